This design comes from an exercise in tuning for small area and a short achievable clock period on the open sky130 flow, not from production work. RTL that was checked went through simulation tests only; none was proved equivalent to the original. Runs are listed by start time; runs that overlapped did not see each other's results, and the first one shown may already differ from the original design. Not every run is shown, and edits may drop behaviour that the tests do not exercise. For runs 4, 6, 9 to 11, 13, 17, 19, 20, 23, 24, 30 and 36, only the layout was checked, not whether the RTL still works.

==> flow/design.v <==
module divu8 (
    input  wire [7:0] n,
    input  wire [7:0] d,
    output wire [7:0] q,
    output wire [7:0] r
);
    wire [7:0] rr [0:8];
    assign rr[8] = 8'd0;
    genvar i;
    generate
        for (i = 7; i >= 0; i = i - 1) begin : st
            localparam W = 8 - i;
            wire [W-1:0] trial;
            if (W == 1) begin : w1
                assign trial = n[i];
            end else begin : wn
                assign trial = {rr[i+1][W-2:0], n[i]};
            end
            wire hz = ~|(d >> W);
            wire [W:0] diff = {1'b0, trial} - {1'b0, d[W-1:0]};
            wire ge = hz & ~diff[W];
            assign q[i] = ge;
            assign rr[i] = ge ? diff[W-1:0] : trial;
        end
    endgenerate
    assign r = rr[0];
endmodule
module main (
    input wire clk,
    input wire rst,
    input wire [7:0] in,
    input wire [2:0] op,
    input wire apply,
    output wire [7:0] tail,
    output wire empty,
    output reg valid
);
    reg [7:0] q0, q1, q2, q3, q4;
    reg [4:0] t;
    assign tail  = q0;
    assign empty = ~t[0];
    wire [7:0] a = t[4] ? q4 : t[3] ? q3 : t[2] ? q2 : q1;
    wire [7:0] b = t[4] ? q3 : t[3] ? q2 : t[2] ? q1 : q0;
    wire [7:0] quo, rem;
    divu8 u_div (.n(b), .d(a), .q(quo), .r(rem));
    reg [7:0] res;
    always @* begin
        case (op)
            3'd0:    res = in;
            3'd2:    res = a + b;
            3'd3:    res = a * b;
            3'd4:    res = b - a;
            3'd5:    res = quo;
            default: res = rem;
        endcase
    end
    wire bad = (op == 3'd7)
             | ((op == 3'd0) & t[4])
             | ((op == 3'd1) & ~t[0])
             | ((op != 3'd0) & (op != 3'd1) & ~t[1])
             | (((op == 3'd5) | (op == 3'd6)) & (a == 8'd0));
    always @(posedge clk) begin
        if (apply && op != 3'd1) begin
            q0 <= res;
            q1 <= q0;
            q2 <= q1;
            q3 <= q2;
            q4 <= q3;
        end
    end
    always @(posedge clk or posedge rst) begin
        if (rst) begin
            t     <= 5'd0;
            valid <= 1'b1;
        end else if (apply) begin
            if (op == 3'd0) t <= {t[3:0], 1'b1};
            else            t <= {1'b0, t[4:1]};
            if (bad) valid <= 1'b0;
        end
    end
endmodule
==> flow/run.sh <==
#!/bin/bash
# synth_recipe.tcl (not shown) runs the flow's synth.tcl, then flattens the netlist and writes it again
# the make line also repeats each setting of config.mk as NAME=value (left out here)
make -C /OpenROAD-flow-scripts/flow DESIGN_CONFIG=/design/flow/config.mk WORK_HOME=/design/flow/orfs CLKGATE_MAP_FILE= SYNTH_SCRIPT=/design/flow/synth_recipe.tcl finish
==> flow/config.mk <==
export PLATFORM = sky130hd
export DESIGN_NAME = main
export DESIGN_NICKNAME = main
export VERILOG_FILES = /design/flow/design.v
export SDC_FILE = /design/flow/constraint.sdc
export NUM_CORES = 4
export LEC_CHECK = 0
export CAP_MARGIN = 20
export CORE_MARGIN = 2
export CORE_UTILIZATION = 40
export SLEW_MARGIN = 20
==> flow/constraint.sdc <==
create_clock -name core_clock -period 15.5 [get_ports {clk}]
set_input_delay 3.1000 -clock core_clock [delete_from_list [all_inputs] [get_ports {clk}]]
set_output_delay 3.1000 -clock core_clock [all_outputs]
set_load 0.01 [all_outputs]
==> summary.txt, run 1 <==
Placement
  – Routability cong.: ~0.94
  – Place WS: 786.1 ps
  – Dpl cells: 793
  – DP Wirelength: 11270 um
  – Port Buffers: 23

Worst setup path
  – Worst path buffer plus inverter count: 6
  – Worst Path Arrival: between 10000 and 15000 ps
  – Critical path type: reg -> reg
  – Worst Path Required: between 15000 and 20000 ps
  – Worst path max stage delay: 660 ps
  – Slowest cell on crit path: dfrtp_1
  – Worst Setup Start Kind: register
  – Most common cell on crit path: o21ai_0
  – Family with the most delay on the worst path: compound AO/OA/AOI/OAI gates
  – Largest fanout on the critical path: 25
  – Crit path capture type: register

Layout
  – Share of layout cells above drive strength 1: 0.06699
  – Synthesis-to-finish area growth: 11.29%
  – ANT cells: 0
  – Nets@finish: about 730
  – Final Util: 0.4584
  – Fillers: approximately 1300
  – Final non-filler cell total: about 800

Die
  – Die Height: 121.0 um
  – Die ar.: ~0.015 mm2
  – Initial Util: 0.4119
  – Die X-Extent: 121.0 um
  – Std cell rows: 42
  – Core area: 0.01330 mm2
  – IO Count: 24

Global route
  – Initial antenna violation count: 0
  – GRT Overall Usage: 0.2055
  – Vias in the first global route: 4615
  – Grt ovf: 0
  – First-pass GRT wire length: about 24000 um
  – Largest net degree at the start of global routing: 41

Synthesis
  – Yosys warns: 2
  – Synthesized area per cell: ~9 um2
  – Synth Flop Type: edfxtp_1
  – Area leader, netlist: edfxtp_1
  – Top post-synthesis cells by area: edfxtp_1, ha_1, fa_1, mux2i_1, xnor2_1
  – Most numerous cell in the Yosys netlist: ha_1
  – Seq/Total Area, Yosys: 0.2470
  – Synth top area share: 0.2193
  – EDFF count, synth: 40
  – FF+latch count, synth: 46
  – Syn nets: 706
  – Syn Std Cell Area: 0.005477 mm2
  – Yosys cell types: 62
  – Gate count of the mapped netlist: 606
  – Synth top cells by count: ha_1, inv_1, nor2_1, edfxtp_1, nand2_1
  – Async S/R FF share, synth: 0.1304

Clock tree
  – Clock slew at reported path FFs: around 60 ps
  – Total CTS buffers: 5
  – CTS tree: done
  – Insertion delay to the later sink of the worst-skew pair: just under 300 ps
  – CTS root buffer: clkbuf_16
  – CTS Buffer Depth: 2
  – H-tree depth: 2
  – Cts hold-fix bufs: 0
  – Clk sinks: 46

Drt
  – Wire length per cell: 18.04 um
  – Vias: 4529
  – Vias/cell: around 5.6
  – Remaining antenna violation count: 0
  – First-pass iteration count of the detailed router: 5
  – Initial drt markers: 354
  – DRC Markers: 0
  – Total Wirelength: 14490 um

Run
  – Max_cap viols: 0

STA
  – Max-slew violations: 0
  – Tcrit/Tclk final: 0.9058
  – Worst Skew: 6.643 ps
  – Fin. Hold Viols: 0
  – FMAX: 71.22 MHz
  – Final WS setup: 1460 ps
  – RSZ-0062 raised after global routing: false
  – Min cycle time layout: 14040 ps
  – Worst slew pin tran: 1088 ps
  – Final setup fails: 0
  – Max_slew headroom: 0.2731
  – Total negative slack: 0 ps

Run status
  – Status: timing/DRC/antenna clean

Worst hold path
  – Worst min path class: reg -> reg
==> cells in the final DEF, fill, tap and decap left out, types with 7 or more instances in the layout <==
cell and count:
xor2_1 17, a31oi_1 8, a21oi_1 38, nor2b_1 11, o21ai_0 39, buf_4 8, nor2_1 53, ha_1 66
inv_1 54, a211oi_1 7, mux2_2 8, nand3_1 9, nand2_1 40, nand2b_1 13, edfxtp_1 40, clkdlybuf4s50_1 23
fa_1 20, a21o_1 25, xnor2_1 30, mux2i_1 29
==> path summary, 6_finish.rpt <==
| kind | startpoint | endpoint | slack (ps) | cells after the start |
|---|---|---|---|---|
| worst max-delay path | t[4] | q0[6] | 1460 | 59 |
| worst min-delay path | q1[6] | q2[6] | 480 | 0 |
| worst max register to register | t[4] | q0[6] | 1460 | 59 |
| worst min register to register | q1[6] | q2[6] | 480 | 0 |
| max in group asynchronous | rst | valid | 12220 | 2 |
| min in group asynchronous | rst | t[0] | 3030 | 2 |
==> per-layer routing <==
metal / track usage / wire length [um] / vias to the layer above
li1: - / - / 2195
met1: 0.2829 / 6780 / 2189
met2: 0.3409 / 6698 / 120
met3: 0.02115 / 660 / 25
met4: 0.06105 / 348 / 0
met5: 0 / 0 / -
==> registers in the layout (all words and copies together) (netlist names) <==
register	count
q0	8
q1	8
q2	8
q3	8
q4	8
t	5
valid	1
==> stage by stage <==
| stage | cell area, um2 | hold slack (ps) |
|---|---|---|
| 2_1_floorplan | 5477 | 444.4 |
| 3_3_place_gp | 5901 | 451.2 |
| 3_5_place_dp | 5901 | 468.8 |
| 4_1_cts | 6066 | 489.3 |
| 5_1_grt | 6095 | 507.6 |
| 6_report | 6095 | 482.2 |
==> what timing repair did <==
action / in CTS / in global routing
setup buffers: 0 / 2
resized for setup: 0 / 4
endpoints found under the setup margin: 0 / 8
==> area by class of cell <==
class                   count  area [um2]  share of cell area
clock buffers               5       125.1             0.02053
repair buffers             31       290.3             0.04763
flip-flops and latches     46        1355              0.2223
multi-input cells         485        3850              0.6317
inverters                  57       214.0             0.03511
well taps                 176       220.2             0.03613
clock inverters             3       40.04            0.006569
==> cell families after synthesis <==
logic type	after synthesis	share of synthesized area
flip-flops	46	0.2470
adder cells (fa/ha/maj)	87	0.2257
AO/OA/AOI/OAI	156	0.1848
XOR/XNOR	47	0.07516
buffers and inverters	75	0.05460
multiplexers	40	0.07768
AND/OR/NAND/NOR	155	0.1350
Power of run 1 is not shown: the default activity estimate is doubtful for this run.
==> run 2, diff against run 1 <==
--- a/flow/design.v
+++ b/flow/design.v
@@ -38,9 +38,18 @@
     reg [7:0] q0, q1, q2, q3, q4;
-    reg [4:0] t;
+    reg [2:0] c;     
     assign tail  = q0;
-    assign empty = ~t[0];
-    wire [7:0] a = t[4] ? q4 : t[3] ? q3 : t[2] ? q2 : q1;
-    wire [7:0] b = t[4] ? q3 : t[3] ? q2 : t[2] ? q1 : q0;
+    assign empty = (c == 3'd0);
+    reg [7:0] a, b;
+    always @* begin
+        case ({c[2], c[0]})
+            2'd0: begin a = q1; b = q0; end
+            2'd1: begin a = q2; b = q1; end
+            2'd2: begin a = q3; b = q2; end
+            default: begin a = q4; b = q3; end
+        endcase
+    end
     wire [7:0] quo, rem;
     divu8 u_div (.n(b), .d(a), .q(quo), .r(rem));
+    wire       sub = op[2];
+    wire [7:0] sum = b + (a ^ {8{sub}}) + {7'd0, sub};
     reg [7:0] res;
@@ -49,13 +58,15 @@
             3'd0:    res = in;
-            3'd2:    res = a + b;
             3'd3:    res = a * b;
-            3'd4:    res = b - a;
             3'd5:    res = quo;
-            default: res = rem;
+            3'd6:    res = rem;
+            default: res = sum;
         endcase
     end
+    wire full = c[2] & c[0];
+    wire ge2  = c[2] | c[1];
+    wire ge1  = c != 3'd0;
     wire bad = (op == 3'd7)
-             | ((op == 3'd0) & t[4])
-             | ((op == 3'd1) & ~t[0])
-             | ((op != 3'd0) & (op != 3'd1) & ~t[1])
+             | ((op == 3'd0) & full)
+             | ((op == 3'd1) & ~ge1)
+             | ((op != 3'd0) & (op != 3'd1) & ~ge2)
              | (((op == 3'd5) | (op == 3'd6)) & (a == 8'd0));
@@ -72,7 +83,7 @@
         if (rst) begin
-            t     <= 5'd0;
+            c     <= 3'd0;
             valid <= 1'b1;
         end else if (apply) begin
-            if (op == 3'd0) t <= {t[3:0], 1'b1};
-            else            t <= {1'b0, t[4:1]};
+            if (op == 3'd0) c <= c + 3'd1;
+            else            c <= c - 3'd1;
             if (bad) valid <= 1'b0;
--- a/flow/config.mk
+++ b/flow/config.mk
@@ -9,3 +9,4 @@
 export CORE_MARGIN = 2
-export CORE_UTILIZATION = 40
+export CORE_UTILIZATION = 60
+export SETUP_SLACK_MARGIN = 5
 export SLEW_MARGIN = 20
==> run 2 against run 1 <==
  * Clock skew grew 1.2 ps
  * Wire length increased by 3.8%
  * Maximum frequency grew 22%
  * Sequential share of layout area decreased by 2.4 points
  * Worst hold slack worse by 9.1 ps
  * Critical endpoint is now q0[7]
  * Still clean
  * Critical path type unchanged
  * Sequential cell count fell by 2
  * Cell count decreased by 9.6%
  * Global-route usage is 11 points higher
==> summary.txt, run 2 <==
Clock tree
  – H-tree depth: 2 (unchanged)
  – Cts hold-fix bufs: 0 (unchanged)
  – CTS tree: done (unchanged)
  – Insertion delay to the later sink of the worst-skew pair: 290 ps (about the same)
  – Clk sinks: 44 (was 46)
  – Total CTS buffers: 5 (unchanged)
  – Clock slew at reported path FFs: 90 ps (was 60 ps)
  – CTS Buffer Depth: 2 (unchanged)
  – CTS root buffer: clkbuf_8 (was clkbuf_16)

Layout
  – Most common cell after layout, fill and taps aside: inv_1 (was ha_1)
  – Synthesis-to-finish area growth: 24.72% (was 11.29%)
  – Nets@finish: 717 (was 726)
  – ANT cells: 0 (unchanged)
  – Most frequent cells in the layout: inv_1, ha_1, buf_4 (was ha_1, inv_1, nor2_1)
  – Share of layout cells above drive strength 1: 0.2621 (was 0.06699)
  – Fillers: 594 (was 1272)

Die
  – Std cell rows: 34 (was 42)
  – Core area: 0.008636 mm2 (was 0.01330 mm2)
  – Initial Util: 0.6124 (was 0.4119)
  – IO Count: 24 (unchanged)
  – Die ar.: 0.009581 mm2 (was 0.01464 mm2)
  – Die X-Extent: 97.89 um (was 121.0 um)
  – Die Height: 97.89 um (was 121.0 um)

STA
  – Worst slew pin tran: 722.4 ps (was 1088 ps)
  – Tcrit/Tclk final: 0.7451 (was 0.9058)
  – FMAX: 86.58 MHz (was 71.22 MHz)
  – RSZ-0062 raised after global routing: true (was false)
  – Max-slew violations: 0 (unchanged)
  – Fin. Hold Viols: 0 (unchanged)
  – Final setup fails: 0 (unchanged)
  – Total negative slack: 0 ps (unchanged)
  – Min cycle time layout: 11550 ps (was 14040 ps)
  – Worst Skew: 7.816 ps (was 6.643 ps)
  – Max_slew headroom: 0.5169 (was 0.2731)

Run status
  – Status: timing/DRC/antenna clean (unchanged)

Run
  – Max_cap viols: 0 (unchanged)

Worst setup path
  – Critical R2R Launch: c[0] (was t[4])
  – Worst Path Arrival: 11680 ps (was 14080 ps)
  – Largest fanout on the critical path: 7 (was 25)
  – Worst Path Required: 15630 ps (was 15540 ps)
  – Worst Setup Start Kind: register (unchanged)
  – Cells on worst reg2reg path: 49 (was 59)
  – FF-to-FF End: q0[7] (was q0[6])
  – Crit path capture type: register (unchanged)
  – Slowest cell on crit path: mux4_2 (was dfrtp_1)
  – Worst path max stage delay: 590 ps (was 660 ps)
  – Worst path buffer plus inverter count: 3 (was 6)
  – Family with the most delay on the worst path: compound AO/OA/AOI/OAI gates (unchanged)
  – R2R Setup Slk: 3950 ps (was 1460 ps)
  – Critical path type: reg -> reg (unchanged)
  – Most common cell on crit path: a21o_1 (was o21ai_0)

Synthesis
  – FF+latch count, synth: 44 (was 46)
  – Area leader, netlist: edfxtp_1 (unchanged)
  – Synth Flop Type: edfxtp_1 (unchanged)
  – Async S/R FF share, synth: 0.09091 (was 0.1304)
  – Seq/Total Area, Yosys: 0.2463 (was 0.2470)
  – Syn nets: 633 (was 706)
  – EDFF count, synth: 40 (unchanged)
  – Synth top cells by count: ha_1, inv_1, nand2_1, nor2_1, edfxtp_1 (was ha_1, inv_1, nor2_1, edfxtp_1, nand2_1)
  – Syn Std Cell Area: 0.005289 mm2 (was 0.005477 mm2)
  – Top post-synthesis cells by area: edfxtp_1, ha_1, fa_1, xnor2_1, mux4_2 (was edfxtp_1, ha_1, fa_1, mux2i_1, xnor2_1)
  – Most numerous cell in the Yosys netlist: ha_1 (unchanged)
  – Yosys warns: 2 (unchanged)
  – Synthesized area per cell: 9.923 um2 (was 9.037 um2)
  – Yosys cell types: 71 (was 62)
  – Synth top area share: 0.2271 (was 0.2193)
  – Gate count of the mapped netlist: 533 (was 606)

Drt
  – Vias: 4560 (was 4529)
  – Total Wirelength: 15040 um (was 14490 um)
  – Wire length per cell: 20.72 um (was 18.04 um)
  – Vias/cell: 6.281 (was 5.640)
  – Initial drt markers: 359 (was 354)
  – First-pass iteration count of the detailed router: 5 (unchanged)
  – DRC Markers: 0 (unchanged)
  – Remaining antenna violation count: 0 (unchanged)

Global route
  – Vias in the first global route: 4668 (was 4615)
  – Largest net degree at the start of global routing: 29 (was 41)
  – Grt ovf: 0 (unchanged)
  – First-pass GRT wire length: 23930 um (was 23890 um)
  – Initial antenna violation count: 0 (unchanged)
  – GRT Overall Usage: 0.3147 (was 0.2055)

Worst hold path
  – Hold path endpoint: q4[5] (was q2[6])
  – WHS Path Cells: 0 (unchanged)
  – Hold_sp: q3[5] (was q1[6])
  – Worst min path class: reg -> reg (unchanged)

Placement
  – Port Buffers: 23 (unchanged)
  – Routability cong.: 0.9560 (was 0.9365)
  – DP Wirelength: 10230 um (was 11270 um)
## run 2: cell types whose count changed after synthesis, moves of 6 or more
cell / previous run / this run
a21o_1: 25 / 18
mux4_2: 0 / 13
nand2b_1: 13 / 2
inv_1: 54 / 63
clkbuf_1: 12 / 6
mux2i_1: 29 / 9
o21ai_0: 39 / 18
a21oi_1: 38 / 25
a31oi_1: 9 / 3
nor2b_1: 12 / 6
xnor2_1: 30 / 38
nor2_1: 53 / 43
## run 2: worst register-to-register path, delay by kind of cell, from the launching register on
family,cells,cell delay [ps]
buffers and inverters,3,380
multiplexers,6,2100
flip-flops,1,530
AND/OR/NAND/NOR,8,1610
adder cells (fa/ha/maj),7,2080
AO/OA/AOI/OAI,25,4700
## run 2: per-layer routing
| layer | up-vias | GRT usage | share of wire |
|---|---|---|---|
| met5 | - | 0 | 0 |
| met4 | 0 | 0.08440 | 0.028 |
| met3 | 35 | 0.05655 | 0.080 |
| met2 | 216 | 0.5153 | 0.47 |
| met1 | 2229 | 0.4342 | 0.42 |
| li1 | 2080 | - | - |
## run 2: cell type report
type / instances / area (um2) / area share
Multi-Input combinational cell: 413 / 4025 / 0.6102
Clock inverter: 2 / 35.03 / 0.005311
Clock buffer: 6 / 72.57 / 0.01100
Tap cell: 108 / 135.1 / 0.02049
Inverter: 64 / 242.7 / 0.03680
Timing Repair Buffer: 89 / 775.7 / 0.1176
Sequential cell: 44 / 1310 / 0.1986
## run 2: timing repair
| item | in CTS | in global routing |
|---|---|---|
| resized for setup | 46 | 11 |
| pin swaps | 45 | 42 |
| buffers inserted | 49 | 16 |
| endpoints found under the hold margin | 0 | 0 |
| endpoints found under the setup margin | 8 | 8 |
| gates cloned | 0 | 0 |
## run 2: through the flow
step | std cells | instance area (um2) | hold WS [ps] | worst slack, ps | utilization
6_report | 726 | 6596 | 473.1 | 3950 | 0.7638
5_1_grt | 726 | 6596 | 485.7 | 3435 | 0.7638
4_1_cts | 710 | 6407 | 470.5 | 4236 | 0.7420
3_3_place_gp | 653 | 5727 | 447.2 | 2798 | 0.6631
3_5_place_dp | 653 | 5727 | 459.4 | 2511 | 0.6631
2_1_floorplan | 533 | 5410 | 435.6 | 4139 | -
## run 2: worst max path at each step
stage | depth (start not counted) | to | startpoint
2_1_floorplan | 52 | q0[7] | c[0]
3_3_place_gp | 50 | q0[7] | c[2]
3_5_place_dp | 49 | q0[7] | c[2]
4_1_cts | 50 | q0[7] | c[0]
5_1_grt | 50 | q0[7] | c[2]
6_report | 49 | q0[7] | c[0]
## run 2: kinds of logic (layout without fill, tap and decap cells)
kind of cell | Yosys count | count (layout) | share of synthesized area
buffers and inverters | 76 | 161 | 0.05607
flip-flops | 44 | 44 | 0.2463
AO/OA/AOI/OAI | 117 | 117 | 0.1613
XOR/XNOR | 52 | 52 | 0.08611
multiplexers | 35 | 35 | 0.1098
adder cells (fa/ha/maj) | 86 | 86 | 0.2333
AND/OR/NAND/NOR | 123 | 123 | 0.1072
Power of run 2 is left out: the tool's default activity adds up to more than one toggle a clock period on the data nets, which glitch-free logic cannot reach.
==> run 3, diff against run 2 <==
--- a/flow/config.mk
+++ b/flow/config.mk
@@ -9,4 +9,3 @@
 export CORE_MARGIN = 2
-export CORE_UTILIZATION = 60
-export SETUP_SLACK_MARGIN = 5
+export CORE_UTILIZATION = 40
 export SLEW_MARGIN = 20
==> run 3 against run 2 <==
  * Still clean on timing, DRC and antenna
  * Critical path type unchanged
  * Clock skew fell by 2.7 ps
  * Wire length fell by 7.7%
  * Global-route usage fell by 11 points
  * Cell count rose by 0.69%
  * Via count fell by 9.7%
  * Worst hold slack got worse by 0.59 ps
  * First-iteration DRC count fell by 14%
  * Sequential cell count did not move
  * Setup slack got worse by 2600 ps
  * Core utilization fell by 31 points
  * Non-clock buffer count fell by 63
  * Synthesized cell count did not move
==> summary.txt, run 3 <==
Synthesis
  – Syn nets: 633 (unchanged)
  – EDFF count, synth: 40 (unchanged)
  – Seq/Total Area, Yosys: 0.2463 (unchanged)
  – FF+latch count, synth: 44 (unchanged)
  – Synth top area share: 0.2271 (unchanged)
  – Synth Flop Type: edfxtp_1 (unchanged)
  – Most numerous cell in the Yosys netlist: ha_1 (unchanged)
  – Area leader, netlist: edfxtp_1 (unchanged)
  – Synthesized area per cell: 9.923 um2 (unchanged)
  – Synth top cells by count: ha_1, inv_1, nand2_1, nor2_1, edfxtp_1 (unchanged)
  – Yosys cell types: 71 (unchanged)
  – Async S/R FF share, synth: 0.09091 (unchanged)
  – Top post-synthesis cells by area: edfxtp_1, ha_1, fa_1, xnor2_1, mux4_2 (unchanged)
  – Syn Std Cell Area: 0.005289 mm2 (unchanged)
  – Gate count of the mapped netlist: 533 (unchanged)
  – Yosys warns: 2 (unchanged)

Worst setup path
  – Worst Setup Start Kind: register (unchanged)
  – Crit path capture type: register (unchanged)
  – Largest fanout on the critical path: 14 (was 7)
  – Slowest cell on crit path: mux4_2 (unchanged)
  – Worst path max stage delay: 650 ps (was 590 ps)
  – Critical path type: reg -> reg (unchanged)
  – Worst Path Required: 15610 ps (was 15630 ps)
  – Most common cell on crit path: a21o_1 (unchanged)
  – Worst Path Arrival: 14290 ps (was 11680 ps)

STA
  – RSZ-0062 raised after global routing: false (was true)
  – Final setup fails: 0 (unchanged)
  – Total negative slack: 0 ps (unchanged)
  – Worst Skew: 5.096 ps (was 7.816 ps)
  – Min cycle time layout: 14180 ps (was 11550 ps)
  – Fin. Hold Viols: 0 (unchanged)
  – Worst slew pin tran: 832.0 ps (was 722.4 ps)
  – Max-slew violations: 0 (unchanged)
  – Tcrit/Tclk final: 0.9149 (was 0.7451)
  – Max_slew headroom: 0.4453 (was 0.5169)
  – FMAX: 70.51 MHz (was 86.58 MHz)

Global route
  – GRT Overall Usage: 0.1999 (was 0.3147)
  – Largest net degree at the start of global routing: 24 (was 29)
  – Vias in the first global route: 4072 (was 4668)
  – Grt ovf: 0 (unchanged)
  – First-pass GRT wire length: 22110 um (was 23930 um)
  – Initial antenna violation count: 0 (unchanged)

Clock tree
  – CTS tree: done (unchanged)
  – CTS Buffer Depth: 2 (unchanged)
  – Clk sinks: 44 (unchanged)
  – Cts hold-fix bufs: 0 (unchanged)
  – CTS root buffer: clkbuf_16 (was clkbuf_8)
  – Insertion delay to the later sink of the worst-skew pair: 280 ps (was 290 ps)
  – Clock slew at reported path FFs: 60 ps (was 90 ps)
  – Post-CTS setup repair buffer count: 0 (was 49)
  – H-tree depth: 2 (unchanged)
  – Post-cts sizing count: 0 (was 46)
  – Total CTS buffers: 5 (unchanged)

Die
  – IO Count: 24 (unchanged)
  – Core area: 0.01309 mm2 (was 0.008636 mm2)
  – Std cell rows: 42 (was 34)
  – Die ar.: 0.01416 mm2 (was 0.009581 mm2)
  – Die Height: 119.0 um (was 97.89 um)
  – Die X-Extent: 119.0 um (was 97.89 um)
  – Initial Util: 0.4042 (was 0.6124)

Layout
  – Most common cell after layout, fill and taps aside: ha_1 (was inv_1)
  – ANT cells: 0 (unchanged)
  – Share of layout cells above drive strength 1: 0.09730 (was 0.2621)
  – Design Area, Final: 0.005884 mm2 (was 0.006596 mm2)
  – Most frequent cells in the layout: ha_1, inv_1, nor2_1, nand2_1, edfxtp_1 (was inv_1, ha_1, buf_4)
  – Synthesis-to-finish area growth: 11.26% (was 24.72%)
  – Nets@finish: 654 (was 717)

Drt
  – Total Wirelength: 13890 um (was 15040 um)
  – Vias: 4117 (was 4560)
  – Wire length per cell: 19.01 um (was 20.72 um)
  – Remaining antenna violation count: 0 (unchanged)
  – DRC Markers: 0 (unchanged)
  – First-pass iteration count of the detailed router: 4 (was 5)
  – Vias/cell: 5.632 (was 6.281)
  – Initial drt markers: 307 (was 359)

Placement
  – Routability cong.: 0.9772 (was 0.9560)
  – Post-DP Area: 0.005705 mm2 (was 0.005727 mm2)
  – DP Wirelength: 10850 um (was 10230 um)
  – Port Buffers: 23 (unchanged)

Run
  – Max_cap viols: 0 (unchanged)

Worst hold path
  – Worst min path class: reg -> reg (unchanged)

Run status
  – Status: timing/DRC/antenna clean (unchanged)
## run 3: cell counts after synthesis
Identical to the previous run, type by type.
## run 3: cells by family (layout without fill, tap and decap cells)
logic type,count (synthesis),in the layout,share of synthesized area
flip-flops,44,44,0.2463
adder cells (fa/ha/maj),86,86,0.2333
buffers and inverters,76,98,0.05607
AND/OR/NAND/NOR,123,123,0.1072
AO/OA/AOI/OAI,117,117,0.1613
XOR/XNOR,52,52,0.08611
multiplexers,35,35,0.1098
## run 3: layer usage
| layer | vias to the layer above | track usage | part of all wire |
|---|---|---|---|
| li1 | 1953 | - | - |
| met1 | 2011 | 0.2830 | 0.46 |
| met2 | 136 | 0.3319 | 0.48 |
| met3 | 17 | 0.01868 | 0.050 |
| met4 | 0 | 0.04613 | 0.018 |
| met5 | - | 0 | 0 |
## run 3: worst paths after layout
path                            start     to  slack, ps  cells after the start
worst max-delay path             c[0]  q0[7]       1320                     51
worst min-delay path            q1[2]  q2[2]        470                      0
worst max register to register   c[0]  q0[7]       1320                     51
worst min register to register  q1[2]  q2[2]        470                      0
max in group asynchronous         rst  valid      12280                      2
min in group asynchronous         rst   c[1]       3000                      2
## run 3: stage by stage
| step | setup WS [ps] | hold WS [ps] | utilization | cells |
|---|---|---|---|---|
| 6_report | 1318 | 472.5 | 0.4497 | 731 |
| 4_1_cts | 827.2 | 479.5 | 0.4486 | 731 |
| 3_5_place_dp | 902.8 | 454.4 | 0.4360 | 723 |
| 3_3_place_gp | 1357 | 450.8 | 0.4360 | 723 |
| 5_1_grt | 138.2 | 494.1 | 0.4497 | 731 |
| 2_1_floorplan | 2607 | 435.6 | - | 533 |
## run 3: critical path, delay by kind of cell, from the launching register on
family / cells / cell delay, ps
flip-flops: 1 / 510
adder cells (fa/ha/maj): 7 / 2510
buffers and inverters: 4 / 630
multiplexers: 7 / 2540
AO/OA/AOI/OAI: 24 / 5790
AND/OR/NAND/NOR: 9 / 2020
## run 3: area by class of cell
type                       instances  area [um2]
sequential                        44        1305
tap                              176       220.2
clock buffer                       6       128.9
clock inverter                     2       35.03
multi-input combinational        413        3702
fill                            1197        7201
timing repair buffer              26       252.7
inverter                          64       240.2
Power of run 3 is left out for the same reason.
==> run 4, diff against run 3 <==
--- a/flow/design.v
+++ b/flow/design.v
@@ -6,19 +6,27 @@
 );
-    wire [7:0] rr [0:8];
-    assign rr[8] = 8'd0;
-    genvar i;
+    wire [9:0] d1 = {2'b00, d};
+    wire [9:0] d2 = {1'b0, d, 1'b0};
+    wire [9:0] d3 = d1 + d2;
+    wire [7:0] rr [0:4];
+    assign rr[4] = 8'd0;
+    genvar k;
     generate
-        for (i = 7; i >= 0; i = i - 1) begin : st
-            localparam W = 8 - i;
-            wire [W-1:0] trial;
-            if (W == 1) begin : w1
-                assign trial = n[i];
+        for (k = 3; k >= 0; k = k - 1) begin : st
+            localparam W = 8 - 2 * k;
+            wire [9:0] x;
+            if (W == 2) begin : w2
+                assign x = {8'd0, n[2*k+1], n[2*k]};
             end else begin : wn
-                assign trial = {rr[i+1][W-2:0], n[i]};
+                assign x = {{(10-W){1'b0}}, rr[k+1][W-3:0], n[2*k+1], n[2*k]};
             end
-            wire hz = ~|(d >> W);
-            wire [W:0] diff = {1'b0, trial} - {1'b0, d[W-1:0]};
-            wire ge = hz & ~diff[W];
-            assign q[i] = ge;
-            assign rr[i] = ge ? diff[W-1:0] : trial;
+            wire g1 = x >= d1;
+            wire g2 = x >= d2;
+            wire g3 = x >= d3;
+            wire [W-1:0] s1 = x[W-1:0] - d1[W-1:0];
+            wire [W-1:0] s2 = x[W-1:0] - d2[W-1:0];
+            wire [W-1:0] s3 = x[W-1:0] - d3[W-1:0];
+            assign q[2*k+1] = g2;
+            assign q[2*k]   = g3 | (g1 & ~g2);
+            wire [W-1:0] nr = g3 ? s3 : g2 ? s2 : g1 ? s1 : x[W-1:0];
+            assign rr[k] = nr;
         end
--- a/flow/config.mk
+++ b/flow/config.mk
@@ -9,3 +9,4 @@
 export CORE_MARGIN = 2
-export CORE_UTILIZATION = 40
+export CORE_UTILIZATION = 60
+export SETUP_SLACK_MARGIN = 5
 export SLEW_MARGIN = 20
==> run 4 against run 3 <==
  * Via count up 54%
  * Worst hold slack improved by 8.1 ps
  * Core utilization up 26 points
  * Global-route usage grew 14 points
  * First-iteration DRC count increased by 100%
  * Non-clock buffer count up 28
  * Critical path depth decreased by 12
  * Critical path type unchanged
==> summary.txt, run 4 <==
Layout
  – Nets@finish: 919 (was 654)
  – Synthesis-to-finish area growth: 14.23% (was 11.26%)
  – Most frequent cells in the layout: ha_1, inv_1, nor2_1 (was ha_1, inv_1, nor2_1, nand2_1, edfxtp_1)
  – Most common cell after layout, fill and taps aside: ha_1 (unchanged)
  – Design Area, Final: 0.007812 mm2 (was 0.005884 mm2)
  – ANT cells: 0 (unchanged)
  – Fillers: 834 (was 1197)
  – Share of layout cells above drive strength 1: 0.1290 (was 0.09730)

Clock tree
  – Clock slew at reported path FFs: 70 ps (was 60 ps)
  – CTS Buffer Depth: 2 (unchanged)
  – Cts hold-fix bufs: 0 (unchanged)
  – Total CTS buffers: 5 (unchanged)
  – CTS root buffer: clkbuf_16 (unchanged)
  – CTS tree: done (unchanged)
  – H-tree depth: 2 (unchanged)
  – Clk sinks: 44 (unchanged)
  – Insertion delay to the later sink of the worst-skew pair: 300 ps (was 280 ps)

Worst setup path
  – Worst Setup Start Kind: register (unchanged)
  – Worst Path Arrival: 10250 ps (was 14290 ps)
  – Worst Path Required: 15500 ps (was 15610 ps)
  – Worst Setup SP: c[0] (unchanged)
  – Family with the most delay on the worst path: compound AO/OA/AOI/OAI gates (unchanged)
  – Slowest cell on crit path: mux4_2 (unchanged)
  – Critical path type: reg -> reg (unchanged)
  – Most common cell on crit path: ha_1 (was a21o_1)
  – Largest fanout on the critical path: 14 (unchanged)
  – Crit path capture type: register (unchanged)
  – Worst path buffer plus inverter count: 3 (was 4)
  – Worst path max stage delay: 610 ps (was 650 ps)
  – Critical R2R Launch: c[0] (unchanged)

Drt
  – Wire length per cell: 23.27 um (was 19.01 um)
  – Remaining antenna violation count: 0 (unchanged)
  – DRC Markers: 0 (unchanged)
  – Vias/cell: 6.830 (was 5.632)
  – Total Wirelength: 21670 um (was 13890 um)
  – Initial drt markers: 621 (was 307)
  – First-pass iteration count of the detailed router: 8 (was 4)
  – Vias: 6359 (was 4117)

Global route
  – Initial antenna violation count: 1 (was 0)
  – Largest net degree at the start of global routing: 36 (was 24)
  – Vias in the first global route: 6007 (was 4072)
  – First-pass GRT wire length: 32690 um (was 22110 um)
  – Grt ovf: 0 (unchanged)
  – GRT Overall Usage: 0.3386 (was 0.1999)

Die
  – Std cell rows: 38 (was 42)
  – Die ar.: 0.01227 mm2 (was 0.01416 mm2)
  – Die Height: 110.8 um (was 119.0 um)
  – Initial Util: 0.6227 (was 0.4042)
  – Die X-Extent: 110.8 um (was 119.0 um)
  – Core area: 0.01098 mm2 (was 0.01309 mm2)
  – IO Count: 24 (unchanged)

Synthesis
  – Seq/Total Area, Yosys: 0.1905 (was 0.2463)
  – Synthesized area per cell: 9.023 um2 (was 9.923 um2)
  – EDFF count, synth: 40 (unchanged)
  – Adder-cell area share of the yosys netlist: 0.2378 (was 0.2333)
  – Syn nets: 887 (was 633)
  – Synth Flop Type: edfxtp_1 (unchanged)
  – Synth Area in Compound Gates: 0.2040 (was 0.1613)
  – Area leader, netlist: edfxtp_1 (unchanged)
  – Async S/R FF share, synth: 0.09091 (unchanged)
  – XOR/XNOR Fraction of Synth Area: 0.09093 (was 0.08611)
  – FF+latch count, synth: 44 (unchanged)
  – Syn Std Cell Area: 0.006839 mm2 (was 0.005289 mm2)
  – Synth top cells by count: ha_1, inv_1, nor2_1, a21oi_1, nand2_1 (was ha_1, inv_1, nand2_1, nor2_1, edfxtp_1)
  – Top post-synthesis cells by area: edfxtp_1, ha_1, fa_1, mux4_2, xnor2_1 (was edfxtp_1, ha_1, fa_1, xnor2_1, mux4_2)
  – Multiplexer share of the synthesized area: 0.07775 (was 0.1098)
  – Largest family of logic cells by synthesized area: adder cells (unchanged)
  – Synth top area share: 0.1756 (was 0.2271)
  – Simple-Gate Fraction of Synth Area: 0.1394 (was 0.1072)
  – Most numerous cell in the Yosys netlist: ha_1 (unchanged)
  – Yosys cell types: 74 (was 71)
  – Gate count of the mapped netlist: 758 (was 533)
  – Yosys warns: 2 (unchanged)

STA
  – Hold slack: 480.7 ps (was 472.5 ps)
  – Tcrit/Tclk final: 0.6612 (was 0.9149)
  – Max_slew headroom: 0.4650 (was 0.4453)
  – Worst slew pin tran: 792.5 ps (was 832.0 ps)
  – RSZ-0062 raised after global routing: false (unchanged)
  – FMAX: 97.57 MHz (was 70.51 MHz)
  – Fin. Hold Viols: 0 (unchanged)
  – Final setup fails: 0 (unchanged)
  – Worst Skew: 7.153 ps (was 5.096 ps)
  – Total negative slack: 0 ps (unchanged)
  – Min cycle time layout: 10250 ps (was 14180 ps)
  – Max-slew violations: 0 (unchanged)

Placement
  – Post-DP Area: 0.007164 mm2 (was 0.005705 mm2)
  – Port Buffers: 23 (unchanged)
  – DP Wirelength: 15470 um (was 10850 um)
  – Routability cong.: 1.023 (was 0.9772)

Worst hold path
  – Worst min path class: reg -> reg (unchanged)
  – Hold_sp: q1[7] (was q1[2])

Run
  – Max_cap viols: 0 (unchanged)

Run status
  – Status: timing/DRC/antenna clean (unchanged)
-- run 4: repair_timing --
| action | CTS | global route |
|---|---|---|
| gates cloned | 2 | 2 |
| buffers inserted | 6 | 17 |
| pin swaps | 2 | 7 |
| gates resized for setup | 19 | 29 |
| setup endpoints to repair | 8 | 8 |
-- run 4: final cells by class --
cell class,count,area [um2],share of cell area
clock inverters,2,60.06,0.007687
flip-flops and latches,44,1304,0.1669
multi-input cells,616,5385,0.6893
inverters,69,259.0,0.03315
clock buffers,6,128.9,0.01650
well taps,140,175.2,0.02242
repair buffers,54,500.5,0.06406
-- run 4: stage by stage --
step,setup WS [ps],std cells,util
after CTS,5009,912,0.6850
after floorplan,5074,758,-
after global placement,3928,896,0.6523
after detailed placement,3494,896,0.6523
after global routing,4898,931,0.7113
final,5251,931,0.7113
-- run 4: layer usage --
metal	part of all wire	global-route usage	wire (um)	vias up
met5	0	0	0	-
met2	0.46	0.5476	10050	411
met1	0.39	0.4397	8481	3019
met3	0.095	0.06506	2058	95
met4	0.050	0.1558	1082	0
li1	-	-	-	2834
-- run 4: cell families (layout without fill, tap and decap cells) --
family | count (synthesis) | after routing
buffers and inverters | 101 | 131
DFF | 44 | 44
xor gates and xnor gates | 71 | 71
adders and majority gates | 115 | 115
muxes | 32 | 34
and+or+nand+nor | 189 | 189
AOI/OAI and AO/OA | 206 | 207
-- run 4: worst paths after layout --
kind | endpoint | slack [ps] | depth (start not counted)
worst max-delay path | q0[6] | 5250 | 39
min in group asynchronous | c[2] | 2990 | 2
max in group asynchronous | valid | 12280 | 2
worst min register to register | q2[7] | 480 | 0
worst min-delay path | q2[7] | 480 | 0
worst max register to register | q0[6] | 5250 | 39
Power of run 4 is left out for the same reason.
==> run 5, diff against run 4 <==
--- a/flow/design.v
+++ b/flow/design.v
@@ -6,27 +6,19 @@
 );
-    wire [9:0] d1 = {2'b00, d};
-    wire [9:0] d2 = {1'b0, d, 1'b0};
-    wire [9:0] d3 = d1 + d2;
-    wire [7:0] rr [0:4];
-    assign rr[4] = 8'd0;
-    genvar k;
+    wire [7:0] rr [0:8];
+    assign rr[8] = 8'd0;
+    genvar i;
     generate
-        for (k = 3; k >= 0; k = k - 1) begin : st
-            localparam W = 8 - 2 * k;
-            wire [9:0] x;
-            if (W == 2) begin : w2
-                assign x = {8'd0, n[2*k+1], n[2*k]};
+        for (i = 7; i >= 0; i = i - 1) begin : st
+            localparam W = 8 - i;
+            wire [W-1:0] trial;
+            if (W == 1) begin : w1
+                assign trial = n[i];
             end else begin : wn
-                assign x = {{(10-W){1'b0}}, rr[k+1][W-3:0], n[2*k+1], n[2*k]};
+                assign trial = {rr[i+1][W-2:0], n[i]};
             end
-            wire g1 = x >= d1;
-            wire g2 = x >= d2;
-            wire g3 = x >= d3;
-            wire [W-1:0] s1 = x[W-1:0] - d1[W-1:0];
-            wire [W-1:0] s2 = x[W-1:0] - d2[W-1:0];
-            wire [W-1:0] s3 = x[W-1:0] - d3[W-1:0];
-            assign q[2*k+1] = g2;
-            assign q[2*k]   = g3 | (g1 & ~g2);
-            wire [W-1:0] nr = g3 ? s3 : g2 ? s2 : g1 ? s1 : x[W-1:0];
-            assign rr[k] = nr;
+            wire hz = ~|(d >> W);
+            wire [W:0] diff = {1'b0, trial} - {1'b0, d[W-1:0]};
+            wire ge = hz & ~diff[W];
+            assign q[i] = ge;
+            assign rr[i] = ge ? diff[W-1:0] : trial;
         end
==> flow/flow/run.sh (new file) <==
#!/bin/bash
MARGIN=$(cat flow/margin.txt)
sed "s/SETUP_SLACK_MARGIN=[0-9.]*/SETUP_SLACK_MARGIN=$MARGIN/" standard.sh > standard_margin.sh
bash standard_margin.sh > standard.log 2>&1
==> flow/flow/margin.txt (new file) <==
8
==> flow/standard.sh (new file) <==
#!/bin/bash
# synth_recipe.tcl (not shown) runs the flow's synth.tcl, then flattens the netlist and writes it again
# the make line also repeats each setting of config.mk as NAME=value (left out here)
make -C /OpenROAD-flow-scripts/flow DESIGN_CONFIG=/design/flow/config.mk WORK_HOME=/design/flow/orfs CLKGATE_MAP_FILE= SYNTH_SCRIPT=/design/flow/synth_recipe.tcl "${@:-finish}"
--- a/flow/config.mk
+++ b/flow/config.mk
@@ -7,2 +7,3 @@
 export LEC_CHECK = 0
+export ABC_AREA = 1
 export CAP_MARGIN = 20
removed: flow/run.sh
==> run 5 against run 4 <==
  * Non-clock buffer count grew 57
  * First-iteration DRC count decreased by 40%
  * Via count shrank 16%
  * Clock skew grew 1.1 ps
  * Wire length decreased by 20%
  * Critical path depth grew 33
  * Maximum frequency down 0.37%
  * Cell count is 4.8% lower
  * Count of clock-buffer cells in the layout is the same
  * Core utilization grew 10 points
  * Largest cell class unchanged
==> summary.txt, run 5 <==
Run status
  – Status: timing/DRC/antenna clean (unchanged)

Synthesis
  – Most numerous cell in the Yosys netlist: nand2_1 (was ha_1)
  – Syn nets: 765 (was 887)
  – Synthesized area per cell: 8.077 um2 (was 9.023 um2)
  – Syn Std Cell Area: 0.005371 mm2 (was 0.006839 mm2)
  – Gate count of the mapped netlist: 665 (was 758)
  – Top post-synthesis cells by area: edfxtp_1, ha_1, nand2_1, fa_1, inv_1 (was edfxtp_1, ha_1, fa_1, mux4_2, xnor2_1)
  – Yosys warns: 2 (unchanged)
  – Synth top cells by count: nand2_1, inv_1, ha_1, edfxtp_1, nand3_1 (was ha_1, inv_1, nor2_1, a21oi_1, nand2_1)
  – Synth Flop Type: edfxtp_1 (unchanged)
  – EDFF count, synth: 40 (unchanged)
  – Area leader, netlist: edfxtp_1 (unchanged)
  – Async S/R FF share, synth: 0.09091 (unchanged)
  – Yosys cell types: 51 (was 74)
  – Seq/Total Area, Yosys: 0.2425 (was 0.1905)
  – Synth top area share: 0.2236 (was 0.1756)
  – FF+latch count, synth: 44 (unchanged)

Drt
  – Initial drt markers: 373 (was 621)
  – Remaining antenna violation count: 0 (unchanged)
  – Vias: 5339 (was 6359)
  – Wire length per cell: 19.54 um (was 23.27 um)
  – DRC Markers: 0 (unchanged)
  – Total Wirelength: 17310 um (was 21670 um)
  – First-pass iteration count of the detailed router: 5 (was 8)
  – Vias/cell: 6.026 (was 6.830)

STA
  – Final setup fails: 0 (unchanged)
  – Max_slew headroom: 0.5175 (was 0.4650)
  – Max-slew violations: 0 (unchanged)
  – Worst Skew: 8.248 ps (was 7.153 ps)
  – Fin. Hold Viols: 0 (unchanged)
  – Tcrit/Tclk final: 0.6637 (was 0.6612)
  – FMAX: 97.20 MHz (was 97.57 MHz)
  – Total negative slack: 0 ps (unchanged)
  – Final WS setup: 5212 ps (was 5251 ps)
  – RSZ-0062 raised after global routing: true (was false)
  – Min cycle time layout: 10290 ps (was 10250 ps)
  – Worst slew pin tran: 721.1 ps (was 792.5 ps)

Worst setup path
  – Worst path max stage delay: 570 ps (was 610 ps)
  – Worst path buffer plus inverter count: 14 (was 3)
  – Worst Setup Start Kind: register (unchanged)
  – Worst Path Required: 15520 ps (was 15500 ps)
  – Slowest cell on crit path: dfrtp_4 (was mux4_2)
  – Critical path type: reg -> reg (unchanged)
  – Most common cell on crit path: nand2_2 (was ha_1)
  – Family with the most delay on the worst path: simple AND/OR/NAND/NOR gates (was compound AO/OA/AOI/OAI gates)
  – Largest fanout on the critical path: 6 (was 14)
  – Crit path capture type: register (unchanged)
  – Worst Path Arrival: 10310 ps (was 10250 ps)

Run
  – Max_cap viols: 0 (unchanged)

Placement
  – Routability cong.: 0.9889 (was 1.023)
  – DP Wirelength: 11140 um (was 15470 um)
  – Place WS: 4025 ps (was 3494 ps)
  – Port Buffers: 23 (unchanged)

Clock tree
  – Cts hold-fix bufs: 0 (unchanged)
  – CTS Buffer Depth: 2 (unchanged)
  – Clock slew at reported path FFs: 90 ps (was 70 ps)
  – CTS root buffer: clkbuf_8 (was clkbuf_16)
  – Total CTS buffers: 5 (unchanged)
  – Clk sinks: 44 (unchanged)
  – CTS tree: done (unchanged)
  – Insertion delay to the later sink of the worst-skew pair: 300 ps (about the same)
  – H-tree depth: 2 (unchanged)

Die
  – Initial Util: 0.6159 (was 0.6227)
  – Die X-Extent: 98.62 um (was 110.8 um)
  – Die Height: 98.62 um (was 110.8 um)
  – Std cell rows: 34 (was 38)
  – Core area: 0.008721 mm2 (was 0.01098 mm2)
  – IO Count: 24 (unchanged)
  – Die ar.: 0.009725 mm2 (was 0.01227 mm2)

Layout
  – Most frequent cells in the layout: nand2_1, buf_4, inv_1 (was ha_1, inv_1, nor2_1)
  – Fillers: 530 (was 834)
  – ANT cells: 0 (unchanged)
  – Most common cell after layout, fill and taps aside: nand2_1 (was ha_1)
  – Share of layout cells above drive strength 1: 0.3265 (was 0.1290)
  – Nets@finish: 877 (was 919)
  – Synthesis-to-finish area growth: 32.31% (was 14.23%)

Global route
  – Grt ovf: 0 (unchanged)
  – Largest net degree at the start of global routing: 24 (was 36)
  – Vias in the first global route: 5220 (was 6007)
  – GRT Overall Usage: 0.3375 (was 0.3386)
  – First-pass GRT wire length: 25810 um (was 32690 um)
  – Initial antenna violation count: 0 (was 1)

Worst hold path
  – Worst min path class: reg -> reg (unchanged)
[run 5: cell count changes in the layout (fill, tap and decap cells not counted), moves of 27 or more]
cell,delta
nand2_1,+79
buf_4,+51
ha_1,-37
a21oi_1,-31
nor2_1,-28
nand3_1,+27
[run 5: final timing paths]
check                      startpoint     to  slack [ps]  cells past startpoint
setup / recovery                 c[2]  q0[6]        5210                     72
hold / removal                  valid  valid         480                      1
setup reg to reg                 c[2]  q0[6]        5210                     72
hold reg to reg                 valid  valid         480                      1
max in group asynchronous         rst  valid       12300                      2
min in group asynchronous         rst   c[0]        2970                      2
[run 5: metal layers]
| layer | global-route usage | part of all wire | vias up |
|---|---|---|---|
| li1 | - | - | 2440 |
| met4 | 0.1486 | 0.050 | 0 |
| met3 | 0.06879 | 0.098 | 79 |
| met2 | 0.5379 | 0.47 | 309 |
| met5 | 0 | 0 | - |
| met1 | 0.4469 | 0.39 | 2511 |
[run 5: what timing repair did]
action | 4_1_cts | 5_1_grt
setup endpoints to repair | 8 | 8
gates cloned | 2 | 0
resized for setup | 77 | 31
pin swaps | 44 | 29
buffers inserted | 62 | 25
[run 5: kinds of logic after synthesis]
logic type,count (synthesis),share of synthesized area
and+or+nand+nor,278,0.2574
DFF,44,0.2425
buffers and inverters,105,0.08013
adders and majority gates,86,0.2297
AOI/OAI and AO/OA,114,0.1284
xor gates and xnor gates,38,0.06196
[run 5: final cells by class]
type	count	area (um2)	share of cell area
clock inverter	2	35.03	0.004930
sequential	44	1310	0.1843
inverter	97	389.1	0.05475
multi-input combinational	518	4242	0.5968
clock buffer	6	72.57	0.01021
tap	108	135.1	0.01901
timing repair buffer	111	923.4	0.1299
[run 5: per-stage QoR]
| step | cell area (um2) | hold WS (ps) | utilization | cells |
|---|---|---|---|---|
| 3_3_place_gp | 5873 | 456.3 | 0.6735 | 789 |
| 4_1_cts | 6793 | 484.8 | 0.7789 | 861 |
| 6_report | 7107 | 482.1 | 0.8149 | 886 |
| 3_5_place_dp | 5873 | 463.9 | 0.6735 | 789 |
| 2_1_floorplan | 5559 | 444.6 | - | 665 |
| 5_1_grt | 7107 | 509.8 | 0.8149 | 886 |
Power of run 5 is left out for the same reason.
==> run 6, diff against run 5 <==
--- a/flow/design.v
+++ b/flow/design.v
@@ -6,19 +6,27 @@
 );
-    wire [7:0] rr [0:8];
-    assign rr[8] = 8'd0;
-    genvar i;
+    wire [9:0] d1 = {2'b00, d};
+    wire [9:0] d2 = {1'b0, d, 1'b0};
+    wire [9:0] d3 = d1 + d2;
+    wire [7:0] rr [0:4];
+    assign rr[4] = 8'd0;
+    genvar k;
     generate
-        for (i = 7; i >= 0; i = i - 1) begin : st
-            localparam W = 8 - i;
-            wire [W-1:0] trial;
-            if (W == 1) begin : w1
-                assign trial = n[i];
+        for (k = 3; k >= 0; k = k - 1) begin : st
+            localparam W = 8 - 2 * k;
+            wire [9:0] x;
+            if (W == 2) begin : w2
+                assign x = {8'd0, n[2*k+1], n[2*k]};
             end else begin : wn
-                assign trial = {rr[i+1][W-2:0], n[i]};
+                assign x = {{(10-W){1'b0}}, rr[k+1][W-3:0], n[2*k+1], n[2*k]};
             end
-            wire hz = ~|(d >> W);
-            wire [W:0] diff = {1'b0, trial} - {1'b0, d[W-1:0]};
-            wire ge = hz & ~diff[W];
-            assign q[i] = ge;
-            assign rr[i] = ge ? diff[W-1:0] : trial;
+            wire g1 = x >= d1;
+            wire g2 = x >= d2;
+            wire g3 = x >= d3;
+            wire [W-1:0] s1 = x[W-1:0] - d1[W-1:0];
+            wire [W-1:0] s2 = x[W-1:0] - d2[W-1:0];
+            wire [W-1:0] s3 = x[W-1:0] - d3[W-1:0];
+            assign q[2*k+1] = g2;
+            assign q[2*k]   = g3 | (g1 & ~g2);
+            wire [W-1:0] nr = g3 ? s3 : g2 ? s2 : g1 ? s1 : x[W-1:0];
+            assign rr[k] = nr;
         end
==> run 6 against run 5 <==
  * Sequential share of layout area fell by 4.0 points
  * Maximum frequency rose by 23%
  * Core utilization fell by 2.1 points
  * Wire length rose by 46%
  * Area after synthesis rose by 30%
  * Clock skew rose by 2.5 ps
  * Non-clock buffer count rose by 9
  * Worst hold slack got worse by 1.3 ps
  * Sequential cell count did not move
  * Final area rose by 27%
  * Largest cell class unchanged
==> summary.txt, run 6 <==
Run status
  – Status: timing/DRC/antenna clean (unchanged)

Clock tree
  – CTS Buffer Depth: 2 (unchanged)
  – Total CTS buffers: 5 (unchanged)
  – Cts hold-fix bufs: 0 (unchanged)
  – Insertion delay to the later sink of the worst-skew pair: 290 ps (was 300 ps)
  – CTS root buffer: clkbuf_16 (was clkbuf_8)
  – Clock slew at reported path FFs: 70 ps (was 90 ps)
  – Clk sinks: 44 (unchanged)
  – CTS tree: done (unchanged)
  – H-tree depth: 2 (unchanged)

Die
  – Die X-Extent: 111.8 um (was 98.62 um)
  – Std cell rows: 39 (was 34)
  – Initial Util: 0.6134 (was 0.6159)
  – Core area: 0.01137 mm2 (was 0.008721 mm2)
  – Die ar.: 0.01250 mm2 (was 0.009725 mm2)
  – Die Height: 111.8 um (was 98.62 um)
  – IO Count: 24 (unchanged)

Synthesis
  – Async S/R FF share, synth: 0.09091 (unchanged)
  – FF+latch count, synth: 44 (unchanged)
  – Synth Flop Type: edfxtp_1 (unchanged)
  – Syn Std Cell Area: 0.006974 mm2 (was 0.005371 mm2)
  – Most numerous cell in the Yosys netlist: nand2_1 (unchanged)
  – Yosys warns: 2 (unchanged)
  – Top post-synthesis cells by area: edfxtp_1, ha_1, nand2_1, fa_1, inv_1 (unchanged)
  – Synth top area share: 0.1722 (was 0.2236)
  – EDFF count, synth: 40 (unchanged)
  – Area leader, netlist: edfxtp_1 (unchanged)
  – Seq/Total Area, Yosys: 0.1868 (was 0.2425)
  – Yosys cell types: 63 (was 51)
  – Synthesized area per cell: 7.706 um2 (was 8.077 um2)
  – Gate count of the mapped netlist: 905 (was 665)
  – Syn nets: 1034 (was 765)
  – Synth top cells by count: nand2_1, inv_1, ha_1, nand3_1, nor2_1 (was nand2_1, inv_1, ha_1, edfxtp_1, nand3_1)

Layout
  – Most frequent cells in the layout: nand2_1, inv_1, buf_4 (was nand2_1, buf_4, inv_1)
  – Final Util: 0.7934 (was 0.8149)
  – ANT cells: 0 (unchanged)
  – Share of layout cells above drive strength 1: 0.3157 (was 0.3265)
  – Nets@finish: 1151 (was 877)
  – Synthesis-to-finish area growth: 29.35% (was 32.31%)
  – Most common cell after layout, fill and taps aside: nand2_1 (unchanged)

STA
  – Total negative slack: 0 ps (unchanged)
  – Fin. Hold Viols: 0 (unchanged)
  – Worst slew pin tran: 1054 ps (was 721.1 ps)
  – Final setup fails: 0 (unchanged)
  – Final WS setup: 7143 ps (was 5212 ps)
  – Max-slew violations: 0 (unchanged)
  – FMAX: 119.7 MHz (was 97.20 MHz)
  – Worst Skew: 10.75 ps (was 8.248 ps)
  – Tcrit/Tclk final: 0.5392 (was 0.6637)
  – Max_slew headroom: 0.2948 (was 0.5175)
  – RSZ-0062 raised after global routing: true (unchanged)
  – Hold slack: 480.8 ps (was 482.1 ps)
  – Min cycle time layout: 8357 ps (was 10290 ps)

Drt
  – Initial drt markers: 968 (was 373)
  – Total Wirelength: 25290 um (was 17310 um)
  – Wire length per cell: 21.69 um (was 19.54 um)
  – Vias/cell: 6.323 (was 6.026)
  – DRC Markers: 0 (unchanged)
  – Remaining antenna violation count: 0 (unchanged)
  – Vias: 7373 (was 5339)
  – First-pass iteration count of the detailed router: 8 (was 5)

Worst setup path
  – Worst Path Required: 15540 ps (was 15520 ps)
  – Family with the most delay on the worst path: simple AND/OR/NAND/NOR gates (unchanged)
  – Worst Setup Start Kind: register (unchanged)
  – Slowest cell on crit path: dfrtp_4 (unchanged)
  – Worst path buffer plus inverter count: 8 (was 14)
  – Crit path capture type: register (unchanged)
  – Worst Path Arrival: 8390 ps (was 10310 ps)
  – Largest fanout on the critical path: 6 (unchanged)
  – Critical path type: reg -> reg (unchanged)
  – Worst path max stage delay: 580 ps (was 570 ps)
  – Most common cell on crit path: nand2_1 (was nand2_2)

Global route
  – Grt ovf: 0 (unchanged)
  – Largest net degree at the start of global routing: 35 (was 24)
  – First-pass GRT wire length: 37700 um (was 25810 um)
  – Initial antenna violation count: 0 (unchanged)
  – Vias in the first global route: 7169 (was 5220)
  – GRT Overall Usage: 0.3822 (was 0.3375)

Worst hold path
  – Worst min path class: reg -> reg (unchanged)

Placement
  – DP Wirelength: 16840 um (was 11140 um)
  – Place WS: 5953 ps (was 4025 ps)
  – Routability cong.: 1.025 (was 0.9889)
  – Port Buffers: 23 (unchanged)

Run
  – Max_cap viols: 0 (unchanged)
-- run 6: path summary, 6_finish.rpt --
check / depth (start not counted) / from / slack [ps] / endpoint
min in group asynchronous: 2 / rst / 2990 / c[0]
max in group asynchronous: 2 / rst / 12290 / valid
max: 57 / c[2] / 7140 / q0[2]
min reg2reg: 1 / valid / 480 / valid
min: 1 / valid / 480 / valid
max reg2reg: 57 / c[2] / 7140 / q0[2]
-- run 6: repair_timing --
action,4_1_cts,5_1_grt
resized for setup,88,48
pin swaps,48,44
setup buffers,64,26
cloned,2,0
setup endpoints to repair,8,8
-- run 6: through the flow --
| step | cells | cell area, um2 |
|---|---|---|
| 2_1_floorplan | 905 | 7157 |
| 3_3_place_gp | 1066 | 7518 |
| 3_5_place_dp | 1066 | 7518 |
| 4_1_cts | 1140 | 8603 |
| 5_1_grt | 1166 | 9021 |
| 6_report | 1166 | 9021 |
-- run 6: area by class of cell --
| cell class | instances | area [um2] |
|---|---|---|
| Multi-Input combinational cell | 719 | 5776 |
| Fill cell | 742 | 2349 |
| Sequential cell | 44 | 1306 |
| Timing Repair Buffer | 120 | 1044 |
| Inverter | 132 | 545.5 |
| Tap cell | 143 | 178.9 |
| Clock buffer | 5 | 125.1 |
| Clock inverter | 3 | 46.29 |
-- run 6: logic make-up after synthesis --
family	share of synthesized area
simple gates	0.2985
xor+xnor	0.06638
buf+inv	0.08558
fa+ha+maj	0.2332
flops	0.1868
compound gates	0.1295
-- run 6: per-layer routing --
layer	vias to the layer above	part of all wire	track usage
li1	3262	-	-
met1	3456	0.36	0.4544
met2	510	0.48	0.6558
met3	145	0.090	0.07349
met4	0	0.068	0.2000
met5	-	0	0
Power of run 6 is left out for the same reason.
==> run 7, diff against run 6 <==
--- a/flow/design.v
+++ b/flow/design.v
@@ -6,27 +6,19 @@
 );
-    wire [9:0] d1 = {2'b00, d};
-    wire [9:0] d2 = {1'b0, d, 1'b0};
-    wire [9:0] d3 = d1 + d2;
-    wire [7:0] rr [0:4];
-    assign rr[4] = 8'd0;
-    genvar k;
+    wire [7:0] rr [0:8];
+    assign rr[8] = 8'd0;
+    genvar i;
     generate
-        for (k = 3; k >= 0; k = k - 1) begin : st
-            localparam W = 8 - 2 * k;
-            wire [9:0] x;
-            if (W == 2) begin : w2
-                assign x = {8'd0, n[2*k+1], n[2*k]};
+        for (i = 7; i >= 0; i = i - 1) begin : st
+            localparam W = 8 - i;
+            wire [W-1:0] trial;
+            if (W == 1) begin : w1
+                assign trial = n[i];
             end else begin : wn
-                assign x = {{(10-W){1'b0}}, rr[k+1][W-3:0], n[2*k+1], n[2*k]};
+                assign trial = {rr[i+1][W-2:0], n[i]};
             end
-            wire g1 = x >= d1;
-            wire g2 = x >= d2;
-            wire g3 = x >= d3;
-            wire [W-1:0] s1 = x[W-1:0] - d1[W-1:0];
-            wire [W-1:0] s2 = x[W-1:0] - d2[W-1:0];
-            wire [W-1:0] s3 = x[W-1:0] - d3[W-1:0];
-            assign q[2*k+1] = g2;
-            assign q[2*k]   = g3 | (g1 & ~g2);
-            wire [W-1:0] nr = g3 ? s3 : g2 ? s2 : g1 ? s1 : x[W-1:0];
-            assign rr[k] = nr;
+            wire hz = ~|(d >> W);
+            wire [W:0] diff = {1'b0, trial} - {1'b0, d[W-1:0]};
+            wire ge = hz & ~diff[W];
+            assign q[i] = ge;
+            assign rr[i] = ge ? diff[W-1:0] : trial;
         end
==> flow/run.sh (new file) <==
#!/bin/bash
# synth_recipe.tcl (not shown) runs the flow's synth.tcl, then flattens the netlist and writes it again
# the make line also repeats each setting of config.mk as NAME=value (left out here)
make -C /OpenROAD-flow-scripts/flow DESIGN_CONFIG=/design/flow/config.mk WORK_HOME=/design/flow/orfs CLKGATE_MAP_FILE= SYNTH_SCRIPT=/design/flow/synth_recipe.tcl finish
removed: flow/flow/run.sh
removed: flow/flow/margin.txt
removed: flow/standard.sh
==> run 7 against run 6 <==
  * Sequential share of layout area grew 4.6 points
  * Sequential cell count stayed put
  * Synthesized cell count is 27% lower
  * Global-route usage fell by 5.8 points
  * Maximum frequency decreased by 18%
  * Die area shrank 22%
  * Critical endpoint unchanged
==> summary.txt, run 7 <==
Synthesis
  – Yosys cell types: 51 (was 63)
  – EDFF count, synth: 40 (unchanged)
  – Yosys warns: 2 (unchanged)
  – Synth top cells by count: nand2_1, inv_1, ha_1, edfxtp_1, nand3_1 (was nand2_1, inv_1, ha_1, nand3_1, nor2_1)
  – Synth top area share: 0.2236 (was 0.1722)
  – Gate count of the mapped netlist: 665 (was 905)
  – Most numerous cell in the Yosys netlist: nand2_1 (unchanged)
  – Top post-synthesis cells by area: edfxtp_1, ha_1, nand2_1, fa_1, inv_1 (unchanged)
  – Synth Flop Type: edfxtp_1 (unchanged)
  – Async S/R FF share, synth: 0.09091 (unchanged)
  – Seq/Total Area, Yosys: 0.2425 (was 0.1868)
  – Area leader, netlist: edfxtp_1 (unchanged)
  – Synthesized area per cell: 8.077 um2 (was 7.706 um2)
  – FF+latch count, synth: 44 (unchanged)
  – Syn nets: 765 (was 1034)
  – Syn Std Cell Area: 0.005371 mm2 (was 0.006974 mm2)

Die
  – Core area: 0.008721 mm2 (was 0.01137 mm2)
  – Die Height: 98.62 um (was 111.8 um)
  – Initial Util: 0.6159 (was 0.6134)
  – Std cell rows: 34 (was 39)
  – IO Count: 24 (unchanged)
  – Die ar.: 0.009725 mm2 (was 0.01250 mm2)
  – Die X-Extent: 98.62 um (was 111.8 um)

Drt
  – Wire length per cell: 18.95 um (was 21.69 um)
  – Remaining antenna violation count: 0 (unchanged)
  – DRC Markers: 0 (unchanged)
  – Vias: 5154 (was 7373)
  – First-pass iteration count of the detailed router: 6 (was 8)
  – Initial drt markers: 546 (was 968)
  – Total Wirelength: 16390 um (was 25290 um)
  – Vias/cell: 5.958 (was 6.323)

STA
  – Max-slew violations: 0 (unchanged)
  – Final WS setup: 5310 ps (was 7143 ps)
  – Total negative slack: 0 ps (unchanged)
  – Min cycle time layout: 10190 ps (was 8357 ps)
  – RSZ-0062 raised after global routing: false (was true)
  – Tcrit/Tclk final: 0.6575 (was 0.5392)
  – Final setup fails: 0 (unchanged)
  – Max_slew headroom: 0.5103 (was 0.2948)
  – FMAX: 98.13 MHz (was 119.7 MHz)
  – Fin. Hold Viols: 0 (unchanged)
  – Worst Skew: 4.477 ps (was 10.75 ps)
  – Worst slew pin tran: 731.8 ps (was 1054 ps)
  – Hold slack: 485.1 ps (was 480.8 ps)

Clock tree
  – Insertion delay to the later sink of the worst-skew pair: 300 ps (was 290 ps)
  – H-tree depth: 2 (unchanged)
  – CTS Buffer Depth: 2 (unchanged)
  – Clock slew at reported path FFs: 80 ps (was 70 ps)
  – Total CTS buffers: 5 (unchanged)
  – Clk sinks: 44 (unchanged)
  – CTS root buffer: clkbuf_8 (was clkbuf_16)
  – Cts hold-fix bufs: 0 (unchanged)
  – CTS tree: done (unchanged)

Global route
  – GRT Overall Usage: 0.3241 (was 0.3822)
  – Largest net degree at the start of global routing: 32 (was 35)
  – First-pass GRT wire length: 24850 um (was 37700 um)
  – Grt ovf: 0 (unchanged)
  – Initial antenna violation count: 0 (unchanged)
  – Vias in the first global route: 4907 (was 7169)

Layout
  – Most common cell after layout, fill and taps aside: nand2_1 (unchanged)
  – Nets@finish: 856 (was 1151)
  – Synthesis-to-finish area growth: 27.63% (was 29.35%)
  – Final Util: 0.7861 (was 0.7934)
  – ANT cells: 0 (unchanged)
  – Share of layout cells above drive strength 1: 0.2933 (was 0.3157)
  – Most frequent cells in the layout: nand2_1, inv_1, buf_4 (unchanged)

Worst setup path
  – Most common cell on crit path: nand2_2 (was nand2_1)
  – Worst Setup Start Kind: register (unchanged)
  – Worst path max stage delay: 530 ps (was 580 ps)
  – Crit path capture type: register (unchanged)
  – Worst Path Arrival: 10230 ps (was 8390 ps)
  – Slowest cell on crit path: dfrtp_4 (unchanged)
  – Worst Path Required: 15540 ps (about the same)
  – Largest fanout on the critical path: 9 (was 6)
  – Critical path type: reg -> reg (unchanged)

Placement
  – Routability cong.: 0.9632 (was 1.025)
  – Port Buffers: 23 (unchanged)
  – DP Wirelength: 11360 um (was 16840 um)
  – Place WS: 3269 ps (was 5953 ps)

Run
  – Max_cap viols: 0 (unchanged)

Run status
  – Status: timing/DRC/antenna clean (unchanged)

Worst hold path
  – Worst min path class: reg -> reg (unchanged)
==> run 7: cell types whose count changed in the layout (fill, tap and decap cells not counted), sizes merged, moves of 25 or more <==
| cell | before | now |
|---|---|---|
| ha | 90 | 65 |
| nand3 | 80 | 49 |
| inv | 129 | 93 |
| buf | 96 | 69 |
| nor2 | 73 | 41 |
| nand2 | 206 | 159 |
==> run 7: worst max-delay path, delay by kind of cell (launching register included) <==
| family | cells | cell delay, ps |
|---|---|---|
| AOI/OAI and AO/OA | 21 | 2700 |
| adders and majority gates | 8 | 2180 |
| buffers and inverters | 16 | 1730 |
| DFF | 1 | 530 |
| and+or+nand+nor | 26 | 2760 |
==> run 7: final timing paths <==
| check | cells after the start | endpoint | slack (ps) | start |
|---|---|---|---|---|
| worst max register to register | 71 | q0[2] | 5310 | c[2] |
| worst min register to register | 0 | q2[4] | 490 | q1[4] |
| min in group asynchronous | 2 | c[0] | 2990 | rst |
| worst max-delay path | 71 | q0[2] | 5310 | c[2] |
| worst min-delay path | 0 | q2[4] | 490 | q1[4] |
| max in group asynchronous | 2 | valid | 12280 | rst |
==> run 7: metal layers <==
metal  vias up  wire, um  GRT usage
li1       2408         -          -
met1      2421      6965     0.4522
met2       272      7553     0.5086
met3        53      1309    0.05106
met4         0       561     0.1286
met5         -         0          0
==> run 7: cell families after synthesis <==
group | synth area share
simple gates | 0.2574
xor+xnor | 0.06196
flops | 0.2425
compound gates | 0.1284
fa+ha+maj | 0.2297
buf+inv | 0.08013
==> run 7: cell type report <==
class,instances,area (um2)
Clock inverter,2,35.03
Fill cell,601,1866
Tap cell,108,135.1
Clock buffer,6,72.57
Inverter,97,386.6
Timing Repair Buffer,92,790.8
Sequential cell,44,1310
Multi-Input combinational cell,516,4125
==> run 7: metrics by stage <==
stage          cells  instance area [um2]
2_1_floorplan    665                 5375
3_3_place_gp     790                 5700
3_5_place_dp     790                 5700
4_1_cts          819                 6136
5_1_grt          865                 6855
6_report         865                 6855
==> run 7: repair_timing <==
| item | CTS | global route |
|---|---|---|
| pin swaps | 5 | 54 |
| resized for setup | 36 | 93 |
| setup endpoints to repair | 8 | 8 |
| gates cloned | 0 | 0 |
| setup buffers | 21 | 46 |
| hold endpoints to repair | 0 | 0 |
Power of run 7 is left out for the same reason.
==> run 8, diff against run 7 <==
--- a/flow/config.mk
+++ b/flow/config.mk
@@ -10,3 +10,3 @@
 export CORE_MARGIN = 2
-export CORE_UTILIZATION = 60
+export CORE_UTILIZATION = 75
 export SETUP_SLACK_MARGIN = 5
==> run 8 against run 7 <==
  * The run now fails in 5_1_grt
  * Synthesized cell count did not move
  * Area after synthesis unchanged
==> summary.txt, run 8 <==
Synthesis
  – Top post-synthesis cells by area: edfxtp_1, ha_1, nand2_1, fa_1, inv_1 (unchanged)
  – Synth top cells by count: nand2_1, inv_1, ha_1, edfxtp_1, nand3_1 (unchanged)
  – Syn Std Cell Area: 0.005371 mm2 (unchanged)
  – Seq/Total Area, Yosys: 0.2425 (unchanged)
  – Async S/R FF share, synth: 0.09091 (unchanged)
  – FF+latch count, synth: 44 (unchanged)
  – Gate count of the mapped netlist: 665 (unchanged)
  – Synthesized area per cell: 8.077 um2 (unchanged)
  – Synth Flop Type: edfxtp_1 (unchanged)
  – Synth top area share: 0.2236 (unchanged)
  – Most numerous cell in the Yosys netlist: nand2_1 (unchanged)
  – EDFF count, synth: 40 (unchanged)
  – Area leader, netlist: edfxtp_1 (unchanged)
  – Yosys cell types: 51 (unchanged)
  – Yosys warns: 2 (unchanged)
  – Syn nets: 765 (unchanged)

Placement
  – Routability cong.: 1.002 (was 0.9632)
  – Port Buffers: 23 (unchanged)
  – DP Wirelength: 11280 um (was 11360 um)

Clock tree
  – CTS Buffer Depth: 2 (unchanged)
  – Cts hold-fix bufs: 0 (unchanged)
  – Total CTS buffers: 5 (unchanged)
  – H-tree depth: 2 (unchanged)
  – Clk sinks: 44 (unchanged)
  – CTS root buffer: clkbuf_8 (unchanged)

Die
  – Initial Util: 0.7820 (was 0.6159)
  – IO Count: 24 (unchanged)
  – Die X-Extent: 88.63 um (was 98.62 um)
  – Std cell rows: 30 (was 34)
  – Die Height: 88.63 um (was 98.62 um)

Run status
  – Stopped at: 5_1_grt
  – Status: aborted with a tool error (was timing/DRC/antenna clean)
  – Halt Reason: [ERROR DPL-0038] Utilization greater than 100%, impossible to legalize

STA
  – Worst endpoint, post-GRT repair: q0[7]$_DFFE_PP_/D
  – Worst_ep kind: register input

Global route
  – Largest net degree at the start of global routing: 24
run 8: cell families after synthesis:
group | count (synthesis) | synth area share
DFF | 44 | 0.2425
adders and majority gates | 86 | 0.2297
buffers and inverters | 105 | 0.08013
xor gates and xnor gates | 38 | 0.06196
AOI/OAI and AO/OA | 114 | 0.1284
and+or+nand+nor | 278 | 0.2574
run 8: metrics by stage:
stage	util	setup WS [ps]	area, um2	instances	hold slack [ps]
3_3_place_gp	0.8277	3876	5685	778	463.2
3_5_place_dp	0.8277	3320	5685	778	468.7
4_1_cts	0.8960	5014	6155	812	494.1
2_1_floorplan	-	5067	5375	665	444.6
run 8: worst min-delay path by stage:
stage               startpoint    end  depth (start not counted)
detailed placement       q1[3]  q2[3]                          0
floorplan                q1[0]  q2[0]                          0
global placement         q1[3]  q2[3]                          0
CTS                      q1[5]  q2[5]                          0
run 8: timing repair:
item	4_1_cts
gates cloned	0
pin swaps	7
setup buffers	26
resized for setup	33
setup endpoints to repair	8
==> run 9, diff against run 8 <==
--- a/flow/design.v
+++ b/flow/design.v
@@ -27,2 +27,48 @@
 endmodule
+module mul8lo (
+    input  wire [7:0] a,
+    input  wire [7:0] b,
+    output wire [7:0] p
+);
+    wire [7:0] s [0:7];
+    wire [8:0] c [0:7];
+    genvar i, j;
+    generate
+        for (j = 0; j < 8; j = j + 1) begin : r0
+            assign s[0][j] = a[j] & b[0];
+        end
+        assign c[0] = 9'd0;
+        for (i = 1; i < 8; i = i + 1) begin : row
+            for (j = 0; j < i; j = j + 1) begin : lo
+                assign s[i][j] = s[i-1][j];
+            end
+            assign c[i][i:0] = {(i+1){1'b0}};
+            for (j = i; j < 8; j = j + 1) begin : col
+                wire x = s[i-1][j];
+                wire y = c[i-1][j];
+                wire z = a[j-i] & b[i];
+                assign s[i][j]   = x ^ y ^ z;
+                assign c[i][j+1] = (x & y) | (x & z) | (y & z);
+            end
+        end
+    endgenerate
+    assign p = s[7];
+endmodule
+module addsub8 (
+    input  wire [7:0] a,
+    input  wire [7:0] b,
+    input  wire       sub,
+    output wire [7:0] y
+);
+    wire [7:0] x = a ^ {8{sub}};
+    wire [8:0] c;
+    assign c[0] = sub;
+    genvar j;
+    generate
+        for (j = 0; j < 8; j = j + 1) begin : bt
+            assign y[j]   = b[j] ^ x[j] ^ c[j];
+            assign c[j+1] = (b[j] & x[j]) | (b[j] & c[j]) | (x[j] & c[j]);
+        end
+    endgenerate
+endmodule
 module main (
@@ -53,3 +99,5 @@
     wire       sub = op[2];
-    wire [7:0] sum = b + (a ^ {8{sub}}) + {7'd0, sub};
+    wire [7:0] sum, prod;
+    addsub8 u_as (.a(a), .b(b), .sub(sub), .y(sum));
+    mul8lo u_mul (.a(a), .b(b), .p(prod));
     reg [7:0] res;
@@ -58,3 +106,3 @@
             3'd0:    res = in;
-            3'd3:    res = a * b;
+            3'd3:    res = prod;
             3'd5:    res = quo;
--- a/flow/config.mk
+++ b/flow/config.mk
@@ -10,3 +10,3 @@
 export CORE_MARGIN = 2
-export CORE_UTILIZATION = 75
+export CORE_UTILIZATION = 60
 export SETUP_SLACK_MARGIN = 5
==> run 9 against run 8 <==
  * Synthesized cell count down 8.0%
  * Area after synthesis fell by 3.6%
  * Now clean on timing, DRC and antenna
==> summary.txt, run 9 <==
Layout
  – Nets@finish: 790
  – Most common cell after layout, fill and taps aside: nand2_1
  – Multi-input combinational cell area: about 0.0039 mm2
  – Synthesis-to-finish area growth: 26.09%
  – Sequential cell area: 0.001310 mm2
  – ANT cells: 0
  – Most frequent cells in the layout: nand2_1, inv_1, buf_4
  – Share of layout cells above drive strength 1: 0.3047
  – Fillers: 548
  – Final non-filler cell total: roughly 800

Clock tree
  – Clock slew at reported path FFs: 80 ps
  – CTS root buffer: clkbuf_8 (unchanged)
  – CTS tree: done
  – Cts hold-fix bufs: 0 (unchanged)
  – Insertion delay to the later sink of the worst-skew pair: 300 ps
  – Total CTS buffers: 5 (unchanged)
  – CTS Buffer Depth: 2 (unchanged)
  – H-tree depth: 2 (unchanged)
  – Clk sinks: 44 (unchanged)

Worst hold path
  – Hold_sp: q1[3]
  – Worst min path class: reg -> reg

Worst setup path
  – Worst path max stage delay: about 550 ps
  – Slowest cell on crit path: dfrtp_4
  – Critical R2R Launch: c[2]
  – Worst Path Arrival: 10320 ps
  – Worst Path Required: 15530 ps
  – Worst Setup SP: c[2]
  – Family with the most delay on the worst path: compound AO/OA/AOI/OAI gates
  – WP depth: 67
  – Most common cell on crit path: nand2_2
  – FF-to-FF End: q0[2]
  – Critical path type: reg -> reg
  – Cells on worst reg2reg path: 67
  – R2R Setup Slk: 5210 ps
  – Worst setup path end: q0[2]
  – Crit path capture type: register
  – Worst path buffer plus inverter count: 9
  – Worst Setup Start Kind: register
  – Largest fanout on the critical path: 8

Global route
  – Largest net degree at the start of global routing: 26
  – First-pass GRT wire length: 22740 um
  – GRT Overall Usage: 0.3044
  – Met1 GRT Util: 0.3965
  – Routing usage on met2: 0.5272
  – Top Usage Layer GRT: met2
  – Grt ovf: 0
  – Vias in the first global route: between 4000 and 5000
  – Initial antenna violation count: 0
  – GRT met3 Usage: 0.02601

Placement
  – Dpl cells: 733 (was 778)
  – Port Buffers: 23 (unchanged)
  – Routability cong.: 0.9151 (was 1.002)
  – Place WS: 3664 ps (was 3320 ps)
  – DP Wirelength: 10410 um (was 11280 um)

Synthesis
  – Seq/Total Area, Yosys: 0.2515 (was 0.2425)
  – Area leader, netlist: edfxtp_1 (unchanged)
  – EDFF count, synth: 40 (unchanged)
  – Synthesized area per cell: 8.462 um2 (was 8.077 um2)
  – FF+latch count, synth: 44 (unchanged)
  – Syn Std Cell Area: 0.005179 mm2 (was 0.005371 mm2)
  – Synth top area share: 0.2319 (was 0.2236)
  – Gate count of the mapped netlist: 612 (was 665)
  – Yosys warns: 3 (was 2)
  – Yosys cell types: 50 (was 51)
  – Async S/R FF share, synth: 0.09091 (unchanged)
  – Syn nets: 704 (was 765)
  – Most numerous cell in the Yosys netlist: nand2_1 (unchanged)
  – Top post-synthesis cells by area: edfxtp_1, ha_1, fa_1, nand2_1, inv_1 (was edfxtp_1, ha_1, nand2_1, fa_1, inv_1)
  – Synth Flop Type: edfxtp_1 (unchanged)
  – Synth top cells by count: nand2_1, inv_1, ha_1, edfxtp_1, o21ai_0 (was nand2_1, inv_1, ha_1, edfxtp_1, nand3_1)

Die
  – Die X-Extent: 96.91 um (was 88.63 um)
  – Initial Util: 0.6240 (was 0.7820)
  – Core area: 0.008299 mm2
  – IO Count: 24 (unchanged)
  – Die Height: 96.91 um (was 88.63 um)
  – Std cell rows: 33 (was 30)
  – Die ar.: 0.009391 mm2

Drt
  – Initial drt markers: 365
  – Vias: a little under 5000
  – Wire length per cell: ~19 um
  – First-pass iteration count of the detailed router: 5
  – Vias/cell: 6.019
  – Total Wirelength: 15490 um
  – DRC Markers: 0
  – Remaining antenna violation count: 0

STA
  – Worst Skew: 3.535 ps
  – Total negative slack: 0 ps
  – Min cycle time layout: slightly above 10000 ps
  – Final WS setup: 5210 ps
  – Final setup fails: 0
  – Tcrit/Tclk final: 0.6639
  – Hold slack: roughly 490 ps
  – Max-slew violations: 0
  – RSZ-0062 raised after global routing: true
  – Fin. Hold Viols: 0
  – Max_slew headroom: 0.4514
  – FMAX: ~100 MHz
  – Worst slew pin tran: 816.6 ps

Run
  – Max_cap viols: 0

Run status
  – Status: timing/DRC/antenna clean (was aborted with a tool error)
## run 9: layout make-up
type,instances,area share
well taps,105,0.02012
clock buffers,6,0.01111
flip-flops and latches,44,0.2006
repair buffers,88,0.1169
clock inverters,2,0.001724
multi-input cells,464,0.5932
inverters,94,0.05518
repair inverters,1,0.001150
## run 9: how the worst min path moves through the flow
stage	cells past startpoint	slack, ps	end
6_report	0	490	q2[3]
5_1_grt	1	500	valid
4_1_cts	0	480	q2[2]
3_5_place_dp	0	460	q2[2]
3_3_place_gp	0	460	q2[2]
2_1_floorplan	0	440	q4[3]
## run 9: routing by layer
metal | part of all wire | vias to the layer above
met5 | 0 | -
met4 | 0.038 | 0
met3 | 0.079 | 54
met2 | 0.50 | 303
met1 | 0.38 | 2279
li1 | - | 2203
## run 9: worst register-to-register path: cells and delay by family (launching register included)
| kind | cells | cell delay (ps) |
|---|---|---|
| AO/OA/AOI/OAI | 26 | 3760 |
| AND/OR/NAND/NOR | 24 | 2640 |
| adder cells (fa/ha/maj) | 8 | 2310 |
| buffers and inverters | 9 | 780 |
| flip-flops | 1 | 550 |
## run 9: logic make-up after synthesis
logic type,count (synthesis),synth area share
compound gates,110,0.1266
xor+xnor,37,0.06258
fa+ha+maj,78,0.2305
buf+inv,104,0.08214
flops,44,0.2515
simple gates,239,0.2467
## run 9: stage by stage
stage	area (um2)	util
6_report	6530	0.7868
5_1_grt	6530	0.7868
4_1_cts	5989	0.7217
3_5_place_dp	5534	0.6668
3_3_place_gp	5534	0.6668
2_1_floorplan	5215	-
## run 9: what timing repair did
item | in CTS | in global routing
pin swaps | 18 | 49
cloned | 2 | 0
buffers inserted | 32 | 29
endpoints found under the setup margin | 8 | 8
resized for setup | 25 | 76
Power of run 9 is left out for the same reason.
==> run 10, diff against run 9 <==
--- a/flow/config.mk
+++ b/flow/config.mk
@@ -11,2 +11,3 @@
 export CORE_UTILIZATION = 60
+export PLACE_DENSITY = 0.8
 export SETUP_SLACK_MARGIN = 5
==> run 10 against run 9 <==
  * Non-clock buffer count up 45
  * Register-to-register slack got worse by 460 ps
  * Area after synthesis unchanged
  * Worst hold slack lost 3.5 ps
  * Sequential cell count did not move
  * Critical endpoint is now q0[0]
  * Wire length increased by 24%
  * Via count is 13% higher
  * Setup slack worse by 460 ps
  * Synthesized cell count stayed put
==> summary.txt, run 10 <==
Die
  – Core area: 0.008299 mm2 (unchanged)
  – Die Height: 96.91 um (unchanged)
  – Die X-Extent: 96.91 um (unchanged)
  – Die ar.: 0.009391 mm2 (unchanged)
  – Std cell rows: 33 (unchanged)
  – Initial Util: 0.6240 (unchanged)
  – IO Count: 24 (unchanged)

Clock tree
  – Clock slew at reported path FFs: 90 ps (was 80 ps)
  – CTS tree: done (unchanged)
  – CTS root buffer: clkbuf_8 (unchanged)
  – Cts hold-fix bufs: 0 (unchanged)
  – Total CTS buffers: 5 (unchanged)
  – CTS Buffer Depth: 2 (unchanged)
  – H-tree depth: 2 (unchanged)
  – Clk sinks: 44 (unchanged)
  – Insertion delay to the later sink of the worst-skew pair: 310 ps (was 300 ps)

Drt
  – Total Wirelength: 19270 um (was 15490 um)
  – Wire length per cell: 22.69 um (was 19.26 um)
  – Vias/cell: 6.468 (was 6.019)
  – First-pass iteration count of the detailed router: 10 (was 5)
  – DRC Markers: 0 (unchanged)
  – Initial drt markers: 753 (was 365)
  – Vias: 5491 (was 4839)
  – Remaining antenna violation count: 0 (unchanged)

Global route
  – Largest net degree at the start of global routing: 35 (was 26)
  – Vias in the first global route: 5055 (was 4520)
  – Initial antenna violation count: 0 (unchanged)
  – First-pass GRT wire length: 25650 um (was 22740 um)
  – GRT Overall Usage: 0.3464 (was 0.3044)
  – Grt ovf: 0 (unchanged)

STA
  – RSZ-0062 raised after global routing: true (unchanged)
  – Hold slack: 491.0 ps (was 494.5 ps)
  – Worst Skew: 9.285 ps (was 3.535 ps)
  – Tcrit/Tclk final: 0.6938 (was 0.6639)
  – FMAX: 92.99 MHz (was 97.18 MHz)
  – Total negative slack: 0 ps (unchanged)
  – Min cycle time layout: 10750 ps (was 10290 ps)
  – Max-slew violations: 0 (unchanged)
  – Worst slew pin tran: 1202 ps (was 816.6 ps)
  – Fin. Hold Viols: 0 (unchanged)
  – Final setup fails: 0 (unchanged)
  – Max_slew headroom: 0.1927 (was 0.4514)

Worst setup path
  – Worst Path Required: 15560 ps (was 15530 ps)
  – Cells on worst reg2reg path: 75 (was 67)
  – Worst Path Arrival: 10810 ps (was 10320 ps)
  – Critical path type: reg -> reg (unchanged)
  – FF-to-FF End: q0[0] (was q0[2])
  – Worst path max stage delay: 590 ps (was 550 ps)
  – Worst Setup SP: c[2] (unchanged)
  – Worst Setup Start Kind: register (unchanged)
  – Critical R2R Launch: c[2] (unchanged)
  – Crit path capture type: register (unchanged)
  – Most common cell on crit path: buf_4 (was nand2_2)
  – Slowest cell on crit path: dfrtp_4 (unchanged)
  – Largest fanout on the critical path: 7 (was 8)
  – R2R Setup Slk: 4750 ps (was 5210 ps)
  – Worst setup path end: q0[0] (was q0[2])

Layout
  – Nets@finish: 835 (was 790)
  – Final Util: 0.8462 (was 0.7868)
  – Most frequent cells in the layout: buf_4, nand2_1, inv_1 (was nand2_1, inv_1, buf_4)
  – Fillers: 396 (was 548)
  – Share of layout cells above drive strength 1: 0.3642 (was 0.3047)
  – ANT cells: 0 (unchanged)
  – Most common cell after layout, fill and taps aside: buf_4 (was nand2_1)
  – Synthesis-to-finish area growth: 35.61% (was 26.09%)
  – Design Area, Final: 0.007023 mm2 (was 0.006530 mm2)

Synthesis
  – Syn nets: 704 (unchanged)
  – Most numerous cell in the Yosys netlist: nand2_1 (unchanged)
  – FF+latch count, synth: 44 (unchanged)
  – Gate count of the mapped netlist: 612 (unchanged)
  – Synth top cells by count: nand2_1, inv_1, ha_1, edfxtp_1, o21ai_0 (unchanged)
  – Seq/Total Area, Yosys: 0.2515 (unchanged)
  – Yosys cell types: 50 (unchanged)
  – Synth top area share: 0.2319 (unchanged)
  – EDFF count, synth: 40 (unchanged)
  – Synth Flop Type: edfxtp_1 (unchanged)
  – Yosys warns: 3 (unchanged)
  – Top post-synthesis cells by area: edfxtp_1, ha_1, fa_1, nand2_1, inv_1 (unchanged)
  – Syn Std Cell Area: 0.005179 mm2 (unchanged)
  – Synthesized area per cell: 8.462 um2 (unchanged)
  – Async S/R FF share, synth: 0.09091 (unchanged)
  – Area leader, netlist: edfxtp_1 (unchanged)

Worst hold path
  – Worst min path class: reg -> reg (unchanged)

Placement
  – DP Wirelength: 10360 um (was 10410 um)
  – Routability cong.: 1.001 (was 0.9151)
  – Post-DP Area: 0.005542 mm2 (was 0.005534 mm2)
  – Port Buffers: 23 (unchanged)

Run status
  – Status: timing/DRC/antenna clean (unchanged)

Run
  – Max_cap viols: 0 (unchanged)
[run 10: cell counts after synthesis]
No cell type changed its count.
[run 10: repair_timing]
| action | in CTS | in global routing |
|---|---|---|
| gates resized for setup | 29 | 112 |
| setup buffers | 77 | 28 |
| cloned | 2 | 0 |
| pin swaps | 24 | 61 |
| endpoints found under the setup margin | 8 | 8 |
[run 10: area by class of cell]
| type | count | area, um2 | share of cell area |
|---|---|---|---|
| Clock inverter | 2 | 38.79 | 0.005523 |
| Timing Repair Buffer | 133 | 1127 | 0.1605 |
| Inverter | 94 | 362.8 | 0.05167 |
| Timing Repair inverter | 1 | 7.507 | 0.001069 |
| Multi-Input combinational cell | 464 | 3963 | 0.5642 |
| Sequential cell | 44 | 1310 | 0.1865 |
| Tap cell | 105 | 131.4 | 0.01871 |
| Clock buffer | 6 | 82.58 | 0.01176 |
[run 10: how the worst min path moves through the flow]
| stage | from | end | slack (ps) | cells after the start |
|---|---|---|---|---|
| 2_1_floorplan | q3[3] | q4[3] | 440 | 0 |
| 3_3_place_gp | q1[6] | q2[6] | 450 | 0 |
| 3_5_place_dp | q1[6] | q2[6] | 460 | 0 |
| 4_1_cts | q1[6] | q2[6] | 480 | 0 |
| 5_1_grt | q3[5] | q4[5] | 510 | 0 |
| 6_report | valid | valid | 490 | 1 |
[run 10: layer usage]
layer	track usage	vias up	part of all wire
li1	-	2286	-
met1	0.4096	2476	0.33
met2	0.5641	527	0.46
met3	0.06358	202	0.11
met4	0.2503	0	0.094
met5	0	-	0
[run 10: critical path, delay by kind of cell, from the launching register on]
| kind | cells | cell delay, ps |
|---|---|---|
| buffers and inverters | 43 | 5030 |
| AO/OA/AOI/OAI | 16 | 2180 |
| AND/OR/NAND/NOR | 12 | 1510 |
| adder cells (fa/ha/maj) | 4 | 1180 |
| flip-flops | 1 | 590 |
[run 10: cell families after synthesis]
| kind of cell | count (synthesis) | share of synthesized area |
|---|---|---|
| compound gates | 110 | 0.1266 |
| xor+xnor | 37 | 0.06258 |
| simple gates | 239 | 0.2467 |
| buf+inv | 104 | 0.08214 |
| flops | 44 | 0.2515 |
| fa+ha+maj | 78 | 0.2305 |
[run 10: stage by stage]
| stage | setup WS, ps | instances |
|---|---|---|
| after floorplan | 5005 | 612 |
| after global routing | 4312 | 849 |
| after CTS | 5008 | 821 |
| after global placement | 4083 | 734 |
| final | 4746 | 849 |
| after detailed placement | 3453 | 734 |
Power of run 10 is left out for the same reason.
==> run 11, diff against run 10 <==
--- a/flow/config.mk
+++ b/flow/config.mk
@@ -8,7 +8,7 @@
 export ABC_AREA = 1
-export CAP_MARGIN = 20
+export CAP_MARGIN = 0
 export CORE_MARGIN = 2
 export CORE_UTILIZATION = 60
-export PLACE_DENSITY = 0.8
 export SETUP_SLACK_MARGIN = 5
-export SLEW_MARGIN = 20
+export SLEW_MARGIN = 0
+export TNS_END_PERCENT = 10
==> run 11 against run 10 <==
  * Non-clock buffer count is 48 lower
  * Register-to-register slack improved by 480 ps
  * Die area unchanged
  * Highest routed layer unchanged
==> summary.txt, run 11 <==
Run status
  – Status: timing/DRC/antenna clean (unchanged)

STA
  – FMAX: 97.37 MHz (was 92.99 MHz)
  – Final setup fails: 0 (unchanged)
  – Fin. Hold Viols: 0 (unchanged)
  – Max-slew violations: 0 (unchanged)
  – Worst slew pin tran: 1169 ps (was 1202 ps)
  – Min cycle time layout: 10270 ps (was 10750 ps)
  – Worst Skew: 2.641 ps (was 9.285 ps)
  – RSZ-0062 raised after global routing: true (unchanged)
  – Tcrit/Tclk final: 0.6626 (was 0.6938)
  – Max_slew headroom: 0.2144 (was 0.1927)
  – Total negative slack: 0 ps (unchanged)

Global route
  – Largest net degree at the start of global routing: 26 (was 35)
  – GRT Overall Usage: 0.3044 (was 0.3464)
  – Vias in the first global route: 4520 (was 5055)
  – Grt ovf: 0 (unchanged)
  – Initial antenna violation count: 0 (unchanged)
  – First-pass GRT wire length: 22740 um (was 25650 um)

Layout
  – Final Util: 0.7781 (was 0.8462)
  – Most frequent cells in the layout: nand2_1, inv_1, buf_4 (was buf_4, nand2_1, inv_1)
  – Design Area, Final: 0.006457 mm2 (was 0.007023 mm2)
  – Nets@finish: 787 (was 835)
  – ANT cells: 0 (unchanged)
  – Final non-filler cell total: 801 (was 849)
  – Share of layout cells above drive strength 1: 0.2859 (was 0.3642)
  – Synthesis-to-finish area growth: 24.69% (was 35.61%)
  – Most common cell after layout, fill and taps aside: nand2_1 (was buf_4)

Worst setup path
  – Worst path max stage delay: 550 ps (was 590 ps)
  – Crit path capture type: register (unchanged)
  – Slowest cell on crit path: dfrtp_4 (unchanged)
  – Worst Path Required: 15520 ps (was 15560 ps)
  – Cells on worst reg2reg path: 67 (was 75)
  – Critical path type: reg -> reg (unchanged)
  – Most common cell on crit path: nand2_2 (was buf_4)
  – Worst Path Arrival: 10300 ps (was 10810 ps)
  – Family with the most delay on the worst path: compound AO/OA/AOI/OAI gates (was buffers and inverters)
  – Worst Setup Start Kind: register (unchanged)
  – Worst path buffer plus inverter count: 9 (was 43)
  – WP depth: 67 (was 75)
  – Largest fanout on the critical path: 8 (was 7)

Synthesis
  – Syn nets: 704 (unchanged)
  – EDFF count, synth: 40 (unchanged)
  – Synth top area share: 0.2319 (unchanged)
  – Async S/R FF share, synth: 0.09091 (unchanged)
  – Most numerous cell in the Yosys netlist: nand2_1 (unchanged)
  – Yosys cell types: 50 (unchanged)
  – FF+latch count, synth: 44 (unchanged)
  – Synth top cells by count: nand2_1, inv_1, ha_1, edfxtp_1, o21ai_0 (unchanged)
  – Synthesized area per cell: 8.462 um2 (unchanged)
  – Top post-synthesis cells by area: edfxtp_1, ha_1, fa_1, nand2_1, inv_1 (unchanged)
  – Gate count of the mapped netlist: 612 (unchanged)
  – Yosys warns: 3 (unchanged)
  – Seq/Total Area, Yosys: 0.2515 (unchanged)
  – Synth Flop Type: edfxtp_1 (unchanged)
  – Syn Std Cell Area: 0.005179 mm2 (unchanged)
  – Area leader, netlist: edfxtp_1 (unchanged)

Die
  – Core area: 0.008299 mm2 (unchanged)
  – Die ar.: 0.009391 mm2 (unchanged)
  – IO Count: 24 (unchanged)
  – Die Height: 96.91 um (unchanged)
  – Std cell rows: 33 (unchanged)
  – Initial Util: 0.6240 (unchanged)
  – Die X-Extent: 96.91 um (unchanged)

Drt
  – Initial drt markers: 465 (was 753)
  – First-pass iteration count of the detailed router: 5 (was 10)
  – Detail Route met2 WL: 7540 um (was 8844 um)
  – Total Wirelength: 15180 um (was 19270 um)
  – M1 WL: 5985 um (was 6451 um)
  – Vias: 4773 (was 5491)
  – Wire length per cell: 18.95 um (was 22.69 um)
  – Highest routed layer: met4 (unchanged)
  – Met3 WL post-DR: 1034 um (was 2163 um)
  – Vias/cell: 5.959 (was 6.468)
  – Remaining antenna violation count: 0 (unchanged)
  – DRC Markers: 0 (unchanged)

Placement
  – Dpl cells: 733 (was 734)
  – Routability cong.: 0.9151 (was 1.001)
  – Post-DP Area: 0.005534 mm2 (was 0.005542 mm2)
  – Port Buffers: 23 (unchanged)
  – DP Wirelength: 10410 um (was 10360 um)

Clock tree
  – Clk sinks: 44 (unchanged)
  – Cts hold-fix bufs: 0 (unchanged)
  – H-tree depth: 2 (unchanged)
  – Clock slew at reported path FFs: 80 ps (was 90 ps)
  – Insertion delay to the later sink of the worst-skew pair: 290 ps (was 310 ps)
  – Total CTS buffers: 5 (unchanged)
  – CTS root buffer: clkbuf_8 (unchanged)
  – CTS tree: done (unchanged)
  – CTS Buffer Depth: 2 (unchanged)

Worst hold path
  – WHS Path Cells: 0 (was 1)
  – Worst min path class: reg -> reg (unchanged)

Run
  – Max_cap viols: 0 (unchanged)
[run 11: logic make-up (layout without fill, tap and decap cells)]
logic type      after synthesis  in the layout  share of synthesized area
simple gates                239            239                     0.2467
compound gates              110            110                     0.1266
buf+inv                     104            188                    0.08214
fa+ha+maj                    78             78                     0.2305
flops                        44             44                     0.2515
xor+xnor                     37             37                    0.06258
[run 11: area by class of cell]
class                      count  area [um2]
multi-input combinational    464        3831
timing repair inverter         1       7.507
fill                         565        1842
clock buffer                   6       72.57
tap                          105       131.4
inverter                      94       360.3
sequential                    44        1310
timing repair buffer          85       733.2
clock inverter                 2       11.26
[run 11: repair_timing]
action / CTS / global route
cloned: 2 / 0
gates resized for setup: 25 / 63
pin swaps: 18 / 47
setup endpoints to repair: 8 / 8
setup buffers: 32 / 26
[run 11: final timing paths]
check | endpoint | slack, ps | startpoint
worst max-delay path | q0[2] | 5230 | c[2]
worst min-delay path | q2[4] | 500 | q1[4]
worst max register to register | q0[2] | 5230 | c[2]
worst min register to register | q2[4] | 500 | q1[4]
max in group asynchronous | valid | 12260 | rst
min in group asynchronous | c[1] | 3000 | rst
[run 11: stage by stage]
stage / hold slack [ps] / setup WS (ps)
2_1_floorplan: 438.6 / 5005
3_3_place_gp: 463.9 / 3974
3_5_place_dp: 463.8 / 3664
4_1_cts: 484.3 / 5017
5_1_grt: 502.0 / 4712
6_report: 495.1 / 5230
[run 11: routing by layer]
layer	up-vias	GRT usage
met5	-	0
met4	0	0.1159
met3	56	0.02601
met2	259	0.5272
met1	2272	0.3965
li1	2186	-
Power of run 11 is left out for the same reason.
==> run 12, diff against run 11 <==
--- a/flow/design.v
+++ b/flow/design.v
@@ -6,22 +6,215 @@
 );
-    wire [7:0] rr [0:8];
-    assign rr[8] = 8'd0;
-    genvar i;
-    generate
-        for (i = 7; i >= 0; i = i - 1) begin : st
-            localparam W = 8 - i;
-            wire [W-1:0] trial;
-            if (W == 1) begin : w1
-                assign trial = n[i];
-            end else begin : wn
-                assign trial = {rr[i+1][W-2:0], n[i]};
-            end
-            wire hz = ~|(d >> W);
-            wire [W:0] diff = {1'b0, trial} - {1'b0, d[W-1:0]};
-            wire ge = hz & ~diff[W];
-            assign q[i] = ge;
-            assign rr[i] = ge ? diff[W-1:0] : trial;
-        end
-    endgenerate
-    assign r = rr[0];
+    wire hz7 = ~d[1] & ~d[2] & ~d[3] & ~d[4] & ~d[5] & ~d[6] & ~d[7];
+    wire g7_0_0 = ~n[7] & d[0];
+    wire p7_0_0 = ~(n[7] ^ d[0]);
+    wire ge7 = hz7 & ~g7_0_0;
+    assign q[7] = ge7;
+    wire r7_0 = ge7 ? (n[7] ^ d[0] ^ 1'b0) : n[7];
+    wire hz6 = ~d[2] & ~d[3] & ~d[4] & ~d[5] & ~d[6] & ~d[7];
+    wire g6_0_0 = ~n[6] & d[0];
+    wire p6_0_0 = ~(n[6] ^ d[0]);
+    wire g6_1_0 = ~r7_0 & d[1];
+    wire p6_1_0 = ~(r7_0 ^ d[1]);
+    wire g6_1_1 = g6_1_0 | (p6_1_0 & g6_0_0);
+    wire p6_1_1 = p6_1_0 & p6_0_0;
+    wire ge6 = hz6 & ~g6_1_1;
+    assign q[6] = ge6;
+    wire r6_0 = ge6 ? (n[6] ^ d[0] ^ 1'b0) : n[6];
+    wire r6_1 = ge6 ? (r7_0 ^ d[1] ^ g6_0_0) : r7_0;
+    wire hz5 = ~d[3] & ~d[4] & ~d[5] & ~d[6] & ~d[7];
+    wire g5_0_0 = ~n[5] & d[0];
+    wire p5_0_0 = ~(n[5] ^ d[0]);
+    wire g5_1_0 = ~r6_0 & d[1];
+    wire p5_1_0 = ~(r6_0 ^ d[1]);
+    wire g5_2_0 = ~r6_1 & d[2];
+    wire p5_2_0 = ~(r6_1 ^ d[2]);
+    wire g5_1_1 = g5_1_0 | (p5_1_0 & g5_0_0);
+    wire p5_1_1 = p5_1_0 & p5_0_0;
+    wire g5_2_2 = g5_2_0 | (p5_2_0 & g5_1_1);
+    wire p5_2_2 = p5_2_0 & p5_1_1;
+    wire ge5 = hz5 & ~g5_2_2;
+    assign q[5] = ge5;
+    wire r5_0 = ge5 ? (n[5] ^ d[0] ^ 1'b0) : n[5];
+    wire r5_1 = ge5 ? (r6_0 ^ d[1] ^ g5_0_0) : r6_0;
+    wire r5_2 = ge5 ? (r6_1 ^ d[2] ^ g5_1_1) : r6_1;
+    wire hz4 = ~d[4] & ~d[5] & ~d[6] & ~d[7];
+    wire g4_0_0 = ~n[4] & d[0];
+    wire p4_0_0 = ~(n[4] ^ d[0]);
+    wire g4_1_0 = ~r5_0 & d[1];
+    wire p4_1_0 = ~(r5_0 ^ d[1]);
+    wire g4_2_0 = ~r5_1 & d[2];
+    wire p4_2_0 = ~(r5_1 ^ d[2]);
+    wire g4_3_0 = ~r5_2 & d[3];
+    wire p4_3_0 = ~(r5_2 ^ d[3]);
+    wire g4_1_1 = g4_1_0 | (p4_1_0 & g4_0_0);
+    wire p4_1_1 = p4_1_0 & p4_0_0;
+    wire g4_3_1 = g4_3_0 | (p4_3_0 & g4_2_0);
+    wire p4_3_1 = p4_3_0 & p4_2_0;
+    wire g4_2_2 = g4_2_0 | (p4_2_0 & g4_1_1);
+    wire p4_2_2 = p4_2_0 & p4_1_1;
+    wire g4_3_2 = g4_3_1 | (p4_3_1 & g4_1_1);
+    wire p4_3_2 = p4_3_1 & p4_1_1;
+    wire ge4 = hz4 & ~g4_3_2;
+    assign q[4] = ge4;
+    wire r4_0 = ge4 ? (n[4] ^ d[0] ^ 1'b0) : n[4];
+    wire r4_1 = ge4 ? (r5_0 ^ d[1] ^ g4_0_0) : r5_0;
+    wire r4_2 = ge4 ? (r5_1 ^ d[2] ^ g4_1_1) : r5_1;
+    wire r4_3 = ge4 ? (r5_2 ^ d[3] ^ g4_2_2) : r5_2;
+    wire hz3 = ~d[5] & ~d[6] & ~d[7];
+    wire g3_0_0 = ~n[3] & d[0];
+    wire p3_0_0 = ~(n[3] ^ d[0]);
+    wire g3_1_0 = ~r4_0 & d[1];
+    wire p3_1_0 = ~(r4_0 ^ d[1]);
+    wire g3_2_0 = ~r4_1 & d[2];
+    wire p3_2_0 = ~(r4_1 ^ d[2]);
+    wire g3_3_0 = ~r4_2 & d[3];
+    wire p3_3_0 = ~(r4_2 ^ d[3]);
+    wire g3_4_0 = ~r4_3 & d[4];
+    wire p3_4_0 = ~(r4_3 ^ d[4]);
+    wire g3_1_1 = g3_1_0 | (p3_1_0 & g3_0_0);
+    wire p3_1_1 = p3_1_0 & p3_0_0;
+    wire g3_3_1 = g3_3_0 | (p3_3_0 & g3_2_0);
+    wire p3_3_1 = p3_3_0 & p3_2_0;
+    wire g3_2_2 = g3_2_0 | (p3_2_0 & g3_1_1);
+    wire p3_2_2 = p3_2_0 & p3_1_1;
+    wire g3_3_2 = g3_3_1 | (p3_3_1 & g3_1_1);
+    wire p3_3_2 = p3_3_1 & p3_1_1;
+    wire g3_4_3 = g3_4_0 | (p3_4_0 & g3_3_2);
+    wire p3_4_3 = p3_4_0 & p3_3_2;
+    wire ge3 = hz3 & ~g3_4_3;
+    assign q[3] = ge3;
+    wire r3_0 = ge3 ? (n[3] ^ d[0] ^ 1'b0) : n[3];
+    wire r3_1 = ge3 ? (r4_0 ^ d[1] ^ g3_0_0) : r4_0;
+    wire r3_2 = ge3 ? (r4_1 ^ d[2] ^ g3_1_1) : r4_1;
+    wire r3_3 = ge3 ? (r4_2 ^ d[3] ^ g3_2_2) : r4_2;
+    wire r3_4 = ge3 ? (r4_3 ^ d[4] ^ g3_3_2) : r4_3;
+    wire hz2 = ~d[6] & ~d[7];
+    wire g2_0_0 = ~n[2] & d[0];
+    wire p2_0_0 = ~(n[2] ^ d[0]);
+    wire g2_1_0 = ~r3_0 & d[1];
+    wire p2_1_0 = ~(r3_0 ^ d[1]);
+    wire g2_2_0 = ~r3_1 & d[2];
+    wire p2_2_0 = ~(r3_1 ^ d[2]);
+    wire g2_3_0 = ~r3_2 & d[3];
+    wire p2_3_0 = ~(r3_2 ^ d[3]);
+    wire g2_4_0 = ~r3_3 & d[4];
+    wire p2_4_0 = ~(r3_3 ^ d[4]);
+    wire g2_5_0 = ~r3_4 & d[5];
+    wire p2_5_0 = ~(r3_4 ^ d[5]);
+    wire g2_1_1 = g2_1_0 | (p2_1_0 & g2_0_0);
+    wire p2_1_1 = p2_1_0 & p2_0_0;
+    wire g2_3_1 = g2_3_0 | (p2_3_0 & g2_2_0);
+    wire p2_3_1 = p2_3_0 & p2_2_0;
+    wire g2_5_1 = g2_5_0 | (p2_5_0 & g2_4_0);
+    wire p2_5_1 = p2_5_0 & p2_4_0;
+    wire g2_2_2 = g2_2_0 | (p2_2_0 & g2_1_1);
+    wire p2_2_2 = p2_2_0 & p2_1_1;
+    wire g2_3_2 = g2_3_1 | (p2_3_1 & g2_1_1);
+    wire p2_3_2 = p2_3_1 & p2_1_1;
+    wire g2_4_3 = g2_4_0 | (p2_4_0 & g2_3_2);
+    wire p2_4_3 = p2_4_0 & p2_3_2;
+    wire g2_5_3 = g2_5_1 | (p2_5_1 & g2_3_2);
+    wire p2_5_3 = p2_5_1 & p2_3_2;
+    wire ge2 = hz2 & ~g2_5_3;
+    assign q[2] = ge2;
+    wire r2_0 = ge2 ? (n[2] ^ d[0] ^ 1'b0) : n[2];
+    wire r2_1 = ge2 ? (r3_0 ^ d[1] ^ g2_0_0) : r3_0;
+    wire r2_2 = ge2 ? (r3_1 ^ d[2] ^ g2_1_1) : r3_1;
+    wire r2_3 = ge2 ? (r3_2 ^ d[3] ^ g2_2_2) : r3_2;
+    wire r2_4 = ge2 ? (r3_3 ^ d[4] ^ g2_3_2) : r3_3;
+    wire r2_5 = ge2 ? (r3_4 ^ d[5] ^ g2_4_3) : r3_4;
+    wire hz1 = ~d[7];
+    wire g1_0_0 = ~n[1] & d[0];
+    wire p1_0_0 = ~(n[1] ^ d[0]);
+    wire g1_1_0 = ~r2_0 & d[1];
+    wire p1_1_0 = ~(r2_0 ^ d[1]);
+    wire g1_2_0 = ~r2_1 & d[2];
+    wire p1_2_0 = ~(r2_1 ^ d[2]);
+    wire g1_3_0 = ~r2_2 & d[3];
+    wire p1_3_0 = ~(r2_2 ^ d[3]);
+    wire g1_4_0 = ~r2_3 & d[4];
+    wire p1_4_0 = ~(r2_3 ^ d[4]);
+    wire g1_5_0 = ~r2_4 & d[5];
+    wire p1_5_0 = ~(r2_4 ^ d[5]);
+    wire g1_6_0 = ~r2_5 & d[6];
+    wire p1_6_0 = ~(r2_5 ^ d[6]);
+    wire g1_1_1 = g1_1_0 | (p1_1_0 & g1_0_0);
+    wire p1_1_1 = p1_1_0 & p1_0_0;
+    wire g1_3_1 = g1_3_0 | (p1_3_0 & g1_2_0);
+    wire p1_3_1 = p1_3_0 & p1_2_0;
+    wire g1_5_1 = g1_5_0 | (p1_5_0 & g1_4_0);
+    wire p1_5_1 = p1_5_0 & p1_4_0;
+    wire g1_2_2 = g1_2_0 | (p1_2_0 & g1_1_1);
+    wire p1_2_2 = p1_2_0 & p1_1_1;
+    wire g1_3_2 = g1_3_1 | (p1_3_1 & g1_1_1);
+    wire p1_3_2 = p1_3_1 & p1_1_1;
+    wire g1_6_2 = g1_6_0 | (p1_6_0 & g1_5_1);
+    wire p1_6_2 = p1_6_0 & p1_5_1;
+    wire g1_4_3 = g1_4_0 | (p1_4_0 & g1_3_2);
+    wire p1_4_3 = p1_4_0 & p1_3_2;
+    wire g1_5_3 = g1_5_1 | (p1_5_1 & g1_3_2);
+    wire p1_5_3 = p1_5_1 & p1_3_2;
+    wire g1_6_3 = g1_6_2 | (p1_6_2 & g1_3_2);
+    wire p1_6_3 = p1_6_2 & p1_3_2;
+    wire ge1 = hz1 & ~g1_6_3;
+    assign q[1] = ge1;
+    wire r1_0 = ge1 ? (n[1] ^ d[0] ^ 1'b0) : n[1];
+    wire r1_1 = ge1 ? (r2_0 ^ d[1] ^ g1_0_0) : r2_0;
+    wire r1_2 = ge1 ? (r2_1 ^ d[2] ^ g1_1_1) : r2_1;
+    wire r1_3 = ge1 ? (r2_2 ^ d[3] ^ g1_2_2) : r2_2;
+    wire r1_4 = ge1 ? (r2_3 ^ d[4] ^ g1_3_2) : r2_3;
+    wire r1_5 = ge1 ? (r2_4 ^ d[5] ^ g1_4_3) : r2_4;
+    wire r1_6 = ge1 ? (r2_5 ^ d[6] ^ g1_5_3) : r2_5;
+    wire hz0 = 1'b1;
+    wire g0_0_0 = ~n[0] & d[0];
+    wire p0_0_0 = ~(n[0] ^ d[0]);
+    wire g0_1_0 = ~r1_0 & d[1];
+    wire p0_1_0 = ~(r1_0 ^ d[1]);
+    wire g0_2_0 = ~r1_1 & d[2];
+    wire p0_2_0 = ~(r1_1 ^ d[2]);
+    wire g0_3_0 = ~r1_2 & d[3];
+    wire p0_3_0 = ~(r1_2 ^ d[3]);
+    wire g0_4_0 = ~r1_3 & d[4];
+    wire p0_4_0 = ~(r1_3 ^ d[4]);
+    wire g0_5_0 = ~r1_4 & d[5];
+    wire p0_5_0 = ~(r1_4 ^ d[5]);
+    wire g0_6_0 = ~r1_5 & d[6];
+    wire p0_6_0 = ~(r1_5 ^ d[6]);
+    wire g0_7_0 = ~r1_6 & d[7];
+    wire p0_7_0 = ~(r1_6 ^ d[7]);
+    wire g0_1_1 = g0_1_0 | (p0_1_0 & g0_0_0);
+    wire p0_1_1 = p0_1_0 & p0_0_0;
+    wire g0_3_1 = g0_3_0 | (p0_3_0 & g0_2_0);
+    wire p0_3_1 = p0_3_0 & p0_2_0;
+    wire g0_5_1 = g0_5_0 | (p0_5_0 & g0_4_0);
+    wire p0_5_1 = p0_5_0 & p0_4_0;
+    wire g0_7_1 = g0_7_0 | (p0_7_0 & g0_6_0);
+    wire p0_7_1 = p0_7_0 & p0_6_0;
+    wire g0_2_2 = g0_2_0 | (p0_2_0 & g0_1_1);
+    wire p0_2_2 = p0_2_0 & p0_1_1;
+    wire g0_3_2 = g0_3_1 | (p0_3_1 & g0_1_1);
+    wire p0_3_2 = p0_3_1 & p0_1_1;
+    wire g0_6_2 = g0_6_0 | (p0_6_0 & g0_5_1);
+    wire p0_6_2 = p0_6_0 & p0_5_1;
+    wire g0_7_2 = g0_7_1 | (p0_7_1 & g0_5_1);
+    wire p0_7_2 = p0_7_1 & p0_5_1;
+    wire g0_4_3 = g0_4_0 | (p0_4_0 & g0_3_2);
+    wire p0_4_3 = p0_4_0 & p0_3_2;
+    wire g0_5_3 = g0_5_1 | (p0_5_1 & g0_3_2);
+    wire p0_5_3 = p0_5_1 & p0_3_2;
+    wire g0_6_3 = g0_6_2 | (p0_6_2 & g0_3_2);
+    wire p0_6_3 = p0_6_2 & p0_3_2;
+    wire g0_7_3 = g0_7_2 | (p0_7_2 & g0_3_2);
+    wire p0_7_3 = p0_7_2 & p0_3_2;
+    wire ge0 = hz0 & ~g0_7_3;
+    assign q[0] = ge0;
+    wire r0_0 = ge0 ? (n[0] ^ d[0] ^ 1'b0) : n[0];
+    wire r0_1 = ge0 ? (r1_0 ^ d[1] ^ g0_0_0) : r1_0;
+    wire r0_2 = ge0 ? (r1_1 ^ d[2] ^ g0_1_1) : r1_1;
+    wire r0_3 = ge0 ? (r1_2 ^ d[3] ^ g0_2_2) : r1_2;
+    wire r0_4 = ge0 ? (r1_3 ^ d[4] ^ g0_3_2) : r1_3;
+    wire r0_5 = ge0 ? (r1_4 ^ d[5] ^ g0_4_3) : r1_4;
+    wire r0_6 = ge0 ? (r1_5 ^ d[6] ^ g0_5_3) : r1_5;
+    wire r0_7 = ge0 ? (r1_6 ^ d[7] ^ g0_6_3) : r1_6;
+    assign r = {r0_7, r0_6, r0_5, r0_4, r0_3, r0_2, r0_1, r0_0};
 endmodule
==> run 12 against run 11 <==
  * Count of clock-buffer cells in the layout is the same
  * Non-clock buffer count shrank 14
  * First-iteration DRC count shrank 18%
  * Clock skew is 8.5 ps higher
  * Critical path type unchanged
==> summary.txt, run 12 <==
Synthesis
  – Yosys cell types: 47 (was 50)
  – Syn Std Cell Area: 0.004826 mm2 (was 0.005179 mm2)
  – Syn nets: 645 (was 704)
  – FF+latch count, synth: 44 (unchanged)
  – Yosys warns: 2 (was 3)
  – EDFF count, synth: 40 (unchanged)
  – Seq/Total Area, Yosys: 0.2699 (was 0.2515)
  – Top post-synthesis cells by area: edfxtp_1, fa_1, ha_1, nand2_1, inv_1 (was edfxtp_1, ha_1, fa_1, nand2_1, inv_1)
  – Synth top cells by count: nand2_1, inv_1, ha_1, edfxtp_1, fa_1 (was nand2_1, inv_1, ha_1, edfxtp_1, o21ai_0)
  – Most numerous cell in the Yosys netlist: nand2_1 (unchanged)
  – Synthesized area per cell: 8.758 um2 (was 8.462 um2)
  – Gate count of the mapped netlist: 551 (was 612)
  – Synth top area share: 0.2489 (was 0.2319)
  – Synth Flop Type: edfxtp_1 (unchanged)
  – Async S/R FF share, synth: 0.09091 (unchanged)
  – Area leader, netlist: edfxtp_1 (unchanged)

Drt
  – Total Wirelength: 14010 um (was 15180 um)
  – DRC Markers: 0 (unchanged)
  – First-pass iteration count of the detailed router: 5 (unchanged)
  – Vias/cell: 5.867 (was 5.959)
  – Wire length per cell: 19.42 um (was 18.95 um)
  – Initial drt markers: 379 (was 465)
  – Vias: 4230 (was 4773)
  – Remaining antenna violation count: 0 (unchanged)

Worst setup path
  – Slowest cell on crit path: dfrtp_4 (unchanged)
  – Worst path max stage delay: 530 ps (was 550 ps)
  – Critical path type: reg -> reg (unchanged)
  – Crit path capture type: register (unchanged)
  – Worst Path Required: 15550 ps (was 15520 ps)
  – Largest fanout on the critical path: 12 (was 8)
  – Critical R2R Launch: c[0] (was c[2])
  – Worst Setup Start Kind: register (unchanged)
  – Worst Path Arrival: 10760 ps (was 10300 ps)
  – FF-to-FF End: q0[4] (was q0[2])
  – R2R Setup Slk: 4790 ps (was 5230 ps)
  – Cells on worst reg2reg path: 64 (was 67)
  – Most common cell on crit path: fa_2 (was nand2_2)

Global route
  – First-pass GRT wire length: 22650 um (was 22740 um)
  – Top Usage Layer GRT: met2 (unchanged)
  – GRT Overall Usage: 0.3385 (was 0.3044)
  – GRT met3 Usage: 0.03130 (was 0.02601)
  – Vias in the first global route: 4384 (was 4520)
  – Largest net degree at the start of global routing: 22 (was 26)
  – Initial antenna violation count: 0 (unchanged)
  – Routing usage on met2: 0.5887 (was 0.5272)
  – Met1 GRT Util: 0.4237 (was 0.3965)
  – Grt ovf: 0 (unchanged)

STA
  – Min cycle time layout: 10710 ps (was 10270 ps)
  – Final setup fails: 0 (unchanged)
  – FMAX: 93.39 MHz (was 97.37 MHz)
  – Max_slew headroom: 0.4141 (was 0.2144)
  – Max-slew violations: 0 (unchanged)
  – RSZ-0062 raised after global routing: true (unchanged)
  – Fin. Hold Viols: 0 (unchanged)
  – Worst Skew: 11.09 ps (was 2.641 ps)
  – Worst slew pin tran: 872.1 ps (was 1169 ps)
  – Total negative slack: 0 ps (unchanged)
  – Tcrit/Tclk final: 0.6908 (was 0.6626)

Layout
  – ANT cells: 0 (unchanged)
  – Final Util: 0.7527 (was 0.7781)
  – Synthesis-to-finish area growth: 21.16% (was 24.69%)
  – Most frequent cells in the layout: nand2_1, inv_1, buf_4 (unchanged)
  – Most common cell after layout, fill and taps aside: nand2_1 (unchanged)
  – Share of layout cells above drive strength 1: 0.2391 (was 0.2859)
  – Nets@finish: 712 (was 787)
  – Fillers: 571 (was 565)

Die
  – IO Count: 24 (unchanged)
  – Initial Util: 0.6213 (was 0.6240)
  – Std cell rows: 32 (was 33)
  – Die Height: 93.69 um (was 96.91 um)
  – Die X-Extent: 93.69 um (was 96.91 um)
  – Core area: 0.007767 mm2 (was 0.008299 mm2)
  – Die ar.: 0.008777 mm2 (was 0.009391 mm2)

Clock tree
  – CTS tree: done (unchanged)
  – H-tree depth: 2 (unchanged)
  – Insertion delay to the later sink of the worst-skew pair: 300 ps (was 290 ps)
  – CTS root buffer: clkbuf_8 (unchanged)
  – Cts hold-fix bufs: 0 (unchanged)
  – Total CTS buffers: 5 (unchanged)
  – Clk sinks: 44 (unchanged)
  – Clock slew at reported path FFs: 80 ps (about the same)
  – CTS Buffer Depth: 2 (unchanged)

Run status
  – Status: timing/DRC/antenna clean (unchanged)

Run
  – Max_cap viols: 0 (unchanged)

Worst hold path
  – Worst min path class: reg -> reg (unchanged)
  – Hold path endpoint: q2[2] (was q2[4])
  – WHS Path Cells: 0 (unchanged)
  – Hold_sp: q1[2] (was q1[4])

Placement
  – DP Wirelength: 10160 um (was 10410 um)
  – Port Buffers: 23 (unchanged)
  – Routability cong.: 0.9437 (was 0.9151)
## run 12: kinds of logic after synthesis
family,Yosys count,synth area share
fa+ha+maj,80,0.2681
xor+xnor,31,0.05626
buf+inv,86,0.07467
flops,44,0.2699
simple gates,225,0.2193
compound gates,85,0.1117
## run 12: metal layers
metal / up-vias / part of all wire
met1: 2005 / 0.39
met3: 56 / 0.060
met5: - / 0
li1: 1954 / -
met4: 0 / 0.052
met2: 215 / 0.50
## run 12: critical path, delay by kind of cell, from the launching register on
kind	cells	cell delay (ps)
and+or+nand+nor	26	3020
AOI/OAI and AO/OA	20	2810
adders and majority gates	9	3160
DFF	1	530
buffers and inverters	9	950
## run 12: how the worst max path moves through the flow
stage	start	endpoint	slack, ps	depth (start not counted)
CTS	c[0]	q0[4]	5010	60
finish	c[0]	q0[4]	4790	64
floorplan	c[0]	q0[0]	5010	60
global placement	c[0]	q0[0]	3660	61
global route	c[0]	q0[4]	4210	64
detailed placement	c[0]	q0[0]	3190	63
## run 12: area by class of cell
type	count	area, um2	share of cell area
Multi-Input combinational cell	422	3413	0.5838
Sequential cell	44	1308	0.2236
Timing Repair Buffer	71	593.1	0.1014
Inverter	74	297.8	0.05093
Tap cell	102	127.6	0.02183
Clock buffer	6	72.57	0.01241
Clock inverter	2	35.03	0.005992
## run 12: repair_timing
item	4_1_cts	5_1_grt
pin swaps	35	0
buffers inserted	44	0
gates resized for setup	42	0
setup endpoints to repair	8	8
cloned	1	0
## run 12: stage by stage
stage / hold slack, ps / worst slack, ps / std cells / area, um2
6_report: 445.6 / 4792 / 721 / 5847
5_1_grt: 457.4 / 4212 / 721 / 5847
4_1_cts: 447.0 / 5008 / 721 / 5847
2_1_floorplan: 426.4 / 5010 / 551 / 4982
3_3_place_gp: 431.6 / 3658 / 668 / 5270
3_5_place_dp: 437.4 / 3194 / 668 / 5270
Power of run 12 is left out for the same reason.
==> run 13, diff against run 12 <==
--- a/flow/design.v
+++ b/flow/design.v
@@ -277,14 +277,7 @@
     reg [7:0] q0, q1, q2, q3, q4;
-    reg [2:0] c;     
+    reg [5:0] s;     
     assign tail  = q0;
-    assign empty = (c == 3'd0);
-    reg [7:0] a, b;
-    always @* begin
-        case ({c[2], c[0]})
-            2'd0: begin a = q1; b = q0; end
-            2'd1: begin a = q2; b = q1; end
-            2'd2: begin a = q3; b = q2; end
-            default: begin a = q4; b = q3; end
-        endcase
-    end
+    assign empty = s[0];
+    wire [7:0] a = ({8{s[2]}} & q1) | ({8{s[3]}} & q2) | ({8{s[4]}} & q3) | ({8{s[5]}} & q4);
+    wire [7:0] b = ({8{s[2]}} & q0) | ({8{s[3]}} & q1) | ({8{s[4]}} & q2) | ({8{s[5]}} & q3);
     wire [7:0] quo, rem;
@@ -305,5 +298,5 @@
     end
-    wire full = c[2] & c[0];
-    wire ge2  = c[2] | c[1];
-    wire ge1  = c != 3'd0;
+    wire full = s[5];
+    wire ge2  = ~s[0] & ~s[1];
+    wire ge1  = ~s[0];
     wire bad = (op == 3'd7)
@@ -324,7 +317,7 @@
         if (rst) begin
-            c     <= 3'd0;
+            s     <= 6'd1;
             valid <= 1'b1;
         end else if (apply) begin
-            if (op == 3'd0) c <= c + 3'd1;
-            else            c <= c - 3'd1;
+            if (op == 3'd0) s <= {s[4:0], 1'b0};
+            else            s <= {1'b0, s[5:1]};
             if (bad) valid <= 1'b0;
==> run 13 against run 12 <==
  * Sequential share of layout area shrank 1.3 points
  * Register-to-register slack gained 370 ps
  * Critical endpoint is now q0[5]
  * Clock skew grew 3.2 ps
  * Synthesized cell count grew 2.5%
  * Worst hold slack gained 24 ps
  * Critical path depth shrank 5
==> summary.txt, run 13 <==
Layout
  – Multi-input combinational cell area: 0.003676 mm2 (was 0.003413 mm2)
  – Fillers: 520 (was 571)
  – Synthesis-to-finish area growth: 30.73% (was 21.16%)
  – Share of layout cells above drive strength 1: 0.3501 (was 0.2391)
  – Most frequent cells in the layout: nand2_1, buf_4, inv_1 (was nand2_1, inv_1, buf_4)
  – Most common cell after layout, fill and taps aside: nand2_1 (unchanged)
  – Sequential cell area: 0.001386 mm2 (was 0.001308 mm2)
  – Nets@finish: 766 (was 712)
  – ANT cells: 0 (unchanged)
  – Final Util: 0.8033 (was 0.7527)

Synthesis
  – Adder-cell area share of the yosys netlist: 0.2535 (was 0.2681)
  – FF+latch count, synth: 47 (was 44)
  – Synth Flop Type: edfxtp_1 (unchanged)
  – Synth top cells by count: nand2_1, inv_1, ha_1, edfxtp_1, nor2_1 (was nand2_1, inv_1, ha_1, edfxtp_1, fa_1)
  – Most numerous cell in the Yosys netlist: nand2_1 (unchanged)
  – Syn nets: 658 (was 645)
  – Async S/R FF share, synth: 0.1489 (was 0.09091)
  – Yosys warns: 2 (unchanged)
  – Area leader, netlist: edfxtp_1 (unchanged)
  – Yosys cell types: 54 (was 47)
  – Largest family of logic cells by synthesized area: adder cells (unchanged)
  – Simple-Gate Fraction of Synth Area: 0.2351 (was 0.2193)
  – XOR/XNOR Fraction of Synth Area: 0.05056 (was 0.05626)
  – Seq/Total Area, Yosys: 0.2745 (was 0.2699)
  – Syn Std Cell Area: 0.005024 mm2 (was 0.004826 mm2)
  – Top post-synthesis cells by area: edfxtp_1, fa_1, ha_1, nand2_1, inv_1 (unchanged)
  – Multiplexer share of the synthesized area: 0 (unchanged)
  – Gate count of the mapped netlist: 565 (was 551)
  – EDFF count, synth: 40 (unchanged)
  – Synth Area in Compound Gates: 0.1078 (was 0.1117)
  – Synthesized area per cell: 8.891 um2 (was 8.758 um2)
  – Synth top area share: 0.2391 (was 0.2489)

STA
  – Min cycle time layout: 10340 ps (was 10710 ps)
  – Total negative slack: 0 ps (unchanged)
  – FMAX: 96.75 MHz (was 93.39 MHz)
  – Fin. Hold Viols: 0 (unchanged)
  – Max_slew headroom: 0.3400 (was 0.4141)
  – Worst slew pin tran: 982.4 ps (was 872.1 ps)
  – Tcrit/Tclk final: 0.6669 (was 0.6908)
  – Worst Skew: 14.27 ps (was 11.09 ps)
  – Final setup fails: 0 (unchanged)
  – Max-slew violations: 0 (unchanged)
  – RSZ-0062 raised after global routing: true (unchanged)

Worst setup path
  – Cells on worst reg2reg path: 59 (was 64)
  – Most common cell on crit path: fa_2 (unchanged)
  – Worst Setup SP: s[2] (was c[0])
  – Crit path capture type: register (unchanged)
  – Worst Path Arrival: 10370 ps (was 10760 ps)
  – Critical R2R Launch: s[2] (was c[0])
  – R2R Setup Slk: 5160 ps (was 4790 ps)
  – Worst path buffer plus inverter count: 8 (was 9)
  – Largest fanout on the critical path: 8 (was 12)
  – Worst Path Required: 15530 ps (was 15550 ps)
  – Family with the most delay on the worst path: compound AO/OA/AOI/OAI gates (was adder cells)
  – Critical path type: reg -> reg (unchanged)
  – Worst path max stage delay: 510 ps (was 530 ps)
  – Worst Setup Start Kind: register (unchanged)
  – Slowest cell on crit path: dfrtp_4 (unchanged)
  – FF-to-FF End: q0[5] (was q0[4])

Clock tree
  – CTS tree: done (unchanged)
  – Cts hold-fix bufs: 0 (unchanged)
  – Total CTS buffers: 5 (unchanged)
  – Clk sinks: 47 (was 44)
  – H-tree depth: 2 (unchanged)
  – CTS Buffer Depth: 2 (unchanged)
  – Insertion delay to the later sink of the worst-skew pair: 300 ps (about the same)
  – CTS root buffer: clkbuf_8 (unchanged)
  – Clock slew at reported path FFs: 90 ps (was 80 ps)

Global route
  – Initial antenna violation count: 0 (unchanged)
  – First-pass GRT wire length: 20780 um (was 22650 um)
  – Largest net degree at the start of global routing: 34 (was 22)
  – Vias in the first global route: 4164 (was 4384)
  – Grt ovf: 0 (unchanged)
  – GRT Overall Usage: 0.3022 (was 0.3385)

Worst hold path
  – Hold path endpoint: q2[0] (was q2[2])
  – Worst min path class: reg -> reg (unchanged)
  – WHS Path Cells: 0 (unchanged)
  – Hold_sp: q1[0] (was q1[2])

Die
  – IO Count: 24 (unchanged)
  – Die ar.: 0.009120 mm2 (was 0.008777 mm2)
  – Die X-Extent: 95.50 um (was 93.69 um)
  – Std cell rows: 33 (was 32)
  – Initial Util: 0.6145 (was 0.6213)
  – Core area: 0.008175 mm2 (was 0.007767 mm2)
  – Die Height: 95.50 um (was 93.69 um)

Drt
  – Total Wirelength: 14450 um (was 14010 um)
  – First-pass iteration count of the detailed router: 5 (unchanged)
  – Wire length per cell: 18.55 um (was 19.42 um)
  – DRC Markers: 0 (unchanged)
  – Initial drt markers: 254 (was 379)
  – Vias: 4450 (was 4230)
  – Remaining antenna violation count: 0 (unchanged)
  – Vias/cell: 5.712 (was 5.867)

Placement
  – DP Wirelength: 9393 um (was 10160 um)
  – Port Buffers: 23 (unchanged)
  – Routability cong.: 0.9294 (was 0.9437)

Run status
  – Status: timing/DRC/antenna clean (unchanged)

Run
  – Max_cap viols: 0 (unchanged)
==> run 13: per-stage QoR <==
step	setup slack, ps	area (um2)	hold slack (ps)	instances
after floorplan	5016	5051	426.4	565
after global placement	4027	5353	434.9	683
after detailed placement	3676	5353	444.6	683
after CTS	5013	5844	464.7	733
after global routing	4716	6568	473.8	779
final	5164	6568	469.6	779
==> run 13: cell type report <==
class,count,share of cell area
well taps,105,0.02000
clock inverters,1,0.0007620
clock buffers,7,0.01315
repair buffers,113,0.1429
multi-input cells,422,0.5597
inverters,83,0.05125
repair inverters,1,0.001143
flip-flops and latches,47,0.2111
==> run 13: cells by family after synthesis <==
family,Yosys count
fa+ha+maj,79
flops,47
xor+xnor,29
compound gates,76
simple gates,238
buf+inv,96
==> run 13: worst max path at each step <==
| stage | to | slack (ps) | cells past startpoint |
|---|---|---|---|
| 5_1_grt | q0[3] | 4720 | 60 |
| 2_1_floorplan | q0[5] | 5020 | 61 |
| 3_5_place_dp | q0[4] | 3680 | 58 |
| 6_report | q0[5] | 5160 | 59 |
| 4_1_cts | q0[4] | 5010 | 63 |
| 3_3_place_gp | q0[4] | 4030 | 55 |
==> run 13: layer usage <==
| layer | vias to the layer above | wire, um | track usage |
|---|---|---|---|
| met4 | 0 | 509 | 0.1131 |
| met3 | 39 | 754 | 0.03478 |
| met5 | - | 0 | 0 |
| met2 | 159 | 7419 | 0.5211 |
| li1 | 2064 | - | - |
| met1 | 2188 | 5767 | 0.3914 |
==> run 13: what timing repair did <==
item | in CTS | in global routing
cloned | 0 | 1
pin swaps | 13 | 61
resized for setup | 32 | 94
buffers inserted | 42 | 45
setup endpoints to repair | 8 | 8
Power of run 13 is not shown: the default activity estimate is doubtful for this run.
==> run 14, diff against run 13 <==
--- a/flow/design.v
+++ b/flow/design.v
@@ -277,7 +277,14 @@
     reg [7:0] q0, q1, q2, q3, q4;
-    reg [5:0] s;     
+    reg [2:0] c;     
     assign tail  = q0;
-    assign empty = s[0];
-    wire [7:0] a = ({8{s[2]}} & q1) | ({8{s[3]}} & q2) | ({8{s[4]}} & q3) | ({8{s[5]}} & q4);
-    wire [7:0] b = ({8{s[2]}} & q0) | ({8{s[3]}} & q1) | ({8{s[4]}} & q2) | ({8{s[5]}} & q3);
+    assign empty = (c == 3'd0);
+    reg [7:0] a, b;
+    always @* begin
+        case ({c[2], c[0]})
+            2'd0: begin a = q1; b = q0; end
+            2'd1: begin a = q2; b = q1; end
+            2'd2: begin a = q3; b = q2; end
+            default: begin a = q4; b = q3; end
+        endcase
+    end
     wire [7:0] quo, rem;
@@ -298,5 +305,5 @@
     end
-    wire full = s[5];
-    wire ge2  = ~s[0] & ~s[1];
-    wire ge1  = ~s[0];
+    wire full = c[2] & c[0];
+    wire ge2  = c[2] | c[1];
+    wire ge1  = c != 3'd0;
     wire bad = (op == 3'd7)
@@ -317,7 +324,7 @@
         if (rst) begin
-            s     <= 6'd1;
+            c     <= 3'd0;
             valid <= 1'b1;
         end else if (apply) begin
-            if (op == 3'd0) s <= {s[4:0], 1'b0};
-            else            s <= {1'b0, s[5:1]};
+            if (op == 3'd0) c <= c + 3'd1;
+            else            c <= c - 3'd1;
             if (bad) valid <= 1'b0;
--- a/flow/config.mk
+++ b/flow/config.mk
@@ -7,3 +7,2 @@
 export LEC_CHECK = 0
-export ABC_AREA = 1
 export CAP_MARGIN = 0
==> run 14 against run 13 <==
  * Maximum frequency is 9.5% lower
  * Still clean
  * Count of clock-buffer cells in the layout down 2
  * Cell count fell by 20%
  * Core utilization fell by 2.8 points
  * Global-route usage grew 1.6 points
  * First-iteration DRC count up 46%
  * Sequential share of layout area grew 0.64 points
  * Non-clock buffer count shrank 32
  * Worst hold slack better by 15 ps
  * Die area shrank 3.4%
  * Via count down 12%
  * Critical endpoint is now q0[6]
==> summary.txt, run 14 <==
Synthesis
  – Syn Std Cell Area: 0.004845 mm2 (was 0.005024 mm2)
  – Async S/R FF share, synth: 0.09091 (was 0.1489)
  – Synth Flop Type: edfxtp_1 (unchanged)
  – Seq/Total Area, Yosys: 0.2689 (was 0.2745)
  – Synthesized area per cell: 10.72 um2 (was 8.891 um2)
  – Top post-synthesis cells by area: edfxtp_1, fa_1, ha_1, mux4_2, inv_1 (was edfxtp_1, fa_1, ha_1, nand2_1, inv_1)
  – Gate count of the mapped netlist: 452 (was 565)
  – EDFF count, synth: 40 (unchanged)
  – Syn nets: 546 (was 658)
  – Yosys cell types: 57 (was 54)
  – Yosys warns: 2 (unchanged)
  – Synth top cells by count: inv_1, ha_1, edfxtp_1, fa_1, nand2_1 (was nand2_1, inv_1, ha_1, edfxtp_1, nor2_1)
  – Synth top area share: 0.2479 (was 0.2391)
  – FF+latch count, synth: 44 (was 47)
  – Area leader, netlist: edfxtp_1 (unchanged)
  – Most numerous cell in the Yosys netlist: inv_1 (was nand2_1)

Worst setup path
  – Worst setup path end: q0[6] (was q0[5])
  – Family with the most delay on the worst path: compound AO/OA/AOI/OAI gates (unchanged)
  – Worst Path Arrival: 11480 ps (was 10370 ps)
  – Worst path buffer plus inverter count: 4 (was 8)
  – WP depth: 47 (was 59)
  – Worst path max stage delay: 580 ps (was 510 ps)
  – Largest fanout on the critical path: 6 (was 8)
  – Worst Path Required: 15560 ps (was 15530 ps)
  – Critical R2R Launch: c[2] (was s[2])
  – Worst Setup SP: c[2] (was s[2])
  – R2R Setup Slk: 4080 ps (was 5160 ps)
  – Most common cell on crit path: fa_2 (unchanged)
  – Worst Setup Start Kind: register (unchanged)
  – Crit path capture type: register (unchanged)
  – Slowest cell on crit path: mux4_2 (was dfrtp_4)
  – Critical path type: reg -> reg (unchanged)
  – Cells on worst reg2reg path: 47 (was 59)
  – FF-to-FF End: q0[6] (was q0[5])

Clock tree
  – Clock slew at reported path FFs: 90 ps (about the same)
  – CTS root buffer: clkbuf_8 (unchanged)
  – Cts hold-fix bufs: 0 (unchanged)
  – Clk sinks: 44 (was 47)
  – H-tree depth: 2 (unchanged)
  – CTS tree: done (unchanged)
  – Total CTS buffers: 5 (unchanged)
  – Insertion delay to the later sink of the worst-skew pair: 300 ps (about the same)
  – CTS Buffer Depth: 2 (unchanged)

Global route
  – Initial antenna violation count: 0 (unchanged)
  – Grt ovf: 0 (unchanged)
  – Vias in the first global route: 3909 (was 4164)
  – GRT Overall Usage: 0.3181 (was 0.3022)
  – Largest net degree at the start of global routing: 27 (was 34)
  – First-pass GRT wire length: 21070 um (was 20780 um)

Die
  – Initial Util: 0.6237 (was 0.6145)
  – Std cell rows: 32 (was 33)
  – Die Height: 93.86 um (was 95.50 um)
  – Die X-Extent: 93.86 um (was 95.50 um)
  – Die ar.: 0.008809 mm2 (was 0.009120 mm2)
  – IO Count: 24 (unchanged)
  – Core area: 0.007767 mm2 (was 0.008175 mm2)

STA
  – Max-slew violations: 0 (unchanged)
  – Max_slew headroom: 0.4182 (was 0.3400)
  – Min cycle time layout: 11420 ps (was 10340 ps)
  – Worst slew pin tran: 870.0 ps (was 982.4 ps)
  – RSZ-0062 raised after global routing: true (unchanged)
  – Final WS setup: 4083 ps (was 5164 ps)
  – Fin. Hold Viols: 0 (unchanged)
  – Tcrit/Tclk final: 0.7366 (was 0.6669)
  – Total negative slack: 0 ps (unchanged)
  – Worst Skew: 10.29 ps (was 14.27 ps)
  – FMAX: 87.59 MHz (was 96.75 MHz)
  – Final setup fails: 0 (unchanged)

Placement
  – Routability cong.: 0.8645 (was 0.9294)
  – Port Buffers: 23 (unchanged)
  – DP Wirelength: 9174 um (was 9393 um)
  – Post-DP Area: 0.005356 mm2 (was 0.005353 mm2)
  – Place WS: 2676 ps (was 3676 ps)

Layout
  – Most frequent cells in the layout: buf_4, inv_1, edfxtp_1 (was nand2_1, buf_4, inv_1)
  – ANT cells: 0 (unchanged)
  – Synthesis-to-finish area growth: 24.35% (was 30.73%)
  – Most common cell after layout, fill and taps aside: buf_4 (was nand2_1)
  – Final Util: 0.7756 (was 0.8033)
  – Design Area, Final: 0.006025 mm2 (was 0.006568 mm2)
  – Share of layout cells above drive strength 1: 0.2797 (was 0.3501)
  – Nets@finish: 615 (was 766)

Drt
  – Remaining antenna violation count: 0 (unchanged)
  – Wire length per cell: 22.31 um (was 18.55 um)
  – Vias: 3933 (was 4450)
  – Vias/cell: 6.303 (was 5.712)
  – Total Wirelength: 13920 um (was 14450 um)
  – First-pass iteration count of the detailed router: 5 (unchanged)
  – DRC Markers: 0 (unchanged)
  – Initial drt markers: 372 (was 254)

Worst hold path
  – Worst min path class: reg -> reg (unchanged)

Run
  – Max_cap viols: 0 (unchanged)

Run status
  – Status: timing/DRC/antenna clean (unchanged)
## run 14: final cells by class
class | count | area, um2
multi-input combinational | 343 | 3577
fill | 535 | 1743
sequential | 44 | 1310
timing repair buffer | 81 | 723.2
inverter | 46 | 175.2
tap | 102 | 127.6
clock buffer | 5 | 68.82
clock inverter | 3 | 42.54
## run 14: metal layers
metal | vias to the layer above | global-route usage | routed length (um)
li1 | 1745 | - | -
met1 | 1982 | 0.4468 | 5754
met2 | 184 | 0.5131 | 6675
met3 | 22 | 0.06501 | 1173
met4 | 0 | 0.07246 | 316
met5 | - | 0 | 0
## run 14: cell families after synthesis
group                      after synthesis  share of synthesized area
xor gates and xnor gates                35                    0.06327
and+or+nand+nor                        110                     0.1113
DFF                                     44                     0.2689
adders and majority gates               80                     0.2670
buffers and inverters                   65                    0.05605
AOI/OAI and AO/OA                       84                     0.1139
muxes                                   34                     0.1196
## run 14: what timing repair did
item | in CTS | in global routing
setup endpoints to repair | 8 | 8
buffers inserted | 33 | 22
pin swaps | 13 | 39
resized for setup | 17 | 14
hold endpoints to repair | 0 | 0
cloned | 0 | 1
## run 14: how the worst min path moves through the flow
stage | from | to | slack [ps] | cells after the start
4_1_cts | q2[6] | q3[6] | 480 | 0
3_3_place_gp | q2[5] | q3[5] | 450 | 0
2_1_floorplan | q2[3] | q3[3] | 430 | 0
5_1_grt | q0[6] | q1[6] | 500 | 0
6_report | q0[6] | q1[6] | 480 | 0
3_5_place_dp | q1[5] | q2[5] | 460 | 0
## run 14: metrics by stage
| stage | cells | hold WS [ps] |
|---|---|---|
| finish | 624 | 484.3 |
| global route | 624 | 500.3 |
| CTS | 601 | 483.8 |
| detailed placement | 560 | 456.0 |
| global placement | 560 | 451.4 |
| floorplan | 452 | 432.3 |
Power of run 14 is not shown: default switching activity piles up to over one toggle a cycle in this logic, so the estimate is an artifact.
==> run 15, diff against run 14 <==
--- a/flow/config.mk
+++ b/flow/config.mk
@@ -7,2 +7,3 @@
 export LEC_CHECK = 0
+export ABC_AREA = 1
 export CAP_MARGIN = 0
@@ -10,3 +11,3 @@
 export CORE_UTILIZATION = 60
-export SETUP_SLACK_MARGIN = 5
+export SETUP_SLACK_MARGIN = 4
 export SLEW_MARGIN = 0
==> run 15 against run 14 <==
  * Global-route usage is 0.26 points lower
  * Sequential cell count stayed put
  * Wire length is 4.2% lower
  * Area after synthesis is 0.39% lower
  * Sequential share of layout area is 0.62 points higher
  * Maximum frequency is 3.0% higher
  * Setup slack better by 330 ps
  * Critical path depth is 12 higher
  * Count of clock-buffer cells in the layout stayed put
  * Non-clock buffer count is 5 lower
  * Register-to-register slack better by 330 ps
==> summary.txt, run 15 <==
Run status
  – Status: timing/DRC/antenna clean (unchanged)

Drt
  – Wire length per cell: 18.37 um (was 22.31 um)
  – Initial drt markers: 243 (was 372)
  – M1 WL: 5447 um (was 5754 um)
  – Detail Route met2 WL: 6602 um (was 6675 um)
  – Total Wirelength: 13340 um (was 13920 um)
  – First-pass iteration count of the detailed router: 6 (was 5)
  – DRC Markers: 0 (unchanged)
  – Highest routed layer: met4 (unchanged)
  – Met3 WL post-DR: 645 um (was 1173 um)
  – Remaining antenna violation count: 0 (unchanged)
  – Vias/cell: 5.782 (was 6.303)
  – Vias: 4198 (was 3933)

Clock tree
  – Clk sinks: 44 (unchanged)
  – Total CTS buffers: 5 (unchanged)
  – Clock slew at reported path FFs: 80 ps (was 90 ps)
  – CTS Buffer Depth: 2 (unchanged)
  – H-tree depth: 2 (unchanged)
  – CTS root buffer: clkbuf_8 (unchanged)
  – CTS tree: done (unchanged)
  – Insertion delay to the later sink of the worst-skew pair: 300 ps (about the same)
  – Cts hold-fix bufs: 0 (unchanged)

Layout
  – Share of layout cells above drive strength 1: 0.2356 (was 0.2797)
  – Most common cell after layout, fill and taps aside: nand2_1 (was buf_4)
  – Most frequent cells in the layout: nand2_1, inv_1, buf_4 (was buf_4, inv_1, edfxtp_1)
  – Nets@finish: 717 (was 615)
  – Synthesis-to-finish area growth: 21.13% (was 24.35%)
  – ANT cells: 0 (unchanged)

Worst setup path
  – Critical R2R Launch: c[2] (unchanged)
  – Worst path max stage delay: 480 ps (was 580 ps)
  – Critical path type: reg -> reg (unchanged)
  – Worst Setup Start Kind: register (unchanged)
  – Worst Path Required: 15550 ps (was 15560 ps)
  – Worst Setup SP: c[2] (unchanged)
  – Family with the most delay on the worst path: adder cells (was compound AO/OA/AOI/OAI gates)
  – Worst Path Arrival: 11130 ps (was 11480 ps)
  – R2R Setup Slk: 4410 ps (was 4080 ps)
  – Crit path capture type: register (unchanged)
  – Worst path buffer plus inverter count: 6 (was 4)
  – Most common cell on crit path: a21oi_2 (was fa_2)
  – Slowest cell on crit path: dfrtp_2 (was mux4_2)
  – Largest fanout on the critical path: 8 (was 6)

Die
  – Std cell rows: 32 (unchanged)
  – IO Count: 24 (unchanged)
  – Die Height: 93.69 um (was 93.86 um)
  – Core area: 0.007767 mm2 (unchanged)
  – Die ar.: 0.008777 mm2 (was 0.008809 mm2)
  – Initial Util: 0.6213 (was 0.6237)
  – Die X-Extent: 93.69 um (was 93.86 um)

Synthesis
  – Most numerous cell in the Yosys netlist: nand2_1 (was inv_1)
  – Largest family of logic cells by synthesized area: adder cells (unchanged)
  – FF+latch count, synth: 44 (unchanged)
  – Synthesized area per cell: 8.758 um2 (was 10.72 um2)
  – Yosys cell types: 47 (was 57)
  – Syn Std Cell Area: 0.004826 mm2 (was 0.004845 mm2)
  – Seq/Total Area, Yosys: 0.2699 (was 0.2689)
  – Synth Area in Compound Gates: 0.1117 (was 0.1139)
  – Adder-cell area share of the yosys netlist: 0.2681 (was 0.2670)
  – Synth top area share: 0.2489 (was 0.2479)
  – Syn nets: 645 (was 546)
  – Simple-Gate Fraction of Synth Area: 0.2193 (was 0.1113)
  – EDFF count, synth: 40 (unchanged)
  – Top post-synthesis cells by area: edfxtp_1, fa_1, ha_1, nand2_1, inv_1 (was edfxtp_1, fa_1, ha_1, mux4_2, inv_1)
  – Async S/R FF share, synth: 0.09091 (unchanged)
  – XOR/XNOR Fraction of Synth Area: 0.05626 (was 0.06327)
  – Synth top cells by count: nand2_1, inv_1, ha_1, edfxtp_1, fa_1 (was inv_1, ha_1, edfxtp_1, fa_1, nand2_1)
  – Synth Flop Type: edfxtp_1 (unchanged)
  – Multiplexer share of the synthesized area: 0 (was 0.1196)
  – Yosys warns: 2 (unchanged)
  – Area leader, netlist: edfxtp_1 (unchanged)
  – Gate count of the mapped netlist: 551 (was 452)

STA
  – Worst Skew: 6.295 ps (was 10.29 ps)
  – Final setup fails: 0 (unchanged)
  – Fin. Hold Viols: 0 (unchanged)
  – Tcrit/Tclk final: 0.7152 (was 0.7366)
  – Worst slew pin tran: 816.7 ps (was 870.0 ps)
  – Min cycle time layout: 11090 ps (was 11420 ps)
  – Final WS setup: 4414 ps (was 4083 ps)
  – Total negative slack: 0 ps (unchanged)
  – Hold slack: 456.4 ps (was 484.3 ps)
  – RSZ-0062 raised after global routing: false (was true)
  – Max-slew violations: 0 (unchanged)
  – Max_slew headroom: 0.4513 (was 0.4182)
  – FMAX: 90.21 MHz (was 87.59 MHz)

Placement
  – Place WS: 2206 ps (was 2676 ps)
  – Port Buffers: 23 (unchanged)
  – Routability cong.: 0.9146 (was 0.8645)
  – DP Wirelength: 9605 um (was 9174 um)

Worst hold path
  – Hold_sp: q1[2] (was q0[6])
  – Worst min path class: reg -> reg (unchanged)

Global route
  – Vias in the first global route: 4191 (was 3909)
  – GRT Overall Usage: 0.3155 (was 0.3181)
  – Grt ovf: 0 (unchanged)
  – Largest net degree at the start of global routing: 38 (was 27)
  – First-pass GRT wire length: 21210 um (was 21070 um)
  – Initial antenna violation count: 0 (unchanged)

Run
  – Max_cap viols: 0 (unchanged)
run 15: kinds of logic after synthesis:
| kind of cell | after synthesis |
|---|---|
| and+or+nand+nor | 225 |
| adders and majority gates | 80 |
| buffers and inverters | 86 |
| AOI/OAI and AO/OA | 85 |
| xor gates and xnor gates | 31 |
| DFF | 44 |
run 15: path summary, 6_finish.rpt:
| path | end | cells past startpoint |
|---|---|---|
| worst max register to register | q0[4] | 59 |
| max in group asynchronous | valid | 2 |
| worst min register to register | q2[2] | 0 |
| worst min-delay path | q2[2] | 0 |
| worst max-delay path | q0[4] | 59 |
| min in group asynchronous | c[0] | 2 |
run 15: final cells by class:
type	instances	area [um2]
Inverter	74	316.6
Sequential cell	44	1308
Tap cell	102	127.6
Clock inverter	3	37.54
Fill cell	577	1922
Timing Repair Buffer	76	643.1
Multi-Input combinational cell	421	3339
Clock buffer	5	68.82
Timing Repair inverter	1	5.005
run 15: what timing repair did:
action	CTS	global route
resized for setup	36	37
setup buffers	24	24
pin swaps	9	22
setup endpoints to repair	8	8
cloned	0	1
run 15: worst register-to-register path: cells and delay by family (launching register included):
kind | cells | cell delay, ps
AND/OR/NAND/NOR | 23 | 3190
adder cells (fa/ha/maj) | 10 | 3250
AO/OA/AOI/OAI | 20 | 3120
buffers and inverters | 6 | 820
flip-flops | 1 | 480
run 15: metrics by stage:
step                      utilization  cells  instance area, um2
after floorplan                     -    551                4836
after CTS                      0.7189    701                5584
after detailed placement       0.6630    669                5150
after global routing           0.7526    726                5846
final                          0.7526    726                5846
after global placement         0.6630    669                5150
run 15: layer usage:
layer	vias up	global-route usage
li1	1969	-
met1	1998	0.4118
met2	184	0.5220
met3	47	0.02970
met4	0	0.1655
met5	-	0
Power of run 15 is left out for the same reason.
==> run 16, diff against run 15 <==
==> flow/flow/run.sh (new file) <==
#!/bin/bash
MARGIN=$(cat flow/margin.txt)
sed "s/SETUP_SLACK_MARGIN=[0-9.]*/SETUP_SLACK_MARGIN=$MARGIN/" standard.sh > standard_margin.sh
bash standard_margin.sh > standard.log 2>&1
==> flow/flow/margin.txt (new file) <==
6.5
==> flow/standard.sh (new file) <==
#!/bin/bash
# synth_recipe.tcl (not shown) runs the flow's synth.tcl, then flattens the netlist and writes it again
# the make line also repeats each setting of config.mk as NAME=value (left out here)
make -C /OpenROAD-flow-scripts/flow DESIGN_CONFIG=/design/flow/config.mk WORK_HOME=/design/flow/orfs CLKGATE_MAP_FILE= SYNTH_SCRIPT=/design/flow/synth_recipe.tcl "${@:-finish}"
--- a/flow/config.mk
+++ b/flow/config.mk
@@ -11,3 +11,3 @@
 export CORE_UTILIZATION = 60
-export SETUP_SLACK_MARGIN = 4
+export SETUP_SLACK_MARGIN = 5
 export SLEW_MARGIN = 0
removed: flow/run.sh
==> run 16 against run 15 <==
  * Final area up 1.4%
  * Still clean
  * Area after synthesis did not move
  * Sequential cell count unchanged
  * Critical path type unchanged
  * Via count down 0.21%
==> summary.txt, run 16 <==
Run status
  – Status: timing/DRC/antenna clean (unchanged)

Synthesis
  – EDFF count, synth: 40 (unchanged)
  – Synth Area in Compound Gates: 0.1117 (unchanged)
  – FF+latch count, synth: 44 (unchanged)
  – Largest family of logic cells by synthesized area: adder cells (unchanged)
  – Adder-cell area share of the yosys netlist: 0.2681 (unchanged)
  – Yosys cell types: 47 (unchanged)
  – Most numerous cell in the Yosys netlist: nand2_1 (unchanged)
  – Async S/R FF share, synth: 0.09091 (unchanged)
  – Synth top cells by count: nand2_1, inv_1, ha_1, edfxtp_1, fa_1 (unchanged)
  – Yosys warns: 2 (unchanged)
  – Syn nets: 645 (unchanged)
  – Syn Std Cell Area: 0.004826 mm2 (unchanged)
  – Top post-synthesis cells by area: edfxtp_1, fa_1, ha_1, nand2_1, inv_1 (unchanged)
  – Synth top area share: 0.2489 (unchanged)
  – XOR/XNOR Fraction of Synth Area: 0.05626 (unchanged)
  – Seq/Total Area, Yosys: 0.2699 (unchanged)
  – Gate count of the mapped netlist: 551 (unchanged)
  – Area leader, netlist: edfxtp_1 (unchanged)
  – Synth Flop Type: edfxtp_1 (unchanged)
  – Multiplexer share of the synthesized area: 0 (unchanged)
  – Simple-Gate Fraction of Synth Area: 0.2193 (unchanged)
  – Synthesized area per cell: 8.758 um2 (unchanged)

Worst hold path
  – Worst min path class: reg -> reg (unchanged)
  – WHS Path Cells: 0 (unchanged)
  – Hold_sp: q1[0] (was q1[2])
  – Hold path endpoint: q2[0] (was q2[2])

Die
  – Die ar.: 0.008777 mm2 (unchanged)
  – IO Count: 24 (unchanged)
  – Die Height: 93.69 um (unchanged)
  – Die X-Extent: 93.69 um (unchanged)
  – Core area: 0.007767 mm2 (unchanged)
  – Initial Util: 0.6213 (unchanged)
  – Std cell rows: 32 (unchanged)

Drt
  – Vias/cell: 5.810 (was 5.782)
  – Remaining antenna violation count: 0 (unchanged)
  – Vias: 4189 (was 4198)
  – DRC Markers: 0 (unchanged)
  – Initial drt markers: 361 (was 243)
  – Wire length per cell: 18.35 um (was 18.37 um)
  – First-pass iteration count of the detailed router: 7 (was 6)
  – Total Wirelength: 13230 um (was 13340 um)

Clock tree
  – Total CTS buffers: 5 (unchanged)
  – Insertion delay to the later sink of the worst-skew pair: 300 ps (about the same)
  – Cts hold-fix bufs: 0 (unchanged)
  – CTS tree: done (unchanged)
  – Clk sinks: 44 (unchanged)
  – CTS Buffer Depth: 2 (unchanged)
  – CTS root buffer: clkbuf_8 (unchanged)
  – Clock slew at reported path FFs: 80 ps (about the same)
  – H-tree depth: 2 (unchanged)

Worst setup path
  – R2R Setup Slk: 5050 ps (was 4410 ps)
  – Critical R2R Launch: c[0] (was c[2])
  – Worst Path Arrival: 10480 ps (was 11130 ps)
  – Crit path capture type: register (unchanged)
  – Worst path max stage delay: 570 ps (was 480 ps)
  – FF-to-FF End: q0[0] (was q0[4])
  – Critical path type: reg -> reg (unchanged)
  – Worst Setup Start Kind: register (unchanged)
  – Cells on worst reg2reg path: 60 (was 59)
  – Largest fanout on the critical path: 10 (was 8)
  – Most common cell on crit path: fa_2 (was a21oi_2)
  – Slowest cell on crit path: dfrtp_4 (was dfrtp_2)
  – Worst Path Required: 15540 ps (was 15550 ps)

STA
  – RSZ-0062 raised after global routing: true (was false)
  – Final setup fails: 0 (unchanged)
  – Total negative slack: 0 ps (unchanged)
  – Fin. Hold Viols: 0 (unchanged)
  – Max-slew violations: 0 (unchanged)
  – Worst slew pin tran: 841.6 ps (was 816.7 ps)
  – FMAX: 95.73 MHz (was 90.21 MHz)
  – Min cycle time layout: 10450 ps (was 11090 ps)
  – Tcrit/Tclk final: 0.6739 (was 0.7152)
  – Final WS setup: 5054 ps (was 4414 ps)
  – Max_slew headroom: 0.4346 (was 0.4513)
  – Worst Skew: 5.986 ps (was 6.295 ps)

Layout
  – Final non-filler cell total: 721 (was 726)
  – Nets@finish: 712 (was 717)
  – Fillers: 564 (was 577)
  – ANT cells: 0 (unchanged)
  – Synthesis-to-finish area growth: 22.84% (was 21.13%)
  – Most frequent cells in the layout: nand2_1, inv_1, buf_4 (unchanged)
  – Share of layout cells above drive strength 1: 0.2536 (was 0.2356)
  – Design Area, Final: 0.005928 mm2 (was 0.005846 mm2)
  – Most common cell after layout, fill and taps aside: nand2_1 (unchanged)

Placement
  – Port Buffers: 23 (unchanged)
  – DP Wirelength: 9687 um (was 9605 um)
  – Dpl cells: 669 (unchanged)
  – Place WS: 3424 ps (was 2206 ps)
  – Routability cong.: 0.9460 (was 0.9146)
  – Post-DP Area: 0.005356 mm2 (was 0.005150 mm2)

Global route
  – Vias in the first global route: 4371 (was 4191)
  – First-pass GRT wire length: 21960 um (was 21210 um)
  – GRT Overall Usage: 0.3289 (was 0.3155)
  – Initial antenna violation count: 0 (unchanged)
  – Largest net degree at the start of global routing: 38 (unchanged)
  – Grt ovf: 0 (unchanged)

Run
  – Max_cap viols: 0 (unchanged)
[run 16: cell counts after synthesis]
No cell type changed its count.
[run 16: logic make-up (layout without fill, tap and decap cells)]
kind of cell,count (synthesis),in the layout
fa+ha+maj,80,80
xor+xnor,31,31
flops,44,44
compound gates,85,85
buf+inv,86,154
simple gates,225,225
[run 16: worst max-delay path: cells and delay by family (launching register included)]
| family | cells | cell delay (ps) |
|---|---|---|
| DFF | 1 | 570 |
| buffers and inverters | 5 | 530 |
| adders and majority gates | 9 | 3120 |
| AOI/OAI and AO/OA | 24 | 3480 |
| and+or+nand+nor | 22 | 2460 |
[run 16: layout make-up]
class	count	area, um2	share of cell area
clock buffer	6	72.57	0.01224
clock inverter	2	35.03	0.005910
inverter	74	300.3	0.05065
multi-input combinational	421	3473	0.5859
sequential	44	1308	0.2206
tap	102	127.6	0.02153
timing repair buffer	72	611.8	0.1032
[run 16: per-stage QoR]
step	hold slack, ps	utilization
after floorplan	426.4	-
after global placement	432.0	0.6896
after detailed placement	448.0	0.6896
after CTS	467.9	0.7624
after global routing	485.4	0.7632
final	463.4	0.7632
[run 16: metal layers]
metal | global-route usage | wire (um)
met5 | 0 | 0
met4 | 0.1630 | 600
met3 | 0.03291 | 696
met2 | 0.5560 | 6572
met1 | 0.4215 | 5362
[run 16: repair_timing]
| action | CTS | global route |
|---|---|---|
| endpoints found under the setup margin | 8 | 8 |
| resized for setup | 28 | 2 |
| buffers inserted | 44 | 0 |
| pin swaps | 30 | 0 |
[run 16: worst max path at each step]
stage | start | end | slack [ps] | cells after the start
3_5_place_dp | c[0] | q0[0] | 3420 | 62
2_1_floorplan | c[0] | q0[0] | 5140 | 65
4_1_cts | c[2] | q0[0] | 5250 | 62
3_3_place_gp | c[0] | q0[0] | 3760 | 61
6_report | c[0] | q0[0] | 5050 | 60
5_1_grt | c[2] | q0[0] | 4370 | 62
Power of run 16 is left out for the same reason.
==> run 17, diff against run 16 <==
--- a/flow/design.v
+++ b/flow/design.v
@@ -4,3 +4,5 @@
     output wire [7:0] q,
-    output wire [7:0] r
+    output wire [7:0] r,
+    output wire [7:0] t0,    
+    output wire [7:0] s0     
 );
@@ -11,3 +13,4 @@
     assign q[7] = ge7;
-    wire r7_0 = ge7 ? (n[7] ^ d[0] ^ 1'b0) : n[7];
+    wire s7_0 = n[7] ^ d[0] ^ 1'b0;
+    wire r7_0 = ge7 ? s7_0 : n[7];
     wire hz6 = ~d[2] & ~d[3] & ~d[4] & ~d[5] & ~d[6] & ~d[7];
@@ -21,4 +24,6 @@
     assign q[6] = ge6;
-    wire r6_0 = ge6 ? (n[6] ^ d[0] ^ 1'b0) : n[6];
-    wire r6_1 = ge6 ? (r7_0 ^ d[1] ^ g6_0_0) : r7_0;
+    wire s6_0 = n[6] ^ d[0] ^ 1'b0;
+    wire r6_0 = ge6 ? s6_0 : n[6];
+    wire s6_1 = r7_0 ^ d[1] ^ g6_0_0;
+    wire r6_1 = ge6 ? s6_1 : r7_0;
     wire hz5 = ~d[3] & ~d[4] & ~d[5] & ~d[6] & ~d[7];
@@ -36,5 +41,8 @@
     assign q[5] = ge5;
-    wire r5_0 = ge5 ? (n[5] ^ d[0] ^ 1'b0) : n[5];
-    wire r5_1 = ge5 ? (r6_0 ^ d[1] ^ g5_0_0) : r6_0;
-    wire r5_2 = ge5 ? (r6_1 ^ d[2] ^ g5_1_1) : r6_1;
+    wire s5_0 = n[5] ^ d[0] ^ 1'b0;
+    wire r5_0 = ge5 ? s5_0 : n[5];
+    wire s5_1 = r6_0 ^ d[1] ^ g5_0_0;
+    wire r5_1 = ge5 ? s5_1 : r6_0;
+    wire s5_2 = r6_1 ^ d[2] ^ g5_1_1;
+    wire r5_2 = ge5 ? s5_2 : r6_1;
     wire hz4 = ~d[4] & ~d[5] & ~d[6] & ~d[7];
@@ -58,6 +66,10 @@
     assign q[4] = ge4;
-    wire r4_0 = ge4 ? (n[4] ^ d[0] ^ 1'b0) : n[4];
-    wire r4_1 = ge4 ? (r5_0 ^ d[1] ^ g4_0_0) : r5_0;
-    wire r4_2 = ge4 ? (r5_1 ^ d[2] ^ g4_1_1) : r5_1;
-    wire r4_3 = ge4 ? (r5_2 ^ d[3] ^ g4_2_2) : r5_2;
+    wire s4_0 = n[4] ^ d[0] ^ 1'b0;
+    wire r4_0 = ge4 ? s4_0 : n[4];
+    wire s4_1 = r5_0 ^ d[1] ^ g4_0_0;
+    wire r4_1 = ge4 ? s4_1 : r5_0;
+    wire s4_2 = r5_1 ^ d[2] ^ g4_1_1;
+    wire r4_2 = ge4 ? s4_2 : r5_1;
+    wire s4_3 = r5_2 ^ d[3] ^ g4_2_2;
+    wire r4_3 = ge4 ? s4_3 : r5_2;
     wire hz3 = ~d[5] & ~d[6] & ~d[7];
@@ -85,7 +97,12 @@
     assign q[3] = ge3;
-    wire r3_0 = ge3 ? (n[3] ^ d[0] ^ 1'b0) : n[3];
-    wire r3_1 = ge3 ? (r4_0 ^ d[1] ^ g3_0_0) : r4_0;
-    wire r3_2 = ge3 ? (r4_1 ^ d[2] ^ g3_1_1) : r4_1;
-    wire r3_3 = ge3 ? (r4_2 ^ d[3] ^ g3_2_2) : r4_2;
-    wire r3_4 = ge3 ? (r4_3 ^ d[4] ^ g3_3_2) : r4_3;
+    wire s3_0 = n[3] ^ d[0] ^ 1'b0;
+    wire r3_0 = ge3 ? s3_0 : n[3];
+    wire s3_1 = r4_0 ^ d[1] ^ g3_0_0;
+    wire r3_1 = ge3 ? s3_1 : r4_0;
+    wire s3_2 = r4_1 ^ d[2] ^ g3_1_1;
+    wire r3_2 = ge3 ? s3_2 : r4_1;
+    wire s3_3 = r4_2 ^ d[3] ^ g3_2_2;
+    wire r3_3 = ge3 ? s3_3 : r4_2;
+    wire s3_4 = r4_3 ^ d[4] ^ g3_3_2;
+    wire r3_4 = ge3 ? s3_4 : r4_3;
     wire hz2 = ~d[6] & ~d[7];
@@ -119,8 +136,14 @@
     assign q[2] = ge2;
-    wire r2_0 = ge2 ? (n[2] ^ d[0] ^ 1'b0) : n[2];
-    wire r2_1 = ge2 ? (r3_0 ^ d[1] ^ g2_0_0) : r3_0;
-    wire r2_2 = ge2 ? (r3_1 ^ d[2] ^ g2_1_1) : r3_1;
-    wire r2_3 = ge2 ? (r3_2 ^ d[3] ^ g2_2_2) : r3_2;
-    wire r2_4 = ge2 ? (r3_3 ^ d[4] ^ g2_3_2) : r3_3;
-    wire r2_5 = ge2 ? (r3_4 ^ d[5] ^ g2_4_3) : r3_4;
+    wire s2_0 = n[2] ^ d[0] ^ 1'b0;
+    wire r2_0 = ge2 ? s2_0 : n[2];
+    wire s2_1 = r3_0 ^ d[1] ^ g2_0_0;
+    wire r2_1 = ge2 ? s2_1 : r3_0;
+    wire s2_2 = r3_1 ^ d[2] ^ g2_1_1;
+    wire r2_2 = ge2 ? s2_2 : r3_1;
+    wire s2_3 = r3_2 ^ d[3] ^ g2_2_2;
+    wire r2_3 = ge2 ? s2_3 : r3_2;
+    wire s2_4 = r3_3 ^ d[4] ^ g2_3_2;
+    wire r2_4 = ge2 ? s2_4 : r3_3;
+    wire s2_5 = r3_4 ^ d[5] ^ g2_4_3;
+    wire r2_5 = ge2 ? s2_5 : r3_4;
     wire hz1 = ~d[7];
@@ -160,9 +183,16 @@
     assign q[1] = ge1;
-    wire r1_0 = ge1 ? (n[1] ^ d[0] ^ 1'b0) : n[1];
-    wire r1_1 = ge1 ? (r2_0 ^ d[1] ^ g1_0_0) : r2_0;
-    wire r1_2 = ge1 ? (r2_1 ^ d[2] ^ g1_1_1) : r2_1;
-    wire r1_3 = ge1 ? (r2_2 ^ d[3] ^ g1_2_2) : r2_2;
-    wire r1_4 = ge1 ? (r2_3 ^ d[4] ^ g1_3_2) : r2_3;
-    wire r1_5 = ge1 ? (r2_4 ^ d[5] ^ g1_4_3) : r2_4;
-    wire r1_6 = ge1 ? (r2_5 ^ d[6] ^ g1_5_3) : r2_5;
+    wire s1_0 = n[1] ^ d[0] ^ 1'b0;
+    wire r1_0 = ge1 ? s1_0 : n[1];
+    wire s1_1 = r2_0 ^ d[1] ^ g1_0_0;
+    wire r1_1 = ge1 ? s1_1 : r2_0;
+    wire s1_2 = r2_1 ^ d[2] ^ g1_1_1;
+    wire r1_2 = ge1 ? s1_2 : r2_1;
+    wire s1_3 = r2_2 ^ d[3] ^ g1_2_2;
+    wire r1_3 = ge1 ? s1_3 : r2_2;
+    wire s1_4 = r2_3 ^ d[4] ^ g1_3_2;
+    wire r1_4 = ge1 ? s1_4 : r2_3;
+    wire s1_5 = r2_4 ^ d[5] ^ g1_4_3;
+    wire r1_5 = ge1 ? s1_5 : r2_4;
+    wire s1_6 = r2_5 ^ d[6] ^ g1_5_3;
+    wire r1_6 = ge1 ? s1_6 : r2_5;
     wire hz0 = 1'b1;
@@ -210,10 +240,34 @@
     assign q[0] = ge0;
-    wire r0_0 = ge0 ? (n[0] ^ d[0] ^ 1'b0) : n[0];
-    wire r0_1 = ge0 ? (r1_0 ^ d[1] ^ g0_0_0) : r1_0;
-    wire r0_2 = ge0 ? (r1_1 ^ d[2] ^ g0_1_1) : r1_1;
-    wire r0_3 = ge0 ? (r1_2 ^ d[3] ^ g0_2_2) : r1_2;
-    wire r0_4 = ge0 ? (r1_3 ^ d[4] ^ g0_3_2) : r1_3;
-    wire r0_5 = ge0 ? (r1_4 ^ d[5] ^ g0_4_3) : r1_4;
-    wire r0_6 = ge0 ? (r1_5 ^ d[6] ^ g0_5_3) : r1_5;
-    wire r0_7 = ge0 ? (r1_6 ^ d[7] ^ g0_6_3) : r1_6;
+    wire s0_0 = n[0] ^ d[0] ^ 1'b0;
+    wire r0_0 = ge0 ? s0_0 : n[0];
+    assign t0[0] = n[0];
+    assign s0[0] = s0_0;
+    wire s0_1 = r1_0 ^ d[1] ^ g0_0_0;
+    wire r0_1 = ge0 ? s0_1 : r1_0;
+    assign t0[1] = r1_0;
+    assign s0[1] = s0_1;
+    wire s0_2 = r1_1 ^ d[2] ^ g0_1_1;
+    wire r0_2 = ge0 ? s0_2 : r1_1;
+    assign t0[2] = r1_1;
+    assign s0[2] = s0_2;
+    wire s0_3 = r1_2 ^ d[3] ^ g0_2_2;
+    wire r0_3 = ge0 ? s0_3 : r1_2;
+    assign t0[3] = r1_2;
+    assign s0[3] = s0_3;
+    wire s0_4 = r1_3 ^ d[4] ^ g0_3_2;
+    wire r0_4 = ge0 ? s0_4 : r1_3;
+    assign t0[4] = r1_3;
+    assign s0[4] = s0_4;
+    wire s0_5 = r1_4 ^ d[5] ^ g0_4_3;
+    wire r0_5 = ge0 ? s0_5 : r1_4;
+    assign t0[5] = r1_4;
+    assign s0[5] = s0_5;
+    wire s0_6 = r1_5 ^ d[6] ^ g0_5_3;
+    wire r0_6 = ge0 ? s0_6 : r1_5;
+    assign t0[6] = r1_5;
+    assign s0[6] = s0_6;
+    wire s0_7 = r1_6 ^ d[7] ^ g0_6_3;
+    wire r0_7 = ge0 ? s0_7 : r1_6;
+    assign t0[7] = r1_6;
+    assign s0[7] = s0_7;
     assign r = {r0_7, r0_6, r0_5, r0_4, r0_3, r0_2, r0_1, r0_0};
@@ -289,4 +343,4 @@
     end
-    wire [7:0] quo, rem;
-    divu8 u_div (.n(b), .d(a), .q(quo), .r(rem));
+    wire [7:0] quo, rem, dt, ds;
+    divu8 u_div (.n(b), .d(a), .q(quo), .r(rem), .t0(dt), .s0(ds));
     wire       sub = op[2];
@@ -295,12 +349,16 @@
     mul8lo u_mul (.a(a), .b(b), .p(prod));
-    reg [7:0] res;
+    reg [7:0] early;
     always @* begin
         case (op)
-            3'd0:    res = in;
-            3'd3:    res = prod;
-            3'd5:    res = quo;
-            3'd6:    res = rem;
-            default: res = sum;
+            3'd0:    early = in;
+            3'd3:    early = prod;
+            3'd5:    early = {quo[7:1], 1'b0};
+            default: early = sum;
         endcase
     end
+    wire       is5  = (op == 3'd5);
+    wire       is6  = (op == 3'd6);
+    wire [7:0] res1 = is6 ? ds : (early | {7'd0, is5});
+    wire [7:0] res0 = is6 ? dt : early;
+    wire [7:0] res  = quo[0] ? res1 : res0;
     wire full = c[2] & c[0];
==> flow/run.sh (new file) <==
#!/bin/bash
# synth_recipe.tcl (not shown) runs the flow's synth.tcl, then flattens the netlist and writes it again
# the make line also repeats each setting of config.mk as NAME=value (left out here)
make -C /OpenROAD-flow-scripts/flow DESIGN_CONFIG=/design/flow/config.mk WORK_HOME=/design/flow/orfs CLKGATE_MAP_FILE= SYNTH_SCRIPT=/design/flow/synth_recipe.tcl finish
removed: flow/flow/run.sh
removed: flow/flow/margin.txt
removed: flow/standard.sh
==> run 17 against run 16 <==
  * Maximum frequency grew 0.56%
  * Register-to-register slack better by 60 ps
  * Synthesized cell count is 2.7% higher
  * Final area rose by 7.4%
  * Core utilization grew 1.9 points
  * Wire length increased by 13%
  * Clock skew rose by 2.3 ps
  * Critical path depth fell by 1
  * Largest cell class unchanged
==> summary.txt, run 17 <==
Layout
  – Design Area, Final: 0.006365 mm2 (was 0.005928 mm2)
  – Most frequent cells in the layout: nand2_1, inv_1, buf_4 (unchanged)
  – Sequential cell area: 0.001310 mm2 (was 0.001308 mm2)
  – Multi-input combinational cell area: 0.003751 mm2 (was 0.003473 mm2)
  – Share of layout cells above drive strength 1: 0.3282 (was 0.2536)
  – Fillers: 535 (was 564)
  – Nets@finish: 748 (was 712)
  – Synthesis-to-finish area growth: 28.23% (was 22.84%)
  – Most common cell after layout, fill and taps aside: nand2_1 (unchanged)
  – ANT cells: 0 (unchanged)

Clock tree
  – CTS root buffer: clkbuf_8 (unchanged)
  – Insertion delay to the later sink of the worst-skew pair: 300 ps (about the same)
  – Clock slew at reported path FFs: 80 ps (about the same)
  – CTS tree: done (unchanged)
  – Total CTS buffers: 5 (unchanged)
  – H-tree depth: 2 (unchanged)
  – Clk sinks: 44 (unchanged)
  – CTS Buffer Depth: 2 (unchanged)
  – Cts hold-fix bufs: 0 (unchanged)

Worst setup path
  – Largest fanout on the critical path: 8 (was 10)
  – Worst Setup Start Kind: register (unchanged)
  – Slowest cell on crit path: dfrtp_4 (unchanged)
  – Worst Path Required: 15550 ps (was 15540 ps)
  – Most common cell on crit path: nand2_2 (was fa_2)
  – Worst Path Arrival: 10440 ps (was 10480 ps)
  – Critical path type: reg -> reg (unchanged)
  – R2R Setup Slk: 5110 ps (was 5050 ps)
  – Cells on worst reg2reg path: 59 (was 60)
  – Crit path capture type: register (unchanged)
  – Critical R2R Launch: c[0] (unchanged)
  – Worst path buffer plus inverter count: 8 (was 5)
  – FF-to-FF End: q0[5] (was q0[0])
  – Worst path max stage delay: 560 ps (was 570 ps)
  – Family with the most delay on the worst path: adder cells (was compound AO/OA/AOI/OAI gates)

Synthesis
  – Async S/R FF share, synth: 0.09091 (unchanged)
  – EDFF count, synth: 40 (unchanged)
  – Synthesized area per cell: 8.769 um2 (was 8.758 um2)
  – Synth top cells by count: nand2_1, inv_1, ha_1, edfxtp_1 (was nand2_1, inv_1, ha_1, edfxtp_1, fa_1)
  – FF+latch count, synth: 44 (unchanged)
  – Area leader, netlist: edfxtp_1 (unchanged)
  – Syn Std Cell Area: 0.004964 mm2 (was 0.004826 mm2)
  – Syn nets: 660 (was 645)
  – Synth Flop Type: edfxtp_1 (unchanged)
  – Gate count of the mapped netlist: 566 (was 551)
  – Top post-synthesis cells by area: edfxtp_1, fa_1, ha_1, nand2_1, inv_1 (unchanged)
  – Seq/Total Area, Yosys: 0.2624 (was 0.2699)
  – Yosys cell types: 53 (was 47)
  – Synth top area share: 0.2420 (was 0.2489)
  – Yosys warns: 2 (unchanged)
  – Most numerous cell in the Yosys netlist: nand2_1 (unchanged)

Drt
  – Remaining antenna violation count: 0 (unchanged)
  – First-pass iteration count of the detailed router: 5 (was 7)
  – Initial drt markers: 407 (was 361)
  – Wire length per cell: 19.71 um (was 18.35 um)
  – Total Wirelength: 14980 um (was 13230 um)
  – Vias/cell: 5.955 (was 5.810)
  – DRC Markers: 0 (unchanged)
  – Vias: 4526 (was 4189)

Placement
  – Routability cong.: 0.9734 (was 0.9460)
  – Post-DP Area: 0.005328 mm2 (was 0.005356 mm2)
  – Port Buffers: 23 (unchanged)
  – DP Wirelength: 10060 um (was 9687 um)

Worst hold path
  – Hold_sp: q1[0] (unchanged)
  – Worst min path class: reg -> reg (unchanged)
  – Hold path endpoint: q2[0] (unchanged)
  – WHS Path Cells: 0 (unchanged)

STA
  – Max_slew headroom: 0.3735 (was 0.4346)
  – Final setup fails: 0 (unchanged)
  – RSZ-0062 raised after global routing: true (unchanged)
  – Hold slack: 450.0 ps (was 463.4 ps)
  – Fin. Hold Viols: 0 (unchanged)
  – Min cycle time layout: 10390 ps (was 10450 ps)
  – Tcrit/Tclk final: 0.6702 (was 0.6739)
  – Total negative slack: 0 ps (unchanged)
  – Max-slew violations: 0 (unchanged)
  – FMAX: 96.26 MHz (was 95.73 MHz)
  – Worst Skew: 8.261 ps (was 5.986 ps)
  – Worst slew pin tran: 932.6 ps (was 841.6 ps)

Global route
  – First-pass GRT wire length: 21470 um (was 21960 um)
  – Largest net degree at the start of global routing: 31 (was 38)
  – Initial antenna violation count: 0 (unchanged)
  – Vias in the first global route: 4277 (was 4371)
  – Grt ovf: 0 (unchanged)
  – GRT Overall Usage: 0.3156 (was 0.3289)

Run status
  – Status: timing/DRC/antenna clean (unchanged)

Die
  – Std cell rows: 33 (was 32)
  – Die Height: 94.96 um (was 93.69 um)
  – Core area: 0.008134 mm2 (was 0.007767 mm2)
  – Die ar.: 0.009016 mm2 (was 0.008777 mm2)
  – IO Count: 24 (unchanged)
  – Die X-Extent: 94.96 um (was 93.69 um)
  – Initial Util: 0.6102 (was 0.6213)

Run
  – Max_cap viols: 0 (unchanged)
run 17: changes by cell type after synthesis, moves of 6 or more:
cell	before	now
nand2_1	109	122
o21ai_0	30	17
o21ai_2	3	12
inv_1	66	72
run 17: kinds of logic after synthesis:
logic type,Yosys count,synth area share
adders and majority gates,80,0.2607
and+or+nand+nor,240,0.2349
AOI/OAI and AO/OA,82,0.1170
buffers and inverters,94,0.07764
xor gates and xnor gates,26,0.04739
DFF,44,0.2624
run 17: how the worst max path moves through the flow:
stage	from	endpoint	slack [ps]	depth (start not counted)
floorplan	c[0]	q0[4]	5020	65
global placement	c[2]	q0[5]	3730	58
detailed placement	c[2]	q0[4]	3410	63
CTS	c[2]	q0[4]	5000	63
global route	c[0]	q0[4]	4680	63
finish	c[0]	q0[5]	5110	59
run 17: stage by stage:
| step | utilization | setup WS [ps] | cells |
|---|---|---|---|
| finish | 0.7825 | 5112 | 760 |
| global placement | 0.6550 | 3729 | 688 |
| CTS | 0.7184 | 4998 | 734 |
| global route | 0.7825 | 4682 | 760 |
| detailed placement | 0.6550 | 3407 | 688 |
| floorplan | - | 5018 | 566 |
run 17: final cells by class:
type / count / area share
clock buffers: 6 / 0.01140
clock inverters: 2 / 0.001769
well taps: 105 / 0.02064
multi-input cells: 429 / 0.5893
flip-flops and latches: 44 / 0.2058
repair buffers: 88 / 0.1179
inverters: 86 / 0.05308
run 17: routing by layer:
layer / vias up / part of all wire / track usage
met5: - / 0 / 0
met4: 0 / 0.061 / 0.1304
met3: 75 / 0.065 / 0.03512
met2: 233 / 0.50 / 0.5615
met1: 2170 / 0.37 / 0.3889
li1: 2048 / - / -
run 17: worst register-to-register path: cells and delay by family, from the launching register on:
kind	cells	cell delay, ps
adder cells (fa/ha/maj)	11	3520
AND/OR/NAND/NOR	27	3070
AO/OA/AOI/OAI	12	2000
buffers and inverters	8	780
flip-flops	1	560
XOR/XNOR	1	170
run 17: repair_timing:
item	in CTS	in global routing
setup buffers	37	26
endpoints found under the setup margin	8	8
gates cloned	1	0
pin swaps	22	45
gates resized for setup	32	74
Power of run 17 is left out for the same reason.
==> run 18, diff against run 17 <==
==> flow/design.v: back to that of run 12 <==
==> flow/flow/run.sh (new file) <==
#!/bin/bash
# The standard layout (standard.sh) with extra ORFS settings read from
# flow/extra.txt (for example power recovery, which downsizes gates off the
# critical paths). ORFS writes each step's log under orfs/logs; make's own
# output goes to standard.log.
EXTRA=$(cat flow/extra.txt)
sed "s|\"\${@:-finish}\"|$EXTRA \"\${@:-finish}\"|" standard.sh > standard_extra.sh
bash standard_extra.sh > standard.log 2>&1
==> flow/flow/extra.txt (new file) <==
RECOVER_POWER=100
==> flow/standard.sh (new file) <==
#!/bin/bash
# synth_recipe.tcl (not shown) runs the flow's synth.tcl, then flattens the netlist and writes it again
# the make line also repeats each setting of config.mk as NAME=value (left out here)
make -C /OpenROAD-flow-scripts/flow DESIGN_CONFIG=/design/flow/config.mk WORK_HOME=/design/flow/orfs CLKGATE_MAP_FILE= SYNTH_SCRIPT=/design/flow/synth_recipe.tcl "${@:-finish}"
removed: flow/run.sh
==> run 18 against run 17 <==
  * Still clean on timing, DRC and antenna
  * Sequential share of layout area grew 2.0 points
  * Non-clock buffer count decreased by 17
  * Worst hold slack got worse by 5.2 ps
  * Clock skew rose by 4.7 ps
  * Synthesized cell count down 2.7%
  * Critical path depth is 6 higher
  * Cell count decreased by 5.1%
  * Register-to-register slack lost 1300 ps
  * Setup slack lost 1300 ps
  * Global-route usage grew 2.3 points
  * Area after synthesis shrank 2.8%
  * Largest cell class unchanged
  * Highest routed layer unchanged
==> summary.txt, run 18 <==
Run status
  – Status: timing/DRC/antenna clean (unchanged)

STA
  – Min cycle time layout: 11700 ps (was 10390 ps)
  – FMAX: 85.48 MHz (was 96.26 MHz)
  – Max_slew headroom: 0.2599 (was 0.3735)
  – Fin. Hold Viols: 0 (unchanged)
  – Worst slew pin tran: 1110 ps (was 932.6 ps)
  – Total negative slack: 0 ps (unchanged)
  – Tcrit/Tclk final: 0.7548 (was 0.6702)
  – Worst Skew: 12.97 ps (was 8.261 ps)
  – RSZ-0062 raised after global routing: true (unchanged)
  – Final setup fails: 0 (unchanged)
  – Final WS setup: 3801 ps (was 5112 ps)
  – Max-slew violations: 0 (unchanged)

Die
  – IO Count: 24 (unchanged)
  – Initial Util: 0.6213 (was 0.6102)
  – Core area: 0.007767 mm2 (was 0.008134 mm2)
  – Die X-Extent: 93.69 um (was 94.96 um)
  – Die Height: 93.69 um (was 94.96 um)
  – Std cell rows: 32 (was 33)
  – Die ar.: 0.008777 mm2 (was 0.009016 mm2)

Synthesis
  – FF+latch count, synth: 44 (unchanged)
  – Syn Std Cell Area: 0.004826 mm2 (was 0.004964 mm2)
  – Yosys warns: 2 (unchanged)
  – Most numerous cell in the Yosys netlist: nand2_1 (unchanged)
  – Syn nets: 645 (was 660)
  – Synthesized area per cell: 8.758 um2 (was 8.769 um2)
  – Area leader, netlist: edfxtp_1 (unchanged)
  – Top post-synthesis cells by area: edfxtp_1, fa_1, ha_1, nand2_1, inv_1 (unchanged)
  – Async S/R FF share, synth: 0.09091 (unchanged)
  – Synth top cells by count: nand2_1, inv_1, ha_1, edfxtp_1, fa_1 (was nand2_1, inv_1, ha_1, edfxtp_1)
  – EDFF count, synth: 40 (unchanged)
  – Synth top area share: 0.2489 (was 0.2420)
  – Gate count of the mapped netlist: 551 (was 566)
  – Synth Flop Type: edfxtp_1 (unchanged)
  – Yosys cell types: 47 (was 53)
  – Seq/Total Area, Yosys: 0.2699 (was 0.2624)

Global route
  – Grt ovf: 0 (unchanged)
  – First-pass GRT wire length: 22650 um (was 21470 um)
  – Vias in the first global route: 4384 (was 4277)
  – Initial antenna violation count: 0 (unchanged)
  – GRT Overall Usage: 0.3385 (was 0.3156)
  – Largest net degree at the start of global routing: 22 (was 31)

Worst setup path
  – Critical path type: reg -> reg (unchanged)
  – Worst path max stage delay: 490 ps (was 560 ps)
  – Worst Setup SP: c[2] (was c[0])
  – Largest fanout on the critical path: 12 (was 8)
  – Worst Path Required: 15550 ps (about the same)
  – Critical R2R Launch: c[2] (was c[0])
  – Slowest cell on crit path: dfrtp_1 (was dfrtp_4)
  – Worst Setup Start Kind: register (unchanged)
  – Crit path capture type: register (unchanged)
  – Family with the most delay on the worst path: compound AO/OA/AOI/OAI gates (was adder cells)
  – Worst path buffer plus inverter count: 10 (was 8)
  – Worst Path Arrival: 11750 ps (was 10440 ps)

Placement
  – Port Buffers: 23 (unchanged)
  – DP Wirelength: 10160 um (was 10060 um)
  – Place WS: 3194 ps (was 3407 ps)
  – Routability cong.: 0.9437 (was 0.9734)
  – Dpl cells: 668 (was 688)

Clock tree
  – Clock slew at reported path FFs: 90 ps (was 80 ps)
  – CTS root buffer: clkbuf_8 (unchanged)
  – CTS tree: done (unchanged)
  – Clk sinks: 44 (unchanged)
  – Insertion delay to the later sink of the worst-skew pair: 310 ps (was 300 ps)
  – Total CTS buffers: 5 (unchanged)
  – CTS Buffer Depth: 2 (unchanged)
  – H-tree depth: 2 (unchanged)

Layout
  – Synthesis-to-finish area growth: 20.07% (was 28.23%)
  – Fillers: 582 (was 535)
  – Multi-input combinational cell area: 0.003377 mm2 (was 0.003751 mm2)
  – Share of layout cells above drive strength 1: 0.2197 (was 0.3282)
  – Final non-filler cell total: 721 (was 760)
  – Most frequent cells in the layout: nand2_1, inv_1, buf_4 (unchanged)
  – Most common cell after layout, fill and taps aside: nand2_1 (unchanged)
  – ANT cells: 0 (unchanged)
  – Sequential cell area: 0.001306 mm2 (was 0.001310 mm2)
  – Nets@finish: 712 (was 748)

Drt
  – Remaining antenna violation count: 0 (unchanged)
  – Wire length per cell: 19.38 um (was 19.71 um)
  – Initial drt markers: 325 (was 407)
  – Vias/cell: 5.911 (was 5.955)
  – DRC Markers: 0 (unchanged)
  – First-pass iteration count of the detailed router: 5 (unchanged)
  – Vias: 4262 (was 4526)
  – Total Wirelength: 13970 um (was 14980 um)

Worst hold path
  – Hold_sp: q1[2] (was q1[0])
  – Worst min path class: reg -> reg (unchanged)

Run
  – Max_cap viols: 0 (unchanged)
==> run 18: cell types whose count changed after synthesis, moves of 6 or more <==
cell and delta:
o21ai_2 -9, inv_1 -6, o21ai_0 +13, nand2_1 -13
==> run 18: kinds of logic after synthesis <==
kind of cell / share of synthesized area
buffers and inverters: 0.07467
AOI/OAI and AO/OA: 0.1117
adders and majority gates: 0.2681
and+or+nand+nor: 0.2193
xor gates and xnor gates: 0.05626
DFF: 0.2699
==> run 18: repair_timing <==
item,in CTS,in global routing
pin swaps,35,0
setup buffers,44,0
hold buffers,0,0
gates resized for setup,42,0
cloned,1,0
endpoints found under the setup margin,8,8
==> run 18: final cells by class <==
cell class	count	share of cell area
multi-input cells	422	0.5828
flip-flops and latches	44	0.2254
repair buffers	71	0.09976
inverters	74	0.05139
well taps	102	0.02203
clock buffers	6	0.01252
clock inverters	2	0.006046
==> run 18: worst paths after layout <==
path	endpoint	slack, ps	depth (start not counted)
min reg2reg	q2[2]	440	0
max in group asynchronous	valid	12180	2
min	q2[2]	440	0
max reg2reg	q0[4]	3800	65
max	q0[4]	3800	65
min in group asynchronous	c[1]	3100	2
==> run 18: worst register-to-register path, delay by kind of cell (launching register included) <==
kind	cells	cell delay, ps
simple gates	24	3040
fa+ha+maj	9	3170
flops	1	490
compound gates	22	3260
buf+inv	10	1520
==> run 18: metrics by stage <==
| stage | util | hold WS [ps] | instance area, um2 |
|---|---|---|---|
| 2_1_floorplan | - | 426.4 | 4982 |
| 3_3_place_gp | 0.6785 | 431.6 | 5270 |
| 5_1_grt | 0.7460 | 457.4 | 5794 |
| 6_report | 0.7460 | 444.8 | 5794 |
| 3_5_place_dp | 0.6785 | 437.4 | 5270 |
| 4_1_cts | 0.7527 | 447.0 | 5847 |
==> run 18: layer usage <==
metal	global-route usage	vias to the layer above	wire [um]
met5	0	-	0
met4	0.1618	0	736
met3	0.03130	63	809
met2	0.5887	218	6978
met1	0.4237	2028	5446
li1	-	1953	-
Power of run 18 is left out for the same reason.
==> run 19, diff against run 18 <==
--- a/flow/design.v
+++ b/flow/design.v
@@ -1,4 +1,7 @@
 module divu8 (
-    input  wire [7:0] n,
-    input  wire [7:0] d,
+    input  wire [7:0] n,       
+    input  wire [7:0] d,       
+    input  wire [31:0] nc,     
+    input  wire [31:0] dc,     
+    input  wire [1:0] sel,     
     output wire [7:0] q,
@@ -6,19 +9,74 @@
 );
-    wire hz7 = ~d[1] & ~d[2] & ~d[3] & ~d[4] & ~d[5] & ~d[6] & ~d[7];
-    wire g7_0_0 = ~n[7] & d[0];
-    wire p7_0_0 = ~(n[7] ^ d[0]);
-    wire ge7 = hz7 & ~g7_0_0;
-    assign q[7] = ge7;
-    wire r7_0 = ge7 ? (n[7] ^ d[0] ^ 1'b0) : n[7];
-    wire hz6 = ~d[2] & ~d[3] & ~d[4] & ~d[5] & ~d[6] & ~d[7];
-    wire g6_0_0 = ~n[6] & d[0];
-    wire p6_0_0 = ~(n[6] ^ d[0]);
-    wire g6_1_0 = ~r7_0 & d[1];
-    wire p6_1_0 = ~(r7_0 ^ d[1]);
-    wire g6_1_1 = g6_1_0 | (p6_1_0 & g6_0_0);
-    wire p6_1_1 = p6_1_0 & p6_0_0;
-    wire ge6 = hz6 & ~g6_1_1;
-    assign q[6] = ge6;
-    wire r6_0 = ge6 ? (n[6] ^ d[0] ^ 1'b0) : n[6];
-    wire r6_1 = ge6 ? (r7_0 ^ d[1] ^ g6_0_0) : r7_0;
+    wire k0_hz7 = ~dc[1] & ~dc[2] & ~dc[3] & ~dc[4] & ~dc[5] & ~dc[6] & ~dc[7];
+    wire k0_g7_0_0 = ~nc[7] & dc[0];
+    wire k0_p7_0_0 = ~(nc[7] ^ dc[0]);
+    wire k0_ge7 = k0_hz7 & ~k0_g7_0_0;
+    wire k0_r7_0 = k0_ge7 ? (nc[7] ^ dc[0] ^ 1'b0) : nc[7];
+    wire k0_hz6 = ~dc[2] & ~dc[3] & ~dc[4] & ~dc[5] & ~dc[6] & ~dc[7];
+    wire k0_g6_0_0 = ~nc[6] & dc[0];
+    wire k0_p6_0_0 = ~(nc[6] ^ dc[0]);
+    wire k0_g6_1_0 = ~k0_r7_0 & dc[1];
+    wire k0_p6_1_0 = ~(k0_r7_0 ^ dc[1]);
+    wire k0_g6_1_1 = k0_g6_1_0 | (k0_p6_1_0 & k0_g6_0_0);
+    wire k0_p6_1_1 = k0_p6_1_0 & k0_p6_0_0;
+    wire k0_ge6 = k0_hz6 & ~k0_g6_1_1;
+    wire k0_r6_0 = k0_ge6 ? (nc[6] ^ dc[0] ^ 1'b0) : nc[6];
+    wire k0_r6_1 = k0_ge6 ? (k0_r7_0 ^ dc[1] ^ k0_g6_0_0) : k0_r7_0;
+    wire k1_hz7 = ~dc[9] & ~dc[10] & ~dc[11] & ~dc[12] & ~dc[13] & ~dc[14] & ~dc[15];
+    wire k1_g7_0_0 = ~nc[15] & dc[8];
+    wire k1_p7_0_0 = ~(nc[15] ^ dc[8]);
+    wire k1_ge7 = k1_hz7 & ~k1_g7_0_0;
+    wire k1_r7_0 = k1_ge7 ? (nc[15] ^ dc[8] ^ 1'b0) : nc[15];
+    wire k1_hz6 = ~dc[10] & ~dc[11] & ~dc[12] & ~dc[13] & ~dc[14] & ~dc[15];
+    wire k1_g6_0_0 = ~nc[14] & dc[8];
+    wire k1_p6_0_0 = ~(nc[14] ^ dc[8]);
+    wire k1_g6_1_0 = ~k1_r7_0 & dc[9];
+    wire k1_p6_1_0 = ~(k1_r7_0 ^ dc[9]);
+    wire k1_g6_1_1 = k1_g6_1_0 | (k1_p6_1_0 & k1_g6_0_0);
+    wire k1_p6_1_1 = k1_p6_1_0 & k1_p6_0_0;
+    wire k1_ge6 = k1_hz6 & ~k1_g6_1_1;
+    wire k1_r6_0 = k1_ge6 ? (nc[14] ^ dc[8] ^ 1'b0) : nc[14];
+    wire k1_r6_1 = k1_ge6 ? (k1_r7_0 ^ dc[9] ^ k1_g6_0_0) : k1_r7_0;
+    wire k2_hz7 = ~dc[17] & ~dc[18] & ~dc[19] & ~dc[20] & ~dc[21] & ~dc[22] & ~dc[23];
+    wire k2_g7_0_0 = ~nc[23] & dc[16];
+    wire k2_p7_0_0 = ~(nc[23] ^ dc[16]);
+    wire k2_ge7 = k2_hz7 & ~k2_g7_0_0;
+    wire k2_r7_0 = k2_ge7 ? (nc[23] ^ dc[16] ^ 1'b0) : nc[23];
+    wire k2_hz6 = ~dc[18] & ~dc[19] & ~dc[20] & ~dc[21] & ~dc[22] & ~dc[23];
+    wire k2_g6_0_0 = ~nc[22] & dc[16];
+    wire k2_p6_0_0 = ~(nc[22] ^ dc[16]);
+    wire k2_g6_1_0 = ~k2_r7_0 & dc[17];
+    wire k2_p6_1_0 = ~(k2_r7_0 ^ dc[17]);
+    wire k2_g6_1_1 = k2_g6_1_0 | (k2_p6_1_0 & k2_g6_0_0);
+    wire k2_p6_1_1 = k2_p6_1_0 & k2_p6_0_0;
+    wire k2_ge6 = k2_hz6 & ~k2_g6_1_1;
+    wire k2_r6_0 = k2_ge6 ? (nc[22] ^ dc[16] ^ 1'b0) : nc[22];
+    wire k2_r6_1 = k2_ge6 ? (k2_r7_0 ^ dc[17] ^ k2_g6_0_0) : k2_r7_0;
+    wire k3_hz7 = ~dc[25] & ~dc[26] & ~dc[27] & ~dc[28] & ~dc[29] & ~dc[30] & ~dc[31];
+    wire k3_g7_0_0 = ~nc[31] & dc[24];
+    wire k3_p7_0_0 = ~(nc[31] ^ dc[24]);
+    wire k3_ge7 = k3_hz7 & ~k3_g7_0_0;
+    wire k3_r7_0 = k3_ge7 ? (nc[31] ^ dc[24] ^ 1'b0) : nc[31];
+    wire k3_hz6 = ~dc[26] & ~dc[27] & ~dc[28] & ~dc[29] & ~dc[30] & ~dc[31];
+    wire k3_g6_0_0 = ~nc[30] & dc[24];
+    wire k3_p6_0_0 = ~(nc[30] ^ dc[24]);
+    wire k3_g6_1_0 = ~k3_r7_0 & dc[25];
+    wire k3_p6_1_0 = ~(k3_r7_0 ^ dc[25]);
+    wire k3_g6_1_1 = k3_g6_1_0 | (k3_p6_1_0 & k3_g6_0_0);
+    wire k3_p6_1_1 = k3_p6_1_0 & k3_p6_0_0;
+    wire k3_ge6 = k3_hz6 & ~k3_g6_1_1;
+    wire k3_r6_0 = k3_ge6 ? (nc[30] ^ dc[24] ^ 1'b0) : nc[30];
+    wire k3_r6_1 = k3_ge6 ? (k3_r7_0 ^ dc[25] ^ k3_g6_0_0) : k3_r7_0;
+    reg [1:0] qe;
+    reg [1:0] re;
+    always @* begin
+        case (sel)
+            2'd0: begin qe = {k0_ge7, k0_ge6}; re = {k0_r6_1, k0_r6_0}; end
+            2'd1: begin qe = {k1_ge7, k1_ge6}; re = {k1_r6_1, k1_r6_0}; end
+            2'd2: begin qe = {k2_ge7, k2_ge6}; re = {k2_r6_1, k2_r6_0}; end
+            default: begin qe = {k3_ge7, k3_ge6}; re = {k3_r6_1, k3_r6_0}; end
+        endcase
+    end
+    assign q[7] = qe[1];
+    assign q[6] = qe[0];
     wire hz5 = ~d[3] & ~d[4] & ~d[5] & ~d[6] & ~d[7];
@@ -26,6 +84,6 @@
     wire p5_0_0 = ~(n[5] ^ d[0]);
-    wire g5_1_0 = ~r6_0 & d[1];
-    wire p5_1_0 = ~(r6_0 ^ d[1]);
-    wire g5_2_0 = ~r6_1 & d[2];
-    wire p5_2_0 = ~(r6_1 ^ d[2]);
+    wire g5_1_0 = ~re[0] & d[1];
+    wire p5_1_0 = ~(re[0] ^ d[1]);
+    wire g5_2_0 = ~re[1] & d[2];
+    wire p5_2_0 = ~(re[1] ^ d[2]);
     wire g5_1_1 = g5_1_0 | (p5_1_0 & g5_0_0);
@@ -35,6 +93,6 @@
     wire ge5 = hz5 & ~g5_2_2;
-    assign q[5] = ge5;
     wire r5_0 = ge5 ? (n[5] ^ d[0] ^ 1'b0) : n[5];
-    wire r5_1 = ge5 ? (r6_0 ^ d[1] ^ g5_0_0) : r6_0;
-    wire r5_2 = ge5 ? (r6_1 ^ d[2] ^ g5_1_1) : r6_1;
+    wire r5_1 = ge5 ? (re[0] ^ d[1] ^ g5_0_0) : re[0];
+    wire r5_2 = ge5 ? (re[1] ^ d[2] ^ g5_1_1) : re[1];
+    assign q[5] = ge5;
     wire hz4 = ~d[4] & ~d[5] & ~d[6] & ~d[7];
@@ -57,3 +115,2 @@
     wire ge4 = hz4 & ~g4_3_2;
-    assign q[4] = ge4;
     wire r4_0 = ge4 ? (n[4] ^ d[0] ^ 1'b0) : n[4];
@@ -62,2 +119,3 @@
     wire r4_3 = ge4 ? (r5_2 ^ d[3] ^ g4_2_2) : r5_2;
+    assign q[4] = ge4;
     wire hz3 = ~d[5] & ~d[6] & ~d[7];
@@ -84,3 +142,2 @@
     wire ge3 = hz3 & ~g3_4_3;
-    assign q[3] = ge3;
     wire r3_0 = ge3 ? (n[3] ^ d[0] ^ 1'b0) : n[3];
@@ -90,2 +147,3 @@
     wire r3_4 = ge3 ? (r4_3 ^ d[4] ^ g3_3_2) : r4_3;
+    assign q[3] = ge3;
     wire hz2 = ~d[6] & ~d[7];
@@ -118,3 +176,2 @@
     wire ge2 = hz2 & ~g2_5_3;
-    assign q[2] = ge2;
     wire r2_0 = ge2 ? (n[2] ^ d[0] ^ 1'b0) : n[2];
@@ -125,2 +182,3 @@
     wire r2_5 = ge2 ? (r3_4 ^ d[5] ^ g2_4_3) : r3_4;
+    assign q[2] = ge2;
     wire hz1 = ~d[7];
@@ -159,3 +217,2 @@
     wire ge1 = hz1 & ~g1_6_3;
-    assign q[1] = ge1;
     wire r1_0 = ge1 ? (n[1] ^ d[0] ^ 1'b0) : n[1];
@@ -167,2 +224,3 @@
     wire r1_6 = ge1 ? (r2_5 ^ d[6] ^ g1_5_3) : r2_5;
+    assign q[1] = ge1;
     wire hz0 = 1'b1;
@@ -209,3 +267,2 @@
     wire ge0 = hz0 & ~g0_7_3;
-    assign q[0] = ge0;
     wire r0_0 = ge0 ? (n[0] ^ d[0] ^ 1'b0) : n[0];
@@ -218,2 +275,3 @@
     wire r0_7 = ge0 ? (r1_6 ^ d[7] ^ g0_6_3) : r1_6;
+    assign q[0] = ge0;
     assign r = {r0_7, r0_6, r0_5, r0_4, r0_3, r0_2, r0_1, r0_0};
@@ -290,3 +348,4 @@
     wire [7:0] quo, rem;
-    divu8 u_div (.n(b), .d(a), .q(quo), .r(rem));
+    divu8 u_div (.n(b), .d(a), .nc({q3, q2, q1, q0}), .dc({q4, q3, q2, q1}), .sel({c[2], c[0]}),
+                 .q(quo), .r(rem));
     wire       sub = op[2];
==> flow/run.sh (new file) <==
#!/bin/bash
# synth_recipe.tcl (not shown) runs the flow's synth.tcl, then flattens the netlist and writes it again
# the make line also repeats each setting of config.mk as NAME=value (left out here)
make -C /OpenROAD-flow-scripts/flow DESIGN_CONFIG=/design/flow/config.mk WORK_HOME=/design/flow/orfs CLKGATE_MAP_FILE= SYNTH_SCRIPT=/design/flow/synth_recipe.tcl finish
removed: flow/flow/run.sh
removed: flow/flow/extra.txt
removed: flow/standard.sh
==> run 19 against run 18 <==
  * Largest cell class unchanged
  * Still clean on timing, DRC and antenna
  * Setup slack better by 1200 ps
  * Non-clock buffer count is 10 higher
  * Wire length is 16% higher
  * Highest routed layer unchanged
  * Count of clock-buffer cells in the layout is 1 lower
  * Via count is 21% higher
  * Maximum frequency is 12% higher
  * Worst hold slack better by 46 ps
==> summary.txt, run 19 <==
Drt
  – Remaining antenna violation count: 0 (unchanged)
  – Total Wirelength: 16230 um (was 13970 um)
  – Vias: 5141 (was 4262)
  – Initial drt markers: 339 (was 325)
  – First-pass iteration count of the detailed router: 5 (unchanged)
  – Vias/cell: 5.999 (was 5.911)
  – DRC Markers: 0 (unchanged)
  – Wire length per cell: 18.94 um (was 19.38 um)

Worst setup path
  – Critical R2R Launch: q2[7] (was c[2])
  – Crit path capture type: register (unchanged)
  – Largest fanout on the critical path: 8 (was 12)
  – Worst path max stage delay: 440 ps (was 490 ps)
  – Worst Setup Start Kind: register (unchanged)
  – Most common cell on crit path: nand2_2
  – Slowest cell on crit path: edfxtp_1 (was dfrtp_1)
  – Worst Path Required: 15680 ps (was 15550 ps)
  – Worst Setup SP: q2[7] (was c[2])
  – Worst Path Arrival: 10630 ps (was 11750 ps)
  – Critical path type: reg -> reg (unchanged)

Global route
  – Met1 GRT Util: 0.4067 (was 0.4237)
  – Top Usage Layer GRT: met2 (unchanged)
  – Initial antenna violation count: 0 (unchanged)
  – First-pass GRT wire length: 24610 um (was 22650 um)
  – Vias in the first global route: 4960 (was 4384)
  – Routing usage on met2: 0.5615 (was 0.5887)
  – GRT met3 Usage: 0.02908 (was 0.03130)
  – GRT Overall Usage: 0.3223 (was 0.3385)
  – Largest net degree at the start of global routing: 39 (was 22)
  – Grt ovf: 0 (unchanged)

Die
  – Core area: 0.008678 mm2 (was 0.007767 mm2)
  – Die ar.: 0.009692 mm2 (was 0.008777 mm2)
  – Die Height: 98.45 um (was 93.69 um)
  – Die X-Extent: 98.45 um (was 93.69 um)
  – Initial Util: 0.6168 (was 0.6213)
  – IO Count: 24 (unchanged)
  – Std cell rows: 34 (was 32)

STA
  – Worst slew pin tran: 1077 ps (was 1110 ps)
  – Final setup fails: 0 (unchanged)
  – Max-slew violations: 0 (unchanged)
  – Fin. Hold Viols: 0 (unchanged)
  – Min cycle time layout: 10450 ps (was 11700 ps)
  – Hold slack: 490.6 ps (was 444.8 ps)
  – Total negative slack: 0 ps (unchanged)
  – Worst Skew: 8.286 ps (was 12.97 ps)
  – FMAX: 95.68 MHz (was 85.48 MHz)
  – Max_slew headroom: 0.2762 (was 0.2599)
  – Tcrit/Tclk final: 0.6743 (was 0.7548)
  – RSZ-0062 raised after global routing: true (unchanged)

Synthesis
  – EDFF count, synth: 40 (unchanged)
  – Seq/Total Area, Yosys: 0.2433 (was 0.2699)
  – Most numerous cell in the Yosys netlist: nand2_1 (unchanged)
  – Synth top cells by count: nand2_1, inv_1, nor2_1, ha_1, nand3_1 (was nand2_1, inv_1, ha_1, edfxtp_1, fa_1)
  – Syn Std Cell Area: 0.005353 mm2 (was 0.004826 mm2)
  – Gate count of the mapped netlist: 669 (was 551)
  – Yosys warns: 3 (was 2)
  – Top post-synthesis cells by area: edfxtp_1, fa_1, nand2_1, ha_1, inv_1 (was edfxtp_1, fa_1, ha_1, nand2_1, inv_1)
  – Synth Flop Type: edfxtp_1 (unchanged)
  – Syn nets: 770 (was 645)
  – Synth top area share: 0.2244 (was 0.2489)
  – Async S/R FF share, synth: 0.09091 (unchanged)
  – Synthesized area per cell: 8.001 um2 (was 8.758 um2)
  – Yosys cell types: 50 (was 47)
  – Area leader, netlist: edfxtp_1 (unchanged)
  – FF+latch count, synth: 44 (unchanged)

Worst hold path
  – Hold_sp: valid (was q1[2])
  – Worst min path class: reg -> reg (unchanged)

Placement
  – Post-DP Area: 0.005702 mm2 (was 0.005270 mm2)
  – Routability cong.: 1.040 (was 0.9437)
  – Port Buffers: 23 (unchanged)
  – DP Wirelength: 11740 um (was 10160 um)

Layout
  – Most common cell after layout, fill and taps aside: nand2_1 (unchanged)
  – Most frequent cells in the layout: nand2_1, inv_1, buf_4 (unchanged)
  – Nets@finish: 849 (was 712)
  – Design Area, Final: 0.006631 mm2 (was 0.005794 mm2)
  – Synthesis-to-finish area growth: 23.89% (was 20.07%)
  – ANT cells: 0 (unchanged)
  – Share of layout cells above drive strength 1: 0.2697 (was 0.2197)

Clock tree
  – Clock slew at reported path FFs: 90 ps (about the same)
  – Cts hold-fix bufs: 0 (unchanged)
  – CTS root buffer: clkbuf_8 (unchanged)
  – CTS Buffer Depth: 2 (unchanged)
  – Total CTS buffers: 5 (unchanged)
  – Clk sinks: 44 (unchanged)
  – CTS tree: done (unchanged)
  – H-tree depth: 2 (unchanged)
  – Insertion delay to the later sink of the worst-skew pair: 310 ps (about the same)

Run
  – Max_cap viols: 0 (unchanged)

Run status
  – Status: timing/DRC/antenna clean (unchanged)
run 19: changes by cell type in the layout (fill, tap and decap cells not counted), sizes merged, moves of 12 or more:
cell	previous run	this run
buf	45	58
clkdlybuf4s50	11	23
dlygate4sd3	12	0
inv	73	97
nand2	118	162
nand3	37	50
nor2	38	65
run 19: routing by layer:
layer  wire (um)  vias to the layer above
met5           0                        -
met4         704                        0
met3         970                       64
met2        8242                      237
met1        6312                     2489
li1            -                     2351
run 19: final cells by class:
| type | instances | area (um2) |
|---|---|---|
| multi-input combinational | 515 | 4004 |
| fill | 635 | 2047 |
| sequential | 44 | 1305 |
| timing repair buffer | 81 | 673.1 |
| inverter | 99 | 385.4 |
| tap | 108 | 135.1 |
| clock buffer | 5 | 68.82 |
| clock inverter | 3 | 47.55 |
| timing repair inverter | 2 | 12.51 |
run 19: cell families after synthesis:
group | Yosys count | share of synthesized area
AND/OR/NAND/NOR | 317 | 0.2688
flip-flops | 44 | 0.2433
AO/OA/AOI/OAI | 88 | 0.1050
adder cells (fa/ha/maj) | 87 | 0.2623
XOR/XNOR | 23 | 0.03763
buffers and inverters | 110 | 0.08298
run 19: through the flow:
| stage | instances | setup WS (ps) | utilization |
|---|---|---|---|
| after floorplan | 669 | 5051 | - |
| after global placement | 795 | 4160 | 0.6570 |
| after detailed placement | 795 | 3769 | 0.6570 |
| after CTS | 817 | 5008 | 0.6939 |
| after global routing | 857 | 4547 | 0.7641 |
| final | 857 | 5049 | 0.7641 |
run 19: timing repair:
action	CTS	global route
pin swaps	13	67
buffers inserted	14	38
cloned	0	2
setup endpoints to repair	8	8
gates resized for setup	30	87
run 19: worst paths after layout:
check / depth (start not counted) / slack (ps) / endpoint
worst max-delay path: 65 / 5050 / q0[0]
worst min-delay path: 1 / 490 / valid
worst max register to register: 65 / 5050 / q0[0]
worst min register to register: 1 / 490 / valid
max in group asynchronous: 2 / 12260 / valid
min in group asynchronous: 2 / 2990 / c[1]
run 19: worst max-delay path: cells and delay by family, from the launching register on:
family                     cells  cell delay (ps)
DFF                            1              440
adders and majority gates      9             2910
buffers and inverters          9              820
and+or+nand+nor               30             3680
AOI/OAI and AO/OA             17             2480
Power of run 19 is left out for the same reason.
==> run 20, diff against run 19 <==
--- a/flow/design.v
+++ b/flow/design.v
@@ -1,7 +1,4 @@
 module divu8 (
-    input  wire [7:0] n,       
-    input  wire [7:0] d,       
-    input  wire [31:0] nc,     
-    input  wire [31:0] dc,     
-    input  wire [1:0] sel,     
+    input  wire [7:0] n,
+    input  wire [7:0] d,
     output wire [7:0] q,
@@ -9,74 +6,19 @@
 );
-    wire k0_hz7 = ~dc[1] & ~dc[2] & ~dc[3] & ~dc[4] & ~dc[5] & ~dc[6] & ~dc[7];
-    wire k0_g7_0_0 = ~nc[7] & dc[0];
-    wire k0_p7_0_0 = ~(nc[7] ^ dc[0]);
-    wire k0_ge7 = k0_hz7 & ~k0_g7_0_0;
-    wire k0_r7_0 = k0_ge7 ? (nc[7] ^ dc[0] ^ 1'b0) : nc[7];
-    wire k0_hz6 = ~dc[2] & ~dc[3] & ~dc[4] & ~dc[5] & ~dc[6] & ~dc[7];
-    wire k0_g6_0_0 = ~nc[6] & dc[0];
-    wire k0_p6_0_0 = ~(nc[6] ^ dc[0]);
-    wire k0_g6_1_0 = ~k0_r7_0 & dc[1];
-    wire k0_p6_1_0 = ~(k0_r7_0 ^ dc[1]);
-    wire k0_g6_1_1 = k0_g6_1_0 | (k0_p6_1_0 & k0_g6_0_0);
-    wire k0_p6_1_1 = k0_p6_1_0 & k0_p6_0_0;
-    wire k0_ge6 = k0_hz6 & ~k0_g6_1_1;
-    wire k0_r6_0 = k0_ge6 ? (nc[6] ^ dc[0] ^ 1'b0) : nc[6];
-    wire k0_r6_1 = k0_ge6 ? (k0_r7_0 ^ dc[1] ^ k0_g6_0_0) : k0_r7_0;
-    wire k1_hz7 = ~dc[9] & ~dc[10] & ~dc[11] & ~dc[12] & ~dc[13] & ~dc[14] & ~dc[15];
-    wire k1_g7_0_0 = ~nc[15] & dc[8];
-    wire k1_p7_0_0 = ~(nc[15] ^ dc[8]);
-    wire k1_ge7 = k1_hz7 & ~k1_g7_0_0;
-    wire k1_r7_0 = k1_ge7 ? (nc[15] ^ dc[8] ^ 1'b0) : nc[15];
-    wire k1_hz6 = ~dc[10] & ~dc[11] & ~dc[12] & ~dc[13] & ~dc[14] & ~dc[15];
-    wire k1_g6_0_0 = ~nc[14] & dc[8];
-    wire k1_p6_0_0 = ~(nc[14] ^ dc[8]);
-    wire k1_g6_1_0 = ~k1_r7_0 & dc[9];
-    wire k1_p6_1_0 = ~(k1_r7_0 ^ dc[9]);
-    wire k1_g6_1_1 = k1_g6_1_0 | (k1_p6_1_0 & k1_g6_0_0);
-    wire k1_p6_1_1 = k1_p6_1_0 & k1_p6_0_0;
-    wire k1_ge6 = k1_hz6 & ~k1_g6_1_1;
-    wire k1_r6_0 = k1_ge6 ? (nc[14] ^ dc[8] ^ 1'b0) : nc[14];
-    wire k1_r6_1 = k1_ge6 ? (k1_r7_0 ^ dc[9] ^ k1_g6_0_0) : k1_r7_0;
-    wire k2_hz7 = ~dc[17] & ~dc[18] & ~dc[19] & ~dc[20] & ~dc[21] & ~dc[22] & ~dc[23];
-    wire k2_g7_0_0 = ~nc[23] & dc[16];
-    wire k2_p7_0_0 = ~(nc[23] ^ dc[16]);
-    wire k2_ge7 = k2_hz7 & ~k2_g7_0_0;
-    wire k2_r7_0 = k2_ge7 ? (nc[23] ^ dc[16] ^ 1'b0) : nc[23];
-    wire k2_hz6 = ~dc[18] & ~dc[19] & ~dc[20] & ~dc[21] & ~dc[22] & ~dc[23];
-    wire k2_g6_0_0 = ~nc[22] & dc[16];
-    wire k2_p6_0_0 = ~(nc[22] ^ dc[16]);
-    wire k2_g6_1_0 = ~k2_r7_0 & dc[17];
-    wire k2_p6_1_0 = ~(k2_r7_0 ^ dc[17]);
-    wire k2_g6_1_1 = k2_g6_1_0 | (k2_p6_1_0 & k2_g6_0_0);
-    wire k2_p6_1_1 = k2_p6_1_0 & k2_p6_0_0;
-    wire k2_ge6 = k2_hz6 & ~k2_g6_1_1;
-    wire k2_r6_0 = k2_ge6 ? (nc[22] ^ dc[16] ^ 1'b0) : nc[22];
-    wire k2_r6_1 = k2_ge6 ? (k2_r7_0 ^ dc[17] ^ k2_g6_0_0) : k2_r7_0;
-    wire k3_hz7 = ~dc[25] & ~dc[26] & ~dc[27] & ~dc[28] & ~dc[29] & ~dc[30] & ~dc[31];
-    wire k3_g7_0_0 = ~nc[31] & dc[24];
-    wire k3_p7_0_0 = ~(nc[31] ^ dc[24]);
-    wire k3_ge7 = k3_hz7 & ~k3_g7_0_0;
-    wire k3_r7_0 = k3_ge7 ? (nc[31] ^ dc[24] ^ 1'b0) : nc[31];
-    wire k3_hz6 = ~dc[26] & ~dc[27] & ~dc[28] & ~dc[29] & ~dc[30] & ~dc[31];
-    wire k3_g6_0_0 = ~nc[30] & dc[24];
-    wire k3_p6_0_0 = ~(nc[30] ^ dc[24]);
-    wire k3_g6_1_0 = ~k3_r7_0 & dc[25];
-    wire k3_p6_1_0 = ~(k3_r7_0 ^ dc[25]);
-    wire k3_g6_1_1 = k3_g6_1_0 | (k3_p6_1_0 & k3_g6_0_0);
-    wire k3_p6_1_1 = k3_p6_1_0 & k3_p6_0_0;
-    wire k3_ge6 = k3_hz6 & ~k3_g6_1_1;
-    wire k3_r6_0 = k3_ge6 ? (nc[30] ^ dc[24] ^ 1'b0) : nc[30];
-    wire k3_r6_1 = k3_ge6 ? (k3_r7_0 ^ dc[25] ^ k3_g6_0_0) : k3_r7_0;
-    reg [1:0] qe;
-    reg [1:0] re;
-    always @* begin
-        case (sel)
-            2'd0: begin qe = {k0_ge7, k0_ge6}; re = {k0_r6_1, k0_r6_0}; end
-            2'd1: begin qe = {k1_ge7, k1_ge6}; re = {k1_r6_1, k1_r6_0}; end
-            2'd2: begin qe = {k2_ge7, k2_ge6}; re = {k2_r6_1, k2_r6_0}; end
-            default: begin qe = {k3_ge7, k3_ge6}; re = {k3_r6_1, k3_r6_0}; end
-        endcase
-    end
-    assign q[7] = qe[1];
-    assign q[6] = qe[0];
+    wire hz7 = ~d[1] & ~d[2] & ~d[3] & ~d[4] & ~d[5] & ~d[6] & ~d[7];
+    wire g7_0_0 = ~n[7] & d[0];
+    wire p7_0_0 = ~(n[7] ^ d[0]);
+    wire ge7 = hz7 & ~g7_0_0;
+    assign q[7] = ge7;
+    wire r7_0 = ge7 ? (n[7] ^ d[0] ^ 1'b0) : n[7];
+    wire hz6 = ~d[2] & ~d[3] & ~d[4] & ~d[5] & ~d[6] & ~d[7];
+    wire g6_0_0 = ~n[6] & d[0];
+    wire p6_0_0 = ~(n[6] ^ d[0]);
+    wire g6_1_0 = ~r7_0 & d[1];
+    wire p6_1_0 = ~(r7_0 ^ d[1]);
+    wire g6_1_1 = g6_1_0 | (p6_1_0 & g6_0_0);
+    wire p6_1_1 = p6_1_0 & p6_0_0;
+    wire ge6 = hz6 & ~g6_1_1;
+    assign q[6] = ge6;
+    wire r6_0 = ge6 ? (n[6] ^ d[0] ^ 1'b0) : n[6];
+    wire r6_1 = ge6 ? (r7_0 ^ d[1] ^ g6_0_0) : r7_0;
     wire hz5 = ~d[3] & ~d[4] & ~d[5] & ~d[6] & ~d[7];
@@ -84,6 +26,6 @@
     wire p5_0_0 = ~(n[5] ^ d[0]);
-    wire g5_1_0 = ~re[0] & d[1];
-    wire p5_1_0 = ~(re[0] ^ d[1]);
-    wire g5_2_0 = ~re[1] & d[2];
-    wire p5_2_0 = ~(re[1] ^ d[2]);
+    wire g5_1_0 = ~r6_0 & d[1];
+    wire p5_1_0 = ~(r6_0 ^ d[1]);
+    wire g5_2_0 = ~r6_1 & d[2];
+    wire p5_2_0 = ~(r6_1 ^ d[2]);
     wire g5_1_1 = g5_1_0 | (p5_1_0 & g5_0_0);
@@ -93,6 +35,6 @@
     wire ge5 = hz5 & ~g5_2_2;
-    wire r5_0 = ge5 ? (n[5] ^ d[0] ^ 1'b0) : n[5];
-    wire r5_1 = ge5 ? (re[0] ^ d[1] ^ g5_0_0) : re[0];
-    wire r5_2 = ge5 ? (re[1] ^ d[2] ^ g5_1_1) : re[1];
     assign q[5] = ge5;
+    wire r5_0 = ge5 ? (n[5] ^ d[0] ^ 1'b0) : n[5];
+    wire r5_1 = ge5 ? (r6_0 ^ d[1] ^ g5_0_0) : r6_0;
+    wire r5_2 = ge5 ? (r6_1 ^ d[2] ^ g5_1_1) : r6_1;
     wire hz4 = ~d[4] & ~d[5] & ~d[6] & ~d[7];
@@ -115,2 +57,3 @@
     wire ge4 = hz4 & ~g4_3_2;
+    assign q[4] = ge4;
     wire r4_0 = ge4 ? (n[4] ^ d[0] ^ 1'b0) : n[4];
@@ -119,3 +62,2 @@
     wire r4_3 = ge4 ? (r5_2 ^ d[3] ^ g4_2_2) : r5_2;
-    assign q[4] = ge4;
     wire hz3 = ~d[5] & ~d[6] & ~d[7];
@@ -142,2 +84,3 @@
     wire ge3 = hz3 & ~g3_4_3;
+    assign q[3] = ge3;
     wire r3_0 = ge3 ? (n[3] ^ d[0] ^ 1'b0) : n[3];
@@ -147,3 +90,2 @@
     wire r3_4 = ge3 ? (r4_3 ^ d[4] ^ g3_3_2) : r4_3;
-    assign q[3] = ge3;
     wire hz2 = ~d[6] & ~d[7];
@@ -176,2 +118,3 @@
     wire ge2 = hz2 & ~g2_5_3;
+    assign q[2] = ge2;
     wire r2_0 = ge2 ? (n[2] ^ d[0] ^ 1'b0) : n[2];
@@ -182,3 +125,2 @@
     wire r2_5 = ge2 ? (r3_4 ^ d[5] ^ g2_4_3) : r3_4;
-    assign q[2] = ge2;
     wire hz1 = ~d[7];
@@ -217,2 +159,3 @@
     wire ge1 = hz1 & ~g1_6_3;
+    assign q[1] = ge1;
     wire r1_0 = ge1 ? (n[1] ^ d[0] ^ 1'b0) : n[1];
@@ -224,3 +167,2 @@
     wire r1_6 = ge1 ? (r2_5 ^ d[6] ^ g1_5_3) : r2_5;
-    assign q[1] = ge1;
     wire hz0 = 1'b1;
@@ -267,2 +209,3 @@
     wire ge0 = hz0 & ~g0_7_3;
+    assign q[0] = ge0;
     wire r0_0 = ge0 ? (n[0] ^ d[0] ^ 1'b0) : n[0];
@@ -275,3 +218,2 @@
     wire r0_7 = ge0 ? (r1_6 ^ d[7] ^ g0_6_3) : r1_6;
-    assign q[0] = ge0;
     assign r = {r0_7, r0_6, r0_5, r0_4, r0_3, r0_2, r0_1, r0_0};
@@ -338,14 +280,10 @@
     assign empty = (c == 3'd0);
-    reg [7:0] a, b;
-    always @* begin
-        case ({c[2], c[0]})
-            2'd0: begin a = q1; b = q0; end
-            2'd1: begin a = q2; b = q1; end
-            2'd2: begin a = q3; b = q2; end
-            default: begin a = q4; b = q3; end
-        endcase
-    end
+    wire s2 = ~c[2] & ~c[0];
+    wire s3 = ~c[2] &  c[0];
+    wire s4 =  c[2] & ~c[0];
+    wire s5 =  c[2] &  c[0];
+    wire [7:0] a = ({8{s2}} & q1) | ({8{s3}} & q2) | ({8{s4}} & q3) | ({8{s5}} & q4);
+    wire [7:0] b = ({8{s2}} & q0) | ({8{s3}} & q1) | ({8{s4}} & q2) | ({8{s5}} & q3);
     wire [7:0] quo, rem;
-    divu8 u_div (.n(b), .d(a), .nc({q3, q2, q1, q0}), .dc({q4, q3, q2, q1}), .sel({c[2], c[0]}),
-                 .q(quo), .r(rem));
+    divu8 u_div (.n(b), .d(a), .q(quo), .r(rem));
     wire       sub = op[2];
==> run 20 against run 19 <==
  * Still clean
  * Via count down 12%
  * Cell count down 12%
  * Area after synthesis down 9.2%
  * Wire length down 9.1%
  * Sequential share of layout area up 1.5 points
  * First-iteration DRC count up 7.1%
  * Count of clock-buffer cells in the layout up 1
  * Core utilization up 2.7 points
  * Register-to-register slack worse by 360 ps
  * Clock skew up 2.8 ps
  * Synthesized cell count down 14%
  * Worst hold slack worse by 42 ps
  * Critical endpoint is now q0[2]
  * Largest cell class unchanged
==> summary.txt, run 20 <==
STA
  – FMAX: 92.46 MHz (was 95.68 MHz)
  – Fin. Hold Viols: 0 (unchanged)
  – Min cycle time layout: 10820 ps (was 10450 ps)
  – Worst Skew: 11.09 ps (was 8.286 ps)
  – Final WS setup: 4684 ps (was 5049 ps)
  – RSZ-0062 raised after global routing: true (unchanged)
  – Total negative slack: 0 ps (unchanged)
  – Final setup fails: 0 (unchanged)
  – Max_slew headroom: 0.4460 (was 0.2762)
  – Max-slew violations: 0 (unchanged)
  – Worst slew pin tran: 824.6 ps (was 1077 ps)
  – Tcrit/Tclk final: 0.6978 (was 0.6743)

Run
  – Max_cap viols: 0 (unchanged)

Layout
  – Most frequent cells in the layout: nand2_1, inv_1, buf_4 (unchanged)
  – ANT cells: 0 (unchanged)
  – Synthesis-to-finish area growth: 26.55% (was 23.89%)
  – Share of layout cells above drive strength 1: 0.2759 (was 0.2697)
  – Fillers: 501 (was 635)
  – Most common cell after layout, fill and taps aside: nand2_1 (unchanged)
  – Nets@finish: 749 (was 849)

Placement
  – Port Buffers: 23 (unchanged)
  – Place WS: 3253 ps (was 3769 ps)
  – DP Wirelength: 10250 um (was 11740 um)
  – Routability cong.: 1.022 (was 1.040)

Global route
  – Largest net degree at the start of global routing: 34 (was 39)
  – Vias in the first global route: 4437 (was 4960)
  – First-pass GRT wire length: 22510 um (was 24610 um)
  – GRT Overall Usage: 0.3367 (was 0.3223)
  – Grt ovf: 0 (unchanged)
  – Initial antenna violation count: 0 (unchanged)

Die
  – Core area: 0.007767 mm2 (was 0.008678 mm2)
  – Std cell rows: 32 (was 34)
  – Initial Util: 0.6255 (was 0.6168)
  – IO Count: 24 (unchanged)
  – Die X-Extent: 93.99 um (was 98.45 um)
  – Die Height: 93.99 um (was 98.45 um)
  – Die ar.: 0.008833 mm2 (was 0.009692 mm2)

Clock tree
  – CTS tree: done (unchanged)
  – Clock slew at reported path FFs: 90 ps (about the same)
  – CTS root buffer: clkbuf_8 (unchanged)
  – Clk sinks: 44 (unchanged)
  – Cts hold-fix bufs: 0 (unchanged)
  – Total CTS buffers: 5 (unchanged)
  – CTS Buffer Depth: 2 (unchanged)
  – H-tree depth: 2 (unchanged)
  – Insertion delay to the later sink of the worst-skew pair: 300 ps (was 310 ps)

Synthesis
  – Synthesized area per cell: 8.479 um2 (was 8.001 um2)
  – Top post-synthesis cells by area: edfxtp_1, fa_1, ha_1, nand2_1, inv_1 (was edfxtp_1, fa_1, nand2_1, ha_1, inv_1)
  – Most numerous cell in the Yosys netlist: nand2_1 (unchanged)
  – Gate count of the mapped netlist: 573 (was 669)
  – Yosys cell types: 45 (was 50)
  – Synth top cells by count: nand2_1, inv_1, ha_1, edfxtp_1, nor2_1 (was nand2_1, inv_1, nor2_1, ha_1, nand3_1)
  – Syn Std Cell Area: 0.004858 mm2 (was 0.005353 mm2)
  – Syn nets: 667 (was 770)
  – Synth top area share: 0.2472 (was 0.2244)
  – Yosys warns: 2 (was 3)
  – Seq/Total Area, Yosys: 0.2681 (was 0.2433)
  – Area leader, netlist: edfxtp_1 (unchanged)
  – EDFF count, synth: 40 (unchanged)
  – Async S/R FF share, synth: 0.09091 (unchanged)
  – FF+latch count, synth: 44 (unchanged)
  – Synth Flop Type: edfxtp_1 (unchanged)

Drt
  – First-pass iteration count of the detailed router: 5 (unchanged)
  – Remaining antenna violation count: 0 (unchanged)
  – Total Wirelength: 14750 um (was 16230 um)
  – Vias: 4509 (was 5141)
  – DRC Markers: 0 (unchanged)
  – Initial drt markers: 363 (was 339)
  – Vias/cell: 5.949 (was 5.999)
  – Wire length per cell: 19.46 um (was 18.94 um)

Worst setup path
  – Worst Path Arrival: 10860 ps (was 10630 ps)
  – R2R Setup Slk: 4680 ps (was 5050 ps)
  – Worst Setup Start Kind: register (unchanged)
  – Critical path type: reg -> reg (unchanged)
  – Most common cell on crit path: fa_2 (was nand2_2)
  – Slowest cell on crit path: dfrtp_2 (was edfxtp_1)
  – Largest fanout on the critical path: 7 (was 8)
  – Worst path max stage delay: 480 ps (was 440 ps)
  – Worst Path Required: 15550 ps (was 15680 ps)
  – Worst path buffer plus inverter count: 10 (was 9)
  – Crit path capture type: register (unchanged)
  – Family with the most delay on the worst path: simple AND/OR/NAND/NOR gates (unchanged)

Run status
  – Status: timing/DRC/antenna clean (unchanged)

Worst hold path
  – Worst min path class: reg -> reg (unchanged)
-- run 20: cell count changes after synthesis, moves of 6 or more --
cell	change
nand3_1	-6
o21ai_0	-7
nor2_1	-21
inv_1	-19
nand2_1	-21
a21oi_1	-6
-- run 20: worst paths after layout --
check / from / depth (start not counted) / end
worst min register to register: q1[1] / 0 / q2[1]
max in group asynchronous: rst / 2 / valid
worst max-delay path: c[2] / 65 / q0[2]
worst min-delay path: q1[1] / 0 / q2[1]
worst max register to register: c[2] / 65 / q0[2]
min in group asynchronous: rst / 2 / c[1]
-- run 20: final cells by class --
type,instances,area [um2],area share
Clock inverter,2,60.06,0.009768
Timing Repair Buffer,84,711.9,0.1158
Sequential cell,44,1305,0.2123
Clock buffer,6,72.57,0.01180
Tap cell,102,127.6,0.02076
Multi-Input combinational cell,439,3540,0.5757
Inverter,81,331.6,0.05393
-- run 20: cell families (layout without fill, tap and decap cells) --
group / after synthesis / after routing / share of synthesized area
adder cells (fa/ha/maj): 80 / 80 / 0.2663
AND/OR/NAND/NOR: 257 / 258 / 0.2416
XOR/XNOR: 30 / 30 / 0.05408
buffers and inverters: 91 / 173 / 0.07546
flip-flops: 44 / 44 / 0.2681
AO/OA/AOI/OAI: 71 / 71 / 0.09452
-- run 20: layer usage --
metal / track usage / up-vias / routed length [um] / share of wire
li1: - / 2032 / - / -
met1: 0.4082 / 2169 / 5413 / 0.37
met2: 0.6065 / 245 / 7597 / 0.51
met3: 0.03692 / 63 / 1032 / 0.070
met4: 0.1401 / 0 / 711 / 0.048
met5: 0 / - / 0 / 0
-- run 20: stage by stage --
step	std cells	hold slack, ps	area [um2]	util
after floorplan	573	426.4	4921	-
after CTS	737	452.8	5846	0.7526
final	758	449.1	6148	0.7916
after global placement	691	430.8	5236	0.6741
after detailed placement	691	434.0	5236	0.6741
after global routing	758	468.5	6148	0.7916
-- run 20: repair_timing --
| action | 4_1_cts | 5_1_grt |
|---|---|---|
| buffers inserted | 37 | 21 |
| pin swaps | 25 | 40 |
| cloned | 1 | 0 |
| endpoints found under the setup margin | 8 | 8 |
| gates resized for setup | 51 | 41 |
-- run 20: worst reg2reg max path, delay by kind of cell, from the launching register on --
family          cells  cell delay [ps]
compound gates     18             2740
fa+ha+maj           9             3020
buf+inv            10             1090
flops               1              480
simple gates       28             3210
Power of run 20 is left out for the same reason.
==> run 21, diff against run 20 <==
--- a/flow/design.v
+++ b/flow/design.v
@@ -280,8 +280,11 @@
     assign empty = (c == 3'd0);
-    wire s2 = ~c[2] & ~c[0];
-    wire s3 = ~c[2] &  c[0];
-    wire s4 =  c[2] & ~c[0];
-    wire s5 =  c[2] &  c[0];
-    wire [7:0] a = ({8{s2}} & q1) | ({8{s3}} & q2) | ({8{s4}} & q3) | ({8{s5}} & q4);
-    wire [7:0] b = ({8{s2}} & q0) | ({8{s3}} & q1) | ({8{s4}} & q2) | ({8{s5}} & q3);
+    reg [7:0] a, b;
+    always @* begin
+        case ({c[2], c[0]})
+            2'd0: begin a = q1; b = q0; end
+            2'd1: begin a = q2; b = q1; end
+            2'd2: begin a = q3; b = q2; end
+            default: begin a = q4; b = q3; end
+        endcase
+    end
     wire [7:0] quo, rem;
--- a/flow/config.mk
+++ b/flow/config.mk
@@ -10,3 +10,3 @@
 export CORE_MARGIN = 2
-export CORE_UTILIZATION = 60
+export CORE_UTILIZATION = 50
 export SETUP_SLACK_MARGIN = 5
==> run 21 against run 20 <==
  * Clock skew is 2.0 ps higher
  * Die area is 18% higher
  * Setup slack better by 160 ps
  * Still clean on timing, DRC and antenna
  * Wire length is 3.5% lower
  * Sequential cell count stayed put
  * Non-clock buffer count is 6 higher
  * First-iteration DRC count is 23% lower
  * Count of clock-buffer cells in the layout stayed put
  * Via count is 6.4% lower
  * Critical endpoint unchanged
  * Synthesized cell count is 3.8% lower
  * Area after synthesis is 0.67% lower
  * Sequential share of layout area is 0.058 points lower
==> summary.txt, run 21 <==
Clock tree
  – Clk sinks: 44 (unchanged)
  – CTS Buffer Depth: 2 (unchanged)
  – Clock slew at reported path FFs: 90 ps (about the same)
  – Total CTS buffers: 5 (unchanged)
  – Cts hold-fix bufs: 0 (unchanged)
  – H-tree depth: 2 (unchanged)
  – Insertion delay to the later sink of the worst-skew pair: 300 ps (about the same)
  – CTS tree: done (unchanged)
  – CTS root buffer: clkbuf_8 (unchanged)

Synthesis
  – Top post-synthesis cells by area: edfxtp_1, fa_1, ha_1, nand2_1, inv_1 (unchanged)
  – Synth top area share: 0.2489 (was 0.2472)
  – Adder-cell area share of the yosys netlist: 0.2681 (was 0.2663)
  – Synthesized area per cell: 8.758 um2 (was 8.479 um2)
  – Yosys cell types: 47 (was 45)
  – Seq/Total Area, Yosys: 0.2699 (was 0.2681)
  – Largest family of logic cells by synthesized area: adder cells (unchanged)
  – FF+latch count, synth: 44 (unchanged)
  – Syn nets: 645 (was 667)
  – Syn Std Cell Area: 0.004826 mm2 (was 0.004858 mm2)
  – Synth Area in Compound Gates: 0.1117 (was 0.09451)
  – Simple-Gate Fraction of Synth Area: 0.2193 (was 0.2416)
  – Most numerous cell in the Yosys netlist: nand2_1 (unchanged)
  – Area leader, netlist: edfxtp_1 (unchanged)
  – Async S/R FF share, synth: 0.09091 (unchanged)
  – Yosys warns: 2 (unchanged)
  – Synth Flop Type: edfxtp_1 (unchanged)
  – Gate count of the mapped netlist: 551 (was 573)
  – EDFF count, synth: 40 (unchanged)
  – Synth top cells by count: nand2_1, inv_1, ha_1, edfxtp_1, fa_1 (was nand2_1, inv_1, ha_1, edfxtp_1, nor2_1)
  – Multiplexer share of the synthesized area: 0 (unchanged)
  – XOR/XNOR Fraction of Synth Area: 0.05626 (was 0.05408)

Placement
  – DP Wirelength: 10300 um (was 10250 um)
  – Port Buffers: 23 (unchanged)
  – Post-DP Area: 0.005311 mm2 (was 0.005236 mm2)
  – Routability cong.: 0.9072 (was 1.022)

Drt
  – Detail Route met2 WL: 7077 um (was 7597 um)
  – First-pass iteration count of the detailed router: 6 (was 5)
  – Total Wirelength: 14230 um (was 14750 um)
  – Vias: 4219 (was 4509)
  – Initial drt markers: 279 (was 363)
  – Met3 WL post-DR: 717 um (was 1032 um)
  – Vias/cell: 5.508 (was 5.949)
  – DRC Markers: 0 (unchanged)
  – M1 WL: 5836 um (was 5413 um)
  – Highest routed layer: met4 (unchanged)
  – Wire length per cell: 18.58 um (was 19.46 um)
  – Remaining antenna violation count: 0 (unchanged)

Run
  – Max_cap viols: 0 (unchanged)

STA
  – FMAX: 93.87 MHz (was 92.46 MHz)
  – Tcrit/Tclk final: 0.6873 (was 0.6978)
  – Max_slew headroom: 0.4220 (was 0.4460)
  – Fin. Hold Viols: 0 (unchanged)
  – Final setup fails: 0 (unchanged)
  – Worst slew pin tran: 860.4 ps (was 824.6 ps)
  – Max-slew violations: 0 (unchanged)
  – Min cycle time layout: 10650 ps (was 10820 ps)
  – RSZ-0062 raised after global routing: true (unchanged)
  – Total negative slack: 0 ps (unchanged)
  – Worst Skew: 13.05 ps (was 11.09 ps)

Die
  – Std cell rows: 35 (was 32)
  – Initial Util: 0.5198 (was 0.6255)
  – Core area: 0.009284 mm2 (was 0.007767 mm2)
  – Die ar.: 0.01045 mm2 (was 0.008833 mm2)
  – Die Height: 102.2 um (was 93.99 um)
  – IO Count: 24 (unchanged)
  – Die X-Extent: 102.2 um (was 93.99 um)

Layout
  – Most common cell after layout, fill and taps aside: nand2_1 (unchanged)
  – Share of layout cells above drive strength 1: 0.2983 (was 0.2759)
  – ANT cells: 0 (unchanged)
  – Design Area, Final: 0.006177 mm2 (was 0.006148 mm2)
  – Final Util: 0.6654 (was 0.7916)
  – Nets@finish: 730 (was 749)
  – Synthesis-to-finish area growth: 28.00% (was 26.55%)
  – Most frequent cells in the layout: nand2_1, inv_1, buf_4 (unchanged)

Worst setup path
  – Worst Path Required: 15540 ps (was 15550 ps)
  – Critical path type: reg -> reg (unchanged)
  – Slowest cell on crit path: dfrtp_2 (unchanged)
  – Worst Path Arrival: 10700 ps (was 10860 ps)
  – Crit path capture type: register (unchanged)
  – Largest fanout on the critical path: 8 (was 7)
  – Worst Setup Start Kind: register (unchanged)
  – Worst path max stage delay: 510 ps (was 480 ps)

Global route
  – Largest net degree at the start of global routing: 36 (was 34)
  – First-pass GRT wire length: 21980 um (was 22510 um)
  – Grt ovf: 0 (unchanged)
  – Initial antenna violation count: 0 (unchanged)
  – GRT Overall Usage: 0.2793 (was 0.3367)
  – Vias in the first global route: 4254 (was 4437)

Worst hold path
  – Worst min path class: reg -> reg (unchanged)

Run status
  – Status: timing/DRC/antenna clean (unchanged)
==> run 21: cell families (layout without fill, tap and decap cells) <==
kind of cell,after synthesis,count (layout)
AND/OR/NAND/NOR,225,225
buffers and inverters,86,172
AO/OA/AOI/OAI,85,85
adder cells (fa/ha/maj),80,80
flip-flops,44,44
XOR/XNOR,31,31
==> run 21: repair_timing <==
item,CTS,global route
setup endpoints to repair,8,8
pin swaps,21,43
gates resized for setup,42,46
setup buffers,47,15
hold endpoints to repair,0,0
==> run 21: metrics by stage <==
step / cells / setup slack, ps / hold WS (ps)
after floorplan: 551 / 5010 / 426.4
after global placement: 696 / 3557 / 433.7
after detailed placement: 696 / 3203 / 435.7
after CTS: 751 / 4991 / 450.7
after global routing: 766 / 4312 / 462.1
final: 766 / 4847 / 446.1
==> run 21: critical path, delay by kind of cell (launching register included) <==
| kind | cells | cell delay [ps] |
|---|---|---|
| compound gates | 23 | 3360 |
| fa+ha+maj | 9 | 3070 |
| buf+inv | 6 | 730 |
| flops | 1 | 510 |
| simple gates | 24 | 2720 |
==> run 21: final cells by class <==
| class | instances | area, um2 |
|---|---|---|
| Fill cell | 769 | 3107 |
| Clock buffer | 6 | 72.57 |
| Tap cell | 129 | 161.4 |
| Multi-Input combinational cell | 421 | 3510 |
| Clock inverter | 2 | 35.03 |
| Timing Repair Buffer | 90 | 788.3 |
| Sequential cell | 44 | 1308 |
| Inverter | 74 | 302.8 |
==> run 21: path summary, 6_finish.rpt <==
path	start	endpoint	slack [ps]	cells past startpoint
worst max-delay path	c[2]	q0[2]	4850	62
worst min-delay path	q1[2]	q2[2]	450	0
worst max register to register	c[2]	q0[2]	4850	62
worst min register to register	q1[2]	q2[2]	450	0
max in group asynchronous	rst	valid	12280	2
min in group asynchronous	rst	c[0]	2990	2
==> run 21: metal layers <==
metal / up-vias / track usage
met5: - / 0
met4: 0 / 0.1333
met3: 48 / 0.02668
met2: 154 / 0.4904
met1: 2028 / 0.3458
li1: 1989 / -
Power of run 21 is left out for the same reason.
==> run 22, diff against run 21 <==
--- a/flow/config.mk
+++ b/flow/config.mk
@@ -10,3 +10,3 @@
 export CORE_MARGIN = 2
-export CORE_UTILIZATION = 50
+export CORE_UTILIZATION = 68
 export SETUP_SLACK_MARGIN = 5
==> run 22 against run 21 <==
  * Final area fell by 5.0%
  * Setup slack got worse by 120 ps
  * Clock skew fell by 6.5 ps
  * Area after synthesis did not move
  * Cell count fell by 6.4%
  * Critical path type unchanged
  * Largest cell class unchanged
  * Maximum frequency fell by 1.1%
  * Wire length fell by 2.1%
  * Sequential share of layout area rose by 1.1 points
  * Core utilization rose by 19 points
  * Non-clock buffer count fell by 16
  * Sequential cell count did not move
==> summary.txt, run 22 <==
Run status
  – Status: timing/DRC/antenna clean (unchanged)

Layout
  – Share of layout cells above drive strength 1: 0.2609 (was 0.2983)
  – Most common cell after layout, fill and taps aside: nand2_1 (unchanged)
  – Most frequent cells in the layout: nand2_1, inv_1, buf_4 (unchanged)
  – ANT cells: 0 (unchanged)
  – Synthesis-to-finish area growth: 21.55% (was 28.00%)
  – Nets@finish: 714 (was 730)

Clock tree
  – Clock slew at reported path FFs: 90 ps (about the same)
  – Insertion delay to the later sink of the worst-skew pair: 300 ps (about the same)
  – CTS root buffer: clkbuf_8 (unchanged)
  – CTS tree: done (unchanged)
  – Total CTS buffers: 5 (unchanged)
  – Clk sinks: 44 (unchanged)
  – CTS Buffer Depth: 2 (unchanged)
  – H-tree depth: 2 (unchanged)

Global route
  – Vias in the first global route: 4417 (was 4254)
  – GRT Overall Usage: 0.3691 (was 0.2793)
  – First-pass GRT wire length: 21620 um (was 21980 um)
  – Largest net degree at the start of global routing: 27 (was 36)
  – Initial antenna violation count: 0 (unchanged)
  – Grt ovf: 0 (unchanged)

Drt
  – Wire length per cell: 19.43 um (was 18.58 um)
  – M1 WL: 4944 um (was 5836 um)
  – Total Wirelength: 13930 um (was 14230 um)
  – DRC Markers: 0 (unchanged)
  – Initial drt markers: 351 (was 279)
  – Detail Route met2 WL: 6890 um (was 7077 um)
  – First-pass iteration count of the detailed router: 6 (unchanged)
  – Vias/cell: 6.192 (was 5.508)
  – Vias: 4440 (was 4219)
  – Met3 WL post-DR: 1155 um (was 717 um)
  – Highest routed layer: met4 (unchanged)
  – Remaining antenna violation count: 0 (unchanged)

Worst setup path
  – Worst Path Required: 15560 ps (was 15540 ps)
  – Crit path capture type: register (unchanged)
  – Slowest cell on crit path: dfrtp_4 (was dfrtp_2)
  – Largest fanout on the critical path: 10 (was 8)
  – Worst path max stage delay: 540 ps (was 510 ps)
  – R2R Setup Slk: 4730 ps (was 4850 ps)
  – Critical path type: reg -> reg (unchanged)
  – Critical R2R Launch: c[0] (was c[2])
  – Worst Setup Start Kind: register (unchanged)
  – Worst Setup SP: c[0] (was c[2])
  – Worst Path Arrival: 10830 ps (was 10700 ps)

Synthesis
  – Synth top cells by count: nand2_1, inv_1, ha_1, edfxtp_1, fa_1 (unchanged)
  – Synth Flop Type: edfxtp_1 (unchanged)
  – Top post-synthesis cells by area: edfxtp_1, fa_1, ha_1, nand2_1, inv_1 (unchanged)
  – Seq/Total Area, Yosys: 0.2699 (unchanged)
  – Syn nets: 645 (unchanged)
  – EDFF count, synth: 40 (unchanged)
  – Gate count of the mapped netlist: 551 (unchanged)
  – Most numerous cell in the Yosys netlist: nand2_1 (unchanged)
  – FF+latch count, synth: 44 (unchanged)
  – Async S/R FF share, synth: 0.09091 (unchanged)
  – Yosys cell types: 47 (unchanged)
  – Synth top area share: 0.2489 (unchanged)
  – Area leader, netlist: edfxtp_1 (unchanged)
  – Synthesized area per cell: 8.758 um2 (unchanged)
  – Syn Std Cell Area: 0.004826 mm2 (unchanged)
  – Yosys warns: 2 (unchanged)

Placement
  – Port Buffers: 23 (unchanged)
  – Routability cong.: 0.9598 (was 0.9072)
  – DP Wirelength: 9849 um (was 10300 um)

STA
  – Min cycle time layout: 10770 ps (was 10650 ps)
  – Fin. Hold Viols: 0 (unchanged)
  – Final setup fails: 0 (unchanged)
  – Worst Skew: 6.537 ps (was 13.05 ps)
  – Total negative slack: 0 ps (unchanged)
  – FMAX: 92.85 MHz (was 93.87 MHz)
  – RSZ-0062 raised after global routing: true (unchanged)
  – Worst slew pin tran: 799.2 ps (was 860.4 ps)
  – Max-slew violations: 0 (unchanged)
  – Tcrit/Tclk final: 0.6948 (was 0.6873)
  – Max_slew headroom: 0.4631 (was 0.4220)

Run
  – Max_cap viols: 0 (unchanged)

Die
  – IO Count: 24 (unchanged)
  – Die X-Extent: 88.24 um (was 102.2 um)
  – Initial Util: 0.7064 (was 0.5198)
  – Std cell rows: 30 (was 35)
  – Core area: 0.006832 mm2 (was 0.009284 mm2)
  – Die ar.: 0.007786 mm2 (was 0.01045 mm2)
  – Die Height: 88.24 um (was 102.2 um)

Worst hold path
  – Hold_sp: q1[2] (unchanged)
  – Worst min path class: reg -> reg (unchanged)
[run 22: cell types whose count changed in the layout (fill, tap and decap cells not counted), moves of 3 or more]
cell / before / now
nand3_2: 12 / 9
or2_4: 4 / 1
buf_4: 57 / 46
nand3_1: 23 / 26
buf_6: 8 / 3
nand2_1: 91 / 95
[run 22: worst max-delay path, delay by kind of cell (launching register included)]
family	cells	cell delay, ps
buffers and inverters	5	600
DFF	1	540
AOI/OAI and AO/OA	21	3300
adders and majority gates	9	3160
and+or+nand+nor	25	2950
[run 22: area by class of cell]
class	count	area, um2
Fill cell	386	965.9
Tap cell	96	120.1
Clock inverter	3	18.77
Sequential cell	44	1308
Inverter	74	302.8
Timing Repair Buffer	74	619.3
Multi-Input combinational cell	421	3428
Clock buffer	5	68.82
[run 22: path summary, 6_finish.rpt]
path | endpoint | cells after the start
hold reg to reg | q2[2] | 0
setup / recovery | q0[2] | 60
max in group asynchronous | valid | 2
min in group asynchronous | c[2] | 2
hold / removal | q2[2] | 0
setup reg to reg | q0[2] | 60
[run 22: what timing repair did]
| action | CTS | global route |
|---|---|---|
| gates resized for setup | 25 | 25 |
| endpoints found under the setup margin | 8 | 8 |
| buffers inserted | 37 | 10 |
| hold buffers | 0 | 0 |
| pin swaps | 16 | 17 |
[run 22: cells by family (layout without fill, tap and decap cells)]
kind of cell / after synthesis / in the layout / share of synthesized area
flops: 44 / 44 / 0.2699
simple gates: 225 / 225 / 0.2193
compound gates: 85 / 85 / 0.1117
xor+xnor: 31 / 31 / 0.05626
fa+ha+maj: 80 / 80 / 0.2681
buf+inv: 86 / 156 / 0.07467
[run 22: metal layers]
| metal | vias up | global-route usage |
|---|---|---|
| li1 | 1954 | - |
| met1 | 2104 | 0.4380 |
| met3 | 97 | 0.05784 |
| met4 | 0 | 0.2025 |
| met5 | - | 0 |
| met2 | 285 | 0.6411 |
[run 22: stage by stage]
stage	std cells	cell area [um2]	setup slack, ps	util	hold slack (ps)
floorplan	551	4982	5010	-	426.4
global placement	662	5263	3709	0.7703	437.5
detailed placement	662	5263	3339	0.7703	456.5
CTS	707	5712	5009	0.8361	477.2
global route	717	5866	4207	0.8586	495.3
finish	717	5866	4730	0.8586	475.6
Power of run 22 is left out for the same reason.
==> run 23, diff against run 22 <==
--- a/flow/design.v
+++ b/flow/design.v
@@ -1,4 +1,5 @@
-module divu8 (
-    input  wire [7:0] n,
-    input  wire [7:0] d,
+module divmul8 (
+    input  wire [7:0] n,       
+    input  wire [7:0] d,       
+    input  wire       mul,     
     output wire [7:0] q,
@@ -6,2 +7,5 @@
 );
+    wire [7:0] nd = -d;
+    wire [7:0] ds = mul ? nd : d;
+    wire [3:0] pt = n[7:4] * d[3:0];
     wire hz7 = ~d[1] & ~d[2] & ~d[3] & ~d[4] & ~d[5] & ~d[6] & ~d[7];
@@ -62,13 +66,18 @@
     wire r4_3 = ge4 ? (r5_2 ^ d[3] ^ g4_2_2) : r5_2;
-    wire hz3 = ~d[5] & ~d[6] & ~d[7];
-    wire g3_0_0 = ~n[3] & d[0];
-    wire p3_0_0 = ~(n[3] ^ d[0]);
-    wire g3_1_0 = ~r4_0 & d[1];
-    wire p3_1_0 = ~(r4_0 ^ d[1]);
-    wire g3_2_0 = ~r4_1 & d[2];
-    wire p3_2_0 = ~(r4_1 ^ d[2]);
-    wire g3_3_0 = ~r4_2 & d[3];
-    wire p3_3_0 = ~(r4_2 ^ d[3]);
-    wire g3_4_0 = ~r4_3 & d[4];
-    wire p3_4_0 = ~(r4_3 ^ d[4]);
+    wire t3_0 = mul ? 1'b0 : n[3];
+    wire t3_1 = mul ? pt[0] : r4_0;
+    wire t3_2 = mul ? pt[1] : r4_1;
+    wire t3_3 = mul ? pt[2] : r4_2;
+    wire t3_4 = mul ? pt[3] : r4_3;
+    wire hz3 = ~d[5] & ~d[6] & ~d[7] & ~mul;
+    wire g3_0_0 = ~t3_0 & ds[0];
+    wire p3_0_0 = ~(t3_0 ^ ds[0]);
+    wire g3_1_0 = ~t3_1 & ds[1];
+    wire p3_1_0 = ~(t3_1 ^ ds[1]);
+    wire g3_2_0 = ~t3_2 & ds[2];
+    wire p3_2_0 = ~(t3_2 ^ ds[2]);
+    wire g3_3_0 = ~t3_3 & ds[3];
+    wire p3_3_0 = ~(t3_3 ^ ds[3]);
+    wire g3_4_0 = ~t3_4 & ds[4];
+    wire p3_4_0 = ~(t3_4 ^ ds[4]);
     wire g3_1_1 = g3_1_0 | (p3_1_0 & g3_0_0);
@@ -83,22 +92,23 @@
     wire p3_4_3 = p3_4_0 & p3_3_2;
-    wire ge3 = hz3 & ~g3_4_3;
+    wire ge3 = (hz3 & ~g3_4_3) | (mul & n[3]);
     assign q[3] = ge3;
-    wire r3_0 = ge3 ? (n[3] ^ d[0] ^ 1'b0) : n[3];
-    wire r3_1 = ge3 ? (r4_0 ^ d[1] ^ g3_0_0) : r4_0;
-    wire r3_2 = ge3 ? (r4_1 ^ d[2] ^ g3_1_1) : r4_1;
-    wire r3_3 = ge3 ? (r4_2 ^ d[3] ^ g3_2_2) : r4_2;
-    wire r3_4 = ge3 ? (r4_3 ^ d[4] ^ g3_3_2) : r4_3;
-    wire hz2 = ~d[6] & ~d[7];
-    wire g2_0_0 = ~n[2] & d[0];
-    wire p2_0_0 = ~(n[2] ^ d[0]);
-    wire g2_1_0 = ~r3_0 & d[1];
-    wire p2_1_0 = ~(r3_0 ^ d[1]);
-    wire g2_2_0 = ~r3_1 & d[2];
-    wire p2_2_0 = ~(r3_1 ^ d[2]);
-    wire g2_3_0 = ~r3_2 & d[3];
-    wire p2_3_0 = ~(r3_2 ^ d[3]);
-    wire g2_4_0 = ~r3_3 & d[4];
-    wire p2_4_0 = ~(r3_3 ^ d[4]);
-    wire g2_5_0 = ~r3_4 & d[5];
-    wire p2_5_0 = ~(r3_4 ^ d[5]);
+    wire r3_0 = ge3 ? (t3_0 ^ ds[0] ^ 1'b0) : t3_0;
+    wire r3_1 = ge3 ? (t3_1 ^ ds[1] ^ g3_0_0) : t3_1;
+    wire r3_2 = ge3 ? (t3_2 ^ ds[2] ^ g3_1_1) : t3_2;
+    wire r3_3 = ge3 ? (t3_3 ^ ds[3] ^ g3_2_2) : t3_3;
+    wire r3_4 = ge3 ? (t3_4 ^ ds[4] ^ g3_3_2) : t3_4;
+    wire nb2 = n[2] & ~mul;
+    wire hz2 = ~d[6] & ~d[7] & ~mul;
+    wire g2_0_0 = ~nb2 & ds[0];
+    wire p2_0_0 = ~(nb2 ^ ds[0]);
+    wire g2_1_0 = ~r3_0 & ds[1];
+    wire p2_1_0 = ~(r3_0 ^ ds[1]);
+    wire g2_2_0 = ~r3_1 & ds[2];
+    wire p2_2_0 = ~(r3_1 ^ ds[2]);
+    wire g2_3_0 = ~r3_2 & ds[3];
+    wire p2_3_0 = ~(r3_2 ^ ds[3]);
+    wire g2_4_0 = ~r3_3 & ds[4];
+    wire p2_4_0 = ~(r3_3 ^ ds[4]);
+    wire g2_5_0 = ~r3_4 & ds[5];
+    wire p2_5_0 = ~(r3_4 ^ ds[5]);
     wire g2_1_1 = g2_1_0 | (p2_1_0 & g2_0_0);
@@ -117,25 +127,26 @@
     wire p2_5_3 = p2_5_1 & p2_3_2;
-    wire ge2 = hz2 & ~g2_5_3;
+    wire ge2 = (hz2 & ~g2_5_3) | (mul & n[2]);
     assign q[2] = ge2;
-    wire r2_0 = ge2 ? (n[2] ^ d[0] ^ 1'b0) : n[2];
-    wire r2_1 = ge2 ? (r3_0 ^ d[1] ^ g2_0_0) : r3_0;
-    wire r2_2 = ge2 ? (r3_1 ^ d[2] ^ g2_1_1) : r3_1;
-    wire r2_3 = ge2 ? (r3_2 ^ d[3] ^ g2_2_2) : r3_2;
-    wire r2_4 = ge2 ? (r3_3 ^ d[4] ^ g2_3_2) : r3_3;
-    wire r2_5 = ge2 ? (r3_4 ^ d[5] ^ g2_4_3) : r3_4;
-    wire hz1 = ~d[7];
-    wire g1_0_0 = ~n[1] & d[0];
-    wire p1_0_0 = ~(n[1] ^ d[0]);
-    wire g1_1_0 = ~r2_0 & d[1];
-    wire p1_1_0 = ~(r2_0 ^ d[1]);
-    wire g1_2_0 = ~r2_1 & d[2];
-    wire p1_2_0 = ~(r2_1 ^ d[2]);
-    wire g1_3_0 = ~r2_2 & d[3];
-    wire p1_3_0 = ~(r2_2 ^ d[3]);
-    wire g1_4_0 = ~r2_3 & d[4];
-    wire p1_4_0 = ~(r2_3 ^ d[4]);
-    wire g1_5_0 = ~r2_4 & d[5];
-    wire p1_5_0 = ~(r2_4 ^ d[5]);
-    wire g1_6_0 = ~r2_5 & d[6];
-    wire p1_6_0 = ~(r2_5 ^ d[6]);
+    wire r2_0 = ge2 ? (nb2 ^ ds[0] ^ 1'b0) : nb2;
+    wire r2_1 = ge2 ? (r3_0 ^ ds[1] ^ g2_0_0) : r3_0;
+    wire r2_2 = ge2 ? (r3_1 ^ ds[2] ^ g2_1_1) : r3_1;
+    wire r2_3 = ge2 ? (r3_2 ^ ds[3] ^ g2_2_2) : r3_2;
+    wire r2_4 = ge2 ? (r3_3 ^ ds[4] ^ g2_3_2) : r3_3;
+    wire r2_5 = ge2 ? (r3_4 ^ ds[5] ^ g2_4_3) : r3_4;
+    wire nb1 = n[1] & ~mul;
+    wire hz1 = ~d[7] & ~mul;
+    wire g1_0_0 = ~nb1 & ds[0];
+    wire p1_0_0 = ~(nb1 ^ ds[0]);
+    wire g1_1_0 = ~r2_0 & ds[1];
+    wire p1_1_0 = ~(r2_0 ^ ds[1]);
+    wire g1_2_0 = ~r2_1 & ds[2];
+    wire p1_2_0 = ~(r2_1 ^ ds[2]);
+    wire g1_3_0 = ~r2_2 & ds[3];
+    wire p1_3_0 = ~(r2_2 ^ ds[3]);
+    wire g1_4_0 = ~r2_3 & ds[4];
+    wire p1_4_0 = ~(r2_3 ^ ds[4]);
+    wire g1_5_0 = ~r2_4 & ds[5];
+    wire p1_5_0 = ~(r2_4 ^ ds[5]);
+    wire g1_6_0 = ~r2_5 & ds[6];
+    wire p1_6_0 = ~(r2_5 ^ ds[6]);
     wire g1_1_1 = g1_1_0 | (p1_1_0 & g1_0_0);
@@ -158,28 +169,29 @@
     wire p1_6_3 = p1_6_2 & p1_3_2;
-    wire ge1 = hz1 & ~g1_6_3;
+    wire ge1 = (hz1 & ~g1_6_3) | (mul & n[1]);
     assign q[1] = ge1;
-    wire r1_0 = ge1 ? (n[1] ^ d[0] ^ 1'b0) : n[1];
-    wire r1_1 = ge1 ? (r2_0 ^ d[1] ^ g1_0_0) : r2_0;
-    wire r1_2 = ge1 ? (r2_1 ^ d[2] ^ g1_1_1) : r2_1;
-    wire r1_3 = ge1 ? (r2_2 ^ d[3] ^ g1_2_2) : r2_2;
-    wire r1_4 = ge1 ? (r2_3 ^ d[4] ^ g1_3_2) : r2_3;
-    wire r1_5 = ge1 ? (r2_4 ^ d[5] ^ g1_4_3) : r2_4;
-    wire r1_6 = ge1 ? (r2_5 ^ d[6] ^ g1_5_3) : r2_5;
-    wire hz0 = 1'b1;
-    wire g0_0_0 = ~n[0] & d[0];
-    wire p0_0_0 = ~(n[0] ^ d[0]);
-    wire g0_1_0 = ~r1_0 & d[1];
-    wire p0_1_0 = ~(r1_0 ^ d[1]);
-    wire g0_2_0 = ~r1_1 & d[2];
-    wire p0_2_0 = ~(r1_1 ^ d[2]);
-    wire g0_3_0 = ~r1_2 & d[3];
-    wire p0_3_0 = ~(r1_2 ^ d[3]);
-    wire g0_4_0 = ~r1_3 & d[4];
-    wire p0_4_0 = ~(r1_3 ^ d[4]);
-    wire g0_5_0 = ~r1_4 & d[5];
-    wire p0_5_0 = ~(r1_4 ^ d[5]);
-    wire g0_6_0 = ~r1_5 & d[6];
-    wire p0_6_0 = ~(r1_5 ^ d[6]);
-    wire g0_7_0 = ~r1_6 & d[7];
-    wire p0_7_0 = ~(r1_6 ^ d[7]);
+    wire r1_0 = ge1 ? (nb1 ^ ds[0] ^ 1'b0) : nb1;
+    wire r1_1 = ge1 ? (r2_0 ^ ds[1] ^ g1_0_0) : r2_0;
+    wire r1_2 = ge1 ? (r2_1 ^ ds[2] ^ g1_1_1) : r2_1;
+    wire r1_3 = ge1 ? (r2_2 ^ ds[3] ^ g1_2_2) : r2_2;
+    wire r1_4 = ge1 ? (r2_3 ^ ds[4] ^ g1_3_2) : r2_3;
+    wire r1_5 = ge1 ? (r2_4 ^ ds[5] ^ g1_4_3) : r2_4;
+    wire r1_6 = ge1 ? (r2_5 ^ ds[6] ^ g1_5_3) : r2_5;
+    wire nb0 = n[0] & ~mul;
+    wire hz0 = 1'b1 & ~mul;
+    wire g0_0_0 = ~nb0 & ds[0];
+    wire p0_0_0 = ~(nb0 ^ ds[0]);
+    wire g0_1_0 = ~r1_0 & ds[1];
+    wire p0_1_0 = ~(r1_0 ^ ds[1]);
+    wire g0_2_0 = ~r1_1 & ds[2];
+    wire p0_2_0 = ~(r1_1 ^ ds[2]);
+    wire g0_3_0 = ~r1_2 & ds[3];
+    wire p0_3_0 = ~(r1_2 ^ ds[3]);
+    wire g0_4_0 = ~r1_3 & ds[4];
+    wire p0_4_0 = ~(r1_3 ^ ds[4]);
+    wire g0_5_0 = ~r1_4 & ds[5];
+    wire p0_5_0 = ~(r1_4 ^ ds[5]);
+    wire g0_6_0 = ~r1_5 & ds[6];
+    wire p0_6_0 = ~(r1_5 ^ ds[6]);
+    wire g0_7_0 = ~r1_6 & ds[7];
+    wire p0_7_0 = ~(r1_6 ^ ds[7]);
     wire g0_1_1 = g0_1_0 | (p0_1_0 & g0_0_0);
@@ -208,43 +220,14 @@
     wire p0_7_3 = p0_7_2 & p0_3_2;
-    wire ge0 = hz0 & ~g0_7_3;
+    wire ge0 = (hz0 & ~g0_7_3) | (mul & n[0]);
     assign q[0] = ge0;
-    wire r0_0 = ge0 ? (n[0] ^ d[0] ^ 1'b0) : n[0];
-    wire r0_1 = ge0 ? (r1_0 ^ d[1] ^ g0_0_0) : r1_0;
-    wire r0_2 = ge0 ? (r1_1 ^ d[2] ^ g0_1_1) : r1_1;
-    wire r0_3 = ge0 ? (r1_2 ^ d[3] ^ g0_2_2) : r1_2;
-    wire r0_4 = ge0 ? (r1_3 ^ d[4] ^ g0_3_2) : r1_3;
-    wire r0_5 = ge0 ? (r1_4 ^ d[5] ^ g0_4_3) : r1_4;
-    wire r0_6 = ge0 ? (r1_5 ^ d[6] ^ g0_5_3) : r1_5;
-    wire r0_7 = ge0 ? (r1_6 ^ d[7] ^ g0_6_3) : r1_6;
+    wire r0_0 = ge0 ? (nb0 ^ ds[0] ^ 1'b0) : nb0;
+    wire r0_1 = ge0 ? (r1_0 ^ ds[1] ^ g0_0_0) : r1_0;
+    wire r0_2 = ge0 ? (r1_1 ^ ds[2] ^ g0_1_1) : r1_1;
+    wire r0_3 = ge0 ? (r1_2 ^ ds[3] ^ g0_2_2) : r1_2;
+    wire r0_4 = ge0 ? (r1_3 ^ ds[4] ^ g0_3_2) : r1_3;
+    wire r0_5 = ge0 ? (r1_4 ^ ds[5] ^ g0_4_3) : r1_4;
+    wire r0_6 = ge0 ? (r1_5 ^ ds[6] ^ g0_5_3) : r1_5;
+    wire r0_7 = ge0 ? (r1_6 ^ ds[7] ^ g0_6_3) : r1_6;
     assign r = {r0_7, r0_6, r0_5, r0_4, r0_3, r0_2, r0_1, r0_0};
 endmodule
-module mul8lo (
-    input  wire [7:0] a,
-    input  wire [7:0] b,
-    output wire [7:0] p
-);
-    wire [7:0] s [0:7];
-    wire [8:0] c [0:7];
-    genvar i, j;
-    generate
-        for (j = 0; j < 8; j = j + 1) begin : r0
-            assign s[0][j] = a[j] & b[0];
-        end
-        assign c[0] = 9'd0;
-        for (i = 1; i < 8; i = i + 1) begin : row
-            for (j = 0; j < i; j = j + 1) begin : lo
-                assign s[i][j] = s[i-1][j];
-            end
-            assign c[i][i:0] = {(i+1){1'b0}};
-            for (j = i; j < 8; j = j + 1) begin : col
-                wire x = s[i-1][j];
-                wire y = c[i-1][j];
-                wire z = a[j-i] & b[i];
-                assign s[i][j]   = x ^ y ^ z;
-                assign c[i][j+1] = (x & y) | (x & z) | (y & z);
-            end
-        end
-    endgenerate
-    assign p = s[7];
-endmodule
 module addsub8 (
@@ -290,7 +273,6 @@
     wire [7:0] quo, rem;
-    divu8 u_div (.n(b), .d(a), .q(quo), .r(rem));
+    divmul8 u_div (.n(b), .d(a), .mul(op == 3'd3), .q(quo), .r(rem));
     wire       sub = op[2];
-    wire [7:0] sum, prod;
+    wire [7:0] sum;
     addsub8 u_as (.a(a), .b(b), .sub(sub), .y(sum));
-    mul8lo u_mul (.a(a), .b(b), .p(prod));
     reg [7:0] res;
@@ -299,3 +281,3 @@
             3'd0:    res = in;
-            3'd3:    res = prod;
+            3'd3:    res = rem;      
             3'd5:    res = quo;
--- a/flow/config.mk
+++ b/flow/config.mk
@@ -10,3 +10,3 @@
 export CORE_MARGIN = 2
-export CORE_UTILIZATION = 68
+export CORE_UTILIZATION = 60
 export SETUP_SLACK_MARGIN = 5
==> run 23 against run 22 <==
  * Still clean
  * Wire length down 2.2%
  * Global-route usage down 5.0 points
  * Clock skew up 0.93 ps
  * Final area up 0.92%
  * Area after synthesis down 7.2%
==> summary.txt, run 23 <==
Worst hold path
  – Worst min path class: reg -> reg (unchanged)
  – Hold path endpoint: q2[2] (unchanged)
  – WHS Path Cells: 0 (unchanged)
  – Hold_sp: q1[2] (unchanged)

STA
  – Max-slew violations: 0 (unchanged)
  – Total negative slack: 0 ps (unchanged)
  – Worst slew pin tran: 982.9 ps (was 799.2 ps)
  – RSZ-0062 raised after global routing: true (unchanged)
  – Final setup fails: 0 (unchanged)
  – Max_slew headroom: 0.3397 (was 0.4631)
  – Fin. Hold Viols: 0 (unchanged)
  – FMAX: 88.05 MHz (was 92.85 MHz)
  – Hold slack: 483.9 ps (was 475.6 ps)
  – Tcrit/Tclk final: 0.7328 (was 0.6948)
  – Worst Skew: 7.472 ps (was 6.537 ps)
  – Min cycle time layout: 11360 ps (was 10770 ps)

Layout
  – Synthesis-to-finish area growth: 32.15% (was 21.55%)
  – ANT cells: 0 (unchanged)
  – Most frequent cells in the layout: nand2_1, buf_4, inv_1 (was nand2_1, inv_1, buf_4)
  – Share of layout cells above drive strength 1: 0.3460 (was 0.2609)
  – Fillers: 458 (was 386)
  – Nets@finish: 703 (was 714)
  – Most common cell after layout, fill and taps aside: nand2_1 (unchanged)

Worst setup path
  – Critical R2R Launch: c[0] (unchanged)
  – Worst path buffer plus inverter count: 13 (was 5)
  – Cells on worst reg2reg path: 73 (was 60)
  – R2R Setup Slk: 4140 ps (was 4730 ps)
  – Critical path type: reg -> reg (unchanged)
  – Crit path capture type: register (unchanged)
  – Worst Path Arrival: 11360 ps (was 10830 ps)
  – WP depth: 73 (was 60)
  – Most common cell on crit path: nand2_2
  – Worst Setup Start Kind: register (unchanged)
  – Largest fanout on the critical path: 10 (unchanged)
  – Slowest cell on crit path: dfrtp_4 (unchanged)
  – Family with the most delay on the worst path: simple AND/OR/NAND/NOR gates (was compound AO/OA/AOI/OAI gates)
  – Worst path max stage delay: 560 ps (was 540 ps)
  – Worst Path Required: 15500 ps (was 15560 ps)
  – FF-to-FF End: q0[4] (was q0[2])

Global route
  – Vias in the first global route: 4171 (was 4417)
  – Initial antenna violation count: 0 (unchanged)
  – First-pass GRT wire length: 20760 um (was 21620 um)
  – Grt ovf: 0 (unchanged)
  – GRT Overall Usage: 0.3192 (was 0.3691)
  – Largest net degree at the start of global routing: 26 (was 27)

Synthesis
  – Synth Area in Compound Gates: 0.1017 (was 0.1117)
  – Multiplexer share of the synthesized area: 0 (unchanged)
  – XOR/XNOR Fraction of Synth Area: 0.05866 (was 0.05626)
  – Area leader, netlist: edfxtp_1 (unchanged)
  – Seq/Total Area, Yosys: 0.2908 (was 0.2699)
  – Synth top area share: 0.2682 (was 0.2489)
  – Syn nets: 610 (was 645)
  – Adder-cell area share of the yosys netlist: 0.2078 (was 0.2681)
  – Gate count of the mapped netlist: 536 (was 551)
  – Yosys warns: 1 (was 2)
  – Synth top cells by count: nand2_1, inv_1, nand3_1, edfxtp_1, ha_1 (was nand2_1, inv_1, ha_1, edfxtp_1, fa_1)
  – Async S/R FF share, synth: 0.09091 (unchanged)
  – Yosys cell types: 42 (was 47)
  – EDFF count, synth: 40 (unchanged)
  – FF+latch count, synth: 44 (unchanged)
  – Most numerous cell in the Yosys netlist: nand2_1 (unchanged)
  – Simple-Gate Fraction of Synth Area: 0.2754 (was 0.2193)
  – Largest family of logic cells by synthesized area: simple AND/OR/NAND/NOR gates (was adder cells)
  – Synthesized area per cell: 8.357 um2 (was 8.758 um2)
  – Synth Flop Type: edfxtp_1 (unchanged)
  – Syn Std Cell Area: 0.004479 mm2 (was 0.004826 mm2)
  – Top post-synthesis cells by area: edfxtp_1, fa_1, nand2_1, ha_1, nand3_1 (was edfxtp_1, fa_1, ha_1, nand2_1, inv_1)

Die
  – IO Count: 24 (unchanged)
  – Die Height: 90.41 um (was 88.24 um)
  – Die X-Extent: 90.41 um (was 88.24 um)
  – Std cell rows: 31 (was 30)
  – Core area: 0.007253 mm2 (was 0.006832 mm2)
  – Die ar.: 0.008173 mm2 (was 0.007786 mm2)
  – Initial Util: 0.6176 (was 0.7064)

Placement
  – Port Buffers: 23 (unchanged)
  – DP Wirelength: 8722 um (was 9849 um)
  – Routability cong.: 0.8986 (was 0.9598)

Clock tree
  – Clock slew at reported path FFs: 80 ps (was 90 ps)
  – H-tree depth: 2 (unchanged)
  – CTS Buffer Depth: 2 (unchanged)
  – CTS tree: done (unchanged)
  – Cts hold-fix bufs: 0 (unchanged)
  – Insertion delay to the later sink of the worst-skew pair: 290 ps (was 300 ps)
  – CTS root buffer: clkbuf_8 (unchanged)
  – Total CTS buffers: 5 (unchanged)
  – Clk sinks: 44 (unchanged)

Run status
  – Status: timing/DRC/antenna clean (unchanged)

Drt
  – Vias/cell: 5.925 (was 6.192)
  – Wire length per cell: 18.68 um (was 19.43 um)
  – First-pass iteration count of the detailed router: 7 (was 6)
  – Remaining antenna violation count: 0 (unchanged)
  – Total Wirelength: 13620 um (was 13930 um)
  – Initial drt markers: 357 (was 351)
  – DRC Markers: 0 (unchanged)
  – Vias: 4319 (was 4440)

Run
  – Max_cap viols: 0 (unchanged)
## run 23: cell count changes after synthesis, moves of 5 or more
| cell | delta |
|---|---|
| nand2_1 | +19 |
| fa_1 | -15 |
| inv_1 | -15 |
| nand3_1 | +12 |
| o211ai_1 | -8 |
| o21ai_1 | +8 |
| xor2_1 | -8 |
| nor2_1 | -7 |
| xnor2_1 | +7 |
| a21o_1 | -5 |
| ha_1 | -5 |
| nand2_4 | +5 |
## run 23: cells by family (layout without fill, tap and decap cells)
logic type | count (synthesis) | after routing
AO/OA/AOI/OAI | 78 | 79
adder cells (fa/ha/maj) | 60 | 60
XOR/XNOR | 30 | 30
flip-flops | 44 | 44
AND/OR/NAND/NOR | 255 | 256
buffers and inverters | 69 | 161
## run 23: layer usage
metal / share of wire / global-route usage / wire length, um
met1: 0.37 / 0.3900 / 5084
met2: 0.50 / 0.5602 / 6790
met3: 0.078 / 0.03840 / 1065
met5: 0 / 0 / 0
met4: 0.050 / 0.1551 / 680
## run 23: worst max-delay path by stage
stage                     start     to  slack, ps
after global routing       c[0]  q0[0]       3710
after detailed placement   c[0]  q0[6]       2710
after floorplan            c[2]  q0[5]       5010
after CTS                  c[2]  q0[4]       4680
final                      c[0]  q0[4]       4140
after global placement     c[0]  q0[4]       2940
## run 23: what timing repair did
item	4_1_cts	5_1_grt
gates cloned	2	0
setup endpoints to repair	8	8
gates resized for setup	46	50
pin swaps	34	57
buffers inserted	41	28
hold endpoints to repair	0	0
## run 23: area by class of cell
class,count,area (um2),area share
Multi-Input combinational cell,425,3363,0.5682
Clock inverter,2,35.03,0.005918
Timing Repair Buffer,95,789.5,0.1334
Tap cell,99,123.9,0.02093
Clock buffer,6,72.57,0.01226
Inverter,58,225.2,0.03805
Sequential cell,44,1310,0.2213
## run 23: through the flow
stage	cell area, um2	cells	util	worst slack (ps)
after floorplan	4588	536	-	5012
after global placement	4887	650	0.6738	2937
after detailed placement	4887	650	0.6738	2707
after CTS	5495	701	0.7576	4678
after global routing	5919	729	0.8161	3705
final	5919	729	0.8161	4142
Power of run 23 is left out for the same reason.
==> run 24, diff against run 23 <==
--- a/flow/design.v
+++ b/flow/design.v
@@ -9,3 +9,3 @@
     wire [7:0] ds = mul ? nd : d;
-    wire [3:0] pt = n[7:4] * d[3:0];
+    wire [2:0] pt = n[7:5] * d[2:0];
     wire hz7 = ~d[1] & ~d[2] & ~d[3] & ~d[4] & ~d[5] & ~d[6] & ~d[7];
@@ -43,11 +43,15 @@
     wire r5_2 = ge5 ? (r6_1 ^ d[2] ^ g5_1_1) : r6_1;
-    wire hz4 = ~d[4] & ~d[5] & ~d[6] & ~d[7];
-    wire g4_0_0 = ~n[4] & d[0];
-    wire p4_0_0 = ~(n[4] ^ d[0]);
-    wire g4_1_0 = ~r5_0 & d[1];
-    wire p4_1_0 = ~(r5_0 ^ d[1]);
-    wire g4_2_0 = ~r5_1 & d[2];
-    wire p4_2_0 = ~(r5_1 ^ d[2]);
-    wire g4_3_0 = ~r5_2 & d[3];
-    wire p4_3_0 = ~(r5_2 ^ d[3]);
+    wire t4_0 = mul ? 1'b0 : n[4];
+    wire t4_1 = mul ? pt[0] : r5_0;
+    wire t4_2 = mul ? pt[1] : r5_1;
+    wire t4_3 = mul ? pt[2] : r5_2;
+    wire hz4 = ~d[4] & ~d[5] & ~d[6] & ~d[7] & ~mul;
+    wire g4_0_0 = ~t4_0 & ds[0];
+    wire p4_0_0 = ~(t4_0 ^ ds[0]);
+    wire g4_1_0 = ~t4_1 & ds[1];
+    wire p4_1_0 = ~(t4_1 ^ ds[1]);
+    wire g4_2_0 = ~t4_2 & ds[2];
+    wire p4_2_0 = ~(t4_2 ^ ds[2]);
+    wire g4_3_0 = ~t4_3 & ds[3];
+    wire p4_3_0 = ~(t4_3 ^ ds[3]);
     wire g4_1_1 = g4_1_0 | (p4_1_0 & g4_0_0);
@@ -60,24 +64,20 @@
     wire p4_3_2 = p4_3_1 & p4_1_1;
-    wire ge4 = hz4 & ~g4_3_2;
+    wire ge4 = (hz4 & ~g4_3_2) | (mul & n[4]);
     assign q[4] = ge4;
-    wire r4_0 = ge4 ? (n[4] ^ d[0] ^ 1'b0) : n[4];
-    wire r4_1 = ge4 ? (r5_0 ^ d[1] ^ g4_0_0) : r5_0;
-    wire r4_2 = ge4 ? (r5_1 ^ d[2] ^ g4_1_1) : r5_1;
-    wire r4_3 = ge4 ? (r5_2 ^ d[3] ^ g4_2_2) : r5_2;
-    wire t3_0 = mul ? 1'b0 : n[3];
-    wire t3_1 = mul ? pt[0] : r4_0;
-    wire t3_2 = mul ? pt[1] : r4_1;
-    wire t3_3 = mul ? pt[2] : r4_2;
-    wire t3_4 = mul ? pt[3] : r4_3;
+    wire r4_0 = ge4 ? (t4_0 ^ ds[0] ^ 1'b0) : t4_0;
+    wire r4_1 = ge4 ? (t4_1 ^ ds[1] ^ g4_0_0) : t4_1;
+    wire r4_2 = ge4 ? (t4_2 ^ ds[2] ^ g4_1_1) : t4_2;
+    wire r4_3 = ge4 ? (t4_3 ^ ds[3] ^ g4_2_2) : t4_3;
+    wire nb3 = n[3] & ~mul;
     wire hz3 = ~d[5] & ~d[6] & ~d[7] & ~mul;
-    wire g3_0_0 = ~t3_0 & ds[0];
-    wire p3_0_0 = ~(t3_0 ^ ds[0]);
-    wire g3_1_0 = ~t3_1 & ds[1];
-    wire p3_1_0 = ~(t3_1 ^ ds[1]);
-    wire g3_2_0 = ~t3_2 & ds[2];
-    wire p3_2_0 = ~(t3_2 ^ ds[2]);
-    wire g3_3_0 = ~t3_3 & ds[3];
-    wire p3_3_0 = ~(t3_3 ^ ds[3]);
-    wire g3_4_0 = ~t3_4 & ds[4];
-    wire p3_4_0 = ~(t3_4 ^ ds[4]);
+    wire g3_0_0 = ~nb3 & ds[0];
+    wire p3_0_0 = ~(nb3 ^ ds[0]);
+    wire g3_1_0 = ~r4_0 & ds[1];
+    wire p3_1_0 = ~(r4_0 ^ ds[1]);
+    wire g3_2_0 = ~r4_1 & ds[2];
+    wire p3_2_0 = ~(r4_1 ^ ds[2]);
+    wire g3_3_0 = ~r4_2 & ds[3];
+    wire p3_3_0 = ~(r4_2 ^ ds[3]);
+    wire g3_4_0 = ~r4_3 & ds[4];
+    wire p3_4_0 = ~(r4_3 ^ ds[4]);
     wire g3_1_1 = g3_1_0 | (p3_1_0 & g3_0_0);
@@ -94,7 +94,7 @@
     assign q[3] = ge3;
-    wire r3_0 = ge3 ? (t3_0 ^ ds[0] ^ 1'b0) : t3_0;
-    wire r3_1 = ge3 ? (t3_1 ^ ds[1] ^ g3_0_0) : t3_1;
-    wire r3_2 = ge3 ? (t3_2 ^ ds[2] ^ g3_1_1) : t3_2;
-    wire r3_3 = ge3 ? (t3_3 ^ ds[3] ^ g3_2_2) : t3_3;
-    wire r3_4 = ge3 ? (t3_4 ^ ds[4] ^ g3_3_2) : t3_4;
+    wire r3_0 = ge3 ? (nb3 ^ ds[0] ^ 1'b0) : nb3;
+    wire r3_1 = ge3 ? (r4_0 ^ ds[1] ^ g3_0_0) : r4_0;
+    wire r3_2 = ge3 ? (r4_1 ^ ds[2] ^ g3_1_1) : r4_1;
+    wire r3_3 = ge3 ? (r4_2 ^ ds[3] ^ g3_2_2) : r4_2;
+    wire r3_4 = ge3 ? (r4_3 ^ ds[4] ^ g3_3_2) : r4_3;
     wire nb2 = n[2] & ~mul;
==> run 24 against run 23 <==
  * Cell count fell by 2.7%
  * Still clean on timing, DRC and antenna
  * Global-route usage grew 1.1 points
  * Count of clock-buffer cells in the layout did not move
  * First-iteration DRC count is 5.3% lower
  * Largest cell class unchanged
  * Maximum frequency fell by 1.1%
  * Highest routed layer unchanged
  * Critical endpoint is now q0[5]
  * Clock skew up 0.74 ps
  * Synthesized cell count is 3.5% lower
  * Final area is 4.7% lower
  * Sequential cell count is the same
  * Via count shrank 4.7%
  * Setup slack worse by 120 ps
  * Wire length decreased by 7.8%
==> summary.txt, run 24 <==
Run status
  – Status: timing/DRC/antenna clean (unchanged)

Clock tree
  – Clk sinks: 44 (unchanged)
  – CTS tree: done (unchanged)
  – H-tree depth: 2 (unchanged)
  – CTS Buffer Depth: 2 (unchanged)
  – Cts hold-fix bufs: 0 (unchanged)
  – CTS root buffer: clkbuf_8 (unchanged)
  – Clock slew at reported path FFs: 80 ps (about the same)
  – Insertion delay to the later sink of the worst-skew pair: 300 ps (was 290 ps)
  – Total CTS buffers: 5 (unchanged)

Global route
  – Routing usage on met2: 0.5780 (was 0.5602)
  – Vias in the first global route: 4160 (was 4171)
  – Met1 GRT Util: 0.4094 (was 0.3900)
  – GRT met3 Usage: 0.02612 (was 0.03840)
  – GRT Overall Usage: 0.3297 (was 0.3192)
  – Grt ovf: 0 (unchanged)
  – Top Usage Layer GRT: met2 (unchanged)
  – Initial antenna violation count: 0 (unchanged)
  – First-pass GRT wire length: 19700 um (was 20760 um)
  – Largest net degree at the start of global routing: 41 (was 26)

Synthesis
  – Async S/R FF share, synth: 0.09091 (unchanged)
  – Yosys warns: 1 (unchanged)
  – Gate count of the mapped netlist: 517 (was 536)
  – Yosys cell types: 46 (was 42)
  – Syn Std Cell Area: 0.004320 mm2 (was 0.004479 mm2)
  – FF+latch count, synth: 44 (unchanged)
  – EDFF count, synth: 40 (unchanged)
  – Synth Flop Type: edfxtp_1 (unchanged)
  – Syn nets: 587 (was 610)
  – Synth top area share: 0.2780 (was 0.2682)
  – Synth top cells by count: nand2_1, inv_1, nand3_1, edfxtp_1, ha_1 (unchanged)
  – Top post-synthesis cells by area: edfxtp_1, fa_1, nand2_1, ha_1, nand3_1 (unchanged)
  – Seq/Total Area, Yosys: 0.3015 (was 0.2908)
  – Area leader, netlist: edfxtp_1 (unchanged)
  – Synthesized area per cell: 8.357 um2 (about the same)
  – Most numerous cell in the Yosys netlist: nand2_1 (unchanged)

STA
  – Min cycle time layout: 11480 ps (was 11360 ps)
  – FMAX: 87.11 MHz (was 88.05 MHz)
  – Max-slew violations: 0 (unchanged)
  – Max_slew headroom: 0.2711 (was 0.3397)
  – Hold slack: 483.0 ps (was 483.9 ps)
  – Total negative slack: 0 ps (unchanged)
  – RSZ-0062 raised after global routing: true (unchanged)
  – Tcrit/Tclk final: 0.7407 (was 0.7328)
  – Worst slew pin tran: 1091 ps (was 982.9 ps)
  – Worst Skew: 8.208 ps (was 7.472 ps)
  – Fin. Hold Viols: 0 (unchanged)
  – Final setup fails: 0 (unchanged)

Worst setup path
  – Crit path capture type: register (unchanged)
  – Slowest cell on crit path: dfrtp_4 (unchanged)
  – Most common cell on crit path: nand2_1 (was nand2_2)
  – Worst Setup SP: c[0] (unchanged)
  – Worst Path Required: 15530 ps (was 15500 ps)
  – Largest fanout on the critical path: 8 (was 10)
  – FF-to-FF End: q0[5] (was q0[4])
  – Worst Setup Start Kind: register (unchanged)
  – Worst Path Arrival: 11510 ps (was 11360 ps)
  – Critical R2R Launch: c[0] (unchanged)
  – Worst path max stage delay: 550 ps (was 560 ps)
  – Worst setup path end: q0[5] (was q0[4])
  – Cells on worst reg2reg path: 80 (was 73)
  – Critical path type: reg -> reg (unchanged)
  – R2R Setup Slk: 4020 ps (was 4140 ps)

Run
  – Max_cap viols: 0 (unchanged)

Placement
  – DP Wirelength: 8333 um (was 8722 um)
  – Port Buffers: 23 (unchanged)
  – Routability cong.: 0.9199 (was 0.8986)

Drt
  – DRC Markers: 0 (unchanged)
  – Remaining antenna violation count: 0 (unchanged)
  – Wire length per cell: 17.71 um (was 18.68 um)
  – First-pass iteration count of the detailed router: 5 (was 7)
  – Total Wirelength: 12560 um (was 13620 um)
  – Initial drt markers: 338 (was 357)
  – Vias: 4114 (was 4319)
  – Vias/cell: 5.803 (was 5.925)

Worst hold path
  – Worst min path class: reg -> reg (unchanged)

Layout
  – Nets@finish: 682 (was 703)
  – Final Util: 0.8215 (was 0.8161)
  – ANT cells: 0 (unchanged)
  – Share of layout cells above drive strength 1: 0.3051 (was 0.3460)
  – Most common cell after layout, fill and taps aside: nand2_1 (unchanged)
  – Most frequent cells in the layout: nand2_1, buf_4, inv_1, nand3_1, edfxtp_1 (was nand2_1, buf_4, inv_1)
  – Synthesis-to-finish area growth: 30.61% (was 32.15%)

Die
  – Die X-Extent: 88.86 um (was 90.41 um)
  – IO Count: 24 (unchanged)
  – Die Height: 88.86 um (was 90.41 um)
  – Core area: 0.006869 mm2 (was 0.007253 mm2)
  – Initial Util: 0.6290 (was 0.6176)
  – Std cell rows: 30 (was 31)
  – Die ar.: 0.007895 mm2 (was 0.008173 mm2)
-- run 24: cell count changes after synthesis, moves of 4 or more --
cell / change
or2_0: +5
xor2_1: +4
ha_1: -4
nand2_1: -6
or2_4: -4
xnor2_1: -7
o21ai_1: -6
-- run 24: per-layer routing --
layer,routed length [um],vias to the layer above
li1,-,1919
met1,4964,1963
met2,6373,197
met3,756,35
met4,462,0
met5,0,-
-- run 24: worst max-delay path: cells and delay by family (launching register included) --
family / cells / cell delay, ps
simple gates: 35 / 3780
fa+ha+maj: 10 / 2870
compound gates: 21 / 2750
buf+inv: 14 / 1240
flops: 1 / 550
-- run 24: cell type report --
type                    count  area, um2
well taps                  96      120.1
repair buffers             98      827.0
multi-input cells         406       3077
inverters                  56      217.7
fillers                   441       1226
repair inverters            1      7.507
flip-flops and latches     44       1310
clock inverters             2      11.26
clock buffers               6      72.57
-- run 24: stage by stage --
step / worst slack [ps] / area, um2 / instances
after floorplan: 4621 / 4498 / 517
after global placement: 2470 / 4763 / 625
after detailed placement: 2200 / 4763 / 625
after CTS: 4245 / 5444 / 692
after global routing: 3341 / 5643 / 709
final: 4020 / 5643 / 709
-- run 24: worst min path at each step --
stage | from | endpoint | slack [ps] | cells after the start
floorplan | q3[2] | q4[2] | 440 | 0
global placement | q1[2] | q2[2] | 460 | 0
detailed placement | q3[2] | q4[2] | 450 | 0
CTS | q1[4] | q2[4] | 480 | 0
global route | q1[3] | q2[3] | 490 | 0
finish | valid | valid | 480 | 1
-- run 24: logic make-up after synthesis --
family | count (synthesis) | synth area share
compound gates | 79 | 0.1112
xor+xnor | 27 | 0.05474
fa+ha+maj | 56 | 0.2039
buf+inv | 67 | 0.06458
flops | 44 | 0.3015
simple gates | 244 | 0.2641
-- run 24: repair_timing --
| item | CTS | global route |
|---|---|---|
| gates cloned | 1 | 0 |
| gates resized for setup | 46 | 19 |
| setup endpoints to repair | 8 | 8 |
| pin swaps | 27 | 11 |
| setup buffers | 58 | 17 |
Power of run 24 is left out for the same reason.
==> run 25, diff against run 24 <==
--- a/flow/design.v
+++ b/flow/design.v
@@ -7,5 +7,4 @@
 );
-    wire [7:0] nd = -d;
-    wire [7:0] ds = mul ? nd : d;
-    wire [2:0] pt = n[7:5] * d[2:0];
+    wire [7:0] ds = d ^ {8{mul}};
+    wire [3:0] pt = n[7:4] * d[3:0];
     wire hz7 = ~d[1] & ~d[2] & ~d[3] & ~d[4] & ~d[5] & ~d[6] & ~d[7];
@@ -43,15 +42,11 @@
     wire r5_2 = ge5 ? (r6_1 ^ d[2] ^ g5_1_1) : r6_1;
-    wire t4_0 = mul ? 1'b0 : n[4];
-    wire t4_1 = mul ? pt[0] : r5_0;
-    wire t4_2 = mul ? pt[1] : r5_1;
-    wire t4_3 = mul ? pt[2] : r5_2;
-    wire hz4 = ~d[4] & ~d[5] & ~d[6] & ~d[7] & ~mul;
-    wire g4_0_0 = ~t4_0 & ds[0];
-    wire p4_0_0 = ~(t4_0 ^ ds[0]);
-    wire g4_1_0 = ~t4_1 & ds[1];
-    wire p4_1_0 = ~(t4_1 ^ ds[1]);
-    wire g4_2_0 = ~t4_2 & ds[2];
-    wire p4_2_0 = ~(t4_2 ^ ds[2]);
-    wire g4_3_0 = ~t4_3 & ds[3];
-    wire p4_3_0 = ~(t4_3 ^ ds[3]);
+    wire hz4 = ~d[4] & ~d[5] & ~d[6] & ~d[7];
+    wire g4_0_0 = ~n[4] & d[0];
+    wire p4_0_0 = ~(n[4] ^ d[0]);
+    wire g4_1_0 = ~r5_0 & d[1];
+    wire p4_1_0 = ~(r5_0 ^ d[1]);
+    wire g4_2_0 = ~r5_1 & d[2];
+    wire p4_2_0 = ~(r5_1 ^ d[2]);
+    wire g4_3_0 = ~r5_2 & d[3];
+    wire p4_3_0 = ~(r5_2 ^ d[3]);
     wire g4_1_1 = g4_1_0 | (p4_1_0 & g4_0_0);
@@ -64,21 +59,26 @@
     wire p4_3_2 = p4_3_1 & p4_1_1;
-    wire ge4 = (hz4 & ~g4_3_2) | (mul & n[4]);
+    wire ge4 = hz4 & ~g4_3_2;
     assign q[4] = ge4;
-    wire r4_0 = ge4 ? (t4_0 ^ ds[0] ^ 1'b0) : t4_0;
-    wire r4_1 = ge4 ? (t4_1 ^ ds[1] ^ g4_0_0) : t4_1;
-    wire r4_2 = ge4 ? (t4_2 ^ ds[2] ^ g4_1_1) : t4_2;
-    wire r4_3 = ge4 ? (t4_3 ^ ds[3] ^ g4_2_2) : t4_3;
-    wire nb3 = n[3] & ~mul;
+    wire r4_0 = ge4 ? (n[4] ^ d[0] ^ 1'b0) : n[4];
+    wire r4_1 = ge4 ? (r5_0 ^ d[1] ^ g4_0_0) : r5_0;
+    wire r4_2 = ge4 ? (r5_1 ^ d[2] ^ g4_1_1) : r5_1;
+    wire r4_3 = ge4 ? (r5_2 ^ d[3] ^ g4_2_2) : r5_2;
+    wire t3_0 = mul ? 1'b0 : n[3];
+    wire t3_1 = mul ? pt[0] : r4_0;
+    wire t3_2 = mul ? pt[1] : r4_1;
+    wire t3_3 = mul ? pt[2] : r4_2;
+    wire t3_4 = mul ? pt[3] : r4_3;
     wire hz3 = ~d[5] & ~d[6] & ~d[7] & ~mul;
-    wire g3_0_0 = ~nb3 & ds[0];
-    wire p3_0_0 = ~(nb3 ^ ds[0]);
-    wire g3_1_0 = ~r4_0 & ds[1];
-    wire p3_1_0 = ~(r4_0 ^ ds[1]);
-    wire g3_2_0 = ~r4_1 & ds[2];
-    wire p3_2_0 = ~(r4_1 ^ ds[2]);
-    wire g3_3_0 = ~r4_2 & ds[3];
-    wire p3_3_0 = ~(r4_2 ^ ds[3]);
-    wire g3_4_0 = ~r4_3 & ds[4];
-    wire p3_4_0 = ~(r4_3 ^ ds[4]);
-    wire g3_1_1 = g3_1_0 | (p3_1_0 & g3_0_0);
+    wire g3_0_0 = ~t3_0 & ds[0];
+    wire p3_0_0 = ~(t3_0 ^ ds[0]);
+    wire g3_1_0 = ~t3_1 & ds[1];
+    wire p3_1_0 = ~(t3_1 ^ ds[1]);
+    wire g3_2_0 = ~t3_2 & ds[2];
+    wire p3_2_0 = ~(t3_2 ^ ds[2]);
+    wire g3_3_0 = ~t3_3 & ds[3];
+    wire p3_3_0 = ~(t3_3 ^ ds[3]);
+    wire g3_4_0 = ~t3_4 & ds[4];
+    wire p3_4_0 = ~(t3_4 ^ ds[4]);
+    wire g3_0_b = g3_0_0 | (p3_0_0 & mul);
+    wire g3_1_1 = g3_1_0 | (p3_1_0 & g3_0_b);
     wire p3_1_1 = p3_1_0 & p3_0_0;
@@ -94,7 +94,7 @@
     assign q[3] = ge3;
-    wire r3_0 = ge3 ? (nb3 ^ ds[0] ^ 1'b0) : nb3;
-    wire r3_1 = ge3 ? (r4_0 ^ ds[1] ^ g3_0_0) : r4_0;
-    wire r3_2 = ge3 ? (r4_1 ^ ds[2] ^ g3_1_1) : r4_1;
-    wire r3_3 = ge3 ? (r4_2 ^ ds[3] ^ g3_2_2) : r4_2;
-    wire r3_4 = ge3 ? (r4_3 ^ ds[4] ^ g3_3_2) : r4_3;
+    wire r3_0 = ge3 ? (t3_0 ^ ds[0] ^ mul) : t3_0;
+    wire r3_1 = ge3 ? (t3_1 ^ ds[1] ^ g3_0_b) : t3_1;
+    wire r3_2 = ge3 ? (t3_2 ^ ds[2] ^ g3_1_1) : t3_2;
+    wire r3_3 = ge3 ? (t3_3 ^ ds[3] ^ g3_2_2) : t3_3;
+    wire r3_4 = ge3 ? (t3_4 ^ ds[4] ^ g3_3_2) : t3_4;
     wire nb2 = n[2] & ~mul;
@@ -113,3 +113,4 @@
     wire p2_5_0 = ~(r3_4 ^ ds[5]);
-    wire g2_1_1 = g2_1_0 | (p2_1_0 & g2_0_0);
+    wire g2_0_b = g2_0_0 | (p2_0_0 & mul);
+    wire g2_1_1 = g2_1_0 | (p2_1_0 & g2_0_b);
     wire p2_1_1 = p2_1_0 & p2_0_0;
@@ -129,4 +130,4 @@
     assign q[2] = ge2;
-    wire r2_0 = ge2 ? (nb2 ^ ds[0] ^ 1'b0) : nb2;
-    wire r2_1 = ge2 ? (r3_0 ^ ds[1] ^ g2_0_0) : r3_0;
+    wire r2_0 = ge2 ? (nb2 ^ ds[0] ^ mul) : nb2;
+    wire r2_1 = ge2 ? (r3_0 ^ ds[1] ^ g2_0_b) : r3_0;
     wire r2_2 = ge2 ? (r3_1 ^ ds[2] ^ g2_1_1) : r3_1;
@@ -151,3 +152,4 @@
     wire p1_6_0 = ~(r2_5 ^ ds[6]);
-    wire g1_1_1 = g1_1_0 | (p1_1_0 & g1_0_0);
+    wire g1_0_b = g1_0_0 | (p1_0_0 & mul);
+    wire g1_1_1 = g1_1_0 | (p1_1_0 & g1_0_b);
     wire p1_1_1 = p1_1_0 & p1_0_0;
@@ -171,4 +173,4 @@
     assign q[1] = ge1;
-    wire r1_0 = ge1 ? (nb1 ^ ds[0] ^ 1'b0) : nb1;
-    wire r1_1 = ge1 ? (r2_0 ^ ds[1] ^ g1_0_0) : r2_0;
+    wire r1_0 = ge1 ? (nb1 ^ ds[0] ^ mul) : nb1;
+    wire r1_1 = ge1 ? (r2_0 ^ ds[1] ^ g1_0_b) : r2_0;
     wire r1_2 = ge1 ? (r2_1 ^ ds[2] ^ g1_1_1) : r2_1;
@@ -196,3 +198,4 @@
     wire p0_7_0 = ~(r1_6 ^ ds[7]);
-    wire g0_1_1 = g0_1_0 | (p0_1_0 & g0_0_0);
+    wire g0_0_b = g0_0_0 | (p0_0_0 & mul);
+    wire g0_1_1 = g0_1_0 | (p0_1_0 & g0_0_b);
     wire p0_1_1 = p0_1_0 & p0_0_0;
@@ -222,4 +225,4 @@
     assign q[0] = ge0;
-    wire r0_0 = ge0 ? (nb0 ^ ds[0] ^ 1'b0) : nb0;
-    wire r0_1 = ge0 ? (r1_0 ^ ds[1] ^ g0_0_0) : r1_0;
+    wire r0_0 = ge0 ? (nb0 ^ ds[0] ^ mul) : nb0;
+    wire r0_1 = ge0 ? (r1_0 ^ ds[1] ^ g0_0_b) : r1_0;
     wire r0_2 = ge0 ? (r1_1 ^ ds[2] ^ g0_1_1) : r1_1;
@@ -273,3 +276,3 @@
     wire [7:0] quo, rem;
-    divmul8 u_div (.n(b), .d(a), .mul(op == 3'd3), .q(quo), .r(rem));
+    divmul8 u_div (.n(b), .d(a), .mul(op[1] & op[0]), .q(quo), .r(rem));
     wire       sub = op[2];
==> run 25 against run 24 <==
  * Setup slack better by 840 ps
  * Area after synthesis is 0.20% higher
  * First-iteration DRC count is 23% higher
  * Sequential cell count unchanged
  * Via count up 4.2%
  * Count of clock-buffer cells in the layout unchanged
  * Worst hold slack got worse by 5.2 ps
  * Clock skew fell by 2.4 ps
  * Final area up 3.1%
  * Maximum frequency increased by 7.9%
  * Global-route usage fell by 0.97 points
  * Critical endpoint is now q0[6]
==> summary.txt, run 25 <==
Layout
  – Share of layout cells above drive strength 1: 0.3514 (was 0.3051)
  – Nets@finish: 661 (was 682)
  – Synthesis-to-finish area growth: 34.36% (was 30.61%)
  – Fillers: 412 (was 441)
  – Most common cell after layout, fill and taps aside: nand2_1 (unchanged)
  – Final Util: 0.8422 (was 0.8215)
  – Final non-filler cell total: 688 (was 709)
  – ANT cells: 0 (unchanged)
  – Most frequent cells in the layout: nand2_1, buf_4, edfxtp_1 (was nand2_1, buf_4, inv_1, nand3_1, edfxtp_1)

Synthesis
  – Synth Flop Type: edfxtp_1 (unchanged)
  – Synth top cells by count: nand2_1, nand3_1, inv_1, edfxtp_1, ha_1 (was nand2_1, inv_1, nand3_1, edfxtp_1, ha_1)
  – Top post-synthesis cells by area: edfxtp_1, nand2_1, fa_1, ha_1, nand3_1 (was edfxtp_1, fa_1, nand2_1, ha_1, nand3_1)
  – Multiplexer share of the synthesized area: 0 (unchanged)
  – Yosys warns: 1 (unchanged)
  – Adder-cell area share of the yosys netlist: 0.2035 (was 0.2039)
  – Seq/Total Area, Yosys: 0.3009 (was 0.3015)
  – Largest family of logic cells by synthesized area: simple AND/OR/NAND/NOR gates (unchanged)
  – Syn nets: 581 (was 587)
  – Synth Area in Compound Gates: 0.1121 (was 0.1112)
  – Gate count of the mapped netlist: 511 (was 517)
  – Syn Std Cell Area: 0.004329 mm2 (was 0.004320 mm2)
  – EDFF count, synth: 40 (unchanged)
  – FF+latch count, synth: 44 (unchanged)
  – Yosys cell types: 50 (was 46)
  – Synthesized area per cell: 8.472 um2 (was 8.357 um2)
  – Simple-Gate Fraction of Synth Area: 0.2564 (was 0.2641)
  – Synth top area share: 0.2775 (was 0.2780)
  – Area leader, netlist: edfxtp_1 (unchanged)
  – Most numerous cell in the Yosys netlist: nand2_1 (unchanged)
  – Async S/R FF share, synth: 0.09091 (unchanged)
  – XOR/XNOR Fraction of Synth Area: 0.06676 (was 0.05474)

Worst setup path
  – Worst path buffer plus inverter count: 9 (was 14)
  – Largest fanout on the critical path: 7 (was 8)
  – Critical path type: reg -> reg (unchanged)
  – Worst Path Arrival: 10680 ps (was 11510 ps)
  – Worst Setup Start Kind: register (unchanged)
  – Worst path max stage delay: 570 ps (was 550 ps)
  – Crit path capture type: register (unchanged)
  – Worst Path Required: 15540 ps (was 15530 ps)
  – Slowest cell on crit path: dfrtp_4 (unchanged)
  – Family with the most delay on the worst path: simple AND/OR/NAND/NOR gates (unchanged)

STA
  – Min cycle time layout: 10640 ps (was 11480 ps)
  – Worst Skew: 5.848 ps (was 8.208 ps)
  – FMAX: 93.99 MHz (was 87.11 MHz)
  – Final setup fails: 0 (unchanged)
  – Worst slew pin tran: 1052 ps (was 1091 ps)
  – Max_slew headroom: 0.2965 (was 0.2711)
  – Total negative slack: 0 ps (unchanged)
  – RSZ-0062 raised after global routing: true (unchanged)
  – Max-slew violations: 0 (unchanged)
  – Fin. Hold Viols: 0 (unchanged)
  – Hold slack: 477.8 ps (was 483.0 ps)
  – Tcrit/Tclk final: 0.6864 (was 0.7407)

Die
  – Core area: 0.006907 mm2 (was 0.006869 mm2)
  – Die ar.: 0.007910 mm2 (was 0.007895 mm2)
  – Die Height: 88.94 um (was 88.86 um)
  – Std cell rows: 30 (unchanged)
  – Initial Util: 0.6268 (was 0.6290)
  – IO Count: 24 (unchanged)
  – Die X-Extent: 88.94 um (was 88.86 um)

Global route
  – Grt ovf: 0 (unchanged)
  – Largest net degree at the start of global routing: 34 (was 41)
  – Initial antenna violation count: 0 (unchanged)
  – GRT Overall Usage: 0.3200 (was 0.3297)
  – Vias in the first global route: 3896 (was 4160)
  – First-pass GRT wire length: 19120 um (was 19700 um)

Drt
  – Vias/cell: 6.231 (was 5.803)
  – Wire length per cell: 19.67 um (was 17.71 um)
  – Initial drt markers: 415 (was 338)
  – First-pass iteration count of the detailed router: 6 (was 5)
  – DRC Markers: 0 (unchanged)
  – Total Wirelength: 13540 um (was 12560 um)
  – Vias: 4287 (was 4114)
  – Remaining antenna violation count: 0 (unchanged)

Clock tree
  – CTS Buffer Depth: 2 (unchanged)
  – Total CTS buffers: 5 (unchanged)
  – CTS root buffer: clkbuf_8 (unchanged)
  – Clk sinks: 44 (unchanged)
  – CTS tree: done (unchanged)
  – Insertion delay to the later sink of the worst-skew pair: 300 ps (about the same)
  – H-tree depth: 2 (unchanged)
  – Clock slew at reported path FFs: 80 ps (about the same)

Placement
  – DP Wirelength: 8300 um (was 8333 um)
  – Port Buffers: 23 (unchanged)
  – Dpl cells: 622 (was 625)
  – Routability cong.: 0.9237 (was 0.9199)

Worst hold path
  – Worst min path class: reg -> reg (unchanged)

Run
  – Max_cap viols: 0 (unchanged)

Run status
  – Status: timing/DRC/antenna clean (unchanged)
run 25: through the flow:
stage	setup slack, ps	instance area [um2]
finish	4861	5817
global placement	3534	4647
global route	4369	5817
CTS	5001	5279
floorplan	5044	4337
detailed placement	3293	4647
run 25: per-layer routing:
layer | part of all wire | global-route usage | up-vias | wire length (um)
met5 | 0 | 0 | - | 0
met1 | 0.37 | 0.4015 | 2056 | 4996
met3 | 0.084 | 0.04617 | 81 | 1132
li1 | - | - | 1884 | -
met4 | 0.052 | 0.1425 | 0 | 704
met2 | 0.50 | 0.5502 | 266 | 6702
run 25: final timing paths:
check                      start    end  slack, ps  depth (start not counted)
max                         c[0]  q0[6]       4860                         65
min                        q1[7]  q2[7]        480                          0
max reg2reg                 c[0]  q0[6]       4860                         65
min reg2reg                q1[7]  q2[7]        480                          0
max in group asynchronous    rst  valid      12300                          2
min in group asynchronous    rst   c[0]       2970                          2
run 25: cell type report:
cell class	instances	area (um2)	share of cell area
clock buffer	6	72.57	0.01248
clock inverter	2	35.03	0.006023
inverter	52	220.2	0.03786
multi-input combinational	406	3368	0.5790
sequential	44	1310	0.2252
tap	96	120.1	0.02065
timing repair buffer	81	684.4	0.1177
timing repair inverter	1	6.256	0.001075
run 25: worst reg2reg max path, delay by kind of cell (launching register included):
kind | cells | cell delay, ps
and+or+nand+nor | 35 | 3860
adders and majority gates | 10 | 3300
AOI/OAI and AO/OA | 9 | 1250
buffers and inverters | 9 | 1040
DFF | 1 | 570
xor gates and xnor gates | 2 | 330
run 25: cell families (layout without fill, tap and decap cells):
logic type,Yosys count,count (layout)
AOI/OAI and AO/OA,74,74
xor gates and xnor gates,33,33
adders and majority gates,56,56
buffers and inverters,62,142
DFF,44,44
and+or+nand+nor,242,243
run 25: timing repair:
item                       in CTS  in global routing
hold buffers                    0                  0
pin swaps                      16                 51
gates cloned                    1                  1
resized for setup              66                 76
setup buffers                  33                 23
setup endpoints to repair       8                  8
Power of run 25 is left out for the same reason.
==> run 26, diff against run 25 <==
--- a/flow/design.v
+++ b/flow/design.v
@@ -4,2 +4,4 @@
     input  wire       mul,     
+    input  wire       as,      
+    input  wire       add,     
     output wire [7:0] q,
@@ -8,2 +10,4 @@
     wire [7:0] ds = d ^ {8{mul}};
+    wire inv0 = mul | (as & add);
+    wire [7:0] ds0 = d ^ {8{inv0}};
     wire [3:0] pt = n[7:4] * d[3:0];
@@ -137,3 +141,3 @@
     wire nb1 = n[1] & ~mul;
-    wire hz1 = ~d[7] & ~mul;
+    wire hz1 = ~d[7] & ~mul & ~as;
     wire g1_0_0 = ~nb1 & ds[0];
@@ -173,28 +177,35 @@
     assign q[1] = ge1;
-    wire r1_0 = ge1 ? (nb1 ^ ds[0] ^ mul) : nb1;
-    wire r1_1 = ge1 ? (r2_0 ^ ds[1] ^ g1_0_b) : r2_0;
-    wire r1_2 = ge1 ? (r2_1 ^ ds[2] ^ g1_1_1) : r2_1;
-    wire r1_3 = ge1 ? (r2_2 ^ ds[3] ^ g1_2_2) : r2_2;
-    wire r1_4 = ge1 ? (r2_3 ^ ds[4] ^ g1_3_2) : r2_3;
-    wire r1_5 = ge1 ? (r2_4 ^ ds[5] ^ g1_4_3) : r2_4;
-    wire r1_6 = ge1 ? (r2_5 ^ ds[6] ^ g1_5_3) : r2_5;
+    wire u1_0 = as ? n[1] : nb1;
+    wire r1_0 = ge1 ? (nb1 ^ ds[0] ^ mul) : u1_0;
+    wire u1_1 = as ? n[2] : r2_0;
+    wire r1_1 = ge1 ? (r2_0 ^ ds[1] ^ g1_0_b) : u1_1;
+    wire u1_2 = as ? n[3] : r2_1;
+    wire r1_2 = ge1 ? (r2_1 ^ ds[2] ^ g1_1_1) : u1_2;
+    wire u1_3 = as ? n[4] : r2_2;
+    wire r1_3 = ge1 ? (r2_2 ^ ds[3] ^ g1_2_2) : u1_3;
+    wire u1_4 = as ? n[5] : r2_3;
+    wire r1_4 = ge1 ? (r2_3 ^ ds[4] ^ g1_3_2) : u1_4;
+    wire u1_5 = as ? n[6] : r2_4;
+    wire r1_5 = ge1 ? (r2_4 ^ ds[5] ^ g1_4_3) : u1_5;
+    wire u1_6 = as ? n[7] : r2_5;
+    wire r1_6 = ge1 ? (r2_5 ^ ds[6] ^ g1_5_3) : u1_6;
     wire nb0 = n[0] & ~mul;
-    wire hz0 = 1'b1 & ~mul;
-    wire g0_0_0 = ~nb0 & ds[0];
-    wire p0_0_0 = ~(nb0 ^ ds[0]);
-    wire g0_1_0 = ~r1_0 & ds[1];
-    wire p0_1_0 = ~(r1_0 ^ ds[1]);
-    wire g0_2_0 = ~r1_1 & ds[2];
-    wire p0_2_0 = ~(r1_1 ^ ds[2]);
-    wire g0_3_0 = ~r1_2 & ds[3];
-    wire p0_3_0 = ~(r1_2 ^ ds[3]);
-    wire g0_4_0 = ~r1_3 & ds[4];
-    wire p0_4_0 = ~(r1_3 ^ ds[4]);
-    wire g0_5_0 = ~r1_4 & ds[5];
-    wire p0_5_0 = ~(r1_4 ^ ds[5]);
-    wire g0_6_0 = ~r1_5 & ds[6];
-    wire p0_6_0 = ~(r1_5 ^ ds[6]);
-    wire g0_7_0 = ~r1_6 & ds[7];
-    wire p0_7_0 = ~(r1_6 ^ ds[7]);
-    wire g0_0_b = g0_0_0 | (p0_0_0 & mul);
+    wire hz0 = 1'b1 & ~mul & ~as;
+    wire g0_0_0 = ~nb0 & ds0[0];
+    wire p0_0_0 = ~(nb0 ^ ds0[0]);
+    wire g0_1_0 = ~r1_0 & ds0[1];
+    wire p0_1_0 = ~(r1_0 ^ ds0[1]);
+    wire g0_2_0 = ~r1_1 & ds0[2];
+    wire p0_2_0 = ~(r1_1 ^ ds0[2]);
+    wire g0_3_0 = ~r1_2 & ds0[3];
+    wire p0_3_0 = ~(r1_2 ^ ds0[3]);
+    wire g0_4_0 = ~r1_3 & ds0[4];
+    wire p0_4_0 = ~(r1_3 ^ ds0[4]);
+    wire g0_5_0 = ~r1_4 & ds0[5];
+    wire p0_5_0 = ~(r1_4 ^ ds0[5]);
+    wire g0_6_0 = ~r1_5 & ds0[6];
+    wire p0_6_0 = ~(r1_5 ^ ds0[6]);
+    wire g0_7_0 = ~r1_6 & ds0[7];
+    wire p0_7_0 = ~(r1_6 ^ ds0[7]);
+    wire g0_0_b = g0_0_0 | (p0_0_0 & inv0);
     wire g0_1_1 = g0_1_0 | (p0_1_0 & g0_0_b);
@@ -223,31 +234,14 @@
     wire p0_7_3 = p0_7_2 & p0_3_2;
-    wire ge0 = (hz0 & ~g0_7_3) | (mul & n[0]);
+    wire ge0 = (hz0 & ~g0_7_3) | (mul & n[0]) | as;
     assign q[0] = ge0;
-    wire r0_0 = ge0 ? (nb0 ^ ds[0] ^ mul) : nb0;
-    wire r0_1 = ge0 ? (r1_0 ^ ds[1] ^ g0_0_b) : r1_0;
-    wire r0_2 = ge0 ? (r1_1 ^ ds[2] ^ g0_1_1) : r1_1;
-    wire r0_3 = ge0 ? (r1_2 ^ ds[3] ^ g0_2_2) : r1_2;
-    wire r0_4 = ge0 ? (r1_3 ^ ds[4] ^ g0_3_2) : r1_3;
-    wire r0_5 = ge0 ? (r1_4 ^ ds[5] ^ g0_4_3) : r1_4;
-    wire r0_6 = ge0 ? (r1_5 ^ ds[6] ^ g0_5_3) : r1_5;
-    wire r0_7 = ge0 ? (r1_6 ^ ds[7] ^ g0_6_3) : r1_6;
+    wire r0_0 = ge0 ? (nb0 ^ ds0[0] ^ inv0) : nb0;
+    wire r0_1 = ge0 ? (r1_0 ^ ds0[1] ^ g0_0_b) : r1_0;
+    wire r0_2 = ge0 ? (r1_1 ^ ds0[2] ^ g0_1_1) : r1_1;
+    wire r0_3 = ge0 ? (r1_2 ^ ds0[3] ^ g0_2_2) : r1_2;
+    wire r0_4 = ge0 ? (r1_3 ^ ds0[4] ^ g0_3_2) : r1_3;
+    wire r0_5 = ge0 ? (r1_4 ^ ds0[5] ^ g0_4_3) : r1_4;
+    wire r0_6 = ge0 ? (r1_5 ^ ds0[6] ^ g0_5_3) : r1_5;
+    wire r0_7 = ge0 ? (r1_6 ^ ds0[7] ^ g0_6_3) : r1_6;
     assign r = {r0_7, r0_6, r0_5, r0_4, r0_3, r0_2, r0_1, r0_0};
 endmodule
-module addsub8 (
-    input  wire [7:0] a,
-    input  wire [7:0] b,
-    input  wire       sub,
-    output wire [7:0] y
-);
-    wire [7:0] x = a ^ {8{sub}};
-    wire [8:0] c;
-    assign c[0] = sub;
-    genvar j;
-    generate
-        for (j = 0; j < 8; j = j + 1) begin : bt
-            assign y[j]   = b[j] ^ x[j] ^ c[j];
-            assign c[j+1] = (b[j] & x[j]) | (b[j] & c[j]) | (x[j] & c[j]);
-        end
-    endgenerate
-endmodule
 module main (
@@ -275,7 +269,7 @@
     end
+    wire       mul = op[1] & op[0];
+    wire       as  = ~op[0] & (op[1] ^ op[2]);
+    wire       add = ~op[2];
     wire [7:0] quo, rem;
-    divmul8 u_div (.n(b), .d(a), .mul(op[1] & op[0]), .q(quo), .r(rem));
-    wire       sub = op[2];
-    wire [7:0] sum;
-    addsub8 u_as (.a(a), .b(b), .sub(sub), .y(sum));
+    divmul8 u_div (.n(b), .d(a), .mul(mul), .as(as), .add(add), .q(quo), .r(rem));
     reg [7:0] res;
@@ -284,6 +278,4 @@
             3'd0:    res = in;
-            3'd3:    res = rem;      
             3'd5:    res = quo;
-            3'd6:    res = rem;
-            default: res = sum;
+            default: res = rem;
         endcase
==> run 26 against run 25 <==
  * Cell count grew 7.1%
  * Non-clock buffer count up 34
  * Wire length rose by 15%
  * Clock skew rose by 3.5 ps
  * Area after synthesis decreased by 2.6%
  * Maximum frequency fell by 4.0%
  * Register-to-register slack got worse by 440 ps
==> summary.txt, run 26 <==
Worst setup path
  – Worst Setup Start Kind: register (unchanged)
  – Slowest cell on crit path: dfrtp_4 (unchanged)
  – Worst path buffer plus inverter count: 11 (was 9)
  – Critical path type: reg -> reg (unchanged)
  – Family with the most delay on the worst path: simple AND/OR/NAND/NOR gates (unchanged)
  – Worst path max stage delay: 540 ps (was 570 ps)
  – Worst Path Arrival: 11230 ps (was 10680 ps)
  – Worst Path Required: 15650 ps (was 15540 ps)
  – Largest fanout on the critical path: 7 (unchanged)
  – Crit path capture type: register (unchanged)
  – Most common cell on crit path: nand2_1

Synthesis
  – Synth Flop Type: edfxtp_1 (unchanged)
  – EDFF count, synth: 40 (unchanged)
  – Synthesized area per cell: 7.968 um2 (was 8.472 um2)
  – FF+latch count, synth: 44 (unchanged)
  – Top post-synthesis cells by area: edfxtp_1, nand2_1, ha_1, fa_1, inv_1 (was edfxtp_1, nand2_1, fa_1, ha_1, nand3_1)
  – Syn Std Cell Area: 0.004215 mm2 (was 0.004329 mm2)
  – Yosys cell types: 47 (was 50)
  – Seq/Total Area, Yosys: 0.3090 (was 0.3009)
  – Async S/R FF share, synth: 0.09091 (unchanged)
  – Area leader, netlist: edfxtp_1 (unchanged)
  – Gate count of the mapped netlist: 529 (was 511)
  – Most numerous cell in the Yosys netlist: nand2_1 (unchanged)
  – Synth top cells by count: nand2_1, inv_1, nand3_1, edfxtp_1, nor2_1 (was nand2_1, nand3_1, inv_1, edfxtp_1, ha_1)
  – Yosys warns: 1 (unchanged)
  – Synth top area share: 0.2850 (was 0.2775)
  – Syn nets: 592 (was 581)

STA
  – Worst Skew: 9.300 ps (was 5.848 ps)
  – Total negative slack: 0 ps (unchanged)
  – FMAX: 90.24 MHz (was 93.99 MHz)
  – Max_slew headroom: 0.5608 (was 0.2965)
  – Hold slack: 475.2 ps (was 477.8 ps)
  – Fin. Hold Viols: 0 (unchanged)
  – Final setup fails: 0 (unchanged)
  – Worst slew pin tran: 656.6 ps (was 1052 ps)
  – Tcrit/Tclk final: 0.7150 (was 0.6864)
  – RSZ-0062 raised after global routing: true (unchanged)
  – Min cycle time layout: 11080 ps (was 10640 ps)
  – Max-slew violations: 0 (unchanged)

Run status
  – Status: timing/DRC/antenna clean (unchanged)

Drt
  – Highest routed layer: met4 (unchanged)
  – Detail Route met2 WL: 7700 um (was 6702 um)
  – Total Wirelength: 15610 um (was 13540 um)
  – Vias/cell: 6.251 (was 6.231)
  – DRC Markers: 0 (unchanged)
  – Vias: 4607 (was 4287)
  – Met3 WL post-DR: 1381 um (was 1132 um)
  – First-pass iteration count of the detailed router: 6 (unchanged)
  – M1 WL: 5360 um (was 4996 um)
  – Initial drt markers: 541 (was 415)
  – Remaining antenna violation count: 0 (unchanged)
  – Wire length per cell: 21.18 um (was 19.67 um)

Layout
  – ANT cells: 0 (unchanged)
  – Multi-input combinational cell area: 0.003168 mm2 (was 0.003368 mm2)
  – Share of layout cells above drive strength 1: 0.3604 (was 0.3514)
  – Most common cell after layout, fill and taps aside: nand2_1 (unchanged)
  – Nets@finish: 703 (was 661)
  – Most frequent cells in the layout: nand2_1, buf_4, inv_1 (was nand2_1, buf_4, edfxtp_1)
  – Sequential cell area: 0.001310 mm2 (unchanged)
  – Synthesis-to-finish area growth: 41.67% (was 34.36%)
  – Fillers: 331 (was 412)

Global route
  – First-pass GRT wire length: 20870 um (was 19120 um)
  – Initial antenna violation count: 0 (unchanged)
  – GRT Overall Usage: 0.3561 (was 0.3200)
  – Vias in the first global route: 4384 (was 3896)
  – Largest net degree at the start of global routing: 31 (was 34)
  – Grt ovf: 0 (unchanged)

Die
  – Initial Util: 0.6204 (was 0.6268)
  – Core area: 0.006794 mm2 (was 0.006907 mm2)
  – Die X-Extent: 87.82 um (was 88.94 um)
  – IO Count: 24 (unchanged)
  – Std cell rows: 30 (unchanged)
  – Die ar.: 0.007712 mm2 (was 0.007910 mm2)
  – Die Height: 87.82 um (was 88.94 um)

Run
  – Max_cap viols: 0 (unchanged)

Clock tree
  – H-tree depth: 2 (unchanged)
  – CTS root buffer: clkbuf_8 (unchanged)
  – Clk sinks: 44 (unchanged)
  – CTS Buffer Depth: 2 (unchanged)
  – Total CTS buffers: 5 (unchanged)
  – Cts hold-fix bufs: 0 (unchanged)
  – CTS tree: done (unchanged)
  – Clock slew at reported path FFs: 80 ps (about the same)
  – Insertion delay to the later sink of the worst-skew pair: 290 ps (was 300 ps)

Placement
  – Routability cong.: 0.8919 (was 0.9237)
  – DP Wirelength: 8251 um (was 8300 um)
  – Port Buffers: 23 (unchanged)

Worst hold path
  – Worst min path class: reg -> reg (unchanged)
## run 26: metrics by stage
| stage | utilization | cell area [um2] | instances | worst slack [ps] |
|---|---|---|---|---|
| floorplan | - | 4238 | 529 | 5003 |
| global placement | 0.6669 | 4531 | 639 | 2783 |
| detailed placement | 0.6669 | 4531 | 639 | 2555 |
| CTS | 0.8035 | 5459 | 716 | 4873 |
| global route | 0.8790 | 5972 | 737 | 4034 |
| finish | 0.8790 | 5972 | 737 | 4418 |
## run 26: kinds of logic after synthesis
group	Yosys count	share of synthesized area
AOI/OAI and AO/OA	80	0.1152
xor gates and xnor gates	29	0.06025
adders and majority gates	49	0.1775
buffers and inverters	80	0.07777
DFF	44	0.3090
muxes	1	0.002375
and+or+nand+nor	246	0.2579
## run 26: final timing paths
kind / start / endpoint / slack, ps / cells past startpoint
max: c[2] / q0[5] / 4420 / 68
min: q1[5] / q2[5] / 480 / 0
max reg2reg: c[2] / q0[5] / 4420 / 68
min reg2reg: q1[5] / q2[5] / 480 / 0
max in group asynchronous: rst / valid / 12260 / 2
min in group asynchronous: rst / c[0] / 3010 / 2
## run 26: area by class of cell
class                           count  area share
Sequential cell                    44      0.2194
Clock inverter                      1    0.005028
Timing Repair Buffer              115      0.1647
Multi-Input combinational cell    405      0.5305
Inverter                           69     0.04756
Clock buffer                        7     0.01278
Tap cell                           96     0.02011
## run 26: routing by layer
| layer | track usage | up-vias |
|---|---|---|
| li1 | - | 1977 |
| met3 | 0.05184 | 121 |
| met5 | 0 | - |
| met1 | 0.4213 | 2159 |
| met2 | 0.6212 | 350 |
| met4 | 0.1944 | 0 |
## run 26: timing repair
| item | in CTS | in global routing |
|---|---|---|
| setup endpoints to repair | 8 | 8 |
| gates resized for setup | 66 | 92 |
| pin swaps | 23 | 71 |
| setup buffers | 69 | 21 |
Power of run 26 is left out for the same reason.
==> run 27, diff against run 26 <==
--- a/flow/config.mk
+++ b/flow/config.mk
@@ -11,3 +11,3 @@
 export CORE_UTILIZATION = 60
-export SETUP_SLACK_MARGIN = 5
+export SETUP_SLACK_MARGIN = 4
 export SLEW_MARGIN = 0
==> run 27 against run 26 <==
  * Still clean
  * Sequential share of layout area up 3.0 points
  * Maximum frequency down 0.59%
  * Via count shrank 13%
  * Critical path depth fell by 20
  * Final area shrank 12%
  * Critical endpoint is now q0[3]
==> summary.txt, run 27 <==
Synthesis
  – Syn Std Cell Area: 0.004215 mm2 (unchanged)
  – Yosys cell types: 47 (unchanged)
  – Area leader, netlist: edfxtp_1 (unchanged)
  – Adder-cell area share of the yosys netlist: 0.1775 (unchanged)
  – FF+latch count, synth: 44 (unchanged)
  – Largest family of logic cells by synthesized area: simple AND/OR/NAND/NOR gates (unchanged)
  – Syn nets: 592 (unchanged)
  – Yosys warns: 1 (unchanged)
  – Synth Area in Compound Gates: 0.1152 (unchanged)
  – XOR/XNOR Fraction of Synth Area: 0.06026 (unchanged)
  – Gate count of the mapped netlist: 529 (unchanged)
  – Synthesized area per cell: 7.968 um2 (unchanged)
  – Top post-synthesis cells by area: edfxtp_1, nand2_1, ha_1, fa_1, inv_1 (unchanged)
  – Synth top area share: 0.2850 (unchanged)
  – Seq/Total Area, Yosys: 0.3090 (unchanged)
  – Async S/R FF share, synth: 0.09091 (unchanged)
  – EDFF count, synth: 40 (unchanged)
  – Synth top cells by count: nand2_1, inv_1, nand3_1, edfxtp_1, nor2_1 (unchanged)
  – Multiplexer share of the synthesized area: 0.002375 (unchanged)
  – Most numerous cell in the Yosys netlist: nand2_1 (unchanged)
  – Simple-Gate Fraction of Synth Area: 0.2579 (unchanged)
  – Synth Flop Type: edfxtp_1 (unchanged)

STA
  – Worst Skew: 5.793 ps (was 9.300 ps)
  – Final setup fails: 0 (unchanged)
  – Max_slew headroom: 0.5493 (was 0.5608)
  – Tcrit/Tclk final: 0.7192 (was 0.7150)
  – Fin. Hold Viols: 0 (unchanged)
  – FMAX: 89.70 MHz (was 90.24 MHz)
  – Total negative slack: 0 ps (unchanged)
  – Min cycle time layout: 11150 ps (was 11080 ps)
  – Max-slew violations: 0 (unchanged)
  – RSZ-0062 raised after global routing: false (was true)
  – Worst slew pin tran: 674.5 ps (was 656.6 ps)

Global route
  – GRT Overall Usage: 0.3030 (was 0.3561)
  – First-pass GRT wire length: 17870 um (was 20870 um)
  – Grt ovf: 0 (unchanged)
  – Vias in the first global route: 3616 (was 4384)
  – Initial antenna violation count: 0 (unchanged)
  – Largest net degree at the start of global routing: 39 (was 31)

Worst setup path
  – Worst path buffer plus inverter count: 9 (was 11)
  – Largest fanout on the critical path: 12 (was 7)
  – Cells on worst reg2reg path: 73 (was 68)
  – Crit path capture type: register (unchanged)
  – Critical path type: in -> reg (was reg -> reg)
  – Worst path max stage delay: 550 ps (was 540 ps)
  – Worst Setup Start Kind: input port (was register)
  – Family with the most delay on the worst path: simple AND/OR/NAND/NOR gates (unchanged)
  – Most common cell on crit path: nand2_1 (unchanged)
  – Worst Path Required: 15530 ps (was 15650 ps)
  – WP depth: 48 (was 68)
  – Worst Path Arrival: 11180 ps (was 11230 ps)
  – Slowest cell on crit path: nand2_1 (was dfrtp_4)

Drt
  – Wire length per cell: 16.69 um (was 21.18 um)
  – Vias/cell: 5.793 (was 6.251)
  – First-pass iteration count of the detailed router: 5 (was 6)
  – Highest routed layer: met4 (unchanged)
  – Detail Route met2 WL: 5781 um (was 7700 um)
  – Met3 WL post-DR: 734 um (was 1381 um)
  – DRC Markers: 0 (unchanged)
  – Remaining antenna violation count: 0 (unchanged)
  – Initial drt markers: 396 (was 541)
  – Vias: 4020 (was 4607)
  – M1 WL: 4601 um (was 5360 um)
  – Total Wirelength: 11580 um (was 15610 um)

Layout
  – Share of layout cells above drive strength 1: 0.2274 (was 0.3604)
  – Multi-input combinational cell area: 0.002863 mm2 (was 0.003168 mm2)
  – Design Area, Final: 0.005259 mm2 (was 0.005972 mm2)
  – Final non-filler cell total: 694 (was 737)
  – Most common cell after layout, fill and taps aside: nand2_1 (unchanged)
  – Synthesis-to-finish area growth: 24.76% (was 41.67%)
  – Sequential cell area: 0.001310 mm2 (unchanged)
  – Fillers: 476 (was 331)
  – ANT cells: 0 (unchanged)
  – Nets@finish: 660 (was 703)
  – Most frequent cells in the layout: nand2_1, inv_1, nand3_1 (was nand2_1, buf_4, inv_1)

Clock tree
  – Cts hold-fix bufs: 0 (unchanged)
  – CTS tree: done (unchanged)
  – Clock slew at reported path FFs: 80 ps (about the same)
  – Clk sinks: 44 (unchanged)
  – Insertion delay to the later sink of the worst-skew pair: 290 ps (about the same)
  – Total CTS buffers: 5 (unchanged)
  – CTS Buffer Depth: 2 (unchanged)
  – H-tree depth: 2 (unchanged)
  – CTS root buffer: clkbuf_8 (unchanged)

Die
  – IO Count: 24 (unchanged)
  – Initial Util: 0.6204 (unchanged)
  – Core area: 0.006794 mm2 (unchanged)
  – Die Height: 87.82 um (unchanged)
  – Die ar.: 0.007712 mm2 (unchanged)
  – Std cell rows: 30 (unchanged)
  – Die X-Extent: 87.82 um (unchanged)

Placement
  – Post-DP Area: 0.004512 mm2 (was 0.004531 mm2)
  – Dpl cells: 639 (unchanged)
  – DP Wirelength: 8095 um (was 8251 um)
  – Routability cong.: 0.8888 (was 0.8919)
  – Port Buffers: 23 (unchanged)

Worst hold path
  – Worst min path class: reg -> reg (unchanged)
  – WHS Path Cells: 1 (was 0)

Run status
  – Status: timing/DRC/antenna clean (unchanged)

Run
  – Max_cap viols: 0 (unchanged)
-- run 27: stage by stage --
stage	hold WS [ps]	util	setup slack (ps)
after global routing	495.6	0.7740	3841
final	485.4	0.7740	4352
after floorplan	444.6	-	4481
after detailed placement	467.2	0.6641	2414
after CTS	485.3	0.7127	4007
after global placement	456.6	0.6641	2685
-- run 27: what timing repair did --
item / CTS / global route
setup buffers: 17 / 29
endpoints found under the hold margin: 0 / 0
pin swaps: 3 / 22
gates cloned: 0 / 1
setup endpoints to repair: 8 / 8
resized for setup: 29 / 45
-- run 27: metal layers --
metal / GRT usage / vias up
met3: 0.03205 / 38
met5: 0 / -
li1: - / 1891
met2: 0.4952 / 200
met1: 0.4040 / 1891
met4: 0.1455 / 0
-- run 27: worst paths after layout --
path                       startpoint    end  slack, ps
min reg2reg                     valid  valid        490
max in group asynchronous         rst  valid      12290
max reg2reg                      c[0]  q0[3]       4610
min in group asynchronous         rst   c[1]       2980
max                             op[0]  q0[3]       4350
min                             valid  valid        490
-- run 27: layout make-up --
class                           count  area share
Clock inverter                      2    0.006662
Clock buffer                        6     0.01380
Tap cell                           96     0.02284
Sequential cell                    44      0.2491
Timing Repair Buffer               71      0.1116
Multi-Input combinational cell    406      0.5444
Inverter                           69     0.05163
-- run 27: kinds of logic (layout without fill, tap and decap cells) --
logic type | after synthesis | count (layout)
flops | 44 | 44
fa+ha+maj | 49 | 49
xor+xnor | 29 | 29
mux | 1 | 1
compound gates | 80 | 80
simple gates | 246 | 247
buf+inv | 80 | 148
Power of run 27 is left out for the same reason.
==> run 28, diff against run 27 <==
--- a/flow/config.mk
+++ b/flow/config.mk
@@ -11,3 +11,3 @@
 export CORE_UTILIZATION = 60
-export SETUP_SLACK_MARGIN = 4
+export SETUP_SLACK_MARGIN = 2
 export SLEW_MARGIN = 0
==> run 28 against run 27 <==
  * Wire length decreased by 11%
  * Maximum frequency down 9.8%
  * Final area is 12% lower
  * Area after synthesis did not move
  * Clock skew rose by 1.0 ps
  * Synthesized cell count stayed put
  * Cell count down 6.8%
  * Largest cell class unchanged
  * Via count is 9.2% lower
  * Sequential cell count did not move
==> summary.txt, run 28 <==
Drt
  – Remaining antenna violation count: 0 (unchanged)
  – First-pass iteration count of the detailed router: 5 (unchanged)
  – Wire length per cell: 15.85 um (was 16.69 um)
  – DRC Markers: 0 (unchanged)
  – Total Wirelength: 10260 um (was 11580 um)
  – Initial drt markers: 332 (was 396)
  – Vias: 3652 (was 4020)
  – Vias/cell: 5.645 (was 5.793)

Die
  – Core area: 0.006794 mm2 (unchanged)
  – Die ar.: 0.007712 mm2 (unchanged)
  – Std cell rows: 30 (unchanged)
  – Die Height: 87.82 um (unchanged)
  – Die X-Extent: 87.82 um (unchanged)
  – Initial Util: 0.6204 (unchanged)
  – IO Count: 24 (unchanged)

Synthesis
  – Async S/R FF share, synth: 0.09091 (unchanged)
  – Syn nets: 592 (unchanged)
  – FF+latch count, synth: 44 (unchanged)
  – Syn Std Cell Area: 0.004215 mm2 (unchanged)
  – Most numerous cell in the Yosys netlist: nand2_1 (unchanged)
  – Synth Flop Type: edfxtp_1 (unchanged)
  – Gate count of the mapped netlist: 529 (unchanged)
  – Seq/Total Area, Yosys: 0.3090 (unchanged)
  – Yosys warns: 1 (unchanged)
  – Top post-synthesis cells by area: edfxtp_1, nand2_1, ha_1, fa_1, inv_1 (unchanged)
  – Synth top area share: 0.2850 (unchanged)
  – Synth top cells by count: nand2_1, inv_1, nand3_1, edfxtp_1, nor2_1 (unchanged)
  – Area leader, netlist: edfxtp_1 (unchanged)
  – Synthesized area per cell: 7.968 um2 (unchanged)
  – Yosys cell types: 47 (unchanged)
  – EDFF count, synth: 40 (unchanged)

Placement
  – Port Buffers: 23 (unchanged)
  – DP Wirelength: 8095 um (unchanged)
  – Dpl cells: 639 (unchanged)
  – Routability cong.: 0.8888 (unchanged)
  – Post-DP Area: 0.004512 mm2 (unchanged)

STA
  – RSZ-0062 raised after global routing: true (was false)
  – Max-slew violations: 0 (unchanged)
  – Total negative slack: 0 ps (unchanged)
  – Max_slew headroom: 0.5221 (was 0.5493)
  – Min cycle time layout: 12370 ps (was 11150 ps)
  – Worst slew pin tran: 714.4 ps (was 674.5 ps)
  – Fin. Hold Viols: 0 (unchanged)
  – Final setup fails: 0 (unchanged)
  – Hold slack: 482.3 ps (was 485.4 ps)
  – FMAX: 80.87 MHz (was 89.70 MHz)
  – Tcrit/Tclk final: 0.7978 (was 0.7192)
  – Worst Skew: 6.817 ps (was 5.793 ps)

Layout
  – Nets@finish: 613 (was 660)
  – Most frequent cells in the layout: nand2_1, inv_1, nand3_1 (unchanged)
  – Fillers: 577 (was 476)
  – Design Area, Final: 0.004647 mm2 (was 0.005259 mm2)
  – Share of layout cells above drive strength 1: 0.08348 (was 0.2274)
  – Synthesis-to-finish area growth: 10.24% (was 24.76%)
  – Most common cell after layout, fill and taps aside: nand2_1 (unchanged)
  – Final non-filler cell total: 647 (was 694)
  – ANT cells: 0 (unchanged)

Worst hold path
  – Worst min path class: reg -> reg (unchanged)
  – Hold_sp: valid (unchanged)

Worst setup path
  – Critical R2R Launch: c[0] (unchanged)
  – Crit path capture type: register (unchanged)
  – Family with the most delay on the worst path: simple AND/OR/NAND/NOR gates (unchanged)
  – Worst Path Arrival: 12420 ps (was 11180 ps)
  – Worst Setup Start Kind: register (was input port)
  – Critical path type: reg -> reg (was in -> reg)
  – Worst path buffer plus inverter count: 12 (was 9)
  – Worst Setup SP: c[0] (was op[0])
  – Worst Path Required: 15550 ps (was 15530 ps)
  – Slowest cell on crit path: dfrtp_4 (was nand2_1)
  – Worst path max stage delay: 600 ps (was 550 ps)
  – Largest fanout on the critical path: 23 (was 12)
  – Most common cell on crit path: nand2_1 (unchanged)

Clock tree
  – CTS tree: done (unchanged)
  – CTS root buffer: clkbuf_8 (unchanged)
  – CTS Buffer Depth: 2 (unchanged)
  – H-tree depth: 2 (unchanged)
  – Clock slew at reported path FFs: 80 ps (about the same)
  – Post-CTS setup repair buffer count: 0 (was 17)
  – Insertion delay to the later sink of the worst-skew pair: 300 ps (was 290 ps)
  – Total CTS buffers: 5 (unchanged)
  – Clk sinks: 44 (unchanged)

Global route
  – Initial antenna violation count: 0 (unchanged)
  – GRT Overall Usage: 0.2875 (was 0.3030)
  – First-pass GRT wire length: 16920 um (was 17870 um)
  – Vias in the first global route: 3433 (was 3616)
  – Largest net degree at the start of global routing: 39 (unchanged)
  – Grt ovf: 0 (unchanged)

Run status
  – Status: timing/DRC/antenna clean (unchanged)

Run
  – Max_cap viols: 0 (unchanged)
-- run 28: cell families (layout without fill, tap and decap cells) --
| logic type | after synthesis | in the layout | share of synthesized area |
|---|---|---|---|
| compound gates | 80 | 80 | 0.1152 |
| xor+xnor | 29 | 29 | 0.06025 |
| fa+ha+maj | 49 | 49 | 0.1775 |
| buf+inv | 80 | 102 | 0.07777 |
| flops | 44 | 44 | 0.3090 |
| mux | 1 | 1 | 0.002375 |
| simple gates | 246 | 246 | 0.2579 |
-- run 28: area by class of cell --
cell class | instances | area (um2) | share of cell area
inverters | 69 | 259.0 | 0.05573
flip-flops and latches | 44 | 1308 | 0.2814
clock inverters | 2 | 35.03 | 0.007539
clock buffers | 6 | 72.57 | 0.01562
repair buffers | 25 | 245.2 | 0.05277
multi-input cells | 405 | 2608 | 0.5611
well taps | 96 | 120.1 | 0.02585
-- run 28: worst paths after layout --
path	to	slack, ps	depth (start not counted)
max in group asynchronous	valid	12290	2
setup / recovery	q0[4]	3130	73
hold reg to reg	valid	480	1
min in group asynchronous	c[1]	2980	2
setup reg to reg	q0[4]	3130	73
hold / removal	valid	480	1
-- run 28: repair_timing --
item                                    4_1_cts  5_1_grt
endpoints found under the setup margin        0        8
hold buffers                                  0        0
gates resized for setup                       0       14
-- run 28: layer usage --
layer	wire length, um	GRT usage	share of wire	vias to the layer above
met1	4465	0.3911	0.44	1708
met2	4995	0.4787	0.49	127
li1	-	-	-	1795
met5	0	0	0	-
met3	511	0.02639	0.050	22
met4	282	0.1077	0.027	0
-- run 28: stage by stage --
| stage | utilization | setup WS (ps) |
|---|---|---|
| 2_1_floorplan | - | 4481 |
| 3_3_place_gp | 0.6641 | 2685 |
| 3_5_place_dp | 0.6641 | 2414 |
| 4_1_cts | 0.6799 | 2397 |
| 5_1_grt | 0.6840 | 1980 |
| 6_report | 0.6840 | 3135 |
Power of run 28 is left out for the same reason.
==> run 29, diff against run 28 <==
--- a/flow/config.mk
+++ b/flow/config.mk
@@ -11,3 +11,3 @@
 export CORE_UTILIZATION = 60
-export SETUP_SLACK_MARGIN = 2
+export SETUP_SLACK_MARGIN = 3
 export SLEW_MARGIN = 0
==> run 29 against run 28 <==
  * Still clean on timing, DRC and antenna
  * Area after synthesis did not move
  * Maximum frequency is 6.6% higher
  * Synthesized cell count did not move
  * Worst hold slack better by 2.7 ps
  * Sequential cell count stayed put
  * Count of clock-buffer cells in the layout unchanged
  * Wire length is 5.1% higher
  * Die area unchanged
  * Critical path depth shrank 26
  * First-iteration DRC count rose by 3.0%
  * Via count is 3.5% higher
  * Largest cell class unchanged
  * Highest routed layer unchanged
==> summary.txt, run 29 <==
Layout
  – Most common cell after layout, fill and taps aside: nand2_1 (unchanged)
  – Share of layout cells above drive strength 1: 0.1235 (was 0.08348)
  – Nets@finish: 629 (was 613)
  – Final Util: 0.7129 (was 0.6840)
  – Sequential cell area: 0.001310 mm2 (was 0.001308 mm2)
  – Synthesis-to-finish area growth: 14.90% (was 10.24%)
  – Design Area, Final: 0.004843 mm2 (was 0.004647 mm2)
  – Multi-input combinational cell area: 0.002678 mm2 (was 0.002608 mm2)
  – ANT cells: 0 (unchanged)
  – Most frequent cells in the layout: nand2_1, inv_1, nand3_1 (unchanged)
  – Fillers: 548 (was 577)

Synthesis
  – EDFF count, synth: 40 (unchanged)
  – Gate count of the mapped netlist: 529 (unchanged)
  – Yosys cell types: 47 (unchanged)
  – Top post-synthesis cells by area: edfxtp_1, nand2_1, ha_1, fa_1, inv_1 (unchanged)
  – Synthesized area per cell: 7.968 um2 (unchanged)
  – Area leader, netlist: edfxtp_1 (unchanged)
  – Syn Std Cell Area: 0.004215 mm2 (unchanged)
  – Synth Flop Type: edfxtp_1 (unchanged)
  – Async S/R FF share, synth: 0.09091 (unchanged)
  – FF+latch count, synth: 44 (unchanged)
  – Yosys warns: 1 (unchanged)
  – Seq/Total Area, Yosys: 0.3090 (unchanged)
  – Synth top cells by count: nand2_1, inv_1, nand3_1, edfxtp_1, nor2_1 (unchanged)
  – Most numerous cell in the Yosys netlist: nand2_1 (unchanged)
  – Synth top area share: 0.2850 (unchanged)
  – Syn nets: 592 (unchanged)

STA
  – RSZ-0062 raised after global routing: false (was true)
  – Total negative slack: 0 ps (unchanged)
  – Fin. Hold Viols: 0 (unchanged)
  – Max_slew headroom: 0.5292 (was 0.5221)
  – Worst slew pin tran: 703.8 ps (was 714.4 ps)
  – Final WS setup: 3903 ps (was 3135 ps)
  – Final setup fails: 0 (unchanged)
  – Min cycle time layout: 11600 ps (was 12370 ps)
  – Tcrit/Tclk final: 0.7482 (was 0.7978)
  – Worst Skew: 5.628 ps (was 6.817 ps)
  – FMAX: 86.23 MHz (was 80.87 MHz)
  – Max-slew violations: 0 (unchanged)

Clock tree
  – Clk sinks: 44 (unchanged)
  – Clock slew at reported path FFs: 80 ps (about the same)
  – CTS tree: done (unchanged)
  – Cts hold-fix bufs: 0 (unchanged)
  – Total CTS buffers: 5 (unchanged)
  – CTS Buffer Depth: 2 (unchanged)
  – H-tree depth: 2 (unchanged)
  – Insertion delay to the later sink of the worst-skew pair: 300 ps (about the same)
  – CTS root buffer: clkbuf_8 (unchanged)

Worst setup path
  – Largest fanout on the critical path: 17 (was 23)
  – Worst path max stage delay: 670 ps (was 600 ps)
  – Crit path capture type: register (unchanged)
  – Family with the most delay on the worst path: simple AND/OR/NAND/NOR gates (unchanged)
  – Worst path buffer plus inverter count: 9 (was 12)
  – Worst Path Arrival: 11650 ps (was 12420 ps)
  – Slowest cell on crit path: inv_1 (was dfrtp_4)
  – Critical path type: in -> reg (was reg -> reg)
  – Worst Path Required: 15550 ps (about the same)
  – Most common cell on crit path: nand2_1 (unchanged)
  – Worst Setup Start Kind: input port (was register)

Placement
  – Routability cong.: 0.8888 (unchanged)
  – Port Buffers: 23 (unchanged)
  – Post-DP Area: 0.004512 mm2 (unchanged)
  – Place WS: 2414 ps (unchanged)
  – DP Wirelength: 8095 um (unchanged)

Die
  – Die X-Extent: 87.82 um (unchanged)
  – IO Count: 24 (unchanged)
  – Die ar.: 0.007712 mm2 (unchanged)
  – Initial Util: 0.6204 (unchanged)
  – Std cell rows: 30 (unchanged)
  – Core area: 0.006794 mm2 (unchanged)
  – Die Height: 87.82 um (unchanged)

Drt
  – Total Wirelength: 10780 um (was 10260 um)
  – Wire length per cell: 16.25 um (was 15.85 um)
  – Initial drt markers: 342 (was 332)
  – First-pass iteration count of the detailed router: 6 (was 5)
  – Vias/cell: 5.700 (was 5.645)
  – Vias: 3779 (was 3652)
  – DRC Markers: 0 (unchanged)
  – Remaining antenna violation count: 0 (unchanged)

Global route
  – GRT Overall Usage: 0.2874 (was 0.2875)
  – Initial antenna violation count: 0 (unchanged)
  – First-pass GRT wire length: 16920 um (unchanged)
  – Grt ovf: 0 (unchanged)
  – Largest net degree at the start of global routing: 39 (unchanged)
  – Vias in the first global route: 3436 (was 3433)

Run status
  – Status: timing/DRC/antenna clean (unchanged)

Worst hold path
  – Worst min path class: reg -> reg (unchanged)

Run
  – Max_cap viols: 0 (unchanged)
run 29: cell count changes in the layout (fill, tap and decap cells not counted), moves of 2 or more:
cell,delta
nor2_4,+2
nor2_1,-2
inv_1,-2
nand2_4,+2
buf_4,+14
run 29: cell type report:
cell class,count,share of cell area
flip-flops and latches,44,0.2705
clock inverters,2,0.007233
clock buffers,6,0.01498
well taps,96,0.02480
multi-input cells,405,0.5528
repair buffers,41,0.07492
inverters,69,0.05477
run 29: layer usage:
layer / share of wire / global-route usage / vias to the layer above
met3: 0.060 / 0.02639 / 26
met1: 0.41 / 0.3879 / 1771
li1: - / - / 1832
met4: 0.030 / 0.1077 / 0
met2: 0.50 / 0.4821 / 150
met5: 0 / 0 / -
run 29: final timing paths:
path / startpoint / to / slack (ps) / cells past startpoint
max in group asynchronous: rst / valid / 12290 / 2
worst min register to register: valid / valid / 490 / 1
min in group asynchronous: rst / c[0] / 2980 / 2
worst max register to register: c[2] / q0[4] / 3920 / 71
worst max-delay path: op[0] / q0[4] / 3900 / 47
worst min-delay path: valid / valid / 490 / 1
run 29: stage by stage:
step | instances | hold slack, ps
after floorplan | 529 | 444.6
after global placement | 639 | 456.6
after detailed placement | 639 | 467.2
after CTS | 647 | 485.3
after global routing | 663 | 495.5
final | 663 | 485.1
run 29: cells by family after synthesis:
kind of cell    count (synthesis)  share of synthesized area
buf+inv                        80                    0.07777
xor+xnor                       29                    0.06025
flops                          44                     0.3090
fa+ha+maj                      49                     0.1775
simple gates                  246                     0.2579
mux                             1                   0.002375
compound gates                 80                     0.1152
run 29: what timing repair did:
action,in CTS,in global routing
gates resized for setup,10,21
setup buffers,0,16
pin swaps,0,3
gates cloned,0,0
setup endpoints to repair,8,8
Power of run 29 is left out for the same reason.
==> run 30, diff against run 29 <==
--- a/flow/design.v
+++ b/flow/design.v
@@ -12,3 +12,3 @@
     wire [7:0] ds0 = d ^ {8{inv0}};
-    wire [3:0] pt = n[7:4] * d[3:0];
+    wire [2:0] pt = n[7:5] * d[2:0];
     wire hz7 = ~d[1] & ~d[2] & ~d[3] & ~d[4] & ~d[5] & ~d[6] & ~d[7];
@@ -46,12 +46,17 @@
     wire r5_2 = ge5 ? (r6_1 ^ d[2] ^ g5_1_1) : r6_1;
-    wire hz4 = ~d[4] & ~d[5] & ~d[6] & ~d[7];
-    wire g4_0_0 = ~n[4] & d[0];
-    wire p4_0_0 = ~(n[4] ^ d[0]);
-    wire g4_1_0 = ~r5_0 & d[1];
-    wire p4_1_0 = ~(r5_0 ^ d[1]);
-    wire g4_2_0 = ~r5_1 & d[2];
-    wire p4_2_0 = ~(r5_1 ^ d[2]);
-    wire g4_3_0 = ~r5_2 & d[3];
-    wire p4_3_0 = ~(r5_2 ^ d[3]);
-    wire g4_1_1 = g4_1_0 | (p4_1_0 & g4_0_0);
+    wire t4_0 = mul ? 1'b0 : n[4];
+    wire t4_1 = mul ? pt[0] : r5_0;
+    wire t4_2 = mul ? pt[1] : r5_1;
+    wire t4_3 = mul ? pt[2] : r5_2;
+    wire hz4 = ~d[4] & ~d[5] & ~d[6] & ~d[7] & ~mul;
+    wire g4_0_0 = ~t4_0 & ds[0];
+    wire p4_0_0 = ~(t4_0 ^ ds[0]);
+    wire g4_1_0 = ~t4_1 & ds[1];
+    wire p4_1_0 = ~(t4_1 ^ ds[1]);
+    wire g4_2_0 = ~t4_2 & ds[2];
+    wire p4_2_0 = ~(t4_2 ^ ds[2]);
+    wire g4_3_0 = ~t4_3 & ds[3];
+    wire p4_3_0 = ~(t4_3 ^ ds[3]);
+    wire g4_0_b = g4_0_0 | (p4_0_0 & mul);
+    wire g4_1_1 = g4_1_0 | (p4_1_0 & g4_0_b);
     wire p4_1_1 = p4_1_0 & p4_0_0;
@@ -63,24 +68,20 @@
     wire p4_3_2 = p4_3_1 & p4_1_1;
-    wire ge4 = hz4 & ~g4_3_2;
+    wire ge4 = (hz4 & ~g4_3_2) | (mul & n[4]);
     assign q[4] = ge4;
-    wire r4_0 = ge4 ? (n[4] ^ d[0] ^ 1'b0) : n[4];
-    wire r4_1 = ge4 ? (r5_0 ^ d[1] ^ g4_0_0) : r5_0;
-    wire r4_2 = ge4 ? (r5_1 ^ d[2] ^ g4_1_1) : r5_1;
-    wire r4_3 = ge4 ? (r5_2 ^ d[3] ^ g4_2_2) : r5_2;
-    wire t3_0 = mul ? 1'b0 : n[3];
-    wire t3_1 = mul ? pt[0] : r4_0;
-    wire t3_2 = mul ? pt[1] : r4_1;
-    wire t3_3 = mul ? pt[2] : r4_2;
-    wire t3_4 = mul ? pt[3] : r4_3;
+    wire r4_0 = ge4 ? (t4_0 ^ ds[0] ^ mul) : t4_0;
+    wire r4_1 = ge4 ? (t4_1 ^ ds[1] ^ g4_0_b) : t4_1;
+    wire r4_2 = ge4 ? (t4_2 ^ ds[2] ^ g4_1_1) : t4_2;
+    wire r4_3 = ge4 ? (t4_3 ^ ds[3] ^ g4_2_2) : t4_3;
+    wire nb3 = n[3] & ~mul;
     wire hz3 = ~d[5] & ~d[6] & ~d[7] & ~mul;
-    wire g3_0_0 = ~t3_0 & ds[0];
-    wire p3_0_0 = ~(t3_0 ^ ds[0]);
-    wire g3_1_0 = ~t3_1 & ds[1];
-    wire p3_1_0 = ~(t3_1 ^ ds[1]);
-    wire g3_2_0 = ~t3_2 & ds[2];
-    wire p3_2_0 = ~(t3_2 ^ ds[2]);
-    wire g3_3_0 = ~t3_3 & ds[3];
-    wire p3_3_0 = ~(t3_3 ^ ds[3]);
-    wire g3_4_0 = ~t3_4 & ds[4];
-    wire p3_4_0 = ~(t3_4 ^ ds[4]);
+    wire g3_0_0 = ~nb3 & ds[0];
+    wire p3_0_0 = ~(nb3 ^ ds[0]);
+    wire g3_1_0 = ~r4_0 & ds[1];
+    wire p3_1_0 = ~(r4_0 ^ ds[1]);
+    wire g3_2_0 = ~r4_1 & ds[2];
+    wire p3_2_0 = ~(r4_1 ^ ds[2]);
+    wire g3_3_0 = ~r4_2 & ds[3];
+    wire p3_3_0 = ~(r4_2 ^ ds[3]);
+    wire g3_4_0 = ~r4_3 & ds[4];
+    wire p3_4_0 = ~(r4_3 ^ ds[4]);
     wire g3_0_b = g3_0_0 | (p3_0_0 & mul);
@@ -98,7 +99,7 @@
     assign q[3] = ge3;
-    wire r3_0 = ge3 ? (t3_0 ^ ds[0] ^ mul) : t3_0;
-    wire r3_1 = ge3 ? (t3_1 ^ ds[1] ^ g3_0_b) : t3_1;
-    wire r3_2 = ge3 ? (t3_2 ^ ds[2] ^ g3_1_1) : t3_2;
-    wire r3_3 = ge3 ? (t3_3 ^ ds[3] ^ g3_2_2) : t3_3;
-    wire r3_4 = ge3 ? (t3_4 ^ ds[4] ^ g3_3_2) : t3_4;
+    wire r3_0 = ge3 ? (nb3 ^ ds[0] ^ mul) : nb3;
+    wire r3_1 = ge3 ? (r4_0 ^ ds[1] ^ g3_0_b) : r4_0;
+    wire r3_2 = ge3 ? (r4_1 ^ ds[2] ^ g3_1_1) : r4_1;
+    wire r3_3 = ge3 ? (r4_2 ^ ds[3] ^ g3_2_2) : r4_2;
+    wire r3_4 = ge3 ? (r4_3 ^ ds[4] ^ g3_3_2) : r4_3;
     wire nb2 = n[2] & ~mul;
==> run 30 against run 29 <==
  * Core utilization increased by 1.9 points
  * Register-to-register slack got worse by 240 ps
  * Clock skew about the same
  * Critical path depth increased by 4
  * Count of clock-buffer cells in the layout increased by 1
  * Maximum frequency decreased by 2.0%
  * Wire length increased by 6.1%
==> summary.txt, run 30 <==
Layout
  – Most common cell after layout, fill and taps aside: nand2_1 (unchanged)
  – Synthesis-to-finish area growth: 19.33% (was 14.90%)
  – Nets@finish: 622 (was 629)
  – Final non-filler cell total: 645 (was 663)
  – Most frequent cells in the layout: nand2_1, inv_1, nand3_1 (unchanged)
  – ANT cells: 0 (unchanged)
  – Share of layout cells above drive strength 1: 0.1593 (was 0.1235)

Clock tree
  – H-tree depth: 2 (unchanged)
  – Insertion delay to the later sink of the worst-skew pair: 300 ps (about the same)
  – Clk sinks: 44 (unchanged)
  – CTS tree: done (unchanged)
  – CTS root buffer: clkbuf_8 (unchanged)
  – Clock slew at reported path FFs: 80 ps (about the same)
  – CTS Buffer Depth: 2 (unchanged)
  – Total CTS buffers: 5 (unchanged)

Die
  – Die ar.: 0.007504 mm2 (was 0.007712 mm2)
  – Die X-Extent: 86.63 um (was 87.82 um)
  – Die Height: 86.63 um (was 87.82 um)
  – Initial Util: 0.6131 (was 0.6204)
  – Std cell rows: 30 (unchanged)
  – IO Count: 24 (unchanged)
  – Core area: 0.006681 mm2 (was 0.006794 mm2)

Placement
  – Dpl cells: 602 (was 639)
  – DP Wirelength: 8429 um (was 8095 um)
  – Port Buffers: 23 (unchanged)
  – Routability cong.: 0.9525 (was 0.8888)

Synthesis
  – Synth Flop Type: edfxtp_1 (unchanged)
  – Synth top cells by count: nand2_1, inv_1, nand3_1, edfxtp_1, o21ai_0 (was nand2_1, inv_1, nand3_1, edfxtp_1, nor2_1)
  – Synthesized area per cell: 8.032 um2 (was 7.968 um2)
  – FF+latch count, synth: 44 (unchanged)
  – Top post-synthesis cells by area: edfxtp_1, nand2_1, fa_1, ha_1, nand3_1 (was edfxtp_1, nand2_1, ha_1, fa_1, inv_1)
  – Area leader, netlist: edfxtp_1 (unchanged)
  – Yosys warns: 1 (unchanged)
  – Syn Std Cell Area: 0.004096 mm2 (was 0.004215 mm2)
  – Most numerous cell in the Yosys netlist: nand2_1 (unchanged)
  – EDFF count, synth: 40 (unchanged)
  – Async S/R FF share, synth: 0.09091 (unchanged)
  – Synth top area share: 0.2932 (was 0.2850)
  – Yosys cell types: 44 (was 47)
  – Seq/Total Area, Yosys: 0.3180 (was 0.3090)
  – Gate count of the mapped netlist: 510 (was 529)
  – Syn nets: 568 (was 592)

Worst setup path
  – Critical path type: in -> reg (unchanged)
  – Most common cell on crit path: inv_1 (was nand2_1)
  – Critical R2R Launch: c[2] (unchanged)
  – Worst Setup Start Kind: input port (unchanged)
  – Slowest cell on crit path: clkdlybuf4s50_1 (was inv_1)
  – Largest fanout on the critical path: 12 (was 17)
  – Worst Path Required: 15540 ps (was 15550 ps)
  – Worst path max stage delay: 520 ps (was 670 ps)
  – Crit path capture type: register (unchanged)
  – Worst path buffer plus inverter count: 9 (unchanged)
  – Worst Setup SP: op[1] (was op[0])
  – Worst Path Arrival: 11880 ps (was 11650 ps)
  – Family with the most delay on the worst path: simple AND/OR/NAND/NOR gates (unchanged)

Global route
  – GRT met3 Usage: 0.04000 (was 0.02639)
  – Met1 GRT Util: 0.3982 (was 0.3879)
  – First-pass GRT wire length: 17490 um (was 16920 um)
  – Top Usage Layer GRT: met2 (unchanged)
  – GRT Overall Usage: 0.3047 (was 0.2874)
  – Routing usage on met2: 0.5070 (was 0.4821)
  – Vias in the first global route: 3508 (was 3436)
  – Grt ovf: 0 (unchanged)
  – Largest net degree at the start of global routing: 41 (was 39)
  – Initial antenna violation count: 0 (unchanged)

Drt
  – Vias/cell: 5.912 (was 5.700)
  – Remaining antenna violation count: 0 (unchanged)
  – Vias: 3813 (was 3779)
  – Wire length per cell: 17.73 um (was 16.25 um)
  – DRC Markers: 0 (unchanged)
  – Initial drt markers: 302 (was 342)
  – First-pass iteration count of the detailed router: 5 (was 6)
  – Total Wirelength: 11440 um (was 10780 um)

STA
  – Max-slew violations: 0 (unchanged)
  – Min cycle time layout: 11840 ps (was 11600 ps)
  – Worst Skew: 5.590 ps (was 5.628 ps)
  – RSZ-0062 raised after global routing: false (unchanged)
  – Tcrit/Tclk final: 0.7637 (was 0.7482)
  – Worst slew pin tran: 1137 ps (was 703.8 ps)
  – Total negative slack: 0 ps (unchanged)
  – FMAX: 84.48 MHz (was 86.23 MHz)
  – Max_slew headroom: 0.2400 (was 0.5292)
  – Final setup fails: 0 (unchanged)
  – Fin. Hold Viols: 0 (unchanged)

Run status
  – Status: timing/DRC/antenna clean (unchanged)

Worst hold path
  – Hold_sp: q1[7] (was valid)
  – Worst min path class: reg -> reg (unchanged)

Run
  – Max_cap viols: 0 (unchanged)
run 30: changes by cell type after synthesis, moves of 3 or more:
cell      change
a21oi_1       -8
and2_1        +3
buf_4         -4
ha_1          -5
inv_1         -6
inv_2         +3
nand2_1      -10
nand2_2       -3
nor2_1        -5
o211ai_1      +3
o21ai_0      +11
or2_2         -4
run 30: cell families after synthesis:
logic type / Yosys count / synth area share
AOI/OAI and AO/OA: 86 / 0.1280
muxes: 1 / 0.002444
and+or+nand+nor: 227 / 0.2431
adders and majority gates: 44 / 0.1674
DFF: 44 / 0.3180
xor gates and xnor gates: 30 / 0.06414
buffers and inverters: 78 / 0.07697
run 30: cell type report:
cell class              instances  area [um2]
flip-flops and latches         44        1306
clock inverters                 1       5.005
fillers                       524        1793
clock buffers                   7       76.32
multi-input cells             389        2616
repair buffers                 58       530.5
well taps                      80       100.1
inverters                      66       254.0
run 30: worst reg2reg max path: cells and delay by family (launching register included):
family	cells	cell delay (ps)
fa+ha+maj	10	3590
simple gates	27	3380
compound gates	19	2920
buf+inv	11	1110
flops	1	370
xor+xnor	1	180
run 30: final timing paths:
| check | endpoint | slack (ps) | cells after the start |
|---|---|---|---|
| worst min register to register | q2[7] | 480 | 0 |
| worst min-delay path | q2[7] | 480 | 0 |
| worst max register to register | q0[0] | 3680 | 68 |
| min in group asynchronous | c[0] | 2970 | 2 |
| max in group asynchronous | valid | 12310 | 2 |
| worst max-delay path | q0[0] | 3660 | 51 |
run 30: timing repair:
action,CTS,global route
hold buffers,0,0
resized for setup,11,23
setup buffers,7,27
pin swaps,2,10
endpoints found under the setup margin,8,8
gates cloned,0,1
run 30: through the flow:
| step | hold slack (ps) | worst slack [ps] | area [um2] | utilization |
|---|---|---|---|---|
| CTS | 483.0 | 3030 | 4562 | 0.6828 |
| global route | 496.8 | 2844 | 4888 | 0.7316 |
| finish | 482.4 | 3662 | 4888 | 0.7316 |
| global placement | 452.9 | 2245 | 4374 | 0.6547 |
| floorplan | 438.6 | 4006 | 4096 | - |
| detailed placement | 462.5 | 1970 | 4374 | 0.6547 |
run 30: routing by layer:
metal,part of all wire,routed length [um]
met1,0.40,4625
met2,0.48,5505
met3,0.067,771
met4,0.047,535
met5,0,0
Power of run 30 is left out for the same reason.
==> run 31, diff against run 30 <==
==> flow/design.v: back to that of run 26 <==
--- a/flow/config.mk
+++ b/flow/config.mk
@@ -11,3 +11,3 @@
 export CORE_UTILIZATION = 60
-export SETUP_SLACK_MARGIN = 3
+export SETUP_SLACK_MARGIN = 2.5
 export SLEW_MARGIN = 0
==> run 31 against run 30 <==
  * Critical path depth grew 21
  * Setup slack lost 120 ps
  * Via count shrank 1.8%
  * Wire length shrank 6.3%
  * Sequential cell count is the same
  * Global-route usage shrank 1.7 points
  * Synthesized cell count grew 3.7%
  * First-iteration DRC count grew 22%
  * Count of clock-buffer cells in the layout shrank 1
  * Largest cell class unchanged
==> summary.txt, run 31 <==
Die
  – Core area: 0.006794 mm2 (was 0.006681 mm2)
  – Initial Util: 0.6204 (was 0.6131)
  – Std cell rows: 30 (unchanged)
  – Die X-Extent: 87.82 um (was 86.63 um)
  – Die Height: 87.82 um (was 86.63 um)
  – IO Count: 24 (unchanged)
  – Die ar.: 0.007712 mm2 (was 0.007504 mm2)

Synthesis
  – Area leader, netlist: edfxtp_1 (unchanged)
  – EDFF count, synth: 40 (unchanged)
  – Yosys warns: 1 (unchanged)
  – Most numerous cell in the Yosys netlist: nand2_1 (unchanged)
  – Synth top cells by count: nand2_1, inv_1, nand3_1, edfxtp_1, nor2_1 (was nand2_1, inv_1, nand3_1, edfxtp_1, o21ai_0)
  – Syn Std Cell Area: 0.004215 mm2 (was 0.004096 mm2)
  – Yosys cell types: 47 (was 44)
  – Async S/R FF share, synth: 0.09091 (unchanged)
  – Synth top area share: 0.2850 (was 0.2932)
  – Synthesized area per cell: 7.968 um2 (was 8.032 um2)
  – Gate count of the mapped netlist: 529 (was 510)
  – Top post-synthesis cells by area: edfxtp_1, nand2_1, ha_1, fa_1, inv_1 (was edfxtp_1, nand2_1, fa_1, ha_1, nand3_1)
  – Syn nets: 592 (was 568)
  – Synth Flop Type: edfxtp_1 (unchanged)
  – Seq/Total Area, Yosys: 0.3090 (was 0.3180)
  – FF+latch count, synth: 44 (unchanged)

Clock tree
  – CTS root buffer: clkbuf_8 (unchanged)
  – Clock slew at reported path FFs: 80 ps (about the same)
  – Clk sinks: 44 (unchanged)
  – Insertion delay to the later sink of the worst-skew pair: 300 ps (about the same)
  – H-tree depth: 2 (unchanged)
  – CTS Buffer Depth: 2 (unchanged)
  – Cts hold-fix bufs: 0 (unchanged)
  – CTS tree: done (unchanged)
  – Total CTS buffers: 5 (unchanged)

STA
  – FMAX: 83.61 MHz (was 84.48 MHz)
  – Worst slew pin tran: 715.4 ps (was 1137 ps)
  – Max_slew headroom: 0.5214 (was 0.2400)
  – Total negative slack: 0 ps (unchanged)
  – Tcrit/Tclk final: 0.7716 (was 0.7637)
  – Min cycle time layout: 11960 ps (was 11840 ps)
  – RSZ-0062 raised after global routing: false (unchanged)
  – Max-slew violations: 0 (unchanged)
  – Final setup fails: 0 (unchanged)
  – Fin. Hold Viols: 0 (unchanged)
  – Worst Skew: 6.624 ps (was 5.590 ps)

Drt
  – Total Wirelength: 10710 um (was 11440 um)
  – First-pass iteration count of the detailed router: 5 (unchanged)
  – Vias: 3745 (was 3813)
  – Vias/cell: 5.683 (was 5.912)
  – Remaining antenna violation count: 0 (unchanged)
  – Wire length per cell: 16.26 um (was 17.73 um)
  – DRC Markers: 0 (unchanged)
  – Initial drt markers: 367 (was 302)

Layout
  – Synthesis-to-finish area growth: 13.54% (was 19.33%)
  – Nets@finish: 625 (was 622)
  – Design Area, Final: 0.004786 mm2 (was 0.004888 mm2)
  – Final Util: 0.7044 (was 0.7316)
  – Most frequent cells in the layout: nand2_1, inv_1, nand3_1 (unchanged)
  – ANT cells: 0 (unchanged)
  – Fillers: 554 (was 524)
  – Share of layout cells above drive strength 1: 0.1119 (was 0.1593)
  – Most common cell after layout, fill and taps aside: nand2_1 (unchanged)

Global route
  – GRT Overall Usage: 0.2876 (was 0.3047)
  – Top Usage Layer GRT: met2 (unchanged)
  – Routing usage on met2: 0.4787 (was 0.5070)
  – GRT met3 Usage: 0.02639 (was 0.04000)
  – Initial antenna violation count: 0 (unchanged)
  – Vias in the first global route: 3435 (was 3508)
  – Met1 GRT Util: 0.3915 (was 0.3982)
  – Grt ovf: 0 (unchanged)
  – First-pass GRT wire length: 16930 um (was 17490 um)
  – Largest net degree at the start of global routing: 39 (was 41)

Worst hold path
  – Worst min path class: reg -> reg (unchanged)

Worst setup path
  – Largest fanout on the critical path: 13 (was 12)
  – Crit path capture type: register (unchanged)
  – Worst path max stage delay: 550 ps (was 520 ps)
  – Most common cell on crit path: nand2_1 (was inv_1)
  – Worst Path Arrival: 12010 ps (was 11880 ps)
  – Slowest cell on crit path: dfrtp_4 (was clkdlybuf4s50_1)
  – Worst Setup Start Kind: register (was input port)
  – Worst Path Required: 15550 ps (was 15540 ps)
  – Critical path type: reg -> reg (was in -> reg)

Placement
  – Post-DP Area: 0.004512 mm2 (was 0.004374 mm2)
  – Port Buffers: 23 (unchanged)
  – DP Wirelength: 8095 um (was 8429 um)
  – Routability cong.: 0.8888 (was 0.9525)

Run status
  – Status: timing/DRC/antenna clean (unchanged)

Run
  – Max_cap viols: 0 (unchanged)
[run 31: layout make-up]
type                       instances  area (um2)  area share
inverter                          69       265.3     0.05542
clock inverter                     2       35.03    0.007320
sequential                        44        1310      0.2737
tap                               96       120.1     0.02510
timing repair buffer              37       335.3     0.07007
multi-input combinational        405        2648      0.5532
clock buffer                       6       72.57     0.01516
[run 31: cell families (layout without fill, tap and decap cells)]
| family | Yosys count | in the layout | share of synthesized area |
|---|---|---|---|
| buf+inv | 80 | 114 | 0.07777 |
| compound gates | 80 | 80 | 0.1152 |
| mux | 1 | 1 | 0.002375 |
| flops | 44 | 44 | 0.3090 |
| simple gates | 246 | 246 | 0.2579 |
| fa+ha+maj | 49 | 49 | 0.1775 |
| xor+xnor | 29 | 29 | 0.06025 |
[run 31: path summary, 6_finish.rpt]
check                      depth (start not counted)  startpoint    end  slack [ps]
hold / removal                                     1       valid  valid         490
min in group asynchronous                          2         rst   c[0]        2980
setup reg to reg                                  72        c[0]  q0[4]        3540
setup / recovery                                  72        c[0]  q0[4]        3540
hold reg to reg                                    1       valid  valid         490
max in group asynchronous                          2         rst  valid       12290
[run 31: critical path, delay by kind of cell, from the launching register on]
family / cells / cell delay, ps
AO/OA/AOI/OAI: 12 / 1720
AND/OR/NAND/NOR: 36 / 3940
flip-flops: 1 / 550
adder cells (fa/ha/maj): 10 / 3790
buffers and inverters: 12 / 1270
XOR/XNOR: 2 / 410
[run 31: repair_timing]
item	CTS	global route
buffers inserted	0	12
setup endpoints to repair	3	8
pin swaps	0	2
resized for setup	2	23
[run 31: metal layers]
| layer | wire length (um) | vias up |
|---|---|---|
| met1 | 4610 | 1756 |
| met2 | 5192 | 137 |
| met3 | 522 | 33 |
| met4 | 388 | 0 |
| li1 | - | 1819 |
| met5 | 0 | - |
[run 31: metrics by stage]
step | hold slack (ps) | std cells | setup WS, ps
6_report | 485.0 | 659 | 3539
5_1_grt | 495.5 | 659 | 2482
4_1_cts | 485.3 | 647 | 2641
3_5_place_dp | 467.2 | 639 | 2414
3_3_place_gp | 456.6 | 639 | 2685
2_1_floorplan | 444.6 | 529 | 4481
Power of run 31 is left out for the same reason.
==> run 32, diff against run 31 <==
--- a/flow/config.mk
+++ b/flow/config.mk
@@ -11,3 +11,4 @@
 export CORE_UTILIZATION = 60
-export SETUP_SLACK_MARGIN = 2.5
+export GPL_TIMING_DRIVEN = 0
+export SETUP_SLACK_MARGIN = 3
 export SLEW_MARGIN = 0
==> run 32 against run 31 <==
  * Still clean on timing, DRC and antenna
  * Final area up 2.1%
  * Non-clock buffer count up 9
  * Register-to-register slack better by 390 ps
  * Core utilization up 1.5 points
  * Sequential share of layout area down 0.66 points
  * Critical path type unchanged
  * Largest cell class unchanged
==> summary.txt, run 32 <==
Synthesis
  – Yosys cell types: 47 (unchanged)
  – Syn nets: 592 (unchanged)
  – Gate count of the mapped netlist: 529 (unchanged)
  – Yosys warns: 1 (unchanged)
  – Synth top cells by count: nand2_1, inv_1, nand3_1, edfxtp_1, nor2_1 (unchanged)
  – EDFF count, synth: 40 (unchanged)
  – FF+latch count, synth: 44 (unchanged)
  – Area leader, netlist: edfxtp_1 (unchanged)
  – Synth Flop Type: edfxtp_1 (unchanged)
  – Seq/Total Area, Yosys: 0.3090 (unchanged)
  – Syn Std Cell Area: 0.004215 mm2 (unchanged)
  – Top post-synthesis cells by area: edfxtp_1, nand2_1, ha_1, fa_1, inv_1 (unchanged)
  – Synthesized area per cell: 7.968 um2 (unchanged)
  – Most numerous cell in the Yosys netlist: nand2_1 (unchanged)
  – Async S/R FF share, synth: 0.09091 (unchanged)
  – Synth top area share: 0.2850 (unchanged)

Placement
  – Port Buffers: 23 (unchanged)
  – DP Wirelength: 8294 um (was 8095 um)
  – Post-DP Area: 0.004566 mm2 (was 0.004512 mm2)
  – Routability cong.: 0.9165 (was 0.8888)

Layout
  – Most common cell after layout, fill and taps aside: nand2_1 (unchanged)
  – Multi-input combinational cell area: 0.002691 mm2 (was 0.002648 mm2)
  – Most frequent cells in the layout: nand2_1, inv_1, nand3_1 (unchanged)
  – Final Util: 0.7192 (was 0.7044)
  – Synthesis-to-finish area growth: 15.91% (was 13.54%)
  – Fillers: 548 (was 554)
  – Sequential cell area: 0.001305 mm2 (was 0.001310 mm2)
  – ANT cells: 0 (unchanged)
  – Share of layout cells above drive strength 1: 0.1346 (was 0.1119)
  – Nets@finish: 634 (was 625)
  – Design Area, Final: 0.004886 mm2 (was 0.004786 mm2)

Worst setup path
  – Worst path max stage delay: 460 ps (was 550 ps)
  – Cells on worst reg2reg path: 78 (was 72)
  – Worst Path Arrival: 11610 ps (was 12010 ps)
  – R2R Setup Slk: 3930 ps (was 3540 ps)
  – Worst Path Required: 15540 ps (was 15550 ps)
  – Worst Setup Start Kind: register (unchanged)
  – Crit path capture type: register (unchanged)
  – Critical R2R Launch: c[0] (unchanged)
  – Critical path type: reg -> reg (unchanged)
  – Largest fanout on the critical path: 10 (was 13)
  – Most common cell on crit path: nand2_1 (unchanged)
  – FF-to-FF End: q0[4] (unchanged)
  – Slowest cell on crit path: dfrtp_2 (was dfrtp_4)

Clock tree
  – CTS Buffer Depth: 2 (unchanged)
  – CTS root buffer: clkbuf_8 (unchanged)
  – Total CTS buffers: 5 (unchanged)
  – Clock slew at reported path FFs: 90 ps (was 80 ps)
  – CTS tree: done (unchanged)
  – H-tree depth: 2 (unchanged)
  – Cts hold-fix bufs: 0 (unchanged)
  – Clk sinks: 44 (unchanged)
  – Insertion delay to the later sink of the worst-skew pair: 300 ps (about the same)

Die
  – Std cell rows: 30 (unchanged)
  – IO Count: 24 (unchanged)
  – Die X-Extent: 87.82 um (unchanged)
  – Die ar.: 0.007712 mm2 (unchanged)
  – Initial Util: 0.6204 (unchanged)
  – Core area: 0.006794 mm2 (unchanged)
  – Die Height: 87.82 um (unchanged)

STA
  – Total negative slack: 0 ps (unchanged)
  – Max-slew violations: 0 (unchanged)
  – RSZ-0062 raised after global routing: false (unchanged)
  – Max_slew headroom: 0.4336 (was 0.5214)
  – Fin. Hold Viols: 0 (unchanged)
  – Tcrit/Tclk final: 0.7466 (was 0.7716)
  – Min cycle time layout: 11570 ps (was 11960 ps)
  – Worst Skew: 12.46 ps (was 6.624 ps)
  – Final setup fails: 0 (unchanged)
  – FMAX: 86.42 MHz (was 83.61 MHz)
  – Worst slew pin tran: 848.3 ps (was 715.4 ps)

Drt
  – Wire length per cell: 16.37 um (was 16.26 um)
  – First-pass iteration count of the detailed router: 7 (was 5)
  – DRC Markers: 0 (unchanged)
  – Remaining antenna violation count: 0 (unchanged)
  – Initial drt markers: 362 (was 367)
  – Total Wirelength: 10940 um (was 10710 um)
  – Vias/cell: 5.826 (was 5.683)
  – Vias: 3892 (was 3745)

Run status
  – Status: timing/DRC/antenna clean (unchanged)

Worst hold path
  – Hold path endpoint: q2[7] (was valid)
  – WHS Path Cells: 0 (was 1)
  – Hold_sp: q1[7] (was valid)
  – Worst min path class: reg -> reg (unchanged)

Run
  – Max_cap viols: 0 (unchanged)

Global route
  – Largest net degree at the start of global routing: 41 (was 39)
  – Initial antenna violation count: 0 (unchanged)
  – Grt ovf: 0 (unchanged)
  – Vias in the first global route: 3640 (was 3435)
  – GRT Overall Usage: 0.2974 (was 0.2876)
  – First-pass GRT wire length: 17640 um (was 16930 um)
-- run 32: cell count changes in the layout (fill, tap and decap cells not counted), moves of 3 or more --
| cell | change |
|---|---|
| buf_4 | +4 |
| fa_1 | -3 |
| fa_2 | +3 |
| inv_1 | -3 |
| inv_2 | +4 |
| nor2_1 | +3 |
-- run 32: cell families after synthesis --
family / count (synthesis) / share of synthesized area
flip-flops: 44 / 0.3090
AND/OR/NAND/NOR: 246 / 0.2579
adder cells (fa/ha/maj): 49 / 0.1775
buffers and inverters: 80 / 0.07777
XOR/XNOR: 29 / 0.06025
multiplexers: 1 / 0.002375
AO/OA/AOI/OAI: 80 / 0.1152
-- run 32: layer usage --
| metal | vias to the layer above | global-route usage | routed length [um] | part of all wire |
|---|---|---|---|---|
| met3 | 29 | 0.03487 | 660 | 0.060 |
| met1 | 1868 | 0.3908 | 4470 | 0.41 |
| met4 | 0 | 0.1105 | 333 | 0.030 |
| met2 | 160 | 0.5062 | 5473 | 0.50 |
| li1 | 1835 | - | - | - |
| met5 | - | 0 | 0 | 0 |
-- run 32: how the worst max path moves through the flow --
stage | from | end | slack, ps
5_1_grt | c[0] | q0[4] | 2950
6_report | c[0] | q0[4] | 3930
2_1_floorplan | c[0] | q0[4] | 4480
3_5_place_dp | c[0] | q0[4] | 2450
4_1_cts | c[2] | q0[4] | 3030
3_3_place_gp | c[0] | q0[4] | 2670
-- run 32: critical path, delay by kind of cell (launching register included) --
family,cells,cell delay (ps)
AND/OR/NAND/NOR,38,3450
adder cells (fa/ha/maj),10,3450
AO/OA/AOI/OAI,15,2220
buffers and inverters,14,1580
flip-flops,1,460
XOR/XNOR,1,150
-- run 32: per-stage QoR --
| stage | std cells | hold WS, ps | setup slack (ps) |
|---|---|---|---|
| after floorplan | 529 | 444.6 | 4481 |
| after global placement | 648 | 455.6 | 2669 |
| after detailed placement | 648 | 468.1 | 2450 |
| after CTS | 658 | 470.4 | 3032 |
| after global routing | 668 | 487.9 | 2949 |
| final | 668 | 478.7 | 3928 |
-- run 32: area by class of cell --
cell class / count / area share
multi-input combinational: 405 / 0.5508
sequential: 44 / 0.2671
buffer: 11 / 0.01613
clock buffer: 6 / 0.01485
tap: 96 / 0.02458
inverter: 69 / 0.05378
timing repair buffer: 35 / 0.06556
clock inverter: 2 / 0.007170
-- run 32: repair_timing --
action,in CTS,in global routing
buffers inserted,2,10
pin swaps,0,5
endpoints found under the setup margin,8,8
resized for setup,3,30
Power of run 32 is left out for the same reason.
==> run 33, diff against run 32 <==
--- a/flow/config.mk
+++ b/flow/config.mk
@@ -10,4 +10,3 @@
 export CORE_MARGIN = 2
-export CORE_UTILIZATION = 60
-export GPL_TIMING_DRIVEN = 0
+export CORE_UTILIZATION = 70
 export SETUP_SLACK_MARGIN = 3
==> run 33 against run 32 <==
  * Clock skew is 7.4 ps higher
  * Count of clock-buffer cells in the layout unchanged
  * Non-clock buffer count decreased by 2
  * Via count is 3.3% higher
  * Setup slack worse by 78 ps
  * Core utilization grew 10 points
  * Critical path type unchanged
==> summary.txt, run 33 <==
Drt
  – Initial drt markers: 550 (was 362)
  – Total Wirelength: 12320 um (was 10940 um)
  – Wire length per cell: 19.11 um (was 16.37 um)
  – First-pass iteration count of the detailed router: 5 (was 7)
  – Vias/cell: 6.236 (was 5.826)
  – Vias: 4022 (was 3892)
  – DRC Markers: 0 (unchanged)
  – Remaining antenna violation count: 0 (unchanged)

Global route
  – Met1 GRT Util: 0.4524 (was 0.3908)
  – Top Usage Layer GRT: met2 (unchanged)
  – Largest net degree at the start of global routing: 24 (was 41)
  – Grt ovf: 0 (unchanged)
  – GRT met3 Usage: 0.04286 (was 0.03487)
  – First-pass GRT wire length: 17630 um (was 17640 um)
  – Vias in the first global route: 3569 (was 3640)
  – GRT Overall Usage: 0.3558 (was 0.2974)
  – Initial antenna violation count: 0 (unchanged)
  – Routing usage on met2: 0.6107 (was 0.5062)

Synthesis
  – Syn Std Cell Area: 0.004215 mm2 (unchanged)
  – Top post-synthesis cells by area: edfxtp_1, nand2_1, ha_1, fa_1, inv_1 (unchanged)
  – Area leader, netlist: edfxtp_1 (unchanged)
  – Syn nets: 592 (unchanged)
  – Largest family of logic cells by synthesized area: simple AND/OR/NAND/NOR gates (unchanged)
  – Adder-cell area share of the yosys netlist: 0.1775 (unchanged)
  – Most numerous cell in the Yosys netlist: nand2_1 (unchanged)
  – Synth Area in Compound Gates: 0.1152 (unchanged)
  – Synth top cells by count: nand2_1, inv_1, nand3_1, edfxtp_1, nor2_1 (unchanged)
  – FF+latch count, synth: 44 (unchanged)
  – Yosys warns: 1 (unchanged)
  – Gate count of the mapped netlist: 529 (unchanged)
  – XOR/XNOR Fraction of Synth Area: 0.06026 (unchanged)
  – EDFF count, synth: 40 (unchanged)
  – Async S/R FF share, synth: 0.09091 (unchanged)
  – Yosys cell types: 47 (unchanged)
  – Synth top area share: 0.2850 (unchanged)
  – Synth Flop Type: edfxtp_1 (unchanged)
  – Synthesized area per cell: 7.968 um2 (unchanged)
  – Simple-Gate Fraction of Synth Area: 0.2579 (unchanged)
  – Multiplexer share of the synthesized area: 0.002375 (unchanged)
  – Seq/Total Area, Yosys: 0.3090 (unchanged)

Placement
  – Dpl cells: 618 (was 648)
  – Port Buffers: 23 (unchanged)
  – DP Wirelength: 8814 um (was 8294 um)
  – Routability cong.: 0.9787 (was 0.9165)
  – Place WS: 2445 ps (was 2450 ps)

Layout
  – Final non-filler cell total: 645 (was 668)
  – ANT cells: 0 (unchanged)
  – Most frequent cells in the layout: nand2_1, inv_1, nand3_1 (unchanged)
  – Most common cell after layout, fill and taps aside: nand2_1 (unchanged)
  – Synthesis-to-finish area growth: 14.78% (was 15.91%)
  – Share of layout cells above drive strength 1: 0.1263 (was 0.1346)
  – Nets@finish: 632 (was 634)

STA
  – Tcrit/Tclk final: 0.7516 (was 0.7466)
  – Worst slew pin tran: 969.5 ps (was 848.3 ps)
  – Final setup fails: 0 (unchanged)
  – Worst Skew: 19.86 ps (was 12.46 ps)
  – RSZ-0062 raised after global routing: false (unchanged)
  – Final WS setup: 3850 ps (was 3928 ps)
  – Total negative slack: 0 ps (unchanged)
  – Max_slew headroom: 0.3513 (was 0.4336)
  – Fin. Hold Viols: 0 (unchanged)
  – FMAX: 85.84 MHz (was 86.42 MHz)
  – Max-slew violations: 0 (unchanged)
  – Min cycle time layout: 11650 ps (was 11570 ps)

Clock tree
  – H-tree depth: 2 (unchanged)
  – Total CTS buffers: 5 (unchanged)
  – CTS Buffer Depth: 2 (unchanged)
  – Cts hold-fix bufs: 0 (unchanged)
  – Clock slew at reported path FFs: 100 ps (was 90 ps)
  – Insertion delay to the later sink of the worst-skew pair: 310 ps (was 300 ps)
  – CTS root buffer: clkbuf_8 (unchanged)
  – CTS tree: done (unchanged)
  – Clk sinks: 44 (unchanged)

Die
  – Std cell rows: 28 (was 30)
  – IO Count: 24 (unchanged)
  – Die X-Extent: 81.60 um (was 87.82 um)
  – Core area: 0.005886 mm2 (was 0.006794 mm2)
  – Die ar.: 0.006659 mm2 (was 0.007712 mm2)
  – Initial Util: 0.7162 (was 0.6204)
  – Die Height: 81.60 um (was 87.82 um)

Worst setup path
  – Critical path type: reg -> reg (unchanged)
  – R2R Setup Slk: 3850 ps (was 3930 ps)
  – Crit path capture type: register (unchanged)
  – Worst path max stage delay: 580 ps (was 460 ps)
  – Largest fanout on the critical path: 13 (was 10)
  – Most common cell on crit path: nand2_1 (unchanged)
  – Slowest cell on crit path: dfrtp_4 (was dfrtp_2)
  – Worst Path Arrival: 11680 ps (was 11610 ps)
  – Worst Path Required: 15530 ps (was 15540 ps)
  – Worst Setup Start Kind: register (unchanged)

Run
  – Max_cap viols: 0 (unchanged)

Run status
  – Status: timing/DRC/antenna clean (unchanged)

Worst hold path
  – Worst min path class: reg -> reg (unchanged)
-- run 33: cell counts after synthesis --
No cell type changed its count.
-- run 33: area by class of cell --
class | count | area, um2
multi-input combinational | 405 | 2671
inverter | 69 | 267.8
clock inverter | 2 | 35.03
fill | 371 | 1047
timing repair buffer | 44 | 387.9
clock buffer | 6 | 72.57
tap | 75 | 93.84
sequential | 44 | 1310
-- run 33: critical path, delay by kind of cell (launching register included) --
family                   cells  cell delay, ps
flip-flops                   1             580
XOR/XNOR                     2             320
buffers and inverters       10             820
AND/OR/NAND/NOR             31            3350
adder cells (fa/ha/maj)     10            3790
AO/OA/AOI/OAI               16            2440
-- run 33: metrics by stage --
| step | util | hold slack (ps) | cell area, um2 |
|---|---|---|---|
| after global routing | 0.8221 | 485.9 | 4838 |
| after detailed placement | 0.7621 | 464.1 | 4486 |
| after global placement | 0.7621 | 454.8 | 4486 |
| after CTS | 0.7817 | 480.3 | 4601 |
| after floorplan | - | 444.6 | 4215 |
| final | 0.8221 | 477.5 | 4838 |
-- run 33: metal layers --
layer,up-vias,share of wire
met5,-,0
met4,0,0.042
met3,49,0.085
met2,263,0.51
met1,1874,0.37
li1,1836,-
-- run 33: cells by family after synthesis --
logic type,count (synthesis)
adder cells (fa/ha/maj),49
AO/OA/AOI/OAI,80
buffers and inverters,80
multiplexers,1
XOR/XNOR,29
AND/OR/NAND/NOR,246
flip-flops,44
-- run 33: final timing paths --
| check | from | end | depth (start not counted) |
|---|---|---|---|
| max in group asynchronous | rst | valid | 2 |
| worst min-delay path | q0[6] | q1[6] | 0 |
| worst max register to register | c[0] | q0[3] | 69 |
| worst min register to register | q0[6] | q1[6] | 0 |
| min in group asynchronous | rst | c[2] | 2 |
| worst max-delay path | c[0] | q0[3] | 69 |
-- run 33: what timing repair did --
item / in CTS / in global routing
endpoints found under the setup margin: 8 / 8
gates resized for setup: 5 / 27
gates cloned: 0 / 0
setup buffers: 0 / 19
pin swaps: 0 / 3
Power of run 33 is left out for the same reason.
==> run 34, diff against run 33 <==
==> flow/design.v: back to that of run 25 <==
--- a/flow/config.mk
+++ b/flow/config.mk
@@ -10,3 +10,3 @@
 export CORE_MARGIN = 2
-export CORE_UTILIZATION = 70
+export CORE_UTILIZATION = 60
 export SETUP_SLACK_MARGIN = 3
==> run 34 against run 33 <==
  * Still clean
  * First-iteration DRC count is 54% lower
  * Via count is 9.6% lower
  * Count of clock-buffer cells in the layout increased by 1
  * Synthesized cell count down 3.4%
  * Wire length is 15% lower
  * Die area up 19%
  * Maximum frequency is 0.43% higher
  * Critical path type unchanged
==> summary.txt, run 34 <==
STA
  – Min cycle time layout: 11600 ps (was 11650 ps)
  – Max_slew headroom: 0.2598 (was 0.3513)
  – Worst Skew: 5.704 ps (was 19.86 ps)
  – Tcrit/Tclk final: 0.7484 (was 0.7516)
  – Max-slew violations: 0 (unchanged)
  – FMAX: 86.21 MHz (was 85.84 MHz)
  – RSZ-0062 raised after global routing: false (unchanged)
  – Total negative slack: 0 ps (unchanged)
  – Worst slew pin tran: 1106 ps (was 969.5 ps)
  – Fin. Hold Viols: 0 (unchanged)
  – Final setup fails: 0 (unchanged)

Synthesis
  – Most numerous cell in the Yosys netlist: nand2_1 (unchanged)
  – EDFF count, synth: 40 (unchanged)
  – Top post-synthesis cells by area: edfxtp_1, nand2_1, fa_1, ha_1, nand3_1 (was edfxtp_1, nand2_1, ha_1, fa_1, inv_1)
  – Seq/Total Area, Yosys: 0.3009 (was 0.3090)
  – Synth Flop Type: edfxtp_1 (unchanged)
  – Synth top cells by count: nand2_1, nand3_1, inv_1, edfxtp_1, ha_1 (was nand2_1, inv_1, nand3_1, edfxtp_1, nor2_1)
  – Yosys warns: 1 (unchanged)
  – Synth top area share: 0.2775 (was 0.2850)
  – Area leader, netlist: edfxtp_1 (unchanged)
  – Gate count of the mapped netlist: 511 (was 529)
  – Async S/R FF share, synth: 0.09091 (unchanged)
  – Yosys cell types: 50 (was 47)
  – Synthesized area per cell: 8.472 um2 (was 7.968 um2)
  – FF+latch count, synth: 44 (unchanged)
  – Syn nets: 581 (was 592)
  – Syn Std Cell Area: 0.004329 mm2 (was 0.004215 mm2)

Layout
  – Share of layout cells above drive strength 1: 0.1171 (was 0.1263)
  – ANT cells: 0 (unchanged)
  – Final non-filler cell total: 634 (was 645)
  – Nets@finish: 607 (was 632)
  – Fillers: 594 (was 371)
  – Most common cell after layout, fill and taps aside: nand2_1 (unchanged)
  – Synthesis-to-finish area growth: 11.21% (was 14.78%)
  – Design Area, Final: 0.004815 mm2 (was 0.004838 mm2)
  – Most frequent cells in the layout: nand2_1, nand3_1, inv_1 (was nand2_1, inv_1, nand3_1)

Worst hold path
  – Hold path endpoint: q1[1] (was q1[6])
  – Hold_sp: q0[1] (was q0[6])
  – WHS Path Cells: 0 (unchanged)
  – Worst min path class: reg -> reg (unchanged)

Clock tree
  – Clock slew at reported path FFs: 80 ps (was 100 ps)
  – CTS tree: done (unchanged)
  – Clk sinks: 44 (unchanged)
  – CTS Buffer Depth: 2 (unchanged)
  – H-tree depth: 2 (unchanged)
  – CTS root buffer: clkbuf_8 (unchanged)
  – Total CTS buffers: 5 (unchanged)
  – Insertion delay to the later sink of the worst-skew pair: 300 ps (was 310 ps)

Drt
  – Wire length per cell: 16.59 um (was 19.11 um)
  – Vias: 3637 (was 4022)
  – DRC Markers: 0 (unchanged)
  – Total Wirelength: 10520 um (was 12320 um)
  – Vias/cell: 5.737 (was 6.236)
  – Remaining antenna violation count: 0 (unchanged)
  – Initial drt markers: 254 (was 550)
  – First-pass iteration count of the detailed router: 4 (was 5)

Run status
  – Status: timing/DRC/antenna clean (unchanged)

Run
  – Max_cap viols: 0 (unchanged)

Placement
  – Routability cong.: 0.9790 (was 0.9787)
  – Post-DP Area: 0.004639 mm2 (was 0.004486 mm2)
  – Port Buffers: 23 (unchanged)
  – Dpl cells: 622 (was 618)
  – DP Wirelength: 8104 um (was 8814 um)

Worst setup path
  – Worst Setup Start Kind: register (unchanged)
  – Critical path type: reg -> reg (unchanged)
  – Worst Path Required: 15540 ps (was 15530 ps)
  – R2R Setup Slk: 3900 ps (was 3850 ps)
  – Largest fanout on the critical path: 13 (unchanged)
  – Slowest cell on crit path: dfrtp_4 (unchanged)
  – Crit path capture type: register (unchanged)
  – Critical R2R Launch: c[0] (unchanged)
  – FF-to-FF End: q0[1] (was q0[3])
  – Cells on worst reg2reg path: 63 (was 69)
  – Worst Path Arrival: 11640 ps (was 11680 ps)
  – Worst path max stage delay: 570 ps (was 580 ps)
  – Worst path buffer plus inverter count: 7 (was 10)
  – Family with the most delay on the worst path: adder cells (unchanged)
  – Most common cell on crit path: nand2_1 (unchanged)

Global route
  – Grt ovf: 0 (unchanged)
  – GRT Overall Usage: 0.2816 (was 0.3558)
  – Vias in the first global route: 3539 (was 3569)
  – Largest net degree at the start of global routing: 34 (was 24)
  – First-pass GRT wire length: 17020 um (was 17630 um)
  – Initial antenna violation count: 0 (unchanged)

Die
  – Std cell rows: 30 (was 28)
  – Die X-Extent: 88.94 um (was 81.60 um)
  – Initial Util: 0.6268 (was 0.7162)
  – IO Count: 24 (unchanged)
  – Core area: 0.006907 mm2 (was 0.005886 mm2)
  – Die ar.: 0.007910 mm2 (was 0.006659 mm2)
  – Die Height: 88.94 um (was 81.60 um)
-- run 34: changes by cell type after synthesis, sizes merged, moves of 4 or more --
cell    before  now
inv         69   49
nor2        36   23
a21oi       29   20
fa          18   24
xnor2        6   12
a21boi       6    2
and2         1    5
nand4       12    8
-- run 34: cell families after synthesis --
logic type / count (synthesis) / share of synthesized area
simple gates: 242 / 0.2564
xor+xnor: 33 / 0.06676
compound gates: 74 / 0.1121
flops: 44 / 0.3009
fa+ha+maj: 56 / 0.2035
buf+inv: 62 / 0.06040
-- run 34: timing repair --
| item | 4_1_cts | 5_1_grt |
|---|---|---|
| pin swaps | 0 | 2 |
| cloned | 0 | 1 |
| endpoints found under the hold margin | 0 | 0 |
| hold buffers | 0 | 0 |
| setup endpoints to repair | 8 | 8 |
| buffers inserted | 0 | 3 |
| resized for setup | 3 | 16 |
-- run 34: worst max-delay path by stage --
stage               start    end  slack [ps]  depth (start not counted)
global route         c[0]  q0[1]        2960                         68
CTS                  c[0]  q0[1]        3030                         62
global placement     c[2]  q0[1]        3120                         62
detailed placement   c[2]  q0[1]        2790                         62
finish               c[0]  q0[1]        3900                         63
floorplan            c[2]  q0[5]        4810                         61
-- run 34: area by class of cell --
class / instances / area [um2] / area share
Timing Repair Buffer: 28 / 267.8 / 0.05561
Tap cell: 96 / 120.1 / 0.02495
Multi-Input combinational cell: 405 / 2829 / 0.5876
Sequential cell: 44 / 1310 / 0.2721
Timing Repair inverter: 1 / 5.005 / 0.001040
Inverter: 52 / 201.4 / 0.04184
Clock buffer: 7 / 76.32 / 0.01585
Clock inverter: 1 / 5.005 / 0.001040
-- run 34: worst reg2reg max path, delay by kind of cell, from the launching register on --
family                     cells  cell delay (ps)
AOI/OAI and AO/OA             15             2230
xor gates and xnor gates       2              350
adders and majority gates     11             4200
buffers and inverters          7              800
DFF                            1              570
and+or+nand+nor               28             3180
-- run 34: stage by stage --
step           worst slack (ps)  hold slack, ps    util
3_3_place_gp               3122           456.8  0.6717
3_5_place_dp               2787           456.8  0.6717
5_1_grt                    2959           496.9  0.6971
6_report                   3900           482.6  0.6971
4_1_cts                    3027           485.7  0.6846
2_1_floorplan              4813           444.6       -
-- run 34: layer usage --
metal  wire length, um  track usage  share of wire  vias to the layer above
met5                 0            0              0                        -
met4               235      0.09769          0.022                        0
met2              5114       0.4695           0.49                      119
li1                  -            -              -                     1771
met3               523      0.02770          0.050                       18
met1              4644       0.3865           0.44                     1729
Power of run 34 is left out for the same reason.
==> run 35, diff against run 34 <==
==> flow/design.v: back to that of run 26 <==
--- a/flow/config.mk
+++ b/flow/config.mk
@@ -7,3 +7,2 @@
 export LEC_CHECK = 0
-export ABC_AREA = 1
 export CAP_MARGIN = 0
==> run 35 against run 34 <==
  * Still clean
  * Worst hold slack worse by 29 ps
  * Wire length is 15% higher
  * Synthesized cell count is 19% lower
  * Sequential share of layout area is 3.5 points lower
  * Non-clock buffer count is 56 higher
  * Critical path depth is 9 lower
  * Final area is 14% higher
  * Highest routed layer unchanged
==> summary.txt, run 35 <==
Synthesis
  – Synth top area share: 0.2774 (was 0.2775)
  – Syn Std Cell Area: 0.004330 mm2 (was 0.004329 mm2)
  – Area leader, netlist: edfxtp_1 (unchanged)
  – Adder-cell area share of the yosys netlist: 0.1728 (was 0.2035)
  – Synthesized area per cell: 10.51 um2 (was 8.472 um2)
  – Syn nets: 475 (was 581)
  – Synth Area in Compound Gates: 0.1713 (was 0.1121)
  – Top post-synthesis cells by area: edfxtp_1, ha_1, fa_1, mux4_2, xnor2_1 (was edfxtp_1, nand2_1, fa_1, ha_1, nand3_1)
  – Simple-Gate Fraction of Synth Area: 0.1251 (was 0.2564)
  – XOR/XNOR Fraction of Synth Area: 0.06877 (was 0.06676)
  – Yosys warns: 1 (unchanged)
  – Multiplexer share of the synthesized area: 0.1098 (was 0)
  – Synth top cells by count: nand2_1, edfxtp_1, ha_1, xnor2_1, inv_1 (was nand2_1, nand3_1, inv_1, edfxtp_1, ha_1)
  – Synth Flop Type: edfxtp_1 (unchanged)
  – Gate count of the mapped netlist: 412 (was 511)
  – Yosys cell types: 73 (was 50)
  – Seq/Total Area, Yosys: 0.3008 (was 0.3009)
  – Largest family of logic cells by synthesized area: adder cells (was simple AND/OR/NAND/NOR gates)
  – Async S/R FF share, synth: 0.09091 (unchanged)
  – EDFF count, synth: 40 (unchanged)
  – Most numerous cell in the Yosys netlist: nand2_1 (unchanged)
  – FF+latch count, synth: 44 (unchanged)

Worst setup path
  – Most common cell on crit path: fa_2 (was nand2_1)
  – Slowest cell on crit path: or4_4 (was dfrtp_4)
  – Largest fanout on the critical path: 9 (was 13)
  – Critical path type: reg -> reg (unchanged)
  – Worst Path Required: 15540 ps (about the same)
  – Worst path max stage delay: 560 ps (was 570 ps)
  – R2R Setup Slk: 3150 ps (was 3900 ps)
  – Worst Setup Start Kind: register (unchanged)
  – Crit path capture type: register (unchanged)
  – Worst Path Arrival: 12380 ps (was 11640 ps)

Placement
  – Port Buffers: 23 (unchanged)
  – Routability cong.: 0.8865 (was 0.9790)
  – DP Wirelength: 8211 um (was 8104 um)

STA
  – Max-slew violations: 0 (unchanged)
  – Fin. Hold Viols: 0 (unchanged)
  – Final setup fails: 0 (unchanged)
  – Min cycle time layout: 12350 ps (was 11600 ps)
  – FMAX: 81.00 MHz (was 86.21 MHz)
  – Tcrit/Tclk final: 0.7965 (was 0.7484)
  – Worst Skew: 11.36 ps (was 5.704 ps)
  – Worst slew pin tran: 806.7 ps (was 1106 ps)
  – Total negative slack: 0 ps (unchanged)
  – RSZ-0062 raised after global routing: true (was false)
  – Max_slew headroom: 0.4583 (was 0.2598)

Clock tree
  – Insertion delay to the later sink of the worst-skew pair: 300 ps (about the same)
  – Total CTS buffers: 5 (unchanged)
  – CTS Buffer Depth: 2 (unchanged)
  – Cts hold-fix bufs: 0 (unchanged)
  – CTS root buffer: clkbuf_8 (unchanged)
  – Clock slew at reported path FFs: 80 ps (about the same)
  – CTS tree: done (unchanged)
  – H-tree depth: 2 (unchanged)
  – Clk sinks: 44 (unchanged)

Global route
  – First-pass GRT wire length: 17640 um (was 17020 um)
  – Grt ovf: 0 (unchanged)
  – Initial antenna violation count: 0 (unchanged)
  – Largest net degree at the start of global routing: 26 (was 34)
  – Vias in the first global route: 3343 (was 3539)
  – GRT Overall Usage: 0.2997 (was 0.2816)

Run
  – Max_cap viols: 0 (unchanged)

Worst hold path
  – Worst min path class: reg -> reg (unchanged)

Drt
  – Wire length per cell: 20.87 um (was 16.59 um)
  – Total Wirelength: 12090 um (was 10520 um)
  – Vias: 3732 (was 3637)
  – DRC Markers: 0 (unchanged)
  – Initial drt markers: 305 (was 254)
  – Remaining antenna violation count: 0 (unchanged)
  – Vias/cell: 6.446 (was 5.737)
  – First-pass iteration count of the detailed router: 5 (was 4)

Die
  – Die Height: 88.96 um (was 88.94 um)
  – IO Count: 24 (unchanged)
  – Core area: 0.006907 mm2 (unchanged)
  – Die ar.: 0.007913 mm2 (was 0.007910 mm2)
  – Initial Util: 0.6270 (was 0.6268)
  – Std cell rows: 30 (unchanged)
  – Die X-Extent: 88.96 um (was 88.94 um)

Layout
  – Fillers: 441 (was 594)
  – Most frequent cells in the layout: buf_4, edfxtp_1, nand2_1 (was nand2_1, nand3_1, inv_1)
  – ANT cells: 0 (unchanged)
  – Nets@finish: 545 (was 607)
  – Synthesis-to-finish area growth: 27.13% (was 11.21%)
  – Share of layout cells above drive strength 1: 0.3478 (was 0.1171)
  – Most common cell after layout, fill and taps aside: buf_4 (was nand2_1)

Run status
  – Status: timing/DRC/antenna clean (unchanged)
## run 35: cell types whose count changed after synthesis, moves of 8 or more
cell,before,now
xor2_1,21,5
nor2_1,18,26
mux4_2,0,12
inv_1,43,27
o21ai_1,14,6
nand3_1,45,4
clkbuf_1,2,10
a21o_1,2,11
nand2_1,129,41
nand2_2,9,0
xnor2_1,12,29
## run 35: kinds of logic (layout without fill, tap and decap cells)
group,after synthesis,after routing
simple gates,107,107
compound gates,102,102
fa+ha+maj,49,49
buf+inv,49,120
flops,44,44
xor+xnor,34,34
mux,27,27
## run 35: metrics by stage
stage                     hold slack (ps)  std cells  utilization  setup slack [ps]  area, um2
after floorplan                     435.3        412            -              3006       4410
after global placement              433.0        514       0.6736              1376       4652
after detailed placement            439.9        514       0.6736              1182       4652
after CTS                           453.1        552       0.7426              2980       5129
after global routing                491.8        579       0.7971              2811       5505
final                               453.9        579       0.7971              3155       5505
## run 35: metal layers
metal / up-vias / track usage / share of wire
met2: 218 / 0.4837 / 0.48
met1: 1826 / 0.4368 / 0.40
met4: 0 / 0.05427 / 0.020
li1: 1656 / - / -
met3: 32 / 0.04986 / 0.094
met5: - / 0 / 0
## run 35: layout make-up
cell class,count,area (um2),share of cell area
flip-flops and latches,44,1308,0.2375
clock buffers,6,82.58,0.01500
well taps,96,120.1,0.02182
repair buffers,84,728.2,0.1323
clock inverters,2,38.79,0.007045
multi-input cells,319,3123,0.5673
inverters,28,105.1,0.01909
## run 35: critical path: cells and delay by family (launching register included)
kind	cells	cell delay, ps
AO/OA/AOI/OAI	19	3010
flip-flops	1	460
AND/OR/NAND/NOR	13	3360
multiplexers	3	1040
adder cells (fa/ha/maj)	10	3100
buffers and inverters	7	810
XOR/XNOR	2	280
## run 35: timing repair
action                     CTS  global route
setup buffers               30            27
hold endpoints to repair     0             0
setup endpoints to repair    8             8
resized for setup           36            40
pin swaps                   15            43
## run 35: path summary, 6_finish.rpt
check | start | endpoint | cells past startpoint
worst max-delay path | c[0] | q0[7] | 54
worst min-delay path | valid | valid | 2
worst max register to register | c[0] | q0[7] | 54
worst min register to register | valid | valid | 2
max in group asynchronous | rst | valid | 2
min in group asynchronous | rst | c[2] | 2
Power of run 35 is left out for the same reason.
==> run 36, diff against run 35 <==
--- a/flow/design.v
+++ b/flow/design.v
@@ -4,4 +4,2 @@
     input  wire       mul,     
-    input  wire       as,      
-    input  wire       add,     
     output wire [7:0] q,
@@ -10,5 +8,3 @@
     wire [7:0] ds = d ^ {8{mul}};
-    wire inv0 = mul | (as & add);
-    wire [7:0] ds0 = d ^ {8{inv0}};
-    wire [3:0] pt = n[7:4] * d[3:0];
+    wire [4:0] pt = n[7:3] * d[4:0];
     wire hz7 = ~d[1] & ~d[2] & ~d[3] & ~d[4] & ~d[5] & ~d[6] & ~d[7];
@@ -69,20 +65,14 @@
     wire r4_3 = ge4 ? (r5_2 ^ d[3] ^ g4_2_2) : r5_2;
-    wire t3_0 = mul ? 1'b0 : n[3];
-    wire t3_1 = mul ? pt[0] : r4_0;
-    wire t3_2 = mul ? pt[1] : r4_1;
-    wire t3_3 = mul ? pt[2] : r4_2;
-    wire t3_4 = mul ? pt[3] : r4_3;
-    wire hz3 = ~d[5] & ~d[6] & ~d[7] & ~mul;
-    wire g3_0_0 = ~t3_0 & ds[0];
-    wire p3_0_0 = ~(t3_0 ^ ds[0]);
-    wire g3_1_0 = ~t3_1 & ds[1];
-    wire p3_1_0 = ~(t3_1 ^ ds[1]);
-    wire g3_2_0 = ~t3_2 & ds[2];
-    wire p3_2_0 = ~(t3_2 ^ ds[2]);
-    wire g3_3_0 = ~t3_3 & ds[3];
-    wire p3_3_0 = ~(t3_3 ^ ds[3]);
-    wire g3_4_0 = ~t3_4 & ds[4];
-    wire p3_4_0 = ~(t3_4 ^ ds[4]);
-    wire g3_0_b = g3_0_0 | (p3_0_0 & mul);
-    wire g3_1_1 = g3_1_0 | (p3_1_0 & g3_0_b);
+    wire hz3 = ~d[5] & ~d[6] & ~d[7];
+    wire g3_0_0 = ~n[3] & d[0];
+    wire p3_0_0 = ~(n[3] ^ d[0]);
+    wire g3_1_0 = ~r4_0 & d[1];
+    wire p3_1_0 = ~(r4_0 ^ d[1]);
+    wire g3_2_0 = ~r4_1 & d[2];
+    wire p3_2_0 = ~(r4_1 ^ d[2]);
+    wire g3_3_0 = ~r4_2 & d[3];
+    wire p3_3_0 = ~(r4_2 ^ d[3]);
+    wire g3_4_0 = ~r4_3 & d[4];
+    wire p3_4_0 = ~(r4_3 ^ d[4]);
+    wire g3_1_1 = g3_1_0 | (p3_1_0 & g3_0_0);
     wire p3_1_1 = p3_1_0 & p3_0_0;
@@ -96,23 +86,28 @@
     wire p3_4_3 = p3_4_0 & p3_3_2;
-    wire ge3 = (hz3 & ~g3_4_3) | (mul & n[3]);
+    wire ge3 = hz3 & ~g3_4_3;
     assign q[3] = ge3;
-    wire r3_0 = ge3 ? (t3_0 ^ ds[0] ^ mul) : t3_0;
-    wire r3_1 = ge3 ? (t3_1 ^ ds[1] ^ g3_0_b) : t3_1;
-    wire r3_2 = ge3 ? (t3_2 ^ ds[2] ^ g3_1_1) : t3_2;
-    wire r3_3 = ge3 ? (t3_3 ^ ds[3] ^ g3_2_2) : t3_3;
-    wire r3_4 = ge3 ? (t3_4 ^ ds[4] ^ g3_3_2) : t3_4;
-    wire nb2 = n[2] & ~mul;
+    wire r3_0 = ge3 ? (n[3] ^ d[0] ^ 1'b0) : n[3];
+    wire r3_1 = ge3 ? (r4_0 ^ d[1] ^ g3_0_0) : r4_0;
+    wire r3_2 = ge3 ? (r4_1 ^ d[2] ^ g3_1_1) : r4_1;
+    wire r3_3 = ge3 ? (r4_2 ^ d[3] ^ g3_2_2) : r4_2;
+    wire r3_4 = ge3 ? (r4_3 ^ d[4] ^ g3_3_2) : r4_3;
+    wire t2_0 = mul ? 1'b0 : n[2];
+    wire t2_1 = mul ? pt[0] : r3_0;
+    wire t2_2 = mul ? pt[1] : r3_1;
+    wire t2_3 = mul ? pt[2] : r3_2;
+    wire t2_4 = mul ? pt[3] : r3_3;
+    wire t2_5 = mul ? pt[4] : r3_4;
     wire hz2 = ~d[6] & ~d[7] & ~mul;
-    wire g2_0_0 = ~nb2 & ds[0];
-    wire p2_0_0 = ~(nb2 ^ ds[0]);
-    wire g2_1_0 = ~r3_0 & ds[1];
-    wire p2_1_0 = ~(r3_0 ^ ds[1]);
-    wire g2_2_0 = ~r3_1 & ds[2];
-    wire p2_2_0 = ~(r3_1 ^ ds[2]);
-    wire g2_3_0 = ~r3_2 & ds[3];
-    wire p2_3_0 = ~(r3_2 ^ ds[3]);
-    wire g2_4_0 = ~r3_3 & ds[4];
-    wire p2_4_0 = ~(r3_3 ^ ds[4]);
-    wire g2_5_0 = ~r3_4 & ds[5];
-    wire p2_5_0 = ~(r3_4 ^ ds[5]);
+    wire g2_0_0 = ~t2_0 & ds[0];
+    wire p2_0_0 = ~(t2_0 ^ ds[0]);
+    wire g2_1_0 = ~t2_1 & ds[1];
+    wire p2_1_0 = ~(t2_1 ^ ds[1]);
+    wire g2_2_0 = ~t2_2 & ds[2];
+    wire p2_2_0 = ~(t2_2 ^ ds[2]);
+    wire g2_3_0 = ~t2_3 & ds[3];
+    wire p2_3_0 = ~(t2_3 ^ ds[3]);
+    wire g2_4_0 = ~t2_4 & ds[4];
+    wire p2_4_0 = ~(t2_4 ^ ds[4]);
+    wire g2_5_0 = ~t2_5 & ds[5];
+    wire p2_5_0 = ~(t2_5 ^ ds[5]);
     wire g2_0_b = g2_0_0 | (p2_0_0 & mul);
@@ -134,10 +129,10 @@
     assign q[2] = ge2;
-    wire r2_0 = ge2 ? (nb2 ^ ds[0] ^ mul) : nb2;
-    wire r2_1 = ge2 ? (r3_0 ^ ds[1] ^ g2_0_b) : r3_0;
-    wire r2_2 = ge2 ? (r3_1 ^ ds[2] ^ g2_1_1) : r3_1;
-    wire r2_3 = ge2 ? (r3_2 ^ ds[3] ^ g2_2_2) : r3_2;
-    wire r2_4 = ge2 ? (r3_3 ^ ds[4] ^ g2_3_2) : r3_3;
-    wire r2_5 = ge2 ? (r3_4 ^ ds[5] ^ g2_4_3) : r3_4;
+    wire r2_0 = ge2 ? (t2_0 ^ ds[0] ^ mul) : t2_0;
+    wire r2_1 = ge2 ? (t2_1 ^ ds[1] ^ g2_0_b) : t2_1;
+    wire r2_2 = ge2 ? (t2_2 ^ ds[2] ^ g2_1_1) : t2_2;
+    wire r2_3 = ge2 ? (t2_3 ^ ds[3] ^ g2_2_2) : t2_3;
+    wire r2_4 = ge2 ? (t2_4 ^ ds[4] ^ g2_3_2) : t2_4;
+    wire r2_5 = ge2 ? (t2_5 ^ ds[5] ^ g2_4_3) : t2_5;
     wire nb1 = n[1] & ~mul;
-    wire hz1 = ~d[7] & ~mul & ~as;
+    wire hz1 = ~d[7] & ~mul;
     wire g1_0_0 = ~nb1 & ds[0];
@@ -177,35 +172,28 @@
     assign q[1] = ge1;
-    wire u1_0 = as ? n[1] : nb1;
-    wire r1_0 = ge1 ? (nb1 ^ ds[0] ^ mul) : u1_0;
-    wire u1_1 = as ? n[2] : r2_0;
-    wire r1_1 = ge1 ? (r2_0 ^ ds[1] ^ g1_0_b) : u1_1;
-    wire u1_2 = as ? n[3] : r2_1;
-    wire r1_2 = ge1 ? (r2_1 ^ ds[2] ^ g1_1_1) : u1_2;
-    wire u1_3 = as ? n[4] : r2_2;
-    wire r1_3 = ge1 ? (r2_2 ^ ds[3] ^ g1_2_2) : u1_3;
-    wire u1_4 = as ? n[5] : r2_3;
-    wire r1_4 = ge1 ? (r2_3 ^ ds[4] ^ g1_3_2) : u1_4;
-    wire u1_5 = as ? n[6] : r2_4;
-    wire r1_5 = ge1 ? (r2_4 ^ ds[5] ^ g1_4_3) : u1_5;
-    wire u1_6 = as ? n[7] : r2_5;
-    wire r1_6 = ge1 ? (r2_5 ^ ds[6] ^ g1_5_3) : u1_6;
+    wire r1_0 = ge1 ? (nb1 ^ ds[0] ^ mul) : nb1;
+    wire r1_1 = ge1 ? (r2_0 ^ ds[1] ^ g1_0_b) : r2_0;
+    wire r1_2 = ge1 ? (r2_1 ^ ds[2] ^ g1_1_1) : r2_1;
+    wire r1_3 = ge1 ? (r2_2 ^ ds[3] ^ g1_2_2) : r2_2;
+    wire r1_4 = ge1 ? (r2_3 ^ ds[4] ^ g1_3_2) : r2_3;
+    wire r1_5 = ge1 ? (r2_4 ^ ds[5] ^ g1_4_3) : r2_4;
+    wire r1_6 = ge1 ? (r2_5 ^ ds[6] ^ g1_5_3) : r2_5;
     wire nb0 = n[0] & ~mul;
-    wire hz0 = 1'b1 & ~mul & ~as;
-    wire g0_0_0 = ~nb0 & ds0[0];
-    wire p0_0_0 = ~(nb0 ^ ds0[0]);
-    wire g0_1_0 = ~r1_0 & ds0[1];
-    wire p0_1_0 = ~(r1_0 ^ ds0[1]);
-    wire g0_2_0 = ~r1_1 & ds0[2];
-    wire p0_2_0 = ~(r1_1 ^ ds0[2]);
-    wire g0_3_0 = ~r1_2 & ds0[3];
-    wire p0_3_0 = ~(r1_2 ^ ds0[3]);
-    wire g0_4_0 = ~r1_3 & ds0[4];
-    wire p0_4_0 = ~(r1_3 ^ ds0[4]);
-    wire g0_5_0 = ~r1_4 & ds0[5];
-    wire p0_5_0 = ~(r1_4 ^ ds0[5]);
-    wire g0_6_0 = ~r1_5 & ds0[6];
-    wire p0_6_0 = ~(r1_5 ^ ds0[6]);
-    wire g0_7_0 = ~r1_6 & ds0[7];
-    wire p0_7_0 = ~(r1_6 ^ ds0[7]);
-    wire g0_0_b = g0_0_0 | (p0_0_0 & inv0);
+    wire hz0 = 1'b1 & ~mul;
+    wire g0_0_0 = ~nb0 & ds[0];
+    wire p0_0_0 = ~(nb0 ^ ds[0]);
+    wire g0_1_0 = ~r1_0 & ds[1];
+    wire p0_1_0 = ~(r1_0 ^ ds[1]);
+    wire g0_2_0 = ~r1_1 & ds[2];
+    wire p0_2_0 = ~(r1_1 ^ ds[2]);
+    wire g0_3_0 = ~r1_2 & ds[3];
+    wire p0_3_0 = ~(r1_2 ^ ds[3]);
+    wire g0_4_0 = ~r1_3 & ds[4];
+    wire p0_4_0 = ~(r1_3 ^ ds[4]);
+    wire g0_5_0 = ~r1_4 & ds[5];
+    wire p0_5_0 = ~(r1_4 ^ ds[5]);
+    wire g0_6_0 = ~r1_5 & ds[6];
+    wire p0_6_0 = ~(r1_5 ^ ds[6]);
+    wire g0_7_0 = ~r1_6 & ds[7];
+    wire p0_7_0 = ~(r1_6 ^ ds[7]);
+    wire g0_0_b = g0_0_0 | (p0_0_0 & mul);
     wire g0_1_1 = g0_1_0 | (p0_1_0 & g0_0_b);
@@ -234,14 +222,31 @@
     wire p0_7_3 = p0_7_2 & p0_3_2;
-    wire ge0 = (hz0 & ~g0_7_3) | (mul & n[0]) | as;
+    wire ge0 = (hz0 & ~g0_7_3) | (mul & n[0]);
     assign q[0] = ge0;
-    wire r0_0 = ge0 ? (nb0 ^ ds0[0] ^ inv0) : nb0;
-    wire r0_1 = ge0 ? (r1_0 ^ ds0[1] ^ g0_0_b) : r1_0;
-    wire r0_2 = ge0 ? (r1_1 ^ ds0[2] ^ g0_1_1) : r1_1;
-    wire r0_3 = ge0 ? (r1_2 ^ ds0[3] ^ g0_2_2) : r1_2;
-    wire r0_4 = ge0 ? (r1_3 ^ ds0[4] ^ g0_3_2) : r1_3;
-    wire r0_5 = ge0 ? (r1_4 ^ ds0[5] ^ g0_4_3) : r1_4;
-    wire r0_6 = ge0 ? (r1_5 ^ ds0[6] ^ g0_5_3) : r1_5;
-    wire r0_7 = ge0 ? (r1_6 ^ ds0[7] ^ g0_6_3) : r1_6;
+    wire r0_0 = ge0 ? (nb0 ^ ds[0] ^ mul) : nb0;
+    wire r0_1 = ge0 ? (r1_0 ^ ds[1] ^ g0_0_b) : r1_0;
+    wire r0_2 = ge0 ? (r1_1 ^ ds[2] ^ g0_1_1) : r1_1;
+    wire r0_3 = ge0 ? (r1_2 ^ ds[3] ^ g0_2_2) : r1_2;
+    wire r0_4 = ge0 ? (r1_3 ^ ds[4] ^ g0_3_2) : r1_3;
+    wire r0_5 = ge0 ? (r1_4 ^ ds[5] ^ g0_4_3) : r1_4;
+    wire r0_6 = ge0 ? (r1_5 ^ ds[6] ^ g0_5_3) : r1_5;
+    wire r0_7 = ge0 ? (r1_6 ^ ds[7] ^ g0_6_3) : r1_6;
     assign r = {r0_7, r0_6, r0_5, r0_4, r0_3, r0_2, r0_1, r0_0};
 endmodule
+module addsub8 (
+    input  wire [7:0] a,
+    input  wire [7:0] b,
+    input  wire       sub,
+    output wire [7:0] y
+);
+    wire [7:0] x = a ^ {8{sub}};
+    wire [8:0] c;
+    assign c[0] = sub;
+    genvar j;
+    generate
+        for (j = 0; j < 8; j = j + 1) begin : bt
+            assign y[j]   = b[j] ^ x[j] ^ c[j];
+            assign c[j+1] = (b[j] & x[j]) | (b[j] & c[j]) | (x[j] & c[j]);
+        end
+    endgenerate
+endmodule
 module main (
@@ -269,7 +274,7 @@
     end
-    wire       mul = op[1] & op[0];
-    wire       as  = ~op[0] & (op[1] ^ op[2]);
-    wire       add = ~op[2];
     wire [7:0] quo, rem;
-    divmul8 u_div (.n(b), .d(a), .mul(mul), .as(as), .add(add), .q(quo), .r(rem));
+    divmul8 u_div (.n(b), .d(a), .mul(op[1] & op[0]), .q(quo), .r(rem));
+    wire       sub = op[2];
+    wire [7:0] sum;
+    addsub8 u_as (.a(a), .b(b), .sub(sub), .y(sum));
     reg [7:0] res;
@@ -278,4 +283,6 @@
             3'd0:    res = in;
+            3'd3:    res = rem;      
             3'd5:    res = quo;
-            default: res = rem;
+            3'd6:    res = rem;
+            default: res = sum;
         endcase
--- a/flow/config.mk
+++ b/flow/config.mk
@@ -7,2 +7,3 @@
 export LEC_CHECK = 0
+export ABC_AREA = 1
 export CAP_MARGIN = 0
==> run 36 against run 35 <==
  * Still clean on timing, DRC and antenna
  * Die area rose by 1.4%
  * Sequential cell count did not move
  * Global-route usage fell by 1.7 points
  * Via count rose by 0.78%
  * Highest routed layer unchanged
==> summary.txt, run 36 <==
Worst setup path
  – Critical path type: reg -> reg (unchanged)
  – Crit path capture type: register (unchanged)
  – Worst Path Required: 15520 ps (was 15540 ps)
  – Largest fanout on the critical path: 12 (was 9)
  – Worst Path Arrival: 11610 ps (was 12380 ps)
  – Worst Setup Start Kind: register (unchanged)
  – Slowest cell on crit path: dfrtp_4 (was or4_4)
  – Most common cell on crit path: nand2_1 (was fa_2)
  – Worst path max stage delay: 570 ps (was 560 ps)

Layout
  – Synthesis-to-finish area growth: 13.66% (was 27.13%)
  – Most frequent cells in the layout: nand2_1, inv_1, nand3_1, edfxtp_1, ha_1 (was buf_4, edfxtp_1, nand2_1)
  – Multi-input combinational cell area: 0.002895 mm2 (was 0.003123 mm2)
  – Sequential cell area: 0.001310 mm2 (was 0.001308 mm2)
  – Nets@finish: 624 (was 545)
  – Share of layout cells above drive strength 1: 0.1293 (was 0.3478)
  – Fillers: 585 (was 441)
  – Most common cell after layout, fill and taps aside: nand2_1 (was buf_4)
  – ANT cells: 0 (unchanged)
  – Final non-filler cell total: 648 (was 579)

Synthesis
  – FF+latch count, synth: 44 (unchanged)
  – Synth top cells by count: nand2_1, inv_1, edfxtp_1, nand3_1, ha_1 (was nand2_1, edfxtp_1, ha_1, xnor2_1, inv_1)
  – Synth top area share: 0.2733 (was 0.2774)
  – Yosys warns: 1 (unchanged)
  – Top post-synthesis cells by area: edfxtp_1, fa_1, ha_1, nand2_1, xor2_1 (was edfxtp_1, ha_1, fa_1, mux4_2, xnor2_1)
  – Synthesized area per cell: 8.518 um2 (was 10.51 um2)
  – Most numerous cell in the Yosys netlist: nand2_1 (unchanged)
  – Area leader, netlist: edfxtp_1 (unchanged)
  – Gate count of the mapped netlist: 516 (was 412)
  – Seq/Total Area, Yosys: 0.2963 (was 0.3008)
  – Yosys cell types: 45 (was 73)
  – Async S/R FF share, synth: 0.09091 (unchanged)
  – EDFF count, synth: 40 (unchanged)
  – Synth Flop Type: edfxtp_1 (unchanged)
  – Syn nets: 592 (was 475)
  – Syn Std Cell Area: 0.004395 mm2 (was 0.004330 mm2)

Die
  – Die X-Extent: 89.59 um (was 88.96 um)
  – Die Height: 89.59 um (was 88.96 um)
  – Core area: 0.007176 mm2 (was 0.006907 mm2)
  – Die ar.: 0.008026 mm2 (was 0.007913 mm2)
  – Std cell rows: 31 (was 30)
  – Initial Util: 0.6126 (was 0.6270)
  – IO Count: 24 (unchanged)

Clock tree
  – Clk sinks: 44 (unchanged)
  – Cts hold-fix bufs: 0 (unchanged)
  – Insertion delay to the later sink of the worst-skew pair: 300 ps (about the same)
  – CTS tree: done (unchanged)
  – CTS root buffer: clkbuf_8 (unchanged)
  – Clock slew at reported path FFs: 80 ps (about the same)
  – CTS Buffer Depth: 2 (unchanged)
  – H-tree depth: 2 (unchanged)
  – Total CTS buffers: 5 (unchanged)

Drt
  – DRC Markers: 0 (unchanged)
  – Remaining antenna violation count: 0 (unchanged)
  – Initial drt markers: 292 (was 305)
  – First-pass iteration count of the detailed router: 5 (unchanged)
  – Wire length per cell: 17.05 um (was 20.87 um)
  – Total Wirelength: 11050 um (was 12090 um)
  – Vias: 3761 (was 3732)
  – Vias/cell: 5.804 (was 6.446)

Run
  – Max_cap viols: 0 (unchanged)

Global route
  – Largest net degree at the start of global routing: 41 (was 26)
  – GRT Overall Usage: 0.2828 (was 0.2997)
  – Initial antenna violation count: 0 (unchanged)
  – Grt ovf: 0 (unchanged)
  – Vias in the first global route: 3557 (was 3343)
  – First-pass GRT wire length: 17240 um (was 17640 um)

Placement
  – Place WS: 2423 ps (was 1182 ps)
  – Dpl cells: 627 (was 514)
  – Port Buffers: 23 (unchanged)
  – DP Wirelength: 8330 um (was 8211 um)
  – Routability cong.: 0.9330 (was 0.8865)

STA
  – Worst slew pin tran: 1104 ps (was 806.7 ps)
  – Max-slew violations: 0 (unchanged)
  – Total negative slack: 0 ps (unchanged)
  – Max_slew headroom: 0.2583 (was 0.4583)
  – FMAX: 86.25 MHz (was 81.00 MHz)
  – RSZ-0062 raised after global routing: false (was true)
  – Fin. Hold Viols: 0 (unchanged)
  – Worst Skew: 9.004 ps (was 11.36 ps)
  – Min cycle time layout: 11590 ps (was 12350 ps)
  – Tcrit/Tclk final: 0.7481 (was 0.7965)
  – Final setup fails: 0 (unchanged)
  – Final WS setup: 3905 ps (was 3155 ps)

Worst hold path
  – Worst min path class: reg -> reg (unchanged)

Run status
  – Status: timing/DRC/antenna clean (unchanged)
-- run 36: layout make-up --
class / instances / share of cell area
Multi-Input combinational cell: 398 / 0.5795
Sequential cell: 44 / 0.2622
Timing Repair Buffer: 37 / 0.06712
Inverter: 62 / 0.04783
Tap cell: 99 / 0.02479
Clock buffer: 6 / 0.01653
Clock inverter: 2 / 0.002004
-- run 36: timing repair --
item	4_1_cts	5_1_grt
pin swaps	0	3
hold endpoints to repair	0	0
gates resized for setup	8	20
setup endpoints to repair	8	8
gates cloned	0	1
buffers inserted	3	9
-- run 36: routing by layer --
| layer | vias up | wire (um) | track usage |
|---|---|---|---|
| li1 | 1798 | - | - |
| met1 | 1800 | 4794 | 0.3998 |
| met2 | 140 | 5360 | 0.4699 |
| met3 | 23 | 663 | 0.02377 |
| met4 | 0 | 230 | 0.07734 |
| met5 | - | 0 | 0 |
-- run 36: final timing paths --
kind                        from    end  slack (ps)  cells after the start
setup reg to reg            c[0]  q0[3]        3910                     67
max in group asynchronous    rst  valid       12300                      2
setup / recovery            c[0]  q0[3]        3910                     67
hold / removal             q3[1]  q4[1]         480                      0
min in group asynchronous    rst   c[0]        2980                      2
hold reg to reg            q3[1]  q4[1]         480                      0
-- run 36: cells by family (layout without fill, tap and decap cells) --
| logic type | Yosys count | count (layout) | synth area share |
|---|---|---|---|
| buf+inv | 75 | 107 | 0.06661 |
| mux | 1 | 1 | 0.002277 |
| fa+ha+maj | 62 | 62 | 0.2209 |
| simple gates | 215 | 216 | 0.2223 |
| compound gates | 82 | 82 | 0.1178 |
| xor+xnor | 37 | 37 | 0.07373 |
| flops | 44 | 44 | 0.2963 |
-- run 36: per-stage QoR --
stage / cell area [um2] / utilization / hold WS (ps)
6_report: 4996 / 0.6963 / 475.5
2_1_floorplan: 4395 / - / 426.8
3_3_place_gp: 4712 / 0.6567 / 437.7
5_1_grt: 4996 / 0.6963 / 485.7
3_5_place_dp: 4712 / 0.6567 / 450.8
4_1_cts: 4855 / 0.6765 / 471.0
-- run 36: worst max-delay path: cells and delay by family, from the launching register on --
family	cells	cell delay (ps)
AO/OA/AOI/OAI	18	2860
AND/OR/NAND/NOR	29	3470
buffers and inverters	10	1140
flip-flops	1	570
adder cells (fa/ha/maj)	10	3290
Power of run 36 is left out for the same reason.
==> run 37, diff against run 36 <==
==> flow/design.v: back to that of run 25 <==
--- a/flow/config.mk
+++ b/flow/config.mk
@@ -11,3 +11,3 @@
 export CORE_UTILIZATION = 60
-export SETUP_SLACK_MARGIN = 3
+export SETUP_SLACK_MARGIN = 3.5
 export SLEW_MARGIN = 0
==> run 37 against run 36 <==
  * Final area fell by 1.3%
  * First-iteration DRC count decreased by 19%
  * Core utilization is 1.8 points higher
  * Cell count down 0.46%
  * Largest cell class unchanged
==> summary.txt, run 37 <==
Clock tree
  – CTS Buffer Depth: 2 (unchanged)
  – Clk sinks: 44 (unchanged)
  – Clock slew at reported path FFs: 80 ps (about the same)
  – CTS tree: done (unchanged)
  – Total CTS buffers: 5 (unchanged)
  – CTS root buffer: clkbuf_8 (unchanged)
  – H-tree depth: 2 (unchanged)
  – Insertion delay to the later sink of the worst-skew pair: 300 ps (about the same)

Run
  – Max_cap viols: 0 (unchanged)

Drt
  – Vias: 3684 (was 3761)
  – Wire length per cell: 16.92 um (was 17.05 um)
  – Vias/cell: 5.712 (was 5.804)
  – DRC Markers: 0 (unchanged)
  – Remaining antenna violation count: 0 (unchanged)
  – First-pass iteration count of the detailed router: 4 (was 5)
  – Total Wirelength: 10910 um (was 11050 um)
  – Initial drt markers: 236 (was 292)

Placement
  – Dpl cells: 622 (was 627)
  – Place WS: 2787 ps (was 2423 ps)
  – Routability cong.: 0.9790 (was 0.9330)
  – DP Wirelength: 8104 um (was 8330 um)
  – Port Buffers: 23 (unchanged)

Die
  – Core area: 0.006907 mm2 (was 0.007176 mm2)
  – Die Height: 88.94 um (was 89.59 um)
  – Std cell rows: 30 (was 31)
  – Initial Util: 0.6268 (was 0.6126)
  – Die ar.: 0.007910 mm2 (was 0.008026 mm2)
  – Die X-Extent: 88.94 um (was 89.59 um)
  – IO Count: 24 (unchanged)

Synthesis
  – Synth Flop Type: edfxtp_1 (unchanged)
  – Most numerous cell in the Yosys netlist: nand2_1 (unchanged)
  – EDFF count, synth: 40 (unchanged)
  – Top post-synthesis cells by area: edfxtp_1, nand2_1, fa_1, ha_1, nand3_1 (was edfxtp_1, fa_1, ha_1, nand2_1, xor2_1)
  – Syn nets: 581 (was 592)
  – Async S/R FF share, synth: 0.09091 (unchanged)
  – Syn Std Cell Area: 0.004329 mm2 (was 0.004395 mm2)
  – Seq/Total Area, Yosys: 0.3009 (was 0.2963)
  – Area leader, netlist: edfxtp_1 (unchanged)
  – FF+latch count, synth: 44 (unchanged)
  – Gate count of the mapped netlist: 511 (was 516)
  – Yosys warns: 1 (unchanged)
  – Synth top area share: 0.2775 (was 0.2733)
  – Synthesized area per cell: 8.472 um2 (was 8.518 um2)
  – Yosys cell types: 50 (was 45)
  – Synth top cells by count: nand2_1, nand3_1, inv_1, edfxtp_1, ha_1 (was nand2_1, inv_1, edfxtp_1, nand3_1, ha_1)

Layout
  – Final Util: 0.7143 (was 0.6963)
  – Most common cell after layout, fill and taps aside: nand2_1 (unchanged)
  – Fillers: 585 (unchanged)
  – Most frequent cells in the layout: nand2_1, nand3_1, inv_1 (was nand2_1, inv_1, nand3_1, edfxtp_1, ha_1)
  – ANT cells: 0 (unchanged)
  – Synthesis-to-finish area growth: 13.96% (was 13.66%)
  – Nets@finish: 618 (was 624)
  – Share of layout cells above drive strength 1: 0.1494 (was 0.1293)
  – Final non-filler cell total: 645 (was 648)

STA
  – Final setup fails: 0 (unchanged)
  – Tcrit/Tclk final: 0.7294 (was 0.7481)
  – Min cycle time layout: 11310 ps (was 11590 ps)
  – Max_slew headroom: 0.2390 (was 0.2583)
  – RSZ-0062 raised after global routing: false (unchanged)
  – Worst slew pin tran: 1138 ps (was 1104 ps)
  – Fin. Hold Viols: 0 (unchanged)
  – Max-slew violations: 0 (unchanged)
  – Final WS setup: 4195 ps (was 3905 ps)
  – Total negative slack: 0 ps (unchanged)
  – FMAX: 88.46 MHz (was 86.25 MHz)
  – Worst Skew: 5.681 ps (was 9.004 ps)

Worst setup path
  – Family with the most delay on the worst path: adder cells (was simple AND/OR/NAND/NOR gates)
  – Worst Path Arrival: 11340 ps (was 11610 ps)
  – Worst Setup Start Kind: register (unchanged)
  – Worst path buffer plus inverter count: 7 (was 10)
  – Worst Path Required: 15540 ps (was 15520 ps)
  – Slowest cell on crit path: dfrtp_4 (unchanged)
  – Critical path type: reg -> reg (unchanged)
  – Largest fanout on the critical path: 13 (was 12)
  – Worst Setup SP: c[2] (was c[0])
  – Most common cell on crit path: nand2_1 (unchanged)
  – Worst path max stage delay: 520 ps (was 570 ps)
  – Crit path capture type: register (unchanged)
  – Critical R2R Launch: c[2] (was c[0])

Global route
  – Largest net degree at the start of global routing: 34 (was 41)
  – First-pass GRT wire length: 17060 um (was 17240 um)
  – GRT Overall Usage: 0.2824 (was 0.2828)
  – Vias in the first global route: 3534 (was 3557)
  – Initial antenna violation count: 0 (unchanged)
  – Grt ovf: 0 (unchanged)

Run status
  – Status: timing/DRC/antenna clean (unchanged)

Worst hold path
  – Worst min path class: reg -> reg (unchanged)
  – Hold_sp: q0[1] (was q3[1])
## run 37: cell count changes in the layout (fill, tap and decap cells not counted), moves of 6 or more
cell,before,now
nand2_1,110,127
inv_1,52,41
xor2_1,28,21
o21ai_0,25,14
nor2_1,21,15
nor2_2,0,7
## run 37: cell families after synthesis
logic type,count (synthesis),share of synthesized area
AOI/OAI and AO/OA,74,0.1121
xor gates and xnor gates,33,0.06676
adders and majority gates,56,0.2035
and+or+nand+nor,242,0.2564
buffers and inverters,62,0.06040
DFF,44,0.3009
## run 37: final cells by class
cell class	count	area (um2)	share of cell area
clock buffer	7	76.32	0.01547
clock inverter	1	5.005	0.001014
inverter	52	203.9	0.04134
multi-input combinational	406	2867	0.5810
sequential	44	1310	0.2655
tap	96	120.1	0.02435
timing repair buffer	39	351.6	0.07127
## run 37: routing by layer
metal	global-route usage	vias to the layer above	wire length, um
met5	0	-	0
met3	0.02770	16	553
met1	0.3900	1739	4815
met4	0.09769	0	224
li1	-	1793	-
met2	0.4681	136	5317
## run 37: worst paths after layout
check,end,slack [ps],cells past startpoint
max,q0[4],4190,64
max reg2reg,q0[4],4190,64
min,q1[1],480,0
min reg2reg,q1[1],480,0
min in group asynchronous,c[2],2970,2
max in group asynchronous,valid,12300,2
## run 37: worst register-to-register path, delay by kind of cell (launching register included)
kind,cells,cell delay (ps)
adder cells (fa/ha/maj),11,4110
AND/OR/NAND/NOR,31,3360
AO/OA/AOI/OAI,13,1910
buffers and inverters,7,800
flip-flops,1,520
XOR/XNOR,2,330
## run 37: timing repair
item | in CTS | in global routing
gates cloned | 0 | 1
setup endpoints to repair | 8 | 8
resized for setup | 9 | 22
setup buffers | 0 | 14
pin swaps | 0 | 4
hold buffers | 0 | 0
## run 37: metrics by stage
stage / hold slack, ps / instance area [um2]
after floorplan: 444.6 / 4329
after global placement: 456.8 / 4639
after detailed placement: 456.8 / 4639
after CTS: 485.7 / 4742
after global routing: 496.9 / 4933
final: 482.3 / 4933
Power of run 37 is left out for the same reason.

-- port drivers added, routing unchanged --
Ports are ideal in the flow. The routed layouts listed here were re-timed in OpenROAD.
Step 1, drivers: a clkbuf_16 drives clk and a buf_2 each remaining input, both assumed.
Step 2 adds t to the input delays and takes it off the output delays; t is the mean of the earliest and latest rising clock arrival at the registers after step 1. Input paths then give back, and output paths get back, about the clock's delay inside the block.
Slacks: ideal ports / drivers / drivers and shift; pairs: ideal ports / drivers.
run | t, ns | slack for setup (ns) | worst slew at a driven data input, ns | cell pins on the clock port's net
run 1 | 0.315 | 1.460 / 1.460 / 1.460 | 0.04 | 1
run 2 | 0.318 | 3.950 / 3.950 / 3.950 | 0.04 | 1
run 3 | 0.310 | 1.318 / 1.318 / 1.318 | 0.03 | 1
run 4 | 0.329 | 5.251 / 5.251 / 5.251 | 0.03 | 1
run 5 | 0.329 | 5.212 / 5.212 / 5.212 | 0.04 | 1
run 6 | 0.322 | 7.143 / 7.143 / 7.143 | 0.04 | 1
run 7 | 0.324 | 5.310 / 5.310 / 5.310 | 0.03 | 1
run 9 | 0.324 | 5.210 / 5.210 / 5.210 | 0.04 | 1
run 10 | 0.336 | 4.746 / 4.746 / 4.746 | 0.04 | 1
run 11 | 0.321 | 5.230 / 5.230 / 5.230 | 0.04 | 1
run 12 | 0.326 | 4.792 / 4.792 / 4.792 | 0.04 | 1
run 13 | 0.322 | 5.164 / 5.164 / 5.164 | 0.04 | 1
run 14 | 0.319 | 4.083 / 4.083 / 4.083 | 0.04 | 1
run 15 | 0.325 | 4.414 / 4.414 / 4.414 | 0.03 | 1
run 16 | 0.322 | 5.054 / 5.054 / 5.054 | 0.03 | 1
run 17 | 0.320 | 5.112 / 5.112 / 5.112 | 0.04 | 1
run 18 | 0.327 | 3.801 / 3.801 / 3.801 | 0.03 | 1
run 19 | 0.336 | 5.049 / 5.049 / 5.049 | 0.03 | 1
run 20 | 0.326 | 4.684 / 4.684 / 4.684 | 0.04 | 1
run 21 | 0.318 | 4.847 / 4.847 / 4.847 | 0.04 | 1
run 22 | 0.326 | 4.730 / 4.730 / 4.730 | 0.04 | 1
run 23 | 0.318 | 4.142 / 4.142 / 3.833 | 0.04 | 1
run 24 | 0.324 | 4.020 / 4.020 / 3.744 | 0.04 | 1
run 25 | 0.325 | 4.861 / 4.861 / 4.651 | 0.04 | 1
run 26 | 0.318 | 4.418 / 4.418 / 4.239 | 0.04 | 1
run 27 | 0.318 | 4.352 / 4.353 / 4.035 | 0.03 | 1
run 28 | 0.323 | 3.135 / 3.135 / 3.135 | 0.03 | 1
run 29 | 0.325 | 3.903 / 3.905 / 3.580 | 0.03 | 1
run 30 | 0.322 | 3.662 / 3.655 / 3.333 | 0.04 | 1
run 31 | 0.324 | 3.539 / 3.539 / 3.304 | 0.03 | 1
run 32 | 0.320 | 3.928 / 3.928 / 3.838 | 0.03 | 1
run 33 | 0.331 | 3.850 / 3.850 / 3.557 | 0.04 | 1
run 34 | 0.322 | 3.900 / 3.900 / 3.900 | 0.04 | 1
run 35 | 0.319 | 3.155 / 3.155 / 3.155 | 0.04 | 1
run 36 | 0.322 | 3.905 / 3.905 / 3.905 | 0.04 | 1
run 37 | 0.322 | 4.195 / 4.195 / 4.047 | 0.04 | 1
After both steps every run listed still meets setup and hold. For run 30, which loses most, drivers alone change the setup slack by -0.007 ns; drivers and shift together by -0.329 ns.
